Context: an optimization exercise on an open-source flow, tuned for small area. The choices shown serve that exercise and are no tape-out recipe.
At most, simulation tests tie the RTL to the original design; equivalence was not proved.
The runs stand in the order in which they began. Some may have run side by side, so a run need not build on the results above it, and the first need not be the original design.
Not every run is shown, and edits may drop behaviour that the tests do not exercise.
No functional check of the RTL was part of runs 1 and 37.
Power figures rest on the tool's default switching activity, not on a simulated workload.

### flow/constraint.sdc
create_clock -name core_clock -period 10.0 [get_ports {clk}]
set_input_delay 2.0000 -clock core_clock [delete_from_list [all_inputs] [get_ports {clk}]]
set_output_delay 2.0000 -clock core_clock [all_outputs]
set_load 0.01 [all_outputs]
### flow/run.sh
#!/bin/bash
# synth_recipe.tcl (not shown) runs the flow's synth.tcl, then flattens the netlist and writes it again
# the make line also repeats each setting of config.mk as NAME=value (left out here)
make -C /OpenROAD-flow-scripts/flow DESIGN_CONFIG=/design/flow/config.mk WORK_HOME=/design/flow/orfs CLKGATE_MAP_FILE= SYNTH_SCRIPT=/design/flow/synth_recipe.tcl finish
### flow/design.v
module rising_edge_detector (
    input clk,           
    input reset_n,       
    input input_signal,  
    output rising_edge_detected  
);
reg input_signal_d1;
reg input_signal_d2;
always @(posedge clk or negedge reset_n) begin
    if (!reset_n) begin
        input_signal_d1 <= 0;
        input_signal_d2 <= 0;
    end else begin
        input_signal_d1 <= input_signal;
        input_signal_d2 <= input_signal_d1;
    end
end
assign rising_edge_detected = ~input_signal_d2 & input_signal_d1;
endmodule
module fastinput_in (
    input rst,
    input clk,
    input [3:0]Fast,
    output reg [31:0] channel0,
    output reg [31:0] channel1,
    output reg [31:0] channel2,
    output reg [31:0] channel3
);
wire Rchannel0;
wire Rchannel1;
wire Rchannel2;
wire Rchannel3;
rising_edge_detector rising_edge_detector0 (
    .clk(clk),           
    .reset_n(rst),       
    .input_signal(Fast[0]),  
   .rising_edge_detected(Rchannel0)  
);
rising_edge_detector rising_edge_detector1 (
    .clk(clk),           
    .reset_n(rst),       
    .input_signal(Fast[1]),  
   .rising_edge_detected(Rchannel1)  
);
rising_edge_detector rising_edge_detector2 (
    .clk(clk),           
    .reset_n(rst),       
    .input_signal(Fast[2]),  
   .rising_edge_detected(Rchannel2)  
);
rising_edge_detector rising_edge_detector3 (
    .clk(clk),           
    .reset_n(rst),       
    .input_signal(Fast[3]),  
   .rising_edge_detected(Rchannel3)  
);
always @(posedge clk or negedge rst) begin
    if (!rst) begin
        channel0 <= 32'd0;
    end else if(Rchannel0) begin
        channel0 <= channel0 + 1'b1;
    end
    else begin
        channel0 <= channel0;
    end
end
always @(posedge clk or negedge rst) begin
    if (!rst) begin
        channel1 <= 32'd0;
    end else if(Rchannel1) begin
        channel1 <= channel1 + 1'b1;
    end
    else begin
        channel1 <= channel1;
    end
end
always @(posedge clk or negedge rst) begin
    if (!rst) begin
        channel2 <= 32'd0;
    end else if(Rchannel2) begin
        channel2 <= channel2 + 1'b1;
    end
    else begin
        channel2 <= channel2;
    end
end
always @(posedge clk or negedge rst) begin
    if (!rst) begin
        channel3 <= 32'd0;
    end else if(Rchannel3) begin
        channel3 <= channel3 + 1'b1;
    end
    else begin
        channel3 <= channel3;
    end
end
endmodule
module Receive2uart(
	uart_rxd,
	bps_SET,
	Clk,
	Rst,
	Data_Byte,
	Rx_Done
);
	input uart_rxd;
	input [15:0] bps_SET;
	input Clk;
	input Rst;	
	output reg [7:0]Data_Byte;
	output reg Rx_Done;
	reg s0_uart_rx,s1_uart_rx; 
	reg tmp0_uart_rx,tmp1_uart_rx; 
	reg uart_state;
	reg [2:0]r_data_byte[7:0];
	wire nedege;
	reg [2:0]START_BIT;
	reg [2:0]STOP_BIT;	
always@(posedge Clk or negedge Rst)begin
if(!Rst)begin
	s0_uart_rx <= 1'b0;
	s1_uart_rx <= 1'b0;
end
else begin
	s0_uart_rx <= uart_rxd;
	s1_uart_rx <= s0_uart_rx;
end
end
always@(posedge Clk or negedge Rst)begin
if(!Rst)begin
	tmp0_uart_rx <= 1'b0;
	tmp1_uart_rx <= 1'b0;
end
else begin
	tmp0_uart_rx <= s1_uart_rx;
	tmp1_uart_rx <= tmp0_uart_rx;
end
end
assign nedege = !tmp0_uart_rx & tmp1_uart_rx;
reg [15:0]bps_DR;
always@(posedge Clk or negedge Rst)begin
if(!Rst)
	bps_DR <= 16'd26;
else begin
	case(bps_SET)
		0:bps_DR <= 16'd324;
		1:bps_DR <= 16'd162;
		2:bps_DR <= 16'd80;
		3:bps_DR <= 16'd53;
		4:bps_DR <= 16'd26;
		default:bps_DR <= 16'd26;
	endcase	
end
end
reg [15:0]div_cnt;
reg bps_Clk;
always@(posedge Clk or negedge Rst)begin
if(!Rst)
	div_cnt <= 16'd0;
else if(uart_state)begin
	if(div_cnt == bps_DR)
		div_cnt <= 16'd0;
	else
		div_cnt <= div_cnt + 1'b1;
end	
else
		div_cnt <= 16'd0;
end
always@(posedge Clk or negedge Rst)begin
if(!Rst)
	bps_Clk <= 1'b0;
else if(div_cnt == 16'd1)begin
	bps_Clk <= 1'b1;
end	
else
	bps_Clk <= 1'b0;
end
reg [7:0]bps_cnt;
always@(posedge Clk or negedge Rst)begin
if(!Rst)
	bps_cnt <= 8'd0;
else if(bps_cnt == 8'd159 | (bps_cnt == 8'd12 && (START_BIT > 2)))	
	bps_cnt <= 8'd0;
else if(bps_Clk)
	bps_cnt <= bps_cnt + 1'b1;
else
	bps_cnt <= bps_cnt;
end
always@(posedge Clk or negedge Rst)begin
if(!Rst)
	Rx_Done <= 1'b0;
else if(bps_cnt == 8'd159)	
	Rx_Done <= 1'b1;
else
	Rx_Done <= 1'b0;
end
always@(posedge Clk or negedge Rst)begin
if(!Rst)begin
	START_BIT <= 3'd0;
	r_data_byte[0] <= 3'd0;
	r_data_byte[1] <= 3'd0;
	r_data_byte[2] <= 3'd0;
	r_data_byte[3] <= 3'd0;
	r_data_byte[4] <= 3'd0;
	r_data_byte[5] <= 3'd0;
	r_data_byte[6] <= 3'd0;
	r_data_byte[7] <= 3'd0;	
	STOP_BIT <= 3'd0;
end
else if(bps_Clk)begin
	case(bps_cnt)
		0:begin
		START_BIT <= 3'd0;
		r_data_byte[0] <= 3'd0;
		r_data_byte[1] <= 3'd0;
		r_data_byte[2] <= 3'd0;
		r_data_byte[3] <= 3'd0;
		r_data_byte[4] <= 3'd0;
		r_data_byte[5] <= 3'd0;
		r_data_byte[6] <= 3'd0;
		r_data_byte[7] <= 3'd0;	
		STOP_BIT <= 3'd0;	
		end
		6,7,8,9,10,11:START_BIT <= START_BIT + s1_uart_rx;
		22,23,24,25,26,27:r_data_byte[0] <= r_data_byte[0] + s1_uart_rx;
		38,39,40,40,42,43:r_data_byte[1] <= r_data_byte[1] + s1_uart_rx;
		54,55,56,57,58,59:r_data_byte[2] <= r_data_byte[2] + s1_uart_rx;
		70,71,72,73,74,75:r_data_byte[3] <= r_data_byte[3] + s1_uart_rx;
		86,87,88,89,90,91:r_data_byte[4] <= r_data_byte[4] + s1_uart_rx;
		102,103,104,105,106,107:r_data_byte[5] <= r_data_byte[5] + s1_uart_rx;
		118,119,120,121,122,123:r_data_byte[6] <= r_data_byte[6] + s1_uart_rx;
		134,135,136,137,138,139:r_data_byte[7] <= r_data_byte[7] + s1_uart_rx;
		150,151,152,153,154,155:STOP_BIT <= STOP_BIT + s1_uart_rx;	
		default:
			begin
				START_BIT <= START_BIT;
				r_data_byte[0] <= r_data_byte[0];
				r_data_byte[1] <= r_data_byte[1];
				r_data_byte[2] <= r_data_byte[2];
				r_data_byte[3] <= r_data_byte[3];
				r_data_byte[4] <= r_data_byte[4];
				r_data_byte[5] <= r_data_byte[5];
				r_data_byte[6] <= r_data_byte[6];
				r_data_byte[7] <= r_data_byte[7];	
				STOP_BIT <= STOP_BIT;							
			end
	endcase	
end
end
always@(posedge Clk or negedge Rst)begin
if(!Rst)
	Data_Byte <= 8'd0;
else if(bps_cnt == 8'd159)begin
	Data_Byte[0] <= r_data_byte[0][2];
	Data_Byte[1] <= r_data_byte[1][2];
	Data_Byte[2] <= r_data_byte[2][2];
	Data_Byte[3] <= r_data_byte[3][2];
	Data_Byte[4] <= r_data_byte[4][2];
	Data_Byte[5] <= r_data_byte[5][2];
	Data_Byte[6] <= r_data_byte[6][2];
	Data_Byte[7] <= r_data_byte[7][2];
end	
end
always@(posedge Clk or negedge Rst)begin
if(!Rst)
	uart_state <= 1'b0;
else if(nedege)
	uart_state <= 1'b1;	
else if(Rx_Done || (bps_cnt == 8'd12 && (START_BIT > 2)))
	uart_state <= 1'b0;	
else
	uart_state <= uart_state;	
end
endmodule
module Write2uart(
	Clk,
	Rst,
	Send_en,
	Send_Data,
	bps_SET,
	uart_txd,
	TX_Done,
	uart_state
);
input Clk;
input Rst;
input Send_en;
input [7:0] Send_Data;
output reg uart_txd;
reg bps_clk;
reg [15:0] div_cnt;
output reg uart_state;
reg [15:0] bps_DR;
input [15:0] bps_SET;
output reg TX_Done;
reg [3:0] bps_cnt;
always@(posedge Clk or negedge Rst)begin
if(!Rst)
	bps_clk	<= 1'b0;
else if(div_cnt==16'd1)
	bps_clk	<= 1'b1;	
else
	bps_clk	<= 1'b0;
end
always@(posedge Clk or negedge Rst)begin
if(!Rst)
 uart_state <= 1'b0;
else if(Send_en)
 uart_state <= 1'b1;
else if(bps_cnt == 4'd11)
 uart_state <= 1'b0; 
else
 uart_state <= uart_state;
end
always@(posedge Clk or negedge Rst)begin
if(!Rst)
	bps_cnt <= 0;
else if(bps_cnt==4'd11)
	bps_cnt <= 0;
else if(bps_clk)
	bps_cnt <= bps_cnt + 1'b1;		
else
	bps_cnt <= bps_cnt;	
end
always@(posedge Clk or negedge Rst)begin
if(!Rst)
	div_cnt <= 16'd0;
else if(uart_state)begin
	if(div_cnt == bps_DR)
		div_cnt <= 16'd0;
	else
		div_cnt <= div_cnt + 1'b1;
end
else
	div_cnt <= 16'd0;
end
always@(posedge Clk or negedge Rst)begin
if(!Rst)
	bps_DR <= 16'd433;	
else begin
	case(bps_SET)
	 16'd0  :bps_DR <= 16'd5207; 
	 16'd1  :bps_DR <= 16'd2603; 
	 16'd2 :bps_DR <= 16'd1301; 
	 16'd3 :bps_DR <= 16'd867; 
	 16'd4:bps_DR <= 16'd433; 
	 default:bps_DR <= 16'd433;
	endcase
end
end
always@(posedge Clk or negedge Rst)begin
if(!Rst)
 TX_Done <= 1'b0;
else if(bps_cnt == 4'd11)
 TX_Done <= 1'b1;
else
 TX_Done <= 1'b0;
end
reg [7:0] tSend_Data;
always@(posedge Clk or negedge Rst)begin
if(!Rst)
 tSend_Data <= 8'b0;
else if(Send_en)
 tSend_Data <= Send_Data;
else
 tSend_Data <= tSend_Data;
end
always@(posedge Clk or negedge Rst)begin
if(!Rst)
 uart_txd <= 1'b1;
else begin
	case(bps_cnt)
		4'd0:uart_txd  <= 1'b1;
		4'd1:uart_txd  <= 1'b0;
		4'd2:uart_txd  <= tSend_Data[0];
		4'd3:uart_txd  <= tSend_Data[1];
		4'd4:uart_txd  <= tSend_Data[2];
		4'd5:uart_txd  <= tSend_Data[3];
		4'd6:uart_txd  <= tSend_Data[4];
		4'd7:uart_txd  <= tSend_Data[5];
		4'd8:uart_txd  <= tSend_Data[6];
		4'd9:uart_txd  <= tSend_Data[7];
		4'd10:uart_txd <= 1'b1;
		default:uart_txd  <= 1'b1;
	endcase
end	
end
endmodule
module fastinput (
    input rst,
    input clk,
	input [3:0]CheckIO,
	input  receive,
    output write
);
wire [7:0] data_rx;
wire RxDone;
wire tx_done;
wire [15:0] crc_value;
wire [31:0] channel0;
wire [31:0] channel1;
wire [31:0] channel2;
wire [31:0] channel3;
wire [7:0]  data_tx;
wire [31:0] Check;
wire ReadyWrite1;
reg WriteEnable;
reg ReadyWrite0;
reg [7:0]WriteBuffer[18:0];
reg [4:0]cntSend;
reg [7:0]SendData;
assign Check = channel0 + channel1 + channel2 + channel3;
Write2uart Write2uart(
	.Clk(clk),
	.Rst(rst),
	.Send_en(WriteEnable),
	.Send_Data(SendData),
	.bps_SET(16'd4),
	.uart_txd(write),
	.TX_Done(tx_done),
	.uart_state()
);
fastinput_in fastinput_in (
    .rst(rst),
    .clk(clk),
    .Fast(CheckIO),
    .channel0(channel0),
    .channel1(channel1),
    .channel2(channel2),
    .channel3(channel3)
);
Receive2uart Receive2uart(
	.uart_rxd(receive),
	.bps_SET(16'd4),
	.Clk(clk),
	.Rst(rst),
	.Data_Byte(data_rx),
	.Rx_Done(RxDone)
);
rising_edge_detector rising_edge_detectortx (
    .clk(clk),         
    .reset_n(rst),     
    .input_signal(ReadyWrite0), 
    .rising_edge_detected(ReadyWrite1) 
);
always @(posedge clk or negedge rst) begin
	if (!rst) begin
		WriteEnable <= 1'b0;
	end
	else if (ReadyWrite1) begin
		WriteEnable <= 1'b1;
	end
	else if(cntSend == 5'd18)begin
		WriteEnable <= 1'b0;
	end
	else begin
		WriteEnable <= WriteEnable;
	end
end
always @(posedge clk or negedge rst) begin
    if (!rst) begin
        cntSend <= 5'd0;  
    end 
	else if (tx_done) begin
        cntSend <= cntSend + 1;  
    end
	else if (cntSend == 5'd18) begin
        cntSend <= 5'd0; 
    end
	else begin
		cntSend <= cntSend;
	end
end
always @(posedge clk or negedge rst) begin
    if (!rst) begin
        SendData <= 8'd0;  
    end 
	else if (tx_done) begin
        if (cntSend < 19) 
            SendData <= WriteBuffer[cntSend];
    end
	else begin
		SendData <= SendData;
	end
end
always @(posedge clk or negedge rst) begin
	if (!rst) begin
		ReadyWrite0 <= 1'b0;
	end
	else if(RxDone == 1'b1 && WriteEnable==1'b0 && data_rx == 8'h05)begin
		ReadyWrite0 <= 1'b1;
	end
	else if(tx_done == 1'b1)begin
		ReadyWrite0 <= 1'b0;
	end
	else begin
		ReadyWrite0 <= ReadyWrite0;
	end
end
always @(posedge clk or negedge rst) begin
	if (!rst) begin
		WriteBuffer[0] <=8'h06;
		WriteBuffer[1] <=8'd0;
		WriteBuffer[2] <=8'd0;
		WriteBuffer[3] <=8'd0;
		WriteBuffer[4] <=8'd0;
		WriteBuffer[5] <=8'd0;
		WriteBuffer[6] <=8'd0;
		WriteBuffer[7] <=8'd0;
		WriteBuffer[8] <=8'd0;
		WriteBuffer[9] <=8'd0;
		WriteBuffer[10]<= 8'd0;
		WriteBuffer[11]<= 8'd0;
		WriteBuffer[12]<= 8'd0;
		WriteBuffer[13]<= 8'd0;
		WriteBuffer[14]<= 8'd0;
		WriteBuffer[15]<= 8'd0;
		WriteBuffer[16]<= 8'd0;
		WriteBuffer[17]<= 8'd0;
		WriteBuffer[18]<= 8'd0;
	end
	else if(RxDone == 1'b1 && WriteEnable==1'b0 && data_rx == 8'h05)begin
		WriteBuffer[1]		<= channel0[7:0];
		WriteBuffer[2]		<= channel0[15:8];
		WriteBuffer[3]		<= channel0[23:16];
		WriteBuffer[4]		<= channel0[31:24];
		WriteBuffer[5]		<= channel1[7:0];
		WriteBuffer[6]		<= channel1[15:8];
		WriteBuffer[7]		<= channel1[23:16];
		WriteBuffer[8]		<= channel1[31:24];
		WriteBuffer[9]		<= channel2[7:0];
		WriteBuffer[10]	<= channel2[15:8];
		WriteBuffer[11]	<= channel2[23:16];
		WriteBuffer[12]	<= channel2[31:24];
		WriteBuffer[13]	<= channel3[7:0];
		WriteBuffer[14]	<= channel3[15:8];
		WriteBuffer[15]	<= channel3[23:16];
		WriteBuffer[16]	<= channel3[31:24];
		WriteBuffer[17] 	<= Check[7:0];
		WriteBuffer[18] 	<= Check[15:8];
	end
	else begin
		WriteBuffer[1] 	<= WriteBuffer[1]; 
		WriteBuffer[2]		<=	WriteBuffer[2];	
		WriteBuffer[3]		<=	WriteBuffer[3];	
		WriteBuffer[4]		<=	WriteBuffer[4];	
		WriteBuffer[5]		<=	WriteBuffer[5];	
		WriteBuffer[6]		<=	WriteBuffer[6];	
		WriteBuffer[7]		<=	WriteBuffer[7];	
		WriteBuffer[8]		<=	WriteBuffer[8];	
		WriteBuffer[9]		<=	WriteBuffer[9];	
		WriteBuffer[10]	<=	WriteBuffer[10];
		WriteBuffer[11]	<=	WriteBuffer[11];
		WriteBuffer[12]	<=	WriteBuffer[12];
		WriteBuffer[13]	<=	WriteBuffer[13];
		WriteBuffer[14]	<=	WriteBuffer[14];
		WriteBuffer[15]	<=	WriteBuffer[15];
		WriteBuffer[16]	<=	WriteBuffer[16];
		WriteBuffer[17]	<=	WriteBuffer[17];
		WriteBuffer[18]	<=	WriteBuffer[18];
	end
end
endmodule
### flow/config.mk
export PLATFORM = sky130hd
export DESIGN_NAME = fastinput
export DESIGN_NICKNAME = fastinput
export VERILOG_FILES = /design/flow/design.v
export SDC_FILE = /design/flow/constraint.sdc
export NUM_CORES = 4
export LEC_CHECK = 0
export CAP_MARGIN = 20
export CORE_MARGIN = 2
export CORE_UTILIZATION = 40
export PLACE_DENSITY = 0.6
export SLEW_MARGIN = 20
==> results of run 1 <==
-- sequential cells by signal, summed over array words and instances, names as in the netlist, 3 cells and up --
name and count:
Write2uart.bps_cnt 4, Receive2uart.START_BIT 3, cntSend 5, SendData 8, Write2uart.tSend_Data 8, fastinput_in.channel2 32
Receive2uart.Data_Byte 8, Receive2uart.div_cnt 16, Receive2uart.r_data_byte 24, fastinput_in.channel1 32, Write2uart.div_cnt 16, WriteBuffer 144
Receive2uart.bps_cnt 8, fastinput_in.channel3 32, fastinput_in.channel0 32
-- logic make-up (layout without fill, tap and decap cells) --
group / count (synthesis) / in the layout / share of synthesized area
fa+ha+maj: 85 / 85 / 0.0673
buf+inv: 164 / 193 / 0.0344
compound gates: 246 / 246 / 0.0848
simple gates: 574 / 574 / 0.146
flops: 395 / 395 / 0.517
mux: 122 / 122 / 0.0706
xor+xnor: 176 / 176 / 0.0805
-- metal layers --
layer | global-route usage | up-vias | wire, µm
li1 | - | 6107 | -
met1 | 0.259 | 6430 | 21000
met2 | 0.295 | 257 | 20700
met3 | 0.0401 | 89 | 2400
met4 | 0.0779 | 0 | 1770
met5 | 0 | - | 0
-- cell usage after synthesis, types with 4 or more instances --
master    count  area, µm²
or3_1         9       56.3
mux2_2      104       1170
a22o_1       13        114
o21a_1        4       30.0
o31ai_1       4       30.0
a31oi_1       6       37.5
o21ai_1       4       20.0
buf_2        16       80.1
a221oi_1      5       43.8
o22ai_1       8       50.1
nor2_1       99        372
nand2b_1      8       50.1
nor2b_1      19        119
ha_1         55        688
fa_1         30        601
mux2i_1      18        180
nand2_1     210        788
nor4_1       12       75.1
clkbuf_1     40        150
a221o_1       6       60.1
o21ai_0     107        536
nand4_1      43        269
a21oi_1      19       95.1
nand3_1      78        390
and3_1       29        181
inv_1       102        383
a32oi_1       6       52.6
and4_1       13        114
and2_1        8       50.1
nor3_1       26        130
xor2_1       52        455
a22oi_1      19        143
xnor2_1     124       1090
a21o_1        9       67.6
dfrtp_1     394       9860
-- path summary, 6_finish.rpt --
check                                              start                       end  cells after the start
worst max-delay path                 Write2uart.uart_txd                     write                      1
worst min-delay path             Receive2uart.s0_uart_rx   Receive2uart.s1_uart_rx                      0
worst max register to register  fastinput_in.channel3[2]        WriteBuffer[18][0]                     11
worst min register to register   Receive2uart.s0_uart_rx   Receive2uart.s1_uart_rx                      0
max in group asynchronous                            rst   Receive2uart.div_cnt[0]                      2
min in group asynchronous                            rst  fastinput_in.channel0[1]                      1
-- layout make-up --
class	instances	area share
Clock buffer	66	0.0620
Clock inverter	6	0.00348
Inverter	102	0.0181
Multi-Input combinational cell	1203	0.405
Sequential cell	395	0.466
Tap cell	615	0.0363
Timing Repair Buffer	19	0.00856
-- power breakdown --
group          internal [W]  switching (W)
sequential          0.00167      0.0000994
combinational      0.000293       0.000422
clock              0.000926       0.000632
total               0.00288        0.00115
-- metrics by stage --
step                cell area (µm²)  total power, W  hold slack (ns)  cells  setup slack [ns]
floorplan                     19100         0.00228            0.331   1762              6.78
global placement              19800         0.00249            0.339   2333              6.25
detailed placement            19800         0.00250            0.343   2333              6.22
CTS                           21200         0.00408            0.356   2405              6.34
global route                  21200         0.00425            0.358   2406              6.24
finish                        21200         0.00404            0.354   2406              6.38
==> out/qor.yml, run 1 <==
critPathKind: "register to output port"
drt_first_pass_iters: 7
synthArstFlopShare: 1.00
crit_family: "buffers and inverters"
clk_pin_slew_ns: 0.05
startpoint_type: "register"
clk_latency_ns: 0.58
grt_first_pass_wirelength_um: 72900
skew_ns: 0.0237
leakagePower_nw: 9.62
ir_worst_vdd_uv: 177
antenna_left: 0
period_minus_slack_ns: 3.62
htreeDepth: 2
drv_slew: 0
final_common_cell: "dfrtp_1"
reg2reg_slack_ns: 6.50
fmax_mhz: 276
initial_core_util: 0.403
setup_tns_ns: 0
synth_warnings: 7
die_w_um: 223
core-area_um2: 47400
layout.area.seq_um2: 9890
gr-total-overflow: 0
cp_data_arrival_time_ns: 1.62
dr.first_iter.drc_count: 832
wl_per_cell_um: 19.1
syn-cell-area_um2: 19100
root_buffer: "clkbuf_16"
setup_viol: 0
via_per_inst: 5.35
area_delta_synth_final_pct: 10.8
hold_path.class: "register to register"
rsz0062_at_grt: "false"
dieArea_um2: 49600
status: "no timing/DRC/antenna violations"
gp_congestion: 0.918
yosys_register_bits: 395
diodes: 0
tritoncts: "yes"
die-height_um: 223
avgSynthCellArea_um2: 10.9
synth_ff_type: "dfrtp_1"
maxCapViolations: 0
multiInputGateArea_um2: 8590
finalCritPeriodShare: 0.362
layout_common_cells: "394 x dfrtp_1, 210 x nand2_1, 124 x xnor2_1"
drt_wl_total_um: 45900
fin_nets: 1856
syn-num-nets: 1854
endpoint_kind: "output port"
cp_max_fo: 1
route.vias.total: 12900
fin_util: 0.447
cts_setup_buffers: 0
worst_ep_required_time_ns: 8.00
grt_pass1_vias: 12800
clockBufferDepth: 3
dp_hpwl_um: 33400
fillers: 4462
grt_max_degree: 202
cts_sinks: 395
synth_cell_types: 71
cellPowerDensity_nw_per_um2: 190
syn_inst: 1762
crit_buf_inv: 1
worst_pin_slew_ns: 1.11
pin_count: 8
rows: 80
cts_resized: 0
slowest_stage: "clkdlybuf4s50_1"
max-slew-margin-rel: 0.251
hold_viol: 0
synth_edf_count: 0
postCtsHoldBufs: 0
drc: 0
crit_chain: "clkdlybuf4s50_1"
antenna_found_initial: 0
cts_buffers: 43
drive_gt1_frac: 0.107
track_usage: 0.190
critPathMaxStageDelay_ns: 0.54
portBuffers: 7
ys_seq_area_frac: 0.517
==> run 2: changes to the inputs <==
==> flow/design.v (replaced) <==
module rising_edge_detector (
    input clk,           
    input reset_n,       
    input input_signal,  
    output rising_edge_detected  
);
reg input_signal_d1;
reg input_signal_d2;
always @(posedge clk or negedge reset_n) begin
    if (!reset_n) begin
        input_signal_d1 <= 0;
        input_signal_d2 <= 0;
    end else begin
        input_signal_d1 <= input_signal;
        input_signal_d2 <= input_signal_d1;
    end
end
assign rising_edge_detected = ~input_signal_d2 & input_signal_d1;
endmodule
module fastinput_in (
    input rst,
    input clk,
    input [3:0]Fast,
    output reg [31:0] channel0,
    output reg [31:0] channel1,
    output reg [31:0] channel2,
    output reg [31:0] channel3
);
wire Rchannel0;
wire Rchannel1;
wire Rchannel2;
wire Rchannel3;
rising_edge_detector rising_edge_detector0 (
    .clk(clk),           
    .reset_n(rst),       
    .input_signal(Fast[0]),  
   .rising_edge_detected(Rchannel0)  
);
rising_edge_detector rising_edge_detector1 (
    .clk(clk),           
    .reset_n(rst),       
    .input_signal(Fast[1]),  
   .rising_edge_detected(Rchannel1)  
);
rising_edge_detector rising_edge_detector2 (
    .clk(clk),           
    .reset_n(rst),       
    .input_signal(Fast[2]),  
   .rising_edge_detected(Rchannel2)  
);
rising_edge_detector rising_edge_detector3 (
    .clk(clk),           
    .reset_n(rst),       
    .input_signal(Fast[3]),  
   .rising_edge_detected(Rchannel3)  
);
always @(posedge clk or negedge rst) begin
    if (!rst) begin
        channel0 <= 32'd0;
    end else if(Rchannel0) begin
        channel0 <= channel0 + 1'b1;
    end
    else begin
        channel0 <= channel0;
    end
end
always @(posedge clk or negedge rst) begin
    if (!rst) begin
        channel1 <= 32'd0;
    end else if(Rchannel1) begin
        channel1 <= channel1 + 1'b1;
    end
    else begin
        channel1 <= channel1;
    end
end
always @(posedge clk or negedge rst) begin
    if (!rst) begin
        channel2 <= 32'd0;
    end else if(Rchannel2) begin
        channel2 <= channel2 + 1'b1;
    end
    else begin
        channel2 <= channel2;
    end
end
always @(posedge clk or negedge rst) begin
    if (!rst) begin
        channel3 <= 32'd0;
    end else if(Rchannel3) begin
        channel3 <= channel3 + 1'b1;
    end
    else begin
        channel3 <= channel3;
    end
end
endmodule
module Receive2uart(
	input  uart_rxd,
	input  Clk,
	input  Rst,
	output is_cmd,
	output reg Rx_Done
);
reg s0_uart_rx, s1_uart_rx;
reg tmp0_uart_rx, tmp1_uart_rx;
reg uart_state;
reg [4:0] div_cnt;
reg bps_Clk;
reg [7:0] bps_cnt;
reg [2:0] acc;
reg match;
wire nedege = !tmp0_uart_rx & tmp1_uart_rx;
wire reject = (bps_cnt == 8'd12) && (acc[2] | (acc[1] & acc[0]));
assign is_cmd = match;
always @(posedge Clk or negedge Rst) begin
	if (!Rst) begin
		s0_uart_rx <= 1'b0;
		s1_uart_rx <= 1'b0;
		tmp0_uart_rx <= 1'b0;
		tmp1_uart_rx <= 1'b0;
	end else begin
		s0_uart_rx <= uart_rxd;
		s1_uart_rx <= s0_uart_rx;
		tmp0_uart_rx <= s1_uart_rx;
		tmp1_uart_rx <= tmp0_uart_rx;
	end
end
always @(posedge Clk or negedge Rst) begin
	if (!Rst)
		div_cnt <= 5'd0;
	else if (uart_state && div_cnt != 5'd26)
		div_cnt <= div_cnt + 1'b1;
	else
		div_cnt <= 5'd0;
end
always @(posedge Clk or negedge Rst) begin
	if (!Rst)
		bps_Clk <= 1'b0;
	else
		bps_Clk <= (div_cnt == 5'd1);
end
always @(posedge Clk or negedge Rst) begin
	if (!Rst)
		bps_cnt <= 8'd0;
	else if (bps_cnt == 8'd159 || reject)
		bps_cnt <= 8'd0;
	else if (bps_Clk)
		bps_cnt <= bps_cnt + 1'b1;
end
always @(posedge Clk or negedge Rst) begin
	if (!Rst)
		Rx_Done <= 1'b0;
	else
		Rx_Done <= (bps_cnt == 8'd159);
end
wire in_win = (bps_cnt[3:0] >= 4'd6) && (bps_cnt[3:0] <= 4'd11) && (bps_cnt != 8'd41);
wire [3:0] grp = bps_cnt[7:4];
wire exp_bit = (grp == 4'd1) || (grp == 4'd3);
always @(posedge Clk or negedge Rst) begin
	if (!Rst) begin
		acc <= 3'd0;
		match <= 1'b0;
	end else if (bps_Clk) begin
		if (bps_cnt[3:0] == 4'd0)
			acc <= 3'd0;
		else if (in_win)
			acc <= acc + s1_uart_rx;
		if (bps_cnt == 8'd12)
			match <= 1'b1;
		else if (bps_cnt[3:0] == 4'd12 && grp <= 4'd8 && acc[2] != exp_bit)
			match <= 1'b0;
	end
end
always @(posedge Clk or negedge Rst) begin
	if (!Rst)
		uart_state <= 1'b0;
	else if (nedege)
		uart_state <= 1'b1;
	else if (Rx_Done || reject)
		uart_state <= 1'b0;
end
endmodule
module Write2uart(
	input Clk,
	input Rst,
	input Send_en,
	input [7:0] Send_Data,
	output reg uart_txd,
	output reg TX_Done
);
reg bps_clk;
reg [8:0] div_cnt;
reg uart_state;
reg [3:0] bps_cnt;
always @(posedge Clk or negedge Rst) begin
	if (!Rst)
		bps_clk <= 1'b0;
	else
		bps_clk <= (div_cnt == 9'd1);
end
always @(posedge Clk or negedge Rst) begin
	if (!Rst)
		uart_state <= 1'b0;
	else if (Send_en)
		uart_state <= 1'b1;
	else if (bps_cnt == 4'd11)
		uart_state <= 1'b0;
end
always @(posedge Clk or negedge Rst) begin
	if (!Rst)
		bps_cnt <= 4'd0;
	else if (bps_cnt == 4'd11)
		bps_cnt <= 4'd0;
	else if (bps_clk)
		bps_cnt <= bps_cnt + 1'b1;
end
always @(posedge Clk or negedge Rst) begin
	if (!Rst)
		div_cnt <= 9'd0;
	else if (uart_state && div_cnt != 9'd433)
		div_cnt <= div_cnt + 1'b1;
	else
		div_cnt <= 9'd0;
end
always @(posedge Clk or negedge Rst) begin
	if (!Rst)
		TX_Done <= 1'b0;
	else
		TX_Done <= (bps_cnt == 4'd11);
end
always @(posedge Clk or negedge Rst) begin
	if (!Rst)
		uart_txd <= 1'b1;
	else begin
		case (bps_cnt)
			4'd1: uart_txd <= 1'b0;
			4'd2: uart_txd <= Send_Data[0];
			4'd3: uart_txd <= Send_Data[1];
			4'd4: uart_txd <= Send_Data[2];
			4'd5: uart_txd <= Send_Data[3];
			4'd6: uart_txd <= Send_Data[4];
			4'd7: uart_txd <= Send_Data[5];
			4'd8: uart_txd <= Send_Data[6];
			4'd9: uart_txd <= Send_Data[7];
			default: uart_txd <= 1'b1;
		endcase
	end
end
endmodule
module fastinput (
    input rst,
    input clk,
	input [3:0]CheckIO,
	input  receive,
    output write
);
wire RxDone;
wire is_cmd;
wire tx_done;
wire [31:0] channel0;
wire [31:0] channel1;
wire [31:0] channel2;
wire [31:0] channel3;
wire ReadyWrite1;
reg WriteEnable;
reg ReadyWrite0;
reg [7:0] WriteBuffer [1:17];
reg [4:0] cntSend;
reg [7:0] SendData;
wire [7:0] Check = channel0[7:0] + channel1[7:0] + channel2[7:0] + channel3[7:0];
wire accept = RxDone && !WriteEnable && is_cmd;
Write2uart Write2uart(
	.Clk(clk),
	.Rst(rst),
	.Send_en(WriteEnable),
	.Send_Data(SendData),
	.uart_txd(write),
	.TX_Done(tx_done)
);
fastinput_in fastinput_in (
    .rst(rst),
    .clk(clk),
    .Fast(CheckIO),
    .channel0(channel0),
    .channel1(channel1),
    .channel2(channel2),
    .channel3(channel3)
);
Receive2uart Receive2uart(
	.uart_rxd(receive),
	.Clk(clk),
	.Rst(rst),
	.is_cmd(is_cmd),
	.Rx_Done(RxDone)
);
rising_edge_detector rising_edge_detectortx (
    .clk(clk),
    .reset_n(rst),
    .input_signal(ReadyWrite0),
    .rising_edge_detected(ReadyWrite1)
);
always @(posedge clk or negedge rst) begin
	if (!rst)
		WriteEnable <= 1'b0;
	else if (ReadyWrite1)
		WriteEnable <= 1'b1;
	else if (cntSend == 5'd18)
		WriteEnable <= 1'b0;
end
always @(posedge clk or negedge rst) begin
	if (!rst)
		cntSend <= 5'd0;
	else if (tx_done)
		cntSend <= cntSend + 1'b1;
	else if (cntSend == 5'd18)
		cntSend <= 5'd0;
end
reg [7:0] nextByte;
always @(*) begin
	case (cntSend)
		5'd0:  nextByte = 8'h06;
		5'd1:  nextByte = WriteBuffer[1];
		5'd2:  nextByte = WriteBuffer[2];
		5'd3:  nextByte = WriteBuffer[3];
		5'd4:  nextByte = WriteBuffer[4];
		5'd5:  nextByte = WriteBuffer[5];
		5'd6:  nextByte = WriteBuffer[6];
		5'd7:  nextByte = WriteBuffer[7];
		5'd8:  nextByte = WriteBuffer[8];
		5'd9:  nextByte = WriteBuffer[9];
		5'd10: nextByte = WriteBuffer[10];
		5'd11: nextByte = WriteBuffer[11];
		5'd12: nextByte = WriteBuffer[12];
		5'd13: nextByte = WriteBuffer[13];
		5'd14: nextByte = WriteBuffer[14];
		5'd15: nextByte = WriteBuffer[15];
		5'd16: nextByte = WriteBuffer[16];
		default: nextByte = WriteBuffer[17];
	endcase
end
always @(posedge clk or negedge rst) begin
	if (!rst)
		SendData <= 8'd0;
	else if (tx_done)
		SendData <= nextByte;
end
always @(posedge clk or negedge rst) begin
	if (!rst)
		ReadyWrite0 <= 1'b0;
	else if (accept)
		ReadyWrite0 <= 1'b1;
	else if (tx_done)
		ReadyWrite0 <= 1'b0;
end
always @(posedge clk) begin
	if (accept) begin
		WriteBuffer[1]  <= channel0[7:0];
		WriteBuffer[2]  <= channel0[15:8];
		WriteBuffer[3]  <= channel0[23:16];
		WriteBuffer[4]  <= channel0[31:24];
		WriteBuffer[5]  <= channel1[7:0];
		WriteBuffer[6]  <= channel1[15:8];
		WriteBuffer[7]  <= channel1[23:16];
		WriteBuffer[8]  <= channel1[31:24];
		WriteBuffer[9]  <= channel2[7:0];
		WriteBuffer[10] <= channel2[15:8];
		WriteBuffer[11] <= channel2[23:16];
		WriteBuffer[12] <= channel2[31:24];
		WriteBuffer[13] <= channel3[7:0];
		WriteBuffer[14] <= channel3[15:8];
		WriteBuffer[15] <= channel3[23:16];
		WriteBuffer[16] <= channel3[31:24];
		WriteBuffer[17] <= Check;
	end
end
endmodule
==> out/qor.yml, run 2 <==
status: "no timing/DRC/antenna violations"
tritoncts: "yes"
avgSynthCellArea_um2: 12.9
grt_first_pass_wirelength_um: 49900
gr-total-overflow: 0
rsz0062_at_grt: "false"
worstSetupStartpoint: "Write2uart.uart_txd"
critPathKind: "register to output port"
hold_viol: 0
worst_ep_required_time_ns: 8.00
drv_slew: 0
synth_edf_count: 136
rows: 69
grt_pass1_vias: 8738
final_common_cell: "dfrtp_1"
die-height_um: 195
syn_inst: 1132
diodes: 0
setup_tns_ns: 0
cts_buffers: 36
synth_warnings: 6
fin_cells: 1642
r2r-end: "WriteBuffer[17][7]"
crit_buf_inv: 1
synthTopCellsByCount: "193 x dfrtp_1, 136 x edfxtp_1, 106 x xnor2_1, 100 x nand2_1, 58 x nor2_1"
cts_sinks: 330
dr.first_iter.drc_count: 711
syn-cell-area_um2: 14600
cp_num_cells: 1
track_usage: 0.169
skew_ns: 0.0137
finalCritPeriodShare: 0.354
regToRegStartpoint: "fastinput_in.channel1[1]"
setup_viol: 0
leakagePower_nw: 6.42
clk_latency_ns: 0.52
cts_resized: 0
dp_hpwl_um: 21500
area_delta_synth_final_pct: 11.7
gp_congestion: 0.927
wl_per_cell_um: 18.8
initial_core_util: 0.408
dieArea_um2: 38000
fmax_mhz: 282
drive_gt1_frac: 0.0982
via_per_inst: 5.30
synthArstFlopShare: 0.588
cp_max_fo: 1
clockBufferDepth: 3
fin_nets: 1205
antenna_left: 0
max-slew-margin-rel: 0.322
largest_reg_flops: 136
layout_common_cells: "192 x dfrtp_1, 136 x edfxtp_1, 106 x xnor2_1"
dp.cells: 1576
yosysMostFrequentCell: "dfrtp_1"
ys_seq_area_frac: 0.614
ir_worst_vdd_uv: 176
core-area_um2: 35700
drc: 0
reg2reg_slack_ns: 7.00
syn-num-nets: 1184
r2r_cells: 12
dpl_worst_slack_ns: 6.52
critPathMaxStageDelay_ns: 0.52
htreeDepth: 2
maxCapViolations: 0
antenna_found_initial: 0
pin_count: 8
fin_ws_ns: 6.46
slowest_stage: "clkdlybuf4s50_1"
crit_family: "buffers and inverters"
die_w_um: 195
fin_util: 0.456
drt_first_pass_iters: 8
postCtsHoldBufs: 0
clk_pin_slew_ns: 0.06
cp_data_arrival_time_ns: 1.54
yosys.area.top_type_share: 0.331
grt_max_degree: 75
period_minus_slack_ns: 3.54
crit_end: "write"
startpoint_type: "register"
cellPowerDensity_nw_per_um2: 214
yosys_register_bits: 330
hold_path.class: "register to register"
netlist_top_cells_area: "dfrtp_1 33%, edfxtp_1 28%, xnor2_1 6.4%"
endpoint_kind: "output port"
worst_pin_slew_ns: 1.02
synth_cell_types: 77
regMostFlops: "WriteBuffer"
synth_ff_type: "dfrtp_1"
portBuffers: 7
root_buffer: "clkbuf_16"
route.vias.total: 8703
yosys.area.top_type: "dfrtp_1"
drt_wl_total_um: 30900
crit_chain: "clkdlybuf4s50_1"
cts_setup_buffers: 0
==> run 2: changes by cell type after synthesis, sizes merged, moves of 47 or more <==
cell | previous run | this run
dfrtp | 394 | 193
nand2 | 210 | 100
inv | 102 | 55
edfxtp | 0 | 136
o21ai | 111 | 25
mux2 | 104 | 20
==> run 2: worst reg2reg max path, stage by stage (launching register included) <==
cell     delay (ns)
dfrtp_1        0.39
inv_1          0.09
fa_1           0.53
inv_1          0.05
fa_1           0.50
ha_1           0.18
inv_1          0.06
fa_1           0.39
inv_1          0.07
a21o_1         0.10
a21oi_1        0.09
o21ai_0        0.21
xnor2_1        0.09
==> run 2: stage by stage <==
step / hold slack [ns] / total power, W / cell area (µm²)
6_report: 0.368 / 0.00349 / 16300
5_1_grt: 0.384 / 0.00370 / 16300
4_1_cts: 0.371 / 0.00353 / 16300
3_5_place_dp: 0.358 / 0.00222 / 15100
3_3_place_gp: 0.355 / 0.00221 / 15100
2_1_floorplan: 0.331 / 0.00208 / 14600
==> run 2: per-layer routing <==
| layer | global-route usage | share of wire | vias up |
|---|---|---|---|
| met4 | 0.0693 | 0.038 | 0 |
| met5 | 0 | 0 | - |
| met3 | 0.0316 | 0.049 | 71 |
| met2 | 0.253 | 0.44 | 204 |
| li1 | - | - | 4103 |
| met1 | 0.242 | 0.47 | 4325 |
==> run 2: worst min-delay path by stage <==
stage                     cells after the start                                                  to                                               start  slack (ns)
after floorplan                               0                             Receive2uart.s1_uart_rx                             Receive2uart.s0_uart_rx        0.33
after global routing                          0                             Receive2uart.s1_uart_rx                             Receive2uart.s0_uart_rx        0.38
after CTS                                     0  fastinput_in.rising_edge_detector3.input_signal_d2  fastinput_in.rising_edge_detector3.input_signal_d1        0.37
after global placement                        0  fastinput_in.rising_edge_detector3.input_signal_d2  fastinput_in.rising_edge_detector3.input_signal_d1        0.35
final                                         0  fastinput_in.rising_edge_detector3.input_signal_d2  fastinput_in.rising_edge_detector3.input_signal_d1        0.37
after detailed placement                      0  fastinput_in.rising_edge_detector3.input_signal_d2  fastinput_in.rising_edge_detector3.input_signal_d1        0.36
==> run 2: report_power, final <==
part	total, W	switching (W)	internal, W
Sequential	0.00163	0.000104	0.00152
Clock	0.00130	0.000533	0.000767
Combinational	0.000564	0.000296	0.000267
Total	0.00349	0.000933	0.00256
==> run 2: logic make-up after synthesis <==
group	synth area share
simple gates	0.143
mux	0.0253
flops	0.614
fa+ha+maj	0.0459
xor+xnor	0.0920
compound gates	0.0558
buf+inv	0.0250
==> run 2: final cells by class <==
cell class                 instances  area (µm²)
fill                            3280       19500
sequential                       330        8940
multi-input combinational        717        5270
clock buffer                      51        1060
tap                              461         577
inverter                          56         210
clock inverter                    15         111
timing repair buffer              12         111
==> run 3: changes to the inputs <==
==> flow/design.v (replaced) <==
module rising_edge_detector (
    input clk,           
    input reset_n,       
    input input_signal,  
    output rising_edge_detected  
);
reg input_signal_d1;
reg input_signal_d2;
always @(posedge clk or negedge reset_n) begin
    if (!reset_n) begin
        input_signal_d1 <= 0;
        input_signal_d2 <= 0;
    end else begin
        input_signal_d1 <= input_signal;
        input_signal_d2 <= input_signal_d1;
    end
end
assign rising_edge_detected = ~input_signal_d2 & input_signal_d1;
endmodule
module fi_channel (
    input  clk,
    input  rst,
    input  pin,
    input  ph0,       
    input  dph0,      
    input  [1:0] sph,
    input  hclr,      
    input  frz,
    input  mstate,
    input  accept,
    output hbit,      
    output slbit      
);
wire e;
rising_edge_detector red (
    .clk(clk),
    .reset_n(rst),
    .input_signal(pin),
    .rising_edge_detected(e)
);
reg [3:0] L;
reg fH, fD, cH, cD;
reg [27:0] H;
reg [13:0] D;
reg [3:0] SL;
wire w   = e & (&L);
wire toD = frz | accept;
wire hout = H[0] & ~hclr;
wire a    = mstate & D[0];
wire cHe  = ph0 ? (fH | (mstate & fD)) : cH;
wire hin  = hout ^ a ^ cHe;
wire cHn  = (hout & a) | (hout & cHe) | (a & cHe);
wire cDe  = dph0 ? (fD & frz) : cD;
wire din  = frz & (D[0] ^ cDe);
always @(posedge clk or negedge rst) begin
    if (!rst)
        L <= 4'd0;
    else if (e)
        L <= L + 1'b1;
end
always @(posedge clk or negedge rst) begin
    if (!rst) begin
        fH <= 1'b0;
        fD <= 1'b0;
        cH <= 1'b0;
        cD <= 1'b0;
    end else begin
        fH <= (w & ~toD) | (fH & ~ph0);
        fD <= (w & toD) | (fD & ~(dph0 & frz) & ~(ph0 & mstate));
        cH <= cHn;
        cD <= D[0] & cDe;
    end
end
always @(posedge clk) begin
    H <= {hin, H[27:1]};
    D <= {din, D[13:1]};
    if (accept)
        SL <= L;
end
assign hbit  = hout;
assign slbit = SL[sph];
endmodule
module fastinput_in (
    input  rst,
    input  clk,
    input  [3:0] Fast,
    input  ph0,
    input  dph0,
    input  [1:0] sph,
    input  hclr,
    input  frz,
    input  mstate,
    input  accept,
    output [3:0] hbit,
    output [3:0] slbit
);
genvar i;
generate
    for (i = 0; i < 4; i = i + 1) begin : ch
        fi_channel u (
            .clk(clk), .rst(rst), .pin(Fast[i]),
            .ph0(ph0), .dph0(dph0), .sph(sph),
            .hclr(hclr), .frz(frz), .mstate(mstate), .accept(accept),
            .hbit(hbit[i]), .slbit(slbit[i])
        );
    end
endgenerate
endmodule
module Receive2uart(
	input  uart_rxd,
	input  Clk,
	input  Rst,
	output is_cmd,
	output reg Rx_Done
);
reg s0_uart_rx, s1_uart_rx;
reg tmp0_uart_rx, tmp1_uart_rx;
reg uart_state;
reg [4:0] div_cnt;
reg bps_Clk;
reg [7:0] bps_cnt;
reg [2:0] acc;
reg match;
wire nedege = !tmp0_uart_rx & tmp1_uart_rx;
wire reject = (bps_cnt == 8'd12) && (acc[2] | (acc[1] & acc[0]));
assign is_cmd = match;
always @(posedge Clk or negedge Rst) begin
	if (!Rst) begin
		s0_uart_rx <= 1'b0;
		s1_uart_rx <= 1'b0;
		tmp0_uart_rx <= 1'b0;
		tmp1_uart_rx <= 1'b0;
	end else begin
		s0_uart_rx <= uart_rxd;
		s1_uart_rx <= s0_uart_rx;
		tmp0_uart_rx <= s1_uart_rx;
		tmp1_uart_rx <= tmp0_uart_rx;
	end
end
always @(posedge Clk or negedge Rst) begin
	if (!Rst)
		div_cnt <= 5'd0;
	else if (uart_state && div_cnt != 5'd26)
		div_cnt <= div_cnt + 1'b1;
	else
		div_cnt <= 5'd0;
end
always @(posedge Clk or negedge Rst) begin
	if (!Rst)
		bps_Clk <= 1'b0;
	else
		bps_Clk <= (div_cnt == 5'd1);
end
always @(posedge Clk or negedge Rst) begin
	if (!Rst)
		bps_cnt <= 8'd0;
	else if (bps_cnt == 8'd159 || reject)
		bps_cnt <= 8'd0;
	else if (bps_Clk)
		bps_cnt <= bps_cnt + 1'b1;
end
always @(posedge Clk or negedge Rst) begin
	if (!Rst)
		Rx_Done <= 1'b0;
	else
		Rx_Done <= (bps_cnt == 8'd159);
end
wire in_win = (bps_cnt[3:0] >= 4'd6) && (bps_cnt[3:0] <= 4'd11) && (bps_cnt != 8'd41);
wire [3:0] grp = bps_cnt[7:4];
wire exp_bit = (grp == 4'd1) || (grp == 4'd3);
always @(posedge Clk or negedge Rst) begin
	if (!Rst) begin
		acc <= 3'd0;
		match <= 1'b0;
	end else if (bps_Clk) begin
		if (bps_cnt[3:0] == 4'd0)
			acc <= 3'd0;
		else if (in_win)
			acc <= acc + s1_uart_rx;
		if (bps_cnt == 8'd12)
			match <= 1'b1;
		else if (bps_cnt[3:0] == 4'd12 && grp <= 4'd8 && acc[2] != exp_bit)
			match <= 1'b0;
	end
end
always @(posedge Clk or negedge Rst) begin
	if (!Rst)
		uart_state <= 1'b0;
	else if (nedege)
		uart_state <= 1'b1;
	else if (Rx_Done || reject)
		uart_state <= 1'b0;
end
endmodule
module Write2uart(
	input Clk,
	input Rst,
	input Send_en,
	input nbit,
	output reg uart_txd,
	output reg TX_Done,
	output reg [3:0] q
);
reg bps_clk;
reg bclk_d;
reg [8:0] div_cnt;
reg uart_state;
always @(posedge Clk or negedge Rst) begin
	if (!Rst) begin
		bps_clk <= 1'b0;
		bclk_d <= 1'b0;
	end else begin
		bps_clk <= (div_cnt == 9'd1);
		bclk_d <= bps_clk;
	end
end
always @(posedge Clk or negedge Rst) begin
	if (!Rst)
		uart_state <= 1'b0;
	else if (Send_en)
		uart_state <= 1'b1;
	else if (q == 4'd10)
		uart_state <= 1'b0;
end
always @(posedge Clk or negedge Rst) begin
	if (!Rst)
		q <= 4'd15;
	else if (q == 4'd10)
		q <= 4'd15;
	else if (bps_clk)
		q <= q + 1'b1;
end
always @(posedge Clk or negedge Rst) begin
	if (!Rst)
		div_cnt <= 9'd0;
	else if (uart_state && div_cnt != 9'd433)
		div_cnt <= div_cnt + 1'b1;
	else
		div_cnt <= 9'd0;
end
always @(posedge Clk or negedge Rst) begin
	if (!Rst)
		TX_Done <= 1'b0;
	else
		TX_Done <= (q == 4'd10);
end
always @(posedge Clk or negedge Rst) begin
	if (!Rst)
		uart_txd <= 1'b1;
	else if (bclk_d) begin
		if (q == 4'd0)
			uart_txd <= 1'b0;
		else if (q <= 4'd8)
			uart_txd <= nbit;
		else
			uart_txd <= 1'b1;
	end
end
endmodule
module fastinput (
    input rst,
    input clk,
	input [3:0]CheckIO,
	input  receive,
    output write
);
wire RxDone;
wire is_cmd;
wire tx_done;
wire [3:0] q;
wire ReadyWrite1;
reg WriteEnable;
reg ReadyWrite0;
reg fresh;           
reg [4:0] m;         
reg [4:0] php;
reg hclr;
reg frz;
reg mstate;
reg nbit;
reg [1:0] k;
reg [3:0] SumLo;
reg [3:0] SumHi;
wire accept = RxDone && !WriteEnable && is_cmd;
wire [3:0] hbit;
wire [3:0] slbit;
wire ph0  = (php == 5'd4);
wire dph0 = ph0 || (php == 5'd18);
wire ph31 = (php == 5'd31);
Write2uart Write2uart(
	.Clk(clk),
	.Rst(rst),
	.Send_en(WriteEnable),
	.nbit(nbit),
	.uart_txd(write),
	.TX_Done(tx_done),
	.q(q)
);
fastinput_in fastinput_in (
    .rst(rst),
    .clk(clk),
    .Fast(CheckIO),
    .ph0(ph0),
    .dph0(dph0),
    .sph(php[1:0]),
    .hclr(hclr),
    .frz(frz),
    .mstate(mstate),
    .accept(accept),
    .hbit(hbit),
    .slbit(slbit)
);
Receive2uart Receive2uart(
	.uart_rxd(receive),
	.Clk(clk),
	.Rst(rst),
	.is_cmd(is_cmd),
	.Rx_Done(RxDone)
);
rising_edge_detector rising_edge_detectortx (
    .clk(clk),
    .reset_n(rst),
    .input_signal(ReadyWrite0),
    .rising_edge_detected(ReadyWrite1)
);
always @(posedge clk or negedge rst) begin
	if (!rst)
		WriteEnable <= 1'b0;
	else if (ReadyWrite1)
		WriteEnable <= 1'b1;
	else if (m == 5'd16)
		WriteEnable <= 1'b0;
end
always @(posedge clk or negedge rst) begin
	if (!rst)
		m <= 5'd30;
	else if (tx_done)
		m <= m + 1'b1;
	else if (m == 5'd16)
		m <= 5'd30;
end
always @(posedge clk or negedge rst) begin
	if (!rst)
		fresh <= 1'b1;
	else if (tx_done)
		fresh <= 1'b0;
end
always @(posedge clk or negedge rst) begin
	if (!rst)
		ReadyWrite0 <= 1'b0;
	else if (accept)
		ReadyWrite0 <= 1'b1;
	else if (tx_done)
		ReadyWrite0 <= 1'b0;
end
wire unfz = (m == 5'd15) && q[3] && !q[2];
always @(posedge clk or negedge rst) begin
	if (!rst) begin
		php <= 5'd4;
		hclr <= 1'b1;
		frz <= 1'b0;
		mstate <= 1'b0;
	end else begin
		php <= ph31 ? 5'd4 : php + 1'b1;
		if (ph31)
			hclr <= 1'b0;
		if (accept)
			frz <= 1'b1;
		else if (ph31 && unfz)
			frz <= 1'b0;
		if (ph31)
			mstate <= frz && unfz;
	end
end
wire [3:0] x = php[4] ? slbit : hbit;
wire [1:0] ke = (php == 5'd28) ? 2'd0 : k;
wire [2:0] tot = x[0] + x[1] + x[2] + x[3] + ke;
wire win = (m[4:3] == 2'b00);
always @(posedge clk or negedge rst) begin
	if (!rst)
		k <= 2'd0;
	else
		k <= tot[2:1];
end
always @(posedge clk) begin
	SumLo <= (win && php[4:2] == 3'b111) ? {tot[0], SumLo[3:1]} : {SumLo[0], SumLo[3:1]};
	SumHi <= (win && php[4:2] == 3'b001) ? {tot[0], SumHi[3:1]} : {SumHi[0], SumHi[3:1]};
end
wire [1:0] c = m[3:2];
wire [1:0] j = m[1:0];
wire lowm = (php[1:0] == q[1:0]);
wire lowp = (j == 2'd0) && !q[2];
wire hm   = (php[4:2] == {j, q[2]});
reg cond;
reg src;
always @(*) begin
	if (!m[4]) begin
		cond = lowm && (lowp || hm);
		src  = lowp ? slbit[c] : hbit[c];
	end else if (m == 5'd31) begin
		cond = 1'b1;
		src  = (q == 4'd1) || (q == 4'd2);
	end else if (fresh) begin
		cond = 1'b1;
		src  = 1'b0;
	end else begin
		cond = lowm;
		src  = q[2] ? SumHi[0] : SumLo[0];
	end
end
always @(posedge clk) begin
	if (!q[3] && cond)
		nbit <= src;
end
endmodule
==> out/qor.yml, run 3 <==
status: "no timing/DRC/antenna violations"
clk_pin_slew_ns: 0.06
critPathMaxStageDelay_ns: 0.55
die-height_um: 155
synth_simple_gate_area_share: 0.0903
endpoint_kind: "output port"
grt_max_degree: 89
period_minus_slack_ns: 3.63
worst_pin_slew_ns: 0.782
skew_ns: 0.00890
synth.area.mux_share: 0.0274
leakagePower_nw: 4.47
diodes: 0
regToRegStartpoint: "php[0]"
drt_wl_total_um: 13100
clk_latency_ns: 0.54
rows: 55
ys_seq_area_frac: 0.722
htreeDepth: 1
grt_pass1_vias: 4714
synth_cell_types: 52
gp_congestion: 0.721
multiInputGateArea_um2: 2360
startpoint_type: "register"
syn-num-nets: 705
crit_chain: "clkdlybuf4s50_1"
clockBufferDepth: 3
worst_ep_required_time_ns: 8.00
yosys.area.top_type_share: 0.385
cts_setup_buffers: 0
netlist_top_cells_area: "dfxtp_1 39%, dfrtp_1 25%, edfxtp_1 5.6%"
use_met1: 0.157
fillers: 2001
fin_nets: 728
yosysMostFrequentCell: "dfxtp_1"
fin_hold_ws_ns: 0.323
root_buffer: "clkbuf_16"
largest_reg_flops: 112
grt_first_pass_wirelength_um: 22800
tritoncts: "yes"
synth_top_family_by_area: "simple AND/OR/NAND/NOR gates"
top_usage_layer: "met2"
syn-cell-area_um2: 9140
synth_xor_area_frac: 0.0393
synth_warnings: 5
drc: 0
top_regs: "fastinput_in.ch.u.H x112, fastinput_in.ch.u.D x56"
antenna_found_initial: 0
portBuffers: 7
fin_ws_ns: 6.37
hold_path.class: "register to register"
layout_common_cells: "176 x dfxtp_1, 90 x dfrtp_1, 41 x nor2_1"
dp_hpwl_um: 8420
critPathKind: "register to output port"
met2_usage: 0.182
die_w_um: 155
synthTopCellsByCount: "176 x dfxtp_1, 90 x dfrtp_1, 41 x nor2_1, 32 x inv_1, 31 x ha_1"
cellPowerDensity_nw_per_um2: 243
yosys_register_bits: 295
drv_slew: 0
crit_family: "buffers and inverters"
drive_gt1_frac: 0.105
dieArea_um2: 24100
rsz0062_at_grt: "false"
fin_util: 0.464
maxCapViolations: 0
hold_viol: 0
setup_tns_ns: 0
core-area_um2: 22600
drt_first_pass_iters: 5
track_usage: 0.115
layout.area.seq_um2: 6600
slowest_stage: "clkdlybuf4s50_1"
postCtsHoldBufs: 0
initial_core_util: 0.405
max-slew-margin-rel: 0.479
r2r-end: "SumHi[3]"
reg2reg_slack_ns: 7.20
cts_buffers: 28
via_per_inst: 4.66
gr-total-overflow: 0
synth_compound_gate_area_share: 0.0430
wl_per_cell_um: 13.3
r2r_cells: 6
cp_data_arrival_time_ns: 1.63
dpl_worst_slack_ns: 6.72
hold_start: "fastinput_in.ch[1].u.H[21]"
dr.first_iter.drc_count: 194
regMostFlops: "fastinput_in.ch.u.H"
syn_inst: 660
synth_ff_type: "dfxtp_1"
final_common_cell: "dfxtp_1"
hold_path_depth: 0
yosys.area.top_type: "dfxtp_1"
cp_max_fo: 2
grt.met3_usage: 0.0245
synthArstFlopShare: 0.346
ir_worst_vdd_uv: 123
fmax_mhz: 276
holdPathEnd: "fastinput_in.ch[1].u.H[20]"
finalCritPeriodShare: 0.363
synth_adder_area_share: 0.0578
crit_buf_inv: 1
route.vias.total: 4609
avgSynthCellArea_um2: 13.9
area_delta_synth_final_pct: 14.5
antenna_left: 0
setup_viol: 0
pin_count: 8
cts_sinks: 295
synth_edf_count: 17
design_power_total_w: 0.00255
cts_resized: 0
-- run 3: cell count changes after synthesis, moves of 25 or more --
cell      before  now
dfxtp_1        0  176
nand2_1      100   29
xor2_1        47   22
dfrtp_1      193   90
nand3_1       50   17
xnor2_1      106   19
edfxtp_1     136   17
-- run 3: power breakdown --
group          internal (W)  switching (W)
Clock              0.000614       0.000436
Combinational     0.0000776      0.0000716
Sequential          0.00127      0.0000765
Total               0.00196       0.000584
-- run 3: cells by family after synthesis --
group / Yosys count
AO/OA/AOI/OAI: 61
XOR/XNOR: 41
adder cells (fa/ha/maj): 38
buffers and inverters: 47
flip-flops: 295
multiplexers: 18
AND/OR/NAND/NOR: 160
-- run 3: how the worst max path moves through the flow --
stage	cells after the start	endpoint	startpoint
2_1_floorplan	0	write	Write2uart.uart_txd
3_3_place_gp	2	fastinput_in.ch[3].u.cD	rst
3_5_place_dp	2	fastinput_in.ch[0].u.cD	rst
4_1_cts	1	write	Write2uart.uart_txd
5_1_grt	1	write	Write2uart.uart_txd
6_report	1	write	Write2uart.uart_txd
-- run 3: area by class of cell --
| type | count | share of cell area |
|---|---|---|
| sequential | 295 | 0.630 |
| clock buffer | 38 | 0.0793 |
| clock inverter | 14 | 0.0123 |
| timing repair buffer | 8 | 0.00753 |
| tap | 285 | 0.0341 |
| multi-input combinational | 318 | 0.225 |
| inverter | 32 | 0.0115 |
-- run 3: routing by layer --
layer  wire length [µm]  share of wire
met1               6440           0.49
met2               5830           0.44
met3                550          0.042
met4                314          0.024
met5                  0              0
-- run 3: per-stage QoR --
step,cells,area (µm²)
floorplan,660,9140
global route,990,10500
detailed placement,938,9510
finish,990,10500
global placement,938,9510
CTS,990,10500
==> run 4: changes to the inputs <==
--- a/flow/config.mk
+++ b/flow/config.mk
@@ -8,5 +8,6 @@
 export CAP_MARGIN = 20
 export CORE_MARGIN = 2
 export CORE_UTILIZATION = 40
+export CTS_BUF_LIST = sky130_fd_sc_hd__clkbuf_8
 export PLACE_DENSITY = 0.6
 export SLEW_MARGIN = 20
==> out/qor.yml, run 4 <==
status: "no timing/DRC/antenna violations"
fin_util: 0.464
yosysMostFrequentCell: "dfxtp_1"
clk_latency_ns: 0.56
rows: 55
synth_edf_count: 17
reg2reg_slack_ns: 7.18
core-area_um2: 22600
cp_max_fo: 2
fin_nets: 746
synth.area.mux_share: 0.0274
synth_adder_area_share: 0.0578
dieArea_um2: 24100
drt_wl_total_um: 13500
synthArstFlopShare: 0.346
worst_pin_slew_ns: 0.789
cts_resized: 0
cts_buffers: 46
leakagePower_nw: 4.54
hold_start: "fastinput_in.ch[2].u.H[2]"
setup_viol: 0
synthTopCellsByCount: "176 x dfxtp_1, 90 x dfrtp_1, 41 x nor2_1, 32 x inv_1, 31 x ha_1"
dr.first_iter.drc_count: 227
diodes: 0
root_buffer: "clkbuf_8"
multiInputGateArea_um2: 2360
die-height_um: 155
area_delta_synth_final_pct: 14.5
grt_first_pass_wirelength_um: 23500
critPathMaxStageDelay_ns: 0.55
postCtsHoldBufs: 0
yosys.area.top_type: "dfxtp_1"
die_w_um: 155
grt_pass1_vias: 4966
pin_count: 8
final_common_cell: "dfxtp_1"
synth_xor_area_frac: 0.0393
syn-cell-area_um2: 9140
syn_inst: 660
synth_warnings: 5
max-slew-margin-rel: 0.474
dp_hpwl_um: 8420
startpoint_type: "register"
regToRegStartpoint: "php[0]"
synth_ff_type: "dfxtp_1"
endpoint_kind: "output port"
largest_reg_flops: 112
drt_first_pass_iters: 4
fillers: 2006
drv_slew: 0
netlist_top_cells_area: "dfxtp_1 39%, dfrtp_1 25%, edfxtp_1 5.6%"
antenna_left: 0
yosys.area.top_type_share: 0.385
grt_max_degree: 89
critPathKind: "register to output port"
period_minus_slack_ns: 3.61
skew_ns: 0.0389
synth_cell_types: 52
antenna_found_initial: 0
hold_path.class: "register to register"
cts_sinks: 295
ir_worst_vdd_uv: 129
dp.cells: 938
tritoncts: "yes"
portBuffers: 7
htreeDepth: 2
worst_ep_required_time_ns: 8.00
holdPathEnd: "fastinput_in.ch[2].u.H[1]"
cp_data_arrival_time_ns: 1.61
fin_cells: 1024
synth_simple_gate_area_share: 0.0903
route.vias.total: 4756
avgSynthCellArea_um2: 13.9
crit_family: "buffers and inverters"
wl_per_cell_um: 13.2
hold_viol: 0
gr-total-overflow: 0
crit_chain: "clkdlybuf4s50_1"
r2r-end: "SumLo[3]"
hold_path_depth: 0
regMostFlops: "fastinput_in.ch.u.H"
synth_top_family_by_area: "simple AND/OR/NAND/NOR gates"
via_per_inst: 4.64
clk_pin_slew_ns: 0.06
drc: 0
yosys_register_bits: 295
finalCritPeriodShare: 0.361
gp_congestion: 0.721
ys_seq_area_frac: 0.722
drive_gt1_frac: 0.137
initial_core_util: 0.405
cts_setup_buffers: 0
slowest_stage: "clkdlybuf4s50_1"
design_power_total_w: 0.00249
layout.area.seq_um2: 6600
layout_common_cells: "176 x dfxtp_1, 90 x dfrtp_1, 60 x clkbuf_8"
top_regs: "fastinput_in.ch.u.H x112, fastinput_in.ch.u.D x56"
fmax_mhz: 277
synth_compound_gate_area_share: 0.0430
r2r_cells: 6
rsz0062_at_grt: "false"
clockBufferDepth: 3
setup_tns_ns: 0
track_usage: 0.119
crit_buf_inv: 1
syn-num-nets: 705
maxCapViolations: 0
cellPowerDensity_nw_per_um2: 238
==> run 4: power by group <==
group	internal (W)	switching, W
logic	0.0000776	0.0000715
registers	0.00127	0.0000769
clock network	0.000545	0.000451
total	0.00189	0.000599
==> run 4: worst max-delay path by stage <==
| stage | startpoint | endpoint | slack, ns | cells past startpoint |
|---|---|---|---|---|
| floorplan | Write2uart.uart_txd | write | 7.47 | 0 |
| global placement | rst | fastinput_in.ch[3].u.cD | 6.79 | 2 |
| detailed placement | rst | fastinput_in.ch[0].u.cD | 6.72 | 2 |
| CTS | Write2uart.uart_txd | write | 6.36 | 1 |
| global route | Write2uart.uart_txd | write | 6.33 | 1 |
| finish | Write2uart.uart_txd | write | 6.39 | 1 |
==> run 4: layer usage <==
| metal | part of all wire | global-route usage | vias up |
|---|---|---|---|
| met5 | 0 | 0 | - |
| met4 | 0.026 | 0.0550 | 0 |
| met3 | 0.043 | 0.0326 | 31 |
| met2 | 0.45 | 0.183 | 93 |
| met1 | 0.48 | 0.157 | 2323 |
| li1 | - | - | 2309 |
==> run 4: kinds of logic after synthesis <==
| group | count (synthesis) |
|---|---|
| and+or+nand+nor | 160 |
| adders and majority gates | 38 |
| buffers and inverters | 47 |
| muxes | 18 |
| AOI/OAI and AO/OA | 61 |
| DFF | 295 |
| xor gates and xnor gates | 41 |
==> run 4: final cells by class <==
| cell class | count | share of cell area |
|---|---|---|
| clock buffer | 60 | 0.0789 |
| clock inverter | 26 | 0.0128 |
| inverter | 32 | 0.0115 |
| multi-input combinational | 318 | 0.225 |
| sequential | 295 | 0.630 |
| tap | 285 | 0.0341 |
| timing repair buffer | 8 | 0.00753 |
==> run 4: through the flow <==
step | hold WS [ns] | worst slack [ns] | cell area, µm²
3_5_place_dp | 0.312 | 6.72 | 9510
2_1_floorplan | 0.310 | 7.47 | 9140
6_report | 0.311 | 6.39 | 10500
4_1_cts | 0.305 | 6.36 | 10500
5_1_grt | 0.317 | 6.33 | 10500
3_3_place_gp | 0.311 | 6.79 | 9510
==> run 5: changes to the inputs <==
--- a/flow/config.mk
+++ b/flow/config.mk
@@ -8,6 +8,6 @@
 export CAP_MARGIN = 20
 export CORE_MARGIN = 2
 export CORE_UTILIZATION = 40
-export CTS_BUF_LIST = sky130_fd_sc_hd__clkbuf_8
+export CTS_BUF_LIST = sky130_fd_sc_hd__clkbuf_4
 export PLACE_DENSITY = 0.6
 export SLEW_MARGIN = 20
==> out/qor.yml, run 5 <==
wl_per_cell_um: 12.7
leakagePower_nw: 4.57
setup_viol: 0
r2r-end: "SumLo[3]"
syn_inst: 660
synth_edf_count: 17
critPathKind: "register to output port"
grt_max_degree: 89
syn-cell-area_um2: 9140
area_delta_synth_final_pct: 14.8
worst_pin_slew_ns: 0.802
grt_pass1_vias: 5244
endpoint_kind: "output port"
clockBufferDepth: 3
via_per_inst: 4.59
die-height_um: 155
synth_ff_type: "dfxtp_1"
ir_worst_vdd_uv: 143
cts_buffers: 75
htreeDepth: 3
cts_resized: 0
gp_congestion: 0.721
core-area_um2: 22600
track_usage: 0.123
tritoncts: "yes"
dp_hpwl_um: 8420
avgSynthCellArea_um2: 13.9
drt_first_pass_iters: 4
postCtsHoldBufs: 0
r2r_cells: 6
yosys_register_bits: 295
cp_num_cells: 1
slowest_stage: "clkdlybuf4s50_1"
critPathMaxStageDelay_ns: 0.55
synth_cell_types: 52
fin_cells: 1072
drive_gt1_frac: 0.183
regMostFlops: "fastinput_in.ch.u.H"
clk_pin_slew_ns: 0.06
grt_first_pass_wirelength_um: 24000
largest_reg_flops: 112
yosys.area.top_type: "dfxtp_1"
clk_latency_ns: 0.65
cts_sinks: 295
cp_max_fo: 2
period_minus_slack_ns: 3.73
drc: 0
cellPowerDensity_nw_per_um2: 239
ys_seq_area_frac: 0.722
hold_path.class: "register to register"
gr-total-overflow: 0
max-slew-margin-rel: 0.465
fin_nets: 775
antenna_found_initial: 1
cts_setup_buffers: 0
hold_path_depth: 0
holdPathEnd: "SumLo[0]"
crit_chain: "clkdlybuf4s50_1"
skew_ns: 0.0391
place_area_um2: 9510
top_regs: "fastinput_in.ch.u.H x112, fastinput_in.ch.u.D x56"
fin_area_um2: 10500
worst_ep_required_time_ns: 8.00
dp.cells: 938
synthArstFlopShare: 0.346
dieArea_um2: 24100
startpoint_type: "register"
finalCritPeriodShare: 0.373
hold_viol: 0
initial_core_util: 0.405
fillers: 2049
reg2reg_slack_ns: 7.18
portBuffers: 7
status: "no timing/DRC/antenna violations"
yosysMostFrequentCell: "dfxtp_1"
pin_count: 8
synth_warnings: 5
final_common_cell: "dfxtp_1"
cp_data_arrival_time_ns: 1.73
regToRegStartpoint: "php[0]"
layout_common_cells: "176 x dfxtp_1, 109 x clkbuf_4, 90 x dfrtp_1"
setup_tns_ns: 0
crit_buf_inv: 1
crit_family: "buffers and inverters"
synthTopCellsByCount: "176 x dfxtp_1, 90 x dfrtp_1, 41 x nor2_1, 32 x inv_1, 31 x ha_1"
rows: 55
route.vias.total: 4916
drt_wl_total_um: 13600
syn-num-nets: 705
dr.first_iter.drc_count: 170
rsz0062_at_grt: "false"
maxCapViolations: 0
yosys.area.top_type_share: 0.385
drv_slew: 0
antenna_left: 0
fmax_mhz: 268
hold_start: "SumLo[1]"
fin_hold_ws_ns: 0.308
netlist_top_cells_area: "dfxtp_1 39%, dfrtp_1 25%, edfxtp_1 5.6%"
die_w_um: 155
root_buffer: "clkbuf_4"
## run 5: changes by cell type in the layout (fill, tap and decap cells not counted), moves of 10 or more
cell / previous run / this run
clkbuf_4: 0 / 109
clkbuf_8: 60 / 0
clkinv_1: 0 / 14
clkinv_2: 13 / 3
inv_1: 42 / 32
## run 5: cell type report
type                    count  area, µm²  share of cell area
diodes                      1       2.50            0.000238
clock buffers             109        818              0.0779
clock inverters            24        165              0.0157
inverters                  32        120              0.0114
multi-input cells         318       2360               0.224
flip-flops and latches    295       6600               0.629
well taps                 285        357              0.0340
repair buffers              8       78.8             0.00751
## run 5: through the flow
stage / util / power, W / worst slack [ns]
after global placement: 0.421 / 0.00150 / 6.79
after detailed placement: 0.421 / 0.00152 / 6.72
final: 0.465 / 0.00251 / 6.27
after CTS: 0.465 / 0.00256 / 6.19
after global routing: 0.465 / 0.00265 / 6.18
after floorplan: - / 0.00147 / 7.47
## run 5: cell families (layout without fill, tap and decap cells)
group / after synthesis / count (layout) / share of synthesized area
AO/OA/AOI/OAI: 61 / 61 / 0.0430
buffers and inverters: 47 / 173 / 0.0203
multiplexers: 18 / 18 / 0.0274
flip-flops: 295 / 295 / 0.722
adder cells (fa/ha/maj): 38 / 38 / 0.0578
AND/OR/NAND/NOR: 160 / 160 / 0.0903
other: 0 / 1 / 0
XOR/XNOR: 41 / 41 / 0.0393
## run 5: worst max path at each step
stage	from	end	slack (ns)
floorplan	Write2uart.uart_txd	write	7.47
global placement	rst	fastinput_in.ch[3].u.cD	6.79
detailed placement	rst	fastinput_in.ch[0].u.cD	6.72
CTS	Write2uart.uart_txd	write	6.19
global route	Write2uart.uart_txd	write	6.18
finish	Write2uart.uart_txd	write	6.27
## run 5: layer usage
layer  part of all wire  global-route usage  up-vias
li1                   -                   -     2410
met1               0.48               0.152     2402
met2               0.45               0.188       75
met3              0.041              0.0407       29
met4              0.025              0.0730        0
met5                  0                   0        -
## run 5: power breakdown
| part | internal, W | total (W) | switching [W] |
|---|---|---|---|
| Sequential | 0.00127 | 0.00135 | 0.0000770 |
| Clock | 0.000557 | 0.00101 | 0.000451 |
| Combinational | 0.0000776 | 0.000149 | 0.0000718 |
| Total | 0.00191 | 0.00251 | 0.000599 |
==> run 6: changes to the inputs <==
--- a/flow/design.v
+++ b/flow/design.v
@@ -59,17 +59,15 @@
         L <= L + 1'b1;
 end
 always @(posedge clk or negedge rst) begin
-    if (!rst) begin
+    if (!rst)
         fH <= 1'b0;
-        fD <= 1'b0;
-        cH <= 1'b0;
-        cD <= 1'b0;
-    end else begin
+    else
         fH <= (w & ~toD) | (fH & ~ph0);
-        fD <= (w & toD) | (fD & ~(dph0 & frz) & ~(ph0 & mstate));
-        cH <= cHn;
-        cD <= D[0] & cDe;
-    end
+end
+always @(posedge clk) begin
+    cH <= cHn;
+    fD <= (w & toD) | (fD & ~dph0);
+    cD <= D[0] & cDe;
 end
 always @(posedge clk) begin
     H <= {hin, H[27:1]};
@@ -117,10 +115,10 @@
 reg tmp0_uart_rx, tmp1_uart_rx;
 reg uart_state;
 reg [4:0] div_cnt;
-reg bps_Clk;
 reg [7:0] bps_cnt;
 reg [2:0] acc;
 reg match;
+wire bps_Clk = uart_state && (div_cnt == 5'd2);
 wire nedege = !tmp0_uart_rx & tmp1_uart_rx;
 wire reject = (bps_cnt == 8'd12) && (acc[2] | (acc[1] & acc[0]));
 assign is_cmd = match;
@@ -137,22 +135,14 @@
 		tmp1_uart_rx <= tmp0_uart_rx;
 	end
 end
-always @(posedge Clk or negedge Rst) begin
-	if (!Rst)
-		div_cnt <= 5'd0;
-	else if (uart_state && div_cnt != 5'd26)
+always @(posedge Clk) begin
+	if (uart_state && div_cnt != 5'd26)
 		div_cnt <= div_cnt + 1'b1;
 	else
 		div_cnt <= 5'd0;
 end
 always @(posedge Clk or negedge Rst) begin
 	if (!Rst)
-		bps_Clk <= 1'b0;
-	else
-		bps_Clk <= (div_cnt == 5'd1);
-end
-always @(posedge Clk or negedge Rst) begin
-	if (!Rst)
 		bps_cnt <= 8'd0;
 	else if (bps_cnt == 8'd159 || reject)
 		bps_cnt <= 8'd0;
@@ -168,11 +158,8 @@
 wire in_win = (bps_cnt[3:0] >= 4'd6) && (bps_cnt[3:0] <= 4'd11) && (bps_cnt != 8'd41);
 wire [3:0] grp = bps_cnt[7:4];
 wire exp_bit = (grp == 4'd1) || (grp == 4'd3);
-always @(posedge Clk or negedge Rst) begin
-	if (!Rst) begin
-		acc <= 3'd0;
-		match <= 1'b0;
-	end else if (bps_Clk) begin
+always @(posedge Clk) begin
+	if (bps_Clk) begin
 		if (bps_cnt[3:0] == 4'd0)
 			acc <= 3'd0;
 		else if (in_win)
@@ -201,18 +188,16 @@
 	output reg TX_Done,
 	output reg [3:0] q
 );
-reg bps_clk;
-reg bclk_d;
 reg [8:0] div_cnt;
 reg uart_state;
+wire div_lo  = uart_state && (div_cnt[8:2] == 7'd0);
+wire bps_clk = div_lo && (div_cnt[1:0] == 2'd2);
+wire slot0   = div_lo && (div_cnt[1:0] == 2'd3);
 always @(posedge Clk or negedge Rst) begin
-	if (!Rst) begin
-		bps_clk <= 1'b0;
-		bclk_d <= 1'b0;
-	end else begin
-		bps_clk <= (div_cnt == 9'd1);
-		bclk_d <= bps_clk;
-	end
+	if (!Rst)
+		TX_Done <= 1'b0;
+	else
+		TX_Done <= (q == 4'd10);
 end
 always @(posedge Clk or negedge Rst) begin
 	if (!Rst)
@@ -230,24 +215,16 @@
 	else if (bps_clk)
 		q <= q + 1'b1;
 end
-always @(posedge Clk or negedge Rst) begin
-	if (!Rst)
-		div_cnt <= 9'd0;
-	else if (uart_state && div_cnt != 9'd433)
+always @(posedge Clk) begin
+	if (uart_state && div_cnt != 9'd433)
 		div_cnt <= div_cnt + 1'b1;
 	else
 		div_cnt <= 9'd0;
 end
 always @(posedge Clk or negedge Rst) begin
 	if (!Rst)
-		TX_Done <= 1'b0;
-	else
-		TX_Done <= (q == 4'd10);
-end
-always @(posedge Clk or negedge Rst) begin
-	if (!Rst)
 		uart_txd <= 1'b1;
-	else if (bclk_d) begin
+	else if (slot0) begin
 		if (q == 4'd0)
 			uart_txd <= 1'b0;
 		else if (q <= 4'd8)
@@ -268,9 +245,9 @@
 wire is_cmd;
 wire tx_done;
 wire [3:0] q;
-wire ReadyWrite1;
 reg WriteEnable;
-reg ReadyWrite0;
+reg acc_d1;          
+reg acc_d2;
 reg fresh;           
 reg [4:0] m;         
 reg [4:0] php;
@@ -317,16 +294,19 @@
 	.is_cmd(is_cmd),
 	.Rx_Done(RxDone)
 );
-rising_edge_detector rising_edge_detectortx (
-    .clk(clk),
-    .reset_n(rst),
-    .input_signal(ReadyWrite0),
-    .rising_edge_detected(ReadyWrite1)
-);
+always @(posedge clk or negedge rst) begin
+	if (!rst) begin
+		acc_d1 <= 1'b0;
+		acc_d2 <= 1'b0;
+	end else begin
+		acc_d1 <= accept;
+		acc_d2 <= acc_d1;
+	end
+end
 always @(posedge clk or negedge rst) begin
 	if (!rst)
 		WriteEnable <= 1'b0;
-	else if (ReadyWrite1)
+	else if (acc_d2)
 		WriteEnable <= 1'b1;
 	else if (m == 5'd16)
 		WriteEnable <= 1'b0;
@@ -345,14 +325,6 @@
 	else if (tx_done)
 		fresh <= 1'b0;
 end
-always @(posedge clk or negedge rst) begin
-	if (!rst)
-		ReadyWrite0 <= 1'b0;
-	else if (accept)
-		ReadyWrite0 <= 1'b1;
-	else if (tx_done)
-		ReadyWrite0 <= 1'b0;
-end
 wire unfz = (m == 5'd15) && q[3] && !q[2];
 always @(posedge clk or negedge rst) begin
 	if (!rst) begin
@@ -376,12 +348,8 @@
 wire [1:0] ke = (php == 5'd28) ? 2'd0 : k;
 wire [2:0] tot = x[0] + x[1] + x[2] + x[3] + ke;
 wire win = (m[4:3] == 2'b00);
-always @(posedge clk or negedge rst) begin
-	if (!rst)
-		k <= 2'd0;
-	else
-		k <= tot[2:1];
-end
+always @(posedge clk)
+	k <= tot[2:1];
 always @(posedge clk) begin
 	SumLo <= (win && php[4:2] == 3'b111) ? {tot[0], SumLo[3:1]} : {SumLo[0], SumLo[3:1]};
 	SumHi <= (win && php[4:2] == 3'b001) ? {tot[0], SumHi[3:1]} : {SumHi[0], SumHi[3:1]};
--- a/flow/config.mk
+++ b/flow/config.mk
@@ -8,6 +8,5 @@
 export CAP_MARGIN = 20
 export CORE_MARGIN = 2
 export CORE_UTILIZATION = 40
-export CTS_BUF_LIST = sky130_fd_sc_hd__clkbuf_4
 export PLACE_DENSITY = 0.6
 export SLEW_MARGIN = 20
==> out/qor.yml, run 6 <==
largest_reg_flops: 112
yosysMostFrequentCell: "dfxtp_1"
wl_per_cell_um: 13.3
cts_buffers: 28
ys_seq_area_frac: 0.712
grt_pass1_vias: 4673
netlist_top_cells_area: "dfxtp_1 46%, dfrtp_1 15%, edfxtp_1 7.0%"
cp_num_cells: 1
synth_adder_area_share: 0.0601
clk_pin_slew_ns: 0.06
clockBufferDepth: 3
area_delta_synth_final_pct: 13.5
p_seq_frac: 0.538
hold_viol: 0
die-height_um: 154
syn-cell-area_um2: 8960
initial_core_util: 0.409
power.switching_w: 0.000571
r2r_cells: 6
yosys_register_bits: 291
status: "no timing/DRC/antenna violations"
drive_gt1_frac: 0.102
hold_path_depth: 0
cts_resized: 0
synth_ff_type: "dfxtp_1"
setup_viol: 0
period_minus_slack_ns: 3.60
cp_data_arrival_time_ns: 1.60
synth_warnings: 5
drv_slew: 0
leakagePower_nw: 4.17
regMostFlops: "fastinput_in.ch.u.H"
cellPowerDensity_nw_per_um2: 242
drt_wl_total_um: 13100
fin_nets: 729
synth_xor_area_frac: 0.0391
synth_cell_types: 57
cts_sinks: 291
crit_buf_inv: 1
sw_frac_of_total: 0.232
fmax_mhz: 278
synth_edf_count: 21
crit_chain: "clkdlybuf4s50_1"
root_buffer: "clkbuf_16"
portBuffers: 7
cts_setup_buffers: 0
layout_common_cells: "204 x dfxtp_1, 54 x dfrtp_1, 42 x nor2_1"
syn-num-nets: 710
crit_family: "buffers and inverters"
diodes: 0
maxCapViolations: 0
rows: 54
drt_first_pass_iters: 5
internal-power_w: 0.00189
cp_max_fo: 2
max-slew-margin-rel: 0.406
yosys.area.top_type_share: 0.456
skew_ns: 0.0131
fillers: 1989
core-area_um2: 21900
clockPowerShare: 0.402
worst_pin_slew_ns: 0.891
p_comb_frac: 0.059
grt_max_degree: 67
drc: 0
dp_hpwl_um: 8180
antenna_found_initial: 0
finalCritPeriodShare: 0.360
rsz0062_at_grt: "false"
htreeDepth: 1
clk_latency_ns: 0.55
ir_worst_vdd_uv: 125
gp_congestion: 0.785
synthArstFlopShare: 0.227
endpoint_kind: "output port"
worst_ep_required_time_ns: 8.00
avgSynthCellArea_um2: 13.5
design_power_total_w: 0.00246
syn_inst: 665
hold_path.class: "register to register"
synth_top_family_by_area: "simple AND/OR/NAND/NOR gates"
critPathKind: "register to output port"
final_common_cell: "dfxtp_1"
synth_simple_gate_area_share: 0.0993
dr.first_iter.drc_count: 250
tritoncts: "yes"
synth_compound_gate_area_share: 0.0413
critPathMaxStageDelay_ns: 0.54
synth.area.mux_share: 0.0242
synthTopCellsByCount: "204 x dfxtp_1, 54 x dfrtp_1, 42 x nor2_1, 41 x nand2_1, 31 x ha_1"
pin_count: 8
via_per_inst: 4.61
dieArea_um2: 23600
top_regs: "fastinput_in.ch.u.H x112, fastinput_in.ch.u.D x56"
startpoint_type: "register"
postCtsHoldBufs: 0
yosys.area.top_type: "dfxtp_1"
slowest_stage: "clkdlybuf4s50_1"
track_usage: 0.114
die_w_um: 154
gr-total-overflow: 0
grt_first_pass_wirelength_um: 22700
setup_tns_ns: 0
antenna_left: 0
route.vias.total: 4550
-- run 6: final cells by class --
| class | instances | area, µm² | share of cell area |
|---|---|---|---|
| clock buffers | 35 | 747 | 0.0734 |
| clock inverters | 17 | 143 | 0.0140 |
| inverters | 30 | 113 | 0.0111 |
| multi-input cells | 325 | 2360 | 0.233 |
| flip-flops and latches | 291 | 6380 | 0.627 |
| well taps | 280 | 350 | 0.0344 |
| repair buffers | 8 | 72.6 | 0.00713 |
-- run 6: power by group through the flow --
stage / registers (W) / clock network [W] / logic, W
4_1_cts: 0.00132 / 0.00102 / 0.000149
3_5_place_dp: 0.00135 / 0 / 0.000147
6_report: 0.00133 / 0.000990 / 0.000146
3_3_place_gp: 0.00134 / 0 / 0.000133
2_1_floorplan: 0.00132 / 0 / 0.000123
5_1_grt: 0.00134 / 0.00108 / 0.000168
-- run 6: final timing paths --
kind | from | to | slack (ns)
max in group asynchronous | rst | fastinput_in.ch[0].u.L[0] | 7.79
min | fastinput_in.ch[2].u.D[6] | fastinput_in.ch[2].u.D[5] | 0.32
max reg2reg | php[0] | SumHi[3] | 7.25
max | Write2uart.uart_txd | write | 6.40
min reg2reg | fastinput_in.ch[2].u.D[6] | fastinput_in.ch[2].u.D[5] | 0.32
min in group asynchronous | rst | Receive2uart.bps_cnt[2] | 1.64
-- run 6: metal layers --
layer	track usage	share of wire	wire length, µm
met2	0.179	0.45	5940
met5	0	0	0
met3	0.0245	0.037	485
met4	0.0406	0.024	320
met1	0.158	0.49	6400
-- run 6: cell families after synthesis --
| kind of cell | after synthesis |
|---|---|
| adders and majority gates | 39 |
| buffers and inverters | 49 |
| xor gates and xnor gates | 40 |
| DFF | 291 |
| and+or+nand+nor | 172 |
| muxes | 14 |
| AOI/OAI and AO/OA | 60 |
-- run 6: per-stage QoR --
step | hold WS (ns) | cells | cell area (µm²) | worst slack (ns) | utilization
after floorplan | 0.310 | 665 | 8960 | 7.47 | -
after global placement | 0.310 | 934 | 9280 | 6.95 | 0.424
after detailed placement | 0.312 | 934 | 9280 | 6.94 | 0.424
after CTS | 0.325 | 986 | 10200 | 6.37 | 0.465
after global routing | 0.327 | 986 | 10200 | 6.35 | 0.465
final | 0.322 | 986 | 10200 | 6.40 | 0.465
==> run 7: changes to the inputs <==
--- a/flow/config.mk
+++ b/flow/config.mk
@@ -8,5 +8,7 @@
 export CAP_MARGIN = 20
 export CORE_MARGIN = 2
 export CORE_UTILIZATION = 40
+export CTS_CLUSTER_DIAMETER = 100
+export CTS_CLUSTER_SIZE = 30
 export PLACE_DENSITY = 0.6
 export SLEW_MARGIN = 20
==> out/qor.yml, run 7 <==
status: "no timing/DRC/antenna violations"
cts_sinks: 291
dpl_worst_slack_ns: 6.94
gp_congestion: 0.785
worst_ep_required_time_ns: 8.00
grt_pass1_vias: 4450
fin_hold_ws_ns: 0.328
design_power_total_w: 0.00204
grt_max_degree: 67
slowest_stage: "dfstp_2"
pin_count: 8
yosysMostFrequentCell: "dfxtp_1"
rows: 54
finalCritPeriodShare: 0.354
drc: 0
final_common_cell: "dfxtp_1"
cts_setup_buffers: 0
fmax_mhz: 282
tritoncts: "yes"
hold_viol: 0
yosys.area.top_type_share: 0.456
startpoint_type: "register"
fin_nets: 714
drv_slew: 0
rsz0062_at_grt: "false"
ys_seq_area_frac: 0.712
yosys.area.top_type: "dfxtp_1"
initial_core_util: 0.409
via_per_inst: 4.61
leakagePower_nw: 3.91
dieArea_um2: 23600
crit_chain: "clkdlybuf4s50_1"
dr.first_iter.drc_count: 261
largest_reg_flops: 112
area_delta_synth_final_pct: 7.56
gr-total-overflow: 0
dp_hpwl_um: 8180
crit_buf_inv: 1
die_w_um: 154
critPathMaxStageDelay_ns: 0.54
fin_ws_ns: 6.46
cts_buffers: 13
portBuffers: 7
clk_pin_slew_ns: 0.10
syn_inst: 665
cp_data_arrival_time_ns: 1.54
antenna_left: 0
period_minus_slack_ns: 3.54
skew_ns: 0.0187
synthTopCellsByCount: "204 x dfxtp_1, 54 x dfrtp_1, 42 x nor2_1, 41 x nand2_1, 31 x ha_1"
synth_ff_type: "dfxtp_1"
top_regs: "fastinput_in.ch.u.H x112, fastinput_in.ch.u.D x56"
synth_edf_count: 21
critPathKind: "register to output port"
synth_cell_types: 57
worstSetupStartpoint: "Write2uart.uart_txd"
clk_latency_ns: 0.48
cts_resized: 0
drt_wl_total_um: 12600
root_buffer: "clkbuf_16"
worst_pin_slew_ns: 0.902
die-height_um: 154
ir_worst_vdd_uv: 137
avgSynthCellArea_um2: 13.5
maxCapViolations: 0
regToRegStartpoint: "php[0]"
antenna_found_initial: 0
core-area_um2: 21900
wl_per_cell_um: 13.2
crit_family: "flip-flops"
hold_start: "fastinput_in.ch[1].u.D[2]"
drt_first_pass_iters: 4
synthArstFlopShare: 0.227
setup_viol: 0
route.vias.total: 4397
cp_max_fo: 2
setup_tns_ns: 0
hold_path.class: "register to register"
dp.cells: 934
grt_first_pass_wirelength_um: 21800
regMostFlops: "fastinput_in.ch.u.H"
drive_gt1_frac: 0.0594
cellPowerDensity_nw_per_um2: 212
fin_cells: 953
track_usage: 0.110
postCtsHoldBufs: 0
layout_common_cells: "204 x dfxtp_1, 54 x dfrtp_1, 42 x nor2_1"
clockBufferDepth: 3
endpoint_kind: "output port"
syn-cell-area_um2: 8960
synth_warnings: 5
max-slew-margin-rel: 0.399
diodes: 0
yosys_register_bits: 291
syn-num-nets: 710
htreeDepth: 1
netlist_top_cells_area: "dfxtp_1 46%, dfrtp_1 15%, edfxtp_1 7.0%"
## run 7: cell count changes in the layout (fill, tap and decap cells not counted), moves of 2 or more
cell and delta:
clkinv_2 -11, clkbuf_8 -2, clkinvlp_4 -2, clkbuf_16 -15
## run 7: cells by family after synthesis
kind of cell / share of synthesized area
AOI/OAI and AO/OA: 0.0413
xor gates and xnor gates: 0.0391
adders and majority gates: 0.0601
buffers and inverters: 0.0236
DFF: 0.712
muxes: 0.0242
and+or+nand+nor: 0.0993
## run 7: final timing paths
path | end | slack [ns] | cells after the start
min | fastinput_in.ch[1].u.D[1] | 0.33 | 0
max reg2reg | SumHi[3] | 7.21 | 6
max | write | 6.46 | 1
min in group asynchronous | Receive2uart.bps_cnt[0] | 1.69 | 2
max in group asynchronous | mstate | 7.73 | 2
min reg2reg | fastinput_in.ch[1].u.D[1] | 0.33 | 0
## run 7: layout make-up
class / instances / area, µm²
Sequential cell: 291 / 6380
Multi-Input combinational cell: 325 / 2360
Fill cell: 2029 / 12300
Clock buffer: 18 / 344
Tap cell: 280 / 350
Timing Repair Buffer: 8 / 72.6
Inverter: 30 / 113
Clock inverter: 1 / 8.76
## run 7: through the flow
stage	instance area [µm²]	util
detailed placement	9280	0.424
finish	9630	0.440
CTS	9630	0.440
global placement	9280	0.424
floorplan	8960	-
global route	9630	0.440
## run 7: where the power goes
group          switching (W)  leakage, nW  internal, W
combinational      0.0000695         1.11    0.0000768
clock               0.000328        0.171     0.000246
sequential         0.0000704         2.63      0.00125
## run 7: per-layer routing
metal | track usage | up-vias | wire, µm
li1 | - | 2205 | -
met1 | 0.159 | 2138 | 6340
met2 | 0.171 | 41 | 5690
met3 | 0.0163 | 13 | 232
met4 | 0.0358 | 0 | 306
met5 | 0 | - | 0
==> run 8: changes to the inputs <==
--- a/flow/config.mk
+++ b/flow/config.mk
@@ -8,7 +8,8 @@
 export CAP_MARGIN = 20
 export CORE_MARGIN = 2
 export CORE_UTILIZATION = 40
-export CTS_CLUSTER_DIAMETER = 100
-export CTS_CLUSTER_SIZE = 30
+export CTS_BUF_LIST = sky130_fd_sc_hd__clkbuf_8
+export CTS_CLUSTER_DIAMETER = 80
+export CTS_CLUSTER_SIZE = 16
 export PLACE_DENSITY = 0.6
 export SLEW_MARGIN = 20
==> out/qor.yml, run 8 <==
status: "no timing/DRC/antenna violations"
rows: 54
maxCapViolations: 0
hold_start: "fastinput_in.ch[3].u.D[1]"
track_usage: 0.112
die_w_um: 154
diodes: 0
synthArstFlopShare: 0.227
crit_chain: "clkdlybuf4s50_1"
drc: 0
setup_tns_ns: 0
leakagePower_nw: 3.94
cts_setup_buffers: 0
final_common_cell: "dfxtp_1"
skew_ns: 0.0264
finalCritPeriodShare: 0.364
antenna_left: 0
route.vias.total: 4466
drv_slew: 0
antenna_found_initial: 0
cp_max_fo: 2
portBuffers: 7
drt_first_pass_iters: 4
drive_gt1_frac: 0.0743
syn-cell-area_um2: 8960
hold_path.class: "register to register"
slowest_stage: "dfstp_2"
regToRegStartpoint: "php[0]"
wl_per_cell_um: 13.3
regMostFlops: "fastinput_in.ch.u.H"
gr-total-overflow: 0
avgSynthCellArea_um2: 13.5
hold_viol: 0
dp_hpwl_um: 8180
cts_resized: 0
critPathMaxStageDelay_ns: 0.54
initial_core_util: 0.409
core-area_um2: 21900
clockBufferDepth: 3
yosysMostFrequentCell: "dfxtp_1"
die-height_um: 154
crit_family: "flip-flops"
cts_buffers: 22
syn_inst: 665
tritoncts: "yes"
crit_buf_inv: 1
fin_nets: 723
fin_cells: 966
grt_max_degree: 67
netlist_top_cells_area: "dfxtp_1 46%, dfrtp_1 15%, edfxtp_1 7.0%"
hold_path_depth: 0
yosys.area.top_type_share: 0.456
max-slew-margin-rel: 0.411
yosys.area.top_type: "dfxtp_1"
synthTopCellsByCount: "204 x dfxtp_1, 54 x dfrtp_1, 42 x nor2_1, 41 x nand2_1, 31 x ha_1"
via_per_inst: 4.62
postCtsHoldBufs: 0
rsz0062_at_grt: "false"
r2r-end: "SumHi[3]"
top_regs: "fastinput_in.ch.u.H x112, fastinput_in.ch.u.D x56"
cp_data_arrival_time_ns: 1.64
startpoint_type: "register"
cellPowerDensity_nw_per_um2: 210
ir_worst_vdd_uv: 147
syn-num-nets: 710
area_delta_synth_final_pct: 7.57
pin_count: 8
root_buffer: "clkbuf_8"
grt_pass1_vias: 4534
ys_seq_area_frac: 0.712
dieArea_um2: 23600
fin_hold_ws_ns: 0.307
synth_edf_count: 21
synth_ff_type: "dfxtp_1"
r2r_cells: 6
dp.cells: 934
grt_first_pass_wirelength_um: 22100
synth_warnings: 5
layout_common_cells: "204 x dfxtp_1, 54 x dfrtp_1, 42 x nor2_1"
worst_pin_slew_ns: 0.883
htreeDepth: 1
fin_util: 0.440
dr.first_iter.drc_count: 218
drt_wl_total_um: 12800
yosys_register_bits: 291
gp_congestion: 0.785
worst_ep_required_time_ns: 8.00
synth_cell_types: 57
fmax_mhz: 275
clk_latency_ns: 0.56
setup_viol: 0
fin_ws_ns: 6.36
holdPathEnd: "fastinput_in.ch[3].u.D[0]"
clk_pin_slew_ns: 0.10
cts_sinks: 291
period_minus_slack_ns: 3.64
largest_reg_flops: 112
endpoint_kind: "output port"
critPathKind: "register to output port"
dpl_worst_slack_ns: 6.94
reg2reg_slack_ns: 7.22
## run 8: cell counts after synthesis
No cell type changed its count.
## run 8: layer usage
layer / up-vias / global-route usage / share of wire
met1: 2167 / 0.154 / 0.49
li1: 2227 / - / -
met2: 53 / 0.174 / 0.45
met5: - / 0 / 0
met3: 19 / 0.0256 / 0.041
met4: 0 / 0.0393 / 0.023
## run 8: per-stage QoR
step                cell area, µm²  total power, W
floorplan                     8960         0.00145
global placement              9280         0.00148
detailed placement            9280         0.00150
CTS                           9640         0.00206
global route                  9640         0.00213
finish                        9640         0.00202
## run 8: cell families (layout without fill, tap and decap cells)
| family | after synthesis | in the layout | synth area share |
|---|---|---|---|
| compound gates | 60 | 60 | 0.0413 |
| xor+xnor | 40 | 40 | 0.0391 |
| fa+ha+maj | 39 | 39 | 0.0601 |
| buf+inv | 49 | 70 | 0.0236 |
| flops | 291 | 291 | 0.712 |
| mux | 14 | 14 | 0.0242 |
| simple gates | 172 | 172 | 0.0993 |
## run 8: where the power goes
| group | total, W | internal, W | switching [W] |
|---|---|---|---|
| logic | 0.000146 | 0.0000768 | 0.0000695 |
| registers | 0.00132 | 0.00125 | 0.0000698 |
| clock network | 0.000553 | 0.000207 | 0.000346 |
| total | 0.00202 | 0.00154 | 0.000485 |
## run 8: how the worst max path moves through the flow
stage | to | start | cells after the start
2_1_floorplan | write | Write2uart.uart_txd | 0
3_3_place_gp | write | Write2uart.uart_txd | 1
3_5_place_dp | write | Write2uart.uart_txd | 1
4_1_cts | write | Write2uart.uart_txd | 1
5_1_grt | write | Write2uart.uart_txd | 1
6_report | write | Write2uart.uart_txd | 1
## run 8: final cells by class
type	count	area, µm²
fill	2032	12300
sequential	291	6380
multi-input combinational	325	2360
tap	280	350
clock buffer	22	303
inverter	30	113
timing repair buffer	8	72.6
clock inverter	10	51.3
==> run 9: changes to the inputs <==
==> flow/config.mk (replaced) <==
export PLATFORM = sky130hd
export DESIGN_NAME = fastinput
export DESIGN_NICKNAME = fastinput
export VERILOG_FILES = /design/flow/design.v
export SDC_FILE = /design/flow/constraint.sdc
export NUM_CORES = 4
export LEC_CHECK = 0
export CAP_MARGIN = 20
export CORE_MARGIN = 2
export CORE_UTILIZATION = 65
export CTS_CLUSTER_DIAMETER = 100
export CTS_CLUSTER_SIZE = 30
export PLACE_DENSITY = 0.8
export SLEW_MARGIN = 20
==> out/qor.yml, run 9 <==
top_regs: "fastinput_in.ch.u.H x112, fastinput_in.ch.u.D x56"
power.switching_w: 0.000472
track_usage: 0.184
portBuffers: 7
synth_edf_count: 21
fin_ws_ns: 6.46
die-height_um: 121
grt_max_degree: 67
cts_setup_buffers: 0
fin_area_um2: 9510
area_delta_synth_final_pct: 6.13
drt_wl_total_um: 13100
ys_seq_area_frac: 0.712
max-slew-margin-rel: 0.403
dp_hpwl_um: 8450
wl_per_cell_um: 15.4
yosys_register_bits: 291
die_w_um: 121
leakagePower_nw: 3.91
cellPowerDensity_nw_per_um2: 216
p_comb_frac: 0.072
syn-num-nets: 710
design_power_total_w: 0.00205
yosysMostFrequentCell: "dfxtp_1"
pin_count: 8
period_minus_slack_ns: 3.54
clk_latency_ns: 0.48
cp_data_arrival_time_ns: 1.54
syn-cell-area_um2: 8960
rows: 42
startpoint_type: "register"
critPathMaxStageDelay_ns: 0.54
antenna_left: 0
setup_tns_ns: 0
fmax_mhz: 282
skew_ns: 0.0152
status: "no timing/DRC/antenna violations"
layout_common_cells: "204 x dfxtp_1, 54 x dfrtp_1, 42 x nor2_1"
hold_viol: 0
cp_max_fo: 2
hold_path.class: "register to register"
grt_first_pass_wirelength_um: 21700
gr-total-overflow: 0
internal-power_w: 0.00158
slowest_stage: "dfstp_2"
worst_ep_required_time_ns: 8.00
drv_slew: 0
dpl_worst_slack_ns: 6.97
dieArea_um2: 14700
crit_family: "flip-flops"
cts_resized: 0
ir_worst_vdd_uv: 206
regMostFlops: "fastinput_in.ch.u.H"
crit_buf_inv: 1
crit_chain: "clkdlybuf4s50_1"
synth_cell_types: 57
core-area_um2: 13300
critPathKind: "register to output port"
yosys.area.top_type_share: 0.456
netlist_top_cells_area: "dfxtp_1 46%, dfrtp_1 15%, edfxtp_1 7.0%"
endpoint_kind: "output port"
final_common_cell: "dfxtp_1"
p_seq_frac: 0.647
setup_viol: 0
drc: 0
fin_nets: 714
synthTopCellsByCount: "204 x dfxtp_1, 54 x dfrtp_1, 42 x nor2_1, 41 x nand2_1, 31 x ha_1"
worst_pin_slew_ns: 0.896
clockPowerShare: 0.281
initial_core_util: 0.671
synth_warnings: 5
sw_frac_of_total: 0.230
diodes: 0
root_buffer: "clkbuf_16"
syn_inst: 665
postCtsHoldBufs: 0
yosys.area.top_type: "dfxtp_1"
rsz0062_at_grt: "false"
avgSynthCellArea_um2: 13.5
clockBufferDepth: 3
antenna_found_initial: 0
tritoncts: "yes"
dr.first_iter.drc_count: 297
via_per_inst: 5.31
drive_gt1_frac: 0.0594
clk_pin_slew_ns: 0.11
cts_buffers: 13
htreeDepth: 1
cts_sinks: 291
largest_reg_flops: 112
route.vias.total: 4505
synthArstFlopShare: 0.227
gp_congestion: 0.792
synth_ff_type: "dfxtp_1"
fillers: 899
drt_first_pass_iters: 4
place_area_um2: 9150
grt_pass1_vias: 4565
maxCapViolations: 0
finalCritPeriodShare: 0.354
## run 9: logic make-up (layout without fill, tap and decap cells)
family / after synthesis / in the layout / synth area share
xor+xnor: 40 / 40 / 0.0391
buf+inv: 49 / 57 / 0.0236
compound gates: 60 / 60 / 0.0413
simple gates: 172 / 172 / 0.0993
fa+ha+maj: 39 / 39 / 0.0601
mux: 14 / 14 / 0.0242
flops: 291 / 291 / 0.712
## run 9: power by group through the flow
stage	clock network (W)	logic [W]	registers [W]
after floorplan	0	0.000123	0.00132
after global placement	0	0.000133	0.00134
after detailed placement	0	0.000149	0.00135
after CTS	0.000589	0.000150	0.00132
after global routing	0.000629	0.000169	0.00134
final	0.000576	0.000148	0.00133
## run 9: area by class of cell
cell class                 instances  area [µm²]  area share
tap                              176         220      0.0232
clock inverter                     1        11.3     0.00118
sequential                       291        6380       0.671
multi-input combinational        325        2360       0.249
clock buffer                      18         344      0.0362
timing repair buffer               8        72.6     0.00763
inverter                          30         113      0.0118
## run 9: routing by layer
layer | part of all wire | up-vias | routed length, µm | GRT usage
li1 | - | 2215 | - | -
met1 | 0.46 | 2178 | 5980 | 0.253
met2 | 0.49 | 90 | 6360 | 0.307
met3 | 0.038 | 22 | 496 | 0.0305
met4 | 0.020 | 0 | 260 | 0.0460
met5 | 0 | - | 0 | 0
## run 9: stage by stage
step | std cells | hold slack (ns) | utilization
floorplan | 665 | 0.310 | -
global placement | 830 | 0.311 | 0.686
detailed placement | 830 | 0.312 | 0.686
CTS | 849 | 0.336 | 0.712
global route | 849 | 0.342 | 0.712
finish | 849 | 0.325 | 0.712
## run 9: path summary, 6_finish.rpt
kind                       cells after the start                      start                        end  slack [ns]
setup reg to reg                               6                     php[0]                   SumHi[3]        7.23
setup / recovery                               1        Write2uart.uart_txd                      write        6.46
max in group asynchronous                      2                        rst  fastinput_in.ch[0].u.L[3]        7.76
hold reg to reg                                0  fastinput_in.ch[3].u.D[1]  fastinput_in.ch[3].u.D[0]        0.33
hold / removal                                 0  fastinput_in.ch[3].u.D[1]  fastinput_in.ch[3].u.D[0]        0.33
min in group asynchronous                      2                        rst    Receive2uart.bps_cnt[5]        1.69
## run 9: worst register-to-register path: stages, from the launching register on
cell and delay [ns]:
dfrtp_1 0.58, mux4_1 0.65, a21oi_1 0.22, fa_1 0.45
inv_1 0.09, fa_1 0.41, mux2_2 0.27
==> run 10: changes to the inputs <==
--- a/flow/design.v
+++ b/flow/design.v
@@ -118,7 +118,7 @@
 reg [7:0] bps_cnt;
 reg [2:0] acc;
 reg match;
-wire bps_Clk = uart_state && (div_cnt == 5'd2);
+wire bps_Clk = uart_state && (div_cnt == 5'd3);
 wire nedege = !tmp0_uart_rx & tmp1_uart_rx;
 wire reject = (bps_cnt == 8'd12) && (acc[2] | (acc[1] & acc[0]));
 assign is_cmd = match;
@@ -136,8 +136,8 @@
 	end
 end
 always @(posedge Clk) begin
-	if (uart_state && div_cnt != 5'd26)
-		div_cnt <= div_cnt + 1'b1;
+	if (uart_state && div_cnt != 5'd19)
+		div_cnt <= {div_cnt[3:0], ~(div_cnt[4] ^ div_cnt[2])};
 	else
 		div_cnt <= 5'd0;
 end
@@ -190,9 +190,9 @@
 );
 reg [8:0] div_cnt;
 reg uart_state;
-wire div_lo  = uart_state && (div_cnt[8:2] == 7'd0);
-wire bps_clk = div_lo && (div_cnt[1:0] == 2'd2);
-wire slot0   = div_lo && (div_cnt[1:0] == 2'd3);
+wire div_lo  = uart_state && (div_cnt[8:3] == 6'd0) && div_cnt[1] && div_cnt[0];
+wire bps_clk = div_lo && !div_cnt[2];
+wire slot0   = div_lo && div_cnt[2];
 always @(posedge Clk or negedge Rst) begin
 	if (!Rst)
 		TX_Done <= 1'b0;
@@ -216,8 +216,8 @@
 		q <= q + 1'b1;
 end
 always @(posedge Clk) begin
-	if (uart_state && div_cnt != 9'd433)
-		div_cnt <= div_cnt + 1'b1;
+	if (uart_state && div_cnt != 9'd182)
+		div_cnt <= {div_cnt[7:0], ~(div_cnt[8] ^ div_cnt[4])};
 	else
 		div_cnt <= 9'd0;
 end
--- a/flow/config.mk
+++ b/flow/config.mk
@@ -7,8 +7,8 @@
 export LEC_CHECK = 0
 export CAP_MARGIN = 20
 export CORE_MARGIN = 2
-export CORE_UTILIZATION = 65
+export CORE_UTILIZATION = 40
 export CTS_CLUSTER_DIAMETER = 100
 export CTS_CLUSTER_SIZE = 30
-export PLACE_DENSITY = 0.8
+export PLACE_DENSITY = 0.6
 export SLEW_MARGIN = 20
==> out/qor.yml, run 10 <==
cp_num_cells: 1
dr.first_iter.drc_count: 194
r2r_cells: 6
crit_family: "flip-flops"
dp_hpwl_um: 7830
p_comb_frac: 0.072
die_w_um: 152
worst_pin_slew_ns: 0.843
final_common_cell: "dfxtp_1"
internal-power_w: 0.00159
regMostFlops: "fastinput_in.ch.u.H"
startpoint_type: "register"
clk_pin_slew_ns: 0.12
fmax_mhz: 281
drt_first_pass_iters: 4
initial_core_util: 0.404
synthArstFlopShare: 0.227
drive_gt1_frac: 0.0722
endpoint_kind: "output port"
cp_max_fo: 2
track_usage: 0.105
cp_data_arrival_time_ns: 1.56
drv_slew: 0
setup_viol: 0
postCtsHoldBufs: 0
area_delta_synth_final_pct: 8.50
cts_setup_buffers: 0
avgSynthCellArea_um2: 13.7
critPathMaxStageDelay_ns: 0.55
status: "no timing/DRC/antenna violations"
yosys_register_bits: 291
max-slew-margin-rel: 0.438
root_buffer: "clkbuf_16"
die-height_um: 152
fin_nets: 687
yosys.area.top_type_share: 0.466
p_seq_frac: 0.642
core-area_um2: 21700
netlist_top_cells_area: "dfxtp_1 47%, dfrtp_1 15%, edfxtp_1 7.2%"
ir_worst_vdd_uv: 131
rows: 54
antenna_left: 0
skew_ns: 0.0265
synth_cell_types: 52
drt_wl_total_um: 12000
route.vias.total: 4252
finalCritPeriodShare: 0.356
clk_latency_ns: 0.48
slowest_stage: "dfstp_2"
cellPowerDensity_nw_per_um2: 216
drc: 0
top_regs: "fastinput_in.ch.u.H x112, fastinput_in.ch.u.D x56"
setup_tns_ns: 0
fin_util: 0.438
grt_pass1_vias: 4311
critPathKind: "register to output port"
synth_edf_count: 21
grt_max_degree: 67
power.switching_w: 0.000464
syn-cell-area_um2: 8760
synth_warnings: 5
synth_ff_type: "dfxtp_1"
period_minus_slack_ns: 3.56
sw_frac_of_total: 0.226
dieArea_um2: 23100
design_power_total_w: 0.00205
hold_viol: 0
clockBufferDepth: 3
syn-num-nets: 678
crit_buf_inv: 1
hold_path_depth: 0
grt_first_pass_wirelength_um: 20700
cts_resized: 0
diodes: 0
gp_congestion: 0.890
antenna_found_initial: 0
clockPowerShare: 0.286
pin_count: 8
via_per_inst: 4.57
yosysMostFrequentCell: "dfxtp_1"
ys_seq_area_frac: 0.728
portBuffers: 7
layout_common_cells: "204 x dfxtp_1, 54 x dfrtp_1, 37 x nand2_1"
gr-total-overflow: 0
cts_sinks: 291
maxCapViolations: 0
wl_per_cell_um: 12.9
htreeDepth: 1
rsz0062_at_grt: "false"
crit_chain: "clkdlybuf4s50_1"
hold_path.class: "register to register"
synthTopCellsByCount: "204 x dfxtp_1, 54 x dfrtp_1, 37 x nand2_1, 35 x inv_1, 31 x nor2_1"
tritoncts: "yes"
worst_ep_required_time_ns: 8.00
cts_buffers: 13
syn_inst: 638
leakagePower_nw: 3.82
largest_reg_flops: 112
yosys.area.top_type: "dfxtp_1"
[run 10: cell count changes in the layout (fill, tap and decap cells not counted), moves of 5 or more]
cell    previous run  this run
and4_1             7         0
ha_1              31        26
inv_1             30        35
nor2_1            42        31
xor2_1            19        14
[run 10: layer usage]
metal  GRT usage  vias up  wire length, µm
met5           0        -                0
met4      0.0280        0              265
met3      0.0191       20              331
met2       0.168       48             5370
met1       0.147     2052             6000
li1            -     2132                -
[run 10: per-stage QoR]
stage | setup WS [ns] | cells | hold WS (ns) | area [µm²]
floorplan | 7.47 | 638 | 0.310 | 8760
global placement | 6.97 | 912 | 0.310 | 9130
CTS | 6.42 | 931 | 0.331 | 9510
finish | 6.44 | 931 | 0.333 | 9510
global route | 6.39 | 931 | 0.340 | 9510
detailed placement | 6.96 | 912 | 0.312 | 9130
[run 10: final cells by class]
class	instances	area [µm²]
Fill cell	1939	12200
Sequential cell	291	6380
Multi-Input combinational cell	297	2190
Clock buffer	18	365
Tap cell	280	350
Inverter	35	131
Timing Repair Buffer	9	80.1
Clock inverter	1	7.51
[run 10: cells by family after synthesis]
group | Yosys count | synth area share
AND/OR/NAND/NOR | 154 | 0.0910
multiplexers | 16 | 0.0271
buffers and inverters | 50 | 0.0223
AO/OA/AOI/OAI | 60 | 0.0441
XOR/XNOR | 33 | 0.0330
flip-flops | 291 | 0.728
adder cells (fa/ha/maj) | 34 | 0.0543
[run 10: path summary, 6_finish.rpt]
check / slack, ns / from / endpoint
min in group asynchronous: 1.69 / rst / Receive2uart.bps_cnt[5]
max in group asynchronous: 7.74 / rst / m[0]
hold reg to reg: 0.33 / fastinput_in.ch[3].u.D[13] / fastinput_in.ch[3].u.D[12]
hold / removal: 0.33 / fastinput_in.ch[3].u.D[13] / fastinput_in.ch[3].u.D[12]
setup / recovery: 6.44 / Write2uart.uart_txd / write
setup reg to reg: 7.24 / php[0] / SumLo[3]
[run 10: power groups by stage]
stage / registers (W) / logic, W / clock network, W
after CTS: 0.00132 / 0.000151 / 0.000610
after global placement: 0.00134 / 0.000138 / 0
after floorplan: 0.00132 / 0.000117 / 0
final: 0.00131 / 0.000149 / 0.000586
after detailed placement: 0.00134 / 0.000151 / 0
after global routing: 0.00133 / 0.000170 / 0.000649
==> run 11: changes to the inputs <==
--- a/flow/config.mk
+++ b/flow/config.mk
@@ -5,6 +5,7 @@
 export SDC_FILE = /design/flow/constraint.sdc
 export NUM_CORES = 4
 export LEC_CHECK = 0
+export ABC_AREA = 1
 export CAP_MARGIN = 20
 export CORE_MARGIN = 2
 export CORE_UTILIZATION = 40
==> out/qor.yml, run 11 <==
cp_max_fo: 2
portBuffers: 7
gr-total-overflow: 0
leakagePower_nw: 4.23
worst_ep_required_time_ns: 8.00
yosys_register_bits: 291
hold_path.class: "register to register"
fin_nets: 812
gp_congestion: 0.824
pin_count: 8
yosysMostFrequentCell: "dfxtp_1"
regMostFlops: "fastinput_in.ch.u.H"
postCtsHoldBufs: 0
setup_viol: 0
hold_viol: 0
initial_core_util: 0.408
syn_inst: 756
clk_latency_ns: 0.49
cts_resized: 0
synth_warnings: 5
largest_reg_flops: 112
final_common_cell: "dfxtp_1"
avgSynthCellArea_um2: 11.8
grt_pass1_vias: 4552
endpoint_kind: "output port"
root_buffer: "clkbuf_16"
maxCapViolations: 0
cts_setup_buffers: 0
antenna_left: 0
syn-num-nets: 796
finalCritPeriodShare: 0.355
htreeDepth: 1
cts_buffers: 13
crit_family: "flip-flops"
crit_chain: "clkdlybuf4s50_1"
drv_slew: 0
synth_cell_types: 41
top_regs: "fastinput_in.ch.u.H x112, fastinput_in.ch.u.D x56"
fin_util: 0.443
grt_first_pass_wirelength_um: 21300
synth_edf_count: 21
grt_max_degree: 67
worstSetupStartpoint: "Write2uart.uart_txd"
clockBufferDepth: 3
wl_per_cell_um: 11.6
track_usage: 0.108
synthTopCellsByCount: "204 x dfxtp_1, 107 x nand2_1, 87 x inv_1, 66 x nor2_1, 54 x dfrtp_1"
design_power_total_w: 0.00206
startpoint_type: "register"
dieArea_um2: 23500
via_per_inst: 4.40
cellPowerDensity_nw_per_um2: 213
worst_pin_slew_ns: 0.833
critPathMaxStageDelay_ns: 0.54
clk_pin_slew_ns: 0.11
rows: 54
hold_start: "fastinput_in.ch[2].u.D[3]"
die-height_um: 153
synth_ff_type: "dfxtp_1"
ir_worst_vdd_uv: 137
dp_hpwl_um: 8080
yosys.area.top_type_share: 0.458
critPathKind: "register to output port"
drt_wl_total_um: 12200
status: "no timing/DRC/antenna violations"
crit_buf_inv: 1
cts_sinks: 291
tritoncts: "yes"
drc: 0
yosys.area.top_type: "dfxtp_1"
rsz0062_at_grt: "false"
dr.first_iter.drc_count: 243
layout_common_cells: "204 x dfxtp_1, 107 x nand2_1, 87 x inv_1"
syn-cell-area_um2: 8910
drive_gt1_frac: 0.0709
synthArstFlopShare: 0.227
drt_first_pass_iters: 4
setup_tns_ns: 0
ys_seq_area_frac: 0.716
slowest_stage: "dfstp_2"
netlist_top_cells_area: "dfxtp_1 46%, dfrtp_1 15%, edfxtp_1 7.1%"
cp_data_arrival_time_ns: 1.55
die_w_um: 153
regToRegStartpoint: "php[0]"
skew_ns: 0.0203
max-slew-margin-rel: 0.445
core-area_um2: 21800
diodes: 0
antenna_found_initial: 0
fmax_mhz: 281
period_minus_slack_ns: 3.55
route.vias.total: 4642
area_delta_synth_final_pct: 8.38
-- run 11: cell types whose count changed after synthesis, sizes merged, moves of 12 or more --
cell and change:
nand2 +77, inv +57, nor2b -14, nand3 +26, and2 -13, nor2 +38, clkbuf -12
-- run 11: metrics by stage --
step	setup WS, ns	instance area (µm²)	std cells	hold slack, ns
6_report	6.45	9660	1056	0.334
5_1_grt	6.38	9660	1056	0.342
4_1_cts	6.42	9660	1056	0.336
3_5_place_dp	6.97	9300	1037	0.312
3_3_place_gp	6.97	9300	1037	0.311
2_1_floorplan	7.47	8910	756	0.310
-- run 11: where the power goes --
group	internal [W]	switching (W)	leakage, nW
sequential	0.00128	0.0000609	2.64
combinational	0.0000621	0.0000704	1.41
clock	0.000252	0.000330	0.177
total	0.00160	0.000461	4.23
-- run 11: cell type report --
cell class	instances	area (µm²)
multi-input combinational	365	2140
fill	2053	12200
inverter	93	349
clock buffer	18	354
timing repair buffer	8	72.6
clock inverter	1	8.76
sequential	291	6380
tap	280	350
-- run 11: metal layers --
layer / track usage / wire, µm
met5: 0 / 0
met4: 0.0406 / 392
met3: 0.0196 / 398
met2: 0.168 / 5060
met1: 0.151 / 6380
-- run 11: worst paths after layout --
| check | endpoint | slack [ns] | cells after the start |
|---|---|---|---|
| max | write | 6.45 | 1 |
| min | fastinput_in.ch[2].u.D[2] | 0.33 | 0 |
| max reg2reg | k[0] | 7.25 | 8 |
| min reg2reg | fastinput_in.ch[2].u.D[2] | 0.33 | 0 |
| max in group asynchronous | php[4] | 7.76 | 2 |
| min in group asynchronous | Receive2uart.bps_cnt[0] | 1.70 | 2 |
-- run 11: kinds of logic (layout without fill, tap and decap cells) --
group / after synthesis / after routing / share of synthesized area
adders and majority gates: 33 / 33 / 0.0522
AOI/OAI and AO/OA: 63 / 63 / 0.0423
and+or+nand+nor: 245 / 245 / 0.121
buffers and inverters: 100 / 120 / 0.0435
DFF: 291 / 291 / 0.716
xor gates and xnor gates: 20 / 20 / 0.0197
muxes: 4 / 4 / 0.00505
==> run 12: changes to the inputs <==
--- a/flow/design.v
+++ b/flow/design.v
@@ -141,10 +141,8 @@
 	else
 		div_cnt <= 5'd0;
 end
-always @(posedge Clk or negedge Rst) begin
-	if (!Rst)
-		bps_cnt <= 8'd0;
-	else if (bps_cnt == 8'd159 || reject)
+always @(posedge Clk) begin
+	if (!uart_state || bps_cnt == 8'd159 || reject)
 		bps_cnt <= 8'd0;
 	else if (bps_Clk)
 		bps_cnt <= bps_cnt + 1'b1;
@@ -153,7 +151,7 @@
 	if (!Rst)
 		Rx_Done <= 1'b0;
 	else
-		Rx_Done <= (bps_cnt == 8'd159);
+		Rx_Done <= uart_state && (bps_cnt == 8'd159);
 end
 wire in_win = (bps_cnt[3:0] >= 4'd6) && (bps_cnt[3:0] <= 4'd11) && (bps_cnt != 8'd41);
 wire [3:0] grp = bps_cnt[7:4];
@@ -197,7 +195,7 @@
 	if (!Rst)
 		TX_Done <= 1'b0;
 	else
-		TX_Done <= (q == 4'd10);
+		TX_Done <= uart_state && (q == 4'd10);
 end
 always @(posedge Clk or negedge Rst) begin
 	if (!Rst)
@@ -207,10 +205,8 @@
 	else if (q == 4'd10)
 		uart_state <= 1'b0;
 end
-always @(posedge Clk or negedge Rst) begin
-	if (!Rst)
-		q <= 4'd15;
-	else if (q == 4'd10)
+always @(posedge Clk) begin
+	if (!uart_state || q == 4'd10)
 		q <= 4'd15;
 	else if (bps_clk)
 		q <= q + 1'b1;
==> flow/flow/run.sh (new file) <==
#!/bin/bash
# The standard layout (standard.sh, unchanged synthesis and steps), with
# the port buffers that buffer_ports inserts made from sky130_fd_sc_hd__buf_1
# instead of the delay buffer it picks by default. ORFS writes each step's
# log under orfs/logs; the make output goes to standard.log.
set -euo pipefail
export BUFFER_PORTS_ARGS="-buffer_cell sky130_fd_sc_hd__buf_1"
bash standard.sh > standard.log 2>&1
==> flow/standard.sh (new file) <==
#!/bin/bash
# synth_recipe.tcl (not shown) runs the flow's synth.tcl, then flattens the netlist and writes it again
# the make line also repeats each setting of config.mk as NAME=value (left out here)
make -C /OpenROAD-flow-scripts/flow DESIGN_CONFIG=/design/flow/config.mk WORK_HOME=/design/flow/orfs CLKGATE_MAP_FILE= SYNTH_SCRIPT=/design/flow/synth_recipe.tcl "${@:-finish}"
--- a/flow/config.mk
+++ b/flow/config.mk
@@ -5,7 +5,6 @@
 export SDC_FILE = /design/flow/constraint.sdc
 export NUM_CORES = 4
 export LEC_CHECK = 0
-export ABC_AREA = 1
 export CAP_MARGIN = 20
 export CORE_MARGIN = 2
 export CORE_UTILIZATION = 40
removed: flow/run.sh
==> out/qor.yml, run 12 <==
status: "no timing/DRC/antenna violations"
crit_family: "flip-flops"
wl_per_cell_um: 12.9
drc: 0
synth_ff_type: "dfxtp_1"
fin_nets: 688
initial_core_util: 0.405
drv_slew: 0
final_common_cell: "dfxtp_1"
crit_chain: "buf_1"
cts_buffers: 13
via_per_inst: 4.56
hold_path.class: "register to register"
diodes: 0
dp.cells: 913
grt_pass1_vias: 4196
maxCapViolations: 0
setup_tns_ns: 0
synth_cell_types: 58
syn_inst: 644
dpl_worst_slack_ns: 7.26
grt_max_degree: 55
fin_cells: 932
tritoncts: "yes"
fin_area_um2: 9430
layout_common_cells: "216 x dfxtp_1, 46 x dfrtp_1, 39 x nand2_1"
cts_setup_buffers: 0
regMostFlops: "fastinput_in.ch.u.H"
place_area_um2: 9050
largest_reg_flops: 112
ys_seq_area_frac: 0.722
route.vias.total: 4248
syn-num-nets: 684
rows: 54
cp_max_fo: 2
fin_ws_ns: 6.82
area_delta_synth_final_pct: 7.75
hold_viol: 0
die-height_um: 152
startpoint_type: "register"
dr.first_iter.drc_count: 168
crit_buf_inv: 1
slowest_stage: "dfstp_2"
clk_latency_ns: 0.48
core-area_um2: 21600
synthArstFlopShare: 0.186
synthTopCellsByCount: "216 x dfxtp_1, 46 x dfrtp_1, 39 x nand2_1, 35 x nor2_1, 28 x inv_1"
cts_sinks: 291
finalCritPeriodShare: 0.318
period_minus_slack_ns: 3.18
yosysMostFrequentCell: "dfxtp_1"
cellPowerDensity_nw_per_um2: 217
pin_count: 8
die_w_um: 152
dp_hpwl_um: 8020
fmax_mhz: 315
yosys.area.top_type: "dfxtp_1"
critPathMaxStageDelay_ns: 0.55
setup_viol: 0
antenna_left: 0
postCtsHoldBufs: 0
worst_pin_slew_ns: 0.702
clockBufferDepth: 3
avgSynthCellArea_um2: 13.6
yosys.area.top_type_share: 0.494
synth_edf_count: 21
grt_first_pass_wirelength_um: 20700
critPathKind: "register to output port"
root_buffer: "clkbuf_16"
syn-cell-area_um2: 8750
drt_wl_total_um: 12100
rsz0062_at_grt: "false"
drt_first_pass_iters: 6
worst_ep_required_time_ns: 8.00
cp_data_arrival_time_ns: 1.18
endpoint_kind: "output port"
htreeDepth: 1
gr-total-overflow: 0
cts_resized: 0
yosys_register_bits: 291
antenna_found_initial: 0
dieArea_um2: 23100
netlist_top_cells_area: "dfxtp_1 49%, dfrtp_1 13%, edfxtp_1 7.2%"
synth_warnings: 5
ir_worst_vdd_uv: 146
leakagePower_nw: 3.83
clk_pin_slew_ns: 0.11
drive_gt1_frac: 0.0736
skew_ns: 0.0181
max-slew-margin-rel: 0.532
gp_congestion: 0.791
top_regs: "fastinput_in.ch.u.H x112, fastinput_in.ch.u.D x56"
portBuffers: 7
track_usage: 0.106
-- run 12: cell types whose count changed in the layout (fill, tap and decap cells not counted), sizes merged, moves of 10 or more --
cell | before | now
and2 | 0 | 18
dfxtp | 204 | 216
inv | 93 | 28
nand2 | 114 | 39
nand3 | 36 | 7
nor2 | 69 | 35
nor2b | 0 | 13
o22ai | 10 | 0
-- run 12: per-stage QoR --
step                hold WS (ns)  utilization  power, W
finish                     0.335        0.436   0.00204
global route               0.341        0.436   0.00215
CTS                        0.327        0.436   0.00207
detailed placement         0.312        0.419   0.00148
global placement           0.310        0.419   0.00147
floorplan                  0.310            -   0.00144
-- run 12: where the power goes --
group,internal [W],switching (W),total (W)
logic,0.0000712,0.0000676,0.000139
registers,0.00125,0.0000639,0.00132
clock network,0.000260,0.000328,0.000587
total,0.00158,0.000459,0.00204
-- run 12: routing by layer --
layer | global-route usage | vias to the layer above | wire length (µm)
li1 | - | 2138 | -
met1 | 0.151 | 2038 | 5970
met2 | 0.166 | 55 | 5440
met3 | 0.0222 | 17 | 402
met4 | 0.0267 | 0 | 249
met5 | 0 | - | 0
-- run 12: logic make-up (layout without fill, tap and decap cells) --
family                     after synthesis  in the layout  share of synthesized area
xor gates and xnor gates                30             30                     0.0300
buffers and inverters                   48             56                     0.0220
AOI/OAI and AO/OA                       61             61                     0.0438
adders and majority gates               34             34                     0.0544
and+or+nand+nor                        163            163                      0.101
DFF                                    291            291                      0.722
muxes                                   17             17                     0.0266
-- run 12: path summary, 6_finish.rpt --
kind | from | end | slack (ns) | cells after the start
worst max-delay path | Write2uart.uart_txd | write | 6.82 | 1
worst min-delay path | fastinput_in.ch[0].u.H[21] | fastinput_in.ch[0].u.H[20] | 0.33 | 0
worst max register to register | php[0] | SumHi[3] | 7.28 | 6
worst min register to register | fastinput_in.ch[0].u.H[21] | fastinput_in.ch[0].u.H[20] | 0.33 | 0
max in group asynchronous | rst | Receive2uart.uart_state | 7.88 | 2
min in group asynchronous | rst | fastinput_in.ch[1].u.fH | 1.65 | 2
-- run 12: final cells by class --
| cell class | count | area [µm²] |
|---|---|---|
| clock buffer | 18 | 365 |
| fill | 1972 | 12200 |
| sequential | 291 | 6320 |
| tap | 280 | 350 |
| multi-input combinational | 305 | 2240 |
| inverter | 28 | 105 |
| timing repair buffer | 9 | 42.5 |
| clock inverter | 1 | 7.51 |
==> run 13: changes to the inputs <==
--- a/flow/config.mk
+++ b/flow/config.mk
@@ -8,7 +8,7 @@
 export CAP_MARGIN = 20
 export CORE_MARGIN = 2
 export CORE_UTILIZATION = 40
-export CTS_CLUSTER_DIAMETER = 100
-export CTS_CLUSTER_SIZE = 30
+export CTS_CLUSTER_DIAMETER = 80
+export CTS_CLUSTER_SIZE = 36
 export PLACE_DENSITY = 0.6
 export SLEW_MARGIN = 20
==> out/qor.yml, run 13 <==
crit_family: "flip-flops"
route.vias.total: 4225
clk_latency_ns: 0.49
endpoint_kind: "output port"
finalCritPeriodShare: 0.318
hold_path.class: "register to register"
diodes: 0
antenna_found_initial: 0
ys_seq_area_frac: 0.722
cp_max_fo: 2
rsz0062_at_grt: "false"
hold_path_depth: 0
rows: 54
netlist_top_cells_area: "dfxtp_1 49%, dfrtp_1 13%, edfxtp_1 7.2%"
r2r-end: "SumHi[3]"
gp_congestion: 0.791
grt_pass1_vias: 4189
cts_sinks: 291
track_usage: 0.106
antenna_left: 0
syn_inst: 644
drc: 0
ir_worst_vdd_uv: 142
power.switching_w: 0.000474
cts_resized: 0
cellPowerDensity_nw_per_um2: 219
slowest_stage: "dfstp_2"
synthTopCellsByCount: "216 x dfxtp_1, 46 x dfrtp_1, 39 x nand2_1, 35 x nor2_1, 28 x inv_1"
initial_core_util: 0.405
synthArstFlopShare: 0.186
die_w_um: 152
portBuffers: 7
r2r_cells: 6
max-slew-margin-rel: 0.534
critPathMaxStageDelay_ns: 0.55
cts_buffers: 12
dieArea_um2: 23100
hold_start: "fastinput_in.ch[3].u.D[2]"
yosysMostFrequentCell: "dfxtp_1"
crit_chain: "buf_1"
regToRegStartpoint: "php[0]"
top_regs: "fastinput_in.ch.u.H x112, fastinput_in.ch.u.D x56"
reg2reg_slack_ns: 7.29
dp_hpwl_um: 8020
synth_ff_type: "dfxtp_1"
postCtsHoldBufs: 0
worst_ep_required_time_ns: 8.00
grt_first_pass_wirelength_um: 20700
drt_wl_total_um: 12000
via_per_inst: 4.53
synth_cell_types: 58
period_minus_slack_ns: 3.18
area_delta_synth_final_pct: 8.10
root_buffer: "clkbuf_16"
core-area_um2: 21600
cts_setup_buffers: 0
setup_tns_ns: 0
fin_nets: 687
holdPathEnd: "fastinput_in.ch[3].u.D[1]"
final_common_cell: "dfxtp_1"
hold_viol: 0
sw_frac_of_total: 0.229
dr.first_iter.drc_count: 150
synth_edf_count: 21
critPathKind: "register to output port"
gr-total-overflow: 0
p_comb_frac: 0.067
skew_ns: 0.00911
drive_gt1_frac: 0.0766
place_area_um2: 9050
maxCapViolations: 0
internal-power_w: 0.00160
crit_buf_inv: 1
clockBufferDepth: 3
layout_common_cells: "216 x dfxtp_1, 46 x dfrtp_1, 39 x nand2_1"
drt_first_pass_iters: 6
fin_area_um2: 9460
largest_reg_flops: 112
drv_slew: 0
p_seq_frac: 0.635
yosys_register_bits: 291
syn-cell-area_um2: 8750
tritoncts: "yes"
regMostFlops: "fastinput_in.ch.u.H"
cp_data_arrival_time_ns: 1.18
leakagePower_nw: 3.85
grt_max_degree: 55
fmax_mhz: 314
worst_pin_slew_ns: 0.700
avgSynthCellArea_um2: 13.6
die-height_um: 152
pin_count: 8
wl_per_cell_um: 12.9
yosys.area.top_type: "dfxtp_1"
yosys.area.top_type_share: 0.494
syn-num-nets: 684
setup_viol: 0
clockPowerShare: 0.298
startpoint_type: "register"
synth_warnings: 5
clk_pin_slew_ns: 0.12
cp_num_cells: 1
status: "no timing/DRC/antenna violations"
htreeDepth: 1
[run 13: cell counts after synthesis]
No cell type changed its count.
[run 13: worst max-delay path by stage]
stage | start | slack, ns | endpoint
6_report | Write2uart.uart_txd | 6.82 | write
5_1_grt | Write2uart.uart_txd | 6.77 | write
4_1_cts | Write2uart.uart_txd | 6.78 | write
3_5_place_dp | php[0] | 7.26 | SumHi[3]
3_3_place_gp | Write2uart.uart_txd | 7.33 | write
2_1_floorplan | Write2uart.uart_txd | 7.47 | write
[run 13: stage by stage]
| stage | hold WS [ns] | worst slack (ns) | std cells | total power (W) | utilization |
|---|---|---|---|---|---|
| after floorplan | 0.310 | 7.47 | 644 | 0.00144 | - |
| after global placement | 0.310 | 7.33 | 913 | 0.00147 | 0.419 |
| after detailed placement | 0.312 | 7.26 | 913 | 0.00148 | 0.419 |
| after CTS | 0.339 | 6.78 | 933 | 0.00210 | 0.437 |
| after global routing | 0.345 | 6.77 | 933 | 0.00217 | 0.437 |
| final | 0.337 | 6.82 | 933 | 0.00207 | 0.437 |
[run 13: kinds of logic after synthesis]
family | after synthesis | share of synthesized area
fa+ha+maj | 34 | 0.0544
xor+xnor | 30 | 0.0300
compound gates | 61 | 0.0438
flops | 291 | 0.722
simple gates | 163 | 0.101
buf+inv | 48 | 0.0220
mux | 17 | 0.0266
[run 13: cell type report]
| class | count | area [µm²] |
|---|---|---|
| fillers | 1957 | 12200 |
| flip-flops and latches | 291 | 6320 |
| multi-input cells | 305 | 2240 |
| well taps | 280 | 350 |
| clock buffers | 16 | 337 |
| inverters | 28 | 105 |
| clock inverters | 4 | 66.3 |
| repair buffers | 9 | 42.5 |
[run 13: power groups by stage]
stage	logic (W)	registers, W	clock network (W)
floorplan	0.000121	0.00132	0
global placement	0.000131	0.00134	0
detailed placement	0.000142	0.00134	0
CTS	0.000142	0.00132	0.000641
global route	0.000162	0.00133	0.000683
finish	0.000139	0.00132	0.000618
[run 13: per-layer routing]
| metal | global-route usage | part of all wire | wire length, µm |
|---|---|---|---|
| met5 | 0 | 0 | 0 |
| met4 | 0.0249 | 0.014 | 173 |
| met3 | 0.0228 | 0.036 | 435 |
| met2 | 0.169 | 0.45 | 5450 |
| met1 | 0.149 | 0.50 | 5950 |
==> run 14: changes to the inputs <==
==> flow/flow/run.sh (replaced) <==
#!/bin/bash
set -euo pipefail
export BUFFER_PORTS_ARGS="-buffer_cell sky130_fd_sc_hd__buf_1"
export CTS_ARGS="-sink_clustering_enable -repair_clock_nets -sink_clustering_size 20 -sink_clustering_max_diameter 60 -buf_list sky130_fd_sc_hd__clkbuf_8 -dont_use_dummy_load"
bash standard.sh > standard.log 2>&1
--- a/flow/config.mk
+++ b/flow/config.mk
@@ -8,7 +8,7 @@
 export CAP_MARGIN = 20
 export CORE_MARGIN = 2
 export CORE_UTILIZATION = 40
-export CTS_CLUSTER_DIAMETER = 80
-export CTS_CLUSTER_SIZE = 36
+export CTS_CLUSTER_DIAMETER = 100
+export CTS_CLUSTER_SIZE = 30
 export PLACE_DENSITY = 0.6
 export SLEW_MARGIN = 20
==> out/qor.yml, run 14 <==
fin_ws_ns: 6.83
critPathKind: "register to output port"
grt_pass1_vias: 4263
p_comb_frac: 0.070
clk_pin_slew_ns: 0.11
cts_resized: 0
clockBufferDepth: 3
postCtsHoldBufs: 0
ir_worst_vdd_uv: 122
initial_core_util: 0.405
synth_warnings: 5
grt_first_pass_wirelength_um: 21000
area_delta_synth_final_pct: 6.95
die_w_um: 152
dieArea_um2: 23100
status: "no timing/DRC/antenna violations"
r2r-end: "SumHi[3]"
yosys.area.top_type_share: 0.494
syn-num-nets: 684
route.vias.total: 4275
holdPathEnd: "fastinput_in.ch[2].u.H[9]"
core-area_um2: 21600
crit_buf_inv: 1
layout_common_cells: "216 x dfxtp_1, 46 x dfrtp_1, 39 x nand2_1"
antenna_left: 0
internal-power_w: 0.00152
endpoint_kind: "output port"
slowest_stage: "dfstp_2"
via_per_inst: 4.57
maxCapViolations: 0
clockPowerShare: 0.265
yosys.area.top_type: "dfxtp_1"
dp.cells: 913
dpl_worst_slack_ns: 7.26
skew_ns: 0.0692
synth_cell_types: 58
gr-total-overflow: 0
syn-cell-area_um2: 8750
reg2reg_slack_ns: 7.24
diodes: 0
regMostFlops: "fastinput_in.ch.u.H"
cp_max_fo: 2
final_common_cell: "dfxtp_1"
drt_wl_total_um: 12300
yosys_register_bits: 291
fillers: 1985
root_buffer: "clkbuf_8"
startpoint_type: "register"
fin_nets: 697
largest_reg_flops: 112
cts_setup_buffers: 0
synthTopCellsByCount: "216 x dfxtp_1, 46 x dfrtp_1, 39 x nand2_1, 35 x nor2_1, 28 x inv_1"
setup_viol: 0
setup_tns_ns: 0
dr.first_iter.drc_count: 170
ys_seq_area_frac: 0.722
grt_max_degree: 55
drc: 0
rows: 54
hold_start: "fastinput_in.ch[2].u.H[10]"
tritoncts: "yes"
netlist_top_cells_area: "dfxtp_1 49%, dfrtp_1 13%, edfxtp_1 7.2%"
antenna_found_initial: 0
yosysMostFrequentCell: "dfxtp_1"
finalCritPeriodShare: 0.317
fin_area_um2: 9360
hold_path_depth: 0
max-slew-margin-rel: 0.537
place_area_um2: 9050
clk_latency_ns: 0.55
p_seq_frac: 0.665
die-height_um: 152
fmax_mhz: 315
fin_cells: 935
track_usage: 0.108
gp_congestion: 0.791
cts_sinks: 291
power.switching_w: 0.000460
drive_gt1_frac: 0.0840
hold_path.class: "register to register"
worst_ep_required_time_ns: 8.00
regToRegStartpoint: "php[0]"
top_regs: "fastinput_in.ch.u.H x112, fastinput_in.ch.u.D x56"
r2r_cells: 6
synth_ff_type: "dfxtp_1"
crit_family: "flip-flops"
syn_inst: 644
drt_first_pass_iters: 4
cts_buffers: 22
htreeDepth: 1
critPathMaxStageDelay_ns: 0.53
leakagePower_nw: 3.81
synthArstFlopShare: 0.186
rsz0062_at_grt: "false"
drv_slew: 0
sw_frac_of_total: 0.232
cp_data_arrival_time_ns: 1.17
crit_chain: "buf_1"
pin_count: 8
dp_hpwl_um: 8020
cellPowerDensity_nw_per_um2: 212
wl_per_cell_um: 13.2
worst_pin_slew_ns: 0.695
portBuffers: 7
synth_edf_count: 21
hold_viol: 0
period_minus_slack_ns: 3.17
avgSynthCellArea_um2: 13.6
## run 14: metal layers
layer | wire [µm] | up-vias | track usage
li1 | - | 2149 | -
met1 | 6000 | 2047 | 0.149
met2 | 5520 | 52 | 0.168
met3 | 424 | 27 | 0.0254
met4 | 362 | 0 | 0.0374
met5 | 0 | - | 0
## run 14: power groups by stage
| stage | registers, W | clock network [W] | logic [W] |
|---|---|---|---|
| after CTS | 0.00132 | 0.000554 | 0.000142 |
| final | 0.00132 | 0.000526 | 0.000139 |
| after global placement | 0.00134 | 0 | 0.000131 |
| after floorplan | 0.00132 | 0 | 0.000121 |
| after detailed placement | 0.00134 | 0 | 0.000142 |
| after global routing | 0.00133 | 0.000593 | 0.000162 |
## run 14: logic make-up after synthesis
kind of cell               share of synthesized area
DFF                                            0.722
adders and majority gates                     0.0544
xor gates and xnor gates                      0.0300
AOI/OAI and AO/OA                             0.0438
buffers and inverters                         0.0220
and+or+nand+nor                                0.101
muxes                                         0.0266
## run 14: area by class of cell
| class | instances | area [µm²] | area share |
|---|---|---|---|
| Clock buffer | 22 | 303 | 0.0324 |
| Tap cell | 280 | 350 | 0.0374 |
| Inverter | 28 | 105 | 0.0112 |
| Multi-Input combinational cell | 305 | 2240 | 0.239 |
| Sequential cell | 291 | 6320 | 0.675 |
| Timing Repair Buffer | 9 | 42.5 | 0.00455 |
## run 14: worst max-delay path by stage
| stage | from | endpoint | cells after the start |
|---|---|---|---|
| 2_1_floorplan | Write2uart.uart_txd | write | 0 |
| 3_3_place_gp | Write2uart.uart_txd | write | 1 |
| 3_5_place_dp | php[0] | SumHi[3] | 6 |
| 4_1_cts | Write2uart.uart_txd | write | 1 |
| 5_1_grt | Write2uart.uart_txd | write | 1 |
| 6_report | Write2uart.uart_txd | write | 1 |
## run 14: metrics by stage
stage                util  hold slack (ns)  power [W]
floorplan               -            0.310    0.00144
global placement    0.419            0.310    0.00147
detailed placement  0.419            0.312    0.00148
CTS                 0.433            0.274    0.00201
global route        0.433            0.269    0.00208
finish              0.433            0.267    0.00198
==> run 15: changes to the inputs <==
==> flow/flow/run.sh (replaced) <==
#!/bin/bash
set -euo pipefail
export BUFFER_PORTS_ARGS="-buffer_cell sky130_fd_sc_hd__buf_1"
export CTS_ARGS="-sink_clustering_enable -repair_clock_nets -sink_clustering_size 30 -sink_clustering_max_diameter 100 -dont_use_dummy_load"
bash standard.sh > standard.log 2>&1
==> out/qor.yml, run 15 <==
fin_nets: 688
slowest_stage: "dfstp_2"
clockBufferDepth: 3
pin_count: 8
route.vias.total: 4256
rows: 54
period_minus_slack_ns: 3.17
drc: 0
avgSynthCellArea_um2: 13.6
dr.first_iter.drc_count: 161
layout_common_cells: "216 x dfxtp_1, 46 x dfrtp_1, 39 x nand2_1"
fin_cells: 926
crit_family: "flip-flops"
synth_warnings: 5
cts_resized: 0
startpoint_type: "register"
yosys.area.top_type_share: 0.494
regToRegStartpoint: "php[0]"
syn_inst: 644
grt_pass1_vias: 4206
ir_worst_vdd_uv: 141
synth_ff_type: "dfxtp_1"
crit_buf_inv: 1
final_common_cell: "dfxtp_1"
r2r_cells: 6
hold_path_depth: 0
yosys_register_bits: 291
cp_data_arrival_time_ns: 1.17
crit_chain: "buf_1"
diodes: 0
skew_ns: 0.0222
die_w_um: 152
hold_start: "fastinput_in.ch[2].u.H[14]"
cts_sinks: 291
grt_first_pass_wirelength_um: 20700
worst_pin_slew_ns: 0.702
syn-cell-area_um2: 8750
rsz0062_at_grt: "false"
setup_viol: 0
area_delta_synth_final_pct: 7.21
regMostFlops: "fastinput_in.ch.u.H"
maxCapViolations: 0
grt_max_degree: 55
netlist_top_cells_area: "dfxtp_1 49%, dfrtp_1 13%, edfxtp_1 7.2%"
leakagePower_nw: 3.81
clk_latency_ns: 0.47
clk_pin_slew_ns: 0.11
initial_core_util: 0.405
largest_reg_flops: 112
drv_slew: 0
cp_num_cells: 1
endpoint_kind: "output port"
ys_seq_area_frac: 0.722
drt_first_pass_iters: 4
critPathMaxStageDelay_ns: 0.55
cellPowerDensity_nw_per_um2: 214
setup_tns_ns: 0
yosys.area.top_type: "dfxtp_1"
status: "no timing/DRC/antenna violations"
finalCritPeriodShare: 0.317
dp_hpwl_um: 8020
synth_cell_types: 58
gr-total-overflow: 0
max-slew-margin-rel: 0.532
wl_per_cell_um: 13.0
syn-num-nets: 684
cts_buffers: 13
worstSetupStartpoint: "Write2uart.uart_txd"
hold_path.class: "register to register"
gp_congestion: 0.791
hold_viol: 0
htreeDepth: 1
reg2reg_slack_ns: 7.27
synthArstFlopShare: 0.186
cts_setup_buffers: 0
portBuffers: 7
track_usage: 0.106
drt_wl_total_um: 12100
postCtsHoldBufs: 0
core-area_um2: 21600
die-height_um: 152
tritoncts: "yes"
dieArea_um2: 23100
antenna_found_initial: 0
synthTopCellsByCount: "216 x dfxtp_1, 46 x dfrtp_1, 39 x nand2_1, 35 x nor2_1, 28 x inv_1"
fmax_mhz: 315
top_regs: "fastinput_in.ch.u.H x112, fastinput_in.ch.u.D x56"
root_buffer: "clkbuf_16"
via_per_inst: 4.60
worst_ep_required_time_ns: 8.00
dp.cells: 913
drive_gt1_frac: 0.0712
critPathKind: "register to output port"
yosysMostFrequentCell: "dfxtp_1"
antenna_left: 0
design_power_total_w: 0.00201
synth_edf_count: 21
cp_max_fo: 2
-- run 15: cell types whose count changed in the layout (fill, tap and decap cells not counted), sizes merged --
cell	delta
clkbuf	-9
-- run 15: path summary, 6_finish.rpt --
path                                         endpoint
min reg2reg                fastinput_in.ch[2].u.H[13]
max                                             write
max reg2reg                                  SumHi[3]
min in group asynchronous     fastinput_in.ch[1].u.fH
max in group asynchronous     Receive2uart.uart_state
min                        fastinput_in.ch[2].u.H[13]
-- run 15: final cells by class --
| type | instances | area, µm² |
|---|---|---|
| Tap cell | 280 | 350 |
| Multi-Input combinational cell | 305 | 2240 |
| Clock buffer | 13 | 325 |
| Sequential cell | 291 | 6320 |
| Fill cell | 1968 | 12200 |
| Timing Repair Buffer | 9 | 42.5 |
| Inverter | 28 | 105 |
-- run 15: metrics by stage --
| stage | instance area [µm²] | util | setup WS [ns] | hold WS [ns] |
|---|---|---|---|---|
| global route | 9380 | 0.434 | 6.77 | 0.341 |
| finish | 9380 | 0.434 | 6.83 | 0.327 |
| detailed placement | 9050 | 0.419 | 7.26 | 0.312 |
| global placement | 9050 | 0.419 | 7.33 | 0.310 |
| floorplan | 8750 | - | 7.47 | 0.310 |
| CTS | 9380 | 0.434 | 6.77 | 0.327 |
-- run 15: power by group --
part	leakage, nW	switching (W)	internal, W
combinational	1.08	0.0000675	0.0000712
clock	0.160	0.000318	0.000236
sequential	2.58	0.0000642	0.00125
total	3.81	0.000450	0.00156
-- run 15: kinds of logic after synthesis --
| family | Yosys count | share of synthesized area |
|---|---|---|
| buffers and inverters | 48 | 0.0220 |
| and+or+nand+nor | 163 | 0.101 |
| AOI/OAI and AO/OA | 61 | 0.0438 |
| muxes | 17 | 0.0266 |
| DFF | 291 | 0.722 |
| adders and majority gates | 34 | 0.0544 |
| xor gates and xnor gates | 30 | 0.0300 |
-- run 15: routing by layer --
layer / wire [µm] / global-route usage / vias up / part of all wire
met1: 5950 / 0.151 / 2039 / 0.49
met3: 415 / 0.0222 / 17 / 0.034
li1: - / - / 2135 / -
met4: 249 / 0.0267 / 0 / 0.021
met2: 5430 / 0.166 / 65 / 0.45
met5: 0 / 0 / - / 0
==> run 16: changes to the inputs <==
==> flow/flow/run.sh (replaced) <==
#!/bin/bash
set -euo pipefail
export BUFFER_PORTS_ARGS="-buffer_cell sky130_fd_sc_hd__buf_1"
export CTS_ARGS="-sink_clustering_enable -repair_clock_nets -sink_clustering_size 12 -sink_clustering_max_diameter 50 -buf_list sky130_fd_sc_hd__clkbuf_4 -dont_use_dummy_load"
bash standard.sh > standard.log 2>&1
==> out/qor.yml, run 16 <==
status: "no timing/DRC/antenna violations"
fillers: 1989
cp_data_arrival_time_ns: 1.25
drv_slew: 0
drc: 0
avgSynthCellArea_um2: 13.6
synthTopCellsByCount: "216 x dfxtp_1, 46 x dfrtp_1, 39 x nand2_1, 35 x nor2_1, 28 x inv_1"
crit_chain: "buf_1"
syn_inst: 644
fin_util: 0.431
via_per_inst: 4.60
fin_nets: 709
endpoint_kind: "output port"
root_buffer: "clkbuf_4"
cellPowerDensity_nw_per_um2: 209
dieArea_um2: 23100
synth_warnings: 5
worst_ep_required_time_ns: 8.00
antenna_found_initial: 1
synth_ff_type: "dfxtp_1"
rsz0062_at_grt: "false"
dr.first_iter.drc_count: 176
syn-cell-area_um2: 8750
dp_hpwl_um: 8020
p_seq_frac: 0.677
clk_latency_ns: 0.62
period_minus_slack_ns: 3.25
critPathKind: "register to output port"
skew_ns: 0.0814
area_delta_synth_final_pct: 6.44
cts_sinks: 291
crit_buf_inv: 1
rows: 54
design_power_total_w: 0.00194
gr-total-overflow: 0
hold_path.class: "register to register"
sw_frac_of_total: 0.238
finalCritPeriodShare: 0.325
portBuffers: 7
netlist_top_cells_area: "dfxtp_1 49%, dfrtp_1 13%, edfxtp_1 7.2%"
top_regs: "fastinput_in.ch.u.H x112, fastinput_in.ch.u.D x56"
die_w_um: 152
slowest_stage: "dfstp_2"
clockPowerShare: 0.251
setup_viol: 0
wl_per_cell_um: 13.0
leakagePower_nw: 3.81
multiInputGateArea_um2: 2240
crit_family: "flip-flops"
route.vias.total: 4361
core-area_um2: 21600
grt_pass1_vias: 4420
postCtsHoldBufs: 0
p_comb_frac: 0.072
synthArstFlopShare: 0.186
synth_edf_count: 21
yosys_register_bits: 291
die-height_um: 152
cts_buffers: 34
regMostFlops: "fastinput_in.ch.u.H"
cts_resized: 0
drt_first_pass_iters: 5
layout_common_cells: "216 x dfxtp_1, 46 x dfrtp_1, 39 x nand2_1"
fin_hold_ws_ns: 0.264
yosys.area.top_type_share: 0.494
htreeDepth: 2
worst_pin_slew_ns: 0.703
largest_reg_flops: 112
max-slew-margin-rel: 0.531
fmax_mhz: 308
tritoncts: "yes"
ir_worst_vdd_uv: 96.8
initial_core_util: 0.405
clockBufferDepth: 3
setup_tns_ns: 0
cts_setup_buffers: 0
final_common_cell: "dfxtp_1"
yosysMostFrequentCell: "dfxtp_1"
startpoint_type: "register"
grt_first_pass_wirelength_um: 21400
antenna_left: 0
synth_cell_types: 58
clk_pin_slew_ns: 0.11
drive_gt1_frac: 0.100
power.switching_w: 0.000462
drt_wl_total_um: 12400
grt_max_degree: 55
layout.area.seq_um2: 6320
internal-power_w: 0.00148
gp_congestion: 0.791
yosys.area.top_type: "dfxtp_1"
ys_seq_area_frac: 0.722
hold_viol: 0
maxCapViolations: 0
cp_max_fo: 2
critPathMaxStageDelay_ns: 0.54
pin_count: 8
syn-num-nets: 684
track_usage: 0.112
-- run 16: per-layer routing --
metal,GRT usage,share of wire,vias to the layer above
li1,-,-,2181
met1,0.150,0.48,2077
met2,0.169,0.45,70
met3,0.0342,0.043,33
met4,0.0490,0.026,0
met5,0,0,-
-- run 16: logic make-up after synthesis --
family | after synthesis | share of synthesized area
multiplexers | 17 | 0.0266
XOR/XNOR | 30 | 0.0300
flip-flops | 291 | 0.722
buffers and inverters | 48 | 0.0220
AND/OR/NAND/NOR | 163 | 0.101
AO/OA/AOI/OAI | 61 | 0.0438
adder cells (fa/ha/maj) | 34 | 0.0544
-- run 16: cell type report --
class                      count  area share
timing repair buffer           9     0.00457
multi-input combinational    305       0.240
antenna                        1    0.000269
clock buffer                  34      0.0274
sequential                   291       0.678
inverter                      28      0.0113
tap                          280      0.0376
-- run 16: worst paths after layout --
path,from,endpoint,slack (ns),depth (start not counted)
min in group asynchronous,rst,fastinput_in.ch[1].u.red.input_signal_d2,1.49,2
worst min register to register,fastinput_in.ch[2].u.H[9],fastinput_in.ch[2].u.H[8],0.26,0
worst max-delay path,Write2uart.uart_txd,write,6.75,1
worst min-delay path,fastinput_in.ch[2].u.H[9],fastinput_in.ch[2].u.H[8],0.26,0
max in group asynchronous,rst,m[0],7.94,2
worst max register to register,php[0],SumHi[3],7.27,6
-- run 16: power groups by stage --
stage	Clock, W	Combinational (W)	Sequential [W]
floorplan	0	0.000121	0.00132
global placement	0	0.000131	0.00134
detailed placement	0	0.000142	0.00134
CTS	0.000518	0.000143	0.00132
global route	0.000569	0.000162	0.00133
finish	0.000487	0.000140	0.00132
-- run 16: metrics by stage --
stage | worst slack, ns | cells | cell area [µm²]
3_3_place_gp | 7.33 | 913 | 9050
2_1_floorplan | 7.47 | 644 | 8750
3_5_place_dp | 7.26 | 913 | 9050
4_1_cts | 6.69 | 947 | 9310
5_1_grt | 6.67 | 948 | 9310
6_report | 6.75 | 948 | 9310
==> run 17: changes to the inputs <==
==> flow/flow/run.sh (replaced) <==
#!/bin/bash
set -euo pipefail
export BUFFER_PORTS_ARGS="-buffer_cell sky130_fd_sc_hd__buf_1"
export CTS_ARGS="-sink_clustering_enable -repair_clock_nets -sink_clustering_size 12 -sink_clustering_max_diameter 50 -buf_list {sky130_fd_sc_hd__clkbuf_4 sky130_fd_sc_hd__clkbuf_8} -dont_use_dummy_load"
bash standard.sh > standard.log 2>&1
==> out/qor.yml, run 17 <==
endpoint_kind: "output port"
initial_core_util: 0.405
largest_reg_flops: 112
period_minus_slack_ns: 3.15
finalCritPeriodShare: 0.315
regMostFlops: "fastinput_in.ch.u.H"
syn-num-nets: 684
core-area_um2: 21600
synth_ff_type: "dfxtp_1"
hold_path_depth: 0
antenna_found_initial: 0
drt_wl_total_um: 12400
htreeDepth: 2
clockPowerShare: 0.310
root_buffer: "clkbuf_8"
setup_tns_ns: 0
fin_hold_ws_ns: 0.290
synth_warnings: 5
synth_adder_area_share: 0.0544
hold_path.class: "register to register"
multiInputGateArea_um2: 2240
fmax_mhz: 317
synth_simple_gate_area_share: 0.101
avgSynthCellArea_um2: 13.6
yosys_register_bits: 291
die_w_um: 152
r2r_cells: 6
grt_pass1_vias: 4390
p_comb_frac: 0.066
layout_common_cells: "216 x dfxtp_1, 46 x dfrtp_1, 39 x nand2_1"
area_delta_synth_final_pct: 8.84
dp_hpwl_um: 8020
synth_edf_count: 21
synth_top_family_by_area: "simple AND/OR/NAND/NOR gates"
cp_num_cells: 1
fillers: 1969
grt_first_pass_wirelength_um: 21400
dp.cells: 913
cts_resized: 0
syn_inst: 644
status: "no timing/DRC/antenna violations"
drc: 0
ys_seq_area_frac: 0.722
cp_max_fo: 2
design_power_total_w: 0.00211
crit_buf_inv: 1
maxCapViolations: 0
cts_sinks: 291
postCtsHoldBufs: 0
grt_max_degree: 55
worst_pin_slew_ns: 0.700
diodes: 0
internal-power_w: 0.00163
clk_pin_slew_ns: 0.07
wl_per_cell_um: 13.1
critPathKind: "register to output port"
cts_setup_buffers: 0
crit_chain: "buf_1"
worst_ep_required_time_ns: 8.00
yosysMostFrequentCell: "dfxtp_1"
pin_count: 8
gr-total-overflow: 0
ir_worst_vdd_uv: 116
cellPowerDensity_nw_per_um2: 222
layout.area.seq_um2: 6320
portBuffers: 7
drive_gt1_frac: 0.100
dieArea_um2: 23100
hold_viol: 0
netlist_top_cells_area: "dfxtp_1 49%, dfrtp_1 13%, edfxtp_1 7.2%"
dr.first_iter.drc_count: 191
synth_xor_area_frac: 0.0300
crit_family: "flip-flops"
fin_cells: 947
track_usage: 0.112
final_common_cell: "dfxtp_1"
fin_nets: 709
die-height_um: 152
startpoint_type: "register"
rsz0062_at_grt: "false"
cts_buffers: 34
via_per_inst: 4.60
power.switching_w: 0.000484
p_seq_frac: 0.624
drt_first_pass_iters: 4
leakagePower_nw: 3.90
synthArstFlopShare: 0.186
syn-cell-area_um2: 8750
yosys.area.top_type_share: 0.494
synth.area.mux_share: 0.0266
max-slew-margin-rel: 0.533
tritoncts: "yes"
slowest_stage: "dfstp_2"
antenna_left: 0
critPathMaxStageDelay_ns: 0.53
synth_compound_gate_area_share: 0.0438
rows: 54
gp_congestion: 0.791
clk_latency_ns: 0.52
synthTopCellsByCount: "216 x dfxtp_1, 46 x dfrtp_1, 39 x nand2_1, 35 x nor2_1, 28 x inv_1"
clockBufferDepth: 3
yosys.area.top_type: "dfxtp_1"
route.vias.total: 4360
fin_util: 0.440
sw_frac_of_total: 0.229
top_regs: "fastinput_in.ch.u.H x112, fastinput_in.ch.u.D x56"
setup_viol: 0
synth_cell_types: 58
skew_ns: 0.0551
drv_slew: 0
cp_data_arrival_time_ns: 1.15
[run 17: cell counts after synthesis]
No cell type changed its count.
[run 17: path summary, 6_finish.rpt]
kind	from	endpoint	slack, ns
hold reg to reg	fastinput_in.ch[2].u.H[9]	fastinput_in.ch[2].u.H[8]	0.29
max in group asynchronous	rst	m[0]	7.86
hold / removal	fastinput_in.ch[2].u.H[9]	fastinput_in.ch[2].u.H[8]	0.29
setup reg to reg	php[0]	SumHi[3]	7.30
setup / recovery	Write2uart.uart_txd	write	6.85
min in group asynchronous	rst	fastinput_in.ch[1].u.red.input_signal_d2	1.60
[run 17: cell type report]
type,instances,share of cell area
Clock buffer,34,0.0492
Tap cell,280,0.0368
Timing Repair Buffer,9,0.00447
Multi-Input combinational cell,305,0.235
Inverter,28,0.0110
Sequential cell,291,0.663
[run 17: layer usage]
layer / share of wire / track usage / vias up / wire length (µm)
met2: 0.45 / 0.168 / 75 / 5550
met3: 0.045 / 0.0348 / 30 / 553
met5: 0 / 0 / - / 0
li1: - / - / 2176 / -
met4: 0.027 / 0.0454 / 0 / 331
met1: 0.48 / 0.151 / 2079 / 5990
[run 17: stage by stage]
step / area [µm²] / setup WS, ns
2_1_floorplan: 8750 / 7.47
3_3_place_gp: 9050 / 7.33
3_5_place_dp: 9050 / 7.26
4_1_cts: 9520 / 6.80
5_1_grt: 9520 / 6.80
6_report: 9520 / 6.85
[run 17: cells by family (layout without fill, tap and decap cells)]
kind of cell	count (synthesis)	after routing
DFF	291	291
and+or+nand+nor	163	163
AOI/OAI and AO/OA	61	61
buffers and inverters	48	71
adders and majority gates	34	34
xor gates and xnor gates	30	30
muxes	17	17
[run 17: power by group through the flow]
stage / combinational (W) / sequential (W) / clock, W
after floorplan: 0.000121 / 0.00132 / 0
after global placement: 0.000131 / 0.00134 / 0
after detailed placement: 0.000142 / 0.00134 / 0
after CTS: 0.000143 / 0.00132 / 0.000685
after global routing: 0.000162 / 0.00133 / 0.000735
final: 0.000139 / 0.00132 / 0.000654
==> run 18: changes to the inputs <==
==> flow/flow/run.sh (replaced) <==
#!/bin/bash
set -euo pipefail
export BUFFER_PORTS_ARGS="-buffer_cell sky130_fd_sc_hd__buf_1"
export CTS_ARGS="-sink_clustering_enable -repair_clock_nets -sink_clustering_size 10 -sink_clustering_max_diameter 40 -buf_list sky130_fd_sc_hd__clkbuf_4 -dont_use_dummy_load"
bash standard.sh > standard.log 2>&1
==> out/qor.yml, run 18 <==
syn-cell-area_um2: 8750
largest_reg_flops: 112
cts_setup_buffers: 0
yosysMostFrequentCell: "dfxtp_1"
final_common_cell: "dfxtp_1"
fin_hold_ws_ns: 0.250
synthArstFlopShare: 0.186
synth_top_family_by_area: "simple AND/OR/NAND/NOR gates"
top_layer: "met4"
fin_nets: 715
drt_wl_total_um: 12400
antenna_left: 0
layout_common_cells: "216 x dfxtp_1, 46 x dfrtp_1, 40 x clkbuf_4"
hold_path_depth: 0
die_w_um: 152
maxCapViolations: 0
worst_ep_required_time_ns: 8.00
reg2reg_slack_ns: 7.26
syn_inst: 644
place_area_um2: 9050
synth_cell_types: 58
initial_core_util: 0.405
met3_length_um: 534
drive_gt1_frac: 0.108
top_regs: "fastinput_in.ch.u.H x112, fastinput_in.ch.u.D x56"
worstSetupStartpoint: "Write2uart.uart_txd"
startpoint_type: "register"
critPathKind: "register to output port"
synth_ff_type: "dfxtp_1"
synth_compound_gate_area_share: 0.0438
track_usage: 0.111
dieArea_um2: 23100
gp_congestion: 0.791
tritoncts: "yes"
skew_ns: 0.0775
core-area_um2: 21600
cp_data_arrival_time_ns: 1.22
hold_path.class: "register to register"
synth_simple_gate_area_share: 0.101
design_power_total_w: 0.00198
synth_xor_area_frac: 0.0300
die-height_um: 152
worst_pin_slew_ns: 0.699
yosys.area.top_type_share: 0.494
setup_viol: 0
dr_wl_met2_um: 5640
crit_family: "flip-flops"
yosys.area.top_type: "dfxtp_1"
hold_viol: 0
cellPowerDensity_nw_per_um2: 211
netlist_top_cells_area: "dfxtp_1 49%, dfrtp_1 13%, edfxtp_1 7.2%"
ir_worst_vdd_uv: 89.0
postCtsHoldBufs: 0
drc: 0
grt_first_pass_wirelength_um: 21500
gr-total-overflow: 0
hold_start: "fastinput_in.ch[2].u.H[24]"
period_minus_slack_ns: 3.22
endpoint_kind: "output port"
regToRegStartpoint: "php[0]"
status: "no timing/DRC/antenna violations"
fin_area_um2: 9360
r2r_cells: 6
r2r-end: "SumHi[3]"
yosys_register_bits: 291
antenna_found_initial: 1
area_delta_synth_final_pct: 6.95
cts_buffers: 40
clockBufferDepth: 3
syn-num-nets: 684
drt_first_pass_iters: 4
synthTopCellsByCount: "216 x dfxtp_1, 46 x dfrtp_1, 39 x nand2_1, 35 x nor2_1, 28 x inv_1"
drv_slew: 0
dp_hpwl_um: 8020
finalCritPeriodShare: 0.322
clk_latency_ns: 0.61
slowest_stage: "dfstp_2"
avgSynthCellArea_um2: 13.6
grt_pass1_vias: 4492
regMostFlops: "fastinput_in.ch.u.H"
leakagePower_nw: 3.84
setup_tns_ns: 0
critPathMaxStageDelay_ns: 0.53
ys_seq_area_frac: 0.722
max-slew-margin-rel: 0.534
synth_warnings: 5
clk_pin_slew_ns: 0.09
wl_per_cell_um: 13.0
root_buffer: "clkbuf_4"
rsz0062_at_grt: "false"
wl_met1_um: 5920
grt_max_degree: 55
crit_chain: "buf_1"
route.vias.total: 4389
synth.area.mux_share: 0.0266
htreeDepth: 2
pin_count: 8
synth_adder_area_share: 0.0544
dr.first_iter.drc_count: 133
crit_buf_inv: 1
cts_resized: 0
cts_sinks: 291
synth_edf_count: 21
via_per_inst: 4.60
portBuffers: 7
fmax_mhz: 311
holdPathEnd: "fastinput_in.ch[2].u.H[23]"
cp_max_fo: 2
rows: 54
[run 18: cell types whose count changed in the layout (fill, tap and decap cells not counted), sizes merged]
| cell | delta |
|---|---|
| diode | +1 |
| clkbuf | +6 |
[run 18: how the worst max path moves through the flow]
| stage | end | slack, ns | depth (start not counted) |
|---|---|---|---|
| after global placement | write | 7.33 | 1 |
| after global routing | write | 6.70 | 1 |
| after floorplan | write | 7.47 | 0 |
| after detailed placement | SumHi[3] | 7.26 | 6 |
| after CTS | write | 6.71 | 1 |
| final | write | 6.78 | 1 |
[run 18: final cells by class]
class,instances,area [µm²]
Multi-Input combinational cell,305,2240
Inverter,28,105
Fill cell,1986,12300
Antenna cell,1,2.50
Sequential cell,291,6320
Timing Repair Buffer,9,42.5
Tap cell,280,350
Clock buffer,40,300
[run 18: metal layers]
metal,vias up,global-route usage
met5,-,0
met4,0,0.0503
met3,30,0.0308
met2,79,0.171
met1,2084,0.148
li1,2196,-
[run 18: power breakdown]
part           internal, W  leakage, nW  switching [W]  total (W)
clock network     0.000185        0.184       0.000335   0.000520
registers          0.00125         2.58      0.0000646    0.00132
logic            0.0000712         1.08      0.0000682   0.000139
[run 18: per-stage QoR]
stage	setup slack [ns]	utilization	std cells
CTS	6.71	0.433	953
global route	6.70	0.433	954
floorplan	7.47	-	644
detailed placement	7.26	0.419	913
global placement	7.33	0.419	913
finish	6.78	0.433	954
[run 18: kinds of logic after synthesis]
kind of cell | after synthesis
flip-flops | 291
AND/OR/NAND/NOR | 163
AO/OA/AOI/OAI | 61
buffers and inverters | 48
adder cells (fa/ha/maj) | 34
XOR/XNOR | 30
multiplexers | 17
==> run 19: changes to the inputs <==
==> flow/flow/run.sh (replaced) <==
#!/bin/bash
set -euo pipefail
export BUFFER_PORTS_ARGS="-buffer_cell sky130_fd_sc_hd__buf_1"
export CTS_ARGS="-sink_clustering_enable -repair_clock_nets -sink_clustering_size 12 -sink_clustering_max_diameter 50 -buf_list sky130_fd_sc_hd__clkbuf_4 -dont_use_dummy_load"
bash standard.sh > standard.log 2>&1
--- a/flow/config.mk
+++ b/flow/config.mk
@@ -5,10 +5,9 @@
 export SDC_FILE = /design/flow/constraint.sdc
 export NUM_CORES = 4
 export LEC_CHECK = 0
+export ABC_CLOCK_PERIOD_IN_PS = 100000
 export CAP_MARGIN = 20
 export CORE_MARGIN = 2
 export CORE_UTILIZATION = 40
-export CTS_CLUSTER_DIAMETER = 100
-export CTS_CLUSTER_SIZE = 30
 export PLACE_DENSITY = 0.6
 export SLEW_MARGIN = 20
==> out/qor.yml, run 19 <==
initial_core_util: 0.405
reg2reg_slack_ns: 7.27
place_area_um2: 9050
cts_resized: 0
max-slew-margin-rel: 0.531
rsz0062_at_grt: "false"
clk_latency_ns: 0.62
sw_frac_of_total: 0.238
die_w_um: 152
dp_hpwl_um: 8020
gr-total-overflow: 0
endpoint_kind: "output port"
hold_viol: 0
hold_path_depth: 0
status: "no timing/DRC/antenna violations"
yosys.area.top_type_share: 0.494
wl_per_cell_um: 13.0
cp_max_fo: 2
dieArea_um2: 23100
cts_buffers: 34
synth_cell_types: 58
regMostFlops: "fastinput_in.ch.u.H"
core-area_um2: 21600
root_buffer: "clkbuf_4"
p_seq_frac: 0.677
final_common_cell: "dfxtp_1"
fillers: 1989
maxCapViolations: 0
via_per_inst: 4.60
dp.cells: 913
worstSetupStartpoint: "Write2uart.uart_txd"
yosys.area.top_type: "dfxtp_1"
layout_common_cells: "216 x dfxtp_1, 46 x dfrtp_1, 39 x nand2_1"
ys_seq_area_frac: 0.722
hold_start: "fastinput_in.ch[2].u.H[9]"
clockBufferDepth: 3
hold_path.class: "register to register"
drv_slew: 0
die-height_um: 152
worst_ep_required_time_ns: 8.00
crit_family: "flip-flops"
postCtsHoldBufs: 0
yosys_register_bits: 291
portBuffers: 7
skew_ns: 0.0814
drt_first_pass_iters: 5
antenna_left: 0
startpoint_type: "register"
period_minus_slack_ns: 3.25
finalCritPeriodShare: 0.325
holdPathEnd: "fastinput_in.ch[2].u.H[8]"
slowest_stage: "dfstp_2"
netlist_top_cells_area: "dfxtp_1 49%, dfrtp_1 13%, edfxtp_1 7.2%"
grt_first_pass_wirelength_um: 21400
fmax_mhz: 308
htreeDepth: 2
track_usage: 0.112
synthArstFlopShare: 0.186
grt_max_degree: 55
leakagePower_nw: 3.81
drive_gt1_frac: 0.100
drc: 0
synthTopCellsByCount: "216 x dfxtp_1, 46 x dfrtp_1, 39 x nand2_1, 35 x nor2_1, 28 x inv_1"
route.vias.total: 4361
grt_pass1_vias: 4420
fin_ws_ns: 6.75
fin_cells: 948
antenna_found_initial: 1
fin_area_um2: 9310
dpl_worst_slack_ns: 7.26
synth_edf_count: 21
top_regs: "fastinput_in.ch.u.H x112, fastinput_in.ch.u.D x56"
tritoncts: "yes"
critPathMaxStageDelay_ns: 0.54
cellPowerDensity_nw_per_um2: 209
cp_data_arrival_time_ns: 1.25
ir_worst_vdd_uv: 96.8
crit_chain: "buf_1"
cts_sinks: 291
p_comb_frac: 0.072
synth_ff_type: "dfxtp_1"
syn-num-nets: 684
setup_tns_ns: 0
fin_util: 0.431
cts_setup_buffers: 0
synth_warnings: 5
rows: 54
fin_nets: 709
largest_reg_flops: 112
drt_wl_total_um: 12400
clk_pin_slew_ns: 0.11
multiInputGateArea_um2: 2240
syn-cell-area_um2: 8750
crit_buf_inv: 1
avgSynthCellArea_um2: 13.6
clockPowerShare: 0.251
layout.area.seq_um2: 6320
area_delta_synth_final_pct: 6.44
dr.first_iter.drc_count: 176
worst_pin_slew_ns: 0.703
regToRegStartpoint: "php[0]"
internal-power_w: 0.00148
syn_inst: 644
setup_viol: 0
r2r-end: "SumHi[3]"
power.switching_w: 0.000462
critPathKind: "register to output port"
pin_count: 8
r2r_cells: 6
gp_congestion: 0.791
yosysMostFrequentCell: "dfxtp_1"
-- run 19: changes by cell type in the layout (fill, tap and decap cells not counted), sizes merged --
cell    change
clkbuf      -6
-- run 19: cell type report --
type | instances | area share
Antenna cell | 1 | 0.000269
Sequential cell | 291 | 0.678
Inverter | 28 | 0.0113
Timing Repair Buffer | 9 | 0.00457
Tap cell | 280 | 0.0376
Multi-Input combinational cell | 305 | 0.240
Clock buffer | 34 | 0.0274
-- run 19: power groups by stage --
stage | sequential, W | combinational [W] | clock [W]
5_1_grt | 0.00133 | 0.000162 | 0.000569
3_3_place_gp | 0.00134 | 0.000131 | 0
2_1_floorplan | 0.00132 | 0.000121 | 0
6_report | 0.00132 | 0.000140 | 0.000487
4_1_cts | 0.00132 | 0.000143 | 0.000518
3_5_place_dp | 0.00134 | 0.000142 | 0
-- run 19: logic make-up after synthesis --
family                     after synthesis  share of synthesized area
and+or+nand+nor                        163                      0.101
adders and majority gates               34                     0.0544
DFF                                    291                      0.722
muxes                                   17                     0.0266
AOI/OAI and AO/OA                       61                     0.0438
xor gates and xnor gates                30                     0.0300
buffers and inverters                   48                     0.0220
-- run 19: worst max path at each step --
stage / to / depth (start not counted)
after floorplan: write / 0
after global placement: write / 1
final: write / 1
after global routing: write / 1
after detailed placement: SumHi[3] / 6
after CTS: write / 1
-- run 19: through the flow --
| step | hold slack, ns | total power [W] |
|---|---|---|
| floorplan | 0.310 | 0.00144 |
| global placement | 0.310 | 0.00147 |
| detailed placement | 0.312 | 0.00148 |
| CTS | 0.261 | 0.00198 |
| global route | 0.250 | 0.00206 |
| finish | 0.264 | 0.00194 |
-- run 19: metal layers --
metal / wire [µm] / vias to the layer above / track usage
met3: 531 / 33 / 0.0342
met4: 326 / 0 / 0.0490
li1: - / 2181 / -
met2: 5580 / 70 / 0.169
met5: 0 / - / 0
met1: 5930 / 2077 / 0.150
==> run 20: changes to the inputs <==
==> flow/flow/run.sh (replaced) <==
#!/bin/bash
set -euo pipefail
export BUFFER_PORTS_ARGS="-buffer_cell sky130_fd_sc_hd__buf_1"
export CTS_ARGS="-sink_clustering_enable -repair_clock_nets -sink_clustering_size 12 -sink_clustering_max_diameter 40 -buf_list sky130_fd_sc_hd__clkbuf_4 -dont_use_dummy_load"
bash standard.sh > standard.log 2>&1
--- a/flow/config.mk
+++ b/flow/config.mk
@@ -5,7 +5,6 @@
 export SDC_FILE = /design/flow/constraint.sdc
 export NUM_CORES = 4
 export LEC_CHECK = 0
-export ABC_CLOCK_PERIOD_IN_PS = 100000
 export CAP_MARGIN = 20
 export CORE_MARGIN = 2
 export CORE_UTILIZATION = 40
==> out/qor.yml, run 20 <==
status: "no timing/DRC/antenna violations"
synth_cell_types: 58
clockBufferDepth: 3
finalCritPeriodShare: 0.322
die_w_um: 152
initial_core_util: 0.405
endpoint_kind: "output port"
critPathKind: "register to output port"
regToRegStartpoint: "php[0]"
synth_warnings: 5
syn_inst: 644
dp_hpwl_um: 8020
skew_ns: 0.0884
critPathMaxStageDelay_ns: 0.53
cp_data_arrival_time_ns: 1.22
cts_setup_buffers: 0
htreeDepth: 2
core-area_um2: 21600
hold_path.class: "register to register"
leakagePower_nw: 3.82
top_regs: "fastinput_in.ch.u.H x112, fastinput_in.ch.u.D x56"
cp_max_fo: 2
layout_common_cells: "216 x dfxtp_1, 46 x dfrtp_1, 39 x nand2_1"
ir_worst_vdd_uv: 88.8
fin_util: 0.432
tritoncts: "yes"
drive_gt1_frac: 0.104
cp_num_cells: 1
drt_first_pass_iters: 4
gp_congestion: 0.791
antenna_left: 0
worst_pin_slew_ns: 0.701
crit_family: "flip-flops"
crit_chain: "buf_1"
drt_wl_total_um: 12300
synth_ff_type: "dfxtp_1"
setup_viol: 0
gr-total-overflow: 0
synth_edf_count: 21
hold_start: "fastinput_in.ch[2].u.H[2]"
clk_latency_ns: 0.62
hold_path_depth: 0
cts_buffers: 37
internal-power_w: 0.00150
cts_resized: 0
drc: 0
reg2reg_slack_ns: 7.28
setup_tns_ns: 0
dr.first_iter.drc_count: 143
fin_nets: 712
worst_ep_required_time_ns: 8.00
wl_per_cell_um: 12.9
yosys_register_bits: 291
final_common_cell: "dfxtp_1"
rows: 54
netlist_top_cells_area: "dfxtp_1 49%, dfrtp_1 13%, edfxtp_1 7.2%"
largest_reg_flops: 112
max-slew-margin-rel: 0.533
fillers: 1995
design_power_total_w: 0.00196
via_per_inst: 4.60
grt_max_degree: 55
track_usage: 0.110
yosys.area.top_type: "dfxtp_1"
clockPowerShare: 0.256
r2r-end: "SumHi[3]"
syn-num-nets: 684
fmax_mhz: 311
startpoint_type: "register"
regMostFlops: "fastinput_in.ch.u.H"
portBuffers: 7
postCtsHoldBufs: 0
die-height_um: 152
fin_ws_ns: 6.78
synthTopCellsByCount: "216 x dfxtp_1, 46 x dfrtp_1, 39 x nand2_1, 35 x nor2_1, 28 x inv_1"
dpl_worst_slack_ns: 7.26
holdPathEnd: "fastinput_in.ch[2].u.H[1]"
period_minus_slack_ns: 3.22
rsz0062_at_grt: "false"
drv_slew: 0
sw_frac_of_total: 0.236
antenna_found_initial: 1
r2r_cells: 6
maxCapViolations: 0
pin_count: 8
clk_pin_slew_ns: 0.11
yosys.area.top_type_share: 0.494
avgSynthCellArea_um2: 13.6
hold_viol: 0
cts_sinks: 291
p_seq_frac: 0.673
crit_buf_inv: 1
grt_first_pass_wirelength_um: 21300
power.switching_w: 0.000462
grt_pass1_vias: 4441
slowest_stage: "dfstp_2"
syn-cell-area_um2: 8750
root_buffer: "clkbuf_4"
cellPowerDensity_nw_per_um2: 210
yosysMostFrequentCell: "dfxtp_1"
dieArea_um2: 23100
route.vias.total: 4376
ys_seq_area_frac: 0.722
area_delta_synth_final_pct: 6.69
p_comb_frac: 0.071
synthArstFlopShare: 0.186
-- run 20: per-layer routing --
metal / up-vias / part of all wire / GRT usage
li1: 2194 / - / -
met5: - / 0 / 0
met3: 21 / 0.044 / 0.0331
met2: 80 / 0.46 / 0.171
met4: 0 / 0.020 / 0.0423
met1: 2081 / 0.48 / 0.147
-- run 20: logic make-up after synthesis --
group | count (synthesis) | synth area share
AOI/OAI and AO/OA | 61 | 0.0438
DFF | 291 | 0.722
adders and majority gates | 34 | 0.0544
xor gates and xnor gates | 30 | 0.0300
buffers and inverters | 48 | 0.0220
and+or+nand+nor | 163 | 0.101
muxes | 17 | 0.0266
-- run 20: worst max-delay path by stage --
stage	end	slack, ns	from
after floorplan	write	7.47	Write2uart.uart_txd
after global placement	write	7.33	Write2uart.uart_txd
after detailed placement	SumHi[3]	7.26	php[0]
after CTS	write	6.73	Write2uart.uart_txd
after global routing	write	6.72	Write2uart.uart_txd
final	write	6.78	Write2uart.uart_txd
-- run 20: layout make-up --
type | instances | area (µm²) | area share
Sequential cell | 291 | 6320 | 0.677
Multi-Input combinational cell | 305 | 2240 | 0.240
Tap cell | 280 | 350 | 0.0375
Clock buffer | 37 | 278 | 0.0298
Inverter | 28 | 105 | 0.0113
Timing Repair Buffer | 9 | 42.5 | 0.00456
Antenna cell | 1 | 2.50 | 0.000268
-- run 20: power groups by stage --
stage                     Clock (W)  Combinational (W)  Sequential [W]
after floorplan                   0           0.000121         0.00132
after detailed placement          0           0.000142         0.00134
after CTS                  0.000533           0.000142         0.00132
after global routing       0.000580           0.000162         0.00133
final                      0.000501           0.000139         0.00132
after global placement            0           0.000131         0.00134
-- run 20: metrics by stage --
step | hold slack, ns | cells | area (µm²)
after floorplan | 0.310 | 644 | 8750
after global routing | 0.255 | 951 | 9330
after detailed placement | 0.312 | 913 | 9050
after global placement | 0.310 | 913 | 9050
final | 0.277 | 951 | 9330
after CTS | 0.266 | 950 | 9330
==> run 21: changes to the inputs <==
--- a/flow/design.v
+++ b/flow/design.v
@@ -116,11 +116,11 @@
 reg uart_state;
 reg [4:0] div_cnt;
 reg [7:0] bps_cnt;
-reg [2:0] acc;
+reg [1:0] acc;
 reg match;
 wire bps_Clk = uart_state && (div_cnt == 5'd3);
 wire nedege = !tmp0_uart_rx & tmp1_uart_rx;
-wire reject = (bps_cnt == 8'd12) && (acc[2] | (acc[1] & acc[0]));
+wire reject = (bps_cnt == 8'd12) && (acc == 2'd3);
 assign is_cmd = match;
 always @(posedge Clk or negedge Rst) begin
 	if (!Rst) begin
@@ -156,15 +156,17 @@
 wire in_win = (bps_cnt[3:0] >= 4'd6) && (bps_cnt[3:0] <= 4'd11) && (bps_cnt != 8'd41);
 wire [3:0] grp = bps_cnt[7:4];
 wire exp_bit = (grp == 4'd1) || (grp == 4'd3);
+wire pol = (grp == 4'd0);
+wire dbit = (grp == 4'd2) ? !acc[1] : (acc != 2'd3);
 always @(posedge Clk) begin
 	if (bps_Clk) begin
 		if (bps_cnt[3:0] == 4'd0)
-			acc <= 3'd0;
-		else if (in_win)
-			acc <= acc + s1_uart_rx;
+			acc <= 2'd0;
+		else if (in_win && s1_uart_rx == pol && acc != 2'd3)
+			acc <= acc + 1'b1;
 		if (bps_cnt == 8'd12)
 			match <= 1'b1;
-		else if (bps_cnt[3:0] == 4'd12 && grp <= 4'd8 && acc[2] != exp_bit)
+		else if (bps_cnt[3:0] == 4'd12 && grp <= 4'd8 && dbit != exp_bit)
 			match <= 1'b0;
 	end
 end
@@ -244,7 +246,6 @@
 reg WriteEnable;
 reg acc_d1;          
 reg acc_d2;
-reg fresh;           
 reg [4:0] m;         
 reg [4:0] php;
 reg hclr;
@@ -307,20 +308,15 @@
 	else if (m == 5'd16)
 		WriteEnable <= 1'b0;
 end
+wire fresh = (m == 5'd29);
 always @(posedge clk or negedge rst) begin
 	if (!rst)
-		m <= 5'd30;
+		m <= 5'd29;
 	else if (tx_done)
-		m <= m + 1'b1;
+		m <= (m + 1'b1) | {4'd0, fresh};
 	else if (m == 5'd16)
 		m <= 5'd30;
 end
-always @(posedge clk or negedge rst) begin
-	if (!rst)
-		fresh <= 1'b1;
-	else if (tx_done)
-		fresh <= 1'b0;
-end
 wire unfz = (m == 5'd15) && q[3] && !q[2];
 always @(posedge clk or negedge rst) begin
 	if (!rst) begin
@@ -364,7 +360,7 @@
 	end else if (m == 5'd31) begin
 		cond = 1'b1;
 		src  = (q == 4'd1) || (q == 4'd2);
-	end else if (fresh) begin
+	end else if (m[0]) begin
 		cond = 1'b1;
 		src  = 1'b0;
 	end else begin
==> flow/flow/run.sh (replaced) <==
#!/bin/bash
# The standard layout (standard.sh: unchanged synthesis and steps) with
# two changes:
#  - the port buffers that buffer_ports inserts are sky130_fd_sc_hd__buf_1
#    instead of the delay buffer it picks by default;
#  - clock tree synthesis clusters at most 12 flip-flops within 40 um per
#    sky130_fd_sc_hd__clkbuf_4 and adds no dummy loads.
# ORFS writes each step's log under orfs/logs; the make output goes to
# standard.log.
set -euo pipefail
export BUFFER_PORTS_ARGS="-buffer_cell sky130_fd_sc_hd__buf_1"
export CTS_ARGS="-sink_clustering_enable -repair_clock_nets -sink_clustering_size 12 -sink_clustering_max_diameter 40 -buf_list sky130_fd_sc_hd__clkbuf_4 -dont_use_dummy_load"
bash standard.sh > standard.log 2>&1
==> out/qor.yml, run 21 <==
drt_first_pass_iters: 4
via_per_inst: 4.71
clockBufferDepth: 3
wl_per_cell_um: 13.1
regMostFlops: "fastinput_in.ch.u.H"
sw_frac_of_total: 0.236
finalCritPeriodShare: 0.322
cellPowerDensity_nw_per_um2: 210
grt_pass1_vias: 4412
crit_buf_inv: 1
drive_gt1_frac: 0.0886
synth_cell_types: 52
die_w_um: 151
fin_cells: 943
syn_inst: 637
dieArea_um2: 22900
maxCapViolations: 0
netlist_top_cells_area: "dfxtp_1 50%, dfrtp_1 13%, edfxtp_1 6.9%"
synth_warnings: 5
drc: 0
rows: 53
grt_max_degree: 54
top_regs: "fastinput_in.ch.u.H x112, fastinput_in.ch.u.D x56"
synthTopCellsByCount: "216 x dfxtp_1, 46 x dfrtp_1, 39 x nand2_1, 30 x nor2_1, 26 x ha_1"
p_comb_frac: 0.070
avgSynthCellArea_um2: 13.6
clk_pin_slew_ns: 0.10
die-height_um: 151
synth_ff_type: "dfxtp_1"
yosys_register_bits: 289
synth_edf_count: 20
setup_tns_ns: 0
gp_congestion: 0.789
postCtsHoldBufs: 0
grt_first_pass_wirelength_um: 21100
portBuffers: 7
startpoint_type: "register"
antenna_left: 0
rsz0062_at_grt: "false"
crit_family: "flip-flops"
period_minus_slack_ns: 3.22
ys_seq_area_frac: 0.722
syn-cell-area_um2: 8680
drt_wl_total_um: 12300
fin_nets: 708
design_power_total_w: 0.00194
initial_core_util: 0.410
clockPowerShare: 0.256
p_seq_frac: 0.674
slowest_stage: "dfstp_2"
dp_hpwl_um: 7950
pin_count: 8
critPathKind: "register to output port"
crit_chain: "buf_1"
status: "no timing/DRC/antenna violations"
skew_ns: 0.0973
core-area_um2: 21200
yosysMostFrequentCell: "dfxtp_1"
cts_buffers: 37
cp_max_fo: 2
fin_hold_ws_ns: 0.244
fin_ws_ns: 6.78
dr.first_iter.drc_count: 235
route.vias.total: 4437
ir_worst_vdd_uv: 109
internal-power_w: 0.00148
cp_data_arrival_time_ns: 1.22
gr-total-overflow: 0
cts_resized: 0
clk_latency_ns: 0.63
endpoint_kind: "output port"
htreeDepth: 2
fmax_mhz: 311
dpl_worst_slack_ns: 7.22
leakagePower_nw: 3.79
antenna_found_initial: 1
dp.cells: 904
worst_ep_required_time_ns: 8.00
setup_viol: 0
yosys.area.top_type_share: 0.498
critPathMaxStageDelay_ns: 0.53
area_delta_synth_final_pct: 6.89
max-slew-margin-rel: 0.544
yosys.area.top_type: "dfxtp_1"
hold_path.class: "register to register"
largest_reg_flops: 112
final_common_cell: "dfxtp_1"
syn-num-nets: 677
track_usage: 0.115
hold_viol: 0
layout_common_cells: "216 x dfxtp_1, 46 x dfrtp_1, 39 x nand2_1"
cts_setup_buffers: 0
worst_pin_slew_ns: 0.685
drv_slew: 0
synthArstFlopShare: 0.183
cts_sinks: 289
root_buffer: "clkbuf_4"
power.switching_w: 0.000460
tritoncts: "yes"
## run 21: changes by cell type after synthesis, sizes merged, moves of 4 or more
| cell | change |
|---|---|
| and2 | +4 |
| inv | -6 |
| nand2b | +6 |
| xnor2 | -4 |
| nor2 | -5 |
| nand4 | +5 |
## run 21: final timing paths
kind,slack (ns),start,depth (start not counted),end
setup / recovery,6.78,Write2uart.uart_txd,1,write
hold / removal,0.24,SumHi[2],0,SumHi[1]
setup reg to reg,7.20,php[0],6,SumLo[3]
hold reg to reg,0.24,SumHi[2],0,SumHi[1]
max in group asynchronous,7.94,rst,2,m[1]
min in group asynchronous,1.49,rst,2,fastinput_in.ch[3].u.L[2]
## run 21: per-stage QoR
step	util	area [µm²]
floorplan	-	8680
global placement	0.425	8990
global route	0.438	9270
CTS	0.438	9270
detailed placement	0.425	8990
finish	0.438	9270
## run 21: cells by family (layout without fill, tap and decap cells)
kind of cell | count (synthesis) | after routing | synth area share
AOI/OAI and AO/OA | 57 | 57 | 0.0395
xor gates and xnor gates | 29 | 29 | 0.0293
adders and majority gates | 34 | 34 | 0.0548
buffers and inverters | 39 | 68 | 0.0177
DFF | 289 | 289 | 0.722
muxes | 19 | 19 | 0.0296
other | 0 | 2 | 0
and+or+nand+nor | 170 | 170 | 0.108
## run 21: area by class of cell
| type | instances | area (µm²) |
|---|---|---|
| inverters | 22 | 82.6 |
| repair buffers | 9 | 42.5 |
| well taps | 275 | 344 |
| diodes | 2 | 5.00 |
| multi-input cells | 309 | 2260 |
| fillers | 1876 | 11900 |
| flip-flops and latches | 289 | 6260 |
| clock buffers | 37 | 278 |
## run 21: power groups by stage
stage / Sequential (W) / Clock (W) / Combinational, W
finish: 0.00131 / 0.000498 / 0.000137
detailed placement: 0.00133 / 0 / 0.000138
floorplan: 0.00131 / 0 / 0.000114
CTS: 0.00131 / 0.000530 / 0.000139
global placement: 0.00133 / 0 / 0.000128
global route: 0.00132 / 0.000578 / 0.000158
## run 21: routing by layer
metal,up-vias,track usage,part of all wire
met3,35,0.0364,0.047
li1,2200,-,-
met1,2119,0.150,0.47
met2,83,0.176,0.46
met5,-,0,0
met4,0,0.0477,0.027
==> run 22: changes to the inputs <==
==> flow/flow/run.sh (replaced) <==
#!/bin/bash
set -euo pipefail
here=$(cd "$(dirname "$0")" && pwd)
export BUFFER_PORTS_ARGS="-buffer_cell sky130_fd_sc_hd__buf_1"
export CTS_ARGS="-sink_clustering_enable -repair_clock_nets -sink_clustering_size 12 -sink_clustering_max_diameter 40 -buf_list sky130_fd_sc_hd__clkbuf_4 -dont_use_dummy_load"
{
  echo "proc abc {args} {"
  echo "  set i [lsearch -exact \$args -script]"
  echo "  if {\$i >= 0 && [string match *abc_speed.script [lindex \$args [expr {\$i + 1}]]]} {"
  echo "    lset args [expr {\$i + 1}] $here/area.abc"
  echo "  }"
  echo "  yosys abc {*}\$args"
  echo "}"
  cat synth_recipe.tcl
} > synth_area.tcl
bash standard.sh SYNTH_SCRIPT=$PWD/synth_area.tcl finish > standard.log 2>&1
==> flow/flow/area.abc (new file) <==
&get -n
&st
&dch
&nf -a
&put
==> out/qor.yml, run 22 <==
status: "no timing/DRC/antenna violations"
cts_sinks: 289
syn-num-nets: 648
antenna_found_initial: 1
critPathKind: "register to output port"
crit_family: "flip-flops"
setup_tns_ns: 0
synth_edf_count: 20
setup_viol: 0
place_area_um2: 8860
rows: 53
r2r_cells: 7
ys_seq_area_frac: 0.739
via_per_inst: 4.63
portBuffers: 7
clk_pin_slew_ns: 0.11
root_buffer: "clkbuf_4"
slowest_stage: "dfstp_2"
ir_worst_vdd_uv: 117
yosys.area.top_type_share: 0.510
cp_max_fo: 2
crit_buf_inv: 1
fin_area_um2: 9140
area_delta_synth_final_pct: 7.87
drv_slew: 0
initial_core_util: 0.406
fin_ws_ns: 6.82
pin_count: 8
dieArea_um2: 22400
reg2reg_slack_ns: 7.24
rsz0062_at_grt: "false"
synth_warnings: 5
synthTopCellsByCount: "216 x dfxtp_1, 49 x nand2_1, 46 x dfrtp_1, 27 x clkinv_1, 26 x ha_1"
layout_common_cells: "216 x dfxtp_1, 49 x nand2_1, 46 x dfrtp_1"
cts_buffers: 37
tritoncts: "yes"
largest_reg_flops: 112
regToRegStartpoint: "php[0]"
route.vias.total: 4303
cp_data_arrival_time_ns: 1.18
hold_start: "fastinput_in.ch[2].u.H[18]"
crit_chain: "buf_1"
fin_nets: 696
dpl_worst_slack_ns: 7.14
synth_ff_type: "dfxtp_1"
holdPathEnd: "fastinput_in.ch[2].u.H[17]"
hold_path_depth: 0
dp.cells: 892
syn-cell-area_um2: 8470
regMostFlops: "fastinput_in.ch.u.H"
postCtsHoldBufs: 0
clockBufferDepth: 3
hold_viol: 0
maxCapViolations: 0
skew_ns: 0.130
cellPowerDensity_nw_per_um2: 209
drive_gt1_frac: 0.0795
die-height_um: 150
worst_ep_required_time_ns: 8.00
worst_pin_slew_ns: 1.08
fin_cells: 930
gr-total-overflow: 0
yosysMostFrequentCell: "dfxtp_1"
synth_cell_types: 47
top_regs: "fastinput_in.ch.u.H x112, fastinput_in.ch.u.D x56"
gp_congestion: 0.770
netlist_top_cells_area: "dfxtp_1 51%, dfrtp_1 14%, edfxtp_1 7.1%"
fin_hold_ws_ns: 0.244
track_usage: 0.113
endpoint_kind: "output port"
grt_pass1_vias: 4360
core-area_um2: 20900
die_w_um: 150
hold_path.class: "register to register"
yosys_register_bits: 289
cts_resized: 0
clk_latency_ns: 0.64
wl_per_cell_um: 12.8
avgSynthCellArea_um2: 13.9
leakagePower_nw: 3.56
startpoint_type: "register"
drt_wl_total_um: 11900
syn_inst: 608
fmax_mhz: 314
synthArstFlopShare: 0.183
drc: 0
critPathMaxStageDelay_ns: 0.53
dp_hpwl_um: 7740
final_common_cell: "dfxtp_1"
max-slew-margin-rel: 0.280
period_minus_slack_ns: 3.18
htreeDepth: 2
drt_first_pass_iters: 4
finalCritPeriodShare: 0.318
grt_max_degree: 54
cts_setup_buffers: 0
dr.first_iter.drc_count: 163
r2r-end: "fastinput_in.ch[3].u.D[13]"
antenna_left: 0
grt_first_pass_wirelength_um: 20400
yosys.area.top_type: "dfxtp_1"
-- run 22: changes by cell type after synthesis, moves of 7 or more --
cell	previous run	this run
clkbuf_1	15	0
and2_0	0	22
o21ai_0	7	19
and2_1	22	0
nand2_1	39	49
nor2_1	30	23
nand2b_1	8	1
inv_1	22	0
o21ai_1	13	0
clkinv_1	0	27
-- run 22: kinds of logic (layout without fill, tap and decap cells) --
kind of cell,after synthesis,in the layout,synth area share
mux,17,17,0.0285
compound gates,61,61,0.0434
other cells,0,1,0
flops,289,289,0.739
simple gates,152,152,0.0926
fa+ha+maj,33,33,0.0549
buf+inv,27,73,0.0120
xor+xnor,29,29,0.0300
-- run 22: cell type report --
type | count | area (µm²)
diodes | 1 | 2.50
clock buffers | 37 | 278
fillers | 1916 | 11700
inverters | 27 | 101
multi-input cells | 292 | 2110
flip-flops and latches | 289 | 6260
well taps | 275 | 344
repair buffers | 9 | 42.5
-- run 22: stage by stage --
stage	power [W]	utilization
after floorplan	0.00140	-
after global placement	0.00143	0.424
after detailed placement	0.00144	0.424
after CTS	0.00195	0.437
after global routing	0.00202	0.438
final	0.00191	0.438
-- run 22: per-layer routing --
layer / vias to the layer above / GRT usage / share of wire
met5: - / 0 / 0
met4: 0 / 0.0538 / 0.034
met3: 35 / 0.0308 / 0.041
met2: 69 / 0.171 / 0.45
met1: 2061 / 0.152 / 0.48
li1: 2138 / - / -
-- run 22: how the worst max path moves through the flow --
stage | cells past startpoint | slack (ns) | start | to
CTS | 1 | 6.76 | Write2uart.uart_txd | write
global placement | 7 | 7.33 | php[0] | fastinput_in.ch[1].u.D[13]
global route | 1 | 6.76 | Write2uart.uart_txd | write
finish | 1 | 6.82 | Write2uart.uart_txd | write
detailed placement | 7 | 7.14 | php[0] | fastinput_in.ch[3].u.D[13]
floorplan | 6 | 7.44 | php[0] | SumLo[3]
-- run 22: power breakdown --
| part | leakage, nW | switching, W | internal, W |
|---|---|---|---|
| combinational | 0.834 | 0.0000509 | 0.0000591 |
| clock | 0.170 | 0.000328 | 0.000171 |
| sequential | 2.56 | 0.0000596 | 0.00124 |
| total | 3.56 | 0.000438 | 0.00147 |
==> run 23: changes to the inputs <==
--- a/flow/flow/run.sh
+++ b/flow/flow/run.sh
@@ -9,8 +9,10 @@
   echo "  if {\$i >= 0 && [string match *abc_speed.script [lindex \$args [expr {\$i + 1}]]]} {"
   echo "    lset args [expr {\$i + 1}] $here/area.abc"
   echo "  }"
+  echo "  puts \"abc with script: [lindex \$args [expr {\$i + 1}]]\""
   echo "  yosys abc {*}\$args"
   echo "}"
+  echo "proc extract_fa {args} { puts \"extract_fa skipped\" }"
   cat synth_recipe.tcl
 } > synth_area.tcl
 bash standard.sh SYNTH_SCRIPT=$PWD/synth_area.tcl finish > standard.log 2>&1
==> out/qor.yml, run 23 <==
grt_pass1_vias: 4344
startpoint_type: "register"
crit_family: "flip-flops"
antenna_left: 0
syn_inst: 598
antenna_found_initial: 1
synth_edf_count: 20
rows: 52
yosys.area.top_type: "dfxtp_1"
clockPowerShare: 0.261
clk_pin_slew_ns: 0.11
worst_pin_slew_ns: 0.692
cts_setup_buffers: 0
fin_area_um2: 8830
layout_common_cells: "216 x dfxtp_1, 46 x dfrtp_1, 35 x nor2_1, 35 x clkbuf_4, 33 x nand2_1"
r2r-end: "SumLo[3]"
cts_resized: 0
grt_max_degree: 54
postCtsHoldBufs: 0
wl_per_cell_um: 12.9
final_common_cell: "dfxtp_1"
cts_sinks: 289
initial_core_util: 0.406
clockBufferDepth: 3
cts_buffers: 35
clk_latency_ns: 0.61
root_buffer: "clkbuf_4"
fin_nets: 651
pin_count: 8
p_seq_frac: 0.691
crit_chain: "buf_1"
finalCritPeriodShare: 0.327
setup_tns_ns: 0
holdPathEnd: "fastinput_in.ch[0].u.H[14]"
synth_cell_types: 45
synth_compound_gate_area_share: 0.0530
skew_ns: 0.0616
reg2reg_slack_ns: 7.43
worst_ep_required_time_ns: 8.00
internal-power_w: 0.00145
synthTopCellsByCount: "216 x dfxtp_1, 46 x dfrtp_1, 35 x nor2_1, 33 x nand2_1"
rsz0062_at_grt: "false"
power.switching_w: 0.000432
dp.cells: 877
route.vias.total: 4247
maxCapViolations: 0
design_power_total_w: 0.00188
hold_start: "fastinput_in.ch[0].u.H[15]"
synth_top_family_by_area: "simple AND/OR/NAND/NOR gates"
area_delta_synth_final_pct: 7.89
drive_gt1_frac: 0.0794
dieArea_um2: 21600
cp_max_fo: 2
core-area_um2: 20200
htreeDepth: 2
grt_first_pass_wirelength_um: 20200
synth_ff_type: "dfxtp_1"
cellPowerDensity_nw_per_um2: 213
drc: 0
cp_data_arrival_time_ns: 1.27
hold_viol: 0
track_usage: 0.115
die_w_um: 147
synth_xor_area_frac: 0.0439
portBuffers: 7
netlist_top_cells_area: "dfxtp_1 53%, dfrtp_1 14%, edfxtp_1 7.3%"
p_comb_frac: 0.048
ys_seq_area_frac: 0.765
ir_worst_vdd_uv: 70.9
slowest_stage: "dfstp_2"
critPathKind: "register to output port"
yosys.area.top_type_share: 0.528
synth_warnings: 5
regToRegStartpoint: "php[0]"
synth.area.mux_share: 0.0280
sw_frac_of_total: 0.229
crit_buf_inv: 1
fin_cells: 913
drt_wl_total_um: 11800
tritoncts: "yes"
avgSynthCellArea_um2: 13.7
gr-total-overflow: 0
top_regs: "fastinput_in.ch.u.H x112, fastinput_in.ch.u.D x56"
r2r_cells: 7
yosys_register_bits: 289
drt_first_pass_iters: 4
hold_path.class: "register to register"
period_minus_slack_ns: 3.27
via_per_inst: 4.65
setup_viol: 0
dr.first_iter.drc_count: 243
critPathMaxStageDelay_ns: 0.53
synth_simple_gate_area_share: 0.103
status: "no timing/DRC/antenna violations"
syn-cell-area_um2: 8180
regMostFlops: "fastinput_in.ch.u.H"
gp_congestion: 0.787
drv_slew: 0
yosysMostFrequentCell: "dfxtp_1"
synthArstFlopShare: 0.183
hold_path_depth: 0
dp_hpwl_um: 7480
place_area_um2: 8560
die-height_um: 147
fmax_mhz: 306
syn-num-nets: 605
leakagePower_nw: 3.42
max-slew-margin-rel: 0.539
endpoint_kind: "output port"
synth_adder_area_share: 0.00122
largest_reg_flops: 112
## run 23: cell types whose count changed in the layout (fill, tap and decap cells not counted), moves of 5 or more
cell / before / now
nor3_1: 6 / 13
nor2_1: 23 / 35
ha_1: 26 / 0
xor2_1: 10 / 15
o22ai_1: 1 / 6
nor2b_1: 11 / 18
nand2_1: 49 / 33
a21oi_1: 20 / 26
clkinv_1: 27 / 13
nand3_1: 4 / 16
fa_1: 7 / 0
o21ai_0: 19 / 24
nand4_1: 13 / 3
xnor2_1: 19 / 26
## run 23: metal layers
layer	track usage	up-vias	wire, µm
met4	0.0563	0	371
met5	0	-	0
met3	0.0307	30	481
li1	-	2106	-
met1	0.152	2032	5600
met2	0.175	79	5320
## run 23: final cells by class
type	instances	area, µm²
Multi-Input combinational cell	296	1880
Antenna cell	1	2.50
Timing Repair Buffer	9	42.5
Fill cell	1868	11300
Sequential cell	289	6260
Tap cell	270	338
Clock buffer	35	263
Inverter	13	48.8
## run 23: worst max-delay path by stage
stage          cells past startpoint           startpoint  slack (ns)                                        to
2_1_floorplan                      0  Write2uart.uart_txd        7.47                                     write
3_3_place_gp                       1  Write2uart.uart_txd        7.35                                     write
3_5_place_dp                       2                  rst        7.33  fastinput_in.ch[1].u.red.input_signal_d1
4_1_cts                            1  Write2uart.uart_txd        6.68                                     write
5_1_grt                            1  Write2uart.uart_txd        6.64                                     write
6_report                           1  Write2uart.uart_txd        6.73                                     write
## run 23: stage by stage
stage / util / worst slack (ns) / hold slack (ns)
3_5_place_dp: 0.425 / 7.33 / 0.312
3_3_place_gp: 0.425 / 7.35 / 0.310
4_1_cts: 0.438 / 6.68 / 0.258
5_1_grt: 0.438 / 6.64 / 0.245
6_report: 0.438 / 6.73 / 0.258
2_1_floorplan: - / 7.47 / 0.310
## run 23: kinds of logic after synthesis
group	Yosys count
xor+xnor	41
compound gates	75
simple gates	164
flops	289
mux	15
fa+ha+maj	1
buf+inv	13
## run 23: power by group through the flow
stage	logic (W)	registers, W	clock network, W
floorplan	0.0000721	0.00131	0
global placement	0.0000846	0.00132	0
detailed placement	0.0000916	0.00133	0
CTS	0.0000926	0.00130	0.000519
global route	0.000104	0.00131	0.000564
finish	0.0000900	0.00130	0.000492
==> run 24: changes to the inputs <==
--- a/flow/flow/run.sh
+++ b/flow/flow/run.sh
@@ -12,7 +12,7 @@
   echo "  puts \"abc with script: [lindex \$args [expr {\$i + 1}]]\""
   echo "  yosys abc {*}\$args"
   echo "}"
-  echo "proc extract_fa {args} { puts \"extract_fa skipped\" }"
+  
   cat synth_recipe.tcl
 } > synth_area.tcl
 bash standard.sh SYNTH_SCRIPT=$PWD/synth_area.tcl finish > standard.log 2>&1
==> flow/flow/area.abc (replaced) <==
&get -n
&st
&dch -f
&nf -a -R 1000
&put
==> out/qor.yml, run 24 <==
grt_pass1_vias: 4215
top_usage_layer: "met2"
initial_core_util: 0.404
synthArstFlopShare: 0.183
setup_tns_ns: 0
dr.first_iter.drc_count: 133
wl_per_cell_um: 12.5
crit_chain: "buf_1"
yosys.area.top_type: "dfxtp_1"
place_area_um2: 8830
status: "no timing/DRC/antenna violations"
clockBufferDepth: 3
syn-cell-area_um2: 8440
area_delta_synth_final_pct: 7.84
regMostFlops: "fastinput_in.ch.u.H"
startpoint_type: "register"
finalCritPeriodShare: 0.327
period_minus_slack_ns: 3.27
critPathKind: "register to output port"
p_comb_frac: 0.059
fin_nets: 692
route.vias.total: 4221
cts_sinks: 289
worst_pin_slew_ns: 0.865
netlist_top_cells_area: "dfxtp_1 51%, dfrtp_1 14%, edfxtp_1 7.1%"
synth_ff_type: "dfxtp_1"
synth_warnings: 5
power.switching_w: 0.000446
rows: 53
antenna_found_initial: 2
fin_util: 0.436
cp_max_fo: 2
met2_usage: 0.170
fin_area_um2: 9100
fmax_mhz: 306
root_buffer: "clkbuf_4"
cts_buffers: 36
fillers: 1907
sw_frac_of_total: 0.233
htreeDepth: 2
ys_seq_area_frac: 0.741
max-slew-margin-rel: 0.418
rsz0062_at_grt: "false"
synthTopCellsByCount: "216 x dfxtp_1, 46 x dfrtp_1, 44 x nand2_1, 26 x ha_1, 26 x nor2_1"
die_w_um: 149
die-height_um: 149
dp_hpwl_um: 7340
clockPowerShare: 0.261
syn_inst: 605
drt_first_pass_iters: 4
hold_path.class: "register to register"
leakagePower_nw: 3.54
grt_first_pass_wirelength_um: 20200
critPathMaxStageDelay_ns: 0.54
internal-power_w: 0.00147
cts_setup_buffers: 0
ir_worst_vdd_uv: 131
dieArea_um2: 22300
skew_ns: 0.104
final_common_cell: "dfxtp_1"
track_usage: 0.112
drt_wl_total_um: 11600
yosys_register_bits: 289
yosys.area.top_type_share: 0.512
hold_viol: 0
drv_slew: 0
maxCapViolations: 0
avgSynthCellArea_um2: 14.0
antenna_left: 0
synth_cell_types: 44
setup_viol: 0
worst_ep_required_time_ns: 8.00
gr-total-overflow: 0
cts_resized: 0
synth_edf_count: 20
layout_common_cells: "216 x dfxtp_1, 46 x dfrtp_1, 44 x nand2_1"
postCtsHoldBufs: 0
slowest_stage: "dfstp_2"
drc: 0
p_seq_frac: 0.680
design_power_total_w: 0.00192
cellPowerDensity_nw_per_um2: 210
top_regs: "fastinput_in.ch.u.H x112, fastinput_in.ch.u.D x56"
grt.met3_usage: 0.0333
clk_latency_ns: 0.63
endpoint_kind: "output port"
clk_pin_slew_ns: 0.11
drive_gt1_frac: 0.0769
gp_congestion: 0.778
tritoncts: "yes"
yosysMostFrequentCell: "dfxtp_1"
portBuffers: 7
grt_max_degree: 54
cp_data_arrival_time_ns: 1.27
via_per_inst: 4.55
core-area_um2: 20900
fin_hold_ws_ns: 0.262
largest_reg_flops: 112
crit_family: "flip-flops"
crit_buf_inv: 1
syn-num-nets: 645
use_met1: 0.147
pin_count: 8
-- run 24: cell count changes after synthesis, sizes merged, moves of 7 or more --
| cell | before | now |
|---|---|---|
| xor2 | 15 | 8 |
| xnor2 | 26 | 19 |
| nand2 | 33 | 44 |
| clkinv | 13 | 23 |
| nor3 | 13 | 6 |
| ha | 0 | 26 |
| nor2 | 35 | 26 |
| fa | 0 | 7 |
| nand3 | 16 | 5 |
| nand4 | 3 | 11 |
| nor2b | 18 | 9 |
-- run 24: cells by family after synthesis --
family / Yosys count / share of synthesized area
AO/OA/AOI/OAI: 67 / 0.0483
XOR/XNOR: 27 / 0.0280
adder cells (fa/ha/maj): 33 / 0.0551
buffers and inverters: 23 / 0.0102
flip-flops: 289 / 0.741
multiplexers: 18 / 0.0283
AND/OR/NAND/NOR: 148 / 0.0886
-- run 24: final cells by class --
| type | count | area (µm²) | area share |
|---|---|---|---|
| inverter | 23 | 86.3 | 0.00948 |
| multi-input combinational | 293 | 2100 | 0.230 |
| timing repair buffer | 9 | 42.5 | 0.00467 |
| clock buffer | 36 | 270 | 0.0297 |
| tap | 275 | 344 | 0.0378 |
| sequential | 289 | 6260 | 0.688 |
| antenna | 2 | 5.00 | 0.000550 |
-- run 24: per-layer routing --
| layer | vias up | share of wire |
|---|---|---|
| li1 | 2140 | - |
| met1 | 1986 | 0.48 |
| met2 | 57 | 0.44 |
| met3 | 38 | 0.045 |
| met4 | 0 | 0.034 |
| met5 | - | 0 |
-- run 24: worst paths after layout --
| check | from | endpoint | slack, ns | cells past startpoint |
|---|---|---|---|---|
| setup / recovery | Write2uart.uart_txd | write | 6.73 | 1 |
| hold / removal | fastinput_in.ch[1].u.D[9] | fastinput_in.ch[1].u.D[8] | 0.26 | 0 |
| setup reg to reg | php[0] | k[0] | 7.24 | 6 |
| hold reg to reg | fastinput_in.ch[1].u.D[9] | fastinput_in.ch[1].u.D[8] | 0.26 | 0 |
| max in group asynchronous | rst | m[1] | 7.99 | 2 |
| min in group asynchronous | rst | php[3] | 1.49 | 2 |
-- run 24: metrics by stage --
stage / std cells / worst slack [ns]
floorplan: 605 / 7.43
detailed placement: 889 / 7.29
CTS: 925 / 6.69
finish: 927 / 6.73
global route: 927 / 6.66
global placement: 889 / 7.33
-- run 24: power groups by stage --
stage | registers [W] | clock network, W | logic [W]
floorplan | 0.00131 | 0 | 0.0000906
global placement | 0.00132 | 0 | 0.000106
detailed placement | 0.00133 | 0 | 0.000115
CTS | 0.00130 | 0.000528 | 0.000116
global route | 0.00132 | 0.000575 | 0.000130
finish | 0.00130 | 0.000500 | 0.000112
==> run 25: changes to the inputs <==
--- a/flow/flow/run.sh
+++ b/flow/flow/run.sh
@@ -12,7 +12,7 @@
   echo "  puts \"abc with script: [lindex \$args [expr {\$i + 1}]]\""
   echo "  yosys abc {*}\$args"
   echo "}"
-  
+  echo "proc extract_fa {args} { puts \"extract_fa skipped\" }"
   cat synth_recipe.tcl
 } > synth_area.tcl
 bash standard.sh SYNTH_SCRIPT=$PWD/synth_area.tcl finish > standard.log 2>&1
==> flow/flow/area.abc (replaced) <==
&get -n
&st
&dch
&nf -a
&st
&dch
&nf -a
&st
&dch
&nf -a
&put
==> out/qor.yml, run 25 <==
wl_per_cell_um: 12.3
skew_ns: 0.112
clk_latency_ns: 0.64
via_per_inst: 4.64
cellPowerDensity_nw_per_um2: 210
rows: 52
slowest_stage: "dfstp_2"
cp_data_arrival_time_ns: 1.22
hold_path.class: "register to register"
fin_nets: 675
initial_core_util: 0.408
syn-num-nets: 627
p_comb_frac: 0.045
synth_warnings: 5
syn_inst: 620
grt_pass1_vias: 4307
yosys.area.top_type_share: 0.524
rsz0062_at_grt: "false"
tritoncts: "yes"
finalCritPeriodShare: 0.322
hold_viol: 0
setup_viol: 0
sw_frac_of_total: 0.227
fmax_mhz: 311
fin_ws_ns: 6.78
cts_sinks: 289
portBuffers: 7
layout_common_cells: "216 x dfxtp_1, 46 x dfrtp_1, 42 x nand2_1"
diodes: 0
drt_wl_total_um: 11500
cts_setup_buffers: 0
core-area_um2: 20200
leakagePower_nw: 3.34
critPathMaxStageDelay_ns: 0.53
netlist_top_cells_area: "dfxtp_1 52%, dfrtp_1 14%, edfxtp_1 7.3%"
antenna_left: 0
drt_first_pass_iters: 4
p_seq_frac: 0.692
largest_reg_flops: 112
synthTopCellsByCount: "216 x dfxtp_1, 46 x dfrtp_1, 42 x nand2_1, 38 x nor2_1, 33 x a21oi_1"
ir_worst_vdd_uv: 107
clockBufferDepth: 3
layout.area.seq_um2: 6260
fillers: 1807
internal-power_w: 0.00145
endpoint_kind: "output port"
maxCapViolations: 0
ys_seq_area_frac: 0.758
postCtsHoldBufs: 0
multiInputGateArea_um2: 1930
fin_area_um2: 8910
cts_buffers: 36
yosysMostFrequentCell: "dfxtp_1"
root_buffer: "clkbuf_4"
area_delta_synth_final_pct: 7.97
die-height_um: 148
grt_first_pass_wirelength_um: 20000
dp_hpwl_um: 7300
place_area_um2: 8640
gp_congestion: 0.822
die_w_um: 148
crit_chain: "buf_1"
drive_gt1_frac: 0.0766
syn-cell-area_um2: 8250
critPathKind: "register to output port"
cp_max_fo: 2
synthArstFlopShare: 0.183
dpl_worst_slack_ns: 7.31
synth_cell_types: 47
route.vias.total: 4339
yosys.area.top_type: "dfxtp_1"
period_minus_slack_ns: 3.22
track_usage: 0.112
cts_resized: 0
top_regs: "fastinput_in.ch.u.H x112, fastinput_in.ch.u.D x56"
crit_buf_inv: 1
dr.first_iter.drc_count: 207
clockPowerShare: 0.264
drc: 0
synth_edf_count: 20
worst_ep_required_time_ns: 8.00
avgSynthCellArea_um2: 13.3
htreeDepth: 2
status: "no timing/DRC/antenna violations"
synth_ff_type: "dfxtp_1"
max-slew-margin-rel: 0.560
regMostFlops: "fastinput_in.ch.u.H"
power.switching_w: 0.000424
antenna_found_initial: 0
drv_slew: 0
clk_pin_slew_ns: 0.11
final_common_cell: "dfxtp_1"
dieArea_um2: 21800
pin_count: 8
setup_tns_ns: 0
grt_max_degree: 54
gr-total-overflow: 0
startpoint_type: "register"
yosys_register_bits: 289
worst_pin_slew_ns: 0.660
crit_family: "flip-flops"
==> run 25: cell types whose count changed in the layout (fill, tap and decap cells not counted), moves of 3 or more <==
cell	change
ha_1	-26
a22o_1	-3
nand3_1	+13
clkinv_1	-6
a21oi_1	+11
nor2_1	+12
mux2_1	-5
o21ai_0	+8
fa_1	-7
xnor2_1	+9
==> run 25: cell type report <==
class,count,share of cell area
Multi-Input combinational cell,314,0.217
Timing Repair Buffer,10,0.00562
Tap cell,270,0.0379
Clock buffer,36,0.0303
Inverter,17,0.00716
Sequential cell,289,0.702
==> run 25: routing by layer <==
metal,global-route usage,part of all wire,vias up
li1,-,-,2195
met1,0.147,0.48,2035
met2,0.169,0.44,78
met3,0.0340,0.051,31
met4,0.0543,0.030,0
met5,0,0,-
==> run 25: worst paths after layout <==
path | start | endpoint | slack (ns) | cells past startpoint
worst max register to register | php[0] | SumHi[3] | 7.31 | 6
max in group asynchronous | rst | m[1] | 8.00 | 2
min in group asynchronous | rst | php[1] | 1.48 | 2
worst min-delay path | fastinput_in.ch[3].u.H[6] | fastinput_in.ch[3].u.H[5] | 0.23 | 0
worst max-delay path | Write2uart.uart_txd | write | 6.78 | 1
worst min register to register | fastinput_in.ch[3].u.H[6] | fastinput_in.ch[3].u.H[5] | 0.23 | 0
==> run 25: power groups by stage <==
stage	Sequential [W]	Clock [W]	Combinational (W)
floorplan	0.00130	0	0.0000670
global placement	0.00131	0	0.0000800
detailed placement	0.00132	0	0.0000841
CTS	0.00129	0.000523	0.0000848
global route	0.00130	0.000568	0.0000968
finish	0.00129	0.000493	0.0000833
==> run 25: logic make-up after synthesis <==
family                   count (synthesis)  synth area share
flip-flops                             289             0.758
AND/OR/NAND/NOR                        176             0.108
AO/OA/AOI/OAI                           84            0.0579
XOR/XNOR                                38            0.0421
buffers and inverters                   17           0.00773
multiplexers                            15            0.0246
adder cells (fa/ha/maj)                  1           0.00121
==> run 25: worst register-to-register path: cells and delay by family (launching register included) <==
kind | cells | cell delay (ns)
muxes | 3 | 1.11
xor gates and xnor gates | 3 | 0.86
DFF | 1 | 0.61
==> run 25: through the flow <==
stage / power [W] / hold WS, ns / utilization / std cells
after floorplan: 0.00137 / 0.310 / - / 620
after global placement: 0.00139 / 0.311 / 0.427 / 900
after detailed placement: 0.00140 / 0.312 / 0.427 / 900
after CTS: 0.00190 / 0.219 / 0.440 / 936
after global routing: 0.00197 / 0.219 / 0.440 / 936
final: 0.00187 / 0.226 / 0.440 / 936
==> run 26: changes to the inputs <==
--- a/flow/flow/run.sh
+++ b/flow/flow/run.sh
@@ -2,7 +2,7 @@
 set -euo pipefail
 here=$(cd "$(dirname "$0")" && pwd)
 export BUFFER_PORTS_ARGS="-buffer_cell sky130_fd_sc_hd__buf_1"
-export CTS_ARGS="-sink_clustering_enable -repair_clock_nets -sink_clustering_size 12 -sink_clustering_max_diameter 40 -buf_list sky130_fd_sc_hd__clkbuf_4 -dont_use_dummy_load"
+export CTS_ARGS="-sink_clustering_enable -repair_clock_nets -sink_clustering_size 10 -sink_clustering_max_diameter 40 -buf_list sky130_fd_sc_hd__clkbuf_4 -dont_use_dummy_load"
 {
   echo "proc abc {args} {"
   echo "  set i [lsearch -exact \$args -script]"
==> flow/flow/area.abc (replaced) <==
&get -n
&st
&dch
&nf -a
&put
==> out/qor.yml, run 26 <==
drv_slew: 0
dpl_worst_slack_ns: 7.33
synth_ff_type: "dfxtp_1"
synth_warnings: 5
wl_per_cell_um: 13.0
cts_setup_buffers: 0
setup_viol: 0
finalCritPeriodShare: 0.327
cp_num_cells: 1
worst_ep_required_time_ns: 8.00
root_buffer: "clkbuf_4"
fin_area_um2: 8850
maxCapViolations: 0
syn-num-nets: 605
design_power_total_w: 0.00190
synth_edf_count: 20
grt_max_degree: 54
gp_congestion: 0.787
critPathMaxStageDelay_ns: 0.53
dp_hpwl_um: 7480
max-slew-margin-rel: 0.544
crit_end: "write"
drt_wl_total_um: 11900
dr.first_iter.drc_count: 254
syn_inst: 598
avgSynthCellArea_um2: 13.7
r2r-end: "SumLo[3]"
critPathKind: "register to output port"
fin_ws_ns: 6.73
via_per_inst: 4.67
endpoint_kind: "output port"
synthTopCellsByCount: "216 x dfxtp_1, 46 x dfrtp_1, 35 x nor2_1, 33 x nand2_1"
place_area_um2: 8560
cts_sinks: 289
synthArstFlopShare: 0.183
grt_pass1_vias: 4383
die_w_um: 147
syn-cell-area_um2: 8180
crit_family: "flip-flops"
cp_max_fo: 2
period_minus_slack_ns: 3.27
rows: 52
crit_buf_inv: 1
postCtsHoldBufs: 0
largest_reg_flops: 112
layout_common_cells: "216 x dfxtp_1, 46 x dfrtp_1, 38 x clkbuf_4"
ys_seq_area_frac: 0.765
regToRegStartpoint: "php[0]"
cts_resized: 0
clk_latency_ns: 0.62
startpoint_type: "register"
cts_buffers: 38
cp_data_arrival_time_ns: 1.27
dieArea_um2: 21600
reg2reg_slack_ns: 7.45
status: "no timing/DRC/antenna violations"
drt_first_pass_iters: 4
slowest_stage: "dfstp_2"
fin_nets: 654
gr-total-overflow: 0
grt_first_pass_wirelength_um: 20300
area_delta_synth_final_pct: 8.16
synth_cell_types: 45
clk_pin_slew_ns: 0.10
antenna_left: 0
hold_path.class: "register to register"
portBuffers: 7
drc: 0
netlist_top_cells_area: "dfxtp_1 53%, dfrtp_1 14%, edfxtp_1 7.3%"
track_usage: 0.115
top_regs: "fastinput_in.ch.u.H x112, fastinput_in.ch.u.D x56"
yosysMostFrequentCell: "dfxtp_1"
htreeDepth: 2
clockBufferDepth: 3
fin_util: 0.439
regMostFlops: "fastinput_in.ch.u.H"
r2r_cells: 7
tritoncts: "yes"
die-height_um: 147
fmax_mhz: 306
rsz0062_at_grt: "false"
setup_tns_ns: 0
initial_core_util: 0.406
yosys.area.top_type: "dfxtp_1"
leakagePower_nw: 3.43
worstSetupStartpoint: "Write2uart.uart_txd"
route.vias.total: 4279
yosys_register_bits: 289
fillers: 1858
crit_chain: "buf_1"
yosys.area.top_type_share: 0.528
antenna_found_initial: 1
cellPowerDensity_nw_per_um2: 215
skew_ns: 0.0652
worst_pin_slew_ns: 0.675
ir_worst_vdd_uv: 78.4
hold_viol: 0
pin_count: 8
final_common_cell: "dfxtp_1"
drive_gt1_frac: 0.0837
core-area_um2: 20200
==> run 26: cell count changes after synthesis, sizes merged, moves of 3 or more <==
| cell | change |
|---|---|
| a21oi | -7 |
| clkinv | -4 |
| mux2i | -3 |
| nand2 | -9 |
| nand4 | -6 |
| nor2 | -3 |
| nor2b | +7 |
| nor3 | +6 |
| o21ai | -6 |
| o22ai | +3 |
| xor2 | +6 |
==> run 26: stage by stage <==
stage          std cells  hold slack (ns)
5_1_grt              916            0.268
4_1_cts              915            0.274
3_5_place_dp         877            0.312
6_report             916            0.271
2_1_floorplan        598            0.310
3_3_place_gp         877            0.310
==> run 26: power breakdown <==
part	internal [W]	switching, W
registers	0.00124	0.0000578
logic	0.0000456	0.0000442
clock network	0.000175	0.000333
==> run 26: kinds of logic (layout without fill, tap and decap cells) <==
logic type | count (synthesis) | count (layout) | share of synthesized area
AOI/OAI and AO/OA | 75 | 75 | 0.0531
xor gates and xnor gates | 41 | 41 | 0.0439
adders and majority gates | 1 | 1 | 0.00122
buffers and inverters | 13 | 60 | 0.00596
DFF | 289 | 289 | 0.765
muxes | 15 | 15 | 0.0280
other | 0 | 1 | 0
and+or+nand+nor | 164 | 164 | 0.103
==> run 26: how the worst min path moves through the flow <==
stage                                           from                          to  slack [ns]  depth (start not counted)
after floorplan                             SumHi[1]                    SumHi[0]        0.31                          0
after global placement    fastinput_in.ch[2].u.H[27]  fastinput_in.ch[2].u.H[26]        0.31                          0
after detailed placement   fastinput_in.ch[2].u.H[3]   fastinput_in.ch[2].u.H[2]        0.31                          0
after CTS                 fastinput_in.ch[3].u.H[25]  fastinput_in.ch[3].u.H[24]        0.27                          0
after global routing      fastinput_in.ch[1].u.D[12]  fastinput_in.ch[1].u.D[11]        0.27                          0
final                     fastinput_in.ch[3].u.H[25]  fastinput_in.ch[3].u.H[24]        0.27                          0
==> run 26: per-layer routing <==
layer  global-route usage  routed length, µm
met3               0.0326                500
met2                0.177               5450
met4               0.0577                310
met1                0.149               5620
met5                    0                  0
==> run 26: cell type report <==
cell class                      count  area (µm²)  area share
Antenna cell                        1        2.50    0.000283
Clock buffer                       38         285      0.0322
Inverter                           13        48.8     0.00551
Multi-Input combinational cell    296        1880       0.212
Sequential cell                   289        6260       0.707
Tap cell                          270         338      0.0382
Timing Repair Buffer                9        42.5     0.00481
==> run 27: changes to the inputs <==
--- a/flow/flow/run.sh
+++ b/flow/flow/run.sh
@@ -15,4 +15,5 @@
   echo "proc extract_fa {args} { puts \"extract_fa skipped\" }"
   cat synth_recipe.tcl
 } > synth_area.tcl
+export SYNTH_OPERATIONS_ARGS="-nordff"
 bash standard.sh SYNTH_SCRIPT=$PWD/synth_area.tcl finish > standard.log 2>&1
==> out/qor.yml, run 27 <==
status: "no timing/DRC/antenna violations"
clk_latency_ns: 0.61
finalCritPeriodShare: 0.324
regMostFlops: "fastinput_in.ch.u.H"
cts_setup_buffers: 0
drive_gt1_frac: 0.0820
track_usage: 0.111
gr-total-overflow: 0
crit_family: "flip-flops"
critPathKind: "register to output port"
pin_count: 8
hold_viol: 0
leakagePower_nw: 3.43
cts_sinks: 289
initial_core_util: 0.406
critPathMaxStageDelay_ns: 0.54
synth_cell_types: 43
yosys.area.top_type_share: 0.529
largest_reg_flops: 112
fin_nets: 655
syn-num-nets: 607
via_per_inst: 4.64
layout_common_cells: "216 x dfxtp_1, 49 x nand2_1, 46 x dfrtp_1"
drv_slew: 0
postCtsHoldBufs: 0
drt_wl_total_um: 11500
syn_inst: 600
setup_tns_ns: 0
grt_pass1_vias: 4174
fin_area_um2: 8830
rows: 52
top_regs: "fastinput_in.ch.u.H x112, fastinput_in.ch.u.D x56"
drc: 0
dp_hpwl_um: 7180
setup_viol: 0
reg2reg_slack_ns: 7.31
place_area_um2: 8550
yosysMostFrequentCell: "dfxtp_1"
htreeDepth: 2
grt_max_degree: 54
synth_edf_count: 20
fin_util: 0.439
core-area_um2: 20100
clk_pin_slew_ns: 0.10
die-height_um: 147
crit_chain: "buf_1"
endpoint_kind: "output port"
synth_warnings: 5
tritoncts: "yes"
maxCapViolations: 0
worst_pin_slew_ns: 0.923
rsz0062_at_grt: "false"
antenna_left: 0
crit_buf_inv: 1
yosys.area.top_type: "dfxtp_1"
die_w_um: 147
yosys_register_bits: 289
grt_first_pass_wirelength_um: 19700
synth_ff_type: "dfxtp_1"
cp_data_arrival_time_ns: 1.24
dr.first_iter.drc_count: 188
cp_max_fo: 2
period_minus_slack_ns: 3.24
portBuffers: 7
max-slew-margin-rel: 0.377
startpoint_type: "register"
worst_ep_required_time_ns: 8.00
synthArstFlopShare: 0.183
dieArea_um2: 21600
drt_first_pass_iters: 4
ir_worst_vdd_uv: 93.8
wl_per_cell_um: 12.6
fmax_mhz: 309
skew_ns: 0.0755
slowest_stage: "dfstp_2"
clockBufferDepth: 3
final_common_cell: "dfxtp_1"
ys_seq_area_frac: 0.767
route.vias.total: 4256
gp_congestion: 0.808
cts_resized: 0
hold_path.class: "register to register"
antenna_found_initial: 1
cellPowerDensity_nw_per_um2: 213
area_delta_synth_final_pct: 8.09
root_buffer: "clkbuf_4"
netlist_top_cells_area: "dfxtp_1 53%, dfrtp_1 14%, edfxtp_1 7.4%"
synthTopCellsByCount: "216 x dfxtp_1, 49 x nand2_1, 46 x dfrtp_1, 36 x nor2_1, 29 x o21ai_0"
syn-cell-area_um2: 8170
cts_buffers: 37
avgSynthCellArea_um2: 13.6
[run 27: cell types whose count changed after synthesis, moves of 3 or more]
cell	previous run	this run
o22ai_1	6	1
nand2_1	33	49
mux2i_1	6	3
xnor2_1	26	23
o21ai_0	24	29
nor2b_1	18	13
clkinv_1	13	5
nor3_1	13	10
[run 27: worst paths after layout]
path                                                 from                   endpoint  cells after the start
max in group asynchronous                             rst         Write2uart.TX_Done                      2
worst min-delay path            fastinput_in.ch[2].u.H[3]  fastinput_in.ch[2].u.H[2]                      0
worst max register to register                     php[0]                   SumHi[3]                      7
min in group asynchronous                             rst                     php[4]                      2
worst min register to register  fastinput_in.ch[2].u.H[3]  fastinput_in.ch[2].u.H[2]                      0
worst max-delay path                  Write2uart.uart_txd                      write                      1
[run 27: stage by stage]
stage	std cells	hold WS [ns]	total power, W	worst slack [ns]
global route	917	0.272	0.00198	6.69
finish	917	0.280	0.00188	6.76
global placement	879	0.310	0.00140	7.34
detailed placement	879	0.312	0.00141	7.34
floorplan	600	0.310	0.00138	7.47
CTS	916	0.266	0.00191	6.70
[run 27: per-layer routing]
metal,vias up,wire length (µm),GRT usage
met1,2028,5710,0.154
li1,2127,-,-
met4,0,316,0.0481
met3,32,499,0.0339
met2,69,4980,0.163
met5,-,0,0
[run 27: cell families after synthesis]
family                   share of synthesized area
flip-flops                                   0.767
AND/OR/NAND/NOR                              0.109
AO/OA/AOI/OAI                               0.0510
XOR/XNOR                                    0.0429
multiplexers                                0.0271
buffers and inverters                      0.00230
adder cells (fa/ha/maj)                    0.00123
[run 27: area by class of cell]
| cell class | instances | area [µm²] |
|---|---|---|
| antenna | 1 | 2.50 |
| tap | 270 | 338 |
| fill | 1847 | 11300 |
| sequential | 289 | 6260 |
| timing repair buffer | 9 | 42.5 |
| inverter | 5 | 18.8 |
| multi-input combinational | 306 | 1890 |
| clock buffer | 37 | 278 |
[run 27: where the power goes]
group / internal (W) / switching [W] / leakage (nW)
Combinational: 0.0000445 / 0.0000417 / 0.704
Sequential: 0.00124 / 0.0000572 / 2.55
Clock: 0.000171 / 0.000321 / 0.170
Total: 0.00146 / 0.000420 / 3.43
==> run 28: changes to the inputs <==
--- a/flow/flow/run.sh
+++ b/flow/flow/run.sh
@@ -15,5 +15,4 @@
   echo "proc extract_fa {args} { puts \"extract_fa skipped\" }"
   cat synth_recipe.tcl
 } > synth_area.tcl
-export SYNTH_OPERATIONS_ARGS="-nordff"
 bash standard.sh SYNTH_SCRIPT=$PWD/synth_area.tcl finish > standard.log 2>&1
==> flow/flow/area.abc (replaced) <==
&get -n
&st
&dch -f
&nf -a -R 1000
&put
==> out/qor.yml, run 28 <==
status: "no timing/DRC/antenna violations"
fin_nets: 688
top_regs: "fastinput_in.ch.u.H x112, fastinput_in.ch.u.D x56"
holdPathEnd: "fastinput_in.ch[2].u.H[3]"
wl_per_cell_um: 12.4
core-area_um2: 20200
cp_data_arrival_time_ns: 1.27
fmax_mhz: 306
r2r_cells: 11
initial_core_util: 0.408
slowest_stage: "dfstp_2"
track_usage: 0.117
maxCapViolations: 0
ir_worst_vdd_uv: 91.0
clk_latency_ns: 0.64
clockBufferDepth: 3
startpoint_type: "register"
largest_reg_flops: 112
postCtsHoldBufs: 0
yosys.area.top_type: "dfxtp_1"
clockPowerShare: 0.270
synth_edf_count: 20
synthTopCellsByCount: "216 x dfxtp_1, 53 x nor2_1, 48 x nand2_1, 46 x dfrtp_1, 36 x a21oi_1"
portBuffers: 7
yosys.area.top_type_share: 0.524
p_comb_frac: 0.046
cts_sinks: 289
final_common_cell: "dfxtp_1"
cts_setup_buffers: 0
cts_buffers: 39
route.vias.total: 4385
drc: 0
internal-power_w: 0.00147
via_per_inst: 4.62
layout_common_cells: "216 x dfxtp_1, 53 x nor2_1, 48 x nand2_1"
syn-num-nets: 638
dp_hpwl_um: 7350
rsz0062_at_grt: "false"
critPathKind: "register to output port"
endpoint_kind: "output port"
drv_slew: 0
die-height_um: 148
antenna_left: 0
cellPowerDensity_nw_per_um2: 213
synth_ff_type: "dfxtp_1"
grt_pass1_vias: 4525
worst_ep_required_time_ns: 8.00
worstSetupStartpoint: "Write2uart.uart_txd"
grt_max_degree: 54
avgSynthCellArea_um2: 13.1
die_w_um: 148
setup_viol: 0
sw_frac_of_total: 0.229
grt_first_pass_wirelength_um: 21200
setup_tns_ns: 0
p_seq_frac: 0.684
root_buffer: "clkbuf_4"
dieArea_um2: 21800
synth_cell_types: 46
netlist_top_cells_area: "dfxtp_1 52%, dfrtp_1 14%, edfxtp_1 7.3%"
ys_seq_area_frac: 0.758
yosys_register_bits: 289
tritoncts: "yes"
rows: 52
crit_chain: "buf_1"
max-slew-margin-rel: 0.538
crit_buf_inv: 1
hold_path_depth: 0
worst_pin_slew_ns: 0.683
cp_max_fo: 2
regMostFlops: "fastinput_in.ch.u.H"
regToRegStartpoint: "php[0]"
gp_congestion: 0.791
drt_first_pass_iters: 4
hold_path.class: "register to register"
drt_wl_total_um: 11800
synth_warnings: 5
antenna_found_initial: 1
cts_resized: 0
power.switching_w: 0.000437
htreeDepth: 2
crit_family: "flip-flops"
clk_pin_slew_ns: 0.10
syn_inst: 631
pin_count: 8
period_minus_slack_ns: 3.27
area_delta_synth_final_pct: 8.18
critPathMaxStageDelay_ns: 0.55
drive_gt1_frac: 0.0766
hold_start: "fastinput_in.ch[2].u.H[4]"
gr-total-overflow: 0
syn-cell-area_um2: 8260
fin_hold_ws_ns: 0.252
finalCritPeriodShare: 0.327
r2r-end: "k[1]"
synthArstFlopShare: 0.183
dr.first_iter.drc_count: 176
reg2reg_slack_ns: 7.31
leakagePower_nw: 3.46
skew_ns: 0.101
hold_viol: 0
yosysMostFrequentCell: "dfxtp_1"
[run 28: cell count changes after synthesis, moves of 6 or more]
| cell | before | now |
|---|---|---|
| o21ai_0 | 29 | 21 |
| nor2_1 | 36 | 53 |
| xor2_1 | 17 | 23 |
| clkinv_1 | 5 | 12 |
| a21oi_1 | 28 | 36 |
[run 28: logic make-up (layout without fill, tap and decap cells)]
group / Yosys count / in the layout / synth area share
multiplexers: 8 / 8 / 0.0145
flip-flops: 289 / 289 / 0.758
XOR/XNOR: 46 / 46 / 0.0488
adder cells (fa/ha/maj): 1 / 1 / 0.00121
AO/OA/AOI/OAI: 77 / 77 / 0.0536
other: 0 / 1 / 0
buffers and inverters: 12 / 60 / 0.00545
AND/OR/NAND/NOR: 198 / 198 / 0.118
[run 28: how the worst max path moves through the flow]
stage,to,slack [ns],cells after the start
floorplan,write,7.47,0
global placement,write,7.34,1
detailed placement,k[1],7.31,11
CTS,write,6.68,1
global route,write,6.67,1
finish,write,6.73,1
[run 28: metrics by stage]
stage | setup slack [ns] | cell area, µm² | utilization | cells | total power, W
detailed placement | 7.31 | 8640 | 0.427 | 910 | 0.00142
finish | 6.73 | 8930 | 0.442 | 950 | 0.00191
CTS | 6.68 | 8930 | 0.441 | 949 | 0.00194
floorplan | 7.47 | 8260 | - | 631 | 0.00138
global placement | 7.34 | 8640 | 0.427 | 910 | 0.00141
global route | 6.67 | 8930 | 0.442 | 950 | 0.00202
[run 28: power groups by stage]
stage               clock (W)  combinational (W)  sequential, W
finish               0.000514          0.0000885        0.00130
global route         0.000596           0.000105        0.00132
CTS                  0.000543          0.0000903        0.00130
detailed placement          0          0.0000900        0.00133
global placement            0          0.0000837        0.00132
floorplan                   0          0.0000715        0.00131
[run 28: metal layers]
layer	track usage	vias to the layer above	wire length, µm
met5	0	-	0
met4	0.0510	0	332
met3	0.0333	31	522
met2	0.177	72	5180
met1	0.159	2063	5780
li1	-	2219	-
[run 28: layout make-up]
type | instances | area, µm²
fill | 1842 | 11300
inverter | 12 | 45.0
multi-input combinational | 330 | 1950
antenna | 1 | 2.50
timing repair buffer | 9 | 42.5
sequential | 289 | 6260
clock buffer | 39 | 293
tap | 270 | 338
==> run 29: changes to the inputs <==
==> flow/flow/run.sh (replaced) <==
#!/bin/bash
# The standard layout (standard.sh) with these changes:
#  - synthesis: synth_recipe.tcl unchanged, except that ABC maps the logic
#    with the area-oriented script flow/area.abc instead of abc_speed.script,
#    adders are left to ABC (no extract_fa, no Kogge-Stone carry map).
#    Registers are created and mapped exactly as in the standard synthesis.
#  - the port buffers that buffer_ports inserts are sky130_fd_sc_hd__buf_1
#    instead of the delay buffer it picks by default;
#  - clock tree synthesis clusters at most 10 flip-flops within 40 um per
#    sky130_fd_sc_hd__clkbuf_4 and adds no dummy loads.
# ORFS writes each step's log under orfs/logs; the make output goes to
# standard.log.
set -euo pipefail
here=$(cd "$(dirname "$0")" && pwd)

cat > synth_area.tcl <<EOS
proc abc {args} {
  set i [lsearch -exact \$args -script]
  if {\$i >= 0 && [string match *abc_speed.script [lindex \$args [expr {\$i + 1}]]]} {
    lset args [expr {\$i + 1}] $here/area.abc
  }
  puts "abc script: [lindex \$args [expr {\$i + 1}]]"
  yosys abc {*}\$args
}
proc extract_fa {args} { puts "extract_fa skipped" }
EOS
cat synth_recipe.tcl >> synth_area.tcl

export SYNTH_OPERATIONS_ARGS="-nordff"
export BUFFER_PORTS_ARGS="-buffer_cell sky130_fd_sc_hd__buf_1"
export CTS_ARGS="-sink_clustering_enable -repair_clock_nets -sink_clustering_size 10 -sink_clustering_max_diameter 40 -buf_list sky130_fd_sc_hd__clkbuf_4 -dont_use_dummy_load"
bash standard.sh SYNTH_SCRIPT=$PWD/synth_area.tcl finish > standard.log 2>&1
==> flow/flow/area.abc (replaced) <==
&get -n
&st
&dch
&nf -a
&put
==> out/qor.yml, run 29 <==
status: "no timing/DRC/antenna violations"
synth.area.mux_share: 0.0271
avgSynthCellArea_um2: 13.6
endpoint_kind: "output port"
reg2reg_slack_ns: 7.31
yosysMostFrequentCell: "dfxtp_1"
design_power_total_w: 0.00188
hold_viol: 0
drc: 0
rsz0062_at_grt: "false"
die-height_um: 147
setup_viol: 0
clockBufferDepth: 3
worst_pin_slew_ns: 0.923
sw_frac_of_total: 0.223
p_comb_frac: 0.046
leakagePower_nw: 3.43
grt_first_pass_wirelength_um: 19700
cts_setup_buffers: 0
cts_buffers: 37
synth_adder_area_share: 0.00123
cts_sinks: 289
cts_resized: 0
cp_max_fo: 2
top_regs: "fastinput_in.ch.u.H x112, fastinput_in.ch.u.D x56"
synth_cell_types: 43
core-area_um2: 20100
gr-total-overflow: 0
synth_ff_type: "dfxtp_1"
netlist_top_cells_area: "dfxtp_1 53%, dfrtp_1 14%, edfxtp_1 7.4%"
synthTopCellsByCount: "216 x dfxtp_1, 49 x nand2_1, 46 x dfrtp_1, 36 x nor2_1, 29 x o21ai_0"
clockPowerShare: 0.262
synth_xor_area_frac: 0.0429
layout_common_cells: "216 x dfxtp_1, 49 x nand2_1, 46 x dfrtp_1"
critPathMaxStageDelay_ns: 0.54
tritoncts: "yes"
root_buffer: "clkbuf_4"
portBuffers: 7
fmax_mhz: 309
period_minus_slack_ns: 3.24
crit_end: "write"
yosys.area.top_type: "dfxtp_1"
drt_wl_total_um: 11500
internal-power_w: 0.00146
crit_chain: "buf_1"
via_per_inst: 4.64
hold_path.class: "register to register"
critPathKind: "register to output port"
finalCritPeriodShare: 0.324
track_usage: 0.111
dieArea_um2: 21600
antenna_left: 0
setup_tns_ns: 0
clk_pin_slew_ns: 0.10
route.vias.total: 4256
dp_hpwl_um: 7180
cp_num_cells: 1
synth_top_family_by_area: "simple AND/OR/NAND/NOR gates"
cellPowerDensity_nw_per_um2: 213
r2r_cells: 7
power.switching_w: 0.000420
grt_max_degree: 54
rows: 52
fin_nets: 655
startpoint_type: "register"
grt_pass1_vias: 4174
clk_latency_ns: 0.61
dp.cells: 879
yosys_register_bits: 289
slowest_stage: "dfstp_2"
wl_per_cell_um: 12.6
maxCapViolations: 0
synth_warnings: 5
cp_data_arrival_time_ns: 1.24
ir_worst_vdd_uv: 93.8
regToRegStartpoint: "php[0]"
synthArstFlopShare: 0.183
die_w_um: 147
postCtsHoldBufs: 0
area_delta_synth_final_pct: 8.09
synth_simple_gate_area_share: 0.109
yosys.area.top_type_share: 0.529
dr.first_iter.drc_count: 188
gp_congestion: 0.808
skew_ns: 0.0755
regMostFlops: "fastinput_in.ch.u.H"
htreeDepth: 2
fin_ws_ns: 6.76
initial_core_util: 0.406
pin_count: 8
crit_family: "flip-flops"
r2r-end: "SumHi[3]"
syn-cell-area_um2: 8170
p_seq_frac: 0.692
antenna_found_initial: 1
fillers: 1847
drv_slew: 0
fin_cells: 917
syn_inst: 600
syn-num-nets: 607
crit_buf_inv: 1
max-slew-margin-rel: 0.377
largest_reg_flops: 112
synth_compound_gate_area_share: 0.0510
drt_first_pass_iters: 4
dpl_worst_slack_ns: 7.34
worst_ep_required_time_ns: 8.00
synth_edf_count: 20
worstSetupStartpoint: "Write2uart.uart_txd"
ys_seq_area_frac: 0.767
drive_gt1_frac: 0.0820
final_common_cell: "dfxtp_1"
-- run 29: changes by cell type after synthesis, sizes merged, moves of 3 or more --
| cell | delta |
|---|---|
| nor2 | -17 |
| a21oi | -8 |
| o21ai | +8 |
| mux2 | +3 |
| nand2b | -3 |
| nand4 | -4 |
| clkinv | -7 |
| nor3 | +4 |
| nor3b | -3 |
| mux4 | +3 |
| xor2 | -6 |
-- run 29: cell type report --
type	count	area, µm²	share of cell area
Sequential cell	289	6260	0.709
Antenna cell	1	2.50	0.000283
Tap cell	270	338	0.0383
Inverter	5	18.8	0.00213
Multi-Input combinational cell	306	1890	0.214
Clock buffer	37	278	0.0315
Timing Repair Buffer	9	42.5	0.00482
-- run 29: worst reg2reg max path, delay by kind of cell, from the launching register on --
family    cells  cell delay [ns]
xor+xnor      4             0.74
flops         1             0.65
mux           3             1.13
-- run 29: per-layer routing --
layer,global-route usage,share of wire,up-vias,wire length (µm)
met5,0,0,-,0
met4,0.0481,0.027,0,316
met3,0.0339,0.043,32,499
met2,0.163,0.43,69,4980
met1,0.154,0.50,2028,5710
li1,-,-,2127,-
-- run 29: metrics by stage --
stage                     cell area (µm²)   util  hold slack (ns)
after floorplan                      8170      -            0.310
after global placement               8550  0.425            0.310
after detailed placement             8550  0.425            0.312
after CTS                            8820  0.439            0.266
after global routing                 8830  0.439            0.272
final                                8830  0.439            0.280
-- run 29: worst min path at each step --
| stage | endpoint | from | depth (start not counted) |
|---|---|---|---|
| floorplan | SumHi[0] | SumHi[1] | 0 |
| global placement | fastinput_in.ch[0].u.H[26] | fastinput_in.ch[0].u.H[27] | 0 |
| detailed placement | fastinput_in.ch[0].u.H[11] | fastinput_in.ch[0].u.H[12] | 0 |
| CTS | fastinput_in.ch[2].u.H[2] | fastinput_in.ch[2].u.H[3] | 0 |
| global route | fastinput_in.ch[2].u.H[2] | fastinput_in.ch[2].u.H[3] | 0 |
| finish | fastinput_in.ch[2].u.H[2] | fastinput_in.ch[2].u.H[3] | 0 |
-- run 29: logic make-up after synthesis --
| logic type | count (synthesis) |
|---|---|
| adders and majority gates | 1 |
| DFF | 289 |
| xor gates and xnor gates | 40 |
| buffers and inverters | 5 |
| and+or+nand+nor | 177 |
| muxes | 14 |
| AOI/OAI and AO/OA | 74 |
-- run 29: power groups by stage --
stage | clock (W) | combinational, W | sequential (W)
after global routing | 0.000567 | 0.0000999 | 0.00131
after detailed placement | 0 | 0.0000865 | 0.00133
final | 0.000492 | 0.0000862 | 0.00130
after CTS | 0.000526 | 0.0000876 | 0.00130
after floorplan | 0 | 0.0000690 | 0.00131
after global placement | 0 | 0.0000817 | 0.00132
==> run 30: changes to the inputs <==
==> flow/flow/area.abc (replaced) <==
strash
dch -f
amap -F 4 -A 10
==> out/qor.yml, run 30 <==
hold_path.class: "register to register"
drt_first_pass_iters: 4
clockPowerShare: 0.271
rsz0062_at_grt: "false"
cellPowerDensity_nw_per_um2: 214
yosysMostFrequentCell: "dfxtp_1"
hold_path_depth: 0
holdPathEnd: "fastinput_in.ch[0].u.H[15]"
cts_buffers: 38
htreeDepth: 2
drt_wl_total_um: 12400
grt_pass1_vias: 4727
gr-total-overflow: 0
gp_congestion: 0.880
portBuffers: 7
synth_cell_types: 39
place_area_um2: 8500
route.vias.total: 4627
clk_pin_slew_ns: 0.09
worst_ep_required_time_ns: 8.00
clk_latency_ns: 0.63
maxCapViolations: 0
max-slew-margin-rel: 0.352
top_regs: "fastinput_in.ch.u.H x112, fastinput_in.ch.u.D x56"
worst_pin_slew_ns: 0.960
r2r_cells: 8
fin_area_um2: 8780
yosys.area.top_type: "dfxtp_1"
dp.cells: 936
fin_cells: 974
dp_hpwl_um: 8120
core-area_um2: 20100
cts_resized: 0
wl_per_cell_um: 12.7
rows: 52
tritoncts: "yes"
finalCritPeriodShare: 0.325
sw_frac_of_total: 0.226
syn_inst: 658
grt_first_pass_wirelength_um: 21800
ys_seq_area_frac: 0.771
period_minus_slack_ns: 3.25
p_seq_frac: 0.683
area_delta_synth_final_pct: 8.10
synthArstFlopShare: 0.183
initial_core_util: 0.404
fmax_mhz: 308
cts_setup_buffers: 0
synth_edf_count: 20
hold_viol: 0
netlist_top_cells_area: "dfxtp_1 53%, dfrtp_1 14%, edfxtp_1 7.4%"
largest_reg_flops: 112
r2r-end: "fastinput_in.ch[1].u.D[13]"
crit_buf_inv: 1
antenna_left: 0
syn-num-nets: 665
dr.first_iter.drc_count: 204
slowest_stage: "dfstp_2"
design_power_total_w: 0.00188
drv_slew: 0
root_buffer: "clkbuf_4"
status: "no timing/DRC/antenna violations"
regMostFlops: "fastinput_in.ch.u.H"
drc: 0
synthTopCellsByCount: "216 x dfxtp_1, 94 x nor2_1, 54 x clkinv_1, 46 x dfrtp_1, 39 x o21ai_0"
crit_chain: "buf_1"
cp_data_arrival_time_ns: 1.25
die_w_um: 147
internal-power_w: 0.00145
leakagePower_nw: 3.32
startpoint_type: "register"
cp_num_cells: 1
p_comb_frac: 0.046
reg2reg_slack_ns: 6.87
setup_tns_ns: 0
skew_ns: 0.0826
critPathKind: "register to output port"
layout_common_cells: "216 x dfxtp_1, 94 x nor2_1, 54 x clkinv_1"
regToRegStartpoint: "php[1]"
cp_max_fo: 2
dieArea_um2: 21500
setup_viol: 0
pin_count: 8
endpoint_kind: "output port"
crit_family: "flip-flops"
track_usage: 0.123
die-height_um: 147
critPathMaxStageDelay_ns: 0.54
avgSynthCellArea_um2: 12.3
via_per_inst: 4.75
cts_sinks: 289
hold_start: "fastinput_in.ch[0].u.H[16]"
power.switching_w: 0.000423
fin_hold_ws_ns: 0.276
yosys_register_bits: 289
syn-cell-area_um2: 8120
postCtsHoldBufs: 0
grt_max_degree: 54
diodes: 0
drive_gt1_frac: 0.0668
ir_worst_vdd_uv: 103
synth_warnings: 5
fin_nets: 713
clockBufferDepth: 3
final_common_cell: "dfxtp_1"
antenna_found_initial: 0
yosys.area.top_type_share: 0.532
synth_ff_type: "dfxtp_1"
run 30: through the flow:
step	utilization	setup WS [ns]
floorplan	-	7.47
global placement	0.423	7.20
detailed placement	0.423	6.88
CTS	0.437	6.70
global route	0.437	6.59
finish	0.437	6.75
run 30: cell families after synthesis:
logic type             Yosys count  share of synthesized area
AOI/OAI and AO/OA              129                      0.103
buffers and inverters           54                     0.0250
and+or+nand+nor                186                      0.101
DFF                            289                      0.771
run 30: worst max-delay path by stage:
stage / from / endpoint / slack (ns)
global route: php[1] / fastinput_in.ch[1].u.D[13] / 6.59
finish: Write2uart.uart_txd / write / 6.75
floorplan: Write2uart.uart_txd / write / 7.47
detailed placement: php[1] / fastinput_in.ch[1].u.D[13] / 6.88
CTS: Write2uart.uart_txd / write / 6.70
global placement: php[1] / fastinput_in.ch[2].u.D[13] / 7.20
run 30: worst reg2reg max path: cells and delay by family (launching register included):
| family | cells | cell delay, ns |
|---|---|---|
| compound gates | 3 | 1.43 |
| buf+inv | 3 | 0.83 |
| flops | 1 | 0.38 |
| simple gates | 2 | 0.46 |
run 30: per-layer routing:
| metal | up-vias | track usage | wire (µm) | share of wire |
|---|---|---|---|---|
| li1 | 2352 | - | - | - |
| met1 | 2162 | 0.163 | 5970 | 0.48 |
| met2 | 83 | 0.192 | 5510 | 0.44 |
| met3 | 30 | 0.0381 | 597 | 0.048 |
| met4 | 0 | 0.0466 | 319 | 0.026 |
| met5 | - | 0 | 0 | 0 |
run 30: power groups by stage:
stage	Combinational (W)	Sequential [W]	Clock, W
after floorplan	0.0000677	0.00129	0
after detailed placement	0.0000876	0.00131	0
after global placement	0.0000816	0.00130	0
after global routing	0.000104	0.00129	0.000589
after CTS	0.0000880	0.00128	0.000539
final	0.0000865	0.00128	0.000509
run 30: area by class of cell:
cell class                      instances  area (µm²)
Clock buffer                           38         285
Timing Repair Buffer                    8        35.0
Fill cell                            1866       11300
Sequential cell                       289        6260
Tap cell                              270         338
Multi-Input combinational cell        315        1660
Inverter                               54         203
==> run 31: changes to the inputs <==
--- a/flow/flow/run.sh
+++ b/flow/flow/run.sh
@@ -28,5 +28,5 @@
 
 export SYNTH_OPERATIONS_ARGS="-nordff"
 export BUFFER_PORTS_ARGS="-buffer_cell sky130_fd_sc_hd__buf_1"
-export CTS_ARGS="-sink_clustering_enable -repair_clock_nets -sink_clustering_size 10 -sink_clustering_max_diameter 40 -buf_list sky130_fd_sc_hd__clkbuf_4 -dont_use_dummy_load"
+export CTS_ARGS="-sink_clustering_enable -repair_clock_nets -sink_clustering_size 6 -sink_clustering_max_diameter 30 -buf_list sky130_fd_sc_hd__clkbuf_2 -dont_use_dummy_load"
 bash standard.sh SYNTH_SCRIPT=$PWD/synth_area.tcl finish > standard.log 2>&1
==> out/qor.yml, run 31 <==
startpoint_type: "register"
drt_first_pass_iters: 4
cts_resized: 0
rows: 52
synth_warnings: 5
slowest_stage: "dfstp_2"
antenna_left: 0
hold_path.class: "register to register"
netlist_top_cells_area: "dfxtp_1 53%, dfrtp_1 14%, edfxtp_1 7.4%"
dp_hpwl_um: 8120
synth.area.mux_share: 0
reg2reg_slack_ns: 6.75
worst_ep_required_time_ns: 8.00
synth_xor_area_frac: 0
crit_chain: "buf_1"
fin_nets: 734
ys_seq_area_frac: 0.771
synthArstFlopShare: 0.183
core-area_um2: 20100
avgSynthCellArea_um2: 12.3
skew_ns: 0.158
rsz0062_at_grt: "false"
maxCapViolations: 0
worst_pin_slew_ns: 1.01
wl_met1_um: 6020
dp.cells: 936
worstSetupStartpoint: "Write2uart.uart_txd"
cellPowerDensity_nw_per_um2: 214
die_w_um: 147
leakagePower_nw: 3.39
hold_viol: 0
max-slew-margin-rel: 0.318
wl_per_cell_um: 12.7
tritoncts: "yes"
synth_edf_count: 20
status: "no timing/DRC/antenna violations"
area_delta_synth_final_pct: 8.26
antenna_found_initial: 1
dr.first_iter.drc_count: 207
layout_common_cells: "216 x dfxtp_1, 94 x nor2_1, 60 x clkbuf_2"
pin_count: 8
yosysMostFrequentCell: "dfxtp_1"
fin_cells: 996
synth_cell_types: 39
layout.area.seq_um2: 6260
portBuffers: 7
drc: 0
fin_hold_ws_ns: 0.217
cts_buffers: 59
root_buffer: "clkbuf_2"
fillers: 1868
cp_num_cells: 1
cp_max_fo: 2
crit_family: "flip-flops"
synth_simple_gate_area_share: 0.101
endpoint_kind: "output port"
r2r_cells: 8
setup_viol: 0
yosys.area.top_type_share: 0.532
clk_latency_ns: 0.81
drv_slew: 0
gr-total-overflow: 0
regMostFlops: "fastinput_in.ch.u.H"
top_layer: "met4"
regToRegStartpoint: "php[1]"
final_common_cell: "dfxtp_1"
grt_pass1_vias: 4906
dieArea_um2: 21500
crit_buf_inv: 1
fin_util: 0.437
drt_wl_total_um: 12700
htreeDepth: 2
largest_reg_flops: 112
clockBufferDepth: 3
syn-num-nets: 665
cp_data_arrival_time_ns: 1.39
synth_ff_type: "dfxtp_1"
ir_worst_vdd_uv: 92.8
finalCritPeriodShare: 0.339
route.vias.total: 4728
hold_path_depth: 0
yosys.area.top_type: "dfxtp_1"
syn_inst: 658
multiInputGateArea_um2: 1660
gp_congestion: 0.880
fmax_mhz: 295
dr_wl_met2_um: 5680
syn-cell-area_um2: 8120
track_usage: 0.127
via_per_inst: 4.75
critPathMaxStageDelay_ns: 0.54
postCtsHoldBufs: 0
setup_tns_ns: 0
cts_sinks: 289
initial_core_util: 0.404
top_regs: "fastinput_in.ch.u.H x112, fastinput_in.ch.u.D x56"
synth_top_family_by_area: "compound AO/OA/AOI/OAI gates"
die-height_um: 147
synth_compound_gate_area_share: 0.103
critPathKind: "register to output port"
grt_first_pass_wirelength_um: 22400
met3_length_um: 672
clk_pin_slew_ns: 0.10
cts_setup_buffers: 0
drive_gt1_frac: 0.0938
synth_adder_area_share: 0
crit_end: "write"
grt_max_degree: 54
synthTopCellsByCount: "216 x dfxtp_1, 94 x nor2_1, 54 x clkinv_1, 46 x dfrtp_1, 39 x o21ai_0"
yosys_register_bits: 289
period_minus_slack_ns: 3.39
r2r-end: "fastinput_in.ch[1].u.D[13]"
-- run 31: cell count changes in the layout (fill, tap and decap cells not counted) --
| cell | delta |
|---|---|
| clkbuf_2 | +59 |
| clkbuf_4 | -38 |
| diode_2 | +1 |
-- run 31: cells by family (layout without fill, tap and decap cells) --
| family | count (synthesis) | in the layout |
|---|---|---|
| other | 0 | 1 |
| AOI/OAI and AO/OA | 129 | 129 |
| and+or+nand+nor | 186 | 186 |
| DFF | 289 | 289 |
| buffers and inverters | 54 | 121 |
-- run 31: area by class of cell --
type / instances / share of cell area
timing repair buffer: 8 / 0.00398
multi-input combinational: 315 / 0.189
antenna: 1 / 0.000285
inverter: 54 / 0.0231
clock buffer: 59 / 0.0336
sequential: 289 / 0.712
tap: 270 / 0.0384
-- run 31: how the worst min path moves through the flow --
| stage | from | endpoint | slack (ns) |
|---|---|---|---|
| 2_1_floorplan | SumHi[1] | SumHi[0] | 0.31 |
| 3_3_place_gp | fastinput_in.ch[1].u.D[1] | fastinput_in.ch[1].u.D[0] | 0.31 |
| 3_5_place_dp | fastinput_in.ch[3].u.H[8] | fastinput_in.ch[3].u.H[7] | 0.31 |
| 4_1_cts | fastinput_in.ch[0].u.H[5] | fastinput_in.ch[0].u.H[4] | 0.17 |
| 5_1_grt | fastinput_in.ch[0].u.H[5] | fastinput_in.ch[0].u.H[4] | 0.17 |
| 6_report | fastinput_in.ch[0].u.H[5] | fastinput_in.ch[0].u.H[4] | 0.22 |
-- run 31: routing by layer --
| metal | GRT usage | up-vias |
|---|---|---|
| li1 | - | 2401 |
| met1 | 0.163 | 2198 |
| met2 | 0.195 | 99 |
| met3 | 0.0416 | 30 |
| met4 | 0.0578 | 0 |
| met5 | 0 | - |
-- run 31: power breakdown --
| part | leakage [nW] | internal [W] | switching, W | total, W |
|---|---|---|---|---|
| logic | 0.594 | 0.0000387 | 0.0000478 | 0.0000865 |
| registers | 2.55 | 0.00124 | 0.0000431 | 0.00128 |
| clock network | 0.245 | 0.000153 | 0.000362 | 0.000515 |
-- run 31: stage by stage --
step	area [µm²]	power, W	setup WS [ns]
global route	8790	0.00200	6.48
finish	8790	0.00188	6.61
floorplan	8120	0.00136	7.47
CTS	8790	0.00192	6.54
global placement	8500	0.00138	7.20
detailed placement	8500	0.00139	6.88
==> run 32: changes to the inputs <==
--- a/flow/flow/run.sh
+++ b/flow/flow/run.sh
@@ -28,5 +28,5 @@
 
 export SYNTH_OPERATIONS_ARGS="-nordff"
 export BUFFER_PORTS_ARGS="-buffer_cell sky130_fd_sc_hd__buf_1"
-export CTS_ARGS="-sink_clustering_enable -repair_clock_nets -sink_clustering_size 6 -sink_clustering_max_diameter 30 -buf_list sky130_fd_sc_hd__clkbuf_2 -dont_use_dummy_load"
+export CTS_ARGS="-sink_clustering_enable -repair_clock_nets -sink_clustering_size 11 -sink_clustering_max_diameter 40 -buf_list sky130_fd_sc_hd__clkbuf_4 -dont_use_dummy_load"
 bash standard.sh SYNTH_SCRIPT=$PWD/synth_area.tcl finish > standard.log 2>&1
==> out/qor.yml, run 32 <==
synth_cell_types: 39
synth_warnings: 5
rsz0062_at_grt: "false"
syn-cell-area_um2: 8120
antenna_found_initial: 1
regMostFlops: "fastinput_in.ch.u.H"
synth_edf_count: 20
dpl_worst_slack_ns: 6.88
finalCritPeriodShare: 0.329
cts_setup_buffers: 0
cts_sinks: 289
grt_first_pass_wirelength_um: 21800
synthArstFlopShare: 0.183
fin_nets: 711
syn-num-nets: 665
endpoint_kind: "register"
cp_data_arrival_time_ns: 3.78
largest_reg_flops: 112
layout_common_cells: "216 x dfxtp_1, 94 x nor2_1, 54 x clkinv_1"
final_common_cell: "dfxtp_1"
dr.first_iter.drc_count: 194
grt_pass1_vias: 4694
synth_ff_type: "dfxtp_1"
fillers: 1863
worst_pin_slew_ns: 0.998
syn_inst: 658
top_usage_layer: "met2"
synthTopCellsByCount: "216 x dfxtp_1, 94 x nor2_1, 54 x clkinv_1, 46 x dfrtp_1, 39 x o21ai_0"
grt.met3_usage: 0.0366
yosysMostFrequentCell: "dfxtp_1"
die_w_um: 147
netlist_top_cells_area: "dfxtp_1 53%, dfrtp_1 14%, edfxtp_1 7.4%"
dieArea_um2: 21500
core-area_um2: 20100
max-slew-margin-rel: 0.326
ir_worst_vdd_uv: 98.7
drt_wl_total_um: 12400
top_regs: "fastinput_in.ch.u.H x112, fastinput_in.ch.u.D x56"
portBuffers: 7
startpoint_type: "register"
leakagePower_nw: 3.31
rows: 52
postCtsHoldBufs: 0
drv_slew: 0
worst_ep_required_time_ns: 10.50
clk_latency_ns: 0.62
yosys.area.top_type_share: 0.532
drt_first_pass_iters: 5
hold_path.class: "register to register"
clk_pin_slew_ns: 0.12
maxCapViolations: 0
met2_usage: 0.192
avgSynthCellArea_um2: 12.3
grt_max_degree: 54
gp_congestion: 0.880
track_usage: 0.123
fmax_mhz: 304
fin_ws_ns: 6.71
critPathKind: "register to register"
gr-total-overflow: 0
die-height_um: 147
drc: 0
dp_hpwl_um: 8120
cts_resized: 0
initial_core_util: 0.404
route.vias.total: 4620
setup_viol: 0
cellPowerDensity_nw_per_um2: 212
yosys_register_bits: 289
clockBufferDepth: 3
cts_buffers: 36
fin_util: 0.436
skew_ns: 0.0972
period_minus_slack_ns: 3.29
antenna_left: 0
wl_per_cell_um: 12.7
pin_count: 8
area_delta_synth_final_pct: 7.95
ys_seq_area_frac: 0.771
root_buffer: "clkbuf_4"
fin_hold_ws_ns: 0.258
setup_tns_ns: 0
htreeDepth: 2
drive_gt1_frac: 0.0641
yosys.area.top_type: "dfxtp_1"
via_per_inst: 4.75
tritoncts: "yes"
cp_max_fo: 9
hold_viol: 0
use_met1: 0.162
status: "no timing/DRC/antenna violations"
==> run 32: cell counts after synthesis <==
Identical to the previous run, type by type.
==> run 32: path summary, 6_finish.rpt <==
| check | cells after the start | startpoint | slack [ns] | endpoint |
|---|---|---|---|---|
| min in group asynchronous | 2 | rst | 1.49 | php[4] |
| hold reg to reg | 0 | fastinput_in.ch[0].u.H[26] | 0.26 | fastinput_in.ch[0].u.H[25] |
| setup / recovery | 8 | php[1] | 6.71 | fastinput_in.ch[2].u.D[13] |
| max in group asynchronous | 2 | rst | 7.97 | m[1] |
| hold / removal | 0 | fastinput_in.ch[0].u.H[26] | 0.26 | fastinput_in.ch[0].u.H[25] |
| setup reg to reg | 8 | php[1] | 6.71 | fastinput_in.ch[2].u.D[13] |
==> run 32: logic make-up (layout without fill, tap and decap cells) <==
family | count (synthesis) | in the layout | share of synthesized area
DFF | 289 | 289 | 0.771
other | 0 | 1 | 0
buffers and inverters | 54 | 98 | 0.0250
AOI/OAI and AO/OA | 129 | 129 | 0.103
and+or+nand+nor | 186 | 186 | 0.101
==> run 32: where the power goes <==
| group | switching (W) | internal [W] | leakage, nW |
|---|---|---|---|
| Sequential | 0.0000430 | 0.00124 | 2.55 |
| Combinational | 0.0000476 | 0.0000387 | 0.594 |
| Clock | 0.000329 | 0.000167 | 0.166 |
==> run 32: per-stage QoR <==
step           area (µm²)  instances  power (W)
6_report             8770        973    0.00186
5_1_grt              8770        973    0.00197
4_1_cts              8770        972    0.00190
3_5_place_dp         8500        936    0.00139
3_3_place_gp         8500        936    0.00138
2_1_floorplan        8120        658    0.00136
==> run 32: area by class of cell <==
cell class	count	area [µm²]	area share
multi-input cells	315	1660	0.189
repair buffers	8	35.0	0.00400
flip-flops and latches	289	6260	0.714
diodes	1	2.50	0.000285
well taps	270	338	0.0385
clock buffers	36	270	0.0308
inverters	54	203	0.0231
==> run 32: critical path: stages (launching register included) <==
cell and delay [ns]:
dfrtp_1 0.40, clkinv_1 0.23, nor2_1 0.37, clkinv_1 0.15, o41ai_1 0.89, clkinv_1 0.46
a32oi_1 0.32, nor2_1 0.09, a211oi_1 0.25
==> run 32: layer usage <==
metal,vias to the layer above,routed length (µm)
met4,0,318
met3,28,638
li1,2339,-
met1,2160,5840
met2,93,5570
met5,-,0
==> run 33: changes to the inputs <==
--- a/flow/design.v
+++ b/flow/design.v
@@ -186,13 +186,14 @@
 	input nbit,
 	output reg uart_txd,
 	output reg TX_Done,
-	output reg [3:0] q
+	output reg [3:0] q,
+	output slot0
 );
 reg [8:0] div_cnt;
 reg uart_state;
 wire div_lo  = uart_state && (div_cnt[8:3] == 6'd0) && div_cnt[1] && div_cnt[0];
 wire bps_clk = div_lo && !div_cnt[2];
-wire slot0   = div_lo && div_cnt[2];
+assign slot0 = div_lo && div_cnt[2];
 always @(posedge Clk or negedge Rst) begin
 	if (!Rst)
 		TX_Done <= 1'b0;
@@ -243,6 +244,7 @@
 wire is_cmd;
 wire tx_done;
 wire [3:0] q;
+wire slot0;
 reg WriteEnable;
 reg acc_d1;          
 reg acc_d2;
@@ -252,7 +254,8 @@
 reg frz;
 reg mstate;
 reg nbit;
-reg [1:0] k;
+reg spend;
+reg scarry;
 reg [3:0] SumLo;
 reg [3:0] SumHi;
 wire accept = RxDone && !WriteEnable && is_cmd;
@@ -268,7 +271,8 @@
 	.nbit(nbit),
 	.uart_txd(write),
 	.TX_Done(tx_done),
-	.q(q)
+	.q(q),
+	.slot0(slot0)
 );
 fastinput_in fastinput_in (
     .rst(rst),
@@ -336,16 +340,6 @@
 			mstate <= frz && unfz;
 	end
 end
-wire [3:0] x = php[4] ? slbit : hbit;
-wire [1:0] ke = (php == 5'd28) ? 2'd0 : k;
-wire [2:0] tot = x[0] + x[1] + x[2] + x[3] + ke;
-wire win = (m[4:3] == 2'b00);
-always @(posedge clk)
-	k <= tot[2:1];
-always @(posedge clk) begin
-	SumLo <= (win && php[4:2] == 3'b111) ? {tot[0], SumLo[3:1]} : {SumLo[0], SumLo[3:1]};
-	SumHi <= (win && php[4:2] == 3'b001) ? {tot[0], SumHi[3:1]} : {SumHi[0], SumHi[3:1]};
-end
 wire [1:0] c = m[3:2];
 wire [1:0] j = m[1:0];
 wire lowm = (php[1:0] == q[1:0]);
@@ -372,4 +366,18 @@
 	if (!q[3] && cond)
 		nbit <= src;
 end
+wire sadd = spend && !slot0 && !m[4] && (j == 2'd0) && !q[3] && cond;
+wire sold = (c != 2'd0) && (q[2] ? SumHi[0] : SumLo[0]);
+wire scin = (q[2:0] != 3'd0) && scarry;
+wire snew = sold ^ src ^ scin;
+always @(posedge clk) begin
+	if (slot0)
+		spend <= 1'b1;
+	else if (sadd)
+		spend <= 1'b0;
+	if (sadd)
+		scarry <= (sold & src) | (sold & scin) | (src & scin);
+	SumLo <= (sadd && !q[2]) ? {snew, SumLo[3:1]} : {SumLo[0], SumLo[3:1]};
+	SumHi <= (sadd &&  q[2]) ? {snew, SumHi[3:1]} : {SumHi[0], SumHi[3:1]};
+end
 endmodule
--- a/flow/flow/run.sh
+++ b/flow/flow/run.sh
@@ -1,12 +1,12 @@
 #!/bin/bash
 # The standard layout (standard.sh) with these changes:
 #  - synthesis: synth_recipe.tcl unchanged, except that ABC maps the logic
-#    with the area-oriented script flow/area.abc instead of abc_speed.script,
+#    with the area-oriented mapping in flow/area.abc (amap) instead of abc_speed.script,
 #    adders are left to ABC (no extract_fa, no Kogge-Stone carry map).
 #    Registers are created and mapped exactly as in the standard synthesis.
 #  - the port buffers that buffer_ports inserts are sky130_fd_sc_hd__buf_1
 #    instead of the delay buffer it picks by default;
-#  - clock tree synthesis clusters at most 10 flip-flops within 40 um per
+#  - clock tree synthesis clusters at most 11 flip-flops within 40 um per
 #    sky130_fd_sc_hd__clkbuf_4 and adds no dummy loads.
 # ORFS writes each step's log under orfs/logs; the make output goes to
 # standard.log.
==> out/qor.yml, run 33 <==
cp_max_fo: 2
antenna_left: 0
wl_per_cell_um: 12.8
route.vias.total: 4495
multiInputGateArea_um2: 1600
gp_congestion: 0.794
rows: 51
synth_warnings: 5
postCtsHoldBufs: 0
core-area_um2: 19700
tritoncts: "yes"
rsz0062_at_grt: "false"
cts_sinks: 289
fin_nets: 695
gr-total-overflow: 0
layout_common_cells: "215 x dfxtp_1, 83 x nor2_1, 53 x clkinv_1"
hold_path_depth: 0
fin_util: 0.443
reg2reg_slack_ns: 6.93
ir_worst_vdd_uv: 114
maxCapViolations: 0
drc: 0
layout.area.seq_um2: 6270
synthTopCellsByCount: "215 x dfxtp_1, 83 x nor2_1, 53 x clkinv_1, 46 x dfrtp_1, 37 x nand2_1"
pin_count: 8
hold_start: "fastinput_in.ch[0].u.H[3]"
regMostFlops: "fastinput_in.ch.u.H"
yosys_register_bits: 289
crit_chain: "buf_1"
via_per_inst: 4.72
cellPowerDensity_nw_per_um2: 214
slowest_stage: "dfstp_2"
grt_first_pass_wirelength_um: 20900
clk_latency_ns: 0.61
ys_seq_area_frac: 0.778
fmax_mhz: 311
grt_max_degree: 54
leakagePower_nw: 3.27
synth_ff_type: "dfxtp_1"
place_area_um2: 8430
max-slew-margin-rel: 0.372
antenna_found_initial: 1
root_buffer: "clkbuf_4"
r2r_cells: 8
syn-cell-area_um2: 8060
skew_ns: 0.102
synth_edf_count: 21
area_delta_synth_final_pct: 8.02
setup_tns_ns: 0
dieArea_um2: 21300
die-height_um: 146
crit_buf_inv: 1
endpoint_kind: "output port"
track_usage: 0.118
cts_resized: 0
clk_pin_slew_ns: 0.10
htreeDepth: 2
portBuffers: 7
period_minus_slack_ns: 3.22
critPathMaxStageDelay_ns: 0.53
dp.cells: 914
top_regs: "fastinput_in.ch.u.H x112, fastinput_in.ch.u.D x56"
worst_pin_slew_ns: 0.933
syn_inst: 641
hold_viol: 0
holdPathEnd: "fastinput_in.ch[0].u.H[2]"
final_common_cell: "dfxtp_1"
fillers: 1861
hold_path.class: "register to register"
fin_cells: 952
die_w_um: 146
fin_hold_ws_ns: 0.254
worst_ep_required_time_ns: 8.00
critPathKind: "register to output port"
clockBufferDepth: 3
crit_family: "flip-flops"
cts_setup_buffers: 0
drt_wl_total_um: 12200
yosys.area.top_type: "dfxtp_1"
yosysMostFrequentCell: "dfxtp_1"
setup_viol: 0
finalCritPeriodShare: 0.322
fin_area_um2: 8710
status: "no timing/DRC/antenna violations"
synth_cell_types: 36
avgSynthCellArea_um2: 12.6
cts_buffers: 37
regToRegStartpoint: "php[1]"
netlist_top_cells_area: "dfxtp_1 53%, dfrtp_1 14%, edfxtp_1 7.8%"
grt_pass1_vias: 4469
r2r-end: "fastinput_in.ch[3].u.D[13]"
drt_first_pass_iters: 6
largest_reg_flops: 112
drv_slew: 0
startpoint_type: "register"
cp_data_arrival_time_ns: 1.22
initial_core_util: 0.410
dr.first_iter.drc_count: 230
drive_gt1_frac: 0.0671
dp_hpwl_um: 7840
yosys.area.top_type_share: 0.534
syn-num-nets: 648
synthArstFlopShare: 0.183
## run 33: logic make-up (layout without fill, tap and decap cells)
family	Yosys count	count (layout)	synth area share
other	0	1	0
DFF	289	289	0.778
AOI/OAI and AO/OA	117	117	0.0960
buffers and inverters	53	98	0.0247
and+or+nand+nor	182	182	0.102
## run 33: metal layers
| metal | up-vias | track usage | part of all wire |
|---|---|---|---|
| li1 | 2294 | - | - |
| met1 | 2075 | 0.156 | 0.48 |
| met2 | 94 | 0.179 | 0.44 |
| met3 | 32 | 0.0288 | 0.045 |
| met4 | 0 | 0.0650 | 0.032 |
| met5 | - | 0 | 0 |
## run 33: per-stage QoR
step,worst slack [ns],power (W)
finish,6.78,0.00187
global route,6.61,0.00197
CTS,6.73,0.00190
detailed placement,7.05,0.00139
global placement,7.28,0.00138
floorplan,7.47,0.00136
## run 33: layout make-up
cell class                      count  area share
Antenna cell                        1    0.000287
Timing Repair Buffer                8     0.00402
Sequential cell                   289       0.720
Inverter                           53      0.0228
Clock buffer                       37      0.0319
Tap cell                          265      0.0381
Multi-Input combinational cell    299       0.183
## run 33: how the worst max path moves through the flow
| stage | start | to | slack (ns) | cells past startpoint |
|---|---|---|---|---|
| detailed placement | php[1] | fastinput_in.ch[3].u.D[13] | 7.05 | 8 |
| floorplan | Write2uart.uart_txd | write | 7.47 | 0 |
| finish | Write2uart.uart_txd | write | 6.78 | 1 |
| CTS | Write2uart.uart_txd | write | 6.73 | 1 |
| global placement | php[1] | fastinput_in.ch[2].u.D[13] | 7.28 | 8 |
| global route | Write2uart.div_cnt[1] | SumLo[3] | 6.61 | 11 |
## run 33: power by group
part / internal (W) / switching (W)
combinational: 0.0000387 / 0.0000473
clock: 0.000171 / 0.000330
sequential: 0.00124 / 0.0000421
==> run 34: changes to the inputs <==
--- a/flow/flow/run.sh
+++ b/flow/flow/run.sh
@@ -28,5 +28,5 @@
 
 export SYNTH_OPERATIONS_ARGS="-nordff"
 export BUFFER_PORTS_ARGS="-buffer_cell sky130_fd_sc_hd__buf_1"
-export CTS_ARGS="-sink_clustering_enable -repair_clock_nets -sink_clustering_size 11 -sink_clustering_max_diameter 40 -buf_list sky130_fd_sc_hd__clkbuf_4 -dont_use_dummy_load"
+export CTS_ARGS="-sink_clustering_enable -repair_clock_nets -sink_clustering_size 11 -sink_clustering_max_diameter 40 -buf_list sky130_fd_sc_hd__clkbuf_4 -root_buf sky130_fd_sc_hd__clkbuf_16 -dont_use_dummy_load"
 bash standard.sh SYNTH_SCRIPT=$PWD/synth_area.tcl finish > standard.log 2>&1
==> out/qor.yml, run 34 <==
syn_inst: 641
grt_pass1_vias: 4504
via_per_inst: 4.72
clk_latency_ns: 0.49
tritoncts: "yes"
skew_ns: 0.0667
synthArstFlopShare: 0.183
fin_hold_ws_ns: 0.287
yosys.area.top_type: "dfxtp_1"
setup_viol: 0
clockPowerShare: 0.297
final_common_cell: "dfxtp_1"
clk_pin_slew_ns: 0.09
rows: 51
syn-num-nets: 648
yosysMostFrequentCell: "dfxtp_1"
cp_max_fo: 2
gr-total-overflow: 0
power.switching_w: 0.000427
p_comb_frac: 0.044
startpoint_type: "register"
hold_path.class: "register to register"
leakagePower_nw: 3.31
layout_common_cells: "215 x dfxtp_1, 83 x nor2_1, 53 x clkinv_1"
period_minus_slack_ns: 3.13
yosys_register_bits: 289
cp_data_arrival_time_ns: 1.13
avgSynthCellArea_um2: 12.6
sw_frac_of_total: 0.220
ir_worst_vdd_uv: 114
area_delta_synth_final_pct: 9.08
initial_core_util: 0.410
pin_count: 8
fin_area_um2: 8800
worst_ep_required_time_ns: 8.00
grt_first_pass_wirelength_um: 21100
drt_first_pass_iters: 5
wl_per_cell_um: 12.9
core-area_um2: 19700
cts_setup_buffers: 0
die-height_um: 146
die_w_um: 146
critPathMaxStageDelay_ns: 0.53
dr.first_iter.drc_count: 261
maxCapViolations: 0
critPathKind: "register to output port"
hold_viol: 0
clockBufferDepth: 3
p_seq_frac: 0.659
cts_buffers: 37
netlist_top_cells_area: "dfxtp_1 53%, dfrtp_1 14%, edfxtp_1 7.8%"
synth_warnings: 5
synth_cell_types: 36
cp_num_cells: 1
slowest_stage: "dfstp_2"
dieArea_um2: 21300
design_power_total_w: 0.00194
worst_pin_slew_ns: 0.933
grt_max_degree: 54
dp_hpwl_um: 7840
route.vias.total: 4492
crit_family: "flip-flops"
cts_sinks: 289
finalCritPeriodShare: 0.313
largest_reg_flops: 112
track_usage: 0.119
endpoint_kind: "output port"
setup_tns_ns: 0
antenna_found_initial: 0
synth_edf_count: 21
crit_chain: "buf_1"
postCtsHoldBufs: 0
rsz0062_at_grt: "false"
drive_gt1_frac: 0.0671
root_buffer: "clkbuf_16"
cts_resized: 0
syn-cell-area_um2: 8060
drc: 0
regMostFlops: "fastinput_in.ch.u.H"
antenna_left: 0
r2r_cells: 8
drv_slew: 0
hold_path_depth: 0
internal-power_w: 0.00151
drt_wl_total_um: 12300
gp_congestion: 0.794
place_area_um2: 8430
max-slew-margin-rel: 0.372
cellPowerDensity_nw_per_um2: 221
top_regs: "fastinput_in.ch.u.H x112, fastinput_in.ch.u.D x56"
htreeDepth: 2
synth_ff_type: "dfxtp_1"
yosys.area.top_type_share: 0.534
portBuffers: 7
crit_buf_inv: 1
synthTopCellsByCount: "215 x dfxtp_1, 83 x nor2_1, 53 x clkinv_1, 46 x dfrtp_1, 37 x nand2_1"
status: "no timing/DRC/antenna violations"
diodes: 0
ys_seq_area_frac: 0.778
fmax_mhz: 320
fin_nets: 695
[run 34: cell counts after synthesis]
Identical to the previous run, type by type.
[run 34: cell type report]
type / instances / area (µm²)
inverter: 53 / 199
tap: 265 / 332
clock buffer: 37 / 365
timing repair buffer: 8 / 35.0
sequential: 289 / 6270
multi-input combinational: 299 / 1600
fill: 1855 / 10900
[run 34: metal layers]
metal  share of wire  GRT usage
met1            0.49      0.157
met2            0.44      0.180
met3           0.043     0.0304
met4           0.031     0.0660
met5               0          0
[run 34: worst paths after layout]
check,slack [ns],start,to
worst max-delay path,6.87,Write2uart.uart_txd,write
worst min-delay path,0.29,SumLo[3],SumLo[2]
worst max register to register,6.93,php[1],fastinput_in.ch[3].u.D[13]
worst min register to register,0.29,SumLo[3],SumLo[2]
max in group asynchronous,7.87,rst,m[1]
min in group asynchronous,1.63,rst,fastinput_in.ch[2].u.fH
[run 34: power groups by stage]
| stage | registers, W | clock network (W) | logic (W) |
|---|---|---|---|
| final | 0.00128 | 0.000576 | 0.0000861 |
| after global routing | 0.00129 | 0.000657 | 0.000103 |
| after CTS | 0.00128 | 0.000609 | 0.0000878 |
| after detailed placement | 0.00131 | 0 | 0.0000871 |
| after global placement | 0.00130 | 0 | 0.0000827 |
| after floorplan | 0.00129 | 0 | 0.0000679 |
[run 34: logic make-up after synthesis]
family,count (synthesis),synth area share
simple gates,182,0.102
flops,289,0.778
buf+inv,53,0.0247
compound gates,117,0.0960
[run 34: stage by stage]
stage	cells	worst slack (ns)	util
after floorplan	641	7.47	-
after CTS	951	6.84	0.448
after detailed placement	914	7.05	0.429
after global routing	951	6.65	0.448
after global placement	914	7.28	0.429
final	951	6.87	0.448
==> run 35: changes to the inputs <==
--- a/flow/flow/run.sh
+++ b/flow/flow/run.sh
@@ -28,5 +28,5 @@
 
 export SYNTH_OPERATIONS_ARGS="-nordff"
 export BUFFER_PORTS_ARGS="-buffer_cell sky130_fd_sc_hd__buf_1"
-export CTS_ARGS="-sink_clustering_enable -repair_clock_nets -sink_clustering_size 11 -sink_clustering_max_diameter 40 -buf_list sky130_fd_sc_hd__clkbuf_4 -root_buf sky130_fd_sc_hd__clkbuf_16 -dont_use_dummy_load"
+export CTS_ARGS="-sink_clustering_enable -repair_clock_nets -sink_clustering_size 11 -sink_clustering_max_diameter 40 -buf_list sky130_fd_sc_hd__clkbuf_4 -tree_buf sky130_fd_sc_hd__clkbuf_8 -dont_use_dummy_load"
 bash standard.sh SYNTH_SCRIPT=$PWD/synth_area.tcl finish > standard.log 2>&1
==> out/qor.yml, run 35 <==
status: "no timing/DRC/antenna violations"
wl_per_cell_um: 12.8
pin_count: 8
root_buffer: "clkbuf_4"
cp_max_fo: 2
synth_warnings: 5
clk_pin_slew_ns: 0.10
rsz0062_at_grt: "false"
yosysMostFrequentCell: "dfxtp_1"
yosys.area.top_type_share: 0.534
ir_worst_vdd_uv: 114
hold_viol: 0
cp_data_arrival_time_ns: 1.22
synthTopCellsByCount: "215 x dfxtp_1, 83 x nor2_1, 53 x clkinv_1, 46 x dfrtp_1, 37 x nand2_1"
startpoint_type: "register"
dp_hpwl_um: 7840
syn-num-nets: 648
rows: 51
gr-total-overflow: 0
grt_max_degree: 54
critPathMaxStageDelay_ns: 0.53
clk_latency_ns: 0.61
track_usage: 0.118
via_per_inst: 4.72
maxCapViolations: 0
crit_chain: "buf_1"
die_w_um: 146
skew_ns: 0.102
cellPowerDensity_nw_per_um2: 214
yosys.area.top_type: "dfxtp_1"
grt_first_pass_wirelength_um: 20900
crit_buf_inv: 1
fin_area_um2: 8710
htreeDepth: 2
drive_gt1_frac: 0.0671
fin_nets: 695
fin_hold_ws_ns: 0.254
top_regs: "fastinput_in.ch.u.H x112, fastinput_in.ch.u.D x56"
critPathKind: "register to output port"
core-area_um2: 19700
layout_common_cells: "215 x dfxtp_1, 83 x nor2_1, 53 x clkinv_1"
design_power_total_w: 0.00187
dieArea_um2: 21300
fillers: 1861
setup_viol: 0
netlist_top_cells_area: "dfxtp_1 53%, dfrtp_1 14%, edfxtp_1 7.8%"
setup_tns_ns: 0
endpoint_kind: "output port"
gp_congestion: 0.794
die-height_um: 146
finalCritPeriodShare: 0.322
slowest_stage: "dfstp_2"
worst_ep_required_time_ns: 8.00
cts_sinks: 289
tritoncts: "yes"
clockBufferDepth: 3
synthArstFlopShare: 0.183
leakagePower_nw: 3.27
cts_buffers: 37
place_area_um2: 8430
synth_cell_types: 36
initial_core_util: 0.410
syn-cell-area_um2: 8060
grt_pass1_vias: 4469
portBuffers: 7
avgSynthCellArea_um2: 12.6
cts_resized: 0
worst_pin_slew_ns: 0.933
hold_path.class: "register to register"
cts_setup_buffers: 0
max-slew-margin-rel: 0.372
area_delta_synth_final_pct: 8.02
antenna_left: 0
drv_slew: 0
drc: 0
yosys_register_bits: 289
postCtsHoldBufs: 0
drt_first_pass_iters: 6
drt_wl_total_um: 12200
crit_family: "flip-flops"
largest_reg_flops: 112
period_minus_slack_ns: 3.22
fmax_mhz: 311
antenna_found_initial: 1
route.vias.total: 4495
synth_ff_type: "dfxtp_1"
dr.first_iter.drc_count: 230
syn_inst: 641
regMostFlops: "fastinput_in.ch.u.H"
ys_seq_area_frac: 0.778
synth_edf_count: 21
final_common_cell: "dfxtp_1"
run 35: cell counts after synthesis:
Identical to the previous run, type by type.
run 35: layout make-up:
type	count	area, µm²	area share
multi-input combinational	299	1600	0.183
tap	265	332	0.0381
antenna	1	2.50	0.000287
clock buffer	37	278	0.0319
sequential	289	6270	0.720
inverter	53	199	0.0228
timing repair buffer	8	35.0	0.00402
run 35: path summary, 6_finish.rpt:
check                           slack [ns]  depth (start not counted)                 startpoint                          to
min in group asynchronous             1.51                          2                        rst     fastinput_in.ch[2].u.fH
worst min-delay path                  0.25                          0  fastinput_in.ch[0].u.H[3]   fastinput_in.ch[0].u.H[2]
max in group asynchronous             7.97                          2                        rst                        m[0]
worst max-delay path                  6.78                          1        Write2uart.uart_txd                       write
worst min register to register        0.25                          0  fastinput_in.ch[0].u.H[3]   fastinput_in.ch[0].u.H[2]
worst max register to register        6.93                          8                     php[1]  fastinput_in.ch[3].u.D[13]
run 35: layer usage:
layer  global-route usage  wire length (µm)  vias to the layer above
li1                     -                 -                     2294
met1                0.156              5920                     2075
met2                0.179              5360                       94
met3               0.0288               548                       32
met4               0.0650               394                        0
met5                    0                 0                        -
run 35: cells by family after synthesis:
group,share of synthesized area
AO/OA/AOI/OAI,0.0960
AND/OR/NAND/NOR,0.102
flip-flops,0.778
buffers and inverters,0.0247
run 35: stage by stage:
| stage | setup WS, ns | utilization | instances |
|---|---|---|---|
| CTS | 6.73 | 0.443 | 951 |
| floorplan | 7.47 | - | 641 |
| detailed placement | 7.05 | 0.429 | 914 |
| global placement | 7.28 | 0.429 | 914 |
| global route | 6.61 | 0.443 | 952 |
| finish | 6.78 | 0.443 | 952 |
run 35: report_power, final:
group           total, W  leakage [nW]  internal [W]  switching, W
sequential       0.00128          2.54       0.00124     0.0000421
clock           0.000501         0.170      0.000171      0.000330
combinational  0.0000860         0.555     0.0000387     0.0000473
total            0.00187          3.27       0.00145      0.000419
==> run 36: changes to the inputs <==
--- a/flow/flow/run.sh
+++ b/flow/flow/run.sh
@@ -28,5 +28,5 @@
 
 export SYNTH_OPERATIONS_ARGS="-nordff"
 export BUFFER_PORTS_ARGS="-buffer_cell sky130_fd_sc_hd__buf_1"
-export CTS_ARGS="-sink_clustering_enable -repair_clock_nets -sink_clustering_size 11 -sink_clustering_max_diameter 40 -buf_list sky130_fd_sc_hd__clkbuf_4 -tree_buf sky130_fd_sc_hd__clkbuf_8 -dont_use_dummy_load"
+export CTS_ARGS="-sink_clustering_enable -repair_clock_nets -sink_clustering_size 12 -sink_clustering_max_diameter 35 -buf_list sky130_fd_sc_hd__clkbuf_4 -tree_buf sky130_fd_sc_hd__clkbuf_8 -dont_use_dummy_load"
 bash standard.sh SYNTH_SCRIPT=$PWD/synth_area.tcl finish > standard.log 2>&1
==> out/qor.yml, run 36 <==
status: "no timing/DRC/antenna violations"
fin_ws_ns: 6.74
synthTopCellsByCount: "215 x dfxtp_1, 83 x nor2_1, 53 x clkinv_1, 46 x dfrtp_1, 37 x nand2_1"
track_usage: 0.119
dp_hpwl_um: 7840
setup_viol: 0
setup_tns_ns: 0
ir_worst_vdd_uv: 87.3
syn-num-nets: 648
leakagePower_nw: 3.28
yosys.area.top_type_share: 0.534
p_seq_frac: 0.681
hold_path.class: "register to register"
ys_seq_area_frac: 0.778
cp_num_cells: 1
hold_path_depth: 0
cts_buffers: 40
clk_latency_ns: 0.63
dpl_worst_slack_ns: 7.05
avgSynthCellArea_um2: 12.6
place_area_um2: 8430
fmax_mhz: 306
drv_slew: 0
final_common_cell: "dfxtp_1"
area_delta_synth_final_pct: 8.30
rows: 51
drt_first_pass_iters: 6
p_comb_frac: 0.046
top_usage_layer: "met2"
period_minus_slack_ns: 3.26
fin_cells: 955
die_w_um: 146
cts_resized: 0
endpoint_kind: "output port"
synth_edf_count: 21
syn-cell-area_um2: 8060
drive_gt1_frac: 0.0711
grt_pass1_vias: 4504
regToRegStartpoint: "php[1]"
gr-total-overflow: 0
dp.cells: 914
crit_buf_inv: 1
sw_frac_of_total: 0.223
netlist_top_cells_area: "dfxtp_1 53%, dfrtp_1 14%, edfxtp_1 7.8%"
worst_ep_required_time_ns: 8.00
top_regs: "fastinput_in.ch.u.H x112, fastinput_in.ch.u.D x56"
postCtsHoldBufs: 0
core-area_um2: 19700
clockBufferDepth: 3
reg2reg_slack_ns: 6.93
syn_inst: 641
route.vias.total: 4554
internal-power_w: 0.00146
synth_ff_type: "dfxtp_1"
cp_data_arrival_time_ns: 1.26
worst_pin_slew_ns: 0.933
fin_area_um2: 8730
drc: 0
synth_cell_types: 36
antenna_left: 0
yosys.area.top_type: "dfxtp_1"
initial_core_util: 0.410
antenna_found_initial: 1
fillers: 1852
holdPathEnd: "SumLo[2]"
cp_max_fo: 2
fin_hold_ws_ns: 0.279
maxCapViolations: 0
layout_common_cells: "215 x dfxtp_1, 83 x nor2_1, 53 x clkinv_1"
slowest_stage: "dfstp_2"
critPathMaxStageDelay_ns: 0.53
clk_pin_slew_ns: 0.10
met2_usage: 0.182
startpoint_type: "register"
skew_ns: 0.0794
wl_per_cell_um: 12.8
clockPowerShare: 0.273
hold_start: "SumLo[3]"
cellPowerDensity_nw_per_um2: 215
yosys_register_bits: 289
r2r-end: "fastinput_in.ch[3].u.D[13]"
dieArea_um2: 21300
portBuffers: 7
max-slew-margin-rel: 0.372
cts_sinks: 289
tritoncts: "yes"
hold_viol: 0
regMostFlops: "fastinput_in.ch.u.H"
finalCritPeriodShare: 0.326
crit_family: "flip-flops"
power.switching_w: 0.000420
largest_reg_flops: 112
htreeDepth: 2
die-height_um: 146
grt.met3_usage: 0.0376
critPathKind: "register to output port"
synthArstFlopShare: 0.183
use_met1: 0.154
cts_setup_buffers: 0
yosysMostFrequentCell: "dfxtp_1"
crit_chain: "buf_1"
via_per_inst: 4.77
fin_nets: 698
synth_warnings: 5
r2r_cells: 8
grt_first_pass_wirelength_um: 21000
grt_max_degree: 54
rsz0062_at_grt: "false"
dr.first_iter.drc_count: 249
pin_count: 8
gp_congestion: 0.794
drt_wl_total_um: 12200
root_buffer: "clkbuf_4"
==> run 36: cell types whose count changed in the layout (fill, tap and decap cells not counted) <==
cell      previous run  this run
clkbuf_4            37        40
==> run 36: layer usage <==
layer | share of wire | up-vias
li1 | - | 2293
met1 | 0.47 | 2096
met2 | 0.44 | 127
met3 | 0.055 | 38
met4 | 0.030 | 0
met5 | 0 | -
==> run 36: worst max path at each step <==
| stage | endpoint | from | slack, ns |
|---|---|---|---|
| detailed placement | fastinput_in.ch[3].u.D[13] | php[1] | 7.05 |
| floorplan | write | Write2uart.uart_txd | 7.47 |
| global placement | fastinput_in.ch[2].u.D[13] | php[1] | 7.28 |
| CTS | write | Write2uart.uart_txd | 6.68 |
| global route | write | Write2uart.uart_txd | 6.66 |
| finish | write | Write2uart.uart_txd | 6.74 |
==> run 36: area by class of cell <==
type / count / area (µm²) / area share
Antenna cell: 1 / 2.50 / 0.000287
Clock buffer: 40 / 300 / 0.0344
Inverter: 53 / 199 / 0.0228
Multi-Input combinational cell: 299 / 1600 / 0.183
Sequential cell: 289 / 6270 / 0.718
Tap cell: 265 / 332 / 0.0380
Timing Repair Buffer: 8 / 35.0 / 0.00401
==> run 36: cell families (layout without fill, tap and decap cells) <==
logic type | after synthesis | count (layout) | synth area share
compound gates | 117 | 117 | 0.0960
buf+inv | 53 | 101 | 0.0247
flops | 289 | 289 | 0.778
other cells | 0 | 1 | 0
simple gates | 182 | 182 | 0.102
==> run 36: through the flow <==
step / utilization / power [W]
floorplan: - / 0.00136
global placement: 0.429 / 0.00138
detailed placement: 0.429 / 0.00139
CTS: 0.444 / 0.00192
global route: 0.444 / 0.00199
finish: 0.444 / 0.00188
==> run 36: power by group through the flow <==
stage | logic, W | clock network (W) | registers, W
floorplan | 0.0000679 | 0 | 0.00129
global placement | 0.0000827 | 0 | 0.00130
detailed placement | 0.0000871 | 0 | 0.00131
CTS | 0.0000881 | 0.000548 | 0.00128
global route | 0.000104 | 0.000598 | 0.00129
finish | 0.0000863 | 0.000514 | 0.00128
==> run 37: changes to the inputs <==
--- a/flow/design.v
+++ b/flow/design.v
@@ -121,6 +121,7 @@
 wire bps_Clk = uart_state && (div_cnt == 5'd3);
 wire nedege = !tmp0_uart_rx & tmp1_uart_rx;
 wire reject = (bps_cnt == 8'd12) && (acc == 2'd3);
+wire last   = bps_cnt[7] && (&bps_cnt[4:0]);    
 assign is_cmd = match;
 always @(posedge Clk or negedge Rst) begin
 	if (!Rst) begin
@@ -142,7 +143,7 @@
 		div_cnt <= 5'd0;
 end
 always @(posedge Clk) begin
-	if (!uart_state || bps_cnt == 8'd159 || reject)
+	if (!uart_state || last || reject)
 		bps_cnt <= 8'd0;
 	else if (bps_Clk)
 		bps_cnt <= bps_cnt + 1'b1;
@@ -151,7 +152,7 @@
 	if (!Rst)
 		Rx_Done <= 1'b0;
 	else
-		Rx_Done <= uart_state && (bps_cnt == 8'd159);
+		Rx_Done <= uart_state && last;
 end
 wire in_win = (bps_cnt[3:0] >= 4'd6) && (bps_cnt[3:0] <= 4'd11) && (bps_cnt != 8'd41);
 wire [3:0] grp = bps_cnt[7:4];
@@ -198,18 +199,20 @@
 	if (!Rst)
 		TX_Done <= 1'b0;
 	else
-		TX_Done <= uart_state && (q == 4'd10);
+		TX_Done <= uart_state && q10;
 end
+wire q10 = q[3] && q[1] && !q[0];
+wire q_data = !q[3] || (!q[1] && !q[0]);    
 always @(posedge Clk or negedge Rst) begin
 	if (!Rst)
 		uart_state <= 1'b0;
 	else if (Send_en)
 		uart_state <= 1'b1;
-	else if (q == 4'd10)
+	else if (q10)
 		uart_state <= 1'b0;
 end
 always @(posedge Clk) begin
-	if (!uart_state || q == 4'd10)
+	if (!uart_state || q10)
 		q <= 4'd15;
 	else if (bps_clk)
 		q <= q + 1'b1;
@@ -226,7 +229,7 @@
 	else if (slot0) begin
 		if (q == 4'd0)
 			uart_txd <= 1'b0;
-		else if (q <= 4'd8)
+		else if (q_data)
 			uart_txd <= nbit;
 		else
 			uart_txd <= 1'b1;
@@ -259,6 +262,9 @@
 reg [3:0] SumLo;
 reg [3:0] SumHi;
 wire accept = RxDone && !WriteEnable && is_cmd;
+wire m16   = m[4] && !m[2];
+wire m31   = m[4] && m[1] && m[0];
+wire fresh = m[4] && !m[1] && m[0];    
 wire [3:0] hbit;
 wire [3:0] slbit;
 wire ph0  = (php == 5'd4);
@@ -309,16 +315,15 @@
 		WriteEnable <= 1'b0;
 	else if (acc_d2)
 		WriteEnable <= 1'b1;
-	else if (m == 5'd16)
+	else if (m16)
 		WriteEnable <= 1'b0;
 end
-wire fresh = (m == 5'd29);
 always @(posedge clk or negedge rst) begin
 	if (!rst)
 		m <= 5'd29;
 	else if (tx_done)
 		m <= (m + 1'b1) | {4'd0, fresh};
-	else if (m == 5'd16)
+	else if (m16)
 		m <= 5'd30;
 end
 wire unfz = (m == 5'd15) && q[3] && !q[2];
@@ -351,7 +356,7 @@
 	if (!m[4]) begin
 		cond = lowm && (lowp || hm);
 		src  = lowp ? slbit[c] : hbit[c];
-	end else if (m == 5'd31) begin
+	end else if (m31) begin
 		cond = 1'b1;
 		src  = (q == 4'd1) || (q == 4'd2);
 	end else if (m[0]) begin
--- a/flow/flow/run.sh
+++ b/flow/flow/run.sh
@@ -28,5 +28,5 @@
 
 export SYNTH_OPERATIONS_ARGS="-nordff"
 export BUFFER_PORTS_ARGS="-buffer_cell sky130_fd_sc_hd__buf_1"
-export CTS_ARGS="-sink_clustering_enable -repair_clock_nets -sink_clustering_size 12 -sink_clustering_max_diameter 35 -buf_list sky130_fd_sc_hd__clkbuf_4 -tree_buf sky130_fd_sc_hd__clkbuf_8 -dont_use_dummy_load"
+export CTS_ARGS="-sink_clustering_enable -repair_clock_nets -sink_clustering_size 11 -sink_clustering_max_diameter 40 -buf_list sky130_fd_sc_hd__clkbuf_4 -dont_use_dummy_load"
 bash standard.sh SYNTH_SCRIPT=$PWD/synth_area.tcl finish > standard.log 2>&1
==> out/qor.yml, run 37 <==
gr-total-overflow: 0
layout_common_cells: "215 x dfxtp_1, 81 x nor2_1, 60 x clkinv_1"
crit_family: "flip-flops"
cts_buffers: 36
drt_wl_total_um: 12000
initial_core_util: 0.411
endpoint_kind: "output port"
finalCritPeriodShare: 0.328
postCtsHoldBufs: 0
crit_chain: "buf_1"
synth_warnings: 5
area_delta_synth_final_pct: 7.93
synthArstFlopShare: 0.183
hold_start: "fastinput_in.ch[0].u.H[4]"
yosys.area.top_type: "dfxtp_1"
antenna_found_initial: 1
hold_path.class: "register to register"
startpoint_type: "register"
layout.area.seq_um2: 6270
period_minus_slack_ns: 3.28
rows: 51
cts_sinks: 289
tritoncts: "yes"
cp_max_fo: 2
cellPowerDensity_nw_per_um2: 214
drv_slew: 0
synth_cell_types: 33
track_usage: 0.116
grt_first_pass_wirelength_um: 20600
synth_ff_type: "dfxtp_1"
dr.first_iter.drc_count: 354
syn-num-nets: 655
antenna_left: 0
final_common_cell: "dfxtp_1"
setup_tns_ns: 0
clk_latency_ns: 0.62
die-height_um: 146
dp_hpwl_um: 7680
clockBufferDepth: 3
root_buffer: "clkbuf_4"
clk_pin_slew_ns: 0.10
crit_buf_inv: 1
maxCapViolations: 0
pin_count: 8
synthTopCellsByCount: "215 x dfxtp_1, 81 x nor2_1, 60 x clkinv_1, 46 x dfrtp_1, 41 x nand2_1"
worst_ep_required_time_ns: 8.00
wl_per_cell_um: 12.5
drive_gt1_frac: 0.0650
max-slew-margin-rel: 0.437
cts_resized: 0
grt_max_degree: 54
top_regs: "fastinput_in.ch.u.H x112, fastinput_in.ch.u.D x56"
ir_worst_vdd_uv: 89.8
leakagePower_nw: 3.30
fillers: 1779
portBuffers: 7
grt_pass1_vias: 4465
route.vias.total: 4537
fin_nets: 701
synth_edf_count: 21
drc: 0
hold_viol: 0
cts_setup_buffers: 0
multiInputGateArea_um2: 1560
via_per_inst: 4.74
htreeDepth: 2
dieArea_um2: 21300
core-area_um2: 19600
slowest_stage: "dfstp_2"
gp_congestion: 0.799
yosysMostFrequentCell: "dfxtp_1"
fmax_mhz: 305
die_w_um: 146
critPathMaxStageDelay_ns: 0.55
critPathKind: "register to output port"
yosys.area.top_type_share: 0.534
status: "no timing/DRC/antenna violations"
netlist_top_cells_area: "dfxtp_1 53%, dfrtp_1 14%, edfxtp_1 7.8%"
setup_viol: 0
holdPathEnd: "fastinput_in.ch[0].u.H[3]"
worstSetupStartpoint: "Write2uart.uart_txd"
regMostFlops: "fastinput_in.ch.u.H"
cp_data_arrival_time_ns: 1.28
cp_num_cells: 1
avgSynthCellArea_um2: 12.4
syn_inst: 648
r2r-end: "fastinput_in.ch[3].u.D[13]"
regToRegStartpoint: "php[1]"
ys_seq_area_frac: 0.778
largest_reg_flops: 112
skew_ns: 0.0586
fin_util: 0.444
rsz0062_at_grt: "false"
yosys_register_bits: 289
syn-cell-area_um2: 8060
worst_pin_slew_ns: 0.833
reg2reg_slack_ns: 6.97
hold_path_depth: 0
r2r_cells: 8
drt_first_pass_iters: 5
-- run 37: changes by cell type after synthesis, moves of 4 or more --
cell / change
clkinv_1: +7
nand2_1: +4
nor3_1: +6
o21ai_0: +4
or3_1: -5
-- run 37: power breakdown --
group	internal, W	switching [W]
Combinational	0.0000378	0.0000487
Sequential	0.00124	0.0000410
Clock	0.000167	0.000328
-- run 37: how the worst max path moves through the flow --
stage                            endpoint  slack, ns
2_1_floorplan                       write       7.47
3_3_place_gp   fastinput_in.ch[1].u.D[13]       7.19
3_5_place_dp   fastinput_in.ch[1].u.D[13]       7.05
4_1_cts                             write       6.67
5_1_grt                             write       6.63
6_report                            write       6.72
-- run 37: cells by family after synthesis --
group                  synth area share
DFF                               0.778
AOI/OAI and AO/OA                0.0944
and+or+nand+nor                  0.0995
buffers and inverters            0.0280
-- run 37: cell type report --
| type | count | share of cell area |
|---|---|---|
| Sequential cell | 289 | 0.721 |
| Multi-Input combinational cell | 299 | 0.180 |
| Tap cell | 265 | 0.0381 |
| Clock buffer | 36 | 0.0311 |
| Inverter | 60 | 0.0259 |
| Timing Repair Buffer | 8 | 0.00403 |
| Antenna cell | 1 | 0.000288 |
-- run 37: per-layer routing --
layer	global-route usage	up-vias	wire [µm]
li1	-	2279	-
met1	0.156	2125	5830
met2	0.173	96	5130
met3	0.0342	37	631
met4	0.0569	0	393
met5	0	-	0
-- run 37: per-stage QoR --
step | cell area (µm²) | std cells | total power [W] | setup WS [ns] | hold slack [ns]
after global routing | 8700 | 958 | 0.00196 | 6.63 | 0.321
final | 8700 | 958 | 0.00186 | 6.72 | 0.298
after detailed placement | 8420 | 921 | 0.00139 | 7.05 | 0.312
after global placement | 8420 | 921 | 0.00138 | 7.19 | 0.311
after floorplan | 8060 | 648 | 0.00136 | 7.47 | 0.310
after CTS | 8690 | 957 | 0.00189 | 6.67 | 0.292
==> run 38: changes to the inputs <==
--- a/flow/design.v
+++ b/flow/design.v
@@ -267,8 +267,8 @@
 wire fresh = m[4] && !m[1] && m[0];    
 wire [3:0] hbit;
 wire [3:0] slbit;
-wire ph0  = (php == 5'd4);
-wire dph0 = ph0 || (php == 5'd18);
+wire ph0  = !php[4] && !php[3] && !php[1] && !php[0];    
+wire dph0 = ph0 || (php[3:0] == 4'b0010);               
 wire ph31 = (php == 5'd31);
 Write2uart Write2uart(
 	.Clk(clk),
@@ -358,7 +358,7 @@
 		src  = lowp ? slbit[c] : hbit[c];
 	end else if (m31) begin
 		cond = 1'b1;
-		src  = (q == 4'd1) || (q == 4'd2);
+		src  = !q[2] && (q[1] ^ q[0]);    
 	end else if (m[0]) begin
 		cond = 1'b1;
 		src  = 1'b0;
==> out/qor.yml, run 38 <==
status: "no timing/DRC/antenna violations"
pin_count: 8
cts_resized: 0
synthTopCellsByCount: "215 x dfxtp_1, 91 x nor2_1, 57 x clkinv_1, 46 x dfrtp_1, 37 x o21ai_0"
worst_ep_required_time_ns: 8.00
ys_seq_area_frac: 0.780
slowest_stage: "dfstp_2"
tritoncts: "yes"
crit_end: "write"
setup_tns_ns: 0
synthArstFlopShare: 0.183
portBuffers: 7
synth_warnings: 5
crit_buf_inv: 1
hold_path.class: "register to register"
grt.met3_usage: 0.0354
synth_ff_type: "dfxtp_1"
die_w_um: 146
regMostFlops: "fastinput_in.ch.u.H"
hold_viol: 0
grt_first_pass_wirelength_um: 20700
antenna_left: 0
yosys.area.top_type_share: 0.535
gp_congestion: 0.807
endpoint_kind: "output port"
cts_setup_buffers: 0
dr.first_iter.drc_count: 229
startpoint_type: "register"
htreeDepth: 2
crit_chain: "buf_1"
critPathKind: "register to output port"
design_power_total_w: 0.00187
fmax_mhz: 308
max-slew-margin-rel: 0.423
initial_core_util: 0.410
cts_buffers: 37
clk_latency_ns: 0.63
r2r_cells: 10
fin_cells: 955
core-area_um2: 19600
skew_ns: 0.108
dp.cells: 917
top_usage_layer: "met2"
drt_wl_total_um: 11800
netlist_top_cells_area: "dfxtp_1 54%, dfrtp_1 14%, edfxtp_1 7.8%"
via_per_inst: 4.71
yosysMostFrequentCell: "dfxtp_1"
route.vias.total: 4501
finalCritPeriodShare: 0.324
final_common_cell: "dfxtp_1"
area_delta_synth_final_pct: 8.05
clockBufferDepth: 3
syn-cell-area_um2: 8040
wl_per_cell_um: 12.4
reg2reg_slack_ns: 7.24
drt_first_pass_iters: 4
r2r-end: "SumHi[3]"
grt_pass1_vias: 4511
fillers: 1806
drive_gt1_frac: 0.0668
worstSetupStartpoint: "Write2uart.uart_txd"
fin_nets: 698
die-height_um: 146
yosys.area.top_type: "dfxtp_1"
postCtsHoldBufs: 0
syn_inst: 644
synth_edf_count: 21
drc: 0
cp_data_arrival_time_ns: 1.24
critPathMaxStageDelay_ns: 0.54
antenna_found_initial: 1
worst_pin_slew_ns: 0.856
cp_num_cells: 1
yosys_register_bits: 289
setup_viol: 0
dieArea_um2: 21200
synth_cell_types: 36
met2_usage: 0.180
avgSynthCellArea_um2: 12.5
maxCapViolations: 0
rsz0062_at_grt: "false"
grt_max_degree: 54
ir_worst_vdd_uv: 97.6
gr-total-overflow: 0
cp_max_fo: 2
drv_slew: 0
track_usage: 0.116
leakagePower_nw: 3.28
cellPowerDensity_nw_per_um2: 215
layout_common_cells: "215 x dfxtp_1, 91 x nor2_1, 57 x clkinv_1"
top_regs: "fastinput_in.ch.u.H x112, fastinput_in.ch.u.D x56"
cts_sinks: 289
use_met1: 0.150
root_buffer: "clkbuf_4"
crit_family: "flip-flops"
dp_hpwl_um: 7650
regToRegStartpoint: "php[0]"
largest_reg_flops: 112
syn-num-nets: 651
clk_pin_slew_ns: 0.11
rows: 51
period_minus_slack_ns: 3.24
==> run 38: cell types whose count changed after synthesis, moves of 2 or more <==
cell,before,now
o21a_1,8,6
nor3_1,14,11
nand3_1,6,3
o221ai_1,0,2
clkinv_1,60,57
nor2_1,81,91
nand4_1,5,7
a31oi_1,7,4
nand2_1,41,36
==> run 38: layout make-up <==
class	instances	area, µm²	share of cell area
Clock buffer	37	278	0.0320
Tap cell	265	332	0.0382
Antenna cell	1	2.50	0.000288
Multi-Input combinational cell	298	1550	0.179
Sequential cell	289	6270	0.722
Timing Repair Buffer	8	35.0	0.00403
Inverter	57	214	0.0246
==> run 38: layer usage <==
metal  wire (µm)  vias to the layer above  share of wire
li1            -                     2291              -
met1        5820                     2098           0.49
met2        5120                       80           0.43
met3         528                       32          0.045
met4         362                        0          0.031
met5           0                        -              0
==> run 38: report_power, final <==
group          internal [W]   total, W  switching [W]
registers           0.00124    0.00128      0.0000411
clock network      0.000171   0.000498       0.000327
logic             0.0000390  0.0000879      0.0000490
total               0.00145    0.00187       0.000417
==> run 38: how the worst min path moves through the flow <==
stage | startpoint | endpoint | slack (ns) | cells after the start
after floorplan | SumHi[1] | SumHi[0] | 0.31 | 0
after global placement | SumLo[3] | SumLo[2] | 0.31 | 0
after detailed placement | fastinput_in.ch[0].u.H[10] | fastinput_in.ch[0].u.H[9] | 0.31 | 0
after CTS | fastinput_in.ch[0].u.H[5] | fastinput_in.ch[0].u.H[4] | 0.25 | 0
after global routing | fastinput_in.ch[0].u.H[8] | fastinput_in.ch[0].u.H[7] | 0.26 | 0
final | fastinput_in.ch[0].u.H[5] | fastinput_in.ch[0].u.H[4] | 0.24 | 0
==> run 38: stage by stage <==
| stage | instance area, µm² | worst slack (ns) | hold WS (ns) | util |
|---|---|---|---|---|
| CTS | 8680 | 6.70 | 0.252 | 0.443 |
| global placement | 8400 | 7.33 | 0.309 | 0.429 |
| floorplan | 8040 | 7.47 | 0.310 | - |
| finish | 8680 | 6.76 | 0.242 | 0.443 |
| global route | 8680 | 6.66 | 0.265 | 0.443 |
| detailed placement | 8400 | 7.33 | 0.312 | 0.429 |
==> run 38: cells by family (layout without fill, tap and decap cells) <==
family,after synthesis,after routing,synth area share
AOI/OAI and AO/OA,115,115,0.0926
buffers and inverters,57,102,0.0266
DFF,289,289,0.780
other,0,1,0
and+or+nand+nor,183,183,0.101
==> run 39: changes to the inputs <==
--- a/flow/flow/run.sh
+++ b/flow/flow/run.sh
@@ -28,5 +28,5 @@
 
 export SYNTH_OPERATIONS_ARGS="-nordff"
 export BUFFER_PORTS_ARGS="-buffer_cell sky130_fd_sc_hd__buf_1"
-export CTS_ARGS="-sink_clustering_enable -repair_clock_nets -sink_clustering_size 11 -sink_clustering_max_diameter 40 -buf_list sky130_fd_sc_hd__clkbuf_4 -dont_use_dummy_load"
+export CTS_ARGS="-sink_clustering_enable -repair_clock_nets -sink_clustering_size 20 -sink_clustering_max_diameter 50 -buf_list sky130_fd_sc_hd__clkbuf_8 -dont_use_dummy_load"
 bash standard.sh SYNTH_SCRIPT=$PWD/synth_area.tcl finish > standard.log 2>&1
==> out/qor.yml, run 39 <==
status: "no timing/DRC/antenna violations"
rows: 51
netlist_top_cells_area: "dfxtp_1 54%, dfrtp_1 14%, edfxtp_1 7.8%"
grt_max_degree: 54
antenna_found_initial: 0
clk_pin_slew_ns: 0.11
dieArea_um2: 21200
synthTopCellsByCount: "215 x dfxtp_1, 91 x nor2_1, 57 x clkinv_1, 46 x dfrtp_1, 37 x o21ai_0"
rsz0062_at_grt: "false"
skew_ns: 0.0725
drt_first_pass_iters: 6
maxCapViolations: 0
critPathKind: "register to output port"
worstSetupStartpoint: "Write2uart.uart_txd"
slowest_stage: "dfstp_2"
route.vias.total: 4418
worst_ep_required_time_ns: 8.00
setup_viol: 0
diodes: 0
gp_congestion: 0.807
endpoint_kind: "output port"
antenna_left: 0
cp_max_fo: 2
dp_hpwl_um: 7650
largest_reg_flops: 112
track_usage: 0.113
crit_buf_inv: 1
top_regs: "fastinput_in.ch.u.H x112, fastinput_in.ch.u.D x56"
root_buffer: "clkbuf_8"
cts_resized: 0
critPathMaxStageDelay_ns: 0.54
cts_sinks: 289
synth_edf_count: 21
htreeDepth: 1
synth_warnings: 5
dr.first_iter.drc_count: 261
leakagePower_nw: 3.27
postCtsHoldBufs: 0
fin_nets: 683
die-height_um: 146
tritoncts: "yes"
regMostFlops: "fastinput_in.ch.u.H"
initial_core_util: 0.410
sw_frac_of_total: 0.218
syn-num-nets: 651
yosysMostFrequentCell: "dfxtp_1"
layout.area.seq_um2: 6270
yosys.area.top_type_share: 0.535
portBuffers: 7
crit_family: "flip-flops"
final_common_cell: "dfxtp_1"
multiInputGateArea_um2: 1550
hold_viol: 0
fin_hold_ws_ns: 0.267
setup_tns_ns: 0
synth_cell_types: 36
synthArstFlopShare: 0.183
ir_worst_vdd_uv: 119
internal-power_w: 0.00147
clockPowerShare: 0.275
period_minus_slack_ns: 3.20
cts_buffers: 22
area_delta_synth_final_pct: 8.33
drive_gt1_frac: 0.0460
startpoint_type: "register"
crit_chain: "buf_1"
hold_start: "fastinput_in.ch[0].u.H[21]"
yosys_register_bits: 289
max-slew-margin-rel: 0.431
cellPowerDensity_nw_per_um2: 217
via_per_inst: 4.71
gr-total-overflow: 0
drv_slew: 0
clockBufferDepth: 3
ys_seq_area_frac: 0.780
die_w_um: 146
syn-cell-area_um2: 8040
fmax_mhz: 313
power.switching_w: 0.000411
p_seq_frac: 0.678
p_comb_frac: 0.046
cts_setup_buffers: 0
fillers: 1795
grt_pass1_vias: 4375
yosys.area.top_type: "dfxtp_1"
drt_wl_total_um: 11700
regToRegStartpoint: "php[0]"
wl_per_cell_um: 12.5
avgSynthCellArea_um2: 12.5
grt_first_pass_wirelength_um: 20300
synth_ff_type: "dfxtp_1"
drc: 0
core-area_um2: 19600
syn_inst: 644
cp_data_arrival_time_ns: 1.20
layout_common_cells: "215 x dfxtp_1, 91 x nor2_1, 57 x clkinv_1"
finalCritPeriodShare: 0.320
hold_path.class: "register to register"
fin_util: 0.444
pin_count: 8
worst_pin_slew_ns: 0.844
clk_latency_ns: 0.55
==> run 39: changes by cell type in the layout (fill, tap and decap cells not counted) <==
cell      before  now
diode_2        1    0
clkbuf_8       0   22
clkbuf_4      37    0
==> run 39: path summary, 6_finish.rpt <==
check,to,slack (ns),depth (start not counted)
max,write,6.80,1
min,fastinput_in.ch[0].u.H[20],0.27,0
max reg2reg,SumLo[3],7.31,10
min reg2reg,fastinput_in.ch[0].u.H[20],0.27,0
max in group asynchronous,WriteEnable,7.89,2
min in group asynchronous,fastinput_in.ch[3].u.L[3],1.56,2
==> run 39: metal layers <==
| layer | routed length, µm | global-route usage | share of wire | vias to the layer above |
|---|---|---|---|---|
| met3 | 473 | 0.0248 | 0.040 | 28 |
| li1 | - | - | - | 2246 |
| met2 | 5070 | 0.181 | 0.43 | 72 |
| met1 | 5840 | 0.150 | 0.50 | 2072 |
| met5 | 0 | 0 | 0 | - |
| met4 | 358 | 0.0475 | 0.030 | 0 |
==> run 39: final cells by class <==
cell class                 count  area share
multi-input combinational    298       0.178
tap                          265      0.0381
inverter                      57      0.0246
timing repair buffer           8     0.00402
sequential                   289       0.720
clock buffer                  22      0.0348
==> run 39: logic make-up after synthesis <==
group | synth area share
AOI/OAI and AO/OA | 0.0926
buffers and inverters | 0.0266
DFF | 0.780
and+or+nand+nor | 0.101
==> run 39: metrics by stage <==
step | cell area, µm² | instances | setup WS (ns) | total power [W]
2_1_floorplan | 8040 | 644 | 7.47 | 0.00136
3_3_place_gp | 8400 | 917 | 7.33 | 0.00138
3_5_place_dp | 8400 | 917 | 7.33 | 0.00139
4_1_cts | 8710 | 939 | 6.76 | 0.00191
5_1_grt | 8710 | 939 | 6.73 | 0.00198
6_report | 8710 | 939 | 6.80 | 0.00189
==> run 39: power by group through the flow <==
stage | sequential (W) | combinational (W) | clock, W
2_1_floorplan | 0.00129 | 0.0000684 | 0
3_3_place_gp | 0.00130 | 0.0000824 | 0
3_5_place_dp | 0.00131 | 0.0000888 | 0
4_1_cts | 0.00128 | 0.0000894 | 0.000546
5_1_grt | 0.00129 | 0.000103 | 0.000587
6_report | 0.00128 | 0.0000877 | 0.000519
==> run 40: changes to the inputs <==
--- a/flow/flow/run.sh
+++ b/flow/flow/run.sh
@@ -28,5 +28,5 @@
 
 export SYNTH_OPERATIONS_ARGS="-nordff"
 export BUFFER_PORTS_ARGS="-buffer_cell sky130_fd_sc_hd__buf_1"
-export CTS_ARGS="-sink_clustering_enable -repair_clock_nets -sink_clustering_size 20 -sink_clustering_max_diameter 50 -buf_list sky130_fd_sc_hd__clkbuf_8 -dont_use_dummy_load"
+export CTS_ARGS="-sink_clustering_enable -repair_clock_nets -sink_clustering_size 11 -sink_clustering_max_diameter 40 -buf_list sky130_fd_sc_hd__clkbuf_4 -dont_use_dummy_load"
 bash standard.sh SYNTH_SCRIPT=$PWD/synth_area.tcl finish > standard.log 2>&1
--- a/flow/config.mk
+++ b/flow/config.mk
@@ -7,6 +7,6 @@
 export LEC_CHECK = 0
 export CAP_MARGIN = 20
 export CORE_MARGIN = 2
-export CORE_UTILIZATION = 40
-export PLACE_DENSITY = 0.6
+export CORE_UTILIZATION = 60
+export PLACE_DENSITY = 0.75
 export SLEW_MARGIN = 20
==> out/qor.yml, run 40 <==
status: "no timing/DRC/antenna violations"
yosys_register_bits: 289
dr.first_iter.drc_count: 348
hold_path.class: "register to register"
drt_first_pass_iters: 5
final_common_cell: "dfxtp_1"
setup_tns_ns: 0
skew_ns: 0.0378
portBuffers: 7
rows: 42
internal-power_w: 0.00144
initial_core_util: 0.612
crit_family: "flip-flops"
dieArea_um2: 14300
crit_chain: "buf_1"
drt_wl_total_um: 11800
startpoint_type: "register"
grt_first_pass_wirelength_um: 20800
layout_common_cells: "215 x dfxtp_1, 91 x nor2_1, 57 x clkinv_1"
cts_buffers: 35
cts_setup_buffers: 0
route.vias.total: 4533
cellPowerDensity_nw_per_um2: 216
htreeDepth: 2
top_regs: "fastinput_in.ch.u.H x112, fastinput_in.ch.u.D x56"
drive_gt1_frac: 0.0640
ys_seq_area_frac: 0.780
synth_adder_area_share: 0
power.switching_w: 0.000411
syn-cell-area_um2: 8040
cts_sinks: 289
diodes: 0
yosys.area.top_type_share: 0.535
wl_per_cell_um: 13.7
slowest_stage: "dfstp_2"
max-slew-margin-rel: 0.405
clockPowerShare: 0.261
drc: 0
clk_pin_slew_ns: 0.09
endpoint_kind: "output port"
fin_nets: 696
clockBufferDepth: 3
synth_top_family_by_area: "simple AND/OR/NAND/NOR gates"
grt_max_degree: 54
area_delta_synth_final_pct: 6.44
core-area_um2: 13100
maxCapViolations: 0
period_minus_slack_ns: 3.24
synth.area.mux_share: 0
rsz0062_at_grt: "false"
grt_pass1_vias: 4455
cts_resized: 0
synth_warnings: 5
yosysMostFrequentCell: "dfxtp_1"
synthTopCellsByCount: "215 x dfxtp_1, 91 x nor2_1, 57 x clkinv_1, 46 x dfrtp_1, 37 x o21ai_0"
largest_reg_flops: 112
synthArstFlopShare: 0.183
hold_viol: 0
gp_congestion: 0.816
synth_edf_count: 21
regMostFlops: "fastinput_in.ch.u.H"
synth_cell_types: 36
tritoncts: "yes"
p_comb_frac: 0.048
synth_xor_area_frac: 0
netlist_top_cells_area: "dfxtp_1 54%, dfrtp_1 14%, edfxtp_1 7.8%"
worst_pin_slew_ns: 0.882
p_seq_frac: 0.691
fmax_mhz: 309
syn_inst: 644
cp_data_arrival_time_ns: 1.24
die_w_um: 120
yosys.area.top_type: "dfxtp_1"
worst_ep_required_time_ns: 8.00
critPathMaxStageDelay_ns: 0.53
postCtsHoldBufs: 0
fin_hold_ws_ns: 0.305
synth_ff_type: "dfxtp_1"
die-height_um: 120
crit_buf_inv: 1
leakagePower_nw: 3.27
drv_slew: 0
antenna_left: 0
finalCritPeriodShare: 0.324
synth_simple_gate_area_share: 0.101
dp_hpwl_um: 7800
cp_max_fo: 2
setup_viol: 0
track_usage: 0.181
synth_compound_gate_area_share: 0.0926
syn-num-nets: 651
antenna_found_initial: 0
critPathKind: "register to output port"
sw_frac_of_total: 0.222
pin_count: 8
clk_latency_ns: 0.60
ir_worst_vdd_uv: 124
via_per_inst: 5.25
root_buffer: "clkbuf_4"
gr-total-overflow: 0
avgSynthCellArea_um2: 12.5
[run 40: changes by cell type in the layout (fill, tap and decap cells not counted)]
cell / previous run / this run
clkbuf_8: 22 / 0
clkbuf_4: 0 / 35
[run 40: routing by layer]
metal / GRT usage / up-vias / share of wire
met2: 0.273 / 104 / 0.46
met4: 0.0853 / 0 / 0.027
met1: 0.250 / 2131 / 0.47
li1: - / 2271 / -
met3: 0.0437 / 27 / 0.044
met5: 0 / - / 0
[run 40: through the flow]
stage | util | instances | setup WS (ns) | instance area (µm²) | power, W
final | 0.651 | 863 | 6.76 | 8560 | 0.00185
after global routing | 0.651 | 863 | 6.68 | 8560 | 0.00195
after CTS | 0.651 | 863 | 6.71 | 8560 | 0.00187
after detailed placement | 0.631 | 828 | 7.34 | 8290 | 0.00139
after global placement | 0.631 | 828 | 7.34 | 8290 | 0.00138
after floorplan | - | 644 | 7.47 | 8040 | 0.00136
[run 40: path summary, 6_finish.rpt]
| path | start | slack [ns] | cells past startpoint | endpoint |
|---|---|---|---|---|
| hold / removal | fastinput_in.ch[0].u.H[13] | 0.30 | 0 | fastinput_in.ch[0].u.H[12] |
| setup reg to reg | php[0] | 7.29 | 12 | SumHi[3] |
| setup / recovery | Write2uart.uart_txd | 6.76 | 1 | write |
| min in group asynchronous | rst | 1.49 | 2 | fastinput_in.ch[2].u.fH |
| max in group asynchronous | rst | 8.03 | 2 | fastinput_in.ch[0].u.L[2] |
| hold reg to reg | fastinput_in.ch[0].u.H[13] | 0.30 | 0 | fastinput_in.ch[0].u.H[12] |
[run 40: layout make-up]
type / instances / area (µm²)
flip-flops and latches: 289 / 6270
fillers: 1011 / 4580
multi-input cells: 298 / 1550
clock buffers: 35 / 263
well taps: 176 / 220
inverters: 57 / 214
repair buffers: 8 / 35.0
[run 40: cells by family (layout without fill, tap and decap cells)]
family | after synthesis | count (layout)
flip-flops | 289 | 289
AO/OA/AOI/OAI | 115 | 115
AND/OR/NAND/NOR | 183 | 183
buffers and inverters | 57 | 100
[run 40: power by group through the flow]
stage | Sequential, W | Combinational [W] | Clock (W)
after detailed placement | 0.00131 | 0.0000892 | 0
after global placement | 0.00130 | 0.0000819 | 0
after global routing | 0.00129 | 0.000102 | 0.000556
after floorplan | 0.00129 | 0.0000684 | 0
after CTS | 0.00128 | 0.0000897 | 0.000505
final | 0.00128 | 0.0000887 | 0.000483
==> run 41: changes to the inputs <==
--- a/flow/flow/run.sh
+++ b/flow/flow/run.sh
@@ -28,5 +28,5 @@
 
 export SYNTH_OPERATIONS_ARGS="-nordff"
 export BUFFER_PORTS_ARGS="-buffer_cell sky130_fd_sc_hd__buf_1"
-export CTS_ARGS="-sink_clustering_enable -repair_clock_nets -sink_clustering_size 11 -sink_clustering_max_diameter 40 -buf_list sky130_fd_sc_hd__clkbuf_4 -dont_use_dummy_load"
+export CTS_ARGS="-sink_clustering_enable -repair_clock_nets -sink_clustering_size 12 -sink_clustering_max_diameter 36 -buf_list sky130_fd_sc_hd__clkbuf_4 -dont_use_dummy_load"
 bash standard.sh SYNTH_SCRIPT=$PWD/synth_area.tcl finish > standard.log 2>&1
==> out/qor.yml, run 41 <==
status: "no timing/DRC/antenna violations"
power.switching_w: 0.000417
synthArstFlopShare: 0.183
yosysMostFrequentCell: "dfxtp_1"
antenna_left: 0
clk_latency_ns: 0.63
p_seq_frac: 0.686
track_usage: 0.181
clk_pin_slew_ns: 0.11
syn-num-nets: 651
yosys.area.top_type_share: 0.535
finalCritPeriodShare: 0.322
drc: 0
die-height_um: 120
worstSetupStartpoint: "Write2uart.uart_txd"
maxCapViolations: 0
antenna_found_initial: 1
area_delta_synth_final_pct: 6.66
setup_tns_ns: 0
layout_common_cells: "215 x dfxtp_1, 91 x nor2_1, 57 x clkinv_1"
dp.cells: 828
grt_pass1_vias: 4465
hold_path.class: "register to register"
cp_max_fo: 2
top_regs: "fastinput_in.ch.u.H x112, fastinput_in.ch.u.D x56"
drt_wl_total_um: 11900
htreeDepth: 2
clockBufferDepth: 3
cellPowerDensity_nw_per_um2: 218
cts_sinks: 289
max-slew-margin-rel: 0.436
ys_seq_area_frac: 0.780
leakagePower_nw: 3.28
hold_start: "fastinput_in.ch[0].u.H[21]"
critPathMaxStageDelay_ns: 0.52
synth_warnings: 5
gp_congestion: 0.816
fin_nets: 698
drive_gt1_frac: 0.0668
syn-cell-area_um2: 8040
synthTopCellsByCount: "215 x dfxtp_1, 91 x nor2_1, 57 x clkinv_1, 46 x dfrtp_1, 37 x o21ai_0"
tritoncts: "yes"
grt_first_pass_wirelength_um: 20800
fin_ws_ns: 6.78
via_per_inst: 5.24
regMostFlops: "fastinput_in.ch.u.H"
dpl_worst_slack_ns: 7.34
rsz0062_at_grt: "false"
design_power_total_w: 0.00186
route.vias.total: 4541
worst_ep_required_time_ns: 8.00
synth_ff_type: "dfxtp_1"
netlist_top_cells_area: "dfxtp_1 54%, dfrtp_1 14%, edfxtp_1 7.8%"
largest_reg_flops: 112
drt_first_pass_iters: 5
fmax_mhz: 310
regToRegStartpoint: "php[0]"
reg2reg_slack_ns: 7.31
period_minus_slack_ns: 3.22
yosys.area.top_type: "dfxtp_1"
clockPowerShare: 0.266
rows: 42
skew_ns: 0.0760
endpoint_kind: "output port"
setup_viol: 0
postCtsHoldBufs: 0
p_comb_frac: 0.048
final_common_cell: "dfxtp_1"
worst_pin_slew_ns: 0.836
cts_resized: 0
synth_edf_count: 21
place_area_um2: 8290
startpoint_type: "register"
synth_cell_types: 36
fin_area_um2: 8570
portBuffers: 7
dp_hpwl_um: 7800
crit_buf_inv: 1
gr-total-overflow: 0
fin_cells: 866
cts_setup_buffers: 0
cp_data_arrival_time_ns: 1.22
cts_buffers: 37
wl_per_cell_um: 13.7
avgSynthCellArea_um2: 12.5
yosys_register_bits: 289
syn_inst: 644
root_buffer: "clkbuf_4"
crit_chain: "buf_1"
initial_core_util: 0.612
sw_frac_of_total: 0.223
grt_max_degree: 54
ir_worst_vdd_uv: 129
dr.first_iter.drc_count: 341
core-area_um2: 13100
internal-power_w: 0.00145
hold_viol: 0
critPathKind: "register to output port"
slowest_stage: "dfstp_2"
pin_count: 8
die_w_um: 120
drv_slew: 0
crit_family: "flip-flops"
dieArea_um2: 14300
## run 41: changes by cell type in the layout (fill, tap and decap cells not counted)
cell / change
clkbuf_4: +2
diode_2: +1
## run 41: per-stage QoR
step / hold WS [ns] / util
after floorplan: 0.310 / -
after global placement: 0.310 / 0.631
after detailed placement: 0.312 / 0.631
after CTS: 0.276 / 0.652
after global routing: 0.274 / 0.653
final: 0.272 / 0.653
## run 41: final cells by class
type | instances | area (µm²)
fill | 1019 | 4560
multi-input combinational | 298 | 1550
timing repair buffer | 8 | 35.0
sequential | 289 | 6270
clock buffer | 37 | 278
tap | 176 | 220
antenna | 1 | 2.50
inverter | 57 | 214
## run 41: worst paths after layout
path	to	cells after the start
setup / recovery	write	1
hold / removal	fastinput_in.ch[0].u.H[20]	0
min in group asynchronous	fastinput_in.ch[3].u.L[0]	2
setup reg to reg	SumHi[3]	10
hold reg to reg	fastinput_in.ch[0].u.H[20]	0
max in group asynchronous	m[1]	2
## run 41: layer usage
layer / up-vias / routed length [µm] / global-route usage
met5: - / 0 / 0
met4: 0 / 320 / 0.0875
met3: 27 / 554 / 0.0423
met2: 114 / 5360 / 0.273
met1: 2114 / 5650 / 0.251
li1: 2286 / - / -
## run 41: cell families (layout without fill, tap and decap cells)
logic type,after synthesis,count (layout),synth area share
AND/OR/NAND/NOR,183,183,0.101
AO/OA/AOI/OAI,115,115,0.0926
buffers and inverters,57,102,0.0266
other,0,1,0
flip-flops,289,289,0.780
## run 41: power by group through the flow
stage          combinational, W  clock (W)  sequential, W
2_1_floorplan         0.0000684          0        0.00129
3_3_place_gp          0.0000819          0        0.00130
3_5_place_dp          0.0000892          0        0.00131
4_1_cts               0.0000895   0.000518        0.00128
5_1_grt                0.000102   0.000568        0.00129
6_report              0.0000888   0.000497        0.00128
==> run 42: changes to the inputs <==
--- a/flow/flow/run.sh
+++ b/flow/flow/run.sh
@@ -28,5 +28,5 @@
 
 export SYNTH_OPERATIONS_ARGS="-nordff"
 export BUFFER_PORTS_ARGS="-buffer_cell sky130_fd_sc_hd__buf_1"
-export CTS_ARGS="-sink_clustering_enable -repair_clock_nets -sink_clustering_size 12 -sink_clustering_max_diameter 36 -buf_list sky130_fd_sc_hd__clkbuf_4 -dont_use_dummy_load"
+export CTS_ARGS="-sink_clustering_enable -repair_clock_nets -sink_clustering_size 11 -sink_clustering_max_diameter 40 -buf_list sky130_fd_sc_hd__clkbuf_4 -dont_use_dummy_load"
 bash standard.sh SYNTH_SCRIPT=$PWD/synth_area.tcl finish > standard.log 2>&1
==> flow/flow/area.abc (replaced) <==
strash
balance
rewrite -z
refactor -z
rewrite -z
dch -f
amap -F 4 -A 10
==> out/qor.yml, run 42 <==
status: "no timing/DRC/antenna violations"
hold_viol: 0
diodes: 0
hold_path_depth: 0
clk_pin_slew_ns: 0.10
r2r_cells: 12
synth_ff_type: "dfxtp_1"
cellPowerDensity_nw_per_um2: 215
core-area_um2: 13200
via_per_inst: 5.23
cp_data_arrival_time_ns: 1.26
gp_congestion: 0.874
postCtsHoldBufs: 0
synth_edf_count: 21
route.vias.total: 4573
fin_util: 0.651
yosys.area.top_type_share: 0.534
syn-num-nets: 662
cts_sinks: 289
ys_seq_area_frac: 0.778
track_usage: 0.181
grt_first_pass_wirelength_um: 21000
critPathKind: "register to output port"
setup_tns_ns: 0
cts_setup_buffers: 0
worst_pin_slew_ns: 0.808
synthArstFlopShare: 0.183
top_regs: "fastinput_in.ch.u.H x112, fastinput_in.ch.u.D x56"
critPathMaxStageDelay_ns: 0.54
layout_common_cells: "215 x dfxtp_1, 85 x nor2_1, 63 x clkinv_1"
htreeDepth: 2
finalCritPeriodShare: 0.326
synthTopCellsByCount: "215 x dfxtp_1, 85 x nor2_1, 63 x clkinv_1, 50 x nand2_1, 46 x dfrtp_1"
regMostFlops: "fastinput_in.ch.u.H"
p_seq_frac: 0.693
fin_nets: 708
dp.cells: 839
design_power_total_w: 0.00185
hold_start: "fastinput_in.ch[3].u.H[18]"
drc: 0
yosys_register_bits: 289
area_delta_synth_final_pct: 6.52
slowest_stage: "dfstp_2"
grt_max_degree: 54
die-height_um: 120
maxCapViolations: 0
skew_ns: 0.0465
yosysMostFrequentCell: "dfxtp_1"
clk_latency_ns: 0.59
initial_core_util: 0.611
yosys.area.top_type: "dfxtp_1"
internal-power_w: 0.00144
fmax_mhz: 307
antenna_left: 0
largest_reg_flops: 112
regToRegStartpoint: "php[0]"
startpoint_type: "register"
r2r-end: "SumHi[3]"
crit_family: "flip-flops"
gr-total-overflow: 0
power.switching_w: 0.000403
max-slew-margin-rel: 0.456
crit_buf_inv: 1
antenna_found_initial: 0
dp_hpwl_um: 8010
synth_cell_types: 36
avgSynthCellArea_um2: 12.3
sw_frac_of_total: 0.218
drt_wl_total_um: 12000
cp_max_fo: 2
netlist_top_cells_area: "dfxtp_1 53%, dfrtp_1 14%, edfxtp_1 7.8%"
rsz0062_at_grt: "false"
setup_viol: 0
drt_first_pass_iters: 5
cts_buffers: 36
cts_resized: 0
dpl_worst_slack_ns: 7.35
endpoint_kind: "output port"
tritoncts: "yes"
worst_ep_required_time_ns: 8.00
grt_pass1_vias: 4685
root_buffer: "clkbuf_4"
clockPowerShare: 0.261
leakagePower_nw: 3.27
pin_count: 8
holdPathEnd: "fastinput_in.ch[3].u.H[17]"
ir_worst_vdd_uv: 124
period_minus_slack_ns: 3.26
portBuffers: 7
p_comb_frac: 0.046
fin_ws_ns: 6.74
syn_inst: 655
die_w_um: 120
wl_per_cell_um: 13.7
drv_slew: 0
dieArea_um2: 14400
synth_warnings: 5
reg2reg_slack_ns: 7.30
crit_chain: "buf_1"
hold_path.class: "register to register"
fin_cells: 875
syn-cell-area_um2: 8060
dr.first_iter.drc_count: 310
drive_gt1_frac: 0.0644
rows: 42
clockBufferDepth: 3
final_common_cell: "dfxtp_1"
==> run 42: changes by cell type after synthesis, moves of 6 or more <==
cell / previous run / this run
nand2_1: 36 / 50
o21ai_0: 37 / 44
clkinv_1: 57 / 63
nor2_1: 91 / 85
==> run 42: cell type report <==
class	count	area [µm²]
fillers	989	4600
clock buffers	36	270
well taps	176	220
flip-flops and latches	289	6270
inverters	63	236
repair buffers	8	35.0
multi-input cells	303	1560
==> run 42: power by group through the flow <==
| stage | Clock, W | Combinational [W] | Sequential [W] |
|---|---|---|---|
| after floorplan | 0 | 0.0000669 | 0.00129 |
| after global placement | 0 | 0.0000801 | 0.00130 |
| after detailed placement | 0 | 0.0000865 | 0.00130 |
| after CTS | 0.000509 | 0.0000871 | 0.00128 |
| after global routing | 0.000555 | 0.000101 | 0.00129 |
| final | 0.000482 | 0.0000855 | 0.00128 |
==> run 42: how the worst max path moves through the flow <==
stage / slack [ns] / startpoint / endpoint / cells after the start
6_report: 6.74 / Write2uart.uart_txd / write / 1
5_1_grt: 6.69 / Write2uart.uart_txd / write / 1
4_1_cts: 6.70 / Write2uart.uart_txd / write / 1
3_5_place_dp: 7.35 / Write2uart.uart_txd / write / 1
3_3_place_gp: 7.34 / Write2uart.uart_txd / write / 1
2_1_floorplan: 7.47 / Write2uart.uart_txd / write / 0
==> run 42: kinds of logic (layout without fill, tap and decap cells) <==
logic type             count (synthesis)  in the layout  synth area share
AND/OR/NAND/NOR                      187            187             0.101
AO/OA/AOI/OAI                        116            116            0.0920
buffers and inverters                 63            107            0.0293
flip-flops                           289            289             0.778
==> run 42: metal layers <==
metal  share of wire  vias to the layer above  global-route usage
met2            0.47                      103               0.283
met3           0.047                       25              0.0423
met5               0                        -                   0
li1                -                     2304                   -
met4           0.021                        0              0.0801
met1            0.47                     2141               0.244
==> run 42: metrics by stage <==
stage	hold WS, ns	area [µm²]
2_1_floorplan	0.310	8060
3_3_place_gp	0.311	8320
3_5_place_dp	0.312	8320
4_1_cts	0.297	8590
5_1_grt	0.302	8590
6_report	0.294	8590
==> run 43: changes to the inputs <==
==> flow/flow/area.abc (replaced) <==
strash
dch -f
amap -F 8 -A 20 -C 1000
==> out/qor.yml, run 43 <==
die-height_um: 120
core-area_um2: 13100
drive_gt1_frac: 0.0646
syn_inst: 638
portBuffers: 7
cp_num_cells: 1
htreeDepth: 2
skew_ns: 0.0849
crit_chain: "buf_1"
rsz0062_at_grt: "false"
worst_ep_required_time_ns: 8.00
track_usage: 0.178
rows: 42
hold_path.class: "register to register"
leakagePower_nw: 3.26
cts_setup_buffers: 0
area_delta_synth_final_pct: 6.45
startpoint_type: "register"
cellPowerDensity_nw_per_um2: 216
clockBufferDepth: 3
ir_worst_vdd_uv: 129
grt_pass1_vias: 4493
cp_data_arrival_time_ns: 1.26
r2r_cells: 9
postCtsHoldBufs: 0
route.vias.total: 4505
via_per_inst: 5.26
synthArstFlopShare: 0.183
largest_reg_flops: 112
cts_sinks: 289
grt_first_pass_wirelength_um: 20500
syn-num-nets: 645
status: "no timing/DRC/antenna violations"
gr-total-overflow: 0
critPathKind: "register to output port"
die_w_um: 120
layout_common_cells: "215 x dfxtp_1, 88 x nor2_1, 55 x clkinv_1"
tritoncts: "yes"
drt_wl_total_um: 11800
setup_tns_ns: 0
synthTopCellsByCount: "215 x dfxtp_1, 88 x nor2_1, 55 x clkinv_1, 46 x dfrtp_1, 35 x nand2_1"
fin_area_um2: 8550
slowest_stage: "dfstp_2"
ys_seq_area_frac: 0.781
synth_ff_type: "dfxtp_1"
avgSynthCellArea_um2: 12.6
cts_resized: 0
finalCritPeriodShare: 0.326
crit_buf_inv: 1
dp_hpwl_um: 7710
initial_core_util: 0.611
yosys.area.top_type_share: 0.536
clk_latency_ns: 0.63
wl_per_cell_um: 13.7
antenna_found_initial: 0
synth_warnings: 5
drt_first_pass_iters: 5
setup_viol: 0
fillers: 1022
crit_family: "flip-flops"
drv_slew: 0
place_area_um2: 8290
syn-cell-area_um2: 8030
max-slew-margin-rel: 0.403
root_buffer: "clkbuf_4"
worst_pin_slew_ns: 0.886
period_minus_slack_ns: 3.26
hold_path_depth: 0
synth_cell_types: 34
synth_edf_count: 21
gp_congestion: 0.896
fmax_mhz: 307
critPathMaxStageDelay_ns: 0.54
top_regs: "fastinput_in.ch.u.H x112, fastinput_in.ch.u.D x56"
dr.first_iter.drc_count: 294
endpoint_kind: "output port"
maxCapViolations: 0
drc: 0
cp_max_fo: 2
cts_buffers: 35
fin_nets: 690
dieArea_um2: 14300
hold_viol: 0
antenna_left: 0
clk_pin_slew_ns: 0.10
design_power_total_w: 0.00185
yosysMostFrequentCell: "dfxtp_1"
yosys.area.top_type: "dfxtp_1"
yosys_register_bits: 289
diodes: 0
regMostFlops: "fastinput_in.ch.u.H"
final_common_cell: "dfxtp_1"
grt_max_degree: 54
netlist_top_cells_area: "dfxtp_1 54%, dfrtp_1 14%, edfxtp_1 7.9%"
pin_count: 8
==> run 43: changes by cell type in the layout (fill, tap and decap cells not counted), moves of 4 or more <==
cell      previous run  this run
o31ai_1              0         4
a211oi_1             5        10
o21ai_0             44        34
clkinv_1            63        55
a222oi_1             0         4
nand2_1             50        35
==> run 43: stage by stage <==
stage	std cells	setup WS, ns	hold slack (ns)	util
detailed placement	822	7.35	0.312	0.631
global placement	822	7.35	0.310	0.631
finish	857	6.74	0.305	0.651
floorplan	638	7.47	0.310	-
global route	857	6.68	0.304	0.651
CTS	857	6.70	0.303	0.651
==> run 43: cell families after synthesis <==
group,share of synthesized area
flip-flops,0.781
AO/OA/AOI/OAI,0.0950
AND/OR/NAND/NOR,0.0985
buffers and inverters,0.0257
==> run 43: worst paths after layout <==
path	startpoint	end	slack (ns)
max	Write2uart.uart_txd	write	6.74
min	fastinput_in.ch[0].u.D[9]	fastinput_in.ch[0].u.D[8]	0.31
max reg2reg	php[0]	SumHi[3]	7.18
min reg2reg	fastinput_in.ch[0].u.D[9]	fastinput_in.ch[0].u.D[8]	0.31
max in group asynchronous	rst	WriteEnable	7.99
min in group asynchronous	rst	fastinput_in.ch[2].u.red.input_signal_d2	1.47
==> run 43: layer usage <==
| metal | track usage | share of wire |
|---|---|---|
| met2 | 0.268 | 0.44 |
| met4 | 0.0816 | 0.033 |
| met5 | 0 | 0 |
| met3 | 0.0528 | 0.044 |
| met1 | 0.241 | 0.48 |
==> run 43: area by class of cell <==
type / instances / area, µm² / area share
Timing Repair Buffer: 8 / 35.0 / 0.00410
Multi-Input combinational cell: 294 / 1550 / 0.182
Sequential cell: 289 / 6270 / 0.733
Clock buffer: 35 / 263 / 0.0307
Tap cell: 176 / 220 / 0.0258
Inverter: 55 / 206 / 0.0242
==> run 43: power by group <==
group          switching, W  leakage [nW]  internal (W)   total, W
registers         0.0000417          2.54       0.00124    0.00128
logic             0.0000487         0.552     0.0000381  0.0000867
clock network      0.000318         0.161      0.000163   0.000481
total              0.000409          3.26       0.00144    0.00185
==> run 44: changes to the inputs <==
--- a/flow/flow/run.sh
+++ b/flow/flow/run.sh
@@ -28,5 +28,5 @@
 
 export SYNTH_OPERATIONS_ARGS="-nordff"
 export BUFFER_PORTS_ARGS="-buffer_cell sky130_fd_sc_hd__buf_1"
-export CTS_ARGS="-sink_clustering_enable -repair_clock_nets -sink_clustering_size 11 -sink_clustering_max_diameter 40 -buf_list sky130_fd_sc_hd__clkbuf_4 -dont_use_dummy_load"
+export CTS_ARGS="-sink_clustering_enable -repair_clock_nets -sink_clustering_size 11 -sink_clustering_max_diameter 40 -sink_clustering_buffer sky130_fd_sc_hd__clkbuf_4 -buf_list sky130_fd_sc_hd__clkbuf_8 -dont_use_dummy_load"
 bash standard.sh SYNTH_SCRIPT=$PWD/synth_area.tcl finish > standard.log 2>&1
==> out/qor.yml, run 44 <==
grt_max_degree: 54
clk_latency_ns: 0.51
cts_setup_buffers: 0
worst_ep_required_time_ns: 8.00
synth_cell_types: 34
finalCritPeriodShare: 0.316
slowest_stage: "dfstp_2"
crit_buf_inv: 1
diodes: 0
core-area_um2: 13100
yosys_register_bits: 289
leakagePower_nw: 3.27
rsz0062_at_grt: "false"
setup_viol: 0
gp_congestion: 0.896
yosys.area.top_type_share: 0.536
largest_reg_flops: 112
pin_count: 8
rows: 42
regMostFlops: "fastinput_in.ch.u.H"
antenna_left: 0
hold_path.class: "register to register"
drc: 0
cp_max_fo: 2
gr-total-overflow: 0
fin_nets: 690
synthArstFlopShare: 0.183
grt_pass1_vias: 4507
r2r_cells: 9
drt_first_pass_iters: 5
netlist_top_cells_area: "dfxtp_1 54%, dfrtp_1 14%, edfxtp_1 7.9%"
fmax_mhz: 316
skew_ns: 0.0693
die_w_um: 120
endpoint_kind: "output port"
crit_family: "flip-flops"
syn_inst: 638
track_usage: 0.178
area_delta_synth_final_pct: 6.84
cts_resized: 0
dr.first_iter.drc_count: 279
synth_ff_type: "dfxtp_1"
portBuffers: 7
ir_worst_vdd_uv: 129
max-slew-margin-rel: 0.411
layout_common_cells: "215 x dfxtp_1, 88 x nor2_1, 55 x clkinv_1"
yosys.area.top_type: "dfxtp_1"
grt_first_pass_wirelength_um: 20500
status: "no timing/DRC/antenna violations"
clockBufferDepth: 3
syn-cell-area_um2: 8030
top_regs: "fastinput_in.ch.u.H x112, fastinput_in.ch.u.D x56"
dieArea_um2: 14300
tritoncts: "yes"
cp_num_cells: 1
syn-num-nets: 645
cts_sinks: 289
drv_slew: 0
critPathKind: "register to output port"
antenna_found_initial: 0
final_common_cell: "dfxtp_1"
clk_pin_slew_ns: 0.10
ys_seq_area_frac: 0.781
period_minus_slack_ns: 3.16
synthTopCellsByCount: "215 x dfxtp_1, 88 x nor2_1, 55 x clkinv_1, 46 x dfrtp_1, 35 x nand2_1"
initial_core_util: 0.611
cts_buffers: 35
hold_path_depth: 0
postCtsHoldBufs: 0
maxCapViolations: 0
drt_wl_total_um: 11800
htreeDepth: 2
critPathMaxStageDelay_ns: 0.54
yosysMostFrequentCell: "dfxtp_1"
startpoint_type: "register"
design_power_total_w: 0.00187
route.vias.total: 4513
via_per_inst: 5.27
crit_chain: "buf_1"
dp_hpwl_um: 7710
die-height_um: 120
drive_gt1_frac: 0.0646
root_buffer: "clkbuf_8"
worst_pin_slew_ns: 0.874
cellPowerDensity_nw_per_um2: 218
cp_data_arrival_time_ns: 1.16
place_area_um2: 8290
setup_tns_ns: 0
hold_viol: 0
avgSynthCellArea_um2: 12.6
synth_warnings: 5
wl_per_cell_um: 13.8
synth_edf_count: 21
fin_area_um2: 8580
[run 44: cell counts after synthesis]
No cell type changed its count.
[run 44: path summary, 6_finish.rpt]
kind | start | end | slack, ns
max in group asynchronous | rst | WriteEnable | 7.89
min | fastinput_in.ch[0].u.D[9] | fastinput_in.ch[0].u.D[8] | 0.32
max reg2reg | php[0] | SumHi[3] | 7.20
min reg2reg | fastinput_in.ch[0].u.D[9] | fastinput_in.ch[0].u.D[8] | 0.32
max | Write2uart.uart_txd | write | 6.84
min in group asynchronous | rst | fastinput_in.ch[2].u.red.input_signal_d2 | 1.58
[run 44: routing by layer]
| layer | share of wire | up-vias | global-route usage |
|---|---|---|---|
| met5 | 0 | - | 0 |
| met4 | 0.035 | 0 | 0.0949 |
| met3 | 0.042 | 32 | 0.0409 |
| met2 | 0.44 | 105 | 0.268 |
| met1 | 0.48 | 2124 | 0.243 |
| li1 | - | 2252 | - |
[run 44: cell type report]
type                    count  area (µm²)
clock buffers              35         294
fillers                  1014        4560
inverters                  55         206
multi-input cells         294        1550
flip-flops and latches    289        6270
well taps                 176         220
repair buffers              8        35.0
[run 44: cell families (layout without fill, tap and decap cells)]
| group | after synthesis | in the layout | synth area share |
|---|---|---|---|
| buf+inv | 55 | 98 | 0.0257 |
| compound gates | 115 | 115 | 0.0950 |
| flops | 289 | 289 | 0.781 |
| simple gates | 179 | 179 | 0.0985 |
[run 44: metrics by stage]
| stage | setup slack, ns | utilization | instances | hold slack (ns) |
|---|---|---|---|---|
| floorplan | 7.47 | - | 638 | 0.310 |
| CTS | 6.81 | 0.653 | 857 | 0.310 |
| finish | 6.84 | 0.653 | 857 | 0.316 |
| global placement | 7.35 | 0.631 | 822 | 0.310 |
| detailed placement | 7.35 | 0.631 | 822 | 0.312 |
| global route | 6.78 | 0.653 | 857 | 0.320 |
[run 44: power by group]
group / internal [W] / switching (W)
Clock: 0.000185 / 0.000321
Sequential: 0.00124 / 0.0000417
Combinational: 0.0000381 / 0.0000487
==> run 45: changes to the inputs <==
--- a/flow/flow/run.sh
+++ b/flow/flow/run.sh
@@ -28,5 +28,5 @@
 
 export SYNTH_OPERATIONS_ARGS="-nordff"
 export BUFFER_PORTS_ARGS="-buffer_cell sky130_fd_sc_hd__buf_1"
-export CTS_ARGS="-sink_clustering_enable -repair_clock_nets -sink_clustering_size 11 -sink_clustering_max_diameter 40 -sink_clustering_buffer sky130_fd_sc_hd__clkbuf_4 -buf_list sky130_fd_sc_hd__clkbuf_8 -dont_use_dummy_load"
+export CTS_ARGS="-sink_clustering_enable -sink_clustering_size 11 -sink_clustering_max_diameter 40 -buf_list sky130_fd_sc_hd__clkbuf_4 -dont_use_dummy_load"
 bash standard.sh SYNTH_SCRIPT=$PWD/synth_area.tcl finish > standard.log 2>&1
==> out/qor.yml, run 45 <==
ir_worst_vdd_uv: 129
final_common_cell: "dfxtp_1"
core-area_um2: 13100
synth.area.mux_share: 0
drt_first_pass_iters: 5
synth_top_family_by_area: "simple AND/OR/NAND/NOR gates"
synth_edf_count: 21
synthArstFlopShare: 0.183
yosys.area.top_type_share: 0.536
cts_sinks: 289
diodes: 0
regMostFlops: "fastinput_in.ch.u.H"
cp_data_arrival_time_ns: 1.26
slowest_stage: "dfstp_2"
critPathKind: "register to output port"
status: "no timing/DRC/antenna violations"
skew_ns: 0.0849
fillers: 1022
pin_count: 8
yosysMostFrequentCell: "dfxtp_1"
hold_viol: 0
period_minus_slack_ns: 3.26
clockBufferDepth: 3
track_usage: 0.178
dieArea_um2: 14300
cts_setup_buffers: 0
gp_congestion: 0.896
drc: 0
largest_reg_flops: 112
via_per_inst: 5.26
initial_core_util: 0.611
grt_max_degree: 54
antenna_found_initial: 0
netlist_top_cells_area: "dfxtp_1 54%, dfrtp_1 14%, edfxtp_1 7.9%"
dpl_worst_slack_ns: 7.35
synth_compound_gate_area_share: 0.0950
clk_pin_slew_ns: 0.10
cellPowerDensity_nw_per_um2: 216
route.vias.total: 4505
synth_warnings: 5
crit_buf_inv: 1
gr-total-overflow: 0
cp_max_fo: 2
maxCapViolations: 0
synthTopCellsByCount: "215 x dfxtp_1, 88 x nor2_1, 55 x clkinv_1, 46 x dfrtp_1, 35 x nand2_1"
wl_per_cell_um: 13.7
dr.first_iter.drc_count: 294
root_buffer: "clkbuf_4"
yosys.area.top_type: "dfxtp_1"
die-height_um: 120
area_delta_synth_final_pct: 6.45
fin_ws_ns: 6.74
hold_path.class: "register to register"
tritoncts: "yes"
synth_cell_types: 34
drive_gt1_frac: 0.0646
rows: 42
drt_wl_total_um: 11800
portBuffers: 7
crit_family: "flip-flops"
crit_chain: "buf_1"
syn-cell-area_um2: 8030
cts_resized: 0
fmax_mhz: 307
yosys_register_bits: 289
rsz0062_at_grt: "false"
startpoint_type: "register"
worst_ep_required_time_ns: 8.00
ys_seq_area_frac: 0.781
synth_xor_area_frac: 0
setup_tns_ns: 0
drv_slew: 0
layout_common_cells: "215 x dfxtp_1, 88 x nor2_1, 55 x clkinv_1"
max-slew-margin-rel: 0.403
grt_first_pass_wirelength_um: 20500
endpoint_kind: "output port"
dp_hpwl_um: 7710
synth_simple_gate_area_share: 0.0985
synth_adder_area_share: 0
avgSynthCellArea_um2: 12.6
leakagePower_nw: 3.26
htreeDepth: 2
top_regs: "fastinput_in.ch.u.H x112, fastinput_in.ch.u.D x56"
cts_buffers: 35
fin_nets: 690
postCtsHoldBufs: 0
grt_pass1_vias: 4493
syn_inst: 638
finalCritPeriodShare: 0.326
clk_latency_ns: 0.63
syn-num-nets: 645
critPathMaxStageDelay_ns: 0.54
synth_ff_type: "dfxtp_1"
die_w_um: 120
setup_viol: 0
antenna_left: 0
worst_pin_slew_ns: 0.886
[run 45: cell counts after synthesis]
Identical to the previous run, type by type.
[run 45: cell families after synthesis]
family / count (synthesis)
flops: 289
simple gates: 179
compound gates: 115
buf+inv: 55
[run 45: routing by layer]
metal | share of wire | up-vias | global-route usage
li1 | - | 2258 | -
met3 | 0.044 | 34 | 0.0528
met4 | 0.033 | 0 | 0.0816
met2 | 0.44 | 94 | 0.268
met1 | 0.48 | 2119 | 0.241
met5 | 0 | - | 0
[run 45: power by group]
part | internal (W) | total, W | switching [W]
Sequential | 0.00124 | 0.00128 | 0.0000417
Combinational | 0.0000381 | 0.0000867 | 0.0000487
Clock | 0.000163 | 0.000481 | 0.000318
Total | 0.00144 | 0.00185 | 0.000409
[run 45: cell type report]
class	instances	area, µm²	share of cell area
clock buffers	35	263	0.0307
inverters	55	206	0.0242
multi-input cells	294	1550	0.182
flip-flops and latches	289	6270	0.733
well taps	176	220	0.0258
repair buffers	8	35.0	0.00410
[run 45: final timing paths]
kind                                            from                                       end  slack, ns  cells after the start
setup / recovery                 Write2uart.uart_txd                                     write       6.74                      1
setup reg to reg                              php[0]                                  SumHi[3]       7.18                      9
max in group asynchronous                        rst                               WriteEnable       7.99                      2
hold / removal             fastinput_in.ch[0].u.D[9]                 fastinput_in.ch[0].u.D[8]       0.31                      0
min in group asynchronous                        rst  fastinput_in.ch[2].u.red.input_signal_d2       1.47                      2
hold reg to reg            fastinput_in.ch[0].u.D[9]                 fastinput_in.ch[0].u.D[8]       0.31                      0
[run 45: stage by stage]
stage | utilization | total power [W] | hold WS, ns | area (µm²) | std cells
after floorplan | - | 0.00136 | 0.310 | 8030 | 638
after global placement | 0.631 | 0.00138 | 0.310 | 8290 | 822
after detailed placement | 0.631 | 0.00139 | 0.312 | 8290 | 822
after CTS | 0.651 | 0.00187 | 0.303 | 8550 | 857
after global routing | 0.651 | 0.00195 | 0.304 | 8550 | 857
final | 0.651 | 0.00185 | 0.305 | 8550 | 857
==> run 46: changes to the inputs <==
--- a/flow/design.v
+++ b/flow/design.v
@@ -24,7 +24,7 @@
     input  ph0,       
     input  dph0,      
     input  [1:0] sph,
-    input  hclr,      
+    input  hvalid,    
     input  frz,
     input  mstate,
     input  accept,
@@ -41,17 +41,18 @@
 reg [3:0] L;
 reg fH, fD, cH, cD;
 reg [27:0] H;
-reg [13:0] D;
+reg [13:0] Dn;
 reg [3:0] SL;
 wire w   = e & (&L);
 wire toD = frz | accept;
-wire hout = H[0] & ~hclr;
-wire a    = mstate & D[0];
+wire d0   = ~Dn[0];
+wire hout = H[0] & hvalid;
+wire a    = mstate & d0;
 wire cHe  = ph0 ? (fH | (mstate & fD)) : cH;
 wire hin  = hout ^ a ^ cHe;
 wire cHn  = (hout & a) | (hout & cHe) | (a & cHe);
 wire cDe  = dph0 ? (fD & frz) : cD;
-wire din  = frz & (D[0] ^ cDe);
+wire din  = frz & (d0 ^ cDe);
 always @(posedge clk or negedge rst) begin
     if (!rst)
         L <= 4'd0;
@@ -67,11 +68,11 @@
 always @(posedge clk) begin
     cH <= cHn;
     fD <= (w & toD) | (fD & ~dph0);
-    cD <= D[0] & cDe;
+    cD <= d0 & cDe;
 end
 always @(posedge clk) begin
     H <= {hin, H[27:1]};
-    D <= {din, D[13:1]};
+    Dn <= {~din, Dn[13:1]};
     if (accept)
         SL <= L;
 end
@@ -85,7 +86,7 @@
     input  ph0,
     input  dph0,
     input  [1:0] sph,
-    input  hclr,
+    input  hvalid,
     input  frz,
     input  mstate,
     input  accept,
@@ -98,7 +99,7 @@
         fi_channel u (
             .clk(clk), .rst(rst), .pin(Fast[i]),
             .ph0(ph0), .dph0(dph0), .sph(sph),
-            .hclr(hclr), .frz(frz), .mstate(mstate), .accept(accept),
+            .hvalid(hvalid), .frz(frz), .mstate(mstate), .accept(accept),
             .hbit(hbit[i]), .slbit(slbit[i])
         );
     end
@@ -253,7 +254,7 @@
 reg acc_d2;
 reg [4:0] m;         
 reg [4:0] php;
-reg hclr;
+reg hvalid;
 reg frz;
 reg mstate;
 reg nbit;
@@ -287,7 +288,7 @@
     .ph0(ph0),
     .dph0(dph0),
     .sph(php[1:0]),
-    .hclr(hclr),
+    .hvalid(hvalid),
     .frz(frz),
     .mstate(mstate),
     .accept(accept),
@@ -330,13 +331,13 @@
 always @(posedge clk or negedge rst) begin
 	if (!rst) begin
 		php <= 5'd4;
-		hclr <= 1'b1;
+		hvalid <= 1'b0;
 		frz <= 1'b0;
 		mstate <= 1'b0;
 	end else begin
 		php <= ph31 ? 5'd4 : php + 1'b1;
 		if (ph31)
-			hclr <= 1'b0;
+			hvalid <= 1'b1;
 		if (accept)
 			frz <= 1'b1;
 		else if (ph31 && unfz)
--- a/flow/flow/run.sh
+++ b/flow/flow/run.sh
@@ -28,5 +28,5 @@
 
 export SYNTH_OPERATIONS_ARGS="-nordff"
 export BUFFER_PORTS_ARGS="-buffer_cell sky130_fd_sc_hd__buf_1"
-export CTS_ARGS="-sink_clustering_enable -sink_clustering_size 11 -sink_clustering_max_diameter 40 -buf_list sky130_fd_sc_hd__clkbuf_4 -dont_use_dummy_load"
+export CTS_ARGS="-sink_clustering_enable -repair_clock_nets -sink_clustering_size 11 -sink_clustering_max_diameter 40 -buf_list sky130_fd_sc_hd__clkbuf_4 -dont_use_dummy_load"
 bash standard.sh SYNTH_SCRIPT=$PWD/synth_area.tcl finish > standard.log 2>&1
==> out/qor.yml, run 46 <==
synth_adder_area_share: 0
gr-total-overflow: 0
worst_pin_slew_ns: 0.893
layout_common_cells: "215 x dfxtp_1, 81 x nor2_1, 49 x clkinv_1"
syn_inst: 634
rsz0062_at_grt: "false"
initial_core_util: 0.610
critPathKind: "register to output port"
fin_nets: 686
synth_top_family_by_area: "simple AND/OR/NAND/NOR gates"
die_w_um: 120
wl_per_cell_um: 14.0
top_regs: "fastinput_in.ch.u.H x112, fastinput_in.ch.u.Dn x56"
area_delta_synth_final_pct: 6.46
yosysMostFrequentCell: "dfxtp_1"
setup_viol: 0
synthArstFlopShare: 0.183
crit_buf_inv: 1
avgSynthCellArea_um2: 12.6
ys_seq_area_frac: 0.782
synth_cell_types: 34
synth_compound_gate_area_share: 0.0971
synth_simple_gate_area_share: 0.0979
setup_tns_ns: 0
syn-cell-area_um2: 8020
regMostFlops: "fastinput_in.ch.u.H"
drive_gt1_frac: 0.0635
crit_chain: "buf_1"
yosys.area.top_type_share: 0.537
cellPowerDensity_nw_per_um2: 216
dieArea_um2: 14300
yosys.area.top_type: "dfxtp_1"
clk_latency_ns: 0.59
drt_wl_total_um: 11900
cts_resized: 0
synth_xor_area_frac: 0
finalCritPeriodShare: 0.324
grt_first_pass_wirelength_um: 20300
slowest_stage: "dfstp_2"
synth_warnings: 5
fmax_mhz: 309
maxCapViolations: 0
dr.first_iter.drc_count: 247
drt_first_pass_iters: 4
hold_viol: 0
reg2reg_slack_ns: 7.14
drv_slew: 0
postCtsHoldBufs: 0
drc: 0
syn-num-nets: 641
design_power_total_w: 0.00185
hold_path.class: "register to register"
diodes: 0
endpoint_kind: "output port"
synth_ff_type: "dfxtp_1"
yosys_register_bits: 289
leakagePower_nw: 3.26
fin_hold_ws_ns: 0.318
grt_max_degree: 54
startpoint_type: "register"
htreeDepth: 2
netlist_top_cells_area: "dfxtp_1 54%, dfrtp_1 15%, edfxtp_1 7.9%"
route.vias.total: 4533
root_buffer: "clkbuf_4"
antenna_found_initial: 0
dpl_worst_slack_ns: 7.22
die-height_um: 120
cp_data_arrival_time_ns: 1.24
synthTopCellsByCount: "215 x dfxtp_1, 81 x nor2_1, 49 x clkinv_1, 47 x dfrtp_1, 38 x nand2_1"
largest_reg_flops: 112
status: "no timing/DRC/antenna violations"
via_per_inst: 5.31
fin_ws_ns: 6.76
cts_setup_buffers: 0
worst_ep_required_time_ns: 8.00
antenna_left: 0
rows: 42
clk_pin_slew_ns: 0.09
dp_hpwl_um: 7970
ir_worst_vdd_uv: 164
critPathMaxStageDelay_ns: 0.54
core-area_um2: 13100
cts_buffers: 35
pin_count: 8
final_common_cell: "dfxtp_1"
cp_max_fo: 2
tritoncts: "yes"
grt_pass1_vias: 4477
cts_sinks: 289
max-slew-margin-rel: 0.398
period_minus_slack_ns: 3.24
portBuffers: 7
track_usage: 0.175
clockBufferDepth: 3
gp_congestion: 0.901
skew_ns: 0.0803
crit_family: "flip-flops"
fin_util: 0.650
synth.area.mux_share: 0
synth_edf_count: 21
==> run 46: per-stage QoR <==
step | std cells | instance area [µm²]
after floorplan | 634 | 8020
after global placement | 818 | 8270
final | 853 | 8530
after CTS | 853 | 8530
after detailed placement | 818 | 8270
after global routing | 853 | 8530
==> run 46: final timing paths <==
check,start,depth (start not counted),to
worst max-delay path,Write2uart.uart_txd,1,write
worst min-delay path,fastinput_in.ch[0].u.H[9],0,fastinput_in.ch[0].u.H[8]
worst max register to register,php[0],11,SumHi[3]
worst min register to register,fastinput_in.ch[0].u.H[9],0,fastinput_in.ch[0].u.H[8]
max in group asynchronous,rst,2,fastinput_in.ch[0].u.L[2]
min in group asynchronous,rst,2,fastinput_in.ch[2].u.L[3]
==> run 46: layout make-up <==
type | count | area, µm²
clock buffers | 35 | 263
fillers | 1039 | 4600
inverters | 49 | 184
multi-input cells | 296 | 1560
flip-flops and latches | 289 | 6270
well taps | 176 | 220
repair buffers | 8 | 35.0
==> run 46: power by group <==
| group | switching [W] | internal (W) | total [W] |
|---|---|---|---|
| clock network | 0.000317 | 0.000162 | 0.000479 |
| logic | 0.0000502 | 0.0000381 | 0.0000884 |
| registers | 0.0000410 | 0.00124 | 0.00128 |
| total | 0.000408 | 0.00144 | 0.00185 |
==> run 46: cell families (layout without fill, tap and decap cells) <==
family | Yosys count | count (layout)
buffers and inverters | 49 | 92
flip-flops | 289 | 289
AND/OR/NAND/NOR | 177 | 177
AO/OA/AOI/OAI | 119 | 119
==> run 46: per-layer routing <==
| metal | GRT usage | up-vias | share of wire |
|---|---|---|---|
| met3 | 0.0433 | 21 | 0.039 |
| met4 | 0.0662 | 0 | 0.019 |
| met5 | 0 | - | 0 |
| met1 | 0.234 | 2183 | 0.47 |
| met2 | 0.281 | 81 | 0.47 |
| li1 | - | 2248 | - |
==> run 47: changes to the inputs <==
--- a/flow/flow/run.sh
+++ b/flow/flow/run.sh
@@ -28,5 +28,5 @@
 
 export SYNTH_OPERATIONS_ARGS="-nordff"
 export BUFFER_PORTS_ARGS="-buffer_cell sky130_fd_sc_hd__buf_1"
-export CTS_ARGS="-sink_clustering_enable -repair_clock_nets -sink_clustering_size 11 -sink_clustering_max_diameter 40 -buf_list sky130_fd_sc_hd__clkbuf_4 -dont_use_dummy_load"
+export CTS_ARGS="-sink_clustering_enable -repair_clock_nets -sink_clustering_size 10 -sink_clustering_max_diameter 40 -buf_list sky130_fd_sc_hd__clkbuf_4 -dont_use_dummy_load"
 bash standard.sh SYNTH_SCRIPT=$PWD/synth_area.tcl finish > standard.log 2>&1
==> out/qor.yml, run 47 <==
startpoint_type: "register"
p_comb_frac: 0.047
synthTopCellsByCount: "215 x dfxtp_1, 81 x nor2_1, 49 x clkinv_1, 47 x dfrtp_1, 38 x nand2_1"
leakagePower_nw: 3.26
critPathKind: "register to output port"
max-slew-margin-rel: 0.396
portBuffers: 7
p_seq_frac: 0.690
gp_congestion: 0.901
tritoncts: "yes"
syn_inst: 634
synthArstFlopShare: 0.183
yosysMostFrequentCell: "dfxtp_1"
drive_gt1_frac: 0.0649
cp_max_fo: 2
crit_buf_inv: 1
area_delta_synth_final_pct: 6.62
wl_per_cell_um: 13.9
skew_ns: 0.0504
root_buffer: "clkbuf_4"
internal-power_w: 0.00144
fillers: 1047
route.vias.total: 4512
htreeDepth: 2
fin_nets: 687
clk_latency_ns: 0.59
yosys.area.top_type_share: 0.537
cts_setup_buffers: 0
yosys.area.top_type: "dfxtp_1"
synth_cell_types: 34
cp_num_cells: 1
gr-total-overflow: 0
clk_pin_slew_ns: 0.09
antenna_found_initial: 1
regMostFlops: "fastinput_in.ch.u.H"
period_minus_slack_ns: 3.26
r2r_cells: 11
endpoint_kind: "output port"
dieArea_um2: 14300
rsz0062_at_grt: "false"
ir_worst_vdd_uv: 120
multiInputGateArea_um2: 1560
finalCritPeriodShare: 0.326
synth_warnings: 5
syn-cell-area_um2: 8020
clockBufferDepth: 3
maxCapViolations: 0
avgSynthCellArea_um2: 12.6
cp_data_arrival_time_ns: 1.26
ys_seq_area_frac: 0.782
critPathMaxStageDelay_ns: 0.54
worst_ep_required_time_ns: 8.00
slowest_stage: "dfstp_2"
cts_resized: 0
design_power_total_w: 0.00185
final_common_cell: "dfxtp_1"
drt_first_pass_iters: 5
reg2reg_slack_ns: 7.18
drv_slew: 0
dp_hpwl_um: 7970
grt_first_pass_wirelength_um: 20400
antenna_left: 0
power.switching_w: 0.000410
cts_buffers: 36
dr.first_iter.drc_count: 293
initial_core_util: 0.610
setup_viol: 0
grt_max_degree: 54
worst_pin_slew_ns: 0.896
hold_path_depth: 0
grt_pass1_vias: 4486
die_w_um: 120
yosys_register_bits: 289
fmax_mhz: 307
crit_family: "flip-flops"
layout.area.seq_um2: 6270
postCtsHoldBufs: 0
status: "no timing/DRC/antenna violations"
via_per_inst: 5.27
hold_viol: 0
drt_wl_total_um: 11900
sw_frac_of_total: 0.221
synth_ff_type: "dfxtp_1"
crit_chain: "buf_1"
core-area_um2: 13100
drc: 0
rows: 42
pin_count: 8
syn-num-nets: 641
die-height_um: 120
cellPowerDensity_nw_per_um2: 217
largest_reg_flops: 112
layout_common_cells: "215 x dfxtp_1, 81 x nor2_1, 49 x clkinv_1"
hold_path.class: "register to register"
setup_tns_ns: 0
synth_edf_count: 21
top_regs: "fastinput_in.ch.u.H x112, fastinput_in.ch.u.Dn x56"
netlist_top_cells_area: "dfxtp_1 54%, dfrtp_1 15%, edfxtp_1 7.9%"
cts_sinks: 289
track_usage: 0.179
clockPowerShare: 0.262
[run 47: changes by cell type in the layout (fill, tap and decap cells not counted), sizes merged]
cell / change
diode: +2
clkbuf: +1
[run 47: final timing paths]
check / start / end
max in group asynchronous: rst / php[4]
setup reg to reg: php[0] / SumHi[3]
min in group asynchronous: rst / fastinput_in.ch[2].u.L[3]
setup / recovery: Write2uart.uart_txd / write
hold reg to reg: fastinput_in.ch[0].u.H[9] / fastinput_in.ch[0].u.H[8]
hold / removal: fastinput_in.ch[0].u.H[9] / fastinput_in.ch[0].u.H[8]
[run 47: final cells by class]
cell class,count,area share
antenna,2,0.000586
clock buffer,36,0.0316
inverter,49,0.0215
multi-input combinational,296,0.183
sequential,289,0.734
tap,176,0.0258
timing repair buffer,8,0.00410
[run 47: cell families (layout without fill, tap and decap cells)]
family                 Yosys count  in the layout  share of synthesized area
other                            0              2                          0
AOI/OAI and AO/OA              119            119                     0.0971
and+or+nand+nor                177            177                     0.0979
buffers and inverters           49             93                     0.0229
DFF                            289            289                      0.782
[run 47: metal layers]
metal  global-route usage  up-vias  part of all wire  wire [µm]
met5                    0        -                 0          0
met1                0.237     2151              0.47       5630
met3               0.0385       19             0.034        408
li1                     -     2258                 -          -
met4               0.0838        0             0.021        246
met2                0.284       84              0.47       5630
[run 47: per-stage QoR]
stage          instances  hold slack, ns   util  cell area [µm²]  setup slack [ns]
2_1_floorplan        634           0.310      -             8020              7.47
3_5_place_dp         818           0.312  0.630             8270              7.22
3_3_place_gp         818           0.310  0.630             8270              7.35
4_1_cts              854           0.323  0.650             8540              6.68
6_report             856           0.322  0.650             8550              6.74
5_1_grt              856           0.314  0.650             8550              6.66
[run 47: power groups by stage]
stage	registers, W	logic (W)	clock network, W
after CTS	0.00128	0.0000889	0.000508
after global routing	0.00129	0.000104	0.000554
final	0.00128	0.0000879	0.000486
after floorplan	0.00129	0.0000686	0
after global placement	0.00130	0.0000810	0
after detailed placement	0.00131	0.0000890	0
==> run 48: changes to the inputs <==
--- a/flow/flow/run.sh
+++ b/flow/flow/run.sh
@@ -28,5 +28,5 @@
 
 export SYNTH_OPERATIONS_ARGS="-nordff"
 export BUFFER_PORTS_ARGS="-buffer_cell sky130_fd_sc_hd__buf_1"
-export CTS_ARGS="-sink_clustering_enable -repair_clock_nets -sink_clustering_size 10 -sink_clustering_max_diameter 40 -buf_list sky130_fd_sc_hd__clkbuf_4 -dont_use_dummy_load"
+export CTS_ARGS="-sink_clustering_enable -repair_clock_nets -sink_clustering_size 11 -sink_clustering_max_diameter 40 -buf_list sky130_fd_sc_hd__clkbuf_4 -dont_use_dummy_load"
 bash standard.sh SYNTH_SCRIPT=$PWD/synth_area.tcl finish > standard.log 2>&1
==> flow/flow/area.abc (replaced) <==
strash
dch -f
amap -F 4 -A 10
==> out/qor.yml, run 48 <==
r2r_cells: 10
gp_congestion: 0.887
ys_seq_area_frac: 0.781
crit_buf_inv: 1
die-height_um: 120
drt_first_pass_iters: 4
cp_data_arrival_time_ns: 1.28
reg2reg_slack_ns: 7.29
crit_family: "flip-flops"
initial_core_util: 0.611
syn-num-nets: 649
layout_common_cells: "215 x dfxtp_1, 89 x nor2_1, 49 x clkinv_1"
synth_cell_types: 34
drt_wl_total_um: 11800
cellPowerDensity_nw_per_um2: 214
synthArstFlopShare: 0.183
clockBufferDepth: 3
route.vias.total: 4492
area_delta_synth_final_pct: 6.11
cts_setup_buffers: 0
worst_ep_required_time_ns: 8.00
cp_max_fo: 2
dieArea_um2: 14300
status: "no timing/DRC/antenna violations"
design_power_total_w: 0.00182
syn_inst: 642
fin_cells: 858
cp_num_cells: 1
via_per_inst: 5.24
htreeDepth: 1
netlist_top_cells_area: "dfxtp_1 54%, dfrtp_1 15%, edfxtp_1 7.9%"
drc: 0
critPathKind: "register to output port"
crit_end: "write"
fin_util: 0.648
crit_chain: "buf_1"
core-area_um2: 13100
final_common_cell: "dfxtp_1"
worstSetupStartpoint: "Write2uart.uart_txd"
ir_worst_vdd_uv: 143
dr.first_iter.drc_count: 247
portBuffers: 7
drive_gt1_frac: 0.0573
skew_ns: 0.0948
worst_pin_slew_ns: 0.890
synthTopCellsByCount: "215 x dfxtp_1, 89 x nor2_1, 49 x clkinv_1, 47 x dfrtp_1, 42 x nand2_1"
syn-cell-area_um2: 8030
fin_nets: 690
finalCritPeriodShare: 0.328
cts_sinks: 289
avgSynthCellArea_um2: 12.5
setup_tns_ns: 0
top_regs: "fastinput_in.ch.u.H x112, fastinput_in.ch.u.Dn x56"
hold_path.class: "register to register"
gr-total-overflow: 0
synth_ff_type: "dfxtp_1"
grt_first_pass_wirelength_um: 19900
antenna_left: 0
regMostFlops: "fastinput_in.ch.u.H"
cts_resized: 0
yosys_register_bits: 289
fmax_mhz: 305
setup_viol: 0
track_usage: 0.171
tritoncts: "yes"
die_w_um: 120
synth_warnings: 5
regToRegStartpoint: "php[0]"
clk_latency_ns: 0.68
wl_per_cell_um: 13.8
leakagePower_nw: 3.26
yosys.area.top_type_share: 0.536
pin_count: 8
fin_hold_ws_ns: 0.287
r2r-end: "SumHi[3]"
startpoint_type: "register"
fillers: 1045
largest_reg_flops: 112
antenna_found_initial: 1
hold_viol: 0
critPathMaxStageDelay_ns: 0.54
endpoint_kind: "output port"
root_buffer: "clkbuf_4"
rsz0062_at_grt: "false"
yosys.area.top_type: "dfxtp_1"
period_minus_slack_ns: 3.28
maxCapViolations: 0
max-slew-margin-rel: 0.401
grt_pass1_vias: 4365
yosysMostFrequentCell: "dfxtp_1"
dp_hpwl_um: 7820
synth_edf_count: 21
grt_max_degree: 54
rows: 42
slowest_stage: "dfstp_2"
clk_pin_slew_ns: 0.10
dp.cells: 826
postCtsHoldBufs: 0
cts_buffers: 31
drv_slew: 0
[run 48: metrics by stage]
stage | cell area [µm²] | worst slack (ns)
2_1_floorplan | 8030 | 7.47
3_3_place_gp | 8280 | 7.34
3_5_place_dp | 8280 | 7.34
4_1_cts | 8520 | 6.66
5_1_grt | 8520 | 6.64
6_report | 8520 | 6.72
[run 48: power by group]
group	internal, W	leakage, nW	switching (W)
clock	0.000142	0.143	0.000312
sequential	0.00124	2.54	0.0000416
combinational	0.0000390	0.572	0.0000500
[run 48: cell type report]
cell class	instances	area, µm²	area share
sequential	289	6270	0.736
timing repair buffer	8	35.0	0.00411
clock buffer	31	233	0.0273
multi-input combinational	304	1580	0.185
tap	176	220	0.0258
inverter	49	184	0.0216
antenna	1	2.50	0.000294
[run 48: how the worst min path moves through the flow]
stage | from | slack [ns] | depth (start not counted) | end
floorplan | SumHi[1] | 0.31 | 0 | SumHi[0]
global placement | SumHi[3] | 0.31 | 0 | SumHi[2]
detailed placement | fastinput_in.ch[1].u.H[6] | 0.31 | 0 | fastinput_in.ch[1].u.H[5]
CTS | fastinput_in.ch[0].u.H[3] | 0.30 | 0 | fastinput_in.ch[0].u.H[2]
global route | fastinput_in.ch[0].u.H[10] | 0.30 | 0 | fastinput_in.ch[0].u.H[9]
finish | fastinput_in.ch[0].u.H[3] | 0.29 | 0 | fastinput_in.ch[0].u.H[2]
[run 48: kinds of logic after synthesis]
family                 synth area share
AOI/OAI and AO/OA                0.0919
buffers and inverters            0.0229
DFF                               0.781
and+or+nand+nor                   0.104
[run 48: per-layer routing]
layer / share of wire / vias up / GRT usage / routed length [µm]
met5: 0 / - / 0 / 0
met4: 0.027 / 0 / 0.0750 / 322
met3: 0.039 / 29 / 0.0337 / 455
met2: 0.46 / 79 / 0.268 / 5480
met1: 0.47 / 2115 / 0.235 / 5550
li1: - / 2269 / - / -

separate check: timing with driven ports:
No port has a modelled driver above. Below, the same layouts with a new extraction and two added sets of constraints.
Step 1 (the two cells are an assumption about what drives the block):
set clk [get_ports {clk}]
set_driving_cell -lib_cell sky130_fd_sc_hd__clkbuf_16 $clk
set_driving_cell -lib_cell sky130_fd_sc_hd__buf_2 [delete_from_list [all_inputs] $clk]
Step 2 moves the port delays by t, midway between the first and last clock arrival at a register: inputs arrive t later, outputs are due t later. That takes back most of the time a late clock gives input paths.
Slacks: ideal ports / drivers / drivers and shift; pairs: ideal ports / drivers.
run	shift t [ns]	setup slack, ns	clock arrival spread, ns	slew at the worst register clock pin (ns)	worst data-port slew with drivers (ns)
run 1	0.621	6.381 / 6.325 / 6.377	0.024 / 0.023	0.06 / 0.06	0.05
run 2	0.569	6.456 / 6.403 / 6.656	0.015 / 0.015	0.06 / 0.06	0.05
run 3	0.581	6.371 / 6.329 / 6.910	0.015 / 0.014	0.07 / 0.07	0.03
run 4	0.579	6.390 / 6.353 / 6.931	0.041 / 0.041	0.07 / 0.07	0.03
run 5	0.669	6.270 / 6.233 / 6.902	0.043 / 0.042	0.07 / 0.07	0.03
run 6	0.581	6.398 / 6.356 / 6.937	0.013 / 0.014	0.06 / 0.06	0.03
run 7	0.516	6.459 / 6.412 / 6.927	0.024 / 0.025	0.11 / 0.11	0.03
run 8	0.582	6.364 / 6.326 / 6.908	0.028 / 0.028	0.10 / 0.10	0.03
run 9	0.510	6.460 / 6.418 / 6.929	0.019 / 0.019	0.11 / 0.11	0.03
run 10	0.507	6.444 / 6.404 / 6.911	0.032 / 0.032	0.12 / 0.12	0.03
run 11	0.520	6.447 / 6.400 / 6.919	0.027 / 0.027	0.11 / 0.11	0.03
run 12	0.512	6.823 / 6.778 / 7.279	0.027 / 0.027	0.11 / 0.11	0.03
run 13	0.526	6.815 / 6.770 / 7.288	0.013 / 0.013	0.12 / 0.12	0.03
run 14	0.553	6.826 / 6.784 / 7.244	0.083 / 0.082	0.11 / 0.11	0.03
run 15	0.506	6.828 / 6.784 / 7.275	0.028 / 0.027	0.11 / 0.11	0.03
run 16	0.606	6.751 / 6.711 / 7.274	0.112 / 0.112	0.12 / 0.12	0.03
run 17	0.520	6.845 / 6.806 / 7.298	0.075 / 0.075	0.08 / 0.08	0.03
run 18	0.615	6.783 / 6.745 / 7.260	0.083 / 0.083	0.10 / 0.10	0.03
run 19	0.606	6.751 / 6.711 / 7.274	0.112 / 0.112	0.12 / 0.12	0.03
run 20	0.619	6.784 / 6.745 / 7.279	0.099 / 0.099	0.12 / 0.12	0.03
run 21	0.604	6.781 / 6.745 / 7.202	0.132 / 0.132	0.12 / 0.12	0.03
run 22	0.616	6.819 / 6.780 / 7.239	0.137 / 0.138	0.12 / 0.12	0.03
run 23	0.615	6.734 / 6.698 / 7.313	0.088 / 0.088	0.12 / 0.12	0.03
run 24	0.616	6.729 / 6.692 / 7.240	0.108 / 0.108	0.12 / 0.12	0.03
run 25	0.615	6.780 / 6.745 / 7.311	0.113 / 0.112	0.11 / 0.11	0.03
run 26	0.615	6.734 / 6.698 / 7.313	0.090 / 0.090	0.11 / 0.11	0.03
run 27	0.616	6.759 / 6.718 / 7.310	0.076 / 0.076	0.10 / 0.10	0.03
run 28	0.619	6.727 / 6.692 / 7.311	0.117 / 0.116	0.10 / 0.10	0.03
run 29	0.616	6.759 / 6.718 / 7.310	0.076 / 0.076	0.10 / 0.10	0.03
run 30	0.617	6.750 / 6.714 / 6.869	0.108 / 0.109	0.11 / 0.11	0.03
run 31	0.769	6.615 / 6.578 / 6.745	0.165 / 0.164	0.12 / 0.12	0.03
run 32	0.612	6.714 / 6.714 / 6.714	0.098 / 0.098	0.12 / 0.12	0.03
run 33	0.593	6.782 / 6.739 / 6.933	0.121 / 0.122	0.11 / 0.11	0.03
run 34	0.490	6.871 / 6.828 / 6.930	0.092 / 0.091	0.12 / 0.12	0.03
run 35	0.593	6.782 / 6.739 / 6.933	0.121 / 0.122	0.11 / 0.11	0.03
run 36	0.622	6.736 / 6.699 / 6.935	0.096 / 0.096	0.11 / 0.11	0.03
run 37	0.627	6.716 / 6.681 / 6.970	0.059 / 0.059	0.11 / 0.11	0.03
run 38	0.592	6.757 / 6.723 / 7.244	0.145 / 0.146	0.11 / 0.11	0.03
run 39	0.547	6.804 / 6.768 / 7.311	0.075 / 0.074	0.11 / 0.11	0.03
run 40	0.624	6.762 / 6.728 / 7.291	0.051 / 0.052	0.11 / 0.11	0.03
run 41	0.627	6.777 / 6.740 / 7.308	0.076 / 0.076	0.11 / 0.11	0.03
run 42	0.597	6.742 / 6.707 / 7.299	0.057 / 0.058	0.10 / 0.10	0.03
run 43	0.617	6.739 / 6.707 / 7.181	0.088 / 0.087	0.11 / 0.11	0.03
run 44	0.514	6.838 / 6.803 / 7.203	0.071 / 0.071	0.11 / 0.11	0.03
run 45	0.617	6.739 / 6.707 / 7.181	0.088 / 0.087	0.11 / 0.11	0.03
run 46	0.583	6.760 / 6.727 / 7.142	0.080 / 0.080	0.11 / 0.11	0.03
run 47	0.592	6.739 / 6.704 / 7.181	0.066 / 0.066	0.11 / 0.11	0.03
run 48	0.667	6.717 / 6.679 / 7.292	0.094 / 0.095	0.11 / 0.11	0.03
After both steps every run listed still meets setup and hold. For run 1, which loses most, drivers alone change the setup slack by -0.056 ns; drivers and shift together by -0.004 ns. Setup slack includes reset recovery checks.
